From an optimization exercise on the open Yosys and OpenROAD flow, aimed at small area, a short achievable clock period and few clock cycles; shortcuts taken in it are not production practice. RTL that was checked went through simulation tests only; none was proved equivalent to the original. The runs stand in the order in which they began. Some may have run side by side, so a run need not build on the results above it, and the first need not be the original design. The series may have gaps, and a smaller design here may also do less where the tests do not look. For runs 2 to 6, 11, 12, 14, 17, 19, 23, 25, 26, 28, 31 to 33 and 37, only the layout was checked, not whether the RTL still works. No activity file was given, so power comes from the tool's default toggle rates.

==> flow/design.v <==
module circle(input logic clk, input logic rst_n, input logic [2:0] colour,
              input logic [11:0] centre_x, input logic [11:0] centre_y, input logic [7:0] radius, input logic [11:0] x_min, 
              input logic start, input logic [11:0] y_max, input logic [11:0] y_min, input logic [11:0] x_max, 
              output logic done, output logic [7:0] vga_x, output logic [6:0] vga_y,
              output logic [2:0] vga_colour, output logic vga_plot);
     logic [7:0] offset_x,offset_y;  
     logic signed [11:0] crit;
     logic [2:0] octant;
     logic readvals;
     logic signed [7:0] offset_x_sign, offset_y_sign;  
     assign offset_x_sign = offset_x;  
     assign offset_y_sign = offset_y;
     logic on_axis, on_diag;  
     assign on_axis = (offset_y == 8'd0);
     assign on_diag = (offset_y == offset_x);
     always_ff @( posedge clk ) begin
          if (!rst_n) begin  
               vga_x<=8'd0;
               vga_y<=7'd0;
               offset_x<=8'd0;
               offset_y<=8'd0;
               crit<=12'd0;
               vga_plot<=1'd0;
               done<=1'd0;
               vga_colour<=3'd0;
               readvals<=1'b0;
               octant<=3'd0;
          end
          else if (!start) begin  
               vga_x<=8'd0;
               vga_y<=7'd0;
               offset_x<=8'd0;
               offset_y<=8'd0;
               crit<=12'd0;
               vga_plot<=1'd0;
               done<=1'd0;
               vga_colour<=3'd0;
               readvals<=1'b0;
               octant<=3'd0;
          end
          else if (!readvals) begin 
               offset_y <= 0;
               offset_x <= radius;
               crit <= 1 - radius;
               vga_colour<= colour;
               readvals<=1'b1;
          end
          else if (offset_y <= offset_x) begin  
               if (octant == 3'd0 && 
               centre_x + offset_x >= 0 && centre_x + offset_x < 160 && 
               centre_y + offset_y >= 0 && centre_y + offset_y < 120 &&
               centre_x + offset_x_sign < x_max && centre_x + offset_x_sign > x_min &&
               centre_y + offset_y_sign < y_max && centre_y + offset_y_sign > y_min ) begin
                    vga_x <= centre_x + offset_x;
                    vga_y <= centre_y + offset_y;
                    octant <= 3'd1;
                    vga_plot <= 1'b1;
               end
               else if (octant <= 3'd1 && !on_diag &&
               centre_x + offset_y >= 0 && centre_x + offset_y < 160 && 
               centre_y + offset_x >= 0 && centre_y + offset_x < 120 &&
               centre_x + offset_y_sign < x_max && centre_x + offset_y_sign > x_min &&
               centre_y + offset_x_sign < y_max && centre_y + offset_x_sign > y_min) begin
                    vga_x <= centre_x + offset_y;
                    vga_y <= centre_y + offset_x;
                    octant <= 3'd2;
                    vga_plot <= 1'b1;
               end
               else if (octant <= 3'd2 && !on_axis &&
               centre_x - offset_y >= 0 && centre_x - offset_y < 160 && 
               centre_y + offset_x >= 0 && centre_y + offset_x < 120 &&
               centre_x - offset_y_sign < x_max && centre_x - offset_y_sign > x_min &&
               centre_y + offset_x_sign < y_max && centre_y + offset_x_sign > y_min) begin
                    vga_x <= centre_x - offset_y;
                    vga_y <= centre_y + offset_x;
                    octant <= 3'd3;
                    vga_plot <= 1'b1;
               end
               else if (octant <= 3'd3 && !on_diag &&
               centre_x - offset_x >= 0 && centre_x - offset_x < 160 && 
               centre_y + offset_y >= 0 && centre_y + offset_y < 120 &&
               centre_x - offset_x_sign < x_max && centre_x - offset_x_sign > x_min &&
               centre_y + offset_y_sign < y_max && centre_y + offset_y_sign > y_min) begin
                    vga_x <= centre_x - offset_x;
                    vga_y <= centre_y + offset_y;
                    octant <= 3'd4;
                    vga_plot <= 1'b1;
               end
               else if (octant <= 3'd4 && !on_axis &&
               centre_x - offset_x >= 0 && centre_x - offset_x < 160 && 
               centre_y - offset_y >= 0 && centre_y - offset_y < 120 &&
               centre_x - offset_x_sign < x_max && centre_x - offset_x_sign > x_min &&
               centre_y - offset_y_sign < y_max && centre_y - offset_y_sign > y_min) begin
                    vga_x <= centre_x - offset_x;
                    vga_y <= centre_y - offset_y;
                    octant <= 3'd5;
                    vga_plot <= 1'b1;
               end
               else if (octant <= 3'd5 && !on_diag &&
               centre_x - offset_y >= 0 && centre_x - offset_y < 160 && 
               centre_y - offset_x >= 0 && centre_y - offset_x < 120 &&
               centre_x - offset_y_sign < x_max && centre_x - offset_y_sign > x_min &&
               centre_y - offset_x_sign < y_max && centre_y - offset_x_sign > y_min) begin
                    vga_x <= centre_x - offset_y;
                    vga_y <= centre_y - offset_x;
                    octant <= 3'd6;
                    vga_plot <= 1'b1;
               end
               else if (octant <= 3'd6 && !on_axis &&
               centre_x + offset_y >= 0 && centre_x + offset_y < 160 && 
               centre_y - offset_x >= 0 && centre_y - offset_x < 120 &&
               centre_x + offset_y_sign < x_max && centre_x + offset_y_sign > x_min &&
               centre_y - offset_x_sign < y_max && centre_y - offset_x_sign > y_min) begin
                    vga_x <= centre_x + offset_y;
                    vga_y <= centre_y - offset_x;
                    octant <= 3'd7;
                    vga_plot <= 1'b1;
               end
               else if (octant <= 3'd7 && !on_axis && !on_diag &&
               centre_x + offset_x >= 0 && centre_x + offset_x < 160 && 
               centre_y - offset_y >= 0 && centre_y - offset_y <  120 &&
               centre_x + offset_x_sign < x_max && centre_x + offset_x_sign > x_min &&
               centre_y - offset_y_sign < y_max && centre_y - offset_y_sign > y_min) begin
                    vga_x <= centre_x + offset_x;
                    vga_y <= centre_y - offset_y;
                    octant <= 3'd0;
                    vga_plot <= 1'b1;
                    offset_y<=offset_y+1;
                    if (crit<=0) begin  
                         crit<=crit+(2*offset_y)+1;
                    end 
                    else begin
                         offset_x<=offset_x-1;
                         crit<=crit+(2*(offset_y-offset_x))+1;
                    end
               end
               else begin
                    octant <= 3'd0;
                    vga_plot <= 1'b0;
                    offset_y<=offset_y+1;
                    if (crit<=0) begin
                         crit<=crit+(2*offset_y)+1;
                    end 
                    else begin
                         offset_x<=offset_x-1;
                         crit<=crit+(2*(offset_y-offset_x))+1;
                    end
               end 
          end else begin
               done<=1'b1;
               vga_x<=8'd0;
               vga_y<=7'd0;
               vga_plot<=1'b0;
               vga_colour<=3'd0;
          end
     end
endmodule
module reuleaux(input logic clk, input logic rst_n, input logic [2:0] colour,
                input logic [7:0] centre_x, input logic [6:0] centre_y, input logic [7:0] diameter,
                input logic start, output logic done,
                output logic [7:0] vga_x, output logic [6:0] vga_y,
                output logic [2:0] vga_colour, output logic vga_plot);
logic start_1;  
logic start_2;
logic start_3;
logic [2:0] colour_latch;  
logic [7:0] centre_x_latch, diameter_latch;
logic [6:0] centre_y_latch;
logic [23:0] c_x, c_y, c_x1, c_y1, c_x2, c_y2, c_x3, c_y3, sqrt_6, sqrt_3, diameter_cal, lowest,right,left;
logic done_1;  
logic [7:0] vga_x_1;
logic [6:0] vga_y_1;
logic [2:0] vga_colour_1;
logic vga_plot_1;
logic done_2;  
logic [7:0] vga_x_2;
logic [6:0] vga_y_2;
logic [2:0] vga_colour_2;
logic vga_plot_2;
logic [7:0] vga_x_3;  
logic [6:0] vga_y_3;
logic [2:0] vga_colour_3;
logic vga_plot_3;
logic [11:0] temp_c_x1, temp_c_y1, temp_c_x2, temp_c_y2, temp_c_x3, temp_c_y3;  
logic [11:0] temp_lowest, temp_right, temp_left; 
circle circle_1 (  
    .clk(clk),
    .rst_n(rst_n),
    .colour(colour),
    .centre_x(c_x1[23:12]),
    .centre_y(c_y1[23:12]),
    .radius(diameter),
    .x_min(0),
    .start(start_1),
    .y_max(c_y1[23:12]+1'b1),
    .y_min(0),
    .x_max(c_x3[23:12]),
    .done(done_1),
    .vga_x(vga_x_1),
    .vga_y(vga_y_1),
    .vga_colour(vga_colour_1),
    .vga_plot(vga_plot_1)
);
circle circle_2 (  
    .clk(clk),
    .rst_n(rst_n),
    .colour(colour),
    .centre_x(c_x2[23:12]),
    .centre_y(c_y2[23:12]),
    .radius(diameter),
    .x_min(c_x3[23:12]-1'b1),
    .start(start_2),
    .y_max(c_y2[23:12]+1'b1),
    .y_min(0),
    .x_max(160),
    .done(done_2),
    .vga_x(vga_x_2),
    .vga_y(vga_y_2),
    .vga_colour(vga_colour_2),
    .vga_plot(vga_plot_2)
);
circle circle_3 (  
    .clk(clk),
    .rst_n(rst_n),
    .colour(colour),
    .centre_x(c_x3[23:12]),
    .centre_y(c_y3[23:12]),
    .radius(diameter),
    .x_min(0),
    .start(start_3),
    .y_max(100),
    .y_min(c_y1[23:12]),
    .x_max(160),
    .done(done),
    .vga_x(vga_x_3),
    .vga_y(vga_y_3),
    .vga_colour(vga_colour_3),
    .vga_plot(vga_plot_3)
);
enum {starter, drawcirc1, drawcirc2, drawcirc3} state;  
always_ff @(posedge clk) begin  
    if (~rst_n) begin  
        vga_x <= 8'd0;
        vga_y <= 7'd0;
        colour_latch <= colour;
        vga_plot <= 1'd0;
        state <= starter;
        start_1<=1'b0;
        start_2<=1'b0;
        start_3<=1'b0;
    end else begin
        case (state)  
            starter: begin
                if (!start) begin   
                    vga_colour <= colour_latch;
                    centre_x_latch <= centre_x;
                    centre_y_latch <= centre_y;
                    diameter_latch <= diameter;   
                end else begin
                    state <= drawcirc1;  
                    start_1 <= 1'b1;
                end
            end
            drawcirc1: begin
                if (done_1) begin  
                    state <= drawcirc2;
                    start_1 <= 1'b0;
                    vga_plot <= 1'b0;  
                    start_2 <= 1'b1;
                end else begin  
                    vga_x <= vga_x_1;
                    vga_y <= vga_y_1;
                    vga_plot <= vga_plot_1;
                    vga_colour <= vga_colour_1;
                end
            end
            drawcirc2: begin
                if (done_2) begin  
                    state <= drawcirc3;
                    start_2 <= 1'b0;
                    vga_plot <= 1'b0;  
                    start_3 <= 1'b1;
                end else begin  
                    vga_x <= vga_x_2;
                    vga_y <= vga_y_2;
                    vga_plot <= vga_plot_2;
                    vga_colour <= vga_colour_2;
                end
            end
            drawcirc3: begin
                if (done) begin  
                    state <= starter;
                    start_3 <= 1'b0;
                    vga_plot <= 1'b0;  
                end else begin  
                    vga_x <= vga_x_3;
                    vga_y <= vga_y_3;
                    vga_plot <= vga_plot_3;
                    vga_colour <= vga_colour_3;
                end
            end
            default: begin
                state <= starter;  
            end
        endcase
    end
end
always_comb begin  
     if(diameter_latch % 2 == 0) begin  
          diameter_cal = {diameter_latch, 12'b0};
     end else begin
          diameter_cal = {diameter_latch+1'd1, 12'b0};
     end
          sqrt_6 = {13'b0, 11'd1188};  
          sqrt_3 = {12'b0, 12'd2370};
          c_x = {centre_x_latch, 12'b0};  
          c_y = {centre_y_latch, 12'b0};
          c_x1 = c_x + (diameter_cal >> 1)+12'b100000000000;  
          c_y1 = c_y + (diameter_latch * sqrt_6)+12'b100000000000;
          c_x2 = c_x - (diameter_cal >> 1)+12'b100000000000;
          c_y2 = c_y + (diameter_latch * sqrt_6)+12'b100000000000;
          c_x3 = c_x;
          c_y3 = c_y - (diameter_latch * sqrt_3)+12'b100000000000;
          lowest = c_y - diameter_latch +12'b100000000000;
          right = c_x + diameter_latch +12'b100000000000;
          left = c_x - diameter_latch +12'b100000000000;
    temp_c_x1 = c_x1[23:12];  
    temp_c_y1 = c_y1[23:12];
    temp_c_x2 = c_x2[23:12];
    temp_c_y2 = c_y2[23:12];
    temp_c_x3 = c_x3[23:12];
    temp_c_y3 = c_y3[23:12];
    temp_lowest = lowest[23:12];
    temp_right = right[23:12];
    temp_left = left[23:12];
end
endmodule
==> flow/run.sh <==
#!/bin/bash
# synth_recipe.tcl (not shown) runs the flow's synth.tcl, then flattens the netlist and writes it again
# the make line also repeats each setting of config.mk as NAME=value (left out here)
make -C /OpenROAD-flow-scripts/flow DESIGN_CONFIG=/design/flow/config.mk WORK_HOME=/design/flow/orfs CLKGATE_MAP_FILE= SYNTH_SCRIPT=/design/flow/synth_recipe.tcl finish
==> flow/config.mk <==
export PLATFORM = sky130hd
export DESIGN_NAME = reuleaux
export DESIGN_NICKNAME = reuleaux
export VERILOG_FILES = /design/flow/design.v
export SDC_FILE = /design/flow/constraint.sdc
export NUM_CORES = 4
export LEC_CHECK = 0
export CAP_MARGIN = 20
export CORE_MARGIN = 2
export CORE_UTILIZATION = 40
export SLEW_MARGIN = 20
==> flow/constraint.sdc <==
create_clock -name core_clock -period 10.0 [get_ports {clk}]
set_input_delay 2.0000 -clock core_clock [delete_from_list [all_inputs] [get_ports {clk}]]
set_output_delay 2.0000 -clock core_clock [all_outputs]
set_load 0.01 [all_outputs]
==> impl_metrics.yaml, run 1 <==
logic_synthesis:
  yosys_warnings: 9
  postSynthAreaPerCell_um2: 7.68
  synth_top_area_share_pct: 22.2
  synth_mux_area_share_pct: 1.23
  synthArstFlopShare_pct: 0
  synth_area_leaders: "ha_1 22%, dfxtp_1 11%, xnor2_1 5.2%, a21oi_1 5.0%, inv_1 4.6%"
  yosysSeqAreaShare_pct: 14.2
  synth_cells: 4037
  synth_edf_count: 29
  synth-xor-area-share_pct: 6.75
  synth_seq_cells: 206
  netlist_area_mm2: 0.0310
  synthAdderAreaFrac_pct: 25.0
  yosysUniqueCellTypes: 101
  synth_top_area_cell: "ha_1"
  synth_compound_area_share_pct: 26.3
  syn_nets: 4659
  yosys.area_share.simple_pct: 20.3
  synth_top_family_by_area: "compound AO/OA/AOI/OAI gates"
  synthFlopType: "dfxtp_1"
cts:
  cts_buffers: 29
  clkLatencyLatePin_ps: 610
  clock-root-buffer: "clkbuf_16"
  cts_tree: "built"
  cts_max_level: 1
  clock-sinks: 206
  cts.clk_slew.worst_paths_ps: 60
  postCtsHoldBufs: 0
  clock_path_buffers: 3
global_route:
  antenna_found_initial: 4
  overflow: 0
  grt_max_degree: 51
  grt_pass1_wl_um: 181000
  grt_pass1_vias: 29100
  track_usage_pct: 29.6
drt:
  wl_per_cell_um: 23.5
  drt_pass1_iterations: 6
  via_count: 31300
  drc: 0
  vias_per_cell: 6.09
  routed_wirelength_um: 121000
  drt-initial-drc-count: 2992
  drtAntennaViolNets: 0
timing:
  rsz0062_at_grt: "false"
  finalClockSkew_ps: 13.7
  setup_viol_count_final: 0
  hold_viol: 0
  tns_ps: 0
  tightest_slew_ps: 1120
  fmax_ghz: 0.105
  fin_crit_sh_pct: 95.4
  slew_headroom_pct: 24.0
  hold_ws_ps: 471
  drv_slew: 0
  period_needed_ps: 9540
worst_setup_path:
  arrival_ps: 10050
  path_class: "flip-flop to flip-flop"
  start_kind: "flip-flop"
  slowest_delay_ps: 530
  crit_top_cell: "ha_1"
  path_max_fanout: 10
  crit_slowest_cell: "or4_4"
  cp_data_required_time_ps: 10510
  cp-end-kind: "flip-flop"
place:
  dp_hpwl_um: 97200
  routabilityCongestion: 1.01
  io_buffers: 48
flow_run:
  cap_violations: 0
floorplan:
  fp.dieH_um: 282
  die_w_um: 282
  initial_utilization_pct: 40.2
  pin_count: 49
  rows: 102
  core_area_mm2: 0.0771
  die_area_mm2: 0.0798
layout:
  drive_gt1_share_pct: 5.86
  most-common-layout-cells: "548 x ha_1, 377 x inv_1, 340 x nor2_1"
  layout.nets: 4699
  synthToLayoutAreaGrowth_pct: 9.79
  mostFrequentLayoutCell: "ha_1"
min_path:
  hp-class: "flip-flop to flip-flop"
status:
  outcome: "finished clean"
sequential cells by signal (all words and copies together), names as in the netlist, 8 cells and up:
register / count
circle_1.crit: 12
circle_2.crit: 12
circle_3.crit: 12
centre_x_latch: 8
circle_1.offset_x: 8
circle_1.offset_y: 8
circle_1.vga_x: 8
circle_2.offset_x: 8
circle_2.offset_y: 8
circle_2.vga_x: 8
circle_3.offset_x: 8
circle_3.offset_y: 8
circle_3.vga_x: 8
diameter_latch: 8
vga_x: 8
per-layer routing:
metal / up-vias / share of wire [%] / global-route usage (%)
met5: - / 0.028 / 0
met4: 6 / 4.6 / 11.5
met3: 235 / 8.4 / 4.32
met2: 1371 / 43 / 46.4
met1: 14800 / 44 / 40.9
li1: 14900 / - / -
per-stage QoR:
step                std cells  setup WS, ps  area (µm²)  utilization, %
global route             5138          2.43       34000            44.2
floorplan                4037          1290       31000               -
CTS                      5137           263       33900            44.0
finish                   5139           456       34000            44.2
detailed placement       5085           292       33000            42.8
global placement         5085           379       33000            42.8
critical path: cells and delay by family (launching register included):
kind                       cells  cell delay (ps)
AOI/OAI and AO/OA             11             2760
xor gates and xnor gates       2              390
adders and majority gates      8             2690
buffers and inverters          3              490
DFF                            1              500
and+or+nand+nor               14             2580
cells in the mapped netlist (all sizes together), types with 55 or more instances:
cell type and n:
nand2 236, xor2 55, o21ai 254, nand2b 58
dfxtp 177, nand4 74, nor2b 70, a21o 72
nor2 342, clkbuf 102, xnor2 184, inv 377
a21oi 310, nor3 115, nand3 91, o21a 69
ha 550
cells by family after synthesis:
group	Yosys count
adder cells (fa/ha/maj)	593
AND/OR/NAND/NOR	1238
XOR/XNOR	239
buffers and inverters	502
flip-flops	206
multiplexers	37
AO/OA/AOI/OAI	1222
area by class of cell:
type                            count  area (µm²)
Clock inverter                     16         155
Fill cell                        7847       43000
Sequential cell                   206        4420
Timing Repair Buffer              131        1120
Antenna cell                        1        2.50
Clock buffer                       36         813
Inverter                          380        1430
Multi-Input combinational cell   3329       24800
Tap cell                         1040        1300
worst paths after layout:
kind / startpoint / endpoint / slack (ps) / cells after the start
max: diameter_latch[2] / circle_3.offset_x[5] / 460 / 38
min: circle_1.vga_x[7] / circle_1.vga_x[7] / 470 / 1
max reg2reg: diameter_latch[2] / circle_3.offset_x[5] / 460 / 38
min reg2reg: circle_1.vga_x[7] / circle_1.vga_x[7] / 470 / 1
timing repair:
action                                  CTS  global route
setup buffers                             0             1
endpoints found under the setup margin    0            60
gates resized for setup                   0            15
Testbench counts, summed over its fixed seeds: cycles 34,028.
Power of run 1 is left out: the tool's default activity adds up to more than one toggle a clock period on the data nets, which glitch-free logic cannot reach.
==> inputs of run 2 (changes only) <==
==> flow/design.v (replaced) <==
module circle_control(input logic clk, input logic rst_n, input logic [2:0] colour,
                      input logic [7:0] centre_x, input logic [6:0] centre_y, input logic [7:0] diameter,
                      input logic start, output logic done,
                      output logic [7:0] vga_x, output logic [6:0] vga_y,
                      output logic [2:0] vga_colour, output logic vga_plot);
     logic [17:0] m6;
     logic [18:0] m3;
     assign m6 = diameter * 10'd297 + 18'd510;      
     assign m3 = diameter * 11'd1185 + 19'd1019;    
     logic [6:0] k6;
     logic [7:0] k3;
     assign k6 = m6[16:10];
     assign k3 = m3[18:11];
     logic [6:0] dh;                                
     assign dh = diameter[7:1] + {6'd0, diameter[0]};
     logic [7:0] y1;       
     logic [6:0] y1lo;     
     logic [7:0] kk;       
     logic [6:0] y3;       
     logic [6:0] t3;       
     logic       en3;      
     logic [8:0] y3s;
     logic [7:0] y1c;
     assign y1c = centre_y + k6;
     assign y3s = {2'b00, centre_y} - {1'b0, k3};
     always_ff @(posedge clk) begin
          y1   <= y1c;
          y1lo <= (y1c > 8'd119) ? y1c[6:0] - 7'd119 : 7'd0;
          kk   <= k6 + k3;
          y3   <= y3s[6:0];
          t3   <= 7'd99 - y3s[6:0];
          en3  <= !y3s[8] && (y3s[7:0] <= 8'd99);
     end
     logic [6:0] cxlo;     
     logic [7:0] cxhi;     
     logic       cxok;     
     logic       en2;      
     assign cxlo = (centre_x > 8'd159) ? centre_x[6:0] - 7'd31 : 7'd0;
     assign cxhi = 8'd159 - centre_x;
     assign cxok = (centre_x <= 8'd159);
     assign en2  = (centre_x >= {1'b0, dh}) && (centre_x != 8'd0);
     logic [7:0] ox, oy;
     logic [9:0] crit;      
     logic [2:0] ptr;
     logic busy;
     logic [8:0] u, w;
     assign u = {1'b0, ox} - {2'b00, dh};
     assign w = {1'b0, oy} - {2'b00, dh};
     logic upos, wpos, unn, wnn;    
     assign unn  = !u[8];
     assign wnn  = !w[8];
     assign upos = unn && (u[7:0] != 8'd0);
     assign wpos = wnn && (w[7:0] != 8'd0);
     logic eq, ax;
     assign eq = (ox == oy);
     assign ax = (oy == 8'd0);
     logic xa1, xb1, xa2, xb2, x3a, x3b, x3c;
     assign xa1 = upos && (u[7:0] < centre_x) && (u[7:0] >= {1'b0, cxlo});
     assign xb1 = wpos && (w[7:0] < centre_x) && (w[7:0] >= {1'b0, cxlo});
     assign xa2 = unn && en2 && cxok && (u[7:0] <= cxhi);
     assign xb2 = wnn && en2 && cxok && (w[7:0] <= cxhi);
     assign x3a = cxok && (oy <= cxhi) && !(centre_x == 8'd0 && ax);
     assign x3b = (oy < centre_x) && (oy >= {1'b0, cxlo});
     assign x3c = (ox < centre_x) && (ox >= {1'b0, cxlo});
     logic ya, yb, y3x, y3y;
     assign ya  = (oy < y1) && (oy >= {1'b0, y1lo});
     assign yb  = (ox < y1) && (ox >= {1'b0, y1lo});
     assign y3x = en3 && (ox > kk) && (ox <= {1'b0, t3});
     assign y3y = en3 && (oy > kk) && (oy <= {1'b0, t3});
     logic [6:0] cand;
     assign cand[0] = xa1 && ya;
     assign cand[1] = xb1 && yb && !eq;
     assign cand[2] = xa2 && ya && !(eq && !ax);
     assign cand[3] = xb2 && yb && !ax;
     assign cand[4] = x3a && y3x && !eq;
     assign cand[5] = x3b && y3x && !ax;
     assign cand[6] = x3c && y3y && !eq;
     logic [6:0] rem, rest;
     assign rem = cand & (7'h7f << ptr);
     logic [2:0] sidx;
     always_comb begin
          sidx = 3'd0;
          for (int i = 6; i >= 0; i--) if (rem[i]) sidx = i[2:0];
     end
     assign rest = rem & ~(7'd1 << sidx);
     logic [7:0] xo, yo, ybase;
     logic xs, ys;
     always_comb begin
          case (sidx)
               3'd0: begin xo = u[7:0]; xs = 1'b1; ybase = y1;          yo = oy; ys = 1'b1; end
               3'd1: begin xo = w[7:0]; xs = 1'b1; ybase = y1;          yo = ox; ys = 1'b1; end
               3'd2: begin xo = u[7:0]; xs = 1'b0; ybase = y1;          yo = oy; ys = 1'b1; end
               3'd3: begin xo = w[7:0]; xs = 1'b0; ybase = y1;          yo = ox; ys = 1'b1; end
               3'd4: begin xo = oy;     xs = 1'b0; ybase = {1'b0, y3};  yo = ox; ys = 1'b0; end
               3'd5: begin xo = oy;     xs = 1'b1; ybase = {1'b0, y3};  yo = ox; ys = 1'b0; end
               default: begin xo = ox;  xs = 1'b1; ybase = {1'b0, y3};  yo = oy; ys = 1'b0; end
          endcase
     end
     logic [7:0] px;  logic [6:0] py;
     assign px = xs ? centre_x - xo : centre_x + xo;
     assign py = ys ? ybase[6:0] - yo[6:0] : ybase[6:0] + yo[6:0];
     logic cpos;
     assign cpos = !crit[9] && (crit != 10'd0);
     logic [7:0] ox_n, oy_n;
     logic [9:0] crit_n;
     assign oy_n   = oy + 8'd1;
     assign ox_n   = cpos ? ox - 8'd1 : ox;
     assign crit_n = crit + 10'd1 + {1'b0, oy, 1'b0} - (cpos ? {1'b0, ox, 1'b0} : 10'd0);
     logic adv;
     assign adv = (rest == 7'd0);
     always_ff @(posedge clk) begin
          vga_colour <= colour;
          if (!rst_n || !start) begin
               ox       <= diameter;
               oy       <= 8'd0;
               crit     <= 10'd1 - {2'b00, diameter};
               ptr      <= 3'd0;
               busy     <= 1'b1;
               done     <= 1'b0;
               vga_plot <= 1'b0;
          end else if (busy) begin
               vga_plot <= (rem != 7'd0);
               vga_x    <= px;
               vga_y    <= py;
               if (adv) begin
                    ox   <= ox_n;
                    oy   <= oy_n;
                    crit <= crit_n;
                    ptr  <= 3'd0;
                    if (oy_n > ox_n) begin
                         busy <= 1'b0;
                         done <= 1'b1;
                    end
               end else begin
                    ptr <= sidx + 3'd1;
               end
          end else begin
               vga_plot <= 1'b0;
          end
     end
endmodule
module reuleaux(input logic clk, input logic rst_n, input logic [2:0] colour,
                input logic [7:0] centre_x, input logic [6:0] centre_y, input logic [7:0] diameter,
                input logic start, output logic done,
                output logic [7:0] vga_x, output logic [6:0] vga_y,
                output logic [2:0] vga_colour, output logic vga_plot);
     circle_control u_ctl(.clk(clk), .rst_n(rst_n), .colour(colour), .centre_x(centre_x),
                          .centre_y(centre_y), .diameter(diameter), .start(start), .done(done),
                          .vga_x(vga_x), .vga_y(vga_y), .vga_colour(vga_colour), .vga_plot(vga_plot));
endmodule
==> impl_metrics.yaml, run 2 <==
logic_synthesis:
  synth_top_family_by_area: "adder cells"
  yosysUniqueCellTypes: 84
  synthFlopType: "dfxtp_1"
  yosysSeqAreaShare_pct: 16.2
  yosys.area_share.simple_pct: 14.5
  synth-xor-area-share_pct: 8.92
  synth_compound_area_share_pct: 19.0
  synth_seq_cells: 87
  synthArstFlopShare_pct: 0
  synth_edf_count: 33
  netlist_area_mm2: 0.0128
  synthAdderAreaFrac_pct: 33.4
  postSynthAreaPerCell_um2: 8.58
  ys_top_cells_by_count: "286 x ha_1, 163 x inv_1, 106 x a21oi_1, 87 x xnor2_1, 77 x o21ai_0"
  synth_cells: 1486
  synth_mux_area_share_pct: 1.38
  yosys_warnings: 1
  syn_nets: 1833
  synth_top_area_cell: "ha_1"
  synth_top_area_share_pct: 28.1
  yosysMostFrequentCell: "ha_1"
  synth_area_leaders: "ha_1 28%, dfxtp_1 8.5%, edfxtp_1 7.8%, xnor2_1 6.0%, fa_1 5.0%"
cts:
  clock_path_buffers: 2
  cts_max_level: 3
  cts_buffers: 9
  clock-sinks: 87
  postCtsHoldBufs: 0
  cts.clk_slew.worst_paths_ps: 70
  cts_tree: "built"
  clock-root-buffer: "clkbuf_16"
  clkLatencyLatePin_ps: 360
timing:
  fmax_ghz: 0.107
  tns_ps: 0
  fin_crit_sh_pct: 93.2
  hold_viol: 0
  slew_headroom_pct: 29.9
  setup_slack_ps: 685
  setup_viol_count_final: 0
  drv_slew: 0
  tightest_slew_ps: 1050
  period_needed_ps: 9320
  finalClockSkew_ps: 11.3
  rsz0062_at_grt: "false"
layout:
  fin_area_mm2: 0.0147
  most-common-layout-cells: "285 x ha_1, 163 x inv_1, 107 x buf_4"
  synthToLayoutAreaGrowth_pct: 15.3
  fin_util_pct: 46.7
  largest-register: "u_ctl.crit"
  diodes: 0
  largest_reg_flops: 10
  layout.nets: 1951
  mostFrequentLayoutCell: "ha_1"
  drive_gt1_share_pct: 10.6
worst_setup_path:
  critPathTopFamily: "adder cells"
  crit_buf_inv: 7
  ff2ff_path_depth: 40
  cp_data_required_time_ps: 10100
  cp-end-kind: "flip-flop"
  crit_slowest_cell: "clkdlybuf4s50_1"
  ff2ff_setup_slack_ps: 2070
  crit_top_cell: "ha_1"
  slowest_delay_ps: 540
  r2r_start: "u_ctl.ox[0]"
  path_max_fanout: 18
  r2r-end: "u_ctl.vga_y[6]"
  start_kind: "input pin"
  arrival_ps: 9420
  path_class: "input pin to flip-flop"
floorplan:
  core_area_mm2: 0.0315
  die_w_um: 183
  die_area_mm2: 0.0333
  pin_count: 49
  rows: 65
  fp.dieH_um: 183
  initial_utilization_pct: 40.5
place:
  dp_slack_ps: -192
  dp_hpwl_um: 31700
  routabilityCongestion: 0.968
  io_buffers: 48
  placed_cell_area_mm2: 0.0143
drt:
  vias_per_cell: 5.58
  via_count: 11200
  drt-initial-drc-count: 747
  drc: 0
  wl_per_cell_um: 19.4
  drt_pass1_iterations: 5
  routed_wirelength_um: 39000
  drtAntennaViolNets: 0
global_route:
  antenna_found_initial: 1
  gr-usage-met2_pct: 40.3
  use_met3_pct: 2.77
  grt_pass1_vias: 11100
  top_usage_layer: "met2"
  grt_pass1_wl_um: 61500
  met1_usage_pct: 31.5
  track_usage_pct: 23.8
  grt_max_degree: 36
  overflow: 0
min_path:
  min_to: "u_ctl.done"
  whs_path_depth: 1
  worstHoldStart: "u_ctl.done"
  hp-class: "flip-flop to flip-flop"
status:
  outcome: "finished clean"
power_and_ir_drop:
  powerDensity_mw_per_mm2: 247
  ir_drop_v: 0.000134
  leakagePower_nw: 7.01
flow_run:
  cap_violations: 0
==> run 2: cell types whose count changed in the layout (fill, tap and decap cells not counted), sizes merged, moves of 45 or more <==
cell / before / now
nor2: 342 / 74
ha: 550 / 286
inv: 380 / 169
a21oi: 310 / 106
o21ai: 254 / 81
nand2: 236 / 72
dfxtp: 177 / 54
xnor2: 184 / 89
nor3: 115 / 26
nand4: 74 / 18
nand3: 91 / 37
o21a: 69 / 20
nor2b: 70 / 25
==> run 2: worst reg2reg max path: cells and delay by family (launching register included) <==
kind	cells	cell delay, ps
buffers and inverters	9	1210
adders and majority gates	8	2250
DFF	1	630
and+or+nand+nor	8	1080
AOI/OAI and AO/OA	12	2030
xor gates and xnor gates	3	480
==> run 2: through the flow <==
step / hold WS, ps / cells / power (W)
2_1_floorplan: 463 / 1486 / 0.00246
5_1_grt: 538 / 2011 / 0.00401
3_3_place_gp: 516 / 1991 / 0.00320
4_1_cts: 520 / 2007 / 0.00361
6_report: 510 / 2011 / 0.00363
3_5_place_dp: 504 / 1991 / 0.00325
==> run 2: worst max-delay path by stage <==
stage | startpoint | endpoint | slack [ps] | depth (start not counted)
global placement | diameter[1] | u_ctl.vga_x[7] | -100 | 43
finish | diameter[2] | u_ctl.vga_y[6] | 680 | 41
CTS | diameter[1] | u_ctl.vga_x[7] | 180 | 43
detailed placement | diameter[1] | u_ctl.vga_x[7] | -190 | 43
global route | diameter[2] | u_ctl.vga_y[6] | 20 | 40
floorplan | diameter[0] | u_ctl.vga_x[7] | 160 | 40
==> run 2: area by class of cell <==
cell class / count / area (µm²)
Fill cell: 3036 / 16800
Clock inverter: 7 / 72.6
Tap cell: 402 / 503
Multi-Input combinational cell: 1187 / 9930
Inverter: 164 / 616
Sequential cell: 87 / 2070
Clock buffer: 9 / 225
Timing Repair Buffer: 155 / 1290
==> run 2: repair_timing <==
| action | in CTS | in global routing |
|---|---|---|
| gates resized for setup | 0 | 18 |
| setup endpoints to repair | 0 | 5 |
| setup buffers | 0 | 4 |
==> run 2: kinds of logic after synthesis <==
logic type,count (synthesis)
flip-flops,87
adder cells (fa/ha/maj),322
AO/OA/AOI/OAI,366
AND/OR/NAND/NOR,357
buffers and inverters,212
multiplexers,17
XOR/XNOR,125
==> run 2: layer usage <==
layer	wire length (µm)	vias to the layer above
li1	-	5524
met1	17400	5276
met2	18200	334
met3	2080	79
met4	1360	0
met5	0	-
==> run 2: power by group <==
part	total, W	internal, W	switching (W)
clock	0.000345	0.000177	0.000168
sequential	0.000639	0.000561	0.0000777
combinational	0.00265	0.00121	0.00144
total	0.00363	0.00195	0.00168
==> inputs of run 3 (changes only) <==
==> flow/design.v (replaced) <==
module circle_control(input logic clk, input logic rst_n, input logic [2:0] colour,
                      input logic [7:0] centre_x, input logic [6:0] centre_y, input logic [7:0] diameter,
                      input logic start, output logic done,
                      output logic [7:0] vga_x, output logic [6:0] vga_y,
                      output logic [2:0] vga_colour, output logic vga_plot);
     function automatic logic [9:0] add10(input logic [9:0] x, input logic [9:0] y, input logic c);
          logic k;
          k = c;
          for (int i = 0; i < 10; i++) begin
               add10[i] = x[i] ^ y[i] ^ k;
               k = (x[i] & y[i]) | (x[i] & k) | (y[i] & k);
          end
     endfunction
     function automatic logic [18:0] add19(input logic [18:0] x, input logic [18:0] y);
          logic k;
          k = 1'b0;
          for (int i = 0; i < 19; i++) begin
               add19[i] = x[i] ^ y[i] ^ k;
               k = (x[i] & y[i]) | (x[i] & k) | (y[i] & k);
          end
     endfunction
     logic [18:0] dd, s, m6, m3;
     assign dd = {11'd0, diameter};
     assign s  = add19(dd << 8, add19(dd << 5, dd << 3));
     assign m6 = add19(s, add19(dd, 19'd510));
     assign m3 = add19(s << 2, add19(dd, 19'd1019));
     logic [6:0] k6;
     logic [7:0] k3;
     assign k6 = m6[16:10];
     assign k3 = m3[18:11];
     logic [6:0] dh_c;                              
     assign dh_c = diameter[7:1] + {6'd0, diameter[0]};
     logic [9:0] y3_c, y1_c, kk_c;
     assign y1_c = add10({3'd0, centre_y}, {3'd0, k6}, 1'b0);
     assign y3_c = add10({3'd0, centre_y}, ~{2'd0, k3}, 1'b1);
     assign kk_c = add10({3'd0, k6}, {2'd0, k3}, 1'b0);
     logic [6:0] dh;
     logic [7:0] y1;       
     logic [6:0] y3;       
     logic       en3;      
     logic [7:0] kk;       
     always_ff @(posedge clk) begin
          dh  <= dh_c;
          y1  <= y1_c[7:0];
          y3  <= y3_c[6:0];
          en3 <= !y3_c[9];
          kk  <= kk_c[7:0];
     end
     logic en2;            
     assign en2 = (centre_x >= {1'b0, dh}) && (centre_x != 8'd0);
     logic [7:0] ox, oy;
     logic [8:0] u, w;
     logic [9:0] crit;
     logic [2:0] ptr;
     logic busy;
     logic [9:0] cx, ncx, ny1;
     assign cx  = {2'b00, centre_x};
     assign ncx = ~cx;
     assign ny1 = ~{2'b00, y1};
     logic [9:0] xa1, xb1, xa2, xb2, x3a, x3b, x3c, ya, yb, y3x, y3y;
     assign xa1 = ~add10(ncx, {u[8], u}, 1'b0);
     assign xb1 = ~add10(ncx, {w[8], w}, 1'b0);
     assign xa2 = add10(cx, {u[8], u}, 1'b0);
     assign xb2 = add10(cx, {w[8], w}, 1'b0);
     assign x3a = add10(cx, {2'b00, oy}, 1'b0);
     assign x3b = ~add10(ncx, {2'b00, oy}, 1'b0);
     assign x3c = ~add10(ncx, {2'b00, ox}, 1'b0);
     assign ya  = ~add10(ny1, {2'b00, oy}, 1'b0);
     assign yb  = ~add10(ny1, {2'b00, ox}, 1'b0);
     assign y3x = add10({3'b000, y3}, {2'b00, ox}, 1'b0);
     assign y3y = add10({3'b000, y3}, {2'b00, oy}, 1'b0);
     function automatic logic in159(input logic [9:0] v);    
          in159 = !v[9] && (v[8:0] != 9'd0) && (v[8:0] <= 9'd159);
     endfunction
     function automatic logic in119(input logic [9:0] v);    
          in119 = !v[9] && (v[8:0] != 9'd0) && (v[8:0] <= 9'd119);
     endfunction
     function automatic logic gt8(input logic [7:0] x, input logic [7:0] y);    
          logic r;
          r = 1'b0;
          for (int i = 0; i < 8; i++) r = (x[i] & ~y[i]) | ((x[i] | ~y[i]) & r);
          gt8 = r;
     endfunction
     logic eq, ax, upos, wpos, unn, wnn;
     assign eq   = (ox == oy);
     assign ax   = (oy == 8'd0);
     assign unn  = !u[8];
     assign wnn  = !w[8];
     assign upos = unn && (u[7:0] != 8'd0);
     assign wpos = wnn && (w[7:0] != 8'd0);
     logic ya_ok, yb_ok, y3x_ok;
     assign ya_ok  = in119(ya);
     assign yb_ok  = in119(yb);
     assign y3x_ok = en3 && (y3x[9:0] <= 10'd99) && gt8(ox, kk);
     logic [6:0] cand;
     assign cand[0] = in159(xa1) && upos && ya_ok;
     assign cand[1] = in159(xb1) && wpos && yb_ok && !eq;
     assign cand[2] = en2 && (xa2[9:0] <= 10'd159) && unn && ya_ok && !(eq && !ax);
     assign cand[3] = en2 && (xb2[9:0] <= 10'd159) && wnn && yb_ok && !ax;
     assign cand[4] = (x3a[9:0] <= 10'd159) && !(x3a == 10'd0) && y3x_ok && !eq;
     assign cand[5] = in159(x3b) && y3x_ok && !ax;
     assign cand[6] = en3 && in159(x3c) && (y3y[9:0] <= 10'd99) && gt8(oy, kk) && !eq;
     logic [6:0] rem, rest;
     assign rem = cand & (7'h7f << ptr);
     logic [2:0] sidx;
     always_comb begin
          sidx = 3'd0;
          for (int i = 6; i >= 0; i--) if (rem[i]) sidx = i[2:0];
     end
     assign rest = rem & ~(7'd1 << sidx);
     logic [7:0] px;  logic [6:0] py;
     always_comb begin
          case (sidx)
               3'd0: begin px = xa1[7:0]; py = ya[6:0];  end
               3'd1: begin px = xb1[7:0]; py = yb[6:0];  end
               3'd2: begin px = xa2[7:0]; py = ya[6:0];  end
               3'd3: begin px = xb2[7:0]; py = yb[6:0];  end
               3'd4: begin px = x3a[7:0]; py = y3x[6:0]; end
               3'd5: begin px = x3b[7:0]; py = y3x[6:0]; end
               default: begin px = x3c[7:0]; py = y3y[6:0]; end
          endcase
     end
     logic cpos;
     assign cpos = !crit[9] && (crit != 10'd0);
     logic [9:0] crit_n, e;
     assign e      = add10({1'b0, oy, 1'b1}, cpos ? ~{1'b0, ox, 1'b0} : 10'd0, cpos);    
     assign crit_n = add10(crit, e, 1'b0);
     logic [7:0] ox_n, oy_n;
     assign oy_n = oy + 8'd1;
     assign ox_n = cpos ? ox - 8'd1 : ox;
     logic adv;
     assign adv = (rest == 7'd0);
     always_ff @(posedge clk) begin
          vga_colour <= colour;
          if (!rst_n || !start) begin
               ox       <= diameter;
               oy       <= 8'd0;
               u        <= {1'b0, diameter} - {2'b00, dh_c};
               w        <= 9'd0 - {2'b00, dh_c};
               crit     <= 10'd1 - {2'b00, diameter};
               ptr      <= 3'd0;
               busy     <= 1'b1;
               done     <= 1'b0;
               vga_plot <= 1'b0;
          end else if (busy) begin
               vga_plot <= (rem != 7'd0);
               vga_x    <= px;
               vga_y    <= py;
               if (adv) begin
                    ox   <= ox_n;
                    oy   <= oy_n;
                    u    <= !cpos ? u : (ox == 8'd0) ? 9'h0ff : u - 9'd1;    
                    w    <= w + 9'd1;
                    crit <= crit_n;
                    ptr  <= 3'd0;
                    if (oy_n > ox_n) begin
                         busy <= 1'b0;
                         done <= 1'b1;
                    end
               end else begin
                    ptr <= sidx + 3'd1;
               end
          end else begin
               vga_plot <= 1'b0;
          end
     end
endmodule
module reuleaux(input logic clk, input logic rst_n, input logic [2:0] colour,
                input logic [7:0] centre_x, input logic [6:0] centre_y, input logic [7:0] diameter,
                input logic start, output logic done,
                output logic [7:0] vga_x, output logic [6:0] vga_y,
                output logic [2:0] vga_colour, output logic vga_plot);
     circle_control u_ctl(.clk(clk), .rst_n(rst_n), .colour(colour), .centre_x(centre_x),
                          .centre_y(centre_y), .diameter(diameter), .start(start), .done(done),
                          .vga_x(vga_x), .vga_y(vga_y), .vga_colour(vga_colour), .vga_plot(vga_plot));
endmodule
==> impl_metrics.yaml, run 3 <==
worst_setup_path:
  path_max_fanout: 16
  crit_top_cell: "fa_1"
  ff2ff_setup_slack_ps: 2020
  cp.depth: 25
  crit_slowest_cell: "clkdlybuf4s50_1"
  cp_data_required_time_ps: 10070
  r2r-end: "u_ctl.u[5]"
  critPathLaunch: "centre_x[0]"
  start_kind: "input pin"
  crit_buf_inv: 5
  ff2ff_path_depth: 19
  critPathTopFamily: "adder cells"
  r2r_start: "u_ctl.oy[1]"
  cp-end-kind: "flip-flop"
  endpoint: "u_ctl.u[5]"
  arrival_ps: 9440
  path_class: "input pin to flip-flop"
  slowest_delay_ps: 480
drt:
  drtAntennaViolNets: 0
  vias_per_cell: 5.48
  drt_pass1_iterations: 5
  routed_wirelength_um: 28600
  via_count: 7590
  drc: 0
  wl_per_cell_um: 20.7
  drt-initial-drc-count: 571
logic_synthesis:
  ys_top_cells_by_count: "169 x inv_1, 121 x fa_1, 83 x ha_1, 54 x nand2_1"
  yosysMostFrequentCell: "inv_1"
  synth_top_area_share_pct: 24.2
  yosysSeqAreaShare_pct: 24.9
  synth_area_leaders: "fa_1 24%, edfxtp_1 15%, ha_1 10%, dfxtp_1 9.6%, inv_1 6.3%"
  netlist_area_mm2: 0.0100
  synth_seq_cells: 99
  synth_edf_count: 51
  synth_top_area_cell: "fa_1"
  postSynthAreaPerCell_um2: 10.0
  synthFlopType: "edfxtp_1"
  syn_nets: 1235
  synthArstFlopShare_pct: 0
  yosys_warnings: 1
  yosysUniqueCellTypes: 83
  synth_cells: 1002
cts:
  clock-sinks: 99
  clock_path_buffers: 2
  ctsResizeCount: 0
  clock-root-buffer: "clkbuf_16"
  postCtsHoldBufs: 0
  cts.clk_slew.worst_paths_ps: 70
  cts_tree: "built"
  cts_max_level: 3
  cts_buffers: 9
  clkLatencyLatePin_ps: 360
  post_cts_buffers: 0
layout:
  drive_gt1_share_pct: 6.04
  diodes: 0
  top_regs: "u_ctl.crit: 10 flops, u_ctl.u: 9 flops, u_ctl.w: 9 flops"
  multi_input_area_mm2: 0.00675
  most-common-layout-cells: "169 x inv_1, 121 x fa_1, 83 x ha_1"
  fillers: 2284
  layout.nets: 1288
  largest-register: "u_ctl.crit"
  synthToLayoutAreaGrowth_pct: 11.9
  mostFrequentLayoutCell: "inv_1"
  largest_reg_flops: 10
  layout.area.seq_mm2: 0.00249
power_and_ir_drop:
  ir_drop_v: 0.0000819
  leakagePower_nw: 4.78
  powerDensity_mw_per_mm2: 205
min_path:
  whs_path_depth: 2
  hp-class: "flip-flop to flip-flop"
timing:
  finalClockSkew_ps: 7.64
  period_needed_ps: 9370
  hold_viol: 0
  fin_crit_sh_pct: 93.7
  hold_ws_ps: 538
  setup_viol_count_final: 0
  tightest_slew_ps: 929
  fmax_ghz: 0.107
  slew_headroom_pct: 37.9
  tns_ps: 0
  drv_slew: 0
  rsz0062_at_grt: "false"
global_route:
  track_usage_pct: 23.0
  antenna_found_initial: 0
  grt_pass1_vias: 7725
  grt_max_degree: 45
  overflow: 0
  grt_pass1_wl_um: 45200
place:
  dp_hpwl_um: 23200
  io_buffers: 48
  routabilityCongestion: 0.919
floorplan:
  fp.dieH_um: 162
  die_w_um: 162
  rows: 57
  core_area_mm2: 0.0245
  initial_utilization_pct: 41.0
  pin_count: 49
  die_area_mm2: 0.0263
status:
  outcome: "finished clean"
flow_run:
  cap_violations: 0
run 3: where the power goes:
group          internal, W  leakage (nW)  switching, W
clock             0.000176         0.143      0.000165
combinational     0.000566          3.72      0.000732
sequential        0.000563         0.908      0.000101
total              0.00131          4.78      0.000998
run 3: tightest hold or removal path, stage by stage (launching register included):
cell and delay [ps]:
dfxtp_1 350, nand2_1 80, o21ai_0 70
run 3: cell type report:
class                           count  area share, %
Clock inverter                      6          0.346
Multi-Input combinational cell    706           60.2
Sequential cell                    99           22.2
Clock buffer                       10           2.13
Timing Repair Buffer               67           5.67
Inverter                          172           5.78
Tap cell                          324           3.62
run 3: logic make-up after synthesis:
logic type | count (synthesis) | share of synthesized area (%)
flip-flops | 99 | 24.9
AO/OA/AOI/OAI | 190 | 13.3
adder cells (fa/ha/maj) | 208 | 34.9
buffers and inverters | 197 | 7.73
XOR/XNOR | 56 | 4.90
AND/OR/NAND/NOR | 240 | 13.0
multiplexers | 12 | 1.26
run 3: how the worst min path moves through the flow:
stage               slack, ps         end       start
finish                    540  u_ctl.done  u_ctl.done
global route              560  u_ctl.done  u_ctl.done
CTS                       560  u_ctl.done  u_ctl.done
global placement          540  u_ctl.done  u_ctl.done
detailed placement        540  u_ctl.done  u_ctl.done
floorplan                 480  u_ctl.done  u_ctl.done
run 3: routing by layer:
| metal | routed length [µm] | vias up | part of all wire [%] | global-route usage (%) |
|---|---|---|---|---|
| met1 | 12900 | 3710 | 45 | 31.8 |
| met5 | 0 | - | 0 | 0 |
| met2 | 13000 | 271 | 45 | 35.9 |
| li1 | - | 3561 | - | - |
| met3 | 1980 | 48 | 6.9 | 4.55 |
| met4 | 793 | 0 | 2.8 | 8.25 |
run 3: per-stage QoR:
step	std cells	utilization [%]	cell area [µm²]	worst slack (ps)	total power, W
2_1_floorplan	1002	-	10000	1040	0.00149
3_3_place_gp	1368	44.7	10900	384	0.00194
3_5_place_dp	1368	44.7	10900	260	0.00195
4_1_cts	1384	45.8	11200	631	0.00230
5_1_grt	1384	45.8	11200	211	0.00249
6_report	1384	45.8	11200	635	0.00230
==> inputs of run 4 (changes only) <==
--- a/flow/config.mk
+++ b/flow/config.mk
@@ -8,4 +8,5 @@
 export CAP_MARGIN = 20
 export CORE_MARGIN = 2
 export CORE_UTILIZATION = 40
+export SETUP_SLACK_MARGIN = 5
 export SLEW_MARGIN = 20
==> impl_metrics.yaml, run 4 <==
min_path:
  hp-class: "flip-flop to flip-flop"
  worstHoldStart: "u_ctl.done"
  whs_path_depth: 2
  min_to: "u_ctl.done"
worst_setup_path:
  path_class: "input pin to flip-flop"
  start_kind: "input pin"
  r2r-end: "u_ctl.oy[2]"
  cp_data_required_time_ps: 10310
  crit_slowest_cell: "fa_1"
  slowest_delay_ps: 430
  ff2ff_setup_slack_ps: 2640
  cp-end-kind: "flip-flop"
  path_max_fanout: 6
  crit_top_cell: "fa_2"
  ff2ff_path_depth: 28
  r2r_start: "u_ctl.y1[0]"
  arrival_ps: 7970
layout:
  multi_input_area_mm2: 0.00763
  mostFrequentLayoutCell: "inv_1"
  most-common-layout-cells: "140 x inv_1, 70 x buf_4, 67 x fa_2"
  synthToLayoutAreaGrowth_pct: 28.3
  largest-register: "u_ctl.crit"
  layout.area.seq_mm2: 0.00249
  drive_gt1_share_pct: 27.6
  largest_reg_flops: 10
  layout.nets: 1366
  top_regs: "u_ctl.crit: 10 flops, u_ctl.u: 9 flops, u_ctl.w: 9 flops"
  fillers: 2107
  diodes: 0
floorplan:
  core_area_mm2: 0.0245
  initial_utilization_pct: 41.0
  fp.dieH_um: 162
  rows: 57
  die_area_mm2: 0.0263
  pin_count: 49
  die_w_um: 162
cts:
  clock-root-buffer: "clkbuf_16"
  clock_path_buffers: 2
  cts.clk_slew.worst_paths_ps: 70
  clock-sinks: 99
  cts_buffers: 9
  postCtsHoldBufs: 0
  clkLatencyLatePin_ps: 370
  cts_tree: "built"
  cts_max_level: 3
logic_synthesis:
  syn_nets: 1235
  ys_top_cells_by_count: "169 x inv_1, 121 x fa_1, 83 x ha_1, 54 x nand2_1"
  synth_seq_cells: 99
  postSynthAreaPerCell_um2: 10.0
  synth_top_area_cell: "fa_1"
  synth_edf_count: 51
  synth_area_leaders: "fa_1 24%, edfxtp_1 15%, ha_1 10%, dfxtp_1 9.6%, inv_1 6.3%"
  yosysUniqueCellTypes: 83
  synth_cells: 1002
  yosysMostFrequentCell: "inv_1"
  yosysSeqAreaShare_pct: 24.9
  netlist_area_mm2: 0.0100
  synthFlopType: "edfxtp_1"
  yosys_warnings: 1
  synthArstFlopShare_pct: 0
  synth_top_area_share_pct: 24.2
timing:
  tightest_slew_ps: 960
  rsz0062_at_grt: "true"
  setup_viol_count_final: 0
  period_needed_ps: 7670
  drv_slew: 0
  fin_crit_sh_pct: 76.7
  tns_ps: 0
  slew_headroom_pct: 35.3
  fmax_ghz: 0.130
  finalClockSkew_ps: 11.3
  hold_viol: 0
global_route:
  grt_max_degree: 48
  grt_pass1_vias: 8310
  track_usage_pct: 24.8
  overflow: 0
  antenna_found_initial: 0
  grt_pass1_wl_um: 48900
place:
  routabilityCongestion: 0.967
  io_buffers: 48
  dp_hpwl_um: 23600
status:
  outcome: "finished clean"
power_and_ir_drop:
  ir_drop_v: 0.000100
  fin_total_pwr_w: 0.00271
  leakagePower_nw: 5.16
  powerDensity_mw_per_mm2: 211
drt:
  drt_pass1_iterations: 7
  routed_wirelength_um: 32000
  drt-initial-drc-count: 689
  via_count: 8260
  vias_per_cell: 5.65
  wl_per_cell_um: 21.9
  drc: 0
  drtAntennaViolNets: 0
flow_run:
  cap_violations: 0
[run 4: cell counts after synthesis]
No cell type changed its count.
[run 4: worst max-delay path: cells and delay by family]
family / cells / cell delay (ps)
AOI/OAI and AO/OA: 7 / 1170
and+or+nand+nor: 5 / 1000
buffers and inverters: 9 / 930
adders and majority gates: 8 / 2840
[run 4: cell families (layout without fill, tap and decap cells)]
logic type	Yosys count	in the layout	synth area share, %
flip-flops	99	99	24.9
buffers and inverters	197	328	7.73
AO/OA/AOI/OAI	190	191	13.3
AND/OR/NAND/NOR	240	244	13.0
adder cells (fa/ha/maj)	208	208	34.9
multiplexers	12	12	1.26
XOR/XNOR	56	56	4.90
[run 4: worst max path at each step]
stage	startpoint	endpoint	slack, ps	cells past startpoint
floorplan	centre_x[0]	u_ctl.u[0]	2310	23
global placement	centre_x[1]	u_ctl.crit[7]	850	21
detailed placement	centre_x[1]	u_ctl.crit[6]	730	21
CTS	centre_x[0]	u_ctl.oy[5]	2420	28
global route	centre_x[1]	u_ctl.oy[5]	2150	29
finish	centre_x[1]	u_ctl.oy[2]	2330	29
[run 4: repair_timing]
action | CTS | global route
gates cloned | 5 | 0
pin swaps | 54 | 28
gates resized for setup | 154 | 37
setup endpoints to repair | 92 | 88
setup buffers | 74 | 13
[run 4: metal layers]
layer	part of all wire (%)	vias up	global-route usage, %
li1	-	3724	-
met4	4.0	0	8.89
met2	46	368	40.2
met5	0	-	0
met1	43	4086	33.3
met3	7.1	82	4.85
[run 4: cell type report]
cell class                 count  area share [%]
multi-input combinational    711            59.3
sequential                    99            19.4
timing repair buffer         140            10.5
inverter                     172            5.41
tap                          324            3.15
clock buffer                  12            2.00
clock inverter                 4           0.243
[run 4: report_power, final]
group	leakage (nW)	internal (W)	switching (W)	total, W
clock	0.143	0.000187	0.000175	0.000362
sequential	0.908	0.000564	0.000111	0.000675
combinational	4.11	0.000806	0.000872	0.00168
[run 4: per-stage QoR]
| step | cells | setup slack, ps | hold WS (ps) | util (%) | cell area [µm²] |
|---|---|---|---|---|---|
| 4_1_cts | 1449 | 2420 | 547 | 51.6 | 12600 |
| 3_5_place_dp | 1354 | 725 | 554 | 45.9 | 11200 |
| 2_1_floorplan | 1002 | 2310 | 483 | - | 10500 |
| 5_1_grt | 1462 | 2150 | 557 | 52.6 | 12900 |
| 6_report | 1462 | 2330 | 537 | 52.6 | 12900 |
| 3_3_place_gp | 1354 | 845 | 540 | 45.9 | 11200 |
==> inputs of run 5 (changes only) <==
==> flow/design.v (replaced) <==
module circle_control(input logic clk, input logic rst_n, input logic [2:0] colour,
                      input logic [7:0] centre_x, input logic [6:0] centre_y, input logic [7:0] diameter,
                      input logic start, output logic done,
                      output logic [7:0] vga_x, output logic [6:0] vga_y,
                      output logic [2:0] vga_colour, output logic vga_plot);
     function automatic logic [9:0] fadd(input logic [9:0] x, input logic [9:0] y, input logic c);
          logic [9:0] p, g, gg, pp;
          p = x ^ y;
          g = x & y;
          g[0] = g[0] | (p[0] & c);
          pp = p;
          for (int l = 0; l < 4; l++) begin
               for (int i = 9; i >= 0; i--) begin
                    if (((i >> l) & 1) == 1) begin
                         g[i]  = g[i] | (pp[i] & g[((i >> l) << l) - 1]);
                         pp[i] = pp[i] & pp[((i >> l) << l) - 1];
                    end
               end
          end
          fadd[0] = p[0] ^ c;
          for (int i = 1; i < 10; i++) fadd[i] = p[i] ^ g[i - 1];
     endfunction
     function automatic logic fcmp(input logic [7:0] x, input logic [7:0] y, input logic c);
          logic [9:0] s;
          s = fadd({2'b00, x}, {2'b00, ~y}, c);
          fcmp = s[8];
     endfunction
     function automatic logic [18:0] radd(input logic [18:0] x, input logic [18:0] y);
          logic k;
          k = 1'b0;
          for (int i = 0; i < 19; i++) begin
               radd[i] = x[i] ^ y[i] ^ k;
               k = (x[i] & y[i]) | (x[i] & k) | (y[i] & k);
          end
     endfunction
     logic start_r, start_rr;
     logic [7:0] d_r, cx_r;
     logic [6:0] cy_r;
     always_ff @(posedge clk) begin
          start_r    <= start;
          start_rr   <= start_r;
          d_r        <= diameter;
          cx_r       <= centre_x;
          cy_r       <= centre_y;
          vga_colour <= colour;
     end
     logic [18:0] dd, s, m6, m3;
     assign dd = {11'd0, d_r};
     assign s  = radd(dd << 8, radd(dd << 5, dd << 3));
     assign m6 = radd(s, radd(dd, 19'd510));
     assign m3 = radd(s << 2, radd(dd, 19'd1019));
     logic [6:0] dh_c;                                
     assign dh_c = d_r[7:1] + {6'd0, d_r[0]};
     logic [9:0] x1_c, x2_c;
     assign x1_c = fadd({2'b00, cx_r}, {3'b000, dh_c}, 1'b0);
     assign x2_c = fadd({2'b00, cx_r}, ~{3'b000, dh_c}, 1'b1);
     logic [6:0] k6;
     logic [7:0] k3;
     logic [6:0] dh;
     logic [8:0] x1;       
     logic [7:0] x2;       
     logic       en2;      
     always_ff @(posedge clk) begin
          k6  <= m6[16:10];
          k3  <= m3[18:11];
          dh  <= dh_c;
          x1  <= x1_c[8:0];
          x2  <= x2_c[7:0];
          en2 <= !x2_c[9] && (cx_r != 8'd0);
     end
     logic [9:0] y1_c, y3_c, kk_c;
     assign y1_c = fadd({3'b000, cy_r}, {3'b000, k6}, 1'b0);
     assign y3_c = fadd({3'b000, cy_r}, ~{2'b00, k3}, 1'b1);
     assign kk_c = fadd({3'b000, k6}, {2'b00, k3}, 1'b0);
     logic [7:0] y1;       
     logic [6:0] y3;       
     logic       en3;      
     logic [7:0] kk;       
     always_ff @(posedge clk) begin
          y1  <= y1_c[7:0];
          y3  <= y3_c[6:0];
          en3 <= !y3_c[9];
          kk  <= kk_c[7:0];
     end
     logic [7:0] ox, oy;
     logic [9:0] crit;      
     logic [9:0] cx10, y110, y310;
     assign cx10 = {2'b00, cx_r};
     assign y110 = {2'b00, y1};
     assign y310 = {3'b000, y3};
     logic [9:0] ox10, oy10;
     assign ox10 = {2'b00, ox};
     assign oy10 = {2'b00, oy};
     logic [9:0] xa1, xb1, xa2, xb2, x3a, x3b, x3c, ya, yb, y3x, y3y;
     assign xa1 = fadd({1'b0, x1}, ~ox10, 1'b1);
     assign xb1 = fadd({1'b0, x1}, ~oy10, 1'b1);
     assign xa2 = fadd({2'b00, x2}, ox10, 1'b0);
     assign xb2 = fadd({2'b00, x2}, oy10, 1'b0);
     assign x3a = fadd(cx10, oy10, 1'b0);
     assign x3b = fadd(cx10, ~oy10, 1'b1);
     assign x3c = fadd(cx10, ~ox10, 1'b1);
     assign ya  = fadd(y110, ~oy10, 1'b1);
     assign yb  = fadd(y110, ~ox10, 1'b1);
     assign y3x = fadd(y310, ox10, 1'b0);
     assign y3y = fadd(y310, oy10, 1'b0);
     function automatic logic in159(input logic [9:0] v);    
          in159 = !v[9] && (v[8:0] != 9'd0) && (v[8:0] <= 9'd159);
     endfunction
     function automatic logic in119(input logic [9:0] v);    
          in119 = !v[9] && (v[8:0] != 9'd0) && (v[8:0] <= 9'd119);
     endfunction
     logic eq, ax, oxgt, oxge, oygt, oyge, oxk, oyk;
     assign eq   = (ox == oy);
     assign ax   = (oy == 8'd0);
     assign oxgt = fcmp(ox, {1'b0, dh}, 1'b0);
     assign oxge = fcmp(ox, {1'b0, dh}, 1'b1);
     assign oygt = fcmp(oy, {1'b0, dh}, 1'b0);
     assign oyge = fcmp(oy, {1'b0, dh}, 1'b1);
     assign oxk  = fcmp(ox, kk, 1'b0);
     assign oyk  = fcmp(oy, kk, 1'b0);
     logic ya_ok, yb_ok, y3x_ok;
     assign ya_ok  = in119(ya);
     assign yb_ok  = in119(yb);
     assign y3x_ok = en3 && (y3x <= 10'd99) && oxk;
     logic [6:0] cand;
     assign cand[0] = in159(xa1) && oxgt && ya_ok;
     assign cand[1] = in159(xb1) && oygt && yb_ok && !eq;
     assign cand[2] = en2 && (xa2 <= 10'd159) && oxge && ya_ok && !(eq && !ax);
     assign cand[3] = en2 && (xb2 <= 10'd159) && oyge && yb_ok && !ax;
     assign cand[4] = (x3a <= 10'd159) && (x3a != 10'd0) && y3x_ok && !eq;
     assign cand[5] = in159(x3b) && y3x_ok && !ax;
     assign cand[6] = en3 && in159(x3c) && (y3y <= 10'd99) && oyk && !eq;
     logic cpos, lval;
     assign cpos = !crit[9] && (crit != 10'd0);
     assign lval = !fcmp(oy, ox, 1'b0);               
     logic [9:0] c1, c2;
     assign c1 = fadd(crit, {1'b0, oy, 1'b1}, 1'b0);                        
     assign c2 = fadd(crit, fadd({1'b0, oy, 1'b1}, ~{1'b0, ox, 1'b0}, 1'b1), 1'b0);  
     logic [6:0] cr;        
     logic [7:0] oxc, oyc;
     logic [2:0] ptr;
     logic busy;
     logic [6:0] rem;
     assign rem = cr & (7'h7f << ptr);
     logic [2:0] sidx;
     always_comb begin
          sidx = 3'd0;
          for (int i = 6; i >= 0; i--) if (rem[i]) sidx = i[2:0];
     end
     logic adv;
     assign adv = ((rem & ~(7'd1 << sidx)) == 7'd0);
     logic [7:0] xbase, xoff, ybase, yoff;
     logic xs, ys;
     always_comb begin
          case (sidx)
               3'd0: begin xbase = x1[7:0]; xoff = oxc; xs = 1'b1; ybase = y1;          yoff = oyc; ys = 1'b1; end
               3'd1: begin xbase = x1[7:0]; xoff = oyc; xs = 1'b1; ybase = y1;          yoff = oxc; ys = 1'b1; end
               3'd2: begin xbase = x2;      xoff = oxc; xs = 1'b0; ybase = y1;          yoff = oyc; ys = 1'b1; end
               3'd3: begin xbase = x2;      xoff = oyc; xs = 1'b0; ybase = y1;          yoff = oxc; ys = 1'b1; end
               3'd4: begin xbase = cx_r;    xoff = oyc; xs = 1'b0; ybase = {1'b0, y3};  yoff = oxc; ys = 1'b0; end
               3'd5: begin xbase = cx_r;    xoff = oyc; xs = 1'b1; ybase = {1'b0, y3};  yoff = oxc; ys = 1'b0; end
               default: begin xbase = cx_r; xoff = oxc; xs = 1'b1; ybase = {1'b0, y3};  yoff = oyc; ys = 1'b0; end
          endcase
     end
     logic [9:0] pxs, pys;
     assign pxs = fadd({2'b00, xbase ^ {8{xs}}}, {2'b00, xoff}, 1'b0);
     assign pys = fadd({2'b00, ybase ^ {8{ys}}}, {2'b00, yoff}, 1'b0);
     always_ff @(posedge clk) begin
          if (!start_r) begin
               ox   <= d_r;
               oy   <= 8'd0;
               crit <= 10'd1 - {2'b00, d_r};
          end else if (!start_rr || (busy && adv && lval)) begin
               ox   <= cpos ? ox - 8'd1 : ox;
               oy   <= oy + 8'd1;
               crit <= cpos ? c2 : c1;
          end
          if (!start_rr) begin
               cr   <= cand;
               oxc  <= ox;
               oyc  <= oy;
               ptr  <= 3'd0;
               busy <= 1'b1;
          end else if (busy) begin
               if (adv) begin
                    cr   <= cand;
                    oxc  <= ox;
                    oyc  <= oy;
                    ptr  <= 3'd0;
                    busy <= lval;
               end else begin
                    ptr <= sidx + 3'd1;
               end
          end
          vga_x    <= pxs[7:0] ^ {8{xs}};
          vga_y    <= pys[6:0] ^ {7{ys}};
          vga_plot <= rst_n && start && start_rr && busy && (rem != 7'd0);
          if (!rst_n || !start) done <= 1'b0;
          else if (start_rr && busy && adv && !lval) done <= 1'b1;
     end
endmodule
module reuleaux(input logic clk, input logic rst_n, input logic [2:0] colour,
                input logic [7:0] centre_x, input logic [6:0] centre_y, input logic [7:0] diameter,
                input logic start, output logic done,
                output logic [7:0] vga_x, output logic [6:0] vga_y,
                output logic [2:0] vga_colour, output logic vga_plot);
     circle_control u_ctl(.clk(clk), .rst_n(rst_n), .colour(colour), .centre_x(centre_x),
                          .centre_y(centre_y), .diameter(diameter), .start(start), .done(done),
                          .vga_x(vga_x), .vga_y(vga_y), .vga_colour(vga_colour), .vga_plot(vga_plot));
endmodule
==> impl_metrics.yaml, run 5 <==
layout:
  diodes: 0
  synthToLayoutAreaGrowth_pct: 14.2
  most-common-layout-cells: "203 x ha_1, 136 x inv_1, 116 x dfxtp_1"
  largest-register: "u_ctl.crit"
  fillers: 2883
  drive_gt1_share_pct: 7.96
  largest_reg_flops: 10
  mostFrequentLayoutCell: "ha_1"
  layout.nets: 1627
timing:
  finalClockSkew_ps: 14.4
  fin_crit_sh_pct: 49.8
  tns_ps: 0
  slew_headroom_pct: 20.6
  drv_slew: 0
  period_needed_ps: 4980
  rsz0062_at_grt: "true"
  hold_viol: 0
  setup_viol_count_final: 0
  tightest_slew_ps: 1190
  setup_slack_ps: 5020
  hold_ws_ps: 455
  fmax_ghz: 0.201
drt:
  drtAntennaViolNets: 0
  drt_pass1_iterations: 5
  wl_per_cell_um: 18.9
  drt-initial-drc-count: 549
  vias_per_cell: 5.32
  drc: 0
  via_count: 9184
  routed_wirelength_um: 32600
worst_setup_path:
  path_class: "flip-flop to flip-flop"
  r2r-end: "u_ctl.k6[5]"
  cp_data_required_time_ps: 10320
  critPathLaunch: "u_ctl.d_r[0]"
  arrival_ps: 5300
  start_kind: "flip-flop"
  path_max_fanout: 2
  r2r_start: "u_ctl.d_r[0]"
  ff2ff_path_depth: 18
  cp-end-kind: "flip-flop"
  ff2ff_setup_slack_ps: 5020
logic_synthesis:
  synth_top_area_cell: "ha_1"
  yosys_warnings: 1
  postSynthAreaPerCell_um2: 10.0
  netlist_area_mm2: 0.0126
  synth_cells: 1251
  synth_area_leaders: "ha_1 21%, dfxtp_1 19%, fa_1 12%, edfxtp_1 9.8%, xnor2_1 4.4%"
  synth_edf_count: 41
  synth_seq_cells: 161
  yosysSeqAreaShare_pct: 28.9
  yosysMostFrequentCell: "ha_1"
  syn_nets: 1560
  ys_top_cells_by_count: "207 x ha_1, 143 x inv_1, 120 x dfxtp_1, 77 x a21oi_1, 73 x fa_1"
  synthArstFlopShare_pct: 0
  synthFlopType: "dfxtp_1"
  synth_top_area_share_pct: 20.6
  yosysUniqueCellTypes: 64
cts:
  clkLatencyLatePin_ps: 450
  cts.clk_slew.worst_paths_ps: 70
  clock-sinks: 161
  cts_max_level: 4
  clock_path_buffers: 2
  postCtsHoldBufs: 0
  cts_buffers: 17
  clock-root-buffer: "clkbuf_16"
  cts_tree: "built"
power_and_ir_drop:
  power.internal_w: 0.00246
  leakagePower_nw: 6.45
  netSwitchingPower_w: 0.00173
  switching_share_pct: 41.2
  power.share.sequential_pct: 25.9
  ir_drop_v: 0.000132
  p_comb_share_pct: 56.7
  p_clk_share_pct: 17.4
  powerDensity_mw_per_mm2: 292
place:
  dp_slack_ps: 4770
  dp_hpwl_um: 24900
  routabilityCongestion: 0.847
  io_buffers: 48
global_route:
  antenna_found_initial: 0
  grt_pass1_wl_um: 51600
  grt_pass1_vias: 9244
  grt_max_degree: 39
  track_usage_pct: 20.6
  overflow: 0
min_path:
  whs_path_depth: 1
  min_to: "u_ctl.en3"
  hp-class: "flip-flop to flip-flop"
  worstHoldStart: "u_ctl.k3[7]"
floorplan:
  initial_utilization_pct: 40.8
  rows: 64
  die_w_um: 181
  die_area_mm2: 0.0328
  fp.dieH_um: 181
  core_area_mm2: 0.0307
  pin_count: 49
status:
  outcome: "finished clean"
flow_run:
  cap_violations: 0
-- run 5: cell count changes after synthesis, sizes merged, moves of 12 or more --
cell and delta:
a21o +45, a21oi +46, dfxtp +72, fa -48, ha +124, inv -27, nor2 +21, nor3 +12
o21bai +13, o22ai -12, xnor2 +24, xor2 +16
-- run 5: worst max path at each step --
stage                   to  slack, ps  cells after the start
6_report       u_ctl.k6[5]       5020                     18
5_1_grt        u_ctl.k6[5]       4890                     18
4_1_cts        u_ctl.k3[6]       4950                     17
3_5_place_dp   u_ctl.k3[6]       4770                     16
3_3_place_gp   u_ctl.k3[6]       4870                     16
2_1_floorplan  u_ctl.k3[6]       5040                     17
-- run 5: worst max-delay path, stage by stage, from the launching register on --
cell and delay (ps):
dfxtp_4 370, ha_4 130, inv_2 30, fa_2 330
fa_2 350, fa_2 340, fa_2 530, inv_2 40
fa_2 350, fa_2 360, fa_2 370, fa_2 340
inv_2 60, fa_1 420, inv_2 70, buf_4 110
ha_4 120, ha_4 120, fa_1 410
-- run 5: logic make-up (layout without fill, tap and decap cells) --
| kind of cell | Yosys count | after routing | synth area share, % |
|---|---|---|---|
| AND/OR/NAND/NOR | 246 | 246 | 10.3 |
| AO/OA/AOI/OAI | 272 | 272 | 14.2 |
| XOR/XNOR | 96 | 96 | 6.70 |
| buffers and inverters | 165 | 245 | 4.95 |
| multiplexers | 28 | 28 | 2.37 |
| adder cells (fa/ha/maj) | 283 | 283 | 32.5 |
| flip-flops | 161 | 161 | 28.9 |
-- run 5: power by group through the flow --
stage          combinational (W)  clock (W)  sequential (W)
2_1_floorplan            0.00182          0         0.00105
3_3_place_gp             0.00231          0         0.00110
3_5_place_dp             0.00237          0         0.00110
4_1_cts                  0.00240   0.000739         0.00108
5_1_grt                  0.00272   0.000772         0.00111
6_report                 0.00238   0.000728         0.00108
-- run 5: final cells by class --
type	count	area, µm²	share of cell area (%)
multi-input cells	925	8360	58.3
flip-flops and latches	161	3650	25.5
repair buffers	69	638	4.45
inverters	144	541	3.77
clock buffers	22	508	3.54
well taps	396	495	3.46
clock inverters	10	141	0.987
-- run 5: repair_timing --
| action | 4_1_cts | 5_1_grt |
|---|---|---|
| pin swaps | 2 | 7 |
| gates cloned | 0 | 0 |
| buffers inserted | 4 | 1 |
| resized for setup | 8 | 14 |
| endpoints found under the setup margin | 4 | 7 |
-- run 5: metrics by stage --
stage / total power [W] / util, % / cells / area [µm²]
3_5_place_dp: 0.00347 / 44.2 / 1690 / 13600
2_1_floorplan: 0.00287 / - / 1251 / 12600
3_3_place_gp: 0.00341 / 44.2 / 1690 / 13600
6_report: 0.00419 / 46.6 / 1727 / 14300
4_1_cts: 0.00422 / 46.4 / 1726 / 14300
5_1_grt: 0.00460 / 46.6 / 1727 / 14300
-- run 5: layer usage --
metal	GRT usage [%]	share of wire [%]
met3	3.10	4.3
met1	28.0	46
met4	8.10	3.2
met2	33.1	46
met5	0	0
==> inputs of run 6 (changes only) <==
--- a/flow/config.mk
+++ b/flow/config.mk
@@ -8,5 +8,4 @@
 export CAP_MARGIN = 20
 export CORE_MARGIN = 2
 export CORE_UTILIZATION = 40
-export SETUP_SLACK_MARGIN = 5
 export SLEW_MARGIN = 20
==> impl_metrics.yaml, run 6 <==
cts:
  ctsResizeCount: 0
  clkLatencyLatePin_ps: 440
  post_cts_buffers: 0
  cts_buffers: 17
  clock-root-buffer: "clkbuf_16"
  clock-sinks: 161
  cts_max_level: 4
  clock_path_buffers: 2
  cts.clk_slew.worst_paths_ps: 70
  cts_tree: "built"
  postCtsHoldBufs: 0
layout:
  fillers: 2928
  largest_reg_flops: 10
  largest-register: "u_ctl.crit"
  drive_gt1_share_pct: 5.95
  synthToLayoutAreaGrowth_pct: 13.0
  mostFrequentLayoutCell: "ha_1"
  most-common-layout-cells: "207 x ha_1, 143 x inv_1, 120 x dfxtp_1"
  diodes: 0
  final_cells: 1723
  layout.nets: 1623
logic_synthesis:
  postSynthAreaPerCell_um2: 10.0
  synth_top_area_cell: "ha_1"
  synth_seq_cells: 161
  synthAdderAreaFrac_pct: 32.5
  synthArstFlopShare_pct: 0
  synth_top_family_by_area: "adder cells"
  synth_mux_area_share_pct: 2.37
  synthFlopType: "dfxtp_1"
  synth_area_leaders: "ha_1 21%, dfxtp_1 19%, fa_1 12%, edfxtp_1 9.8%, xnor2_1 4.4%"
  synth_cells: 1251
  synth_compound_area_share_pct: 14.2
  synth_edf_count: 41
  synth_top_area_share_pct: 20.6
  synth-xor-area-share_pct: 6.70
  netlist_area_mm2: 0.0126
  syn_nets: 1560
  yosys.area_share.simple_pct: 10.3
  yosys_warnings: 1
  yosysUniqueCellTypes: 64
  yosysMostFrequentCell: "ha_1"
  ys_top_cells_by_count: "207 x ha_1, 143 x inv_1, 120 x dfxtp_1, 77 x a21oi_1, 73 x fa_1"
  yosysSeqAreaShare_pct: 28.9
global_route:
  track_usage_pct: 20.6
  overflow: 0
  grt_pass1_wl_um: 51800
  grt_max_degree: 39
  antenna_found_initial: 0
  grt_pass1_vias: 9436
place:
  routabilityCongestion: 0.849
  io_buffers: 48
  place_inst: 1691
  dp_hpwl_um: 24900
drt:
  via_count: 9187
  vias_per_cell: 5.33
  drtAntennaViolNets: 0
  routed_wirelength_um: 32600
  drt_pass1_iterations: 5
  drt-initial-drc-count: 550
  drc: 0
  wl_per_cell_um: 18.9
floorplan:
  fp.dieH_um: 181
  die_area_mm2: 0.0328
  die_w_um: 181
  core_area_mm2: 0.0307
  pin_count: 49
  rows: 64
  initial_utilization_pct: 40.8
timing:
  fin_crit_sh_pct: 55.3
  tightest_slew_ps: 1250
  finalClockSkew_ps: 8.78
  period_needed_ps: 5530
  hold_viol: 0
  drv_slew: 0
  tns_ps: 0
  setup_viol_count_final: 0
  slew_headroom_pct: 16.7
  rsz0062_at_grt: "false"
  fmax_ghz: 0.181
min_path:
  hp-class: "flip-flop to flip-flop"
power_and_ir_drop:
  ir_drop_v: 0.000145
  powerDensity_mw_per_mm2: 293
  fin_total_pwr_w: 0.00416
  leakagePower_nw: 6.43
worst_setup_path:
  path_max_fanout: 10
  cp-end-kind: "flip-flop"
  cp_data_required_time_ps: 10320
  path_class: "flip-flop to flip-flop"
  start_kind: "flip-flop"
  arrival_ps: 5850
flow_run:
  cap_violations: 0
status:
  outcome: "finished clean"
run 6: cell counts after synthesis:
No cell type changed its count.
run 6: through the flow:
step	setup WS [ps]	util (%)	cell area, µm²	hold slack, ps
after detailed placement	4470	44.1	13600	438
after CTS	4460	46.1	14200	454
after global routing	4160	46.1	14200	478
after global placement	4560	44.1	13600	438
after floorplan	4660	-	12600	329
final	4470	46.1	14200	449
run 6: worst paths after layout:
path	from	slack, ps	depth (start not counted)	to
setup / recovery	u_ctl.d_r[3]	4470	16	u_ctl.k3[6]
hold / removal	u_ctl.k3[7]	450	1	u_ctl.en3
setup reg to reg	u_ctl.d_r[3]	4470	16	u_ctl.k3[6]
hold reg to reg	u_ctl.k3[7]	450	1	u_ctl.en3
run 6: cells by family after synthesis:
kind of cell    Yosys count
fa+ha+maj               283
compound gates          272
buf+inv                 165
mux                      28
flops                   161
simple gates            246
xor+xnor                 96
run 6: area by class of cell:
cell class	count	area [µm²]	share of cell area, %
clock buffers	22	497	3.50
clock inverters	10	118	0.829
inverters	144	541	3.81
multi-input cells	925	8300	58.5
flip-flops and latches	161	3630	25.6
well taps	396	495	3.49
repair buffers	65	608	4.29
run 6: per-layer routing:
metal | global-route usage [%] | wire, µm
met1 | 27.6 | 15100
met2 | 33.5 | 14900
met3 | 3.12 | 1420
met4 | 8.52 | 1210
met5 | 0 | 0
run 6: power by group:
part | total (W) | leakage (nW) | internal, W | switching, W
clock | 0.000691 | 0.302 | 0.000406 | 0.000285
sequential | 0.00108 | 1.42 | 0.000902 | 0.000178
combinational | 0.00239 | 4.71 | 0.00112 | 0.00127
run 6: critical path, cell delays in order (launching register included):
cell	delay (ps)
dfxtp_1	570
inv_1	210
fa_1	450
fa_1	400
fa_1	400
fa_1	490
inv_1	50
fa_1	400
fa_1	400
fa_1	410
fa_1	380
inv_1	80
fa_1	400
inv_1	80
ha_1	140
ha_1	160
fa_1	400
==> inputs of run 7 (changes only) <==
--- a/flow/design.v
+++ b/flow/design.v
@@ -25,13 +25,27 @@
           s = fadd({2'b00, x}, {2'b00, ~y}, c);
           fcmp = s[8];
      endfunction
-     function automatic logic [18:0] radd(input logic [18:0] x, input logic [18:0] y);
-          logic k;
-          k = 1'b0;
-          for (int i = 0; i < 19; i++) begin
-               radd[i] = x[i] ^ y[i] ^ k;
-               k = (x[i] & y[i]) | (x[i] & k) | (y[i] & k);
-          end
+     function automatic logic [18:0] fadd19(input logic [18:0] x, input logic [18:0] y);
+          logic [18:0] p, g, pp;
+          p = x ^ y;
+          g = x & y;
+          pp = p;
+          for (int l = 0; l < 5; l++) begin
+               for (int i = 18; i >= 0; i--) begin
+                    if (((i >> l) & 1) == 1) begin
+                         g[i]  = g[i] | (pp[i] & g[((i >> l) << l) - 1]);
+                         pp[i] = pp[i] & pp[((i >> l) << l) - 1];
+                    end
+               end
+          end
+          fadd19[0] = p[0];
+          for (int i = 1; i < 19; i++) fadd19[i] = p[i] ^ g[i - 1];
+     endfunction
+     function automatic logic [37:0] csa19(input logic [18:0] x, input logic [18:0] y, input logic [18:0] z);
+          logic [18:0] sm, cy;
+          sm = x ^ y ^ z;
+          cy = ((x & y) | (x & z) | (y & z)) << 1;
+          csa19 = {cy, sm};
      endfunction
      logic start_r, start_rr;
      logic [7:0] d_r, cx_r;
@@ -44,11 +58,15 @@
           cy_r       <= centre_y;
           vga_colour <= colour;
      end
-     logic [18:0] dd, s, m6, m3;
+     logic [18:0] dd, m6, m3;
+     logic [37:0] a6, b6, a3, b3;
      assign dd = {11'd0, d_r};
-     assign s  = radd(dd << 8, radd(dd << 5, dd << 3));
-     assign m6 = radd(s, radd(dd, 19'd510));
-     assign m3 = radd(s << 2, radd(dd, 19'd1019));
+     assign a6 = csa19(dd << 8, dd << 5, dd << 3);
+     assign b6 = csa19(a6[18:0], a6[37:19], dd + 19'd510);
+     assign m6 = fadd19(b6[18:0], b6[37:19]);
+     assign a3 = csa19(dd << 10, dd << 7, dd << 5);
+     assign b3 = csa19(a3[18:0], a3[37:19], dd + 19'd1019);
+     assign m3 = fadd19(b3[18:0], b3[37:19]);
      logic [6:0] dh_c;                                
      assign dh_c = d_r[7:1] + {6'd0, d_r[0]};
      logic [9:0] x1_c, x2_c;
@@ -57,6 +75,7 @@
      logic [6:0] k6;
      logic [7:0] k3;
      logic [6:0] dh;
+     logic       d0;       
      logic [8:0] x1;       
      logic [7:0] x2;       
      logic       en2;      
@@ -64,6 +83,7 @@
           k6  <= m6[16:10];
           k3  <= m3[18:11];
           dh  <= dh_c;
+          d0  <= (d_r == 8'd0);
           x1  <= x1_c[8:0];
           x2  <= x2_c[7:0];
           en2 <= !x2_c[9] && (cx_r != 8'd0);
@@ -91,25 +111,23 @@
      logic [9:0] ox10, oy10;
      assign ox10 = {2'b00, ox};
      assign oy10 = {2'b00, oy};
-     logic [9:0] xa1, xb1, xa2, xb2, x3a, x3b, x3c, ya, yb, y3x, y3y;
+     logic [9:0] xa1, xb1, xa2, xb2, x3a, x3b, ya, yb, y3x;
      assign xa1 = fadd({1'b0, x1}, ~ox10, 1'b1);
      assign xb1 = fadd({1'b0, x1}, ~oy10, 1'b1);
      assign xa2 = fadd({2'b00, x2}, ox10, 1'b0);
      assign xb2 = fadd({2'b00, x2}, oy10, 1'b0);
-     assign x3a = fadd(cx10, oy10, 1'b0);
+     assign x3a = fadd(d0 ? {3'b000, cy_r} : cx10, oy10, 1'b0);
      assign x3b = fadd(cx10, ~oy10, 1'b1);
-     assign x3c = fadd(cx10, ~ox10, 1'b1);
      assign ya  = fadd(y110, ~oy10, 1'b1);
      assign yb  = fadd(y110, ~ox10, 1'b1);
      assign y3x = fadd(y310, ox10, 1'b0);
-     assign y3y = fadd(y310, oy10, 1'b0);
      function automatic logic in159(input logic [9:0] v);    
           in159 = !v[9] && (v[8:0] != 9'd0) && (v[8:0] <= 9'd159);
      endfunction
      function automatic logic in119(input logic [9:0] v);    
           in119 = !v[9] && (v[8:0] != 9'd0) && (v[8:0] <= 9'd119);
      endfunction
-     logic eq, ax, oxgt, oxge, oygt, oyge, oxk, oyk;
+     logic eq, ax, oxgt, oxge, oygt, oyge, oxk;
      assign eq   = (ox == oy);
      assign ax   = (oy == 8'd0);
      assign oxgt = fcmp(ox, {1'b0, dh}, 1'b0);
@@ -117,7 +135,6 @@
      assign oygt = fcmp(oy, {1'b0, dh}, 1'b0);
      assign oyge = fcmp(oy, {1'b0, dh}, 1'b1);
      assign oxk  = fcmp(ox, kk, 1'b0);
-     assign oyk  = fcmp(oy, kk, 1'b0);
      logic ya_ok, yb_ok, y3x_ok;
      assign ya_ok  = in119(ya);
      assign yb_ok  = in119(yb);
@@ -127,41 +144,36 @@
      assign cand[1] = in159(xb1) && oygt && yb_ok && !eq;
      assign cand[2] = en2 && (xa2 <= 10'd159) && oxge && ya_ok && !(eq && !ax);
      assign cand[3] = en2 && (xb2 <= 10'd159) && oyge && yb_ok && !ax;
-     assign cand[4] = (x3a <= 10'd159) && (x3a != 10'd0) && y3x_ok && !eq;
+     assign cand[4] = !d0 && (x3a <= 10'd159) && (x3a != 10'd0) && y3x_ok && !eq;
      assign cand[5] = in159(x3b) && y3x_ok && !ax;
-     assign cand[6] = en3 && in159(x3c) && (y3y <= 10'd99) && oyk && !eq;
+     assign cand[6] = d0 && in159(xa1) && (x3a <= 10'd99) && !ax && !eq;
      logic cpos, lval;
      assign cpos = !crit[9] && (crit != 10'd0);
      assign lval = !fcmp(oy, ox, 1'b0);               
      logic [9:0] c1, c2;
      assign c1 = fadd(crit, {1'b0, oy, 1'b1}, 1'b0);                        
-     assign c2 = fadd(crit, fadd({1'b0, oy, 1'b1}, ~{1'b0, ox, 1'b0}, 1'b1), 1'b0);  
+     logic [9:0] c2s, c2c;                                                 
+     assign c2s = crit ^ {1'b0, oy, 1'b1} ^ ~{1'b0, ox, 1'b0};
+     assign c2c = ((crit & {1'b0, oy, 1'b1}) | (crit & ~{1'b0, ox, 1'b0}) | ({1'b0, oy, 1'b1} & ~{1'b0, ox, 1'b0})) << 1;
+     assign c2 = fadd(c2s, c2c, 1'b1);
      logic [6:0] cr;        
      logic [7:0] oxc, oyc;
-     logic [2:0] ptr;
      logic busy;
-     logic [6:0] rem;
-     assign rem = cr & (7'h7f << ptr);
-     logic [2:0] sidx;
-     always_comb begin
-          sidx = 3'd0;
-          for (int i = 6; i >= 0; i--) if (rem[i]) sidx = i[2:0];
-     end
+     logic [6:0] sel;       
+     assign sel = cr & ~{cr[5:0] | {cr[4:0], 1'b0} | {cr[3:0], 2'b0} | {cr[2:0], 3'b0} |
+                         {cr[1:0], 4'b0} | {cr[0], 5'b0}, 1'b0};
      logic adv;
-     assign adv = ((rem & ~(7'd1 << sidx)) == 7'd0);
+     assign adv = ((cr & ~sel) == 7'd0);
      logic [7:0] xbase, xoff, ybase, yoff;
-     logic xs, ys;
-     always_comb begin
-          case (sidx)
-               3'd0: begin xbase = x1[7:0]; xoff = oxc; xs = 1'b1; ybase = y1;          yoff = oyc; ys = 1'b1; end
-               3'd1: begin xbase = x1[7:0]; xoff = oyc; xs = 1'b1; ybase = y1;          yoff = oxc; ys = 1'b1; end
-               3'd2: begin xbase = x2;      xoff = oxc; xs = 1'b0; ybase = y1;          yoff = oyc; ys = 1'b1; end
-               3'd3: begin xbase = x2;      xoff = oyc; xs = 1'b0; ybase = y1;          yoff = oxc; ys = 1'b1; end
-               3'd4: begin xbase = cx_r;    xoff = oyc; xs = 1'b0; ybase = {1'b0, y3};  yoff = oxc; ys = 1'b0; end
-               3'd5: begin xbase = cx_r;    xoff = oyc; xs = 1'b1; ybase = {1'b0, y3};  yoff = oxc; ys = 1'b0; end
-               default: begin xbase = cx_r; xoff = oxc; xs = 1'b1; ybase = {1'b0, y3};  yoff = oyc; ys = 1'b0; end
-          endcase
-     end
+     logic xs, ys, uox;
+     assign uox   = sel[0] | sel[2] | sel[6];           
+     assign xs    = sel[0] | sel[1] | sel[5] | sel[6];
+     assign ys    = sel[0] | sel[1] | sel[2] | sel[3];
+     assign xbase = ({8{sel[0] | sel[1]}} & x1[7:0]) | ({8{sel[2] | sel[3]}} & x2) |
+                    ({8{sel[4] | sel[5] | sel[6]}} & cx_r);
+     assign ybase = ys ? y1 : {1'b0, y3};
+     assign xoff  = uox ? oxc : oyc;
+     assign yoff  = uox ? oyc : oxc;
      logic [9:0] pxs, pys;
      assign pxs = fadd({2'b00, xbase ^ {8{xs}}}, {2'b00, xoff}, 1'b0);
      assign pys = fadd({2'b00, ybase ^ {8{ys}}}, {2'b00, yoff}, 1'b0);
@@ -179,22 +191,20 @@
                cr   <= cand;
                oxc  <= ox;
                oyc  <= oy;
-               ptr  <= 3'd0;
                busy <= 1'b1;
           end else if (busy) begin
                if (adv) begin
                     cr   <= cand;
                     oxc  <= ox;
                     oyc  <= oy;
-                    ptr  <= 3'd0;
                     busy <= lval;
                end else begin
-                    ptr <= sidx + 3'd1;
+                    cr <= cr & ~sel;
                end
           end
           vga_x    <= pxs[7:0] ^ {8{xs}};
           vga_y    <= pys[6:0] ^ {7{ys}};
-          vga_plot <= rst_n && start && start_rr && busy && (rem != 7'd0);
+          vga_plot <= rst_n && start && start_rr && busy && (cr != 7'd0);
           if (!rst_n || !start) done <= 1'b0;
           else if (start_rr && busy && adv && !lval) done <= 1'b1;
      end
--- a/flow/config.mk
+++ b/flow/config.mk
@@ -8,4 +8,5 @@
 export CAP_MARGIN = 20
 export CORE_MARGIN = 2
 export CORE_UTILIZATION = 40
+export SETUP_SLACK_MARGIN = 5
 export SLEW_MARGIN = 20
==> impl_metrics.yaml, run 7 <==
status:
  outcome: "finished clean"
layout:
  diodes: 0
  drive_gt1_share_pct: 6.11
  synthToLayoutAreaGrowth_pct: 12.3
  largest_reg_flops: 10
  layout.nets: 1568
  fillers: 2884
  most-common-layout-cells: "188 x ha_1, 130 x inv_1, 118 x dfxtp_1"
  largest-register: "u_ctl.crit"
  mostFrequentLayoutCell: "ha_1"
worst_setup_path:
  cp_data_required_time_ps: 10170
  crit_slowest_cell: "dfxtp_1"
  slowest_delay_ps: 720
  cp-end-kind: "flip-flop"
  critPathTopFamily: "adder cells"
  ff2ff_path_depth: 14
  path_class: "flip-flop to flip-flop"
  arrival_ps: 4280
  crit_chain: "inv_1 > fa_1 > inv_1 > ha_1 > a21oi_1 > a21boi_0 > o31a_1 > o21ai_0 > nand2b_1 > fa_1 > xnor2_1 > a21oi_1 > o21ai_0 > a21oi_1"
  start_kind: "flip-flop"
  r2r_start: "u_ctl.oy[2]"
  crit_top_cell: "a21oi_1"
  crit_buf_inv: 2
  r2r-end: "u_ctl.crit[9]"
  ff2ff_setup_slack_ps: 5890
  path_max_fanout: 15
global_route:
  overflow: 0
  grt_max_degree: 47
  antenna_found_initial: 0
  track_usage_pct: 20.3
  grt_pass1_vias: 9101
  grt_pass1_wl_um: 50500
logic_synthesis:
  synthAdderAreaFrac_pct: 30.7
  synth_compound_area_share_pct: 14.2
  syn_nets: 1515
  netlist_area_mm2: 0.0123
  synth_edf_count: 41
  ys_top_cells_by_count: "188 x ha_1, 130 x inv_1, 118 x dfxtp_1, 71 x fa_1, 64 x xnor2_1"
  synth_top_area_share_pct: 19.2
  synth_top_family_by_area: "adder cells"
  synth_seq_cells: 159
  yosysUniqueCellTypes: 73
  synth_area_leaders: "dfxtp_1 19%, ha_1 19%, fa_1 12%, edfxtp_1 10%, xnor2_1 4.5%"
  synth_cells: 1227
  synth_mux_area_share_pct: 2.94
  yosysMostFrequentCell: "ha_1"
  synthFlopType: "dfxtp_1"
  postSynthAreaPerCell_um2: 10.1
  synth_top_area_cell: "dfxtp_1"
  yosysSeqAreaShare_pct: 29.1
  yosys_warnings: 1
  synthArstFlopShare_pct: 0
  yosys.area_share.simple_pct: 10.6
  synth-xor-area-share_pct: 7.53
drt:
  drtAntennaViolNets: 0
  routed_wirelength_um: 31700
  wl_per_cell_um: 18.8
  drt_pass1_iterations: 5
  drt-initial-drc-count: 545
  drc: 0
  vias_per_cell: 5.36
  via_count: 9057
timing:
  slew_headroom_pct: 38.5
  tightest_slew_ps: 923
  rsz0062_at_grt: "false"
  tns_ps: 0
  setup_viol_count_final: 0
  period_needed_ps: 4110
  setup_slack_ps: 5890
  drv_slew: 0
  hold_viol: 0
  fmax_ghz: 0.243
  fin_crit_sh_pct: 41.1
  finalClockSkew_ps: 17.7
cts:
  clock_path_buffers: 2
  post_cts_buffers: 0
  clock-sinks: 159
  cts_max_level: 4
  cts.clk_slew.worst_paths_ps: 80
  cts_buffers: 17
  cts_tree: "built"
  clock-root-buffer: "clkbuf_16"
  clkLatencyLatePin_ps: 440
  postCtsHoldBufs: 0
  ctsResizeCount: 0
floorplan:
  die_area_mm2: 0.0323
  rows: 64
  fp.dieH_um: 180
  die_w_um: 180
  core_area_mm2: 0.0305
  pin_count: 49
  initial_utilization_pct: 40.4
place:
  dp_hpwl_um: 25300
  dp_slack_ps: 5890
  routabilityCongestion: 0.949
  io_buffers: 48
flow_run:
  cap_violations: 0
power_and_ir_drop:
  leakagePower_nw: 6.20
  ir_drop_v: 0.000130
  powerDensity_mw_per_mm2: 233
min_path:
  whs_path_depth: 1
  min_to: "u_ctl.kk[7]"
  worstHoldStart: "u_ctl.k3[7]"
  hp-class: "flip-flop to flip-flop"
[run 7: worst max-delay path by stage]
stage | start | end | slack [ps] | depth (start not counted)
finish | u_ctl.oy[2] | u_ctl.crit[9] | 5890 | 14
global route | u_ctl.oy[2] | u_ctl.crit[9] | 5590 | 14
CTS | u_ctl.oy[2] | u_ctl.crit[9] | 5890 | 14
detailed placement | u_ctl.oy[2] | u_ctl.crit[9] | 5890 | 14
global placement | u_ctl.oy[2] | u_ctl.crit[9] | 5990 | 14
floorplan | u_ctl.d_r[5] | u_ctl.k3[6] | 6370 | 14
[run 7: where the power goes]
group          total (W)  internal [W]  switching, W
clock           0.000649      0.000352      0.000297
combinational    0.00158      0.000751      0.000829
sequential      0.000994      0.000830      0.000164
[run 7: per-stage QoR]
| stage | std cells | instance area [µm²] | hold WS, ps | total power (W) | utilization [%] |
|---|---|---|---|---|---|
| floorplan | 1227 | 12300 | 329 | 0.00214 | - |
| finish | 1689 | 13800 | 492 | 0.00322 | 45.4 |
| detailed placement | 1657 | 13300 | 492 | 0.00258 | 43.5 |
| global placement | 1657 | 13300 | 457 | 0.00255 | 43.5 |
| CTS | 1689 | 13800 | 501 | 0.00324 | 45.4 |
| global route | 1689 | 13800 | 528 | 0.00351 | 45.4 |
[run 7: layout make-up]
cell class / count / area, µm² / area share (%)
clock buffer: 18 / 429 / 3.10
inverter: 130 / 488 / 3.52
sequential: 159 / 3590 / 26.0
clock inverter: 14 / 148 / 1.07
timing repair buffer: 58 / 556 / 4.01
multi-input combinational: 914 / 8140 / 58.8
tap: 396 / 495 / 3.58
[run 7: cell families after synthesis]
logic type                 after synthesis
and+or+nand+nor                        252
xor gates and xnor gates               106
buffers and inverters                  154
AOI/OAI and AO/OA                      262
adders and majority gates              260
muxes                                   34
DFF                                    159
[run 7: per-layer routing]
layer | GRT usage, % | vias up | routed length (µm)
met3 | 4.56 | 42 | 1960
met5 | 0 | - | 0
met2 | 33.0 | 254 | 14600
met4 | 6.37 | 0 | 796
li1 | - | 4444 | -
met1 | 27.0 | 4317 | 14400
Testbench counts for the RTL of run 7, summed over its fixed seeds: cycles 17,484.
==> inputs of run 8 (changes only) <==
--- a/flow/config.mk
+++ b/flow/config.mk
@@ -5,8 +5,8 @@
 export SDC_FILE = /design/flow/constraint.sdc
 export NUM_CORES = 4
 export LEC_CHECK = 0
+export ABC_CLOCK_PERIOD_IN_PS = 3000
 export CAP_MARGIN = 20
 export CORE_MARGIN = 2
-export CORE_UTILIZATION = 40
-export SETUP_SLACK_MARGIN = 5
+export CORE_UTILIZATION = 65
 export SLEW_MARGIN = 20
==> impl_metrics.yaml, run 8 <==
floorplan:
  pin_count: 49
  fp.dieH_um: 142
  core_area_mm2: 0.0186
  die_area_mm2: 0.0201
  die_w_um: 142
  initial_utilization_pct: 66.1
  rows: 50
logic_synthesis:
  synth_compound_area_share_pct: 14.2
  synth_area_leaders: "dfxtp_1 19%, ha_1 19%, fa_1 12%, edfxtp_1 10%, xnor2_1 4.5%"
  synth_top_area_share_pct: 19.2
  yosysMostFrequentCell: "ha_1"
  yosysUniqueCellTypes: 73
  synthAdderAreaFrac_pct: 30.7
  synth_cells: 1227
  postSynthAreaPerCell_um2: 10.1
  yosys.area_share.simple_pct: 10.6
  synth_top_family_by_area: "adder cells"
  ys_top_cells_by_count: "188 x ha_1, 130 x inv_1, 118 x dfxtp_1, 71 x fa_1, 64 x xnor2_1"
  synth_top_area_cell: "dfxtp_1"
  synthFlopType: "dfxtp_1"
  synth-xor-area-share_pct: 7.53
  syn_nets: 1515
  netlist_area_mm2: 0.0123
  yosysSeqAreaShare_pct: 29.1
  synth_mux_area_share_pct: 2.94
  synth_seq_cells: 159
  synthArstFlopShare_pct: 0
  yosys_warnings: 1
  synth_edf_count: 41
timing:
  period_needed_ps: 4190
  finalClockSkew_ps: 13.6
  fin_crit_sh_pct: 41.9
  rsz0062_at_grt: "false"
  tns_ps: 0
  drv_slew: 0
  slew_headroom_pct: 37.8
  hold_viol: 0
  setup_viol_count_final: 0
  fmax_ghz: 0.239
  tightest_slew_ps: 933
min_path:
  hp-class: "flip-flop to flip-flop"
worst_setup_path:
  start_kind: "flip-flop"
  crit_top_cell: "a21oi_1"
  cp_data_required_time_ps: 10160
  arrival_ps: 4350
  crit_slowest_cell: "dfxtp_1"
  cp-end-kind: "flip-flop"
  slowest_delay_ps: 730
  crit_chain: "inv_1 > fa_1 > inv_1 > ha_1 > a21oi_1 > a21boi_0 > o31a_1 > o21ai_0 > nand2b_1 > fa_1 > xnor2_1 > a21oi_1 > o21ai_0 > a21oi_1"
  path_class: "flip-flop to flip-flop"
  path_max_fanout: 15
cts:
  postCtsHoldBufs: 0
  clock-root-buffer: "clkbuf_16"
  clock-sinks: 159
  ctsResizeCount: 0
  clkLatencyLatePin_ps: 440
  post_cts_buffers: 0
  cts.clk_slew.worst_paths_ps: 70
  cts_tree: "built"
  clock_path_buffers: 2
  cts_buffers: 17
  cts_max_level: 4
layout:
  largest-register: "u_ctl.crit"
  synthToLayoutAreaGrowth_pct: 10.5
  fillers: 1392
  layout.nets: 1567
  mostFrequentLayoutCell: "ha_1"
  fin_util_pct: 73.1
  most-common-layout-cells: "188 x ha_1, 130 x inv_1, 118 x dfxtp_1"
  fin_area_mm2: 0.0136
  diodes: 0
  drive_gt1_share_pct: 6.04
  largest_reg_flops: 10
power_and_ir_drop:
  powerDensity_mw_per_mm2: 236
  power.internal_w: 0.00193
  ir_drop_v: 0.000181
  switching_share_pct: 40.2
  netSwitchingPower_w: 0.00129
  p_comb_share_pct: 49.4
  p_clk_share_pct: 19.8
  power.share.sequential_pct: 30.8
  leakagePower_nw: 6.19
drt:
  routed_wirelength_um: 30900
  via_count: 9268
  drt_pass1_iterations: 7
  drtAntennaViolNets: 0
  wl_per_cell_um: 20.2
  vias_per_cell: 6.07
  drc: 0
  drt-initial-drc-count: 766
place:
  routabilityCongestion: 0.933
  placed_cell_area_mm2: 0.0131
  dp_hpwl_um: 24300
  io_buffers: 48
global_route:
  track_usage_pct: 32.4
  antenna_found_initial: 0
  grt_pass1_vias: 8970
  overflow: 0
  grt_max_degree: 47
  grt_pass1_wl_um: 48800
flow_run:
  cap_violations: 0
status:
  outcome: "finished clean"
## run 8: logic make-up after synthesis
| kind of cell | after synthesis |
|---|---|
| AND/OR/NAND/NOR | 252 |
| buffers and inverters | 154 |
| adder cells (fa/ha/maj) | 260 |
| XOR/XNOR | 106 |
| AO/OA/AOI/OAI | 262 |
| multiplexers | 34 |
| flip-flops | 159 |
## run 8: path summary, 6_finish.rpt
check	start	cells past startpoint	slack, ps	end
hold reg to reg	u_ctl.done	2	480	u_ctl.done
setup / recovery	u_ctl.oy[2]	14	5810	u_ctl.crit[9]
setup reg to reg	u_ctl.oy[2]	14	5810	u_ctl.crit[9]
hold / removal	u_ctl.done	2	480	u_ctl.done
## run 8: cell type report
cell class	count	area [µm²]	share of cell area, %
clock buffers	19	454	3.33
inverters	130	488	3.58
clock inverters	13	116	0.854
multi-input cells	914	8140	59.7
repair buffers	57	548	4.02
flip-flops and latches	159	3590	26.4
well taps	234	293	2.15
## run 8: per-stage QoR
stage | power (W) | hold WS [ps] | setup WS (ps) | cells
after floorplan | 0.00214 | 329 | 6370 | 1227
after global placement | 0.00252 | 456 | 6000 | 1494
after detailed placement | 0.00256 | 467 | 5890 | 1494
after CTS | 0.00322 | 487 | 5880 | 1526
after global routing | 0.00348 | 507 | 5480 | 1526
final | 0.00322 | 476 | 5810 | 1526
## run 8: worst max-delay path, delay by kind of cell, from the launching register on
family                   cells  cell delay (ps)
buffers and inverters        2              460
XOR/XNOR                     1              160
adder cells (fa/ha/maj)      3             1310
flip-flops                   1              730
AND/OR/NAND/NOR              1              100
AO/OA/AOI/OAI                7             1130
## run 8: metal layers
metal,track usage [%],up-vias,share of wire [%]
li1,-,4446,-
met4,11.7,0,2.9
met3,6.82,57,7.7
met5,0,-,0
met2,50.9,346,45
met1,44.4,4419,44
## run 8: power by group through the flow
stage / Sequential (W) / Combinational, W / Clock (W)
global route: 0.00101 / 0.00180 / 0.000672
floorplan: 0.000949 / 0.00119 / 0
finish: 0.000993 / 0.00159 / 0.000637
CTS: 0.000989 / 0.00159 / 0.000643
global placement: 0.000999 / 0.00152 / 0
detailed placement: 0.00100 / 0.00156 / 0
==> inputs of run 9 (changes only) <==
--- a/flow/config.mk
+++ b/flow/config.mk
@@ -8,5 +8,5 @@
 export ABC_CLOCK_PERIOD_IN_PS = 3000
 export CAP_MARGIN = 20
 export CORE_MARGIN = 2
-export CORE_UTILIZATION = 65
+export CORE_UTILIZATION = 40
 export SLEW_MARGIN = 20
==> impl_metrics.yaml, run 9 <==
worst_setup_path:
  start_kind: "flip-flop"
  cp_data_required_time_ps: 10170
  path_class: "flip-flop to flip-flop"
  arrival_ps: 4280
  cp-end-kind: "flip-flop"
  path_max_fanout: 15
layout:
  diodes: 0
  drive_gt1_share_pct: 6.11
  mostFrequentLayoutCell: "ha_1"
  most-common-layout-cells: "188 x ha_1, 130 x inv_1, 118 x dfxtp_1"
  fillers: 2884
  multi_input_area_mm2: 0.00814
  synthToLayoutAreaGrowth_pct: 12.3
  layout.nets: 1568
  largest_reg_flops: 10
  final_cells: 1689
  largest-register: "u_ctl.crit"
  layout.area.seq_mm2: 0.00359
timing:
  hold_viol: 0
  period_needed_ps: 4110
  rsz0062_at_grt: "false"
  fmax_ghz: 0.243
  setup_viol_count_final: 0
  fin_crit_sh_pct: 41.1
  tns_ps: 0
  drv_slew: 0
  tightest_slew_ps: 923
  slew_headroom_pct: 38.5
  finalClockSkew_ps: 17.7
global_route:
  grt_max_degree: 47
  grt_pass1_vias: 9101
  antenna_found_initial: 0
  overflow: 0
  grt_pass1_wl_um: 50500
  track_usage_pct: 20.3
cts:
  ctsResizeCount: 0
  cts_tree: "built"
  clock-root-buffer: "clkbuf_16"
  post_cts_buffers: 0
  cts.clk_slew.worst_paths_ps: 80
  postCtsHoldBufs: 0
  cts_buffers: 17
  clock_path_buffers: 2
  clock-sinks: 159
  clkLatencyLatePin_ps: 440
  cts_max_level: 4
logic_synthesis:
  synthArstFlopShare_pct: 0
  synth_edf_count: 41
  yosys_warnings: 1
  postSynthAreaPerCell_um2: 10.1
  yosysUniqueCellTypes: 73
  netlist_area_mm2: 0.0123
  yosysSeqAreaShare_pct: 29.1
  yosysMostFrequentCell: "ha_1"
  synthFlopType: "dfxtp_1"
  synth_cells: 1227
  synth_seq_cells: 159
  synth_top_area_share_pct: 19.2
  synth_top_area_cell: "dfxtp_1"
  synth_area_leaders: "dfxtp_1 19%, ha_1 19%, fa_1 12%, edfxtp_1 10%, xnor2_1 4.5%"
  ys_top_cells_by_count: "188 x ha_1, 130 x inv_1, 118 x dfxtp_1, 71 x fa_1, 64 x xnor2_1"
  syn_nets: 1515
place:
  io_buffers: 48
  place_inst: 1657
  routabilityCongestion: 0.949
  dp_hpwl_um: 25300
flow_run:
  cap_violations: 0
floorplan:
  die_w_um: 180
  core_area_mm2: 0.0305
  initial_utilization_pct: 40.4
  fp.dieH_um: 180
  die_area_mm2: 0.0323
  pin_count: 49
  rows: 64
drt:
  drc: 0
  wl_per_cell_um: 18.8
  routed_wirelength_um: 31700
  drt_pass1_iterations: 5
  via_count: 9057
  drtAntennaViolNets: 0
  vias_per_cell: 5.36
  drt-initial-drc-count: 545
min_path:
  hp-class: "flip-flop to flip-flop"
power_and_ir_drop:
  ir_drop_v: 0.000130
  fin_total_pwr_w: 0.00322
  powerDensity_mw_per_mm2: 233
  leakagePower_nw: 6.20
status:
  outcome: "finished clean"
run 9: cell types whose count changed in the layout (fill, tap and decap cells not counted), sizes merged:
cell,change
clkbuf,-1
buf,+1
inv,-2
clkinvlp,-1
bufinv,+1
clkinv,+3
run 9: path summary, 6_finish.rpt:
check	slack, ps	end	start	cells past startpoint
hold reg to reg	490	u_ctl.kk[7]	u_ctl.k3[7]	1
setup / recovery	5890	u_ctl.crit[9]	u_ctl.oy[2]	14
hold / removal	490	u_ctl.kk[7]	u_ctl.k3[7]	1
setup reg to reg	5890	u_ctl.crit[9]	u_ctl.oy[2]	14
run 9: metal layers:
| metal | share of wire [%] | up-vias | global-route usage [%] |
|---|---|---|---|
| met1 | 45 | 4317 | 27.0 |
| met4 | 2.5 | 0 | 6.37 |
| li1 | - | 4444 | - |
| met2 | 46 | 254 | 33.0 |
| met3 | 6.2 | 42 | 4.56 |
| met5 | 0 | - | 0 |
run 9: critical path, cell delays in order, from the launching register on:
cell      delay (ps)
dfxtp_1          720
inv_1            410
fa_1             600
inv_1             40
ha_1             320
a21oi_1          160
a21boi_0         130
o31a_1           290
o21ai_0          200
nand2b_1         110
fa_1             390
xnor2_1          150
a21oi_1           80
o21ai_0          140
a21oi_1           80
run 9: logic make-up (layout without fill, tap and decap cells):
kind of cell / Yosys count / after routing / synth area share (%)
DFF: 159 / 159 / 29.1
muxes: 34 / 34 / 2.94
AOI/OAI and AO/OA: 262 / 262 / 14.2
xor gates and xnor gates: 106 / 106 / 7.53
adders and majority gates: 260 / 260 / 30.7
and+or+nand+nor: 252 / 252 / 10.6
buffers and inverters: 154 / 220 / 4.87
run 9: power by group:
group	switching [W]	total [W]	internal (W)
Clock	0.000297	0.000649	0.000352
Sequential	0.000164	0.000994	0.000830
Combinational	0.000829	0.00158	0.000751
Total	0.00129	0.00322	0.00193
run 9: area by class of cell:
| class | instances | share of cell area [%] |
|---|---|---|
| Sequential cell | 159 | 26.0 |
| Clock inverter | 14 | 1.07 |
| Tap cell | 396 | 3.58 |
| Timing Repair Buffer | 58 | 4.01 |
| Inverter | 130 | 3.52 |
| Clock buffer | 18 | 3.10 |
| Multi-Input combinational cell | 914 | 58.8 |
run 9: metrics by stage:
| step | hold WS [ps] | utilization, % | setup slack, ps | cell area, µm² |
|---|---|---|---|---|
| finish | 492 | 45.4 | 5890 | 13800 |
| global route | 528 | 45.4 | 5590 | 13800 |
| global placement | 457 | 43.5 | 5990 | 13300 |
| detailed placement | 492 | 43.5 | 5890 | 13300 |
| floorplan | 329 | - | 6370 | 12300 |
| CTS | 501 | 45.4 | 5890 | 13800 |
==> inputs of run 10 (changes only) <==
--- a/flow/config.mk
+++ b/flow/config.mk
@@ -5,7 +5,6 @@
 export SDC_FILE = /design/flow/constraint.sdc
 export NUM_CORES = 4
 export LEC_CHECK = 0
-export ABC_CLOCK_PERIOD_IN_PS = 3000
 export CAP_MARGIN = 20
 export CORE_MARGIN = 2
 export CORE_UTILIZATION = 40
==> impl_metrics.yaml, run 10 <==
floorplan:
  die_area_mm2: 0.0323
  die_w_um: 180
  core_area_mm2: 0.0305
  rows: 64
  initial_utilization_pct: 40.4
  pin_count: 49
  fp.dieH_um: 180
place:
  placed_cell_area_mm2: 0.0133
  dp_hpwl_um: 25300
  io_buffers: 48
  routabilityCongestion: 0.949
timing:
  rsz0062_at_grt: "false"
  tightest_slew_ps: 923
  drv_slew: 0
  tns_ps: 0
  fin_crit_sh_pct: 41.1
  hold_viol: 0
  finalClockSkew_ps: 17.7
  setup_viol_count_final: 0
  slew_headroom_pct: 38.5
  period_needed_ps: 4110
  fmax_ghz: 0.243
logic_synthesis:
  yosysUniqueCellTypes: 73
  ys_top_cells_by_count: "188 x ha_1, 130 x inv_1, 118 x dfxtp_1, 71 x fa_1, 64 x xnor2_1"
  synth_area_leaders: "dfxtp_1 19%, ha_1 19%, fa_1 12%, edfxtp_1 10%, xnor2_1 4.5%"
  synth_edf_count: 41
  yosys_warnings: 1
  synth_cells: 1227
  postSynthAreaPerCell_um2: 10.1
  synth_top_area_cell: "dfxtp_1"
  yosysMostFrequentCell: "ha_1"
  netlist_area_mm2: 0.0123
  synth_top_area_share_pct: 19.2
  syn_nets: 1515
  synthArstFlopShare_pct: 0
  yosysSeqAreaShare_pct: 29.1
  synth_seq_cells: 159
  synthFlopType: "dfxtp_1"
drt:
  met1_length_um: 14400
  wl_met3_um: 1960
  top_layer: "met4"
  routed_wirelength_um: 31700
  drt-initial-drc-count: 545
  met2_length_um: 14600
  drc: 0
  wl_per_cell_um: 18.8
  drtAntennaViolNets: 0
  drt_pass1_iterations: 5
  via_count: 9057
  vias_per_cell: 5.36
layout:
  layout.nets: 1568
  multi_input_area_mm2: 0.00814
  largest_reg_flops: 10
  diodes: 0
  mostFrequentLayoutCell: "ha_1"
  synthToLayoutAreaGrowth_pct: 12.3
  drive_gt1_share_pct: 6.11
  fillers: 2884
  layout.area.seq_mm2: 0.00359
  fin_area_mm2: 0.0138
  largest-register: "u_ctl.crit"
  most-common-layout-cells: "188 x ha_1, 130 x inv_1, 118 x dfxtp_1"
cts:
  cts_max_level: 4
  post_cts_buffers: 0
  cts.clk_slew.worst_paths_ps: 80
  ctsResizeCount: 0
  clock_path_buffers: 2
  clock-sinks: 159
  clock-root-buffer: "clkbuf_16"
  cts_buffers: 17
  clkLatencyLatePin_ps: 440
  postCtsHoldBufs: 0
  cts_tree: "built"
power_and_ir_drop:
  fin_total_pwr_w: 0.00322
  leakagePower_nw: 6.20
  ir_drop_v: 0.000130
  powerDensity_mw_per_mm2: 233
worst_setup_path:
  arrival_ps: 4280
  r2r_start: "u_ctl.oy[2]"
  cp-end-kind: "flip-flop"
  slowest_delay_ps: 720
  critPathTopFamily: "adder cells"
  crit_chain: "inv_1 > fa_1 > inv_1 > ha_1 > a21oi_1 > a21boi_0 > o31a_1 > o21ai_0 > nand2b_1 > fa_1 > xnor2_1 > a21oi_1 > o21ai_0 > a21oi_1"
  start_kind: "flip-flop"
  r2r-end: "u_ctl.crit[9]"
  path_class: "flip-flop to flip-flop"
  path_max_fanout: 15
  crit_buf_inv: 2
  crit_slowest_cell: "dfxtp_1"
  ff2ff_path_depth: 14
  ff2ff_setup_slack_ps: 5890
  cp_data_required_time_ps: 10170
  crit_top_cell: "a21oi_1"
flow_run:
  cap_violations: 0
min_path:
  worstHoldStart: "u_ctl.k3[7]"
  min_to: "u_ctl.kk[7]"
  whs_path_depth: 1
  hp-class: "flip-flop to flip-flop"
global_route:
  grt_pass1_wl_um: 50500
  antenna_found_initial: 0
  overflow: 0
  grt_max_degree: 47
  grt_pass1_vias: 9101
  track_usage_pct: 20.3
status:
  outcome: "finished clean"
==> run 10: cell counts in the layout (fill, tap and decap cells not counted) <==
Identical to the previous run, type by type.
==> run 10: logic make-up (layout without fill, tap and decap cells) <==
logic type,after synthesis,count (layout),share of synthesized area [%]
AO/OA/AOI/OAI,262,262,14.2
XOR/XNOR,106,106,7.53
adder cells (fa/ha/maj),260,260,30.7
buffers and inverters,154,220,4.87
flip-flops,159,159,29.1
multiplexers,34,34,2.94
AND/OR/NAND/NOR,252,252,10.6
==> run 10: power breakdown <==
part / total, W / switching (W) / leakage (nW) / internal (W)
combinational: 0.00158 / 0.000829 / 4.48 / 0.000751
sequential: 0.000994 / 0.000164 / 1.43 / 0.000830
clock: 0.000649 / 0.000297 / 0.283 / 0.000352
==> run 10: worst max path at each step <==
stage / start / cells after the start / to / slack [ps]
after global routing: u_ctl.oy[2] / 14 / u_ctl.crit[9] / 5590
after CTS: u_ctl.oy[2] / 14 / u_ctl.crit[9] / 5890
after floorplan: u_ctl.d_r[5] / 14 / u_ctl.k3[6] / 6370
final: u_ctl.oy[2] / 14 / u_ctl.crit[9] / 5890
after global placement: u_ctl.oy[2] / 14 / u_ctl.crit[9] / 5990
after detailed placement: u_ctl.oy[2] / 14 / u_ctl.crit[9] / 5890
==> run 10: layout make-up <==
| cell class | instances | area share [%] |
|---|---|---|
| inverters | 130 | 3.52 |
| clock buffers | 18 | 3.10 |
| multi-input cells | 914 | 58.8 |
| well taps | 396 | 3.58 |
| clock inverters | 14 | 1.07 |
| flip-flops and latches | 159 | 26.0 |
| repair buffers | 58 | 4.01 |
==> run 10: worst register-to-register path, cell delays in order (launching register included) <==
cell      delay [ps]
dfxtp_1          720
inv_1            420
fa_1             600
inv_1             40
ha_1             320
a21oi_1          160
a21boi_0         130
o31a_1           290
o21ai_0          200
nand2b_1         110
fa_1             390
xnor2_1          150
a21oi_1           80
o21ai_0          140
a21oi_1           80
==> run 10: per-layer routing <==
layer	track usage, %	up-vias
li1	-	4444
met1	27.0	4317
met2	33.0	254
met3	4.56	42
met4	6.37	0
met5	0	-
==> run 10: stage by stage <==
stage,setup WS [ps],utilization (%),cells,hold WS (ps)
2_1_floorplan,6370,-,1227,329
3_3_place_gp,5990,43.5,1657,457
3_5_place_dp,5890,43.5,1657,492
4_1_cts,5890,45.4,1689,501
5_1_grt,5590,45.4,1689,528
6_report,5890,45.4,1689,492
==> inputs of run 11 (changes only) <==
--- a/flow/design.v
+++ b/flow/design.v
@@ -58,14 +58,14 @@
           cy_r       <= centre_y;
           vga_colour <= colour;
      end
-     logic [18:0] dd, m6, m3;
+     logic [18:0] dz, m6, m3;
      logic [37:0] a6, b6, a3, b3;
-     assign dd = {11'd0, d_r};
-     assign a6 = csa19(dd << 8, dd << 5, dd << 3);
-     assign b6 = csa19(a6[18:0], a6[37:19], dd + 19'd510);
+     assign dz = {11'd0, d_r};
+     assign a6 = csa19(dz << 8, dz << 5, dz << 3);
+     assign b6 = csa19(a6[18:0], a6[37:19], dz + 19'd510);
      assign m6 = fadd19(b6[18:0], b6[37:19]);
-     assign a3 = csa19(dd << 10, dd << 7, dd << 5);
-     assign b3 = csa19(a3[18:0], a3[37:19], dd + 19'd1019);
+     assign a3 = csa19(dz << 10, dz << 7, dz << 5);
+     assign b3 = csa19(a3[18:0], a3[37:19], dz + 19'd1019);
      assign m3 = fadd19(b3[18:0], b3[37:19]);
      logic [6:0] dh_c;                                
      assign dh_c = d_r[7:1] + {6'd0, d_r[0]};
@@ -104,6 +104,7 @@
      end
      logic [7:0] ox, oy;
      logic [9:0] crit;      
+     logic [8:0] dd;        
      logic [9:0] cx10, y110, y310;
      assign cx10 = {2'b00, cx_r};
      assign y110 = {2'b00, y1};
@@ -128,7 +129,7 @@
           in119 = !v[9] && (v[8:0] != 9'd0) && (v[8:0] <= 9'd119);
      endfunction
      logic eq, ax, oxgt, oxge, oygt, oyge, oxk;
-     assign eq   = (ox == oy);
+     assign eq   = (dd == 9'd0);
      assign ax   = (oy == 8'd0);
      assign oxgt = fcmp(ox, {1'b0, dh}, 1'b0);
      assign oxge = fcmp(ox, {1'b0, dh}, 1'b1);
@@ -148,14 +149,11 @@
      assign cand[5] = in159(x3b) && y3x_ok && !ax;
      assign cand[6] = d0 && in159(xa1) && (x3a <= 10'd99) && !ax && !eq;
      logic cpos, lval;
-     assign cpos = !crit[9] && (crit != 10'd0);
-     assign lval = !fcmp(oy, ox, 1'b0);               
+     assign cpos = !crit[9];
+     assign lval = dd[8] || eq;                       
      logic [9:0] c1, c2;
      assign c1 = fadd(crit, {1'b0, oy, 1'b1}, 1'b0);                        
-     logic [9:0] c2s, c2c;                                                 
-     assign c2s = crit ^ {1'b0, oy, 1'b1} ^ ~{1'b0, ox, 1'b0};
-     assign c2c = ((crit & {1'b0, oy, 1'b1}) | (crit & ~{1'b0, ox, 1'b0}) | ({1'b0, oy, 1'b1} & ~{1'b0, ox, 1'b0})) << 1;
-     assign c2 = fadd(c2s, c2c, 1'b1);
+     assign c2 = fadd(crit, {dd, 1'b1}, 1'b0);                             
      logic [6:0] cr;        
      logic [7:0] oxc, oyc;
      logic busy;
@@ -181,11 +179,13 @@
           if (!start_r) begin
                ox   <= d_r;
                oy   <= 8'd0;
-               crit <= 10'd1 - {2'b00, d_r};
+               crit <= 10'd0 - {2'b00, d_r};
+               dd   <= 9'd0 - {1'b0, d_r};
           end else if (!start_rr || (busy && adv && lval)) begin
                ox   <= cpos ? ox - 8'd1 : ox;
                oy   <= oy + 8'd1;
                crit <= cpos ? c2 : c1;
+               dd   <= (d0 && ax) ? 9'h102 : dd + (cpos ? 9'd2 : 9'd1);
           end
           if (!start_rr) begin
                cr   <= cand;
==> impl_metrics.yaml, run 11 <==
flow_run:
  cap_violations: 0
logic_synthesis:
  synth_mux_area_share_pct: 2.85
  synth_edf_count: 50
  postSynthAreaPerCell_um2: 10.0
  syn_nets: 1517
  synth_area_leaders: "dfxtp_1 19%, ha_1 18%, edfxtp_1 12%, fa_1 10%, xnor2_1 5.5%"
  synthAdderAreaFrac_pct: 28.4
  netlist_area_mm2: 0.0125
  synthFlopType: "dfxtp_1"
  synth_top_area_share_pct: 18.9
  yosys_warnings: 1
  synth_seq_cells: 168
  ys_top_cells_by_count: "179 x ha_1, 125 x inv_1, 118 x dfxtp_1, 78 x xnor2_1, 65 x nand2_1"
  yosysUniqueCellTypes: 67
  synth_top_family_by_area: "adder cells"
  synth_compound_area_share_pct: 13.9
  synth_cells: 1245
  yosysSeqAreaShare_pct: 31.0
  yosys.area_share.simple_pct: 10.7
  synth_top_area_cell: "dfxtp_1"
  synth-xor-area-share_pct: 8.56
  yosysMostFrequentCell: "ha_1"
  synthArstFlopShare_pct: 0
drt:
  drt_pass1_iterations: 4
  via_count: 9155
  wl_per_cell_um: 19.2
  drtAntennaViolNets: 0
  drc: 0
  drt-initial-drc-count: 646
  vias_per_cell: 5.39
  routed_wirelength_um: 32700
global_route:
  antenna_found_initial: 0
  grt_pass1_wl_um: 51300
  overflow: 0
  track_usage_pct: 20.5
  grt_max_degree: 36
  grt_pass1_vias: 8997
layout:
  layout.area.seq_mm2: 0.00386
  multi_input_area_mm2: 0.00804
  diodes: 0
  top_regs: "u_ctl.crit: 10 flops, u_ctl.dd: 9 flops"
  largest_reg_flops: 10
  layout.nets: 1563
  synthToLayoutAreaGrowth_pct: 11.8
  fillers: 2937
  largest-register: "u_ctl.crit"
  drive_gt1_share_pct: 5.67
  fin_util_pct: 45.5
  most-common-layout-cells: "179 x ha_1, 125 x inv_1, 118 x dfxtp_1"
  mostFrequentLayoutCell: "ha_1"
cts:
  cts_buffers: 17
  post_cts_buffers: 0
  cts_tree: "built"
  clock-sinks: 168
  postCtsHoldBufs: 0
  clock-root-buffer: "clkbuf_16"
  ctsResizeCount: 0
  cts.clk_slew.worst_paths_ps: 70
  cts_max_level: 4
  clkLatencyLatePin_ps: 450
  clock_path_buffers: 2
power_and_ir_drop:
  ir_drop_v: 0.000150
  fin_total_pwr_w: 0.00330
  leakagePower_nw: 6.18
  powerDensity_mw_per_mm2: 236
place:
  dp_slack_ps: 5580
  dp_hpwl_um: 26100
  io_buffers: 48
  routabilityCongestion: 0.900
worst_setup_path:
  path_max_fanout: 14
  crit_slowest_cell: "nor4_1"
  crit_buf_inv: 1
  critPathTopFamily: "simple AND/OR/NAND/NOR gates"
  ff2ff_setup_slack_ps: 5550
  cp_data_required_time_ps: 10310
  arrival_ps: 4770
  slowest_delay_ps: 710
  cp-end-kind: "flip-flop"
  crit_top_cell: "fa_1"
  crit_chain: "nor4_1 > nand2b_1 > or2_2 > inv_1 > fa_1 > ha_1 > a21o_1 > a21oi_1 > nand3_1 > a41o_1 > a31oi_1 > o21bai_1 > fa_1 > xor2_1"
  start_kind: "flip-flop"
  path_class: "flip-flop to flip-flop"
floorplan:
  die_w_um: 181
  die_area_mm2: 0.0326
  core_area_mm2: 0.0307
  pin_count: 49
  rows: 64
  initial_utilization_pct: 40.7
  fp.dieH_um: 181
timing:
  setup_viol_count_final: 0
  fmax_ghz: 0.224
  fin_crit_sh_pct: 44.5
  tns_ps: 0
  hold_viol: 0
  finalClockSkew_ps: 8.43
  period_needed_ps: 4450
  slew_headroom_pct: 36.9
  setup_slack_ps: 5550
  tightest_slew_ps: 946
  drv_slew: 0
  rsz0062_at_grt: "false"
  hold_ws_ps: 466
status:
  outcome: "finished clean"
min_path:
  hp-class: "flip-flop to flip-flop"
[run 11: layout make-up]
type / instances / share of cell area (%)
clock inverter: 15 / 0.977
multi-input combinational: 925 / 57.6
inverter: 125 / 3.36
sequential: 168 / 27.7
tap: 396 / 3.55
timing repair buffer: 54 / 3.77
clock buffer: 17 / 3.05
[run 11: final timing paths]
check / cells after the start / endpoint / startpoint
worst max-delay path: 14 / u_ctl.k3[6] / u_ctl.d_r[5]
worst min-delay path: 2 / u_ctl.busy / u_ctl.busy
worst max register to register: 14 / u_ctl.k3[6] / u_ctl.d_r[5]
worst min register to register: 2 / u_ctl.busy / u_ctl.busy
[run 11: cells by family (layout without fill, tap and decap cells)]
logic type | count (synthesis) | count (layout)
compound gates | 260 | 260
xor+xnor | 122 | 122
fa+ha+maj | 245 | 245
buf+inv | 152 | 211
flops | 168 | 168
mux | 33 | 33
simple gates | 265 | 265
[run 11: through the flow]
step / instance area, µm² / std cells
floorplan: 12500 / 1245
CTS: 14000 / 1700
global placement: 13400 / 1668
finish: 14000 / 1700
global route: 14000 / 1700
detailed placement: 13400 / 1668
[run 11: per-layer routing]
| metal | track usage, % | wire length (µm) |
|---|---|---|
| met2 | 31.7 | 14500 |
| met3 | 3.62 | 1810 |
| met1 | 28.8 | 15500 |
| met5 | 0 | 0 |
| met4 | 7.35 | 882 |
[run 11: worst register-to-register path, cell delays in order, from the launching register on]
cell and delay, ps:
dfxtp_1 520, nor4_1 720, nand2b_1 190, or2_2 360, inv_1 80, fa_1 420, ha_1 340, a21o_1 170
a21oi_1 130, nand3_1 130, a41o_1 310, a31oi_1 310, o21bai_1 120, fa_1 380, xor2_1 140
[run 11: power by group]
| part | internal, W | leakage, nW | total (W) | switching, W |
|---|---|---|---|---|
| Clock | 0.000328 | 0.269 | 0.000641 | 0.000313 |
| Combinational | 0.000764 | 4.38 | 0.00159 | 0.000829 |
| Sequential | 0.000882 | 1.53 | 0.00106 | 0.000179 |
==> inputs of run 12 (changes only) <==
--- a/flow/design.v
+++ b/flow/design.v
@@ -4,21 +4,7 @@
                       output logic [7:0] vga_x, output logic [6:0] vga_y,
                       output logic [2:0] vga_colour, output logic vga_plot);
      function automatic logic [9:0] fadd(input logic [9:0] x, input logic [9:0] y, input logic c);
-          logic [9:0] p, g, gg, pp;
-          p = x ^ y;
-          g = x & y;
-          g[0] = g[0] | (p[0] & c);
-          pp = p;
-          for (int l = 0; l < 4; l++) begin
-               for (int i = 9; i >= 0; i--) begin
-                    if (((i >> l) & 1) == 1) begin
-                         g[i]  = g[i] | (pp[i] & g[((i >> l) << l) - 1]);
-                         pp[i] = pp[i] & pp[((i >> l) << l) - 1];
-                    end
-               end
-          end
-          fadd[0] = p[0] ^ c;
-          for (int i = 1; i < 10; i++) fadd[i] = p[i] ^ g[i - 1];
+          fadd = x + y + {9'd0, c};
      endfunction
      function automatic logic fcmp(input logic [7:0] x, input logic [7:0] y, input logic c);
           logic [9:0] s;
@@ -59,14 +45,11 @@
           vga_colour <= colour;
      end
      logic [18:0] dz, m6, m3;
-     logic [37:0] a6, b6, a3, b3;
-     assign dz = {11'd0, d_r};
-     assign a6 = csa19(dz << 8, dz << 5, dz << 3);
-     assign b6 = csa19(a6[18:0], a6[37:19], dz + 19'd510);
-     assign m6 = fadd19(b6[18:0], b6[37:19]);
-     assign a3 = csa19(dz << 10, dz << 7, dz << 5);
-     assign b3 = csa19(a3[18:0], a3[37:19], dz + 19'd1019);
-     assign m3 = fadd19(b3[18:0], b3[37:19]);
+     logic [18:0] s296;
+     assign dz   = {11'd0, d_r};
+     assign s296 = (dz << 8) + (dz << 5) + (dz << 3);
+     assign m6   = s296 + dz + 19'd510;
+     assign m3   = (s296 << 2) + dz + 19'd1019;
      logic [6:0] dh_c;                                
      assign dh_c = d_r[7:1] + {6'd0, d_r[0]};
      logic [9:0] x1_c, x2_c;
==> impl_metrics.yaml, run 12 <==
status:
  outcome: "finished clean"
timing:
  rsz0062_at_grt: "false"
  fmax_ghz: 0.249
  hold_ws_ps: 467
  finalClockSkew_ps: 9.69
  period_needed_ps: 4010
  slew_headroom_pct: 38.0
  setup_viol_count_final: 0
  tns_ps: 0
  tightest_slew_ps: 922
  hold_viol: 0
  fin_crit_sh_pct: 40.1
  drv_slew: 0
global_route:
  grt_pass1_wl_um: 57600
  overflow: 0
  grt_pass1_vias: 10700
  grt_max_degree: 36
  antenna_found_initial: 0
  track_usage_pct: 21.1
drt:
  drt-initial-drc-count: 726
  vias_per_cell: 5.50
  drc: 0
  drtAntennaViolNets: 0
  via_count: 10800
  wl_per_cell_um: 18.3
  routed_wirelength_um: 35900
  drt_pass1_iterations: 7
place:
  dp_hpwl_um: 28100
  placed_cell_area_mm2: 0.0143
  routabilityCongestion: 0.919
  place_inst: 1934
  io_buffers: 48
power_and_ir_drop:
  p_comb_share_pct: 53.1
  power.share.sequential_pct: 28.5
  power.internal_w: 0.00212
  switching_share_pct: 40.9
  netSwitchingPower_w: 0.00147
  powerDensity_mw_per_mm2: 242
  fin_total_pwr_w: 0.00359
  p_clk_share_pct: 18.4
  ir_drop_v: 0.000130
  leakagePower_nw: 6.58
cts:
  ctsResizeCount: 0
  cts_buffers: 17
  clock-sinks: 168
  clock-root-buffer: "clkbuf_16"
  cts.clk_slew.worst_paths_ps: 70
  postCtsHoldBufs: 0
  clkLatencyLatePin_ps: 440
  clock_path_buffers: 2
  post_cts_buffers: 0
  cts_tree: "built"
  cts_max_level: 4
layout:
  synthToLayoutAreaGrowth_pct: 11.8
  layout.area.seq_mm2: 0.00386
  fillers: 3084
  layout.nets: 1762
  final_cells: 1967
  drive_gt1_share_pct: 5.45
  mostFrequentLayoutCell: "ha_1"
  largest_reg_flops: 10
  largest-register: "u_ctl.crit"
  multi_input_area_mm2: 0.00884
  fin_area_mm2: 0.0149
  top_regs: "u_ctl.crit: 10 flops, u_ctl.dd: 9 flops, u_ctl.x1: 9 flops"
  most-common-layout-cells: "198 x ha_1, 140 x inv_1, 118 x dfxtp_1"
logic_synthesis:
  ys_top_cells_by_count: "198 x ha_1, 140 x inv_1, 118 x dfxtp_1, 102 x nor2_1, 101 x a21oi_1"
  synthFlopType: "dfxtp_1"
  syn_nets: 1710
  synth_top_area_share_pct: 18.6
  synth_top_area_cell: "ha_1"
  yosysMostFrequentCell: "ha_1"
  synth_seq_cells: 168
  synth_area_leaders: "ha_1 19%, dfxtp_1 18%, edfxtp_1 11%, xnor2_1 5.9%, inv_1 3.9%"
  yosysUniqueCellTypes: 87
  yosys_warnings: 1
  netlist_area_mm2: 0.0133
  yosysSeqAreaShare_pct: 29.0
  synth_edf_count: 50
  synth_cells: 1459
  synthArstFlopShare_pct: 0
  postSynthAreaPerCell_um2: 9.12
floorplan:
  fp.dieH_um: 186
  die_w_um: 186
  rows: 66
  initial_utilization_pct: 40.8
  die_area_mm2: 0.0347
  core_area_mm2: 0.0326
  pin_count: 49
worst_setup_path:
  path_max_fanout: 15
  critPathTopFamily: "compound AO/OA/AOI/OAI gates"
  slowest_delay_ps: 740
  path_class: "flip-flop to flip-flop"
  cp-end-kind: "flip-flop"
  arrival_ps: 4380
  cp_data_required_time_ps: 10370
  start_kind: "flip-flop"
  crit_top_cell: "a21oi_1"
  crit_buf_inv: 0
  crit_slowest_cell: "a221oi_4"
  crit_chain: "nor2_1 > nand2_1 > nor3_1 > a221oi_4 > mux2_2 > ha_1 > fa_1 > a21o_1 > a21oi_1 > o21bai_1 > a21oi_1 > xor2_1 > xnor2_1"
flow_run:
  cap_violations: 0
min_path:
  hp-class: "flip-flop to flip-flop"
run 12: kinds of logic after synthesis:
kind of cell	synth area share, %
AND/OR/NAND/NOR	13.9
flip-flops	29.0
AO/OA/AOI/OAI	18.5
adder cells (fa/ha/maj)	22.2
buffers and inverters	4.57
XOR/XNOR	8.82
multiplexers	2.95
run 12: path summary, 6_finish.rpt:
check	from	endpoint	slack, ps	cells after the start
worst max-delay path	u_ctl.cr[2]	u_ctl.vga_y[6]	5990	13
worst min-delay path	u_ctl.k3[7]	u_ctl.en3	470	1
worst max register to register	u_ctl.cr[2]	u_ctl.vga_y[6]	5990	13
worst min register to register	u_ctl.k3[7]	u_ctl.en3	470	1
run 12: per-stage QoR:
| step | util (%) | worst slack, ps |
|---|---|---|
| detailed placement | 43.8 | 6040 |
| global route | 45.6 | 5700 |
| global placement | 43.8 | 6170 |
| CTS | 45.6 | 6020 |
| finish | 45.6 | 5990 |
| floorplan | - | 6650 |
run 12: cell type report:
class / count / area share (%)
repair buffers: 53 / 3.48
multi-input cells: 1130 / 59.4
well taps: 442 / 3.72
clock inverters: 12 / 0.757
diodes: 1 / 0.0168
clock buffers: 20 / 3.08
flip-flops and latches: 168 / 26.0
inverters: 141 / 3.56
run 12: layer usage:
metal	vias to the layer above	global-route usage, %	part of all wire, %
li1	5349	-	-
met1	5109	27.8	45
met2	294	34.7	46
met3	59	2.82	5.4
met4	0	8.92	3.7
met5	-	0	0
run 12: power groups by stage:
stage          combinational [W]  sequential (W)  clock (W)
6_report                 0.00191         0.00103   0.000660
2_1_floorplan            0.00148        0.000990          0
5_1_grt                  0.00216         0.00104   0.000702
4_1_cts                  0.00191         0.00103   0.000679
3_3_place_gp             0.00186         0.00104          0
3_5_place_dp             0.00190         0.00104          0
==> inputs of run 13 (changes only) <==
--- a/flow/design.v
+++ b/flow/design.v
@@ -4,7 +4,21 @@
                       output logic [7:0] vga_x, output logic [6:0] vga_y,
                       output logic [2:0] vga_colour, output logic vga_plot);
      function automatic logic [9:0] fadd(input logic [9:0] x, input logic [9:0] y, input logic c);
-          fadd = x + y + {9'd0, c};
+          logic [9:0] p, g, gg, pp;
+          p = x ^ y;
+          g = x & y;
+          g[0] = g[0] | (p[0] & c);
+          pp = p;
+          for (int l = 0; l < 4; l++) begin
+               for (int i = 9; i >= 0; i--) begin
+                    if (((i >> l) & 1) == 1) begin
+                         g[i]  = g[i] | (pp[i] & g[((i >> l) << l) - 1]);
+                         pp[i] = pp[i] & pp[((i >> l) << l) - 1];
+                    end
+               end
+          end
+          fadd[0] = p[0] ^ c;
+          for (int i = 1; i < 10; i++) fadd[i] = p[i] ^ g[i - 1];
      endfunction
      function automatic logic fcmp(input logic [7:0] x, input logic [7:0] y, input logic c);
           logic [9:0] s;
==> impl_metrics.yaml, run 13 <==
layout:
  drive_gt1_share_pct: 6.96
  fin_area_mm2: 0.0143
  synthToLayoutAreaGrowth_pct: 12.3
  mostFrequentLayoutCell: "ha_1"
  diodes: 0
  layout.nets: 1614
  final_cells: 1752
  fillers: 2993
  largest-register: "u_ctl.crit"
  layout.area.seq_mm2: 0.00386
  multi_input_area_mm2: 0.00823
  largest_reg_flops: 10
  top_regs: "u_ctl.crit: 10 flops, u_ctl.dd: 9 flops"
  most-common-layout-cells: "191 x ha_1, 147 x inv_1, 118 x dfxtp_1"
drt:
  vias_per_cell: 5.43
  via_count: 9516
  drtAntennaViolNets: 0
  routed_wirelength_um: 32700
  wl_per_cell_um: 18.6
  drt-initial-drc-count: 567
  drc: 0
  drt_pass1_iterations: 6
min_path:
  whs_path_depth: 1
  hp-class: "flip-flop to flip-flop"
logic_synthesis:
  synth_cells: 1281
  synth_edf_count: 50
  ys_top_cells_by_count: "191 x ha_1, 147 x inv_1, 118 x dfxtp_1, 79 x xnor2_1, 64 x nor2_1"
  synthArstFlopShare_pct: 0
  yosysUniqueCellTypes: 83
  yosysSeqAreaShare_pct: 30.3
  yosys_warnings: 1
  netlist_area_mm2: 0.0127
  synth_seq_cells: 168
  synthFlopType: "dfxtp_1"
  synth_top_area_cell: "ha_1"
  synth_area_leaders: "ha_1 19%, dfxtp_1 19%, edfxtp_1 12%, fa_1 9.0%, xnor2_1 5.4%"
  postSynthAreaPerCell_um2: 9.94
  yosysMostFrequentCell: "ha_1"
  synth_top_area_share_pct: 18.8
  syn_nets: 1558
place:
  dp_hpwl_um: 25800
  io_buffers: 48
  routabilityCongestion: 0.907
  dp_slack_ps: 6130
  place_inst: 1720
  placed_cell_area_mm2: 0.0137
power_and_ir_drop:
  powerDensity_mw_per_mm2: 231
  leakagePower_nw: 6.35
  ir_drop_v: 0.000124
cts:
  cts_tree: "built"
  cts_max_level: 4
  cts_buffers: 17
  clock-root-buffer: "clkbuf_16"
  clock-sinks: 168
  cts.clk_slew.worst_paths_ps: 80
  clock_path_buffers: 2
  ctsResizeCount: 0
  clkLatencyLatePin_ps: 450
  post_cts_buffers: 0
  postCtsHoldBufs: 0
worst_setup_path:
  slowest_delay_ps: 560
  start_kind: "flip-flop"
  critPathTopFamily: "adder cells"
  crit_chain: "inv_1 > fa_1 > inv_1 > ha_1 > xor2_1 > ha_1 > or3_1 > o31ai_1 > nand2b_1 > o21ai_0 > a311oi_1 > xnor2_1"
  path_max_fanout: 10
  crit_buf_inv: 2
  cp_data_required_time_ps: 10360
  path_class: "flip-flop to flip-flop"
  crit_slowest_cell: "dfxtp_1"
  cp.depth: 12
  arrival_ps: 4250
  ff2ff_path_depth: 12
  cp-end-kind: "flip-flop"
floorplan:
  pin_count: 49
  die_w_um: 182
  initial_utilization_pct: 40.4
  core_area_mm2: 0.0315
  fp.dieH_um: 182
  die_area_mm2: 0.0333
  rows: 65
timing:
  tns_ps: 0
  fmax_ghz: 0.257
  slew_headroom_pct: 42.2
  finalClockSkew_ps: 15.6
  hold_ws_ps: 457
  drv_slew: 0
  period_needed_ps: 3890
  fin_crit_sh_pct: 38.9
  hold_viol: 0
  tightest_slew_ps: 861
  setup_viol_count_final: 0
  setup_slack_ps: 6110
  rsz0062_at_grt: "false"
global_route:
  grt_max_degree: 35
  antenna_found_initial: 0
  grt_pass1_vias: 9430
  grt_pass1_wl_um: 51900
  overflow: 0
  track_usage_pct: 20.4
flow_run:
  cap_violations: 0
status:
  outcome: "finished clean"
==> run 13: changes by cell type after synthesis, sizes merged, moves of 20 or more <==
cell   previous run  this run
a21oi           101        65
nand2            81        61
fa               24        57
o21ai            80        48
nor2            103        67
==> run 13: cells by family (layout without fill, tap and decap cells) <==
logic type	count (synthesis)	count (layout)	synth area share [%]
AOI/OAI and AO/OA	254	254	13.8
DFF	168	168	30.3
adders and majority gates	251	251	28.0
muxes	33	33	2.77
buffers and inverters	167	236	4.99
and+or+nand+nor	290	290	11.9
xor gates and xnor gates	118	118	8.18
==> run 13: cell type report <==
class / instances / area share (%)
well taps: 402 / 3.52
repair buffers: 57 / 3.83
clock buffers: 17 / 2.98
multi-input cells: 946 / 57.6
inverters: 147 / 3.86
flip-flops and latches: 168 / 27.0
clock inverters: 15 / 1.23
==> run 13: routing by layer <==
metal / track usage, % / routed length [µm] / vias up
met5: 0 / 0 / -
met4: 7.77 / 898 / 0
met3: 2.89 / 1690 / 56
met2: 32.6 / 14800 / 260
met1: 28.0 / 15300 / 4566
li1: - / - / 4634
==> run 13: per-stage QoR <==
step	util (%)	total power, W
after floorplan	-	0.00219
after global placement	43.5	0.00259
after detailed placement	43.5	0.00262
after CTS	45.4	0.00332
after global routing	45.4	0.00358
final	45.4	0.00330
==> run 13: power breakdown <==
part / switching, W / leakage, nW / internal (W)
Sequential: 0.000163 / 1.53 / 0.000879
Combinational: 0.000829 / 4.53 / 0.000745
Clock: 0.000329 / 0.294 / 0.000359
Total: 0.00132 / 6.35 / 0.00198
==> run 13: final timing paths <==
check,start,end,slack [ps]
setup / recovery,u_ctl.d_r[3],u_ctl.k3[2],6110
hold / removal,u_ctl.k3[7],u_ctl.en3,460
setup reg to reg,u_ctl.d_r[3],u_ctl.k3[2],6110
hold reg to reg,u_ctl.k3[7],u_ctl.en3,460
Testbench counts for the RTL of run 13, summed over its fixed seeds: cycles 17,484.
==> inputs of run 14 (changes only) <==
--- a/flow/design.v
+++ b/flow/design.v
@@ -93,7 +93,9 @@
      logic [6:0] y3;       
      logic       en3;      
      logic [7:0] kk;       
-     always_ff @(posedge clk) begin
+     logic [7:0] b3;       
+     always_ff @(posedge clk) begin
+          b3  <= d0 ? {1'b0, cy_r} : cx_r;
           y1  <= y1_c[7:0];
           y3  <= y3_c[6:0];
           en3 <= !y3_c[9];
@@ -114,7 +116,7 @@
      assign xb1 = fadd({1'b0, x1}, ~oy10, 1'b1);
      assign xa2 = fadd({2'b00, x2}, ox10, 1'b0);
      assign xb2 = fadd({2'b00, x2}, oy10, 1'b0);
-     assign x3a = fadd(d0 ? {3'b000, cy_r} : cx10, oy10, 1'b0);
+     assign x3a = fadd({2'b00, b3}, oy10, 1'b0);
      assign x3b = fadd(cx10, ~oy10, 1'b1);
      assign ya  = fadd(y110, ~oy10, 1'b1);
      assign yb  = fadd(y110, ~ox10, 1'b1);
@@ -152,7 +154,8 @@
      assign c1 = fadd(crit, {1'b0, oy, 1'b1}, 1'b0);                        
      assign c2 = fadd(crit, {dd, 1'b1}, 1'b0);                             
      logic [6:0] cr;        
-     logic [7:0] oxc, oyc;
+     logic       cdec;      
+     logic [7:0] oyc;
      logic busy;
      logic [6:0] sel;       
      assign sel = cr & ~{cr[5:0] | {cr[4:0], 1'b0} | {cr[3:0], 2'b0} | {cr[2:0], 3'b0} |
@@ -167,18 +170,20 @@
      assign xbase = ({8{sel[0] | sel[1]}} & x1[7:0]) | ({8{sel[2] | sel[3]}} & x2) |
                     ({8{sel[4] | sel[5] | sel[6]}} & cx_r);
      assign ybase = ys ? y1 : {1'b0, y3};
-     assign xoff  = uox ? oxc : oyc;
-     assign yoff  = uox ? oyc : oxc;
+     assign xoff  = uox ? ox : oyc;
+     assign yoff  = uox ? oyc : ox;
      logic [9:0] pxs, pys;
-     assign pxs = fadd({2'b00, xbase ^ {8{xs}}}, {2'b00, xoff}, 1'b0);
-     assign pys = fadd({2'b00, ybase ^ {8{ys}}}, {2'b00, yoff}, 1'b0);
+     assign pxs = fadd({2'b00, xbase ^ {8{xs}}}, {2'b00, xoff}, uox && cdec);
+     assign pys = fadd({2'b00, ybase ^ {8{ys}}}, {2'b00, yoff}, !uox && cdec);
      always_ff @(posedge clk) begin
           if (!start_r) begin
                ox   <= d_r;
                oy   <= 8'd0;
                crit <= 10'd0 - {2'b00, d_r};
                dd   <= 9'd0 - {1'b0, d_r};
+               cdec <= 1'b0;
           end else if (!start_rr || (busy && adv && lval)) begin
+               cdec <= cpos;
                ox   <= cpos ? ox - 8'd1 : ox;
                oy   <= oy + 8'd1;
                crit <= cpos ? c2 : c1;
@@ -186,13 +191,11 @@
           end
           if (!start_rr) begin
                cr   <= cand;
-               oxc  <= ox;
                oyc  <= oy;
                busy <= 1'b1;
           end else if (busy) begin
                if (adv) begin
                     cr   <= cand;
-                    oxc  <= ox;
                     oyc  <= oy;
                     busy <= lval;
                end else begin
==> impl_metrics.yaml, run 14 <==
floorplan:
  initial_utilization_pct: 40.7
  core_area_mm2: 0.0316
  fp.dieH_um: 183
  die_w_um: 183
  die_area_mm2: 0.0336
  rows: 65
  pin_count: 49
cts:
  cts.clk_slew.worst_paths_ps: 70
  ctsResizeCount: 0
  clkLatencyLatePin_ps: 440
  cts_max_level: 4
  postCtsHoldBufs: 0
  clock-root-buffer: "clkbuf_16"
  cts_buffers: 17
  post_cts_buffers: 0
  cts_tree: "built"
  clock_path_buffers: 2
  clock-sinks: 169
global_route:
  track_usage_pct: 20.9
  grt_pass1_wl_um: 53200
  grt_pass1_vias: 9681
  antenna_found_initial: 0
  grt_max_degree: 44
  overflow: 0
timing:
  setup_slack_ps: 5900
  period_needed_ps: 4100
  tns_ps: 0
  rsz0062_at_grt: "false"
  fin_crit_sh_pct: 41.0
  setup_viol_count_final: 0
  fmax_ghz: 0.244
  hold_ws_ps: 443
  drv_slew: 0
  slew_headroom_pct: 36.3
  finalClockSkew_ps: 15.5
  hold_viol: 0
  tightest_slew_ps: 952
drt:
  drt-initial-drc-count: 611
  drtAntennaViolNets: 0
  drc: 0
  drt_pass1_iterations: 5
  routed_wirelength_um: 34000
  wl_per_cell_um: 19.0
  via_count: 9696
  vias_per_cell: 5.43
worst_setup_path:
  cp_data_required_time_ps: 10290
  crit_chain: "nor2_1 > o31ai_4 > xor2_1 > fa_1 > fa_1 > nor2b_1 > o21ai_0 > nand2b_1 > inv_1 > fa_1 > xor2_1 > xnor2_1"
  start_kind: "flip-flop"
  cp-end-kind: "flip-flop"
  ff2ff_setup_slack_ps: 5900
  path_class: "flip-flop to flip-flop"
  ff2ff_path_depth: 12
  r2r_start: "u_ctl.cr[1]"
  r2r-end: "u_ctl.vga_x[5]"
  arrival_ps: 4390
  crit_slowest_cell: "nor2_1"
  path_max_fanout: 16
  crit_top_cell: "fa_1"
  slowest_delay_ps: 780
power_and_ir_drop:
  netSwitchingPower_w: 0.00132
  fin_total_pwr_w: 0.00330
  switching_share_pct: 40.0
  power.share.sequential_pct: 31.4
  power.internal_w: 0.00198
  p_clk_share_pct: 19.6
  powerDensity_mw_per_mm2: 230
  leakagePower_nw: 6.34
  p_comb_share_pct: 49.0
  ir_drop_v: 0.000125
flow_run:
  cap_violations: 0
logic_synthesis:
  synth_cells: 1318
  synth_top_area_cell: "dfxtp_1"
  postSynthAreaPerCell_um2: 9.75
  synthFlopType: "dfxtp_1"
  yosysUniqueCellTypes: 80
  synth_edf_count: 42
  yosys_warnings: 1
  ys_top_cells_by_count: "189 x ha_1, 141 x inv_1, 127 x dfxtp_1, 80 x xnor2_1, 73 x nand2_1"
  synth_seq_cells: 169
  synth_area_leaders: "dfxtp_1 20%, ha_1 18%, edfxtp_1 9.8%, fa_1 9.2%, xnor2_1 5.5%"
  synthArstFlopShare_pct: 0
  synth_top_area_share_pct: 19.8
  yosysMostFrequentCell: "ha_1"
  netlist_area_mm2: 0.0128
  syn_nets: 1595
  yosysSeqAreaShare_pct: 29.6
layout:
  synthToLayoutAreaGrowth_pct: 11.7
  largest_reg_flops: 10
  largest-register: "u_ctl.crit"
  mostFrequentLayoutCell: "ha_1"
  diodes: 0
  layout.nets: 1647
  most-common-layout-cells: "189 x ha_1, 141 x inv_1, 127 x dfxtp_1"
  drive_gt1_share_pct: 5.78
  top_regs: "u_ctl.crit: 10 flops, u_ctl.dd: 9 flops"
place:
  dp_slack_ps: 5930
  dp_hpwl_um: 26500
  io_buffers: 48
  routabilityCongestion: 0.898
min_path:
  hp-class: "flip-flop to flip-flop"
  worstHoldStart: "u_ctl.k3[7]"
  min_to: "u_ctl.kk[7]"
  whs_path_depth: 1
status:
  outcome: "finished clean"
-- run 14: changes by cell type after synthesis, sizes merged, moves of 6 or more --
cell / previous run / this run
a21o: 42 / 33
a22oi: 3 / 9
dfxtp: 118 / 127
edfxtp: 50 / 42
inv: 147 / 141
nand2: 61 / 73
o21ai: 48 / 55
-- run 14: how the worst max path moves through the flow --
stage / startpoint / to / slack [ps]
2_1_floorplan: u_ctl.cr[2] / u_ctl.vga_x[5] / 6320
3_3_place_gp: u_ctl.cr[1] / u_ctl.vga_x[5] / 6020
3_5_place_dp: u_ctl.cr[1] / u_ctl.vga_x[5] / 5930
4_1_cts: u_ctl.cr[1] / u_ctl.vga_x[5] / 5930
5_1_grt: u_ctl.cr[1] / u_ctl.vga_x[5] / 5560
6_report: u_ctl.cr[1] / u_ctl.vga_x[5] / 5900
-- run 14: final cells by class --
| type | count | area (µm²) |
|---|---|---|
| flip-flops and latches | 169 | 3800 |
| well taps | 402 | 503 |
| clock inverters | 14 | 128 |
| multi-input cells | 982 | 8400 |
| clock buffers | 18 | 430 |
| inverters | 143 | 537 |
| repair buffers | 57 | 548 |
| fillers | 3023 | 17200 |
-- run 14: kinds of logic (layout without fill, tap and decap cells) --
kind of cell | Yosys count | after routing | share of synthesized area, %
fa+ha+maj | 250 | 250 | 27.8
xor+xnor | 117 | 117 | 7.98
buf+inv | 167 | 232 | 4.99
simple gates | 310 | 310 | 12.8
mux | 34 | 34 | 2.79
compound gates | 271 | 271 | 14.1
flops | 169 | 169 | 29.6
-- run 14: worst max-delay path: cells and delay by family (launching register included) --
kind | cells | cell delay (ps)
adders and majority gates | 3 | 1280
and+or+nand+nor | 3 | 1010
xor gates and xnor gates | 3 | 570
DFF | 1 | 520
AOI/OAI and AO/OA | 2 | 520
buffers and inverters | 1 | 60
-- run 14: metrics by stage --
stage               utilization (%)  cell area (µm²)  std cells
floorplan                         -            12800       1318
global placement               43.7            13800       1753
detailed placement             43.7            13800       1753
CTS                            45.5            14400       1785
global route                   45.5            14400       1785
finish                         45.5            14400       1785
-- run 14: layer usage --
layer / vias up / wire [µm] / track usage (%) / part of all wire, %
met5: - / 0 / 0 / 0
met4: 0 / 1120 / 7.74 / 3.3
met3: 59 / 1890 / 4.05 / 5.6
met2: 259 / 15600 / 34.3 / 46
met1: 4609 / 15400 / 27.2 / 45
li1: 4769 / - / - / -
-- run 14: power by group through the flow --
stage / Combinational, W / Sequential [W] / Clock, W
floorplan: 0.00124 / 0.00101 / 0
global placement: 0.00158 / 0.00105 / 0
detailed placement: 0.00162 / 0.00105 / 0
CTS: 0.00163 / 0.00104 / 0.000661
global route: 0.00185 / 0.00106 / 0.000685
finish: 0.00162 / 0.00104 / 0.000646
==> inputs of run 15 (changes only) <==
==> flow/design.v: back to that of run 13 <==
--- a/flow/config.mk
+++ b/flow/config.mk
@@ -7,5 +7,6 @@
 export LEC_CHECK = 0
 export CAP_MARGIN = 20
 export CORE_MARGIN = 2
-export CORE_UTILIZATION = 40
+export CORE_UTILIZATION = 50
+export PLACE_DENSITY = 0.8
 export SLEW_MARGIN = 20
==> impl_metrics.yaml, run 15 <==
status:
  outcome: "finished clean"
timing:
  hold_ws_ps: 451
  fin_crit_sh_pct: 40.2
  tns_ps: 0
  finalClockSkew_ps: 10.4
  drv_slew: 0
  setup_slack_ps: 5980
  hold_viol: 0
  rsz0062_at_grt: "false"
  period_needed_ps: 4020
  setup_viol_count_final: 0
  fmax_ghz: 0.249
  tightest_slew_ps: 834
  slew_headroom_pct: 44.3
drt:
  vias_per_cell: 5.87
  drtAntennaViolNets: 0
  via_count: 9842
  drc: 0
  drt_pass1_iterations: 7
  met2_length_um: 14900
  top_layer: "met4"
  wl_met3_um: 2570
  wl_per_cell_um: 19.3
  drt-initial-drc-count: 892
  met1_length_um: 13500
  routed_wirelength_um: 32500
power_and_ir_drop:
  ir_drop_v: 0.000140
  leakagePower_nw: 6.34
  switching_share_pct: 39.4
  netSwitchingPower_w: 0.00131
  power.share.sequential_pct: 31.3
  p_clk_share_pct: 20.4
  powerDensity_mw_per_mm2: 234
  p_comb_share_pct: 48.2
  power.internal_w: 0.00201
layout:
  mostFrequentLayoutCell: "ha_1"
  fillers: 2151
  most-common-layout-cells: "191 x ha_1, 147 x inv_1, 118 x dfxtp_1"
  layout.area.seq_mm2: 0.00386
  diodes: 0
  largest-register: "u_ctl.crit"
  drive_gt1_share_pct: 6.75
  fin_util_pct: 56.5
  layout.nets: 1612
  top_regs: "u_ctl.crit: 10 flops, u_ctl.dd: 9 flops"
  synthToLayoutAreaGrowth_pct: 11.5
  multi_input_area_mm2: 0.00823
  largest_reg_flops: 10
floorplan:
  fp.dieH_um: 164
  die_area_mm2: 0.0268
  core_area_mm2: 0.0251
  die_w_um: 164
  pin_count: 49
  rows: 58
  initial_utilization_pct: 50.7
logic_synthesis:
  synthArstFlopShare_pct: 0
  postSynthAreaPerCell_um2: 9.94
  yosysSeqAreaShare_pct: 30.3
  ys_top_cells_by_count: "191 x ha_1, 147 x inv_1, 118 x dfxtp_1, 79 x xnor2_1, 64 x nor2_1"
  syn_nets: 1558
  netlist_area_mm2: 0.0127
  synthFlopType: "dfxtp_1"
  synth_top_area_cell: "ha_1"
  synth_seq_cells: 168
  synth_edf_count: 50
  yosysMostFrequentCell: "ha_1"
  synth_area_leaders: "ha_1 19%, dfxtp_1 19%, edfxtp_1 12%, fa_1 9.0%, xnor2_1 5.4%"
  synth_cells: 1281
  yosysUniqueCellTypes: 83
  yosys_warnings: 1
  synth_top_area_share_pct: 18.8
worst_setup_path:
  path_max_fanout: 26
  cp-end-kind: "flip-flop"
  ff2ff_setup_slack_ps: 5980
  ff2ff_path_depth: 14
  r2r-end: "u_ctl.vga_x[5]"
  start_kind: "flip-flop"
  slowest_delay_ps: 640
  critPathTopFamily: "simple AND/OR/NAND/NOR gates"
  arrival_ps: 4340
  critPathLaunch: "u_ctl.cr[2]"
  cp_data_required_time_ps: 10330
  cp.depth: 14
  path_class: "flip-flop to flip-flop"
  r2r_start: "u_ctl.cr[2]"
  crit_buf_inv: 2
  crit_slowest_cell: "nor2_1"
  crit_chain: "nor2_2 > nand2_2 > nor2_1 > a22oi_1 > xnor2_1 > ha_1 > inv_1 > fa_1 > inv_1 > a21o_1 > a21oi_1 > fa_1 > xor2_1 > xnor2_1"
  endpoint: "u_ctl.vga_x[5]"
flow_run:
  cap_violations: 0
cts:
  postCtsHoldBufs: 0
  cts_buffers: 17
  clock_path_buffers: 2
  cts_max_level: 4
  clock-sinks: 168
  post_cts_buffers: 0
  clock-root-buffer: "clkbuf_16"
  ctsResizeCount: 0
  clkLatencyLatePin_ps: 440
  cts.clk_slew.worst_paths_ps: 70
  cts_tree: "built"
global_route:
  track_usage_pct: 25.2
  overflow: 0
  grt_max_degree: 35
  antenna_found_initial: 0
  grt_pass1_vias: 9769
  grt_pass1_wl_um: 52000
place:
  routabilityCongestion: 1.04
  io_buffers: 48
  dp_slack_ps: 6050
  dp_hpwl_um: 25000
min_path:
  worstHoldStart: "u_ctl.k3[7]"
  hp-class: "flip-flop to flip-flop"
==> run 15: cell count changes after synthesis, sizes merged, moves of 5 or more <==
cell | previous run | this run
a2111oi | 7 | 2
mux2i | 20 | 15
a31oi | 10 | 5
edfxtp | 42 | 50
a22oi | 9 | 3
nand2 | 73 | 61
o21ai | 55 | 48
or3 | 7 | 2
dfxtp | 127 | 118
inv | 141 | 147
a21o | 33 | 42
==> run 15: cell type report <==
class | instances | area share (%)
flip-flops and latches | 168 | 27.2
clock buffers | 21 | 3.47
inverters | 147 | 3.89
clock inverters | 11 | 0.732
well taps | 330 | 2.91
multi-input cells | 946 | 58.0
repair buffers | 55 | 3.76
==> run 15: stage by stage <==
| stage | cells | total power (W) | cell area, µm² |
|---|---|---|---|
| final | 1678 | 0.00332 | 14200 |
| after detailed placement | 1646 | 0.00262 | 13600 |
| after floorplan | 1281 | 0.00219 | 12700 |
| after global routing | 1678 | 0.00357 | 14200 |
| after global placement | 1646 | 0.00255 | 13600 |
| after CTS | 1678 | 0.00331 | 14200 |
==> run 15: how the worst min path moves through the flow <==
| stage | end | slack (ps) | cells past startpoint |
|---|---|---|---|
| after global routing | u_ctl.en3 | 470 | 1 |
| final | u_ctl.en3 | 450 | 1 |
| after global placement | u_ctl.en3 | 430 | 1 |
| after CTS | u_ctl.en3 | 460 | 1 |
| after detailed placement | u_ctl.en3 | 450 | 1 |
| after floorplan | u_ctl.start_rr | 330 | 0 |
==> run 15: logic make-up after synthesis <==
| kind of cell | share of synthesized area [%] |
|---|---|
| and+or+nand+nor | 11.9 |
| AOI/OAI and AO/OA | 13.8 |
| adders and majority gates | 28.0 |
| DFF | 30.3 |
| buffers and inverters | 4.99 |
| xor gates and xnor gates | 8.18 |
| muxes | 2.77 |
==> run 15: routing by layer <==
layer	up-vias	GRT usage, %
li1	4616	-
met1	4680	32.0
met2	439	41.7
met3	107	4.49
met4	0	11.9
met5	-	0
==> run 15: worst reg2reg max path: stages, from the launching register on <==
cell      delay (ps)
edfxtp_1         520
nor2_2           280
nand2_2          430
nor2_1           650
a22oi_1          250
xnor2_1          220
ha_1             160
inv_1             40
fa_1             400
inv_1             70
a21o_1           110
a21oi_1          110
fa_1             390
xor2_1           160
xnor2_1          120
==> run 15: power by group through the flow <==
stage / registers [W] / logic (W) / clock network (W)
floorplan: 0.00100 / 0.00119 / 0
global placement: 0.00104 / 0.00151 / 0
detailed placement: 0.00105 / 0.00157 / 0
CTS: 0.00103 / 0.00159 / 0.000685
global route: 0.00106 / 0.00180 / 0.000710
finish: 0.00104 / 0.00160 / 0.000678
Testbench counts for the RTL of run 15, summed over its fixed seeds: cycles 17,484.
==> inputs of run 16 (changes only) <==
--- a/flow/config.mk
+++ b/flow/config.mk
@@ -7,6 +7,7 @@
 export LEC_CHECK = 0
 export CAP_MARGIN = 20
 export CORE_MARGIN = 2
-export CORE_UTILIZATION = 50
+export CORE_UTILIZATION = 40
+export GPL_ROUTABILITY_DRIVEN = 0
 export PLACE_DENSITY = 0.8
 export SLEW_MARGIN = 20
==> impl_metrics.yaml, run 16 <==
status:
  outcome: "finished clean"
power_and_ir_drop:
  switching_share_pct: 40.4
  powerDensity_mw_per_mm2: 232
  p_comb_share_pct: 49.0
  ir_drop_v: 0.000105
  p_clk_share_pct: 19.4
  fin_total_pwr_w: 0.00330
  netSwitchingPower_w: 0.00133
  leakagePower_nw: 6.32
  power.share.sequential_pct: 31.6
  power.internal_w: 0.00196
worst_setup_path:
  ff2ff_path_depth: 14
  arrival_ps: 4360
  cp-end-kind: "flip-flop"
  path_class: "flip-flop to flip-flop"
  cp_data_required_time_ps: 10330
  path_max_fanout: 26
  start_kind: "flip-flop"
logic_synthesis:
  synth_top_area_share_pct: 18.8
  yosysSeqAreaShare_pct: 30.3
  syn_nets: 1558
  ys_top_cells_by_count: "191 x ha_1, 147 x inv_1, 118 x dfxtp_1, 79 x xnor2_1, 64 x nor2_1"
  synthFlopType: "dfxtp_1"
  netlist_area_mm2: 0.0127
  postSynthAreaPerCell_um2: 9.94
  synthArstFlopShare_pct: 0
  synth_cells: 1281
  yosysMostFrequentCell: "ha_1"
  synth_seq_cells: 168
  synth_top_area_cell: "ha_1"
  yosysUniqueCellTypes: 83
  synth_area_leaders: "ha_1 19%, dfxtp_1 19%, edfxtp_1 12%, fa_1 9.0%, xnor2_1 5.4%"
  yosys_warnings: 1
  synth_edf_count: 50
layout:
  largest-register: "u_ctl.crit"
  drive_gt1_share_pct: 6.68
  diodes: 0
  layout.nets: 1611
  synthToLayoutAreaGrowth_pct: 11.8
  mostFrequentLayoutCell: "ha_1"
  top_regs: "u_ctl.crit: 10 flops, u_ctl.dd: 9 flops"
  fin_area_mm2: 0.0142
  fillers: 2871
  largest_reg_flops: 10
  most-common-layout-cells: "191 x ha_1, 147 x inv_1, 118 x dfxtp_1"
  fin_util_pct: 45.2
timing:
  fin_crit_sh_pct: 40.3
  setup_viol_count_final: 0
  fmax_ghz: 0.248
  period_needed_ps: 4030
  tightest_slew_ps: 879
  tns_ps: 0
  hold_viol: 0
  drv_slew: 0
  slew_headroom_pct: 41.0
  finalClockSkew_ps: 9.50
  rsz0062_at_grt: "false"
floorplan:
  die_area_mm2: 0.0333
  fp.dieH_um: 182
  die_w_um: 182
  pin_count: 49
  rows: 65
  core_area_mm2: 0.0315
  initial_utilization_pct: 40.4
global_route:
  grt_max_degree: 35
  overflow: 0
  grt_pass1_vias: 10100
  track_usage_pct: 20.4
  antenna_found_initial: 0
  grt_pass1_wl_um: 52800
place:
  dp_hpwl_um: 25800
  io_buffers: 48
  placed_cell_area_mm2: 0.0137
cts:
  cts_max_level: 4
  clock-root-buffer: "clkbuf_16"
  postCtsHoldBufs: 0
  clock_path_buffers: 2
  clock-sinks: 168
  ctsResizeCount: 0
  post_cts_buffers: 0
  cts_tree: "built"
  cts_buffers: 17
  cts.clk_slew.worst_paths_ps: 70
  clkLatencyLatePin_ps: 440
flow_run:
  cap_violations: 0
drt:
  wl_per_cell_um: 18.8
  vias_per_cell: 5.63
  drt_pass1_iterations: 5
  via_count: 9851
  drtAntennaViolNets: 0
  met1_length_um: 13300
  routed_wirelength_um: 32900
  met2_length_um: 15300
  wl_met3_um: 2610
  drc: 0
  drt-initial-drc-count: 850
  top_layer: "met4"
min_path:
  hp-class: "flip-flop to flip-flop"
  whs_path_depth: 1
[run 16: cell counts after synthesis]
No cell type changed its count.
[run 16: kinds of logic (layout without fill, tap and decap cells)]
kind of cell / Yosys count / in the layout / synth area share (%)
multiplexers: 33 / 33 / 2.77
buffers and inverters: 167 / 233 / 4.99
AO/OA/AOI/OAI: 254 / 254 / 13.8
AND/OR/NAND/NOR: 290 / 290 / 11.9
XOR/XNOR: 118 / 118 / 8.18
flip-flops: 168 / 168 / 30.3
adder cells (fa/ha/maj): 251 / 251 / 28.0
[run 16: worst max-delay path: stages (launching register included)]
cell and delay, ps:
edfxtp_1 490, nor2_2 290, nand2_2 440, nor3_1 550
a221oi_2 110, buf_4 230, mux2_2 300, ha_1 180
inv_1 60, fa_1 210, inv_1 50, a21o_1 150
a21oi_1 230, fa_1 470, xnor2_1 140
[run 16: final cells by class]
cell class / count / area [µm²] / area share (%)
multi-input combinational: 946 / 8230 / 57.8
sequential: 168 / 3860 / 27.1
inverter: 147 / 552 / 3.88
timing repair buffer: 54 / 526 / 3.69
tap: 402 / 503 / 3.53
clock buffer: 18 / 429 / 3.01
clock inverter: 14 / 131 / 0.923
[run 16: path summary, 6_finish.rpt]
kind          startpoint             end  slack, ps
min reg2reg  u_ctl.k3[7]       u_ctl.en3        460
min          u_ctl.k3[7]       u_ctl.en3        460
max reg2reg  u_ctl.cr[2]  u_ctl.vga_x[4]       5970
max          u_ctl.cr[2]  u_ctl.vga_x[4]       5970
[run 16: power groups by stage]
| stage | Combinational (W) | Clock (W) | Sequential [W] |
|---|---|---|---|
| 2_1_floorplan | 0.00119 | 0 | 0.00100 |
| 4_1_cts | 0.00160 | 0.000648 | 0.00104 |
| 5_1_grt | 0.00182 | 0.000672 | 0.00106 |
| 3_3_place_gp | 0.00151 | 0 | 0.00104 |
| 3_5_place_dp | 0.00159 | 0 | 0.00105 |
| 6_report | 0.00162 | 0.000640 | 0.00104 |
[run 16: per-layer routing]
layer / vias to the layer above / global-route usage, %
met5: - / 0
met4: 0 / 11.1
met3: 114 / 4.33
met2: 452 / 33.8
met1: 4674 / 24.8
li1: 4611 / -
[run 16: stage by stage]
| step | hold WS, ps | setup slack, ps | cells |
|---|---|---|---|
| 5_1_grt | 468 | 5790 | 1749 |
| 2_1_floorplan | 329 | 6430 | 1281 |
| 3_5_place_dp | 445 | 6140 | 1717 |
| 4_1_cts | 455 | 6050 | 1749 |
| 3_3_place_gp | 425 | 6260 | 1717 |
| 6_report | 460 | 5970 | 1749 |
==> inputs of run 17 (changes only) <==
--- a/flow/design.v
+++ b/flow/design.v
@@ -73,6 +73,7 @@
      logic [7:0] k3;
      logic [6:0] dh;
      logic       d0;       
+     logic       d1;       
      logic [8:0] x1;       
      logic [7:0] x2;       
      logic       en2;      
@@ -81,6 +82,7 @@
           k3  <= m3[18:11];
           dh  <= dh_c;
           d0  <= (d_r == 8'd0);
+          d1  <= (d_r == 8'd1);
           x1  <= x1_c[8:0];
           x2  <= x2_c[7:0];
           en2 <= !x2_c[9] && (cx_r != 8'd0);
@@ -125,11 +127,10 @@
      function automatic logic in119(input logic [9:0] v);    
           in119 = !v[9] && (v[8:0] != 9'd0) && (v[8:0] <= 9'd119);
      endfunction
-     logic eq, ax, oxgt, oxge, oygt, oyge, oxk;
+     logic eq, ax, oxgt, oygt, oyge, oxk;
      assign eq   = (dd == 9'd0);
      assign ax   = (oy == 8'd0);
-     assign oxgt = fcmp(ox, {1'b0, dh}, 1'b0);
-     assign oxge = fcmp(ox, {1'b0, dh}, 1'b1);
+     assign oxgt = !(d1 || (d0 && ax));
      assign oygt = fcmp(oy, {1'b0, dh}, 1'b0);
      assign oyge = fcmp(oy, {1'b0, dh}, 1'b1);
      assign oxk  = fcmp(ox, kk, 1'b0);
@@ -140,11 +141,11 @@
      logic [6:0] cand;
      assign cand[0] = in159(xa1) && oxgt && ya_ok;
      assign cand[1] = in159(xb1) && oygt && yb_ok && !eq;
-     assign cand[2] = en2 && (xa2 <= 10'd159) && oxge && ya_ok && !(eq && !ax);
+     assign cand[2] = en2 && (xa2 <= 10'd159) && ya_ok && !(eq && !ax);
      assign cand[3] = en2 && (xb2 <= 10'd159) && oyge && yb_ok && !ax;
-     assign cand[4] = !d0 && (x3a <= 10'd159) && (x3a != 10'd0) && y3x_ok && !eq;
+     assign cand[4] = (x3a <= 10'd159) && (x3a != 10'd0) && y3x_ok;
      assign cand[5] = in159(x3b) && y3x_ok && !ax;
-     assign cand[6] = d0 && in159(xa1) && (x3a <= 10'd99) && !ax && !eq;
+     assign cand[6] = d0 && !ax && !xa1[9] && (xa1 != 10'd0) && (x3a <= 10'd99);
      logic cpos, lval;
      assign cpos = !crit[9];
      assign lval = dd[8] || eq;                       
--- a/flow/config.mk
+++ b/flow/config.mk
@@ -8,6 +8,4 @@
 export CAP_MARGIN = 20
 export CORE_MARGIN = 2
 export CORE_UTILIZATION = 40
-export GPL_ROUTABILITY_DRIVEN = 0
-export PLACE_DENSITY = 0.8
 export SLEW_MARGIN = 20
==> impl_metrics.yaml, run 17 <==
logic_synthesis:
  yosysSeqAreaShare_pct: 31.1
  synth_area_leaders: "dfxtp_1 19%, ha_1 19%, edfxtp_1 12%, fa_1 9.1%, xnor2_1 5.5%"
  synth_edf_count: 50
  postSynthAreaPerCell_um2: 10.0
  synth_seq_cells: 169
  yosysMostFrequentCell: "ha_1"
  synthFlopType: "dfxtp_1"
  netlist_area_mm2: 0.0125
  yosys_warnings: 1
  syn_nets: 1520
  ys_top_cells_by_count: "185 x ha_1, 154 x inv_1, 119 x dfxtp_1, 78 x xnor2_1, 69 x nor2_1"
  synth_top_area_cell: "dfxtp_1"
  yosysUniqueCellTypes: 78
  synthArstFlopShare_pct: 0
  synth_cells: 1249
  synth_top_area_share_pct: 19.1
worst_setup_path:
  r2r-end: "u_ctl.k6[4]"
  r2r_start: "u_ctl.d_r[3]"
  critPathLaunch: "u_ctl.d_r[3]"
  ff2ff_setup_slack_ps: 5970
  start_kind: "flip-flop"
  path_class: "flip-flop to flip-flop"
  path_max_fanout: 10
  arrival_ps: 4350
  ff2ff_path_depth: 16
  cp-end-kind: "flip-flop"
  cp_data_required_time_ps: 10330
  endpoint: "u_ctl.k6[4]"
layout:
  fillers: 2909
  largest-register: "u_ctl.crit"
  fin_util_pct: 45.8
  synthToLayoutAreaGrowth_pct: 12.3
  most-common-layout-cells: "185 x ha_1, 154 x inv_1, 119 x dfxtp_1"
  multi_input_area_mm2: 0.00796
  top_regs: "u_ctl.crit: 10 flops, u_ctl.dd: 9 flops"
  largest_reg_flops: 10
  layout.area.seq_mm2: 0.00388
  diodes: 0
  mostFrequentLayoutCell: "ha_1"
  layout.nets: 1578
  drive_gt1_share_pct: 6.14
place:
  routabilityCongestion: 0.928
  io_buffers: 48
  dp_slack_ps: 6030
  dp_hpwl_um: 25200
cts:
  clkLatencyLatePin_ps: 450
  clock-root-buffer: "clkbuf_16"
  cts_tree: "built"
  cts_max_level: 4
  ctsResizeCount: 0
  clock_path_buffers: 2
  postCtsHoldBufs: 0
  clock-sinks: 169
  cts.clk_slew.worst_paths_ps: 80
  post_cts_buffers: 0
  cts_buffers: 17
timing:
  rsz0062_at_grt: "false"
  hold_ws_ps: 454
  tns_ps: 0
  setup_slack_ps: 5970
  fmax_ghz: 0.248
  period_needed_ps: 4030
  tightest_slew_ps: 953
  fin_crit_sh_pct: 40.3
  setup_viol_count_final: 0
  drv_slew: 0
  finalClockSkew_ps: 17.0
  hold_viol: 0
  slew_headroom_pct: 36.5
floorplan:
  fp.dieH_um: 181
  core_area_mm2: 0.0307
  die_area_mm2: 0.0327
  pin_count: 49
  rows: 64
  initial_utilization_pct: 40.8
  die_w_um: 181
global_route:
  grt_max_degree: 33
  grt_pass1_wl_um: 50900
  antenna_found_initial: 0
  grt_pass1_vias: 9040
  track_usage_pct: 20.3
  overflow: 0
min_path:
  worstHoldStart: "u_ctl.k3[7]"
  hp-class: "flip-flop to flip-flop"
  whs_path_depth: 1
flow_run:
  cap_violations: 0
status:
  outcome: "finished clean"
drt:
  wl_per_cell_um: 18.8
  drt-initial-drc-count: 739
  via_count: 9146
  drt_pass1_iterations: 5
  routed_wirelength_um: 32300
  vias_per_cell: 5.33
  drtAntennaViolNets: 0
  drc: 0
power_and_ir_drop:
  fin_total_pwr_w: 0.00343
  ir_drop_v: 0.000145
  leakagePower_nw: 6.32
  powerDensity_mw_per_mm2: 244
[run 17: per-stage QoR]
stage	cells	instance area [µm²]
3_3_place_gp	1684	13500
4_1_cts	1716	14000
3_5_place_dp	1684	13500
6_report	1716	14000
5_1_grt	1716	14000
2_1_floorplan	1249	12500
[run 17: per-layer routing]
layer	part of all wire [%]	track usage, %
met5	0	0
met4	2.5	6.55
met3	6.1	3.67
met2	45	32.4
met1	46	27.7
[run 17: layout make-up]
type                            count  share of cell area (%)
Inverter                          155                    4.14
Timing Repair Buffer               58                    3.96
Multi-Input combinational cell    906                    56.7
Sequential cell                   169                    27.7
Clock inverter                     15                    1.03
Tap cell                          396                    3.53
Clock buffer                       17                    3.03
[run 17: worst min-delay path by stage]
| stage | slack, ps | to |
|---|---|---|
| 5_1_grt | 470 | u_ctl.en3 |
| 3_5_place_dp | 450 | u_ctl.en3 |
| 4_1_cts | 460 | u_ctl.en3 |
| 3_3_place_gp | 440 | u_ctl.busy |
| 6_report | 450 | u_ctl.en3 |
| 2_1_floorplan | 380 | u_ctl.start_rr |
[run 17: where the power goes]
group | internal [W] | switching (W)
clock | 0.000334 | 0.000333
sequential | 0.000894 | 0.000174
combinational | 0.000815 | 0.000878
total | 0.00204 | 0.00139
[run 17: kinds of logic after synthesis]
group	count (synthesis)	share of synthesized area (%)
xor gates and xnor gates	121	8.48
muxes	33	2.83
and+or+nand+nor	253	10.3
AOI/OAI and AO/OA	251	13.9
buffers and inverters	174	5.28
DFF	169	31.1
adders and majority gates	248	28.1
[run 17: critical path: stages, from the launching register on]
cell,delay [ps]
dfxtp_1,630
inv_1,250
fa_1,580
inv_1,60
ha_1,240
a211oi_2,420
nor2_1,90
nor2_1,150
nor2_1,110
ha_1,330
nand2_1,70
a21oi_1,40
a221o_1,390
nand4_1,170
mux2i_1,200
nor2_1,70
xnor2_1,110
==> inputs of run 18 (changes only) <==
--- a/flow/design.v
+++ b/flow/design.v
@@ -49,13 +49,11 @@
      endfunction
      logic start_r, start_rr;
      logic [7:0] d_r, cx_r;
-     logic [6:0] cy_r;
      always_ff @(posedge clk) begin
           start_r    <= start;
           start_rr   <= start_r;
           d_r        <= diameter;
           cx_r       <= centre_x;
-          cy_r       <= centre_y;
           vga_colour <= colour;
      end
      logic [18:0] dz, m6, m3;
@@ -71,7 +69,8 @@
      assign x2_c = fadd({2'b00, cx_r}, ~{3'b000, dh_c}, 1'b1);
      logic [6:0] k6;
      logic [7:0] k3;
-     logic [6:0] dh;
+     logic [6:0] dh;       
+     assign dh = dh_c;
      logic       d0;       
      logic       d1;       
      logic [8:0] x1;       
@@ -80,26 +79,22 @@
      always_ff @(posedge clk) begin
           k6  <= m6[16:10];
           k3  <= m3[18:11];
-          dh  <= dh_c;
           d0  <= (d_r == 8'd0);
           d1  <= (d_r == 8'd1);
           x1  <= x1_c[8:0];
           x2  <= x2_c[7:0];
           en2 <= !x2_c[9] && (cx_r != 8'd0);
      end
-     logic [9:0] y1_c, y3_c, kk_c;
-     assign y1_c = fadd({3'b000, cy_r}, {3'b000, k6}, 1'b0);
-     assign y3_c = fadd({3'b000, cy_r}, ~{2'b00, k3}, 1'b1);
-     assign kk_c = fadd({3'b000, k6}, {2'b00, k3}, 1'b0);
+     logic [9:0] y1_c, y3_c;
+     assign y1_c = fadd({3'b000, centre_y}, {3'b000, k6}, 1'b0);
+     assign y3_c = fadd({3'b000, centre_y}, ~{2'b00, k3}, 1'b1);
      logic [7:0] y1;       
      logic [6:0] y3;       
      logic       en3;      
-     logic [7:0] kk;       
      always_ff @(posedge clk) begin
           y1  <= y1_c[7:0];
           y3  <= y3_c[6:0];
           en3 <= !y3_c[9];
-          kk  <= kk_c[7:0];
      end
      logic [7:0] ox, oy;
      logic [9:0] crit;      
@@ -116,7 +111,7 @@
      assign xb1 = fadd({1'b0, x1}, ~oy10, 1'b1);
      assign xa2 = fadd({2'b00, x2}, ox10, 1'b0);
      assign xb2 = fadd({2'b00, x2}, oy10, 1'b0);
-     assign x3a = fadd(d0 ? {3'b000, cy_r} : cx10, oy10, 1'b0);
+     assign x3a = fadd(d0 ? y110 : cx10, oy10, 1'b0);        
      assign x3b = fadd(cx10, ~oy10, 1'b1);
      assign ya  = fadd(y110, ~oy10, 1'b1);
      assign yb  = fadd(y110, ~ox10, 1'b1);
@@ -133,7 +128,11 @@
      assign oxgt = !(d1 || (d0 && ax));
      assign oygt = fcmp(oy, {1'b0, dh}, 1'b0);
      assign oyge = fcmp(oy, {1'b0, dh}, 1'b1);
-     assign oxk  = fcmp(ox, kk, 1'b0);
+     logic [9:0] ks, kc, kd;
+     assign ks   = y310 ^ ox10 ^ ~y110;
+     assign kc   = ((y310 & ox10) | (y310 & ~y110) | (ox10 & ~y110)) << 1;
+     assign kd   = fadd(ks, kc, 1'b0);
+     assign oxk  = !kd[9];
      logic ya_ok, yb_ok, y3x_ok;
      assign ya_ok  = in119(ya);
      assign yb_ok  = in119(yb);
==> impl_metrics.yaml, run 18 <==
logic_synthesis:
  synthFlopType: "dfxtp_1"
  yosysSeqAreaShare_pct: 28.9
  synth_cells: 1208
  postSynthAreaPerCell_um2: 9.86
  yosys_warnings: 1
  synthArstFlopShare_pct: 0
  yosysUniqueCellTypes: 79
  synth_edf_count: 50
  synth_top_area_cell: "ha_1"
  yosysMostFrequentCell: "ha_1"
  synth_area_leaders: "ha_1 19%, dfxtp_1 16%, edfxtp_1 13%, fa_1 10%, xnor2_1 5.7%"
  syn_nets: 1476
  synth_seq_cells: 147
  synth_top_area_share_pct: 18.8
  ys_top_cells_by_count: "179 x ha_1, 153 x inv_1, 97 x dfxtp_1, 78 x xnor2_1"
  netlist_area_mm2: 0.0119
layout:
  drive_gt1_share_pct: 5.65
  largest_reg_flops: 10
  final_cells: 1665
  largest-register: "u_ctl.crit"
  fillers: 2842
  diodes: 0
  synthToLayoutAreaGrowth_pct: 12.9
  most-common-layout-cells: "179 x ha_1, 153 x inv_1, 97 x dfxtp_1"
  top_regs: "u_ctl.crit: 10 flops, u_ctl.dd: 9 flops, u_ctl.x1: 9 flops"
  mostFrequentLayoutCell: "ha_1"
  layout.nets: 1530
drt:
  drt-initial-drc-count: 703
  via_count: 8871
  drtAntennaViolNets: 0
  wl_per_cell_um: 18.5
  vias_per_cell: 5.33
  drc: 0
  routed_wirelength_um: 30800
  drt_pass1_iterations: 5
timing:
  drv_slew: 0
  setup_viol_count_final: 0
  rsz0062_at_grt: "false"
  period_needed_ps: 4070
  finalClockSkew_ps: 12.5
  tns_ps: 0
  fmax_ghz: 0.246
  hold_viol: 0
  slew_headroom_pct: 37.3
  tightest_slew_ps: 940
  fin_crit_sh_pct: 40.7
place:
  io_buffers: 48
  routabilityCongestion: 0.960
  dp_hpwl_um: 24100
  place_inst: 1633
floorplan:
  die_w_um: 177
  pin_count: 49
  core_area_mm2: 0.0295
  initial_utilization_pct: 40.4
  rows: 63
  fp.dieH_um: 177
  die_area_mm2: 0.0312
cts:
  clkLatencyLatePin_ps: 430
  post_cts_buffers: 0
  clock_path_buffers: 2
  clock-sinks: 147
  cts_max_level: 4
  ctsResizeCount: 0
  clock-root-buffer: "clkbuf_16"
  postCtsHoldBufs: 0
  cts.clk_slew.worst_paths_ps: 70
  cts_tree: "built"
  cts_buffers: 17
worst_setup_path:
  crit_buf_inv: 0
  critPathTopFamily: "compound AO/OA/AOI/OAI gates"
  cp-end-kind: "flip-flop"
  slowest_delay_ps: 720
  path_class: "flip-flop to flip-flop"
  crit_slowest_cell: "a221oi_4"
  crit_top_cell: "fa_1"
  arrival_ps: 4370
  crit_chain: "nor2_4 > nand2_2 > nor3_2 > a221oi_4 > mux2_1 > ha_1 > fa_1 > a21o_1 > a21oi_1 > fa_1 > xnor2_1"
  path_max_fanout: 26
  start_kind: "flip-flop"
  cp_data_required_time_ps: 10310
global_route:
  grt_pass1_wl_um: 49200
  antenna_found_initial: 0
  track_usage_pct: 20.7
  grt_pass1_vias: 8898
  overflow: 0
  grt_max_degree: 32
power_and_ir_drop:
  powerDensity_mw_per_mm2: 249
  ir_drop_v: 0.000116
  leakagePower_nw: 6.01
status:
  outcome: "finished clean"
min_path:
  hp-class: "flip-flop to flip-flop"
flow_run:
  cap_violations: 0
[run 18: cell families after synthesis]
group                    after synthesis  synth area share (%)
flip-flops                           147                  28.9
XOR/XNOR                             116                  8.53
multiplexers                          28                  2.54
adder cells (fa/ha/maj)              243                  29.2
buffers and inverters                172                  5.58
AND/OR/NAND/NOR                      242                  10.5
AO/OA/AOI/OAI                        260                  14.7
[run 18: final timing paths]
kind / start / to / slack, ps / cells past startpoint
max: u_ctl.cr[0] / u_ctl.vga_y[4] / 5930 / 11
min: u_ctl.k3[7] / u_ctl.en3 / 390 / 1
max reg2reg: u_ctl.cr[0] / u_ctl.vga_y[4] / 5930 / 11
min reg2reg: u_ctl.k3[7] / u_ctl.en3 / 390 / 1
[run 18: final cells by class]
cell class | instances | area, µm² | area share (%)
inverters | 153 | 574 | 4.27
clock inverters | 13 | 138 | 1.02
flip-flops and latches | 147 | 3440 | 25.6
multi-input cells | 889 | 7800 | 58.0
clock buffers | 19 | 475 | 3.54
well taps | 390 | 488 | 3.63
repair buffers | 54 | 526 | 3.91
[run 18: where the power goes]
part / switching [W] / internal [W] / total (W)
Sequential: 0.000193 / 0.000785 / 0.000977
Clock: 0.000287 / 0.000380 / 0.000667
Combinational: 0.000896 / 0.000803 / 0.00170
[run 18: worst register-to-register path: cells and delay by family (launching register included)]
kind | cells | cell delay, ps
simple gates | 3 | 740
fa+ha+maj | 3 | 1060
flops | 1 | 520
xor+xnor | 1 | 140
mux | 1 | 400
compound gates | 3 | 1100
[run 18: stage by stage]
step	hold slack, ps	util (%)	total power, W	worst slack (ps)	area (µm²)
2_1_floorplan	358	-	0.00221	6490	11900
3_3_place_gp	390	43.5	0.00263	5900	12800
3_5_place_dp	392	43.5	0.00268	5870	12800
4_1_cts	404	45.6	0.00336	5890	13400
5_1_grt	408	45.6	0.00364	5630	13400
6_report	395	45.6	0.00334	5930	13400
[run 18: metal layers]
metal  share of wire [%]  global-route usage, %
met5                   0                      0
met4                 2.1                   6.16
met3                 6.1                   2.61
met2                  45                   33.1
met1                  47                   29.3
Testbench counts for the RTL of run 18, summed over its fixed seeds: cycles 17,484.
==> inputs of run 19 (changes only) <==
--- a/flow/design.v
+++ b/flow/design.v
@@ -56,19 +56,15 @@
           cx_r       <= centre_x;
           vga_colour <= colour;
      end
-     logic [18:0] dz, m6, m3;
-     logic [18:0] s296;
-     assign dz   = {11'd0, d_r};
-     assign s296 = (dz << 8) + (dz << 5) + (dz << 3);
-     assign m6   = s296 + dz + 19'd510;
-     assign m3   = (s296 << 2) + dz + 19'd1019;
+     logic [18:0] dz, m6, m3, s296_c;
+     assign dz     = {11'd0, d_r};
+     assign s296_c = (dz << 8) + (dz << 5) + (dz << 3);
      logic [6:0] dh_c;                                
      assign dh_c = d_r[7:1] + {6'd0, d_r[0]};
      logic [9:0] x1_c, x2_c;
      assign x1_c = fadd({2'b00, cx_r}, {3'b000, dh_c}, 1'b0);
      assign x2_c = fadd({2'b00, cx_r}, ~{3'b000, dh_c}, 1'b1);
-     logic [6:0] k6;
-     logic [7:0] k3;
+     logic [13:0] s296;    
      logic [6:0] dh;       
      assign dh = dh_c;
      logic       d0;       
@@ -77,14 +73,19 @@
      logic [7:0] x2;       
      logic       en2;      
      always_ff @(posedge clk) begin
-          k6  <= m6[16:10];
-          k3  <= m3[18:11];
+          s296 <= s296_c[16:3];
           d0  <= (d_r == 8'd0);
           d1  <= (d_r == 8'd1);
           x1  <= x1_c[8:0];
           x2  <= x2_c[7:0];
           en2 <= !x2_c[9] && (cx_r != 8'd0);
      end
+     assign m6 = {2'b00, s296, 3'b000} + dz + 19'd510;
+     assign m3 = {s296, 5'b00000} + dz + 19'd1019;
+     logic [6:0] k6;
+     logic [7:0] k3;
+     assign k6 = m6[16:10];
+     assign k3 = m3[18:11];
      logic [9:0] y1_c, y3_c;
      assign y1_c = fadd({3'b000, centre_y}, {3'b000, k6}, 1'b0);
      assign y3_c = fadd({3'b000, centre_y}, ~{2'b00, k3}, 1'b1);
@@ -159,19 +160,21 @@
                          {cr[1:0], 4'b0} | {cr[0], 5'b0}, 1'b0};
      logic adv;
      assign adv = ((cr & ~sel) == 7'd0);
-     logic [7:0] xbase, xoff, ybase, yoff;
-     logic xs, ys, uox;
-     assign uox   = sel[0] | sel[2] | sel[6];           
-     assign xs    = sel[0] | sel[1] | sel[5] | sel[6];
-     assign ys    = sel[0] | sel[1] | sel[2] | sel[3];
-     assign xbase = ({8{sel[0] | sel[1]}} & x1[7:0]) | ({8{sel[2] | sel[3]}} & x2) |
-                    ({8{sel[4] | sel[5] | sel[6]}} & cx_r);
-     assign ybase = ys ? y1 : {1'b0, y3};
-     assign xoff  = uox ? oxc : oyc;
-     assign yoff  = uox ? oyc : oxc;
-     logic [9:0] pxs, pys;
-     assign pxs = fadd({2'b00, xbase ^ {8{xs}}}, {2'b00, xoff}, 1'b0);
-     assign pys = fadd({2'b00, ybase ^ {8{ys}}}, {2'b00, yoff}, 1'b0);
+     logic [9:0] pxa, pxb, pxc, pya, pyc;
+     logic       sc;                                  
+     assign sc  = !cr[4];
+     assign pxa = fadd({2'b00, ~x1[7:0]}, {2'b00, cr[0] ? oxc : oyc}, 1'b0);           
+     assign pxb = fadd({2'b00, x2}, {2'b00, cr[2] ? oxc : oyc}, 1'b0);                 
+     assign pxc = fadd({2'b00, cx_r ^ {8{sc}}}, {2'b00, (cr[4] | cr[5]) ? oyc : oxc}, 1'b0);  
+     assign pya = fadd({2'b00, ~y1}, {2'b00, (cr[0] | (!cr[1] & cr[2])) ? oyc : oxc}, 1'b0);  
+     assign pyc = fadd({3'b000, y3}, {2'b00, (cr[4] | cr[5]) ? oxc : oyc}, 1'b0);    
+     logic ga, gb;
+     assign ga = cr[0] | cr[1];
+     assign gb = cr[2] | cr[3];
+     logic [7:0] px;
+     logic [6:0] py;
+     assign px = ga ? ~pxa[7:0] : gb ? pxb[7:0] : (pxc[7:0] ^ {8{sc}});
+     assign py = (ga | gb) ? ~pya[6:0] : pyc[6:0];
      always_ff @(posedge clk) begin
           if (!start_r) begin
                ox   <= d_r;
@@ -199,8 +202,8 @@
                     cr <= cr & ~sel;
                end
           end
-          vga_x    <= pxs[7:0] ^ {8{xs}};
-          vga_y    <= pys[6:0] ^ {7{ys}};
+          vga_x    <= px;
+          vga_y    <= py;
           vga_plot <= rst_n && start && start_rr && busy && (cr != 7'd0);
           if (!rst_n || !start) done <= 1'b0;
           else if (start_rr && busy && adv && !lval) done <= 1'b1;
==> impl_metrics.yaml, run 19 <==
status:
  outcome: "finished clean"
logic_synthesis:
  synth_mux_area_share_pct: 4.73
  synth-xor-area-share_pct: 9.29
  yosysMostFrequentCell: "ha_1"
  yosys_warnings: 1
  syn_nets: 1582
  netlist_area_mm2: 0.0126
  synthAdderAreaFrac_pct: 30.4
  ys_top_cells_by_count: "195 x ha_1, 144 x inv_1, 96 x dfxtp_1, 85 x xnor2_1, 69 x fa_1"
  synth_edf_count: 50
  yosys.area_share.simple_pct: 10.1
  synth_cells: 1289
  synthFlopType: "dfxtp_1"
  synth_compound_area_share_pct: 13.2
  postSynthAreaPerCell_um2: 9.80
  yosysSeqAreaShare_pct: 27.1
  synth_top_area_share_pct: 19.3
  yosysUniqueCellTypes: 70
  synth_top_family_by_area: "adder cells"
  synth_area_leaders: "ha_1 19%, dfxtp_1 15%, edfxtp_1 12%, fa_1 11%, xnor2_1 5.9%"
  synthArstFlopShare_pct: 0
  synth_top_area_cell: "ha_1"
  synth_seq_cells: 146
floorplan:
  rows: 65
  core_area_mm2: 0.0313
  initial_utilization_pct: 40.4
  fp.dieH_um: 182
  pin_count: 49
  die_w_um: 182
  die_area_mm2: 0.0330
layout:
  most-common-layout-cells: "195 x ha_1, 144 x inv_1, 96 x dfxtp_1"
  top_regs: "u_ctl.s296: 14 flops, u_ctl.crit: 10 flops, u_ctl.dd: 9 flops"
  largest-register: "u_ctl.s296"
  synthToLayoutAreaGrowth_pct: 12.0
  diodes: 0
  mostFrequentLayoutCell: "ha_1"
  drive_gt1_share_pct: 6.22
  largest_reg_flops: 14
  layout.nets: 1630
timing:
  tightest_slew_ps: 905
  fmax_ghz: 0.246
  drv_slew: 0
  hold_ws_ps: 501
  setup_viol_count_final: 0
  rsz0062_at_grt: "false"
  finalClockSkew_ps: 18.1
  tns_ps: 0
  fin_crit_sh_pct: 40.7
  hold_viol: 0
  slew_headroom_pct: 39.6
  period_needed_ps: 4070
power_and_ir_drop:
  leakagePower_nw: 6.39
  netSwitchingPower_w: 0.00136
  p_clk_share_pct: 19.6
  p_comb_share_pct: 50.9
  ir_drop_v: 0.000123
  power.share.sequential_pct: 29.6
  powerDensity_mw_per_mm2: 233
  switching_share_pct: 41.5
  power.internal_w: 0.00193
cts:
  clock-root-buffer: "clkbuf_16"
  post_cts_buffers: 0
  ctsResizeCount: 0
  cts_tree: "built"
  postCtsHoldBufs: 0
  clock-sinks: 146
  clkLatencyLatePin_ps: 450
  cts_max_level: 4
  clock_path_buffers: 2
  cts_buffers: 17
  cts.clk_slew.worst_paths_ps: 70
worst_setup_path:
  crit_slowest_cell: "dfxtp_1"
  crit_buf_inv: 3
  path_class: "flip-flop to flip-flop"
  cp_data_required_time_ps: 10330
  critPathTopFamily: "compound AO/OA/AOI/OAI gates"
  cp-end-kind: "flip-flop"
  arrival_ps: 4390
  slowest_delay_ps: 550
  crit_chain: "inv_1 > ha_1 > inv_1 > ha_1 > a211o_1 > a31oi_1 > o21ai_1 > and4_1 > xor2_1 > inv_1 > ha_1 > a21o_1 > a21o_1 > a21o_1 > a21oi_1 > nor2b_1 > nor2_1 > nor2_1"
  start_kind: "flip-flop"
  path_max_fanout: 9
min_path:
  hp-class: "flip-flop to flip-flop"
global_route:
  antenna_found_initial: 0
  grt_pass1_wl_um: 51900
  overflow: 0
  grt_pass1_vias: 9524
  grt_max_degree: 48
  track_usage_pct: 20.4
drt:
  wl_per_cell_um: 18.4
  drt_pass1_iterations: 5
  drt-initial-drc-count: 498
  drtAntennaViolNets: 0
  drc: 0
  vias_per_cell: 5.27
  via_count: 9233
  routed_wirelength_um: 32200
flow_run:
  cap_violations: 0
place:
  dp_hpwl_um: 25400
  routabilityCongestion: 0.916
  io_buffers: 48
## run 19: cell count changes after synthesis, moves of 11 or more
cell / previous run / this run
xor2_1: 38 / 49
ha_1: 179 / 195
o21ai_1: 9 / 31
o21ai_0: 47 / 26
mux2_2: 9 / 25
## run 19: worst min-delay path, stage by stage (launching register included)
cell and delay [ps]:
dfxtp_1 350, a31oi_1 50, nor2_1 70
## run 19: path summary, 6_finish.rpt
| kind | from | end | slack [ps] | cells past startpoint |
|---|---|---|---|---|
| min reg2reg | u_ctl.done | u_ctl.done | 500 | 2 |
| max | u_ctl.d_r[5] | u_ctl.en3 | 5930 | 18 |
| max reg2reg | u_ctl.d_r[5] | u_ctl.en3 | 5930 | 18 |
| min | u_ctl.done | u_ctl.done | 500 | 2 |
## run 19: cell type report
class,count,area [µm²]
repair buffers,53,518
inverters,149,559
fillers,2935,17200
well taps,402,503
clock buffers,18,439
clock inverters,14,145
flip-flops and latches,146,3420
multi-input cells,970,8560
## run 19: power groups by stage
stage	clock, W	combinational [W]	sequential, W
floorplan	0	0.00129	0.000890
global placement	0	0.00163	0.000982
detailed placement	0	0.00167	0.000985
CTS	0.000661	0.00168	0.000972
global route	0.000684	0.00194	0.000991
finish	0.000644	0.00167	0.000973
## run 19: per-stage QoR
stage	instance area (µm²)	cells	utilization (%)	worst slack, ps	power (W)
2_1_floorplan	12600	1289	-	6410	0.00218
3_3_place_gp	13600	1720	43.3	5830	0.00261
3_5_place_dp	13600	1720	43.3	5820	0.00265
4_1_cts	14100	1752	45.2	5950	0.00332
5_1_grt	14100	1752	45.2	5630	0.00361
6_report	14100	1752	45.2	5930	0.00329
## run 19: logic make-up (layout without fill, tap and decap cells)
family,after synthesis,after routing
adder cells (fa/ha/maj),266,266
AND/OR/NAND/NOR,258,258
AO/OA/AOI/OAI,257,257
buffers and inverters,173,234
flip-flops,146,146
XOR/XNOR,134,134
multiplexers,55,55
## run 19: layer usage
layer  track usage [%]  part of all wire, %  vias to the layer above
met5                 0                    0                        -
met4              6.47                  2.7                        0
met3              3.31                  4.0                       46
met2              34.3                   47                      191
met1              26.8                   47                     4416
li1                  -                    -                     4580
==> inputs of run 20 (changes only) <==
==> flow/design.v: back to that of run 18 <==
==> flow/flow/run.sh (new file) <==
#!/bin/bash
set -euo pipefail
bash standard.sh finish SETUP_SLACK_MARGIN=6.5 > standard_flow.log 2>&1
==> flow/standard.sh (new file) <==
#!/bin/bash
# synth_recipe.tcl (not shown) runs the flow's synth.tcl, then flattens the netlist and writes it again
# the make line also repeats each setting of config.mk as NAME=value (left out here)
make -C /OpenROAD-flow-scripts/flow DESIGN_CONFIG=/design/flow/config.mk WORK_HOME=/design/flow/orfs CLKGATE_MAP_FILE= SYNTH_SCRIPT=/design/flow/synth_recipe.tcl "${@:-finish}"
removed: flow/run.sh
==> impl_metrics.yaml, run 20 <==
floorplan:
  die_w_um: 177
  die_area_mm2: 0.0312
  pin_count: 49
  core_area_mm2: 0.0295
  rows: 63
  fp.dieH_um: 177
  initial_utilization_pct: 40.4
power_and_ir_drop:
  switching_share_pct: 41.0
  power.share.sequential_pct: 28.2
  powerDensity_mw_per_mm2: 249
  ir_drop_v: 0.000159
  leakagePower_nw: 6.18
  netSwitchingPower_w: 0.00142
  power.internal_w: 0.00204
  p_clk_share_pct: 18.8
  p_comb_share_pct: 53.0
cts:
  cts_max_level: 4
  cts_tree: "built"
  cts.clk_slew.worst_paths_ps: 60
  clock-root-buffer: "clkbuf_16"
  clkLatencyLatePin_ps: 450
  clock_path_buffers: 2
  clock-sinks: 147
  cts_buffers: 17
layout:
  top_regs: "u_ctl.crit: 10 flops, u_ctl.dd: 9 flops, u_ctl.x1: 9 flops"
  mostFrequentLayoutCell: "ha_1"
  synthToLayoutAreaGrowth_pct: 16.7
  largest-register: "u_ctl.crit"
  drive_gt1_share_pct: 11.4
  largest_reg_flops: 10
  most-common-layout-cells: "178 x ha_1, 145 x inv_1, 84 x dfxtp_1"
  layout.nets: 1558
  diodes: 0
logic_synthesis:
  ys_top_cells_by_count: "179 x ha_1, 153 x inv_1, 97 x dfxtp_1, 78 x xnor2_1"
  syn_nets: 1476
  postSynthAreaPerCell_um2: 9.86
  synth_edf_count: 50
  yosysSeqAreaShare_pct: 28.9
  netlist_area_mm2: 0.0119
  yosys_warnings: 1
  synth_seq_cells: 147
  synth_top_area_cell: "ha_1"
  synthArstFlopShare_pct: 0
  synth_area_leaders: "ha_1 19%, dfxtp_1 16%, edfxtp_1 13%, fa_1 10%, xnor2_1 5.7%"
  yosysMostFrequentCell: "ha_1"
  synthFlopType: "dfxtp_1"
  yosysUniqueCellTypes: 79
  synth_top_area_share_pct: 18.8
  synth_cells: 1208
timing:
  period_needed_ps: 3370
  setup_viol_count_final: 0
  slew_headroom_pct: 43.1
  drv_slew: 0
  fmax_ghz: 0.297
  finalClockSkew_ps: 13.6
  rsz0062_at_grt: "true"
  tightest_slew_ps: 851
  setup_slack_ps: 6630
  hold_viol: 0
  fin_crit_sh_pct: 33.7
  tns_ps: 0
global_route:
  grt_max_degree: 32
  grt_pass1_wl_um: 50200
  overflow: 0
  grt_pass1_vias: 9133
  antenna_found_initial: 0
  track_usage_pct: 21.1
worst_setup_path:
  arrival_ps: 3670
  path_class: "flip-flop to flip-flop"
  path_max_fanout: 13
  start_kind: "flip-flop"
  cp_data_required_time_ps: 10300
  cp-end-kind: "flip-flop"
place:
  dp_hpwl_um: 24200
  io_buffers: 48
  dp_slack_ps: 5890
  routabilityCongestion: 0.959
drt:
  drt_pass1_iterations: 5
  via_count: 9005
  vias_per_cell: 5.32
  wl_per_cell_um: 18.8
  drt-initial-drc-count: 664
  drtAntennaViolNets: 0
  drc: 0
  routed_wirelength_um: 31800
flow_run:
  cap_violations: 0
status:
  outcome: "finished clean"
min_path:
  hp-class: "flip-flop to flip-flop"
run 20: changes by cell type after synthesis, moves of 11 or more:
cell     before  now
o21ai_1      31    9
o21ai_0      26   47
ha_1        195  179
mux2_2       25    9
xor2_1       49   38
run 20: metrics by stage:
| stage | util, % | power [W] | area [µm²] | cells | hold WS (ps) |
|---|---|---|---|---|---|
| floorplan | - | 0.00221 | 11900 | 1208 | 358 |
| global placement | 43.5 | 0.00264 | 12800 | 1632 | 393 |
| detailed placement | 43.5 | 0.00268 | 12800 | 1632 | 401 |
| CTS | 46.1 | 0.00339 | 13600 | 1673 | 405 |
| global route | 47.1 | 0.00375 | 13900 | 1692 | 411 |
| finish | 47.1 | 0.00346 | 13900 | 1692 | 405 |
run 20: path summary, 6_finish.rpt:
check	from	endpoint	slack, ps	cells past startpoint
min	u_ctl.k3[7]	u_ctl.en3	400	1
max	u_ctl.d0	u_ctl.cr[4]	6630	9
max reg2reg	u_ctl.d0	u_ctl.cr[4]	6630	9
min reg2reg	u_ctl.k3[7]	u_ctl.en3	400	1
run 20: layer usage:
| layer | up-vias | GRT usage (%) | wire length (µm) |
|---|---|---|---|
| li1 | 4385 | - | - |
| met1 | 4350 | 29.0 | 14800 |
| met2 | 227 | 34.0 | 14600 |
| met3 | 43 | 3.21 | 1740 |
| met4 | 0 | 7.06 | 592 |
| met5 | - | 0 | 0 |
run 20: area by class of cell:
cell class              instances  area, µm²
fillers                      2809      15600
multi-input cells             889       8020
flip-flops and latches        147       3480
repair buffers                 82        732
inverters                     153        589
well taps                     390        488
clock buffers                  21        463
clock inverters                10        121
run 20: logic make-up (layout without fill, tap and decap cells):
group / count (synthesis) / count (layout) / share of synthesized area [%]
xor gates and xnor gates: 116 / 116 / 8.53
buffers and inverters: 172 / 266 / 5.58
adders and majority gates: 243 / 243 / 29.2
muxes: 28 / 28 / 2.54
DFF: 147 / 147 / 28.9
and+or+nand+nor: 242 / 242 / 10.5
AOI/OAI and AO/OA: 260 / 260 / 14.7
run 20: timing repair:
action	CTS	global route
pin swaps	6	9
cloned	0	0
endpoints found under the hold margin	0	0
setup buffers	10	19
resized for setup	35	41
setup endpoints to repair	30	26
hold buffers	0	0
run 20: power groups by stage:
stage               registers (W)  clock network (W)  logic (W)
floorplan                0.000909                  0    0.00130
finish                   0.000975           0.000651    0.00183
global placement         0.000983                  0    0.00165
CTS                      0.000971           0.000661    0.00176
global route             0.000986           0.000682    0.00208
detailed placement       0.000984                  0    0.00170
run 20: critical path, cell delays in order (launching register included):
cell	delay (ps)
dfxtp_4	450
mux2_2	370
fa_1	440
a21o_1	220
a311o_1	390
a21o_1	220
a21oi_2	250
xor2_1	250
mux2i_1	440
a32o_1	190
Testbench counts for the RTL of run 20, summed over its fixed seeds: cycles 17,484.
==> inputs of run 21 (changes only) <==
==> flow/flow/run.sh (replaced) <==
#!/bin/bash
set -euo pipefail
bash standard.sh finish SETUP_SLACK_MARGIN=7.0 > standard_flow.log 2>&1
==> impl_metrics.yaml, run 21 <==
status:
  outcome: "finished clean"
power_and_ir_drop:
  fin_total_pwr_w: 0.00384
  leakagePower_nw: 6.85
  powerDensity_mw_per_mm2: 248
  ir_drop_v: 0.000135
global_route:
  grt_pass1_wl_um: 52600
  grt_max_degree: 32
  antenna_found_initial: 0
  track_usage_pct: 22.2
  grt_pass1_vias: 9546
  overflow: 0
logic_synthesis:
  synth_top_area_cell: "ha_1"
  yosys_warnings: 1
  yosysSeqAreaShare_pct: 28.9
  netlist_area_mm2: 0.0119
  synthFlopType: "dfxtp_1"
  ys_top_cells_by_count: "179 x ha_1, 153 x inv_1, 97 x dfxtp_1, 78 x xnor2_1"
  synthArstFlopShare_pct: 0
  synth_top_area_share_pct: 18.8
  synth_seq_cells: 147
  synth_cells: 1208
  synth_edf_count: 50
  syn_nets: 1476
  synth_area_leaders: "ha_1 19%, dfxtp_1 16%, edfxtp_1 13%, fa_1 10%, xnor2_1 5.7%"
  yosysMostFrequentCell: "ha_1"
  yosysUniqueCellTypes: 79
  postSynthAreaPerCell_um2: 9.86
min_path:
  whs_path_depth: 1
  worstHoldStart: "u_ctl.k3[7]"
  min_to: "u_ctl.en3"
  hp-class: "flip-flop to flip-flop"
layout:
  largest-register: "u_ctl.crit"
  synthToLayoutAreaGrowth_pct: 29.9
  mostFrequentLayoutCell: "ha_1"
  largest_reg_flops: 10
  top_regs: "u_ctl.crit: 10 flops, u_ctl.dd: 9 flops, u_ctl.x1: 9 flops"
  layout.nets: 1664
  drive_gt1_share_pct: 28.2
  diodes: 0
  fin_util_pct: 52.5
  most-common-layout-cells: "158 x ha_1, 122 x inv_1, 115 x buf_4"
drt:
  drc: 0
  drt_pass1_iterations: 5
  via_count: 9562
  wl_per_cell_um: 18.9
  drtAntennaViolNets: 0
  drt-initial-drc-count: 810
  routed_wirelength_um: 34000
  vias_per_cell: 5.32
worst_setup_path:
  r2r-end: "u_ctl.k3[0]"
  ff2ff_path_depth: 19
  ff2ff_setup_slack_ps: 6810
  cp_data_required_time_ps: 10320
  cp-end-kind: "flip-flop"
  arrival_ps: 3550
  path_max_fanout: 2
  path_class: "input pin to flip-flop"
  r2r_start: "u_ctl.d_r[3]"
  start_kind: "input pin"
timing:
  tightest_slew_ps: 848
  drv_slew: 0
  setup_viol_count_final: 0
  tns_ps: 0
  fin_crit_sh_pct: 32.3
  finalClockSkew_ps: 12.1
  slew_headroom_pct: 43.3
  rsz0062_at_grt: "true"
  period_needed_ps: 3230
  hold_viol: 0
  fmax_ghz: 0.310
cts:
  cts_max_level: 4
  clock-sinks: 147
  cts.clk_slew.worst_paths_ps: 60
  clkLatencyLatePin_ps: 420
  cts_tree: "built"
  cts_buffers: 17
  clock_path_buffers: 2
  clock-root-buffer: "clkbuf_16"
  postCtsHoldBufs: 0
floorplan:
  core_area_mm2: 0.0295
  fp.dieH_um: 177
  initial_utilization_pct: 40.4
  die_w_um: 177
  rows: 63
  die_area_mm2: 0.0312
  pin_count: 49
place:
  routabilityCongestion: 0.902
  io_buffers: 48
  dp_hpwl_um: 24200
flow_run:
  cap_violations: 0
## run 21: cell counts after synthesis
Identical to the previous run, type by type.
## run 21: area by class of cell
type	count	area, µm²
fillers	2622	14000
multi-input cells	890	8710
flip-flops and latches	147	3490
repair buffers	187	1580
inverters	153	618
clock buffers	24	515
well taps	390	488
clock inverters	8	70.1
## run 21: worst max-delay path by stage
stage                     cells after the start        start     endpoint
final                                        10  centre_y[0]  u_ctl.y3[4]
after CTS                                    10  centre_y[0]  u_ctl.y3[4]
after floorplan                               9  centre_y[0]  u_ctl.y3[5]
after detailed placement                     10  centre_y[0]  u_ctl.y3[5]
after global placement                       10  centre_y[0]  u_ctl.y3[4]
after global routing                         10  centre_y[0]  u_ctl.y3[4]
## run 21: kinds of logic after synthesis
group / count (synthesis) / synth area share [%]
xor+xnor: 116 / 8.53
compound gates: 260 / 14.7
mux: 28 / 2.54
flops: 147 / 28.9
buf+inv: 172 / 5.58
fa+ha+maj: 243 / 29.2
simple gates: 242 / 10.5
## run 21: repair_timing
item / 4_1_cts / 5_1_grt
setup buffers: 91 / 43
cloned: 1 / 0
pin swaps: 68 / 72
resized for setup: 180 / 94
setup endpoints to repair: 81 / 57
## run 21: per-layer routing
| metal | vias to the layer above | share of wire [%] | track usage (%) |
|---|---|---|---|
| met1 | 4654 | 45 | 29.6 |
| met2 | 283 | 47 | 36.6 |
| met5 | - | 0 | 0 |
| li1 | 4575 | - | - |
| met3 | 50 | 5.4 | 3.62 |
| met4 | 0 | 2.5 | 7.13 |
## run 21: power breakdown
| part | internal [W] | switching, W |
|---|---|---|
| registers | 0.000785 | 0.000184 |
| logic | 0.00111 | 0.00111 |
| clock network | 0.000385 | 0.000260 |
| total | 0.00228 | 0.00156 |
## run 21: per-stage QoR
stage	area, µm²	instances	hold slack [ps]	setup WS, ps
2_1_floorplan	12200	1208	358	6610
3_3_place_gp	13100	1632	393	5820
3_5_place_dp	13100	1632	410	5780
4_1_cts	14900	1756	419	6750
5_1_grt	15500	1799	424	6700
6_report	15500	1799	423	6770
## run 21: worst max-delay path, cell delays in order
cell      delay [ps]
buf_12            90
inv_12            30
ha_4             140
fa_2             360
nor2b_2          130
o21ai_1           60
nand2b_1         100
inv_2             50
fa_2             560
inv_2             30
==> inputs of run 22 (changes only) <==
==> flow/flow/run.sh (replaced) <==
#!/bin/bash
set -euo pipefail
bash standard.sh finish SETUP_SLACK_MARGIN=6.8 > standard_flow.log 2>&1
==> impl_metrics.yaml, run 22 <==
status:
  outcome: "finished clean"
logic_synthesis:
  yosysMostFrequentCell: "ha_1"
  synth_top_area_cell: "ha_1"
  syn_nets: 1476
  synth_seq_cells: 147
  yosysUniqueCellTypes: 79
  synthFlopType: "dfxtp_1"
  synth_area_leaders: "ha_1 19%, dfxtp_1 16%, edfxtp_1 13%, fa_1 10%, xnor2_1 5.7%"
  synth_cells: 1208
  yosysSeqAreaShare_pct: 28.9
  ys_top_cells_by_count: "179 x ha_1, 153 x inv_1, 97 x dfxtp_1, 78 x xnor2_1"
  postSynthAreaPerCell_um2: 9.86
  netlist_area_mm2: 0.0119
  synth_edf_count: 50
  synthArstFlopShare_pct: 0
  synth_top_area_share_pct: 18.8
  yosys_warnings: 1
worst_setup_path:
  start_kind: "input pin"
  path_max_fanout: 2
  cp-end-kind: "flip-flop"
  ff2ff_setup_slack_ps: 6850
  critPathLaunch: "centre_y[0]"
  arrival_ps: 3500
  cp_data_required_time_ps: 10330
  r2r-end: "u_ctl.cr[4]"
  path_class: "input pin to flip-flop"
  endpoint: "u_ctl.y3[4]"
  r2r_start: "u_ctl.y1[1]"
  ff2ff_path_depth: 9
cts:
  cts_buffers: 17
  clkLatencyLatePin_ps: 440
  clock-root-buffer: "clkbuf_16"
  cts_max_level: 4
  cts_tree: "built"
  cts.clk_slew.worst_paths_ps: 60
  clock_path_buffers: 2
  postCtsHoldBufs: 0
  clock-sinks: 147
drt:
  wl_per_cell_um: 18.6
  routed_wirelength_um: 32500
  vias_per_cell: 5.31
  drtAntennaViolNets: 0
  via_count: 9282
  drt-initial-drc-count: 587
  drc: 0
  drt_pass1_iterations: 5
power_and_ir_drop:
  leakagePower_nw: 6.53
  fin_total_pwr_w: 0.00359
  ir_drop_v: 0.000100
  powerDensity_mw_per_mm2: 243
place:
  io_buffers: 48
  placed_cell_area_mm2: 0.0129
  dp_hpwl_um: 23600
  routabilityCongestion: 0.884
layout:
  top_regs: "u_ctl.crit: 10 flops, u_ctl.dd: 9 flops, u_ctl.x1: 9 flops"
  largest_reg_flops: 10
  largest-register: "u_ctl.crit"
  most-common-layout-cells: "165 x ha_1, 133 x inv_1, 82 x buf_4"
  layout.nets: 1613
  drive_gt1_share_pct: 21.0
  fin_area_mm2: 0.0148
  diodes: 0
  mostFrequentLayoutCell: "ha_1"
  synthToLayoutAreaGrowth_pct: 24.2
global_route:
  grt_max_degree: 32
  track_usage_pct: 20.9
  antenna_found_initial: 0
  grt_pass1_wl_um: 49300
  overflow: 0
  grt_pass1_vias: 9047
timing:
  rsz0062_at_grt: "true"
  fmax_ghz: 0.316
  period_needed_ps: 3170
  fin_crit_sh_pct: 31.7
  tightest_slew_ps: 854
  tns_ps: 0
  hold_viol: 0
  finalClockSkew_ps: 10.5
  drv_slew: 0
  setup_viol_count_final: 0
  slew_headroom_pct: 42.9
floorplan:
  die_w_um: 177
  fp.dieH_um: 177
  initial_utilization_pct: 40.4
  die_area_mm2: 0.0312
  rows: 63
  pin_count: 49
  core_area_mm2: 0.0295
flow_run:
  cap_violations: 0
min_path:
  hp-class: "flip-flop to flip-flop"
## run 22: cell counts after synthesis
Identical to the previous run, type by type.
## run 22: logic make-up (layout without fill, tap and decap cells)
kind of cell / count (synthesis) / count (layout) / share of synthesized area [%]
fa+ha+maj: 243 / 243 / 29.2
buf+inv: 172 / 320 / 5.58
compound gates: 260 / 260 / 14.7
simple gates: 242 / 243 / 10.5
flops: 147 / 147 / 28.9
xor+xnor: 116 / 116 / 8.53
mux: 28 / 28 / 2.54
## run 22: repair_timing
| action | in CTS | in global routing |
|---|---|---|
| pin swaps | 24 | 54 |
| setup endpoints to repair | 65 | 31 |
| gates resized for setup | 114 | 94 |
| cloned | 1 | 0 |
| buffers inserted | 46 | 37 |
## run 22: layer usage
layer,share of wire [%],GRT usage [%],up-vias
met5,0,0,-
met4,2.2,7.06,0
met3,5.7,3.62,48
met2,46,33.6,266
met1,46,28.4,4478
li1,-,-,4490
## run 22: report_power, final
part | internal, W | leakage [nW] | total [W] | switching, W
sequential | 0.000784 | 1.36 | 0.000964 | 0.000180
combinational | 0.000965 | 4.90 | 0.00199 | 0.00103
clock | 0.000377 | 0.277 | 0.000637 | 0.000260
total | 0.00213 | 6.53 | 0.00359 | 0.00147
## run 22: worst max-delay path: stages
cell and delay (ps):
buf_8 110, inv_12 30, ha_4 140, fa_2 340
nor2b_1 120, o21ai_1 70, nand2b_1 90, inv_1 60
fa_2 510, inv_1 40
## run 22: through the flow
step                      hold WS, ps  instances  setup slack [ps]  util [%]
after floorplan                   358       1208              6610         -
after global placement            371       1632              5770      43.8
after detailed placement          376       1632              5770      43.8
after CTS                         386       1710              6720      47.9
after global routing              388       1747              6710      50.2
final                             386       1747              6830      50.2
## run 22: area by class of cell
cell class / instances / area (µm²)
fillers: 2774 / 14700
multi-input cells: 890 / 8480
well taps: 390 / 488
flip-flops and latches: 147 / 3500
clock inverters: 7 / 70.1
repair buffers: 136 / 1130
inverters: 153 / 616
clock buffers: 24 / 504
## run 22: worst min path at each step
stage,from,end,cells past startpoint
finish,u_ctl.k3[7],u_ctl.en3,1
global route,u_ctl.k3[7],u_ctl.en3,1
CTS,u_ctl.k3[7],u_ctl.en3,1
detailed placement,u_ctl.k3[7],u_ctl.en3,1
global placement,u_ctl.k3[7],u_ctl.en3,1
floorplan,u_ctl.start_r,u_ctl.start_rr,0
==> inputs of run 23 (changes only) <==
==> flow/design.v: back to that of run 19 <==
==> impl_metrics.yaml, run 23 <==
drt:
  routed_wirelength_um: 33400
  drt_pass1_iterations: 5
  vias_per_cell: 5.27
  drc: 0
  drtAntennaViolNets: 0
  drt-initial-drc-count: 543
  wl_per_cell_um: 18.4
  via_count: 9573
logic_synthesis:
  yosysSeqAreaShare_pct: 27.1
  netlist_area_mm2: 0.0126
  yosys.area_share.simple_pct: 10.1
  synth-xor-area-share_pct: 9.29
  yosysUniqueCellTypes: 70
  synth_mux_area_share_pct: 4.73
  yosys_warnings: 1
  ys_top_cells_by_count: "195 x ha_1, 144 x inv_1, 96 x dfxtp_1, 85 x xnor2_1, 69 x fa_1"
  synth_area_leaders: "ha_1 19%, dfxtp_1 15%, edfxtp_1 12%, fa_1 11%, xnor2_1 5.9%"
  synthAdderAreaFrac_pct: 30.4
  syn_nets: 1582
  synth_seq_cells: 146
  postSynthAreaPerCell_um2: 9.80
  synth_edf_count: 50
  synthFlopType: "dfxtp_1"
  synth_compound_area_share_pct: 13.2
  synth_cells: 1289
  synth_top_area_share_pct: 19.3
  synthArstFlopShare_pct: 0
  yosysMostFrequentCell: "ha_1"
  synth_top_area_cell: "ha_1"
  synth_top_family_by_area: "adder cells"
layout:
  drive_gt1_share_pct: 19.1
  final_cells: 1817
  most-common-layout-cells: "180 x ha_1, 126 x inv_1, 78 x xnor2_1"
  largest_reg_flops: 14
  synthToLayoutAreaGrowth_pct: 20.1
  diodes: 0
  mostFrequentLayoutCell: "ha_1"
  top_regs: "u_ctl.s296: 14 flops, u_ctl.crit: 10 flops, u_ctl.dd: 9 flops"
  largest-register: "u_ctl.s296"
  layout.nets: 1695
min_path:
  hp-class: "flip-flop to flip-flop"
  whs_path_depth: 0
  worstHoldStart: "u_ctl.d_r[0]"
  min_to: "u_ctl.s296[0]"
worst_setup_path:
  cp-end-kind: "flip-flop"
  path_max_fanout: 3
  arrival_ps: 3700
  ff2ff_setup_slack_ps: 6630
  critPathTopFamily: "compound AO/OA/AOI/OAI gates"
  crit_buf_inv: 4
  slowest_delay_ps: 360
  ff2ff_path_depth: 20
  crit_slowest_cell: "dfxtp_4"
  r2r-end: "u_ctl.en3"
  r2r_start: "u_ctl.d_r[5]"
  critPathLaunch: "u_ctl.d_r[5]"
  cp_data_required_time_ps: 10330
  path_class: "flip-flop to flip-flop"
  start_kind: "flip-flop"
  crit_chain: "inv_4 > buf_4 > ha_4 > inv_2 > ha_4 > a211o_1 > a31oi_2 > o21ai_2 > nand2_1 > xnor2_2 > ha_4 > inv_2 > fa_2 > a21o_1 > a21o_1 > a21o_1 > a21oi_2 > nor2b_1 > nor2_1 > nor2_1"
floorplan:
  initial_utilization_pct: 40.4
  fp.dieH_um: 182
  pin_count: 49
  die_w_um: 182
  core_area_mm2: 0.0313
  die_area_mm2: 0.0330
  rows: 65
cts:
  clock-sinks: 146
  cts_buffers: 17
  clock-root-buffer: "clkbuf_16"
  cts.clk_slew.worst_paths_ps: 70
  clkLatencyLatePin_ps: 440
  cts_tree: "built"
  clock_path_buffers: 2
  cts_max_level: 4
  postCtsHoldBufs: 0
timing:
  period_needed_ps: 3370
  fin_crit_sh_pct: 33.7
  finalClockSkew_ps: 12.0
  drv_slew: 0
  fmax_ghz: 0.297
  rsz0062_at_grt: "true"
  hold_viol: 0
  slew_headroom_pct: 58.5
  setup_viol_count_final: 0
  tns_ps: 0
  tightest_slew_ps: 623
place:
  dp_hpwl_um: 25100
  place_inst: 1719
  routabilityCongestion: 0.868
  io_buffers: 48
global_route:
  overflow: 0
  grt_max_degree: 48
  grt_pass1_wl_um: 52200
  antenna_found_initial: 0
  grt_pass1_vias: 9534
  track_usage_pct: 20.6
power_and_ir_drop:
  leakagePower_nw: 6.82
  ir_drop_v: 0.000132
  fin_total_pwr_w: 0.00350
  powerDensity_mw_per_mm2: 230
flow_run:
  cap_violations: 0
status:
  outcome: "finished clean"
==> run 23: cell count changes in the layout (fill, tap and decap cells not counted), sizes merged, moves of 7 or more <==
cell    delta
a22oi      -7
buf       -18
clkbuf     -9
fa         +9
ha        +16
mux2      +20
mux2i      +7
nor2       +9
nor4       -9
xnor2      +7
xor2      +11
==> run 23: cells by family after synthesis <==
group                    count (synthesis)
adder cells (fa/ha/maj)                266
AND/OR/NAND/NOR                        258
AO/OA/AOI/OAI                          257
buffers and inverters                  173
flip-flops                             146
XOR/XNOR                               134
multiplexers                            55
==> run 23: layout make-up <==
class                           count  area, µm²
Inverter                          149        599
Tap cell                          402        503
Multi-Input combinational cell    970       9030
Clock buffer                       17        425
Sequential cell                   146       3490
Clock inverter                     15        145
Fill cell                        2882      16100
Timing Repair Buffer              118        987
==> run 23: where the power goes <==
part	switching (W)	total [W]	internal, W
Clock	0.000300	0.000630	0.000330
Sequential	0.000194	0.000959	0.000765
Combinational	0.000971	0.00191	0.000937
==> run 23: how the worst max path moves through the flow <==
stage                   to  slack (ps)  cells past startpoint
2_1_floorplan    u_ctl.en3        6580                     11
3_3_place_gp   u_ctl.y1[4]        5810                      9
3_5_place_dp   u_ctl.y1[4]        5790                      9
4_1_cts        u_ctl.y1[4]        6580                     18
5_1_grt        u_ctl.y1[4]        6490                     18
6_report         u_ctl.en3        6630                     20
==> run 23: repair_timing <==
action                     CTS  global route
setup endpoints to repair   47            50
gates resized for setup    110            54
pin swaps                   24            44
setup buffers               45            21
==> run 23: routing by layer <==
metal,routed length (µm),vias up,GRT usage [%],share of wire [%]
li1,-,4715,-,-
met1,15300,4554,26.7,46
met2,15300,236,33.8,46
met3,1390,68,3.57,4.2
met4,1370,0,8.98,4.1
met5,0,-,0,0
==> run 23: per-stage QoR <==
step	area (µm²)	setup slack, ps	hold slack (ps)	utilization (%)
5_1_grt	15200	6490	473	48.5
3_3_place_gp	13600	5810	470	43.6
2_1_floorplan	12800	6580	329	-
4_1_cts	14800	6580	483	47.3
6_report	15200	6630	457	48.5
3_5_place_dp	13600	5790	478	43.6
==> inputs of run 24 (changes only) <==
==> flow/design.v: back to that of run 18 <==
--- a/flow/config.mk
+++ b/flow/config.mk
@@ -7,5 +7,6 @@
 export LEC_CHECK = 0
 export CAP_MARGIN = 20
 export CORE_MARGIN = 2
-export CORE_UTILIZATION = 40
+export CORE_UTILIZATION = 55
+export PLACE_DENSITY = 0.75
 export SLEW_MARGIN = 20
==> impl_metrics.yaml, run 24 <==
power_and_ir_drop:
  leakagePower_nw: 6.54
  power.internal_w: 0.00214
  p_clk_share_pct: 18.6
  p_comb_share_pct: 54.9
  netSwitchingPower_w: 0.00153
  ir_drop_v: 0.000210
  powerDensity_mw_per_mm2: 252
  switching_share_pct: 41.7
  power.share.sequential_pct: 26.5
timing:
  drv_slew: 0
  period_needed_ps: 3200
  finalClockSkew_ps: 10.3
  setup_viol_count_final: 0
  tightest_slew_ps: 788
  rsz0062_at_grt: "true"
  fin_crit_sh_pct: 32.0
  slew_headroom_pct: 47.4
  fmax_ghz: 0.312
  hold_viol: 0
  tns_ps: 0
worst_setup_path:
  crit_slowest_cell: "edfxtp_1"
  cp_data_required_time_ps: 10270
  ff2ff_setup_slack_ps: 6800
  cp-end-kind: "flip-flop"
  r2r-end: "u_ctl.cr[0]"
  path_max_fanout: 3
  critPathTopFamily: "compound AO/OA/AOI/OAI gates"
  ff2ff_path_depth: 15
  crit_chain: "buf_6 > buf_6 > ha_4 > inv_2 > fa_2 > a21o_1 > a21o_1 > a211o_1 > a21oi_2 > o21ba_4 > ha_4 > nand2_4 > nor4_4 > a41o_1 > nor3_1"
  start_kind: "flip-flop"
  crit_buf_inv: 3
  slowest_delay_ps: 420
  path_class: "flip-flop to flip-flop"
  r2r_start: "u_ctl.ox[0]"
  arrival_ps: 3480
drt:
  drc: 0
  drt-initial-drc-count: 716
  vias_per_cell: 5.82
  routed_wirelength_um: 32000
  drtAntennaViolNets: 0
  drt_pass1_iterations: 5
  wl_per_cell_um: 19.6
  via_count: 9500
logic_synthesis:
  netlist_area_mm2: 0.0119
  yosys_warnings: 1
  synth_compound_area_share_pct: 14.7
  synth-xor-area-share_pct: 8.53
  ys_top_cells_by_count: "179 x ha_1, 153 x inv_1, 97 x dfxtp_1, 78 x xnor2_1"
  syn_nets: 1476
  yosys.area_share.simple_pct: 10.5
  synthFlopType: "dfxtp_1"
  synthAdderAreaFrac_pct: 29.2
  synth_cells: 1208
  synth_top_area_cell: "ha_1"
  synth_mux_area_share_pct: 2.54
  yosysUniqueCellTypes: 79
  synth_top_family_by_area: "adder cells"
  synth_area_leaders: "ha_1 19%, dfxtp_1 16%, edfxtp_1 13%, fa_1 10%, xnor2_1 5.7%"
  synthArstFlopShare_pct: 0
  synth_edf_count: 50
  postSynthAreaPerCell_um2: 9.86
  yosysMostFrequentCell: "ha_1"
  synth_top_area_share_pct: 18.8
  yosysSeqAreaShare_pct: 28.9
  synth_seq_cells: 147
layout:
  fin_area_mm2: 0.0146
  largest-register: "u_ctl.crit"
  mostFrequentLayoutCell: "ha_1"
  final_cells: 1631
  largest_reg_flops: 10
  top_regs: "u_ctl.crit: 10 flops, u_ctl.dd: 9 flops, u_ctl.x1: 9 flops"
  most-common-layout-cells: "166 x ha_1, 134 x inv_1, 77 x buf_4"
  synthToLayoutAreaGrowth_pct: 22.4
  layout.nets: 1610
  drive_gt1_share_pct: 20.3
  fillers: 1515
floorplan:
  pin_count: 49
  rows: 53
  die_w_um: 151
  die_area_mm2: 0.0228
  core_area_mm2: 0.0212
  fp.dieH_um: 151
  initial_utilization_pct: 56.3
global_route:
  track_usage_pct: 27.8
  antenna_found_initial: 0
  grt_max_degree: 32
  grt_pass1_vias: 9029
  grt_pass1_wl_um: 47500
  overflow: 0
cts:
  cts.clk_slew.worst_paths_ps: 70
  clock-sinks: 147
  clkLatencyLatePin_ps: 440
  cts_tree: "built"
  cts_max_level: 4
  cts_buffers: 17
  postCtsHoldBufs: 0
  clock-root-buffer: "clkbuf_16"
  clock_path_buffers: 2
place:
  routabilityCongestion: 0.994
  placed_cell_area_mm2: 0.0128
  io_buffers: 48
  place_inst: 1517
  dp_hpwl_um: 22600
status:
  outcome: "finished clean"
min_path:
  hp-class: "flip-flop to flip-flop"
  worstHoldStart: "u_ctl.k3[7]"
  whs_path_depth: 1
  min_to: "u_ctl.en3"
flow_run:
  cap_violations: 0
## run 24: cell types whose count changed after synthesis, moves of 9 or more
cell and change:
fa_1 -9, ha_1 -16, inv_1 +9, mux2_2 -16, nor2_1 -9, nor3_1 -9, o21ai_0 +21, o21ai_1 -22
xor2_1 -11
## run 24: cell type report
cell class                 instances  area (µm²)  area share (%)
antenna                            1        2.50          0.0172
clock buffer                      19         475            3.26
clock inverter                    13         150            1.03
inverter                         153         612            4.20
multi-input combinational        890        8350            57.3
sequential                       147        3500            24.0
tap                              275         344            2.36
timing repair buffer             133        1130            7.79
## run 24: per-stage QoR
stage,setup WS (ps),total power [W],utilization [%],hold WS (ps)
2_1_floorplan,6610,0.00223,-,358
5_1_grt,6680,0.00394,68.9,441
4_1_cts,6690,0.00347,65.8,405
3_5_place_dp,5810,0.00268,60.3,397
6_report,6800,0.00367,68.9,405
3_3_place_gp,5840,0.00261,60.3,398
## run 24: worst max-delay path by stage
stage / startpoint / to / slack (ps) / cells after the start
after floorplan: centre_y[0] / u_ctl.y3[5] / 6610 / 9
after global placement: centre_y[0] / u_ctl.y3[4] / 5840 / 10
after detailed placement: centre_y[0] / u_ctl.y3[5] / 5810 / 10
after CTS: u_ctl.ox[0] / u_ctl.cr[4] / 6690 / 11
after global routing: u_ctl.ox[0] / u_ctl.cr[6] / 6680 / 15
final: u_ctl.ox[0] / u_ctl.cr[0] / 6800 / 15
## run 24: cells by family after synthesis
group                    count (synthesis)
multiplexers                            28
AND/OR/NAND/NOR                        242
adder cells (fa/ha/maj)                243
XOR/XNOR                               116
buffers and inverters                  172
flip-flops                             147
AO/OA/AOI/OAI                          260
## run 24: power groups by stage
stage               clock network (W)  registers [W]  logic [W]
floorplan                           0       0.000911    0.00132
global placement                    0       0.000974    0.00163
detailed placement                  0       0.000981    0.00170
CTS                          0.000686       0.000960    0.00182
global route                 0.000711       0.000979    0.00225
finish                       0.000681       0.000973    0.00201
## run 24: timing repair
action / 4_1_cts / 5_1_grt
buffers inserted: 44 / 36
gates cloned: 0 / 1
setup endpoints to repair: 65 / 28
pin swaps: 21 / 54
resized for setup: 97 / 93
## run 24: metal layers
metal / share of wire [%] / track usage [%] / up-vias
li1: - / - / 4492
met1: 41 / 36.2 / 4546
met2: 47 / 46.0 / 384
met3: 8.2 / 6.08 / 78
met4: 3.3 / 9.77 / 0
met5: 0 / 0 / -
Testbench counts for the RTL of run 24, summed over its fixed seeds: cycles 17,484.
==> inputs of run 25 (changes only) <==
--- a/flow/design.v
+++ b/flow/design.v
@@ -96,7 +96,9 @@
           y3  <= y3_c[6:0];
           en3 <= !y3_c[9];
      end
-     logic [7:0] ox, oy;
+     logic [7:0] ox;
+     logic [8:0] oy;
+     logic       cdec;
      logic [9:0] crit;      
      logic [8:0] dd;        
      logic [9:0] cx10, y110, y310;
@@ -105,15 +107,15 @@
      assign y310 = {3'b000, y3};
      logic [9:0] ox10, oy10;
      assign ox10 = {2'b00, ox};
-     assign oy10 = {2'b00, oy};
+     assign oy10 = {oy[8], oy};
      logic [9:0] xa1, xb1, xa2, xb2, x3a, x3b, ya, yb, y3x;
      assign xa1 = fadd({1'b0, x1}, ~ox10, 1'b1);
-     assign xb1 = fadd({1'b0, x1}, ~oy10, 1'b1);
+     assign xb1 = fadd({1'b0, x1}, ~oy10, 1'b0);
      assign xa2 = fadd({2'b00, x2}, ox10, 1'b0);
-     assign xb2 = fadd({2'b00, x2}, oy10, 1'b0);
-     assign x3a = fadd(d0 ? y110 : cx10, oy10, 1'b0);        
-     assign x3b = fadd(cx10, ~oy10, 1'b1);
-     assign ya  = fadd(y110, ~oy10, 1'b1);
+     assign xb2 = fadd({2'b00, x2}, oy10, 1'b1);
+     assign x3a = fadd(d0 ? y110 : cx10, oy10, 1'b1);        
+     assign x3b = fadd(cx10, ~oy10, 1'b0);
+     assign ya  = fadd(y110, ~oy10, 1'b0);
      assign yb  = fadd(y110, ~ox10, 1'b1);
      assign y3x = fadd(y310, ox10, 1'b0);
      function automatic logic in159(input logic [9:0] v);    
@@ -124,10 +126,12 @@
      endfunction
      logic eq, ax, oxgt, oygt, oyge, oxk;
      assign eq   = (dd == 9'd0);
-     assign ax   = (oy == 8'd0);
+     assign ax   = (oy == 9'h1ff);
      assign oxgt = !(d1 || (d0 && ax));
-     assign oygt = fcmp(oy, {1'b0, dh}, 1'b0);
-     assign oyge = fcmp(oy, {1'b0, dh}, 1'b1);
+     logic [9:0] ot;                                  
+     assign ot   = fadd(oy10, ~{3'b000, dh}, 1'b1);
+     assign oygt = !ot[9];                            
+     assign oyge = !ot[9] || (ot == 10'h3ff);         
      logic [9:0] ks, kc, kd;
      assign ks   = y310 ^ ox10 ^ ~y110;
      assign kc   = ((y310 & ox10) | (y310 & ~y110) | (ox10 & ~y110)) << 1;
@@ -149,10 +153,12 @@
      assign cpos = !crit[9];
      assign lval = dd[8] || eq;                       
      logic [9:0] c1, c2;
-     assign c1 = fadd(crit, {1'b0, oy, 1'b1}, 1'b0);                        
+     logic [9:0] c1s, c1c;                                                  
+     assign c1s = crit ^ {oy, 1'b1} ^ 10'd2;
+     assign c1c = ((crit & {oy, 1'b1}) | (crit & 10'd2) | ({oy, 1'b1} & 10'd2)) << 1;
+     assign c1  = fadd(c1s, c1c, 1'b0);
      assign c2 = fadd(crit, {dd, 1'b1}, 1'b0);                             
      logic [6:0] cr;        
-     logic [7:0] oxc, oyc;
      logic busy;
      logic [6:0] sel;       
      assign sel = cr & ~{cr[5:0] | {cr[4:0], 1'b0} | {cr[3:0], 2'b0} | {cr[2:0], 3'b0} |
@@ -167,33 +173,31 @@
      assign xbase = ({8{sel[0] | sel[1]}} & x1[7:0]) | ({8{sel[2] | sel[3]}} & x2) |
                     ({8{sel[4] | sel[5] | sel[6]}} & cx_r);
      assign ybase = ys ? y1 : {1'b0, y3};
-     assign xoff  = uox ? oxc : oyc;
-     assign yoff  = uox ? oyc : oxc;
+     assign xoff  = uox ? ox : oy[7:0];
+     assign yoff  = uox ? oy[7:0] : ox;
      logic [9:0] pxs, pys;
-     assign pxs = fadd({2'b00, xbase ^ {8{xs}}}, {2'b00, xoff}, 1'b0);
-     assign pys = fadd({2'b00, ybase ^ {8{ys}}}, {2'b00, yoff}, 1'b0);
+     assign pxs = fadd({2'b00, xbase ^ {8{xs}}}, {2'b00, xoff}, uox && cdec);
+     assign pys = fadd({2'b00, ybase ^ {8{ys}}}, {2'b00, yoff}, !uox && cdec);
      always_ff @(posedge clk) begin
           if (!start_r) begin
                ox   <= d_r;
-               oy   <= 8'd0;
+               oy   <= 9'h1ff;
+               cdec <= 1'b0;
                crit <= 10'd0 - {2'b00, d_r};
                dd   <= 9'd0 - {1'b0, d_r};
           end else if (!start_rr || (busy && adv && lval)) begin
                ox   <= cpos ? ox - 8'd1 : ox;
-               oy   <= oy + 8'd1;
+               oy   <= oy + 9'd1;
+               cdec <= cpos;
                crit <= cpos ? c2 : c1;
                dd   <= (d0 && ax) ? 9'h102 : dd + (cpos ? 9'd2 : 9'd1);
           end
           if (!start_rr) begin
                cr   <= cand;
-               oxc  <= ox;
-               oyc  <= oy;
                busy <= 1'b1;
           end else if (busy) begin
                if (adv) begin
                     cr   <= cand;
-                    oxc  <= ox;
-                    oyc  <= oy;
                     busy <= lval;
                end else begin
                     cr <= cr & ~sel;
--- a/flow/config.mk
+++ b/flow/config.mk
@@ -7,6 +7,5 @@
 export LEC_CHECK = 0
 export CAP_MARGIN = 20
 export CORE_MARGIN = 2
-export CORE_UTILIZATION = 55
-export PLACE_DENSITY = 0.75
+export CORE_UTILIZATION = 40
 export SLEW_MARGIN = 20
==> impl_metrics.yaml, run 25 <==
cts:
  cts_buffers: 17
  cts_tree: "built"
  clock-root-buffer: "clkbuf_16"
  cts_max_level: 4
  clkLatencyLatePin_ps: 440
  clock_path_buffers: 2
  clock-sinks: 133
  cts.clk_slew.worst_paths_ps: 70
floorplan:
  die_w_um: 176
  core_area_mm2: 0.0295
  die_area_mm2: 0.0311
  fp.dieH_um: 176
  rows: 63
  initial_utilization_pct: 40.4
  pin_count: 49
layout:
  drive_gt1_share_pct: 23.7
  synthToLayoutAreaGrowth_pct: 27.8
  mostFrequentLayoutCell: "ha_1"
  top_regs: "u_ctl.crit: 10 flops, u_ctl.dd: 9 flops, u_ctl.oy: 9 flops"
  fillers: 2707
  diodes: 0
  multi_input_area_mm2: 0.00900
  largest-register: "u_ctl.crit"
  layout.area.seq_mm2: 0.00305
  largest_reg_flops: 10
  fin_area_mm2: 0.0152
  most-common-layout-cells: "163 x ha_1, 136 x inv_1, 91 x buf_4"
  layout.nets: 1697
timing:
  slew_headroom_pct: 42.2
  setup_slack_ps: 6500
  rsz0062_at_grt: "true"
  fmax_ghz: 0.286
  finalClockSkew_ps: 8.89
  hold_viol: 0
  tightest_slew_ps: 865
  drv_slew: 0
  tns_ps: 0
  period_needed_ps: 3500
  fin_crit_sh_pct: 35.0
  setup_viol_count_final: 0
worst_setup_path:
  cp-end-kind: "flip-flop"
  path_max_fanout: 3
  start_kind: "flip-flop"
  cp_data_required_time_ps: 10190
  path_class: "flip-flop to flip-flop"
  arrival_ps: 3690
place:
  routabilityCongestion: 0.945
  dp_slack_ps: 5770
  placed_cell_area_mm2: 0.0130
  dp_hpwl_um: 25700
  io_buffers: 48
logic_synthesis:
  yosys.area_share.simple_pct: 11.7
  synth_seq_cells: 133
  synth_area_leaders: "ha_1 19%, dfxtp_1 17%, fa_1 11%, edfxtp_1 8.6%, xnor2_1 6.3%"
  yosysMostFrequentCell: "ha_1"
  yosysSeqAreaShare_pct: 25.2
  yosys_warnings: 1
  synthAdderAreaFrac_pct: 30.8
  syn_nets: 1550
  synth_top_area_share_pct: 19.2
  synthFlopType: "dfxtp_1"
  ys_top_cells_by_count: "183 x ha_1, 157 x inv_1, 99 x dfxtp_1, 85 x xnor2_1"
  netlist_area_mm2: 0.0119
  synth_edf_count: 34
  yosysUniqueCellTypes: 72
  synth_top_family_by_area: "adder cells"
  synth_cells: 1271
  synth_mux_area_share_pct: 1.06
  synth-xor-area-share_pct: 9.35
  synthArstFlopShare_pct: 0
  synth_top_area_cell: "ha_1"
  synth_compound_area_share_pct: 15.8
  postSynthAreaPerCell_um2: 9.36
drt:
  drc: 0
  drt_pass1_iterations: 5
  drtAntennaViolNets: 0
  vias_per_cell: 5.39
  drt-initial-drc-count: 722
  routed_wirelength_um: 35600
  wl_per_cell_um: 19.6
  via_count: 9824
power_and_ir_drop:
  powerDensity_mw_per_mm2: 332
  leakagePower_nw: 6.83
  ir_drop_v: 0.000131
global_route:
  grt_max_degree: 48
  grt_pass1_wl_um: 54700
  grt_pass1_vias: 9611
  overflow: 0
  antenna_found_initial: 0
  track_usage_pct: 23.3
min_path:
  hp-class: "flip-flop to flip-flop"
flow_run:
  cap_violations: 0
status:
  outcome: "finished clean"
==> run 25: repair_timing <==
| action | 4_1_cts | 5_1_grt |
|---|---|---|
| hold buffers | 0 | 0 |
| pin swaps | 46 | 62 |
| cloned | 2 | 1 |
| gates resized for setup | 133 | 82 |
| setup buffers | 83 | 21 |
| endpoints found under the setup margin | 76 | 36 |
==> run 25: kinds of logic (layout without fill, tap and decap cells) <==
logic type,after synthesis,in the layout
and+or+nand+nor,278,279
xor gates and xnor gates,127,127
AOI/OAI and AO/OA,280,280
muxes,12,12
DFF,133,133
adders and majority gates,253,253
buffers and inverters,188,347
==> run 25: where the power goes <==
part	total (W)	internal, W	switching (W)
clock	0.000646	0.000350	0.000296
sequential	0.00102	0.000764	0.000258
combinational	0.00338	0.00167	0.00171
total	0.00505	0.00279	0.00226
==> run 25: layout make-up <==
class	instances	area share, %
timing repair buffer	158	9.46
tap	390	3.21
clock buffer	18	2.96
sequential	133	20.1
clock inverter	14	1.00
inverter	157	4.15
multi-input combinational	951	59.2
==> run 25: path summary, 6_finish.rpt <==
check / cells after the start / end / start / slack [ps]
setup / recovery: 15 / u_ctl.cr[3] / u_ctl.ox[0] / 6500
hold / removal: 1 / u_ctl.en3 / u_ctl.k3[7] / 410
setup reg to reg: 15 / u_ctl.cr[3] / u_ctl.ox[0] / 6500
hold reg to reg: 1 / u_ctl.en3 / u_ctl.k3[7] / 410
==> run 25: worst max-delay path: stages, from the launching register on <==
cell and delay (ps):
edfxtp_1 420, buf_12 130, buf_4 110, ha_4 120, inv_1 50, fa_2 360, nand3_2 80, nand2_2 70
fa_1 510, or4b_4 540, o311ai_4 230, o31ai_2 100, mux2i_1 160, a21o_1 190, a2111o_1 120, o31ai_1 70
==> run 25: through the flow <==
step	total power [W]	util [%]	hold WS, ps	cells
3_5_place_dp	0.00377	44.0	422	1682
3_3_place_gp	0.00370	44.0	416	1682
5_1_grt	0.00549	51.6	430	1821
4_1_cts	0.00473	49.9	430	1799
6_report	0.00505	51.6	412	1821
2_1_floorplan	0.00308	-	329	1271
==> run 25: routing by layer <==
metal	track usage [%]	part of all wire [%]	up-vias
met4	6.44	2.0	0
met5	0	0	-
met1	31.5	44	4731
met3	4.22	7.0	43
li1	-	-	4749
met2	38.2	47	301
==> inputs of run 26 (changes only) <==
--- a/flow/design.v
+++ b/flow/design.v
@@ -49,26 +49,24 @@
      endfunction
      logic start_r, start_rr;
      logic [7:0] d_r, cx_r;
+     logic [6:0] cy_r;
      always_ff @(posedge clk) begin
           start_r    <= start;
           start_rr   <= start_r;
           d_r        <= diameter;
           cx_r       <= centre_x;
+          cy_r       <= centre_y;
           vga_colour <= colour;
      end
-     logic [18:0] dz, m6, m3;
-     logic [18:0] s296;
-     assign dz   = {11'd0, d_r};
-     assign s296 = (dz << 8) + (dz << 5) + (dz << 3);
-     assign m6   = s296 + dz + 19'd510;
-     assign m3   = (s296 << 2) + dz + 19'd1019;
+     logic [18:0] dz, s296_c;
+     assign dz     = {11'd0, d_r};
+     assign s296_c = (dz << 8) + (dz << 5) + (dz << 3);
      logic [6:0] dh_c;                                
      assign dh_c = d_r[7:1] + {6'd0, d_r[0]};
      logic [9:0] x1_c, x2_c;
      assign x1_c = fadd({2'b00, cx_r}, {3'b000, dh_c}, 1'b0);
      assign x2_c = fadd({2'b00, cx_r}, ~{3'b000, dh_c}, 1'b1);
-     logic [6:0] k6;
-     logic [7:0] k3;
+     logic [13:0] s296;    
      logic [6:0] dh;       
      assign dh = dh_c;
      logic       d0;       
@@ -77,17 +75,27 @@
      logic [7:0] x2;       
      logic       en2;      
      always_ff @(posedge clk) begin
-          k6  <= m6[16:10];
-          k3  <= m3[18:11];
+          s296 <= s296_c[16:3];
           d0  <= (d_r == 8'd0);
           d1  <= (d_r == 8'd1);
           x1  <= x1_c[8:0];
           x2  <= x2_c[7:0];
           en2 <= !x2_c[9] && (cx_r != 8'd0);
      end
+     logic [19:0] t6, t3, u6s, u6c, u3s, u3c, v6, v3;
+     assign t6  = {3'b000, cy_r, 10'd0};
+     assign u6s = t6 ^ {3'b000, s296, 3'b000} ^ ({12'd0, d_r} + 20'd510);
+     assign u6c = ((t6 & {3'b000, s296, 3'b000}) | (t6 & ({12'd0, d_r} + 20'd510)) |
+                   ({3'b000, s296, 3'b000} & ({12'd0, d_r} + 20'd510))) << 1;
+     assign v6  = u6s + u6c;
+     assign t3  = {2'b00, cy_r, 11'd0};
+     assign u3s = t3 ^ ~{1'b0, s296, 5'b00000} ^ (20'd1029 - {12'd0, d_r});
+     assign u3c = ((t3 & ~{1'b0, s296, 5'b00000}) | (t3 & (20'd1029 - {12'd0, d_r})) |
+                   (~{1'b0, s296, 5'b00000} & (20'd1029 - {12'd0, d_r}))) << 1;
+     assign v3  = u3s + u3c;
      logic [9:0] y1_c, y3_c;
-     assign y1_c = fadd({3'b000, centre_y}, {3'b000, k6}, 1'b0);
-     assign y3_c = fadd({3'b000, centre_y}, ~{2'b00, k3}, 1'b1);
+     assign y1_c = {2'b00, v6[17:10]};
+     assign y3_c = {v3[19], v3[19:11]};
      logic [7:0] y1;       
      logic [6:0] y3;       
      logic       en3;      
@@ -96,9 +104,7 @@
           y3  <= y3_c[6:0];
           en3 <= !y3_c[9];
      end
-     logic [7:0] ox;
-     logic [8:0] oy;
-     logic       cdec;
+     logic [7:0] ox, oy;
      logic [9:0] crit;      
      logic [8:0] dd;        
      logic [9:0] cx10, y110, y310;
@@ -107,15 +113,15 @@
      assign y310 = {3'b000, y3};
      logic [9:0] ox10, oy10;
      assign ox10 = {2'b00, ox};
-     assign oy10 = {oy[8], oy};
+     assign oy10 = {2'b00, oy};
      logic [9:0] xa1, xb1, xa2, xb2, x3a, x3b, ya, yb, y3x;
      assign xa1 = fadd({1'b0, x1}, ~ox10, 1'b1);
-     assign xb1 = fadd({1'b0, x1}, ~oy10, 1'b0);
+     assign xb1 = fadd({1'b0, x1}, ~oy10, 1'b1);
      assign xa2 = fadd({2'b00, x2}, ox10, 1'b0);
-     assign xb2 = fadd({2'b00, x2}, oy10, 1'b1);
-     assign x3a = fadd(d0 ? y110 : cx10, oy10, 1'b1);        
-     assign x3b = fadd(cx10, ~oy10, 1'b0);
-     assign ya  = fadd(y110, ~oy10, 1'b0);
+     assign xb2 = fadd({2'b00, x2}, oy10, 1'b0);
+     assign x3a = fadd(d0 ? y110 : cx10, oy10, 1'b0);        
+     assign x3b = fadd(cx10, ~oy10, 1'b1);
+     assign ya  = fadd(y110, ~oy10, 1'b1);
      assign yb  = fadd(y110, ~ox10, 1'b1);
      assign y3x = fadd(y310, ox10, 1'b0);
      function automatic logic in159(input logic [9:0] v);    
@@ -126,12 +132,10 @@
      endfunction
      logic eq, ax, oxgt, oygt, oyge, oxk;
      assign eq   = (dd == 9'd0);
-     assign ax   = (oy == 9'h1ff);
+     assign ax   = (oy == 8'd0);
      assign oxgt = !(d1 || (d0 && ax));
-     logic [9:0] ot;                                  
-     assign ot   = fadd(oy10, ~{3'b000, dh}, 1'b1);
-     assign oygt = !ot[9];                            
-     assign oyge = !ot[9] || (ot == 10'h3ff);         
+     assign oygt = fcmp(oy, {1'b0, dh}, 1'b0);
+     assign oyge = fcmp(oy, {1'b0, dh}, 1'b1);
      logic [9:0] ks, kc, kd;
      assign ks   = y310 ^ ox10 ^ ~y110;
      assign kc   = ((y310 & ox10) | (y310 & ~y110) | (ox10 & ~y110)) << 1;
@@ -153,12 +157,10 @@
      assign cpos = !crit[9];
      assign lval = dd[8] || eq;                       
      logic [9:0] c1, c2;
-     logic [9:0] c1s, c1c;                                                  
-     assign c1s = crit ^ {oy, 1'b1} ^ 10'd2;
-     assign c1c = ((crit & {oy, 1'b1}) | (crit & 10'd2) | ({oy, 1'b1} & 10'd2)) << 1;
-     assign c1  = fadd(c1s, c1c, 1'b0);
+     assign c1 = fadd(crit, {1'b0, oy, 1'b1}, 1'b0);                        
      assign c2 = fadd(crit, {dd, 1'b1}, 1'b0);                             
      logic [6:0] cr;        
+     logic [7:0] oxc, oyc;
      logic busy;
      logic [6:0] sel;       
      assign sel = cr & ~{cr[5:0] | {cr[4:0], 1'b0} | {cr[3:0], 2'b0} | {cr[2:0], 3'b0} |
@@ -173,31 +175,33 @@
      assign xbase = ({8{sel[0] | sel[1]}} & x1[7:0]) | ({8{sel[2] | sel[3]}} & x2) |
                     ({8{sel[4] | sel[5] | sel[6]}} & cx_r);
      assign ybase = ys ? y1 : {1'b0, y3};
-     assign xoff  = uox ? ox : oy[7:0];
-     assign yoff  = uox ? oy[7:0] : ox;
+     assign xoff  = uox ? oxc : oyc;
+     assign yoff  = uox ? oyc : oxc;
      logic [9:0] pxs, pys;
-     assign pxs = fadd({2'b00, xbase ^ {8{xs}}}, {2'b00, xoff}, uox && cdec);
-     assign pys = fadd({2'b00, ybase ^ {8{ys}}}, {2'b00, yoff}, !uox && cdec);
+     assign pxs = fadd({2'b00, xbase ^ {8{xs}}}, {2'b00, xoff}, 1'b0);
+     assign pys = fadd({2'b00, ybase ^ {8{ys}}}, {2'b00, yoff}, 1'b0);
      always_ff @(posedge clk) begin
           if (!start_r) begin
                ox   <= d_r;
-               oy   <= 9'h1ff;
-               cdec <= 1'b0;
+               oy   <= 8'd0;
                crit <= 10'd0 - {2'b00, d_r};
                dd   <= 9'd0 - {1'b0, d_r};
           end else if (!start_rr || (busy && adv && lval)) begin
                ox   <= cpos ? ox - 8'd1 : ox;
-               oy   <= oy + 9'd1;
-               cdec <= cpos;
+               oy   <= oy + 8'd1;
                crit <= cpos ? c2 : c1;
                dd   <= (d0 && ax) ? 9'h102 : dd + (cpos ? 9'd2 : 9'd1);
           end
           if (!start_rr) begin
                cr   <= cand;
+               oxc  <= ox;
+               oyc  <= oy;
                busy <= 1'b1;
           end else if (busy) begin
                if (adv) begin
                     cr   <= cand;
+                    oxc  <= ox;
+                    oyc  <= oy;
                     busy <= lval;
                end else begin
                     cr <= cr & ~sel;
==> impl_metrics.yaml, run 26 <==
min_path:
  whs_path_depth: 0
  min_to: "u_ctl.s296[0]"
  hp-class: "flip-flop to flip-flop"
  worstHoldStart: "u_ctl.d_r[0]"
global_route:
  antenna_found_initial: 0
  overflow: 0
  grt_max_degree: 55
  gr-usage-met2_pct: 35.6
  grt_pass1_vias: 9758
  top_usage_layer: "met2"
  grt_pass1_wl_um: 54100
  met1_usage_pct: 26.9
  track_usage_pct: 21.3
  use_met3_pct: 3.49
layout:
  final_cells: 1787
  most-common-layout-cells: "191 x ha_1, 102 x inv_1, 85 x dfxtp_1"
  diodes: 0
  largest-register: "u_ctl.s296"
  layout.area.seq_mm2: 0.00362
  mostFrequentLayoutCell: "ha_1"
  fin_area_mm2: 0.0148
  drive_gt1_share_pct: 16.2
  top_regs: "u_ctl.s296: 14 flops, u_ctl.crit: 10 flops, u_ctl.dd: 9 flops"
  largest_reg_flops: 14
  layout.nets: 1658
  multi_input_area_mm2: 0.00880
  synthToLayoutAreaGrowth_pct: 18.1
  fillers: 2907
logic_synthesis:
  synth_area_leaders: "ha_1 20%, dfxtp_1 16%, edfxtp_1 12%, fa_1 8.6%, xnor2_1 5.2%"
  yosysUniqueCellTypes: 75
  synth_cells: 1280
  synthArstFlopShare_pct: 0
  netlist_area_mm2: 0.0126
  synth_top_area_share_pct: 19.6
  yosys_warnings: 1
  postSynthAreaPerCell_um2: 9.82
  yosysMostFrequentCell: "ha_1"
  synthFlopType: "dfxtp_1"
  syn_nets: 1560
  ys_top_cells_by_count: "197 x ha_1, 111 x inv_1, 103 x dfxtp_1, 74 x xnor2_1, 69 x a21oi_1"
  synth_edf_count: 50
  synth_top_area_cell: "ha_1"
  yosysSeqAreaShare_pct: 28.4
  synth_seq_cells: 153
drt:
  drt_pass1_iterations: 5
  drtAntennaViolNets: 0
  routed_wirelength_um: 34500
  wl_per_cell_um: 19.3
  drc: 0
  drt-initial-drc-count: 530
  vias_per_cell: 5.48
  via_count: 9787
worst_setup_path:
  r2r-end: "u_ctl.vga_y[4]"
  crit_chain: "or4_4 > nor3_4 > a221oi_4 > mux2_2 > ha_1 > fa_2 > a21o_1 > a21oi_2 > fa_2 > xnor2_1"
  crit_top_cell: "fa_2"
  slowest_delay_ps: 560
  r2r_start: "u_ctl.cr[3]"
  start_kind: "flip-flop"
  ff2ff_setup_slack_ps: 6780
  crit_slowest_cell: "or4_4"
  ff2ff_path_depth: 10
  path_max_fanout: 4
  cp_data_required_time_ps: 10320
  arrival_ps: 3530
  path_class: "flip-flop to flip-flop"
  cp-end-kind: "flip-flop"
floorplan:
  die_area_mm2: 0.0329
  fp.dieH_um: 181
  core_area_mm2: 0.0307
  initial_utilization_pct: 40.9
  die_w_um: 181
  pin_count: 49
  rows: 64
cts:
  cts_max_level: 4
  clock-sinks: 153
  postCtsHoldBufs: 0
  clock-root-buffer: "clkbuf_16"
  cts_tree: "built"
  clock_path_buffers: 2
  cts.clk_slew.worst_paths_ps: 70
  cts_buffers: 17
  clkLatencyLatePin_ps: 440
power_and_ir_drop:
  switching_share_pct: 41.1
  ir_drop_v: 0.000140
  powerDensity_mw_per_mm2: 245
  power.share.sequential_pct: 26.6
  p_clk_share_pct: 17.8
  netSwitchingPower_w: 0.00149
  power.internal_w: 0.00214
  leakagePower_nw: 6.54
  p_comb_share_pct: 55.6
timing:
  setup_slack_ps: 6780
  fin_crit_sh_pct: 32.2
  drv_slew: 0
  slew_headroom_pct: 41.4
  finalClockSkew_ps: 13.8
  tightest_slew_ps: 872
  hold_viol: 0
  hold_ws_ps: 447
  period_needed_ps: 3220
  rsz0062_at_grt: "true"
  setup_viol_count_final: 0
  tns_ps: 0
  fmax_ghz: 0.311
place:
  dp_slack_ps: 6040
  dp_hpwl_um: 25400
  routabilityCongestion: 0.893
  io_buffers: 48
  place_inst: 1697
  placed_cell_area_mm2: 0.0135
status:
  outcome: "finished clean"
flow_run:
  cap_violations: 0
[run 26: worst max-delay path: cells and delay by family, from the launching register on]
family	cells	cell delay, ps
compound gates	3	480
mux	1	300
fa+ha+maj	3	1020
simple gates	2	740
xor+xnor	1	130
flops	1	430
[run 26: repair_timing]
action	4_1_cts	5_1_grt
setup endpoints to repair	51	44
cloned	1	0
pin swaps	13	26
gates resized for setup	66	50
buffers inserted	46	11
[run 26: how the worst max path moves through the flow]
stage          cells after the start  slack (ps)              to         from
2_1_floorplan                     12        6590  u_ctl.vga_y[4]  u_ctl.cr[2]
3_3_place_gp                      11        6110  u_ctl.vga_x[5]  u_ctl.cr[2]
3_5_place_dp                      11        6040  u_ctl.vga_x[5]  u_ctl.cr[2]
4_1_cts                           14        6720  u_ctl.vga_x[5]  u_ctl.cr[2]
5_1_grt                           14        6710  u_ctl.vga_x[5]  u_ctl.cr[3]
6_report                          10        6780  u_ctl.vga_y[4]  u_ctl.cr[3]
[run 26: power by group through the flow]
stage	logic, W	registers (W)	clock network [W]
6_report	0.00202	0.000966	0.000645
2_1_floorplan	0.00144	0.000915	0
5_1_grt	0.00227	0.000978	0.000682
4_1_cts	0.00193	0.000963	0.000658
3_5_place_dp	0.00183	0.000990	0
3_3_place_gp	0.00178	0.000988	0
[run 26: stage by stage]
stage / util (%) / power (W)
after global placement: 44.0 / 0.00277
final: 48.3 / 0.00363
after global routing: 48.3 / 0.00393
after detailed placement: 44.0 / 0.00282
after CTS: 47.3 / 0.00355
after floorplan: - / 0.00236
[run 26: cell families (layout without fill, tap and decap cells)]
kind of cell,count (synthesis),in the layout,synth area share (%)
xor gates and xnor gates,121,121,8.43
DFF,153,153,28.4
and+or+nand+nor,290,291,12.0
AOI/OAI and AO/OA,286,286,15.3
adders and majority gates,254,254,28.5
muxes,36,36,3.12
buffers and inverters,140,250,4.34
[run 26: metal layers]
| layer | share of wire [%] | wire (µm) |
|---|---|---|
| met1 | 44 | 15100 |
| met2 | 47 | 16200 |
| met3 | 5.5 | 1890 |
| met4 | 4.0 | 1360 |
| met5 | 0 | 0 |
[run 26: area by class of cell]
cell class / count / share of cell area, %
clock inverter: 12 / 0.767
timing repair buffer: 107 / 6.24
sequential: 153 / 24.4
inverter: 111 / 2.90
multi-input combinational: 988 / 59.3
tap: 396 / 3.34
clock buffer: 20 / 3.09
==> inputs of run 27 (changes only) <==
==> flow/design.v: back to that of run 18 <==
==> flow/flow/run.sh (replaced) <==
#!/bin/bash
set -euo pipefail
bash standard.sh finish SETUP_SLACK_MARGIN=6.9 > standard_flow.log 2>&1
==> impl_metrics.yaml, run 27 <==
cts:
  clkLatencyLatePin_ps: 440
  cts_max_level: 4
  cts.clk_slew.worst_paths_ps: 60
  cts_buffers: 17
  cts_tree: "built"
  clock_path_buffers: 2
  clock-root-buffer: "clkbuf_16"
  postCtsHoldBufs: 0
  clock-sinks: 147
drt:
  via_count: 9487
  drt_pass1_iterations: 5
  wl_per_cell_um: 18.9
  routed_wirelength_um: 33500
  drt-initial-drc-count: 633
  drtAntennaViolNets: 0
  drc: 0
  vias_per_cell: 5.35
worst_setup_path:
  path_max_fanout: 3
  crit_chain: "clkinvlp_4 > buf_6 > fa_2 > a21o_1 > a21o_1 > fa_1 > xnor2_1 > a2bb2oi_1 > o21ai_2 > a41o_1 > o22ai_1"
  cp-end-kind: "flip-flop"
  slowest_delay_ps: 500
  crit_slowest_cell: "fa_1"
  crit_top_cell: "a21o_1"
  path_class: "flip-flop to flip-flop"
  arrival_ps: 3380
  cp_data_required_time_ps: 10160
  start_kind: "flip-flop"
place:
  routabilityCongestion: 0.856
  placed_cell_area_mm2: 0.0130
  io_buffers: 48
  dp_hpwl_um: 23700
  dp_slack_ps: 5780
layout:
  largest-register: "u_ctl.crit"
  largest_reg_flops: 10
  synthToLayoutAreaGrowth_pct: 27.9
  top_regs: "u_ctl.crit: 10 flops, u_ctl.dd: 9 flops, u_ctl.x1: 9 flops"
  diodes: 0
  layout.nets: 1637
  mostFrequentLayoutCell: "ha_1"
  drive_gt1_share_pct: 23.4
  fin_util_pct: 51.6
  most-common-layout-cells: "162 x ha_1, 133 x inv_1, 88 x buf_4"
  fin_area_mm2: 0.0152
global_route:
  overflow: 0
  grt_pass1_vias: 9444
  grt_pass1_wl_um: 51800
  grt_max_degree: 32
  antenna_found_initial: 0
  track_usage_pct: 21.9
timing:
  period_needed_ps: 3220
  drv_slew: 0
  fin_crit_sh_pct: 32.2
  tightest_slew_ps: 820
  finalClockSkew_ps: 14.4
  setup_slack_ps: 6780
  slew_headroom_pct: 45.2
  fmax_ghz: 0.311
  hold_viol: 0
  tns_ps: 0
  setup_viol_count_final: 0
  rsz0062_at_grt: "true"
logic_synthesis:
  yosysMostFrequentCell: "ha_1"
  yosysSeqAreaShare_pct: 28.9
  synth_top_area_cell: "ha_1"
  yosysUniqueCellTypes: 79
  ys_top_cells_by_count: "179 x ha_1, 153 x inv_1, 97 x dfxtp_1, 78 x xnor2_1"
  synth_top_area_share_pct: 18.8
  syn_nets: 1476
  yosys_warnings: 1
  synthArstFlopShare_pct: 0
  synth_edf_count: 50
  netlist_area_mm2: 0.0119
  synthFlopType: "dfxtp_1"
  synth_area_leaders: "ha_1 19%, dfxtp_1 16%, edfxtp_1 13%, fa_1 10%, xnor2_1 5.7%"
  postSynthAreaPerCell_um2: 9.86
  synth_cells: 1208
  synth_seq_cells: 147
flow_run:
  cap_violations: 0
power_and_ir_drop:
  ir_drop_v: 0.000119
  netSwitchingPower_w: 0.00152
  fin_total_pwr_w: 0.00375
  p_comb_share_pct: 55.6
  power.internal_w: 0.00223
  leakagePower_nw: 6.73
  power.share.sequential_pct: 26.0
  switching_share_pct: 40.7
  p_clk_share_pct: 18.4
  powerDensity_mw_per_mm2: 246
floorplan:
  die_area_mm2: 0.0312
  pin_count: 49
  fp.dieH_um: 177
  initial_utilization_pct: 40.4
  rows: 63
  core_area_mm2: 0.0295
  die_w_um: 177
min_path:
  hp-class: "flip-flop to flip-flop"
status:
  outcome: "finished clean"
-- run 27: cell count changes after synthesis, sizes merged, moves of 8 or more --
cell / previous run / this run
a31oi: 15 / 6
nand2: 66 / 55
inv: 111 / 153
o21ai: 48 / 56
xor2: 47 / 38
nor3: 30 / 22
clkbuf: 21 / 8
nand3: 29 / 20
ha: 197 / 179
-- run 27: logic make-up after synthesis --
logic type	Yosys count	synth area share, %
compound gates	260	14.7
simple gates	242	10.5
xor+xnor	116	8.53
flops	147	28.9
fa+ha+maj	243	29.2
buf+inv	172	5.58
mux	28	2.54
-- run 27: layout make-up --
cell class,instances,area (µm²)
multi-input combinational,890,8600
fill,2688,14300
clock inverter,7,77.6
tap,390,488
sequential,147,3500
timing repair buffer,160,1410
inverter,153,609
clock buffer,25,549
-- run 27: per-layer routing --
metal	routed length (µm)	vias up	GRT usage (%)
li1	-	4543	-
met1	15200	4628	29.5
met5	0	-	0
met4	638	0	6.96
met2	15800	272	35.7
met3	1820	44	3.66
-- run 27: worst paths after layout --
path                from           to  slack [ps]  depth (start not counted)
min reg2reg  u_ctl.k3[7]    u_ctl.en3         390                          1
min          u_ctl.k3[7]    u_ctl.en3         390                          1
max reg2reg  u_ctl.ox[1]  u_ctl.cr[6]        6780                         11
max          u_ctl.ox[1]  u_ctl.cr[6]        6780                         11
-- run 27: power by group through the flow --
| stage | logic, W | registers (W) | clock network [W] |
|---|---|---|---|
| after global routing | 0.00234 | 0.000983 | 0.000720 |
| after CTS | 0.00194 | 0.000964 | 0.000697 |
| after floorplan | 0.00134 | 0.000912 | 0 |
| final | 0.00208 | 0.000976 | 0.000690 |
| after detailed placement | 0.00171 | 0.000986 | 0 |
| after global placement | 0.00167 | 0.000987 | 0 |
-- run 27: timing repair --
action,4_1_cts,5_1_grt
setup buffers,77,29
endpoints found under the setup margin,69,34
pin swaps,55,71
gates resized for setup,137,90
gates cloned,1,0
-- run 27: worst max-delay path: cells and delay by family, from the launching register on --
family / cells / cell delay [ps]
flops: 1 / 470
buf+inv: 2 / 350
compound gates: 6 / 1090
xor+xnor: 1 / 170
fa+ha+maj: 2 / 890
-- run 27: through the flow --
step	cells	hold WS, ps
2_1_floorplan	1208	358
5_1_grt	1772	398
3_5_place_dp	1633	379
4_1_cts	1743	390
3_3_place_gp	1633	375
6_report	1772	389
Testbench counts for the RTL of run 27, summed over its fixed seeds: cycles 17,484.
==> inputs of run 28 (changes only) <==
--- a/flow/design.v
+++ b/flow/design.v
@@ -49,11 +49,13 @@
      endfunction
      logic start_r, start_rr;
      logic [7:0] d_r, cx_r;
+     logic [6:0] cy_r;
      always_ff @(posedge clk) begin
           start_r    <= start;
           start_rr   <= start_r;
           d_r        <= diameter;
           cx_r       <= centre_x;
+          cy_r       <= centre_y;
           vga_colour <= colour;
      end
      logic [18:0] dz, m6, m3;
@@ -86,8 +88,8 @@
           en2 <= !x2_c[9] && (cx_r != 8'd0);
      end
      logic [9:0] y1_c, y3_c;
-     assign y1_c = fadd({3'b000, centre_y}, {3'b000, k6}, 1'b0);
-     assign y3_c = fadd({3'b000, centre_y}, ~{2'b00, k3}, 1'b1);
+     assign y1_c = fadd({3'b000, cy_r}, {3'b000, k6}, 1'b0);
+     assign y3_c = fadd({3'b000, cy_r}, ~{2'b00, k3}, 1'b1);
      logic [7:0] y1;       
      logic [6:0] y3;       
      logic       en3;      
==> flow/flow/run.sh (replaced) <==
#!/bin/bash
set -euo pipefail
bash standard.sh finish SETUP_SLACK_MARGIN=6.8 > standard_flow.log 2>&1
==> impl_metrics.yaml, run 28 <==
layout:
  mostFrequentLayoutCell: "ha_1"
  layout.nets: 1650
  largest-register: "u_ctl.crit"
  top_regs: "u_ctl.crit: 10 flops, u_ctl.dd: 9 flops"
  drive_gt1_share_pct: 20.6
  largest_reg_flops: 10
  final_cells: 1786
  synthToLayoutAreaGrowth_pct: 24.6
  most-common-layout-cells: "166 x ha_1, 124 x inv_1, 92 x buf_4"
worst_setup_path:
  ff2ff_setup_slack_ps: 6630
  cp_data_required_time_ps: 10180
  ff2ff_path_depth: 15
  cp.depth: 15
  arrival_ps: 3550
  crit_buf_inv: 3
  r2r_start: "u_ctl.ox[0]"
  critPathTopFamily: "compound AO/OA/AOI/OAI gates"
  endpoint: "u_ctl.cr[6]"
  path_max_fanout: 3
  crit_chain: "buf_4 > buf_6 > ha_4 > inv_2 > fa_2 > a21o_1 > a21o_1 > a21oi_2 > a21oi_2 > a21oi_2 > ha_1 > nand2_1 > or4_4 > o41ai_4 > o41ai_2"
  critPathLaunch: "u_ctl.ox[0]"
  crit_top_cell: "a21oi_2"
  r2r-end: "u_ctl.cr[6]"
  path_class: "flip-flop to flip-flop"
  start_kind: "flip-flop"
  slowest_delay_ps: 440
  cp-end-kind: "flip-flop"
  crit_slowest_cell: "o41ai_4"
power_and_ir_drop:
  ir_drop_v: 0.000144
  p_comb_share_pct: 54.2
  netSwitchingPower_w: 0.00149
  switching_share_pct: 39.8
  powerDensity_mw_per_mm2: 246
  leakagePower_nw: 6.67
  p_clk_share_pct: 19.3
  power.share.sequential_pct: 26.5
  power.internal_w: 0.00225
logic_synthesis:
  synthArstFlopShare_pct: 0
  yosysSeqAreaShare_pct: 29.4
  synth_top_area_cell: "ha_1"
  synth_edf_count: 50
  synthFlopType: "dfxtp_1"
  yosys_warnings: 1
  synth_area_leaders: "ha_1 18%, dfxtp_1 17%, edfxtp_1 12%, fa_1 9.9%, xnor2_1 5.8%"
  syn_nets: 1504
  yosysMostFrequentCell: "ha_1"
  postSynthAreaPerCell_um2: 9.86
  synth_top_area_share_pct: 18.4
  netlist_area_mm2: 0.0122
  synth_seq_cells: 154
  ys_top_cells_by_count: "179 x ha_1, 144 x inv_1, 104 x dfxtp_1, 81 x xnor2_1, 69 x nor2_1"
  synth_cells: 1236
  yosysUniqueCellTypes: 72
floorplan:
  rows: 63
  pin_count: 49
  die_area_mm2: 0.0319
  die_w_um: 179
  fp.dieH_um: 179
  initial_utilization_pct: 40.9
  core_area_mm2: 0.0298
global_route:
  grt_max_degree: 31
  grt_pass1_vias: 9336
  track_usage_pct: 21.3
  antenna_found_initial: 0
  grt_pass1_wl_um: 51000
  overflow: 0
status:
  outcome: "finished clean"
cts:
  clock_path_buffers: 2
  clock-sinks: 154
  cts_tree: "built"
  postCtsHoldBufs: 0
  cts_max_level: 4
  cts_buffers: 17
  cts.clk_slew.worst_paths_ps: 70
  clkLatencyLatePin_ps: 440
  clock-root-buffer: "clkbuf_16"
drt:
  vias_per_cell: 5.34
  drt_pass1_iterations: 9
  routed_wirelength_um: 33400
  via_count: 9536
  drt-initial-drc-count: 556
  drtAntennaViolNets: 0
  drc: 0
  wl_per_cell_um: 18.7
place:
  place_inst: 1658
  io_buffers: 48
  dp_hpwl_um: 24300
  routabilityCongestion: 0.879
timing:
  fin_crit_sh_pct: 33.7
  period_needed_ps: 3370
  setup_viol_count_final: 0
  hold_viol: 0
  tns_ps: 0
  tightest_slew_ps: 1020
  fmax_ghz: 0.297
  finalClockSkew_ps: 11.8
  drv_slew: 0
  slew_headroom_pct: 31.3
  rsz0062_at_grt: "true"
min_path:
  whs_path_depth: 1
  hp-class: "flip-flop to flip-flop"
flow_run:
  cap_violations: 0
## run 28: cell types whose count changed in the layout (fill, tap and decap cells not counted), sizes merged, moves of 6 or more
cell	delta
inv	-9
buf	-15
nor2	+10
a21oi	-8
a21o	-8
dfxtp	+7
nor3	+6
o21a	+9
nand2b	-6
## run 28: worst min path at each step
stage | slack [ps] | endpoint | startpoint
6_report | 400 | u_ctl.en3 | u_ctl.k3[7]
5_1_grt | 410 | u_ctl.en3 | u_ctl.k3[7]
4_1_cts | 400 | u_ctl.en3 | u_ctl.k3[7]
3_5_place_dp | 380 | u_ctl.en3 | u_ctl.k3[7]
3_3_place_gp | 380 | u_ctl.en3 | u_ctl.k3[7]
2_1_floorplan | 350 | u_ctl.start_rr | u_ctl.start_r
## run 28: cells by family (layout without fill, tap and decap cells)
group,Yosys count,count (layout),synth area share (%)
compound gates,249,249,13.7
flops,154,154,29.4
other cells,0,1,0
buf+inv,166,324,5.25
fa+ha+maj,244,244,28.7
xor+xnor,117,117,8.41
simple gates,274,275,11.8
mux,32,32,2.83
## run 28: power by group through the flow
| stage | logic (W) | registers, W | clock network (W) |
|---|---|---|---|
| 2_1_floorplan | 0.00132 | 0.000934 | 0 |
| 3_3_place_gp | 0.00167 | 0.00100 | 0 |
| 3_5_place_dp | 0.00171 | 0.00100 | 0 |
| 4_1_cts | 0.00187 | 0.000984 | 0.000733 |
| 5_1_grt | 0.00226 | 0.00100 | 0.000760 |
| 6_report | 0.00202 | 0.000988 | 0.000722 |
## run 28: per-stage QoR
step / area (µm²) / utilization, % / worst slack [ps] / hold WS, ps / total power (W)
global placement: 13200 / 44.3 / 6160 / 380 / 0.00267
global route: 15200 / 51.0 / 6540 / 412 / 0.00402
CTS: 14700 / 49.2 / 6700 / 400 / 0.00359
floorplan: 12300 / - / 6540 / 349 / 0.00226
finish: 15200 / 51.0 / 6630 / 400 / 0.00373
detailed placement: 13200 / 44.3 / 6070 / 381 / 0.00271
## run 28: per-layer routing
metal,GRT usage (%),vias to the layer above,wire length (µm)
met4,9.04,0,1090
met3,2.90,56,1810
met2,35.5,277,15900
met1,27.5,4565,14600
li1,-,4638,-
met5,0,-,0
## run 28: final cells by class
type	instances	area [µm²]
Inverter	145	573
Fill cell	2719	14600
Antenna cell	1	2.50
Multi-Input combinational cell	917	8620
Tap cell	390	488
Timing Repair Buffer	147	1230
Clock inverter	11	193
Clock buffer	21	440
Sequential cell	154	3640
## run 28: repair_timing
item	4_1_cts	5_1_grt
endpoints found under the setup margin	56	23
pin swaps	51	63
gates resized for setup	120	66
cloned	0	1
setup buffers	65	29
## run 28: worst register-to-register path, stage by stage, from the launching register on
cell and delay, ps:
edfxtp_1 350, buf_4 120, buf_6 100, ha_4 130, inv_2 40, fa_2 390
a21o_1 170, a21o_1 190, a21oi_2 200, a21oi_2 90, a21oi_2 140, ha_1 150
nand2_1 50, or4_4 420, o41ai_4 440, o41ai_2 140
==> inputs of run 29 (changes only) <==
--- a/flow/design.v
+++ b/flow/design.v
@@ -49,13 +49,11 @@
      endfunction
      logic start_r, start_rr;
      logic [7:0] d_r, cx_r;
-     logic [6:0] cy_r;
      always_ff @(posedge clk) begin
           start_r    <= start;
           start_rr   <= start_r;
           d_r        <= diameter;
           cx_r       <= centre_x;
-          cy_r       <= centre_y;
           vga_colour <= colour;
      end
      logic [18:0] dz, m6, m3;
@@ -88,8 +86,8 @@
           en2 <= !x2_c[9] && (cx_r != 8'd0);
      end
      logic [9:0] y1_c, y3_c;
-     assign y1_c = fadd({3'b000, cy_r}, {3'b000, k6}, 1'b0);
-     assign y3_c = fadd({3'b000, cy_r}, ~{2'b00, k3}, 1'b1);
+     assign y1_c = fadd({3'b000, centre_y}, {3'b000, k6}, 1'b0);
+     assign y3_c = fadd({3'b000, centre_y}, ~{2'b00, k3}, 1'b1);
      logic [7:0] y1;       
      logic [6:0] y3;       
      logic       en3;      
==> flow/flow/run.sh (replaced) <==
#!/bin/bash
set -euo pipefail
bash standard.sh finish SETUP_SLACK_MARGIN=7.0 > standard_flow.log 2>&1
--- a/flow/config.mk
+++ b/flow/config.mk
@@ -5,6 +5,7 @@
 export SDC_FILE = /design/flow/constraint.sdc
 export NUM_CORES = 4
 export LEC_CHECK = 0
+export ABC_AREA = 1
 export CAP_MARGIN = 20
 export CORE_MARGIN = 2
 export CORE_UTILIZATION = 40
==> impl_metrics.yaml, run 29 <==
drt:
  drtAntennaViolNets: 0
  met1_length_um: 14800
  drc: 0
  drt_pass1_iterations: 6
  vias_per_cell: 5.04
  routed_wirelength_um: 33900
  wl_per_cell_um: 16.6
  wl_met3_um: 1810
  drt-initial-drc-count: 634
  top_layer: "met4"
  via_count: 10300
  met2_length_um: 16100
timing:
  tightest_slew_ps: 855
  finalClockSkew_ps: 19.0
  slew_headroom_pct: 42.9
  setup_viol_count_final: 0
  setup_slack_ps: 6980
  drv_slew: 0
  fmax_ghz: 0.331
  fin_crit_sh_pct: 30.2
  period_needed_ps: 3020
  hold_ws_ps: 436
  tns_ps: 0
  hold_viol: 0
  rsz0062_at_grt: "true"
worst_setup_path:
  path_class: "input pin to flip-flop"
  arrival_ps: 3370
  start_kind: "input pin"
  cp-end-kind: "flip-flop"
  cp_data_required_time_ps: 10350
  path_max_fanout: 2
  ff2ff_path_depth: 15
logic_synthesis:
  yosysSeqAreaShare_pct: 28.1
  ys_top_cells_by_count: "281 x nand2_1, 251 x inv_1, 179 x ha_1, 97 x dfxtp_1, 94 x nor2_1"
  synth_top_area_cell: "ha_1"
  synth_edf_count: 50
  yosysMostFrequentCell: "nand2_1"
  synth_cells: 1487
  synth_area_leaders: "ha_1 18%, dfxtp_1 16%, edfxtp_1 12%, fa_1 9.8%, nand2_1 8.6%"
  postSynthAreaPerCell_um2: 8.25
  yosys_warnings: 1
  synthArstFlopShare_pct: 0
  syn_nets: 1755
  synth_top_area_share_pct: 18.3
  yosysUniqueCellTypes: 60
  netlist_area_mm2: 0.0123
  synthFlopType: "dfxtp_1"
  synth_seq_cells: 147
cts:
  clock-sinks: 147
  clock-root-buffer: "clkbuf_16"
  cts_max_level: 4
  cts_tree: "built"
  clkLatencyLatePin_ps: 440
  clock_path_buffers: 2
  cts_buffers: 17
  cts.clk_slew.worst_paths_ps: 70
layout:
  largest-register: "u_ctl.crit"
  mostFrequentLayoutCell: "nand2_1"
  top_regs: "u_ctl.crit: 10 flops, u_ctl.dd: 9 flops, u_ctl.x1: 9 flops"
  fin_util_pct: 49.6
  fillers: 2833
  most-common-layout-cells: "266 x nand2_1, 224 x inv_1, 162 x ha_1"
  final_cells: 2038
  drive_gt1_share_pct: 21.0
  largest_reg_flops: 10
  synthToLayoutAreaGrowth_pct: 22.9
  layout.nets: 1896
min_path:
  hp-class: "flip-flop to flip-flop"
  whs_path_depth: 1
global_route:
  track_usage_pct: 21.9
  grt_pass1_vias: 9920
  antenna_found_initial: 1
  overflow: 0
  grt_pass1_wl_um: 53200
  grt_max_degree: 25
power_and_ir_drop:
  power.internal_w: 0.00218
  p_comb_share_pct: 58.3
  p_clk_share_pct: 16.2
  power.share.sequential_pct: 25.5
  leakagePower_nw: 7.20
  powerDensity_mw_per_mm2: 258
  switching_share_pct: 44.0
  netSwitchingPower_w: 0.00171
  ir_drop_v: 0.000135
floorplan:
  rows: 64
  initial_utilization_pct: 40.3
  die_w_um: 179
  die_area_mm2: 0.0321
  core_area_mm2: 0.0304
  fp.dieH_um: 179
  pin_count: 49
place:
  dp_slack_ps: 5910
  routabilityCongestion: 0.924
  io_buffers: 48
  place_inst: 1918
  dp_hpwl_um: 25300
status:
  outcome: "finished clean"
flow_run:
  cap_violations: 0
## run 29: cell families after synthesis
| kind of cell | count (synthesis) | synth area share (%) |
|---|---|---|
| xor gates and xnor gates | 79 | 5.79 |
| AOI/OAI and AO/OA | 206 | 9.83 |
| adders and majority gates | 239 | 28.0 |
| and+or+nand+nor | 543 | 19.6 |
| buffers and inverters | 273 | 8.64 |
| DFF | 147 | 28.1 |
## run 29: power groups by stage
stage	logic, W	clock network, W	registers [W]
after floorplan	0.00148	0	0.000924
after global placement	0.00183	0	0.00100
after detailed placement	0.00190	0	0.00100
after CTS	0.00205	0.000640	0.000987
after global routing	0.00260	0.000665	0.00101
final	0.00227	0.000629	0.000992
## run 29: critical path, cell delays in order
cell,delay [ps]
buf_12,90
inv_12,30
ha_4,140
fa_2,350
nor2_2,130
a211oi_2,60
fa_2,530
inv_1,40
## run 29: metal layers
metal / track usage, % / vias to the layer above
li1: - / 5152
met1: 27.9 / 4790
met2: 37.3 / 260
met5: 0 / -
met4: 7.93 / 0
met3: 3.46 / 67
## run 29: layout make-up
type / count / area, µm² / area share, %
Sequential cell: 147 / 3490 / 23.2
Multi-Input combinational cell: 1068 / 8410 / 55.8
Timing Repair Buffer: 137 / 1100 / 7.27
Inverter: 257 / 1010 / 6.73
Clock buffer: 20 / 478 / 3.17
Antenna cell: 1 / 2.50 / 0.0166
Clock inverter: 12 / 93.8 / 0.622
Tap cell: 396 / 495 / 3.28
## run 29: what timing repair did
action                                  CTS  global route
endpoints found under the setup margin   68            55
hold buffers                              0             0
cloned                                    1             0
buffers inserted                         50            36
pin swaps                                27            61
gates resized for setup                 130           138
## run 29: final timing paths
path / startpoint / endpoint / slack [ps]
worst max-delay path: centre_y[0] / u_ctl.y3[4] / 6980
worst min-delay path: u_ctl.k3[7] / u_ctl.en3 / 440
worst max register to register: u_ctl.cr[1] / u_ctl.vga_x[5] / 7000
worst min register to register: u_ctl.k3[7] / u_ctl.en3 / 440
## run 29: per-stage QoR
| stage | total power (W) | instance area [µm²] |
|---|---|---|
| after detailed placement | 0.00290 | 13300 |
| after CTS | 0.00368 | 14500 |
| after floorplan | 0.00241 | 12400 |
| after global routing | 0.00427 | 15100 |
| after global placement | 0.00283 | 13300 |
| final | 0.00389 | 15100 |
Testbench counts for the RTL of run 29, summed over its fixed seeds: cycles 17,484.
==> inputs of run 30 (changes only) <==
==> flow/flow/run.sh (replaced) <==
#!/bin/bash
set -euo pipefail
bash standard.sh finish SETUP_SLACK_MARGIN=6.8 > standard_flow.log 2>&1
==> impl_metrics.yaml, run 30 <==
layout:
  mostFrequentLayoutCell: "nand2_1"
  fillers: 2976
  largest-register: "u_ctl.crit"
  final_cells: 1995
  largest_reg_flops: 10
  drive_gt1_share_pct: 11.9
  fin_util_pct: 47.3
  diodes: 0
  layout.nets: 1854
  top_regs: "u_ctl.crit: 10 flops, u_ctl.dd: 9 flops, u_ctl.x1: 9 flops"
  most-common-layout-cells: "277 x nand2_1, 234 x inv_1, 170 x ha_1"
  synthToLayoutAreaGrowth_pct: 17.4
global_route:
  grt_pass1_wl_um: 51200
  grt_pass1_vias: 9865
  antenna_found_initial: 0
  grt_max_degree: 31
  track_usage_pct: 20.8
  overflow: 0
place:
  dp_hpwl_um: 25300
  io_buffers: 48
  place_inst: 1918
  routabilityCongestion: 0.934
logic_synthesis:
  yosysSeqAreaShare_pct: 28.1
  synth_top_area_share_pct: 18.3
  synth_edf_count: 50
  synth_seq_cells: 147
  yosysMostFrequentCell: "nand2_1"
  yosysUniqueCellTypes: 60
  synth_top_area_cell: "ha_1"
  synthArstFlopShare_pct: 0
  yosys_warnings: 1
  syn_nets: 1755
  postSynthAreaPerCell_um2: 8.25
  synthFlopType: "dfxtp_1"
  ys_top_cells_by_count: "281 x nand2_1, 251 x inv_1, 179 x ha_1, 97 x dfxtp_1, 94 x nor2_1"
  synth_area_leaders: "ha_1 18%, dfxtp_1 16%, edfxtp_1 12%, fa_1 9.8%, nand2_1 8.6%"
  netlist_area_mm2: 0.0123
  synth_cells: 1487
timing:
  fin_crit_sh_pct: 31.0
  tns_ps: 0
  drv_slew: 0
  slew_headroom_pct: 44.3
  period_needed_ps: 3100
  fmax_ghz: 0.322
  setup_viol_count_final: 0
  hold_viol: 0
  rsz0062_at_grt: "true"
  tightest_slew_ps: 834
  finalClockSkew_ps: 13.0
worst_setup_path:
  arrival_ps: 3480
  cp_data_required_time_ps: 10380
  critPathLaunch: "centre_y[3]"
  start_kind: "input pin"
  r2r_start: "u_ctl.cr[0]"
  path_class: "input pin to flip-flop"
  cp-end-kind: "flip-flop"
  path_max_fanout: 3
drt:
  via_count: 10100
  wl_per_cell_um: 16.2
  drtAntennaViolNets: 0
  drc: 0
  drt_pass1_iterations: 5
  vias_per_cell: 5.07
  drt-initial-drc-count: 574
  routed_wirelength_um: 32400
cts:
  cts_buffers: 17
  postCtsHoldBufs: 0
  clock-sinks: 147
  cts.clk_slew.worst_paths_ps: 60
  clkLatencyLatePin_ps: 440
  cts_max_level: 4
  clock-root-buffer: "clkbuf_16"
  cts_tree: "built"
  clock_path_buffers: 2
floorplan:
  pin_count: 49
  initial_utilization_pct: 40.3
  fp.dieH_um: 179
  core_area_mm2: 0.0304
  die_w_um: 179
  rows: 64
  die_area_mm2: 0.0321
flow_run:
  cap_violations: 0
min_path:
  hp-class: "flip-flop to flip-flop"
  worstHoldStart: "u_ctl.k3[7]"
power_and_ir_drop:
  powerDensity_mw_per_mm2: 254
  leakagePower_nw: 6.97
  ir_drop_v: 0.000141
status:
  outcome: "finished clean"
[run 30: cell counts after synthesis]
Identical to the previous run, type by type.
[run 30: metrics by stage]
step           area (µm²)  hold slack [ps]  power [W]  setup WS, ps
2_1_floorplan       12300              329    0.00240          6720
3_3_place_gp        13200              412    0.00282          5950
3_5_place_dp        13200              399    0.00289          5920
4_1_cts             14000              404    0.00356          6710
5_1_grt             14400              418    0.00402          6730
6_report            14400              404    0.00366          6900
[run 30: final cells by class]
| cell class | count | area (µm²) | share of cell area [%] |
|---|---|---|---|
| Inverter | 257 | 1000 | 6.94 |
| Timing Repair Buffer | 95 | 811 | 5.63 |
| Clock buffer | 22 | 487 | 3.38 |
| Tap cell | 396 | 495 | 3.44 |
| Sequential cell | 147 | 3480 | 24.1 |
| Multi-Input combinational cell | 1068 | 8030 | 55.8 |
| Clock inverter | 10 | 96.3 | 0.669 |
[run 30: worst paths after layout]
path,to,slack (ps),cells past startpoint
setup / recovery,u_ctl.y3[4],6900,7
hold / removal,u_ctl.en3,400,1
setup reg to reg,u_ctl.vga_y[4],6930,13
hold reg to reg,u_ctl.en3,400,1
[run 30: cell families (layout without fill, tap and decap cells)]
| kind of cell | after synthesis | count (layout) | share of synthesized area [%] |
|---|---|---|---|
| and+or+nand+nor | 543 | 543 | 19.6 |
| buffers and inverters | 273 | 384 | 8.64 |
| adders and majority gates | 239 | 239 | 28.0 |
| AOI/OAI and AO/OA | 206 | 207 | 9.83 |
| DFF | 147 | 147 | 28.1 |
| xor gates and xnor gates | 79 | 79 | 5.79 |
[run 30: routing by layer]
| metal | GRT usage [%] | vias up | routed length [µm] |
|---|---|---|---|
| met5 | 0 | - | 0 |
| met4 | 8.03 | 0 | 1060 |
| met3 | 2.99 | 69 | 1280 |
| met2 | 34.9 | 228 | 15400 |
| met1 | 27.1 | 4771 | 14600 |
| li1 | - | 5053 | - |
[run 30: repair_timing]
action	4_1_cts	5_1_grt
endpoints found under the setup margin	58	32
buffers inserted	13	31
pin swaps	6	15
gates cloned	0	1
gates resized for setup	55	51
[run 30: critical path, cell delays in order]
cell and delay (ps):
dlygate4sd2_1 300, ha_4 280, nand2_1 80, nor2_2 50, a211oi_2 250, fa_2 480
inv_1 60
[run 30: where the power goes]
group          switching (W)  internal (W)
clock               0.000270      0.000374
sequential          0.000186      0.000798
combinational        0.00113      0.000900
total                0.00159       0.00207
==> inputs of run 31 (changes only) <==
==> flow/design.v: back to that of run 25 <==
==> impl_metrics.yaml, run 31 <==
worst_setup_path:
  crit_buf_inv: 4
  critPathTopFamily: "adder cells"
  slowest_delay_ps: 440
  start_kind: "flip-flop"
  path_class: "flip-flop to flip-flop"
  crit_slowest_cell: "edfxtp_1"
  crit_chain: "nor2_4 > buf_12 > nand2_8 > clkinv_4 > nand2_4 > o22ai_4 > xor2_2 > fa_2 > fa_2 > inv_1 > a31o_2 > inv_1 > fa_1 > xnor2_1 > xor2_1"
  path_max_fanout: 10
  cp_data_required_time_ps: 10310
  cp-end-kind: "flip-flop"
  arrival_ps: 3470
cts:
  cts_tree: "built"
  postCtsHoldBufs: 0
  clock-root-buffer: "clkbuf_16"
  clock-sinks: 133
  cts.clk_slew.worst_paths_ps: 60
  cts_max_level: 4
  cts_buffers: 17
  clkLatencyLatePin_ps: 440
  clock_path_buffers: 2
floorplan:
  fp.dieH_um: 177
  rows: 63
  pin_count: 49
  die_w_um: 177
  initial_utilization_pct: 40.5
  die_area_mm2: 0.0314
  core_area_mm2: 0.0296
logic_synthesis:
  synth_top_area_cell: "ha_1"
  ys_top_cells_by_count: "286 x nand2_1, 257 x inv_1, 183 x ha_1, 99 x dfxtp_1, 90 x nor2_1"
  synth_cells: 1495
  synth_seq_cells: 133
  yosysUniqueCellTypes: 47
  synth_area_leaders: "ha_1 19%, dfxtp_1 16%, fa_1 11%, nand2_1 8.9%, edfxtp_1 8.5%"
  synth_top_area_share_pct: 19.1
  netlist_area_mm2: 0.0120
  synthFlopType: "dfxtp_1"
  synth_edf_count: 34
  yosysMostFrequentCell: "nand2_1"
  synthArstFlopShare_pct: 0
  yosys_warnings: 1
  yosysSeqAreaShare_pct: 25.0
  postSynthAreaPerCell_um2: 8.04
  syn_nets: 1774
place:
  io_buffers: 48
  routabilityCongestion: 0.889
  dp_hpwl_um: 25100
  dp_slack_ps: 5920
global_route:
  grt_pass1_wl_um: 53000
  grt_max_degree: 31
  antenna_found_initial: 0
  grt_pass1_vias: 9999
  overflow: 0
  track_usage_pct: 22.0
layout:
  fillers: 2828
  fin_util_pct: 50.8
  most-common-layout-cells: "269 x nand2_1, 234 x inv_1, 162 x ha_1"
  top_regs: "u_ctl.crit: 10 flops, u_ctl.dd: 9 flops, u_ctl.oy: 9 flops"
  drive_gt1_share_pct: 18.1
  mostFrequentLayoutCell: "nand2_1"
  multi_input_area_mm2: 0.00872
  largest-register: "u_ctl.crit"
  synthToLayoutAreaGrowth_pct: 25.3
  layout.nets: 1911
  layout.area.seq_mm2: 0.00306
  largest_reg_flops: 10
  diodes: 0
drt:
  drt_pass1_iterations: 5
  vias_per_cell: 5.12
  via_count: 10400
  drc: 0
  drt-initial-drc-count: 632
  drtAntennaViolNets: 0
  wl_per_cell_um: 16.9
  routed_wirelength_um: 34400
timing:
  fin_crit_sh_pct: 31.6
  finalClockSkew_ps: 12.1
  fmax_ghz: 0.317
  setup_viol_count_final: 0
  period_needed_ps: 3160
  drv_slew: 0
  tightest_slew_ps: 669
  rsz0062_at_grt: "true"
  hold_viol: 0
  tns_ps: 0
  setup_slack_ps: 6840
  slew_headroom_pct: 55.3
status:
  outcome: "finished clean"
flow_run:
  cap_violations: 0
min_path:
  hp-class: "flip-flop to flip-flop"
-- run 31: cell types whose count changed after synthesis, moves of 5 or more --
cell,delta
edfxtp_1,-16
fa_1,+7
inv_1,+6
nand2_1,+5
nor3_1,-5
o211ai_1,+7
o21ai_0,+7
xnor2_1,+5
xor2_1,+12
-- run 31: layout make-up --
class / instances / area share (%)
tap: 390 / 3.24
inverter: 260 / 6.89
clock inverter: 8 / 0.573
timing repair buffer: 134 / 7.65
multi-input combinational: 1086 / 57.9
sequential: 133 / 20.3
clock buffer: 23 / 3.39
-- run 31: worst register-to-register path: cells and delay by family, from the launching register on --
family          cells  cell delay (ps)
compound gates      2              300
xor+xnor            3              390
fa+ha+maj           3             1170
buf+inv             4              360
flops               1              440
simple gates        3              370
-- run 31: cell families (layout without fill, tap and decap cells) --
| group | after synthesis | in the layout | synth area share [%] |
|---|---|---|---|
| AND/OR/NAND/NOR | 524 | 526 | 18.8 |
| buffers and inverters | 278 | 425 | 8.90 |
| adder cells (fa/ha/maj) | 250 | 250 | 30.2 |
| AO/OA/AOI/OAI | 213 | 213 | 9.94 |
| flip-flops | 133 | 133 | 25.0 |
| XOR/XNOR | 97 | 97 | 7.19 |
-- run 31: worst paths after layout --
| path | from | end | slack, ps | cells after the start |
|---|---|---|---|---|
| setup / recovery | u_ctl.cr[1] | u_ctl.vga_x[5] | 6840 | 15 |
| hold / removal | u_ctl.k3[7] | u_ctl.en3 | 390 | 1 |
| setup reg to reg | u_ctl.cr[1] | u_ctl.vga_x[5] | 6840 | 15 |
| hold reg to reg | u_ctl.k3[7] | u_ctl.en3 | 390 | 1 |
-- run 31: metrics by stage --
stage               hold slack, ps  cells  cell area (µm²)
floorplan                      349   1495            12100
global placement               380   1917            13000
detailed placement             381   1917            13000
CTS                            393   1983            14100
global route                   397   2034            15100
finish                         393   2034            15100
-- run 31: layer usage --
metal	share of wire [%]	GRT usage [%]	wire length, µm	up-vias
met2	47	37.2	16200	297
met4	4.5	9.19	1560	0
met3	4.7	3.49	1630	105
li1	-	-	-	5116
met1	44	27.9	15100	4895
met5	0	0	0	-
-- run 31: what timing repair did --
action,in CTS,in global routing
endpoints found under the setup margin,62,23
pin swaps,13,63
gates resized for setup,107,126
setup buffers,34,49
cloned,1,1
Power of run 31 is not shown: the default activity estimate is doubtful for this run.
==> inputs of run 32 (changes only) <==
==> flow/design.v: back to that of run 26 <==
==> impl_metrics.yaml, run 32 <==
status:
  outcome: "finished clean"
place:
  placed_cell_area_mm2: 0.0138
  routabilityCongestion: 0.899
  dp_slack_ps: 6140
  io_buffers: 48
  dp_hpwl_um: 27300
cts:
  clkLatencyLatePin_ps: 450
  cts_tree: "built"
  clock_path_buffers: 2
  cts_buffers: 17
  postCtsHoldBufs: 0
  clock-root-buffer: "clkbuf_16"
  clock-sinks: 153
  cts_max_level: 4
  cts.clk_slew.worst_paths_ps: 70
power_and_ir_drop:
  p_comb_share_pct: 57.2
  power.internal_w: 0.00219
  leakagePower_nw: 7.25
  switching_share_pct: 44.6
  p_clk_share_pct: 17.3
  power.share.sequential_pct: 25.5
  powerDensity_mw_per_mm2: 268
  ir_drop_v: 0.000147
  netSwitchingPower_w: 0.00176
worst_setup_path:
  crit_slowest_cell: "edfxtp_1"
  path_max_fanout: 7
  cp_data_required_time_ps: 10210
  crit_chain: "ha_2 > fa_1 > nand3_1 > nand2_1 > fa_1 > nor2_1 > nand3b_1 > nand3_1 > nand2_1 > inv_1 > nand2_1 > inv_1 > nand2_1 > nor2_1 > nand3b_1 > nand2_1"
  slowest_delay_ps: 550
  crit_top_cell: "nand2_1"
  start_kind: "flip-flop"
  cp-end-kind: "flip-flop"
  arrival_ps: 3260
  path_class: "flip-flop to flip-flop"
timing:
  drv_slew: 0
  fmax_ghz: 0.327
  fin_crit_sh_pct: 30.6
  tightest_slew_ps: 965
  setup_slack_ps: 6940
  period_needed_ps: 3060
  tns_ps: 0
  slew_headroom_pct: 35.5
  rsz0062_at_grt: "true"
  finalClockSkew_ps: 9.22
  setup_viol_count_final: 0
  hold_viol: 0
layout:
  diodes: 0
  synthToLayoutAreaGrowth_pct: 14.7
  fin_area_mm2: 0.0147
  largest-register: "u_ctl.s296"
  fin_util_pct: 46.6
  top_regs: "u_ctl.s296: 14 flops, u_ctl.crit: 10 flops, u_ctl.dd: 9 flops"
  mostFrequentLayoutCell: "nand2_1"
  largest_reg_flops: 14
  layout.nets: 1960
  drive_gt1_share_pct: 6.97
  most-common-layout-cells: "317 x nand2_1, 240 x inv_1, 193 x ha_1"
logic_synthesis:
  synthFlopType: "dfxtp_1"
  synthArstFlopShare_pct: 0
  synth_edf_count: 50
  synth_seq_cells: 153
  synth_area_leaders: "ha_1 19%, dfxtp_1 16%, edfxtp_1 12%, nand2_1 9.3%, fa_1 8.4%"
  netlist_area_mm2: 0.0129
  syn_nets: 1876
  synth_top_area_share_pct: 19.2
  postSynthAreaPerCell_um2: 8.05
  ys_top_cells_by_count: "319 x nand2_1, 244 x inv_1, 197 x ha_1, 107 x nor2_1, 106 x nand3_1"
  yosysMostFrequentCell: "nand2_1"
  yosysUniqueCellTypes: 46
  synth_top_area_cell: "ha_1"
  yosysSeqAreaShare_pct: 27.7
  synth_cells: 1596
  yosys_warnings: 1
drt:
  drtAntennaViolNets: 0
  drt-initial-drc-count: 765
  drc: 0
  vias_per_cell: 5.23
  drt_pass1_iterations: 5
  via_count: 11000
  wl_per_cell_um: 16.7
  routed_wirelength_um: 35000
global_route:
  overflow: 0
  grt_max_degree: 25
  antenna_found_initial: 0
  grt_pass1_wl_um: 55500
  grt_pass1_vias: 10500
  track_usage_pct: 21.4
floorplan:
  initial_utilization_pct: 40.6
  die_w_um: 183
  rows: 65
  core_area_mm2: 0.0316
  die_area_mm2: 0.0336
  pin_count: 49
  fp.dieH_um: 183
min_path:
  hp-class: "flip-flop to flip-flop"
flow_run:
  cap_violations: 0
-- run 32: cell types whose count changed after synthesis, moves of 5 or more --
cell      delta
or2_2        -5
nand2_1     +33
ha_1        +14
fa_1        -13
a21oi_1     +16
inv_1       -13
nand3_1     +20
nor2_1      +17
o211ai_1     -5
edfxtp_1    +16
nand3b_1     +9
-- run 32: cell families after synthesis --
group	share of synthesized area [%]
fa+ha+maj	27.6
compound gates	10.2
flops	27.7
xor+xnor	6.20
simple gates	20.3
buf+inv	8.02
-- run 32: what timing repair did --
action / CTS / global route
setup endpoints to repair: 37 / 25
pin swaps: 3 / 11
setup buffers: 11 / 21
gates resized for setup: 27 / 38
gates cloned: 1 / 0
-- run 32: cell type report --
| type | count | area [µm²] |
|---|---|---|
| Clock buffer | 17 | 425 |
| Clock inverter | 15 | 176 |
| Fill cell | 3025 | 16900 |
| Inverter | 247 | 942 |
| Multi-Input combinational cell | 1177 | 8380 |
| Sequential cell | 153 | 3580 |
| Tap cell | 402 | 503 |
| Timing Repair Buffer | 84 | 738 |
-- run 32: worst paths after layout --
kind | start | endpoint | slack [ps] | depth (start not counted)
setup / recovery | u_ctl.ox[0] | u_ctl.cr[4] | 6940 | 16
hold / removal | u_ctl.done | u_ctl.done | 460 | 2
setup reg to reg | u_ctl.ox[0] | u_ctl.cr[4] | 6940 | 16
hold reg to reg | u_ctl.done | u_ctl.done | 460 | 2
-- run 32: metrics by stage --
step	instances	hold WS (ps)	total power, W
2_1_floorplan	1596	391	0.00260
3_3_place_gp	2030	452	0.00307
3_5_place_dp	2030	458	0.00314
4_1_cts	2074	467	0.00386
5_1_grt	2095	492	0.00433
6_report	2095	463	0.00395
-- run 32: worst max-delay path: cells and delay by family (launching register included) --
kind | cells | cell delay [ps]
fa+ha+maj | 3 | 1250
buf+inv | 2 | 80
flops | 1 | 550
simple gates | 11 | 920
-- run 32: routing by layer --
metal | GRT usage, % | vias up | share of wire [%]
li1 | - | 5433 | -
met1 | 27.7 | 5158 | 45
met2 | 36.6 | 312 | 47
met3 | 2.90 | 55 | 5.3
met4 | 7.39 | 0 | 2.5
met5 | 0 | - | 0
-- run 32: power by group through the flow --
stage               clock network (W)  registers (W)  logic, W
floorplan                           0       0.000949   0.00165
global placement                    0        0.00102   0.00204
detailed placement                  0        0.00102   0.00211
CTS                          0.000695        0.00101   0.00216
global route                 0.000717        0.00102   0.00259
finish                       0.000683        0.00101   0.00226
==> inputs of run 33 (changes only) <==
--- a/flow/design.v
+++ b/flow/design.v
@@ -47,26 +47,25 @@
           cy = ((x & y) | (x & z) | (y & z)) << 1;
           csa19 = {cy, sm};
      endfunction
-     logic start_r, start_rr;
+     logic start_r;
      logic [7:0] d_r, cx_r;
      logic [6:0] cy_r;
      always_ff @(posedge clk) begin
           start_r    <= start;
-          start_rr   <= start_r;
           d_r        <= diameter;
           cx_r       <= centre_x;
           cy_r       <= centre_y;
           vga_colour <= colour;
      end
-     logic [18:0] dz, s296_c;
-     assign dz     = {11'd0, d_r};
-     assign s296_c = (dz << 8) + (dz << 5) + (dz << 3);
+     logic [19:0] dz, v6, v3;
+     assign dz = {12'd0, d_r};
+     assign v6 = {3'b000, cy_r, 10'd0} + (dz << 8) + (dz << 5) + (dz << 3) + dz + 20'd510;
+     assign v3 = {2'b00, cy_r, 11'd0} - (dz << 10) - (dz << 7) - (dz << 5) - dz + 20'd1028;
      logic [6:0] dh_c;                                
      assign dh_c = d_r[7:1] + {6'd0, d_r[0]};
      logic [9:0] x1_c, x2_c;
      assign x1_c = fadd({2'b00, cx_r}, {3'b000, dh_c}, 1'b0);
      assign x2_c = fadd({2'b00, cx_r}, ~{3'b000, dh_c}, 1'b1);
-     logic [13:0] s296;    
      logic [6:0] dh;       
      assign dh = dh_c;
      logic       d0;       
@@ -75,34 +74,19 @@
      logic [7:0] x2;       
      logic       en2;      
      always_ff @(posedge clk) begin
-          s296 <= s296_c[16:3];
           d0  <= (d_r == 8'd0);
           d1  <= (d_r == 8'd1);
           x1  <= x1_c[8:0];
           x2  <= x2_c[7:0];
           en2 <= !x2_c[9] && (cx_r != 8'd0);
      end
-     logic [19:0] t6, t3, u6s, u6c, u3s, u3c, v6, v3;
-     assign t6  = {3'b000, cy_r, 10'd0};
-     assign u6s = t6 ^ {3'b000, s296, 3'b000} ^ ({12'd0, d_r} + 20'd510);
-     assign u6c = ((t6 & {3'b000, s296, 3'b000}) | (t6 & ({12'd0, d_r} + 20'd510)) |
-                   ({3'b000, s296, 3'b000} & ({12'd0, d_r} + 20'd510))) << 1;
-     assign v6  = u6s + u6c;
-     assign t3  = {2'b00, cy_r, 11'd0};
-     assign u3s = t3 ^ ~{1'b0, s296, 5'b00000} ^ (20'd1029 - {12'd0, d_r});
-     assign u3c = ((t3 & ~{1'b0, s296, 5'b00000}) | (t3 & (20'd1029 - {12'd0, d_r})) |
-                   (~{1'b0, s296, 5'b00000} & (20'd1029 - {12'd0, d_r}))) << 1;
-     assign v3  = u3s + u3c;
-     logic [9:0] y1_c, y3_c;
-     assign y1_c = {2'b00, v6[17:10]};
-     assign y3_c = {v3[19], v3[19:11]};
      logic [7:0] y1;       
      logic [6:0] y3;       
      logic       en3;      
      always_ff @(posedge clk) begin
-          y1  <= y1_c[7:0];
-          y3  <= y3_c[6:0];
-          en3 <= !y3_c[9];
+          y1  <= v6[17:10];
+          y3  <= v3[17:11];
+          en3 <= !v3[19];
      end
      logic [7:0] ox, oy;
      logic [9:0] crit;      
@@ -181,18 +165,18 @@
      assign pxs = fadd({2'b00, xbase ^ {8{xs}}}, {2'b00, xoff}, 1'b0);
      assign pys = fadd({2'b00, ybase ^ {8{ys}}}, {2'b00, yoff}, 1'b0);
      always_ff @(posedge clk) begin
-          if (!start_r) begin
+          if (!start) begin
                ox   <= d_r;
                oy   <= 8'd0;
                crit <= 10'd0 - {2'b00, d_r};
                dd   <= 9'd0 - {1'b0, d_r};
-          end else if (!start_rr || (busy && adv && lval)) begin
+          end else if (!start_r || (busy && adv && lval)) begin
                ox   <= cpos ? ox - 8'd1 : ox;
                oy   <= oy + 8'd1;
                crit <= cpos ? c2 : c1;
                dd   <= (d0 && ax) ? 9'h102 : dd + (cpos ? 9'd2 : 9'd1);
           end
-          if (!start_rr) begin
+          if (!start_r) begin
                cr   <= cand;
                oxc  <= ox;
                oyc  <= oy;
@@ -209,9 +193,9 @@
           end
           vga_x    <= pxs[7:0] ^ {8{xs}};
           vga_y    <= pys[6:0] ^ {7{ys}};
-          vga_plot <= rst_n && start && start_rr && busy && (cr != 7'd0);
+          vga_plot <= rst_n && start && start_r && busy && (cr != 7'd0);
           if (!rst_n || !start) done <= 1'b0;
-          else if (start_rr && busy && adv && !lval) done <= 1'b1;
+          else if (start_r && busy && adv && !lval) done <= 1'b1;
      end
 endmodule
 module reuleaux(input logic clk, input logic rst_n, input logic [2:0] colour,
==> impl_metrics.yaml, run 33 <==
status:
  outcome: "finished clean"
timing:
  period_needed_ps: 3080
  fin_crit_sh_pct: 30.8
  slew_headroom_pct: 45.7
  setup_viol_count_final: 0
  drv_slew: 0
  hold_viol: 0
  rsz0062_at_grt: "true"
  tns_ps: 0
  fmax_ghz: 0.325
  finalClockSkew_ps: 11.5
  tightest_slew_ps: 810
  hold_ws_ps: 454
place:
  routabilityCongestion: 0.950
  dp_hpwl_um: 26800
  io_buffers: 48
  placed_cell_area_mm2: 0.0134
layout:
  diodes: 0
  drive_gt1_share_pct: 10.3
  layout.nets: 1934
  largest_reg_flops: 10
  fin_area_mm2: 0.0148
  synthToLayoutAreaGrowth_pct: 18.3
  top_regs: "u_ctl.crit: 10 flops, u_ctl.dd: 9 flops, u_ctl.x1: 9 flops"
  most-common-layout-cells: "297 x nand2_1, 227 x inv_1, 201 x ha_1"
  mostFrequentLayoutCell: "nand2_1"
  largest-register: "u_ctl.crit"
drt:
  drt_pass1_iterations: 5
  vias_per_cell: 5.21
  routed_wirelength_um: 35300
  wl_per_cell_um: 17.3
  drt-initial-drc-count: 727
  drtAntennaViolNets: 0
  via_count: 10600
  drc: 0
cts:
  clock-sinks: 138
  cts_max_level: 4
  cts.clk_slew.worst_paths_ps: 60
  cts_buffers: 17
  cts_tree: "built"
  clock-root-buffer: "clkbuf_16"
  clkLatencyLatePin_ps: 440
  clock_path_buffers: 2
floorplan:
  core_area_mm2: 0.0307
  die_area_mm2: 0.0328
  pin_count: 49
  die_w_um: 181
  fp.dieH_um: 181
  rows: 64
  initial_utilization_pct: 40.8
worst_setup_path:
  critPathTopFamily: "adder cells"
  crit_slowest_cell: "fa_1"
  critPathLaunch: "u_ctl.d_r[1]"
  cp-end-kind: "flip-flop"
  r2r_start: "u_ctl.d_r[1]"
  crit_chain: "buf_4 > fa_1 > inv_1 > fa_1 > ha_1 > ha_1 > a21oi_1 > o21ai_1 > a21oi_1 > nand2_1 > xor2_1"
  cp_data_required_time_ps: 10320
  start_kind: "flip-flop"
  ff2ff_setup_slack_ps: 6920
  cp.depth: 11
  crit_buf_inv: 2
  slowest_delay_ps: 470
  endpoint: "u_ctl.y3[5]"
  ff2ff_path_depth: 11
  r2r-end: "u_ctl.y3[5]"
  path_max_fanout: 5
  arrival_ps: 3400
  path_class: "flip-flop to flip-flop"
logic_synthesis:
  yosysMostFrequentCell: "nand2_1"
  synth_cells: 1522
  ys_top_cells_by_count: "304 x nand2_1, 239 x inv_1, 207 x ha_1, 103 x a21oi_1, 95 x nand3_1"
  synth_area_leaders: "ha_1 21%, dfxtp_1 14%, edfxtp_1 12%, fa_1 10%, nand2_1 9.1%"
  postSynthAreaPerCell_um2: 8.24
  synth_top_area_share_pct: 20.6
  yosysSeqAreaShare_pct: 26.0
  yosysUniqueCellTypes: 43
  yosys_warnings: 1
  synth_top_area_cell: "ha_1"
  syn_nets: 1823
  synth_edf_count: 50
  netlist_area_mm2: 0.0125
  synth_seq_cells: 138
  synthArstFlopShare_pct: 0
  synthFlopType: "dfxtp_1"
min_path:
  hp-class: "flip-flop to flip-flop"
power_and_ir_drop:
  powerDensity_mw_per_mm2: 260
  fin_total_pwr_w: 0.00387
  ir_drop_v: 0.000127
  leakagePower_nw: 7.21
global_route:
  antenna_found_initial: 1
  grt_max_degree: 27
  grt_pass1_wl_um: 55100
  grt_pass1_vias: 10300
  track_usage_pct: 21.7
  overflow: 0
flow_run:
  cap_violations: 0
run 33: tightest hold or removal path, cell delays in order (launching register included):
cell and delay (ps):
dfxtp_1 320, nand2_1 50, o21ai_0 50
run 33: kinds of logic after synthesis:
logic type | synth area share [%]
XOR/XNOR | 5.94
AND/OR/NAND/NOR | 18.9
adder cells (fa/ha/maj) | 31.0
AO/OA/AOI/OAI | 10.1
buffers and inverters | 7.94
flip-flops | 26.0
run 33: power by group:
group          total, W  internal (W)  switching (W)
combinational   0.00227      0.000985        0.00129
clock          0.000666      0.000398       0.000268
sequential     0.000926      0.000750       0.000176
total           0.00387       0.00213        0.00173
run 33: area by class of cell:
| type | count | area [µm²] |
|---|---|---|
| Clock buffer | 22 | 519 |
| Clock inverter | 10 | 98.8 |
| Fill cell | 2973 | 15900 |
| Inverter | 241 | 955 |
| Multi-Input combinational cell | 1129 | 8530 |
| Sequential cell | 138 | 3300 |
| Tap cell | 396 | 495 |
| Timing Repair Buffer | 105 | 948 |
| Timing Repair inverter | 1 | 5.00 |
run 33: what timing repair did:
action / in CTS / in global routing
resized for setup: 49 / 59
gates cloned: 2 / 1
pin swaps: 3 / 10
setup endpoints to repair: 81 / 37
endpoints found under the hold margin: 0 / 0
setup buffers: 15 / 39
hold buffers: 0 / 0
run 33: worst min-delay path by stage:
stage,start,endpoint,slack [ps],depth (start not counted)
3_3_place_gp,u_ctl.done,u_ctl.done,440,2
5_1_grt,u_ctl.busy,u_ctl.busy,500,2
6_report,u_ctl.done,u_ctl.done,450,2
4_1_cts,u_ctl.done,u_ctl.done,460,2
3_5_place_dp,u_ctl.done,u_ctl.done,450,2
2_1_floorplan,u_ctl.busy,u_ctl.busy,440,2
run 33: through the flow:
stage | util (%) | std cells | worst slack [ps]
6_report | 48.3 | 2042 | 6920
5_1_grt | 48.3 | 2042 | 6740
4_1_cts | 46.4 | 2002 | 6720
3_5_place_dp | 43.7 | 1953 | 6000
3_3_place_gp | 43.7 | 1953 | 6080
2_1_floorplan | - | 1522 | 6800
run 33: layer usage:
| layer | routed length (µm) | share of wire (%) | global-route usage [%] | vias to the layer above |
|---|---|---|---|---|
| met3 | 2200 | 6.2 | 4.43 | 38 |
| met4 | 703 | 2.0 | 6.54 | 0 |
| li1 | - | - | - | 5268 |
| met5 | 0 | 0 | 0 | - |
| met2 | 16300 | 46 | 35.2 | 317 |
| met1 | 16000 | 46 | 29.2 | 5024 |
==> inputs of run 34 (changes only) <==
==> flow/design.v: back to that of run 18 <==
==> flow/flow/run.sh (replaced) <==
#!/bin/bash
set -euo pipefail
bash standard.sh finish SETUP_SLACK_MARGIN=6.6 > standard_flow.log 2>&1
==> impl_metrics.yaml, run 34 <==
status:
  outcome: "finished clean"
floorplan:
  die_area_mm2: 0.0321
  initial_utilization_pct: 40.3
  die_w_um: 179
  core_area_mm2: 0.0304
  pin_count: 49
  rows: 64
  fp.dieH_um: 179
layout:
  drive_gt1_share_pct: 8.01
  final_cells: 1970
  largest-register: "u_ctl.crit"
  diodes: 0
  top_regs: "u_ctl.crit: 10 flops, u_ctl.dd: 9 flops, u_ctl.x1: 9 flops"
  fillers: 2987
  synthToLayoutAreaGrowth_pct: 14.3
  largest_reg_flops: 10
  mostFrequentLayoutCell: "nand2_1"
  layout.nets: 1829
  most-common-layout-cells: "279 x nand2_1, 243 x inv_1, 177 x ha_1"
worst_setup_path:
  cp_data_required_time_ps: 10340
  start_kind: "input pin"
  critPathTopFamily: "adder cells"
  cp.depth: 7
  path_class: "input pin to flip-flop"
  crit_slowest_cell: "fa_2"
  slowest_delay_ps: 560
  path_max_fanout: 3
  crit_buf_inv: 2
  crit_chain: "clkdlybuf4s50_1 > ha_1 > nand2_1 > nor2_2 > a211oi_2 > fa_2 > inv_1"
  ff2ff_path_depth: 12
  cp-end-kind: "flip-flop"
  arrival_ps: 3670
timing:
  setup_slack_ps: 6660
  fin_crit_sh_pct: 33.4
  period_needed_ps: 3340
  tns_ps: 0
  drv_slew: 0
  fmax_ghz: 0.300
  setup_viol_count_final: 0
  hold_ws_ps: 402
  tightest_slew_ps: 812
  hold_viol: 0
  slew_headroom_pct: 45.8
  rsz0062_at_grt: "true"
  finalClockSkew_ps: 12.1
power_and_ir_drop:
  power.share.sequential_pct: 27.4
  fin_total_pwr_w: 0.00357
  powerDensity_mw_per_mm2: 255
  power.internal_w: 0.00203
  p_comb_share_pct: 54.3
  p_clk_share_pct: 18.4
  netSwitchingPower_w: 0.00154
  leakagePower_nw: 6.79
  switching_share_pct: 43.1
  ir_drop_v: 0.000136
place:
  dp_slack_ps: 6000
  routabilityCongestion: 0.895
  dp_hpwl_um: 24800
  place_inst: 1917
  io_buffers: 48
logic_synthesis:
  netlist_area_mm2: 0.0123
  synth_seq_cells: 147
  yosys_warnings: 1
  ys_top_cells_by_count: "281 x nand2_1, 251 x inv_1, 179 x ha_1, 97 x dfxtp_1, 94 x nor2_1"
  yosysSeqAreaShare_pct: 28.1
  postSynthAreaPerCell_um2: 8.25
  synthFlopType: "dfxtp_1"
  synth_area_leaders: "ha_1 18%, dfxtp_1 16%, edfxtp_1 12%, fa_1 9.8%, nand2_1 8.6%"
  synth_top_area_share_pct: 18.3
  yosysUniqueCellTypes: 60
  synth_top_area_cell: "ha_1"
  synthArstFlopShare_pct: 0
  synth_edf_count: 50
  syn_nets: 1755
  yosysMostFrequentCell: "nand2_1"
  synth_cells: 1487
cts:
  clkLatencyLatePin_ps: 440
  postCtsHoldBufs: 0
  cts_buffers: 17
  clock-root-buffer: "clkbuf_16"
  cts_max_level: 4
  clock-sinks: 147
  cts_tree: "built"
  cts.clk_slew.worst_paths_ps: 60
  clock_path_buffers: 2
drt:
  wl_per_cell_um: 16.0
  drtAntennaViolNets: 0
  routed_wirelength_um: 31600
  vias_per_cell: 5.02
  drt-initial-drc-count: 498
  via_count: 9884
  drt_pass1_iterations: 5
  drc: 0
global_route:
  grt_max_degree: 31
  overflow: 0
  antenna_found_initial: 0
  grt_pass1_vias: 9512
  grt_pass1_wl_um: 49800
  track_usage_pct: 20.4
flow_run:
  cap_violations: 0
min_path:
  whs_path_depth: 1
  hp-class: "flip-flop to flip-flop"
[run 34: cell types whose count changed in the layout (fill, tap and decap cells not counted), moves of 9 or more]
cell             change
dlygate4sd2_1       -19
nand3b_1             -9
clkdlybuf4s50_1     +19
a21oi_1             -18
inv_1               +16
buf_4               -29
nand3_1             -10
nand2_1             -18
nor2_1              +18
ha_1                -24
dfxtp_1             +16
[run 34: cell families after synthesis]
| group | Yosys count | share of synthesized area, % |
|---|---|---|
| and+or+nand+nor | 543 | 19.6 |
| DFF | 147 | 28.1 |
| buffers and inverters | 273 | 8.64 |
| AOI/OAI and AO/OA | 206 | 9.83 |
| xor gates and xnor gates | 79 | 5.79 |
| adders and majority gates | 239 | 28.0 |
[run 34: worst paths after layout]
kind	from	to	slack, ps
max	centre_y[3]	u_ctl.y3[4]	6660
min	u_ctl.k3[7]	u_ctl.en3	400
max reg2reg	u_ctl.oy[2]	u_ctl.cr[5]	6730
min reg2reg	u_ctl.k3[7]	u_ctl.en3	400
[run 34: stage by stage]
stage	instance area [µm²]	utilization [%]
after floorplan	12300	-
after global placement	13200	43.3
after detailed placement	13200	43.3
after CTS	13800	45.5
after global routing	14000	46.1
final	14000	46.1
[run 34: timing repair]
action | in CTS | in global routing
gates cloned | 0 | 1
setup endpoints to repair | 26 | 23
resized for setup | 14 | 23
buffers inserted | 5 | 15
pin swaps | 4 | 5
[run 34: power groups by stage]
stage | registers, W | clock network, W | logic (W)
finish | 0.000978 | 0.000656 | 0.00194
global route | 0.000993 | 0.000690 | 0.00224
CTS | 0.000978 | 0.000668 | 0.00191
detailed placement | 0.000991 | 0 | 0.00187
global placement | 0.000990 | 0 | 0.00181
floorplan | 0.000920 | 0 | 0.00147
[run 34: metal layers]
metal,share of wire [%],global-route usage (%)
met5,0,0
met4,3.5,8.27
met3,4.0,2.42
met1,45,26.2
met2,47,34.6
[run 34: worst reg2reg max path, stage by stage, from the launching register on]
cell        delay (ps)
dfxtp_1            670
clkinvlp_4         260
buf_4              240
ha_1               280
nand3_1             80
nand2_1            100
fa_1               490
nor4_1             330
nand4_1            140
nand2_1             70
o21ai_0            160
nand2_1            160
nand2_1             60
[run 34: final cells by class]
class / instances / area [µm²] / area share [%]
Clock buffer: 22 / 500 / 3.57
Inverter: 257 / 983 / 7.01
Timing Repair Buffer: 70 / 647 / 4.61
Tap cell: 396 / 495 / 3.53
Multi-Input combinational cell: 1068 / 7840 / 55.9
Clock inverter: 10 / 93.8 / 0.669
Sequential cell: 147 / 3460 / 24.7
Testbench counts for the RTL of run 34, summed over its fixed seeds: cycles 17,484.
==> inputs of run 35 (changes only) <==
==> flow/flow/run.sh (replaced) <==
#!/bin/bash
set -euo pipefail
bash standard.sh finish SETUP_SLACK_MARGIN=6.9 > standard_flow.log 2>&1
==> impl_metrics.yaml, run 35 <==
global_route:
  track_usage_pct: 20.7
  grt_pass1_wl_um: 50300
  overflow: 0
  grt_pass1_vias: 9516
  antenna_found_initial: 1
  grt_max_degree: 25
worst_setup_path:
  arrival_ps: 1030
  cp-end-kind: "output pin"
  crit_slowest_cell: "dfxtp_1"
  crit_buf_inv: 1
  start_kind: "flip-flop"
  path_class: "flip-flop to output pin"
  slowest_delay_ps: 330
  cp_data_required_time_ps: 8000
  critPathTopFamily: "flip-flops"
  crit_chain: "dlygate4sd2_1"
  path_max_fanout: 2
cts:
  cts_max_level: 4
  cts_tree: "built"
  clock-root-buffer: "clkbuf_16"
  cts_buffers: 17
  postCtsHoldBufs: 0
  clkLatencyLatePin_ps: 430
  clock-sinks: 147
  cts.clk_slew.worst_paths_ps: 70
  clock_path_buffers: 2
logic_synthesis:
  yosysMostFrequentCell: "nand2_1"
  synthFlopType: "dfxtp_1"
  synth_top_area_share_pct: 18.3
  synth_area_leaders: "ha_1 18%, dfxtp_1 16%, edfxtp_1 12%, fa_1 9.8%, nand2_1 8.6%"
  yosys_warnings: 1
  yosysSeqAreaShare_pct: 28.1
  syn_nets: 1755
  synthArstFlopShare_pct: 0
  netlist_area_mm2: 0.0123
  yosysUniqueCellTypes: 60
  synth_top_area_cell: "ha_1"
  synth_seq_cells: 147
  synth_cells: 1487
  postSynthAreaPerCell_um2: 8.25
  ys_top_cells_by_count: "281 x nand2_1, 251 x inv_1, 179 x ha_1, 97 x dfxtp_1, 94 x nor2_1"
  synth_edf_count: 50
floorplan:
  core_area_mm2: 0.0304
  fp.dieH_um: 179
  rows: 64
  pin_count: 49
  initial_utilization_pct: 40.3
  die_area_mm2: 0.0321
  die_w_um: 179
timing:
  period_needed_ps: 3030
  slew_headroom_pct: 45.3
  hold_viol: 0
  finalClockSkew_ps: 11.8
  drv_slew: 0
  tns_ps: 0
  setup_viol_count_final: 0
  fmax_ghz: 0.330
  rsz0062_at_grt: "true"
  fin_crit_sh_pct: 30.3
  tightest_slew_ps: 818
drt:
  wl_met3_um: 1770
  routed_wirelength_um: 32600
  drc: 0
  top_layer: "met4"
  drt-initial-drc-count: 611
  met1_length_um: 14200
  drt_pass1_iterations: 5
  via_count: 10200
  wl_per_cell_um: 16.2
  vias_per_cell: 5.06
  drtAntennaViolNets: 0
  met2_length_um: 15700
layout:
  synthToLayoutAreaGrowth_pct: 19.7
  largest-register: "u_ctl.crit"
  drive_gt1_share_pct: 14.2
  most-common-layout-cells: "275 x nand2_1, 233 x inv_1, 168 x ha_1"
  fillers: 2923
  diodes: 0
  layout.nets: 1868
  fin_util_pct: 48.3
  largest_reg_flops: 10
  mostFrequentLayoutCell: "nand2_1"
  fin_area_mm2: 0.0147
  top_regs: "u_ctl.crit: 10 flops, u_ctl.dd: 9 flops, u_ctl.x1: 9 flops"
power_and_ir_drop:
  ir_drop_v: 0.000151
  powerDensity_mw_per_mm2: 257
  leakagePower_nw: 7.09
place:
  dp_hpwl_um: 24900
  routabilityCongestion: 0.893
  placed_cell_area_mm2: 0.0132
  io_buffers: 48
flow_run:
  cap_violations: 0
status:
  outcome: "finished clean"
min_path:
  hp-class: "flip-flop to flip-flop"
[run 35: layout make-up]
| type | count | area, µm² | share of cell area [%] |
|---|---|---|---|
| clock buffers | 22 | 475 | 3.24 |
| repair buffers | 109 | 962 | 6.55 |
| well taps | 396 | 495 | 3.37 |
| clock inverters | 10 | 144 | 0.979 |
| multi-input cells | 1068 | 8120 | 55.3 |
| inverters | 257 | 1000 | 6.83 |
| flip-flops and latches | 147 | 3490 | 23.7 |
[run 35: timing repair]
item | in CTS | in global routing
endpoints found under the setup margin | 63 | 30
resized for setup | 68 | 72
gates cloned | 1 | 0
setup buffers | 20 | 39
pin swaps | 10 | 29
[run 35: through the flow]
step / setup WS (ps) / std cells / power, W / hold slack [ps]
2_1_floorplan: 6720 / 1487 / 0.00240 / 329
3_3_place_gp: 5960 / 1917 / 0.00282 / 409
3_5_place_dp: 5940 / 1917 / 0.00288 / 398
4_1_cts: 6780 / 1970 / 0.00363 / 409
5_1_grt: 6820 / 2009 / 0.00411 / 424
6_report: 6970 / 2009 / 0.00377 / 406
[run 35: cell families after synthesis]
logic type      synth area share, %
xor+xnor                       5.79
fa+ha+maj                      28.0
simple gates                   19.6
buf+inv                        8.64
flops                          28.1
compound gates                 9.83
[run 35: report_power, final]
group          leakage (nW)  switching [W]  internal (W)
Combinational          5.42        0.00116      0.000943
Sequential             1.36       0.000188      0.000799
Clock                 0.301       0.000267      0.000417
[run 35: path summary, 6_finish.rpt]
kind | start | endpoint | slack [ps] | cells past startpoint
max | u_ctl.done | done | 6970 | 1
min | u_ctl.k3[7] | u_ctl.en3 | 410 | 1
max reg2reg | u_ctl.d_r[1] | u_ctl.k6[5] | 6980 | 16
min reg2reg | u_ctl.k3[7] | u_ctl.en3 | 410 | 1
[run 35: metal layers]
metal,vias up,global-route usage (%)
met5,-,0
met4,0,6.49
li1,5103,-
met1,4753,26.2
met2,255,35.7
met3,57,3.48
==> inputs of run 36 (changes only) <==
==> flow/design.v: back to that of run 13 <==
==> flow/flow/run.sh (replaced) <==
#!/bin/bash
set -euo pipefail
bash standard.sh finish SETUP_SLACK_MARGIN=6.8 > standard_flow.log 2>&1
==> impl_metrics.yaml, run 36 <==
drt:
  wl_per_cell_um: 16.3
  drtAntennaViolNets: 0
  drc: 0
  drt-initial-drc-count: 605
  routed_wirelength_um: 33600
  via_count: 10400
  drt_pass1_iterations: 5
  vias_per_cell: 5.06
worst_setup_path:
  start_kind: "flip-flop"
  slowest_delay_ps: 460
  crit_buf_inv: 4
  ff2ff_setup_slack_ps: 6890
  path_max_fanout: 4
  cp_data_required_time_ps: 10320
  arrival_ps: 3430
  crit_chain: "buf_4 > a21oi_4 > nand2_8 > buf_4 > o21ai_0 > ha_1 > inv_1 > fa_1 > nand3b_1 > nand3_1 > inv_1 > fa_1 > xnor2_1 > xor2_1"
  cp-end-kind: "flip-flop"
  path_class: "flip-flop to flip-flop"
  crit_slowest_cell: "edfxtp_1"
  critPathTopFamily: "adder cells"
timing:
  fmax_ghz: 0.322
  tns_ps: 0
  tightest_slew_ps: 1010
  finalClockSkew_ps: 12.2
  setup_viol_count_final: 0
  hold_viol: 0
  rsz0062_at_grt: "true"
  slew_headroom_pct: 32.7
  period_needed_ps: 3110
  hold_ws_ps: 451
  drv_slew: 0
  fin_crit_sh_pct: 31.1
logic_synthesis:
  synthFlopType: "dfxtp_1"
  yosysUniqueCellTypes: 50
  yosysMostFrequentCell: "nand2_1"
  synth_cells: 1556
  netlist_area_mm2: 0.0129
  yosys_warnings: 1
  synth_area_leaders: "ha_1 18%, dfxtp_1 18%, edfxtp_1 12%, fa_1 8.8%, nand2_1 8.8%"
  synth_top_area_share_pct: 18.5
  synth_top_area_cell: "ha_1"
  synth_edf_count: 50
  postSynthAreaPerCell_um2: 8.32
  ys_top_cells_by_count: "303 x nand2_1, 248 x inv_1, 191 x ha_1, 118 x dfxtp_1, 97 x nand3_1"
  yosysSeqAreaShare_pct: 29.8
  synthArstFlopShare_pct: 0
  syn_nets: 1833
  synth_seq_cells: 168
cts:
  cts_buffers: 17
  cts_max_level: 4
  clock_path_buffers: 2
  cts.clk_slew.worst_paths_ps: 70
  clkLatencyLatePin_ps: 440
  clock-root-buffer: "clkbuf_16"
  clock-sinks: 168
  cts_tree: "built"
  postCtsHoldBufs: 0
floorplan:
  initial_utilization_pct: 40.8
  rows: 65
  core_area_mm2: 0.0317
  die_w_um: 184
  die_area_mm2: 0.0338
  pin_count: 49
  fp.dieH_um: 184
power_and_ir_drop:
  leakagePower_nw: 7.37
  powerDensity_mw_per_mm2: 242
  ir_drop_v: 0.000126
place:
  routabilityCongestion: 0.911
  placed_cell_area_mm2: 0.0139
  dp_hpwl_um: 26400
  place_inst: 1994
  io_buffers: 48
layout:
  largest_reg_flops: 10
  synthToLayoutAreaGrowth_pct: 15.5
  layout.nets: 1919
  mostFrequentLayoutCell: "nand2_1"
  largest-register: "u_ctl.crit"
  top_regs: "u_ctl.crit: 10 flops, u_ctl.dd: 9 flops"
  fillers: 3032
  drive_gt1_share_pct: 8.58
  fin_area_mm2: 0.0149
  final_cells: 2058
  most-common-layout-cells: "301 x nand2_1, 242 x inv_1, 188 x ha_1"
global_route:
  grt_pass1_vias: 10100
  grt_pass1_wl_um: 53600
  overflow: 0
  track_usage_pct: 20.7
  antenna_found_initial: 0
  grt_max_degree: 30
status:
  outcome: "finished clean"
min_path:
  hp-class: "flip-flop to flip-flop"
flow_run:
  cap_violations: 0
run 36: path summary, 6_finish.rpt:
path / start / cells after the start / to
setup reg to reg: u_ctl.cr[2] / 14 / u_ctl.vga_x[5]
setup / recovery: u_ctl.cr[2] / 14 / u_ctl.vga_x[5]
hold / removal: u_ctl.done / 2 / u_ctl.done
hold reg to reg: u_ctl.done / 2 / u_ctl.done
run 36: repair_timing:
item	in CTS	in global routing
setup endpoints to repair	45	20
hold endpoints to repair	0	0
pin swaps	3	9
gates cloned	0	1
setup buffers	5	25
gates resized for setup	37	43
run 36: cell type report:
cell class	instances	area, µm²	share of cell area [%]
Antenna cell	1	2.50	0.0167
Sequential cell	168	3890	26.0
Clock inverter	14	195	1.31
Clock buffer	18	439	2.94
Multi-Input combinational cell	1120	8230	55.0
Timing Repair Buffer	83	734	4.91
Inverter	252	957	6.40
Tap cell	402	503	3.36
run 36: where the power goes:
group / internal [W] / total [W] / switching [W]
Combinational: 0.000800 / 0.00184 / 0.00104
Clock: 0.000427 / 0.000724 / 0.000297
Sequential: 0.000895 / 0.00105 / 0.000155
Total: 0.00212 / 0.00361 / 0.00149
run 36: per-stage QoR:
step	worst slack (ps)	utilization (%)	total power [W]
after floorplan	6860	-	0.00237
after global placement	6500	43.8	0.00276
after detailed placement	6370	43.8	0.00281
after CTS	6730	46.0	0.00355
after global routing	6750	47.1	0.00397
final	6890	47.1	0.00361
run 36: worst reg2reg max path, delay by kind of cell (launching register included):
| family | cells | cell delay, ps |
|---|---|---|
| buf+inv | 4 | 450 |
| simple gates | 3 | 350 |
| fa+ha+maj | 3 | 950 |
| xor+xnor | 2 | 290 |
| compound gates | 2 | 480 |
| flops | 1 | 460 |
run 36: cell families after synthesis:
family,count (synthesis),synth area share (%)
adder cells (fa/ha/maj),248,27.3
AO/OA/AOI/OAI,199,8.51
AND/OR/NAND/NOR,579,19.9
buffers and inverters,269,8.00
flip-flops,168,29.8
XOR/XNOR,93,6.44
run 36: routing by layer:
layer	wire length [µm]	part of all wire [%]	vias to the layer above	GRT usage [%]
li1	-	-	5261	-
met1	15400	46	4914	26.7
met2	16100	48	203	35.5
met3	1260	3.7	41	3.07
met4	846	2.5	0	6.69
met5	0	0	-	0
Testbench counts for the RTL of run 36, summed over its fixed seeds: cycles 17,484.
==> inputs of run 37 (changes only) <==
==> flow/design.v: back to that of run 19 <==
==> impl_metrics.yaml, run 37 <==
cts:
  clock-root-buffer: "clkbuf_16"
  clock-sinks: 146
  cts_tree: "built"
  cts_buffers: 17
  clock_path_buffers: 2
  clkLatencyLatePin_ps: 460
  cts_max_level: 4
  cts.clk_slew.worst_paths_ps: 70
worst_setup_path:
  r2r_start: "u_ctl.d_r[4]"
  path_class: "flip-flop to flip-flop"
  cp_data_required_time_ps: 10360
  arrival_ps: 3580
  ff2ff_setup_slack_ps: 6790
  ff2ff_path_depth: 18
  cp-end-kind: "flip-flop"
  start_kind: "flip-flop"
  r2r-end: "u_ctl.y1[4]"
  path_max_fanout: 4
global_route:
  track_usage_pct: 21.6
  overflow: 0
  grt_max_degree: 26
  grt_pass1_wl_um: 56500
  antenna_found_initial: 0
  grt_pass1_vias: 10800
layout:
  final_cells: 2198
  drive_gt1_share_pct: 9.74
  fillers: 3224
  largest_reg_flops: 14
  synthToLayoutAreaGrowth_pct: 16.5
  top_regs: "u_ctl.s296: 14 flops, u_ctl.crit: 10 flops, u_ctl.dd: 9 flops"
  mostFrequentLayoutCell: "nand2_1"
  diodes: 0
  most-common-layout-cells: "325 x nand2_1, 265 x inv_1, 185 x ha_1"
  layout.nets: 2036
  largest-register: "u_ctl.s296"
floorplan:
  rows: 66
  core_area_mm2: 0.0325
  initial_utilization_pct: 40.5
  die_area_mm2: 0.0344
  fp.dieH_um: 186
  pin_count: 49
  die_w_um: 186
timing:
  rsz0062_at_grt: "true"
  hold_viol: 0
  setup_viol_count_final: 0
  tightest_slew_ps: 848
  finalClockSkew_ps: 8.69
  fin_crit_sh_pct: 32.1
  period_needed_ps: 3210
  tns_ps: 0
  slew_headroom_pct: 43.3
  fmax_ghz: 0.311
  drv_slew: 0
min_path:
  min_to: "u_ctl.done"
  worstHoldStart: "u_ctl.done"
  whs_path_depth: 2
  hp-class: "flip-flop to flip-flop"
drt:
  drt-initial-drc-count: 651
  wl_per_cell_um: 16.2
  drtAntennaViolNets: 0
  routed_wirelength_um: 35600
  via_count: 11100
  drc: 0
  vias_per_cell: 5.03
  drt_pass1_iterations: 5
place:
  routabilityCongestion: 0.909
  io_buffers: 48
  dp_hpwl_um: 28200
  place_inst: 2127
power_and_ir_drop:
  powerDensity_mw_per_mm2: 235
  leakagePower_nw: 7.52
  ir_drop_v: 0.000134
logic_synthesis:
  netlist_area_mm2: 0.0132
  synth_top_area_cell: "ha_1"
  synthFlopType: "dfxtp_1"
  synth_cells: 1655
  postSynthAreaPerCell_um2: 7.97
  yosys_warnings: 1
  yosysUniqueCellTypes: 52
  synth_seq_cells: 146
  yosysSeqAreaShare_pct: 26.0
  synth_area_leaders: "ha_1 18%, dfxtp_1 15%, edfxtp_1 11%, fa_1 10%, nand2_1 9.4%"
  yosysMostFrequentCell: "nand2_1"
  synthArstFlopShare_pct: 0
  ys_top_cells_by_count: "332 x nand2_1, 276 x inv_1, 195 x ha_1, 106 x nand3_1, 102 x o21ai_0"
  synth_edf_count: 50
  synth_top_area_share_pct: 18.5
  syn_nets: 1948
status:
  outcome: "finished clean"
flow_run:
  cap_violations: 0
==> run 37: cell types whose count changed in the layout (fill, tap and decap cells not counted), sizes merged, moves of 5 or more <==
cell and delta:
o21ai +43, fa +12, buf +5, nand3 +8
inv +27, clkbuf +6, xor2 -5, nand3b -6
o221ai -6, dfxtp -22, nor2 +10, nand2 +23
==> run 37: cell families after synthesis <==
kind of cell	synth area share [%]
DFF	26.0
and+or+nand+nor	20.2
adders and majority gates	29.0
muxes	0.0759
AOI/OAI and AO/OA	9.98
xor gates and xnor gates	6.11
buffers and inverters	8.74
==> run 37: stage by stage <==
step | hold WS [ps] | setup slack, ps | utilization, % | power (W) | cell area [µm²]
after floorplan | 330 | 6730 | - | 0.00233 | 13200
after global placement | 444 | 6140 | 43.6 | 0.00280 | 14200
after detailed placement | 443 | 6120 | 43.6 | 0.00286 | 14200
after CTS | 451 | 6670 | 45.8 | 0.00355 | 14900
after global routing | 474 | 6630 | 47.2 | 0.00398 | 15400
final | 446 | 6790 | 47.2 | 0.00361 | 15400
==> run 37: timing repair <==
| action | CTS | global route |
|---|---|---|
| setup buffers | 11 | 27 |
| endpoints found under the setup margin | 61 | 23 |
| pin swaps | 1 | 19 |
| resized for setup | 39 | 65 |
| hold endpoints to repair | 0 | 0 |
| hold buffers | 0 | 0 |
| gates cloned | 1 | 0 |
==> run 37: worst max-delay path: stages, from the launching register on <==
cell and delay (ps):
dfxtp_4 370, clkinvlp_4 130, ha_4 300, inv_4 40, ha_4 250, inv_2 30, o21ai_1 150, nand2_1 70
nand2_1 90, nand2_1 70, nand2_2 100, xor2_2 200, ha_4 160, inv_2 30, fa_2 340, nor2_2 110
a211oi_2 70, fa_2 580, inv_2 30
==> run 37: routing by layer <==
| metal | routed length (µm) | global-route usage [%] |
|---|---|---|
| met3 | 1380 | 3.31 |
| met1 | 16200 | 27.7 |
| met5 | 0 | 0 |
| met2 | 16800 | 36.5 |
| met4 | 1180 | 8.41 |
==> run 37: how the worst max path moves through the flow <==
stage,from,to,slack [ps],depth (start not counted)
floorplan,centre_y[0],u_ctl.y3[5],6730,8
global placement,centre_y[0],u_ctl.y1[4],6140,8
detailed placement,centre_y[0],u_ctl.y1[4],6120,8
CTS,centre_y[2],u_ctl.y1[4],6670,7
global route,u_ctl.d_r[4],u_ctl.y1[4],6630,18
finish,u_ctl.d_r[4],u_ctl.y1[4],6790,18
==> run 37: where the power goes <==
| group | leakage [nW] | total (W) | internal (W) | switching [W] |
|---|---|---|---|---|
| sequential | 1.36 | 0.000970 | 0.000779 | 0.000190 |
| clock | 0.308 | 0.000679 | 0.000389 | 0.000290 |
| combinational | 5.85 | 0.00196 | 0.000823 | 0.00114 |
| total | 7.52 | 0.00361 | 0.00199 | 0.00162 |
==> run 37: layout make-up <==
cell class | instances | area, µm² | area share [%]
multi-input combinational | 1209 | 8910 | 57.9
tap | 442 | 553 | 3.60
clock buffer | 23 | 543 | 3.53
inverter | 281 | 1080 | 7.02
sequential | 146 | 3460 | 22.5
clock inverter | 9 | 77.6 | 0.505
timing repair buffer | 88 | 754 | 4.91
==> inputs of run 38 (changes only) <==
==> flow/design.v: back to that of run 18 <==
--- a/flow/config.mk
+++ b/flow/config.mk
@@ -8,5 +8,5 @@
 export ABC_AREA = 1
 export CAP_MARGIN = 20
 export CORE_MARGIN = 2
-export CORE_UTILIZATION = 40
+export CORE_UTILIZATION = 30
 export SLEW_MARGIN = 20
==> impl_metrics.yaml, run 38 <==
min_path:
  hp-class: "flip-flop to flip-flop"
timing:
  setup_viol_count_final: 0
  drv_slew: 0
  hold_ws_ps: 418
  slew_headroom_pct: 46.3
  rsz0062_at_grt: "true"
  tightest_slew_ps: 804
  fin_crit_sh_pct: 31.7
  fmax_ghz: 0.315
  finalClockSkew_ps: 10.8
  hold_viol: 0
  period_needed_ps: 3170
  tns_ps: 0
cts:
  postCtsHoldBufs: 0
  cts_max_level: 4
  clkLatencyLatePin_ps: 440
  cts_buffers: 17
  cts.clk_slew.worst_paths_ps: 70
  clock-sinks: 147
  clock-root-buffer: "clkbuf_16"
  cts_tree: "built"
  clock_path_buffers: 2
floorplan:
  die_area_mm2: 0.0425
  initial_utilization_pct: 30.2
  die_w_um: 206
  pin_count: 49
  core_area_mm2: 0.0406
  rows: 74
  fp.dieH_um: 206
global_route:
  grt_pass1_wl_um: 51900
  antenna_found_initial: 0
  track_usage_pct: 15.8
  grt_max_degree: 25
  overflow: 0
  grt_pass1_vias: 10000
worst_setup_path:
  slowest_delay_ps: 560
  crit_top_cell: "fa_2"
  crit_chain: "clkbuf_4 > inv_12 > ha_4 > fa_2 > nor2_2 > a211oi_2 > fa_2 > inv_1"
  crit_slowest_cell: "fa_2"
  cp-end-kind: "flip-flop"
  cp_data_required_time_ps: 10340
  arrival_ps: 3520
  start_kind: "input pin"
  path_class: "input pin to flip-flop"
  path_max_fanout: 2
layout:
  diodes: 0
  drive_gt1_share_pct: 13.1
  most-common-layout-cells: "276 x nand2_1, 237 x inv_1, 171 x ha_1"
  fin_area_mm2: 0.0147
  largest_reg_flops: 10
  layout.nets: 1874
  mostFrequentLayoutCell: "nand2_1"
  synthToLayoutAreaGrowth_pct: 19.8
  final_cells: 2151
  top_regs: "u_ctl.crit: 10 flops, u_ctl.dd: 9 flops, u_ctl.x1: 9 flops"
  largest-register: "u_ctl.crit"
power_and_ir_drop:
  netSwitchingPower_w: 0.00164
  ir_drop_v: 0.000118
  switching_share_pct: 44.1
  p_comb_share_pct: 57.3
  leakagePower_nw: 7.07
  p_clk_share_pct: 16.3
  power.internal_w: 0.00209
  power.share.sequential_pct: 26.4
  powerDensity_mw_per_mm2: 254
drt:
  via_count: 10300
  drt-initial-drc-count: 775
  routed_wirelength_um: 32900
  wl_per_cell_um: 15.3
  vias_per_cell: 4.77
  top_layer: "met4"
  wl_met3_um: 1690
  drt_pass1_iterations: 6
  drc: 0
  met2_length_um: 15400
  met1_length_um: 14500
  drtAntennaViolNets: 0
logic_synthesis:
  postSynthAreaPerCell_um2: 8.25
  synth_cells: 1487
  synthFlopType: "dfxtp_1"
  synth_area_leaders: "ha_1 18%, dfxtp_1 16%, edfxtp_1 12%, fa_1 9.8%, nand2_1 8.6%"
  syn_nets: 1755
  yosysUniqueCellTypes: 60
  yosysSeqAreaShare_pct: 28.1
  synth_top_area_cell: "ha_1"
  yosysMostFrequentCell: "nand2_1"
  synth_edf_count: 50
  synth_top_area_share_pct: 18.3
  ys_top_cells_by_count: "281 x nand2_1, 251 x inv_1, 179 x ha_1, 97 x dfxtp_1, 94 x nor2_1"
  synth_seq_cells: 147
  netlist_area_mm2: 0.0123
  synthArstFlopShare_pct: 0
  yosys_warnings: 1
place:
  dp_hpwl_um: 25600
  io_buffers: 48
  routabilityCongestion: 0.940
  placed_cell_area_mm2: 0.0134
  place_inst: 2054
status:
  outcome: "finished clean"
flow_run:
  cap_violations: 0
-- run 38: path summary, 6_finish.rpt --
| kind | from | to | slack [ps] | cells after the start |
|---|---|---|---|---|
| setup / recovery | centre_y[0] | u_ctl.y3[4] | 6830 | 8 |
| hold / removal | u_ctl.k3[7] | u_ctl.en3 | 420 | 1 |
| setup reg to reg | u_ctl.cr[0] | u_ctl.vga_x[5] | 6920 | 15 |
| hold reg to reg | u_ctl.k3[7] | u_ctl.en3 | 420 | 1 |
-- run 38: area by class of cell --
cell class / instances / area [µm²]
Clock buffer: 17 / 425
Tap cell: 532 / 666
Sequential cell: 147 / 3480
Timing Repair Buffer: 114 / 948
Inverter: 257 / 1000
Fill cell: 4124 / 25900
Clock inverter: 15 / 119
Multi-Input combinational cell: 1069 / 8060
-- run 38: metrics by stage --
step,setup slack [ps],total power [W],utilization [%]
2_1_floorplan,6720,0.00240,-
3_3_place_gp,5940,0.00282,33.0
3_5_place_dp,5900,0.00289,33.0
4_1_cts,6730,0.00355,34.8
5_1_grt,6770,0.00409,36.2
6_report,6830,0.00373,36.2
-- run 38: logic make-up after synthesis --
kind of cell | after synthesis | share of synthesized area [%]
AOI/OAI and AO/OA | 206 | 9.83
and+or+nand+nor | 543 | 19.6
adders and majority gates | 239 | 28.0
xor gates and xnor gates | 79 | 5.79
buffers and inverters | 273 | 8.64
DFF | 147 | 28.1
-- run 38: power by group through the flow --
stage	Sequential (W)	Combinational [W]	Clock, W
after floorplan	0.000922	0.00148	0
after detailed placement	0.00100	0.00189	0
after CTS	0.000987	0.00194	0.000621
after global routing	0.00100	0.00244	0.000647
final	0.000987	0.00214	0.000607
after global placement	0.00100	0.00182	0
-- run 38: critical path, delay by kind of cell --
kind / cells / cell delay (ps)
adders and majority gates: 3 / 1100
buffers and inverters: 3 / 240
and+or+nand+nor: 1 / 100
AOI/OAI and AO/OA: 1 / 60
-- run 38: routing by layer --
metal  vias to the layer above  global-route usage [%]
met4                         0                    6.05
met5                         -                       0
met3                        76                    2.52
met1                      4800                    19.8
li1                       5090                       -
met2                       284                    27.3
-- run 38: what timing repair did --
| item | in CTS | in global routing |
|---|---|---|
| endpoints found under the hold margin | 0 | 0 |
| gates cloned | 1 | 1 |
| endpoints found under the setup margin | 59 | 28 |
| pin swaps | 9 | 15 |
| buffers inserted | 17 | 46 |
| resized for setup | 58 | 49 |
Testbench counts for the RTL of run 38, summed over its fixed seeds: cycles 17,484.
==> inputs of run 39 (changes only) <==
--- a/flow/config.mk
+++ b/flow/config.mk
@@ -8,5 +8,5 @@
 export ABC_AREA = 1
 export CAP_MARGIN = 20
 export CORE_MARGIN = 2
-export CORE_UTILIZATION = 30
+export CORE_UTILIZATION = 55
 export SLEW_MARGIN = 20
==> impl_metrics.yaml, run 39 <==
floorplan:
  die_area_mm2: 0.0235
  die_w_um: 153
  initial_utilization_pct: 56.1
  core_area_mm2: 0.0219
  fp.dieH_um: 153
  pin_count: 49
  rows: 54
timing:
  rsz0062_at_grt: "true"
  tns_ps: 0
  slew_headroom_pct: 44.8
  setup_viol_count_final: 0
  period_needed_ps: 3180
  fmax_ghz: 0.315
  tightest_slew_ps: 826
  fin_crit_sh_pct: 31.8
  drv_slew: 0
  finalClockSkew_ps: 11.6
  hold_viol: 0
power_and_ir_drop:
  power.internal_w: 0.00209
  netSwitchingPower_w: 0.00158
  switching_share_pct: 43.0
  leakagePower_nw: 6.96
  ir_drop_v: 0.000112
  power.share.sequential_pct: 26.8
  p_clk_share_pct: 18.0
  powerDensity_mw_per_mm2: 258
  p_comb_share_pct: 55.2
cts:
  clkLatencyLatePin_ps: 430
  clock_path_buffers: 2
  cts.clk_slew.worst_paths_ps: 60
  cts_buffers: 17
  clock-sinks: 147
  clock-root-buffer: "clkbuf_16"
  cts_max_level: 4
  cts_tree: "built"
drt:
  drt_pass1_iterations: 5
  vias_per_cell: 5.32
  via_count: 9988
  wl_per_cell_um: 16.7
  drt-initial-drc-count: 548
  routed_wirelength_um: 31400
  drtAntennaViolNets: 0
  drc: 0
logic_synthesis:
  synth-xor-area-share_pct: 5.79
  synth_compound_area_share_pct: 9.83
  synth_top_family_by_area: "adder cells"
  synth_seq_cells: 147
  synth_mux_area_share_pct: 0
  yosys_warnings: 1
  yosysSeqAreaShare_pct: 28.1
  yosys.area_share.simple_pct: 19.6
  synthAdderAreaFrac_pct: 28.0
  synth_cells: 1487
  synth_top_area_share_pct: 18.3
  ys_top_cells_by_count: "281 x nand2_1, 251 x inv_1, 179 x ha_1, 97 x dfxtp_1, 94 x nor2_1"
  postSynthAreaPerCell_um2: 8.25
  netlist_area_mm2: 0.0123
  yosysUniqueCellTypes: 60
  synthArstFlopShare_pct: 0
  synth_top_area_cell: "ha_1"
  synthFlopType: "dfxtp_1"
  synth_area_leaders: "ha_1 18%, dfxtp_1 16%, edfxtp_1 12%, fa_1 9.8%, nand2_1 8.6%"
  synth_edf_count: 50
  syn_nets: 1755
  yosysMostFrequentCell: "nand2_1"
global_route:
  track_usage_pct: 27.0
  antenna_found_initial: 0
  grt_pass1_vias: 9319
  grt_pass1_wl_um: 49200
  overflow: 0
  grt_max_degree: 25
min_path:
  whs_path_depth: 1
  hp-class: "flip-flop to flip-flop"
  worstHoldStart: "u_ctl.k3[7]"
  min_to: "u_ctl.en3"
worst_setup_path:
  ff2ff_path_depth: 15
  ff2ff_setup_slack_ps: 6880
  path_class: "input pin to flip-flop"
  cp-end-kind: "flip-flop"
  r2r-end: "u_ctl.vga_x[5]"
  path_max_fanout: 2
  arrival_ps: 3510
  r2r_start: "u_ctl.cr[2]"
  cp_data_required_time_ps: 10330
  start_kind: "input pin"
layout:
  fillers: 1895
  most-common-layout-cells: "277 x nand2_1, 236 x inv_1, 173 x ha_1"
  diodes: 0
  drive_gt1_share_pct: 11.2
  layout.nets: 1852
  fin_area_mm2: 0.0142
  synthToLayoutAreaGrowth_pct: 15.7
  largest_reg_flops: 10
  top_regs: "u_ctl.crit: 10 flops, u_ctl.dd: 9 flops, u_ctl.x1: 9 flops"
  mostFrequentLayoutCell: "nand2_1"
  largest-register: "u_ctl.crit"
place:
  placed_cell_area_mm2: 0.0131
  io_buffers: 48
  routabilityCongestion: 0.895
  dp_hpwl_um: 24500
status:
  outcome: "finished clean"
flow_run:
  cap_violations: 0
## run 39: cell counts after synthesis
No cell type changed its count.
## run 39: metal layers
metal  global-route usage (%)  vias to the layer above  wire, µm
li1                         -                     5052         -
met1                     35.2                     4638     13700
met2                     45.4                      242     15100
met3                     4.76                       56      1660
met4                     9.13                        0       908
met5                        0                        -         0
## run 39: area by class of cell
class | instances | area, µm² | area share (%)
Clock buffer | 20 | 437 | 3.08
Clock inverter | 12 | 155 | 1.09
Inverter | 257 | 1000 | 7.07
Multi-Input combinational cell | 1068 | 7970 | 56.2
Sequential cell | 147 | 3470 | 24.5
Tap cell | 280 | 350 | 2.47
Timing Repair Buffer | 93 | 801 | 5.64
## run 39: repair_timing
item,CTS,global route
gates resized for setup,50,44
gates cloned,1,0
hold buffers,0,0
setup endpoints to repair,59,26
buffers inserted,11,31
pin swaps,5,10
## run 39: cell families after synthesis
group / count (synthesis)
buffers and inverters: 273
xor gates and xnor gates: 79
adders and majority gates: 239
and+or+nand+nor: 543
DFF: 147
AOI/OAI and AO/OA: 206
## run 39: worst max-delay path by stage
stage | start | endpoint | slack (ps) | depth (start not counted)
after floorplan | centre_y[0] | u_ctl.y3[5] | 6720 | 7
after global placement | centre_y[0] | u_ctl.y3[4] | 5950 | 8
after detailed placement | centre_y[0] | u_ctl.y3[5] | 5930 | 8
after CTS | u_ctl.cr[0] | u_ctl.vga_x[5] | 6740 | 14
after global routing | u_ctl.cr[2] | u_ctl.vga_x[5] | 6730 | 15
final | centre_y[0] | u_ctl.y3[4] | 6820 | 8
## run 39: power by group through the flow
stage	Clock [W]	Combinational, W	Sequential [W]
finish	0.000660	0.00202	0.000983
global route	0.000693	0.00231	0.000998
CTS	0.000669	0.00192	0.000980
detailed placement	0	0.00188	0.000993
global placement	0	0.00183	0.000992
floorplan	0	0.00148	0.000922
## run 39: worst max-delay path: stages
cell and delay, ps:
buf_2 200, inv_12 30, ha_4 150, fa_2 400, nor2_2 110, a211oi_2 60
fa_2 520, inv_1 30
## run 39: metrics by stage
| stage | hold slack [ps] | power, W | util (%) | setup WS (ps) | instances |
|---|---|---|---|---|---|
| 5_1_grt | 427 | 0.00400 | 64.8 | 6730 | 1877 |
| 3_3_place_gp | 417 | 0.00282 | 59.8 | 5950 | 1802 |
| 4_1_cts | 423 | 0.00357 | 63.1 | 6740 | 1846 |
| 2_1_floorplan | 329 | 0.00240 | - | 6720 | 1487 |
| 6_report | 420 | 0.00366 | 64.8 | 6820 | 1877 |
| 3_5_place_dp | 410 | 0.00287 | 59.8 | 5930 | 1802 |

## afterwards: timing with drivers on the ports
In the flow no input, the clock included, has a driving cell. The finished layouts below were timed again as built, in two steps.
Step 1: set_driving_cell puts a clkbuf_16 on clk and a buf_2 on each other input, an assumption about the parent block.
Step 2 adds t to the input delays and takes it off the output delays; t is the mean of the earliest and latest rising clock arrival at the registers after step 1. Input paths then give back, and output paths get back, about the clock's delay inside the block.
a / b / c = no drivers / after step 1 / after step 2; a / b = the first two.
run	t (ns)	slack for setup (ns)	worst hold slack (ns)	clock arrival spread, ns	worst register clock-pin slew, ns
run 1	0.668	0.456 / 0.456 / 0.456	0.471 / 0.471 / 0.471	0.014 / 0.014	0.07 / 0.07
run 2	0.396	0.685 / 0.675 / 0.279	0.510 / 0.510 / 0.510	0.011 / 0.011	0.08 / 0.08
run 3	0.401	0.635 / 0.641 / 0.240	0.538 / 0.538 / 0.538	0.008 / 0.008	0.07 / 0.07
run 4	0.411	2.332 / 2.288 / 1.876	0.537 / 0.537 / 0.537	0.012 / 0.011	0.08 / 0.08
run 5	0.493	5.017 / 5.017 / 5.017	0.455 / 0.455 / 0.455	0.015 / 0.015	0.08 / 0.08
run 6	0.486	4.465 / 4.465 / 4.465	0.449 / 0.449 / 0.449	0.010 / 0.009	0.07 / 0.07
run 7	0.484	5.889 / 5.889 / 5.889	0.492 / 0.492 / 0.492	0.020 / 0.020	0.08 / 0.08
run 8	0.485	5.812 / 5.812 / 5.812	0.476 / 0.476 / 0.476	0.015 / 0.015	0.07 / 0.07
run 9	0.484	5.889 / 5.889 / 5.889	0.492 / 0.492 / 0.492	0.020 / 0.020	0.08 / 0.08
run 10	0.484	5.889 / 5.889 / 5.889	0.492 / 0.492 / 0.492	0.020 / 0.020	0.08 / 0.08
run 11	0.491	5.545 / 5.545 / 5.545	0.466 / 0.466 / 0.466	0.009 / 0.009	0.07 / 0.07
run 12	0.490	5.991 / 5.991 / 5.991	0.467 / 0.467 / 0.467	0.010 / 0.009	0.07 / 0.07
run 13	0.491	6.114 / 6.114 / 6.114	0.457 / 0.457 / 0.457	0.018 / 0.018	0.08 / 0.08
run 14	0.481	5.903 / 5.903 / 5.903	0.443 / 0.443 / 0.443	0.016 / 0.015	0.08 / 0.08
run 15	0.485	5.982 / 5.982 / 5.982	0.451 / 0.451 / 0.451	0.010 / 0.011	0.07 / 0.07
run 16	0.489	5.974 / 5.974 / 5.974	0.460 / 0.460 / 0.460	0.012 / 0.012	0.07 / 0.07
run 17	0.490	5.970 / 5.970 / 5.970	0.454 / 0.454 / 0.454	0.017 / 0.017	0.08 / 0.08
run 18	0.476	5.932 / 5.932 / 5.878	0.395 / 0.395 / 0.395	0.015 / 0.015	0.07 / 0.07
run 19	0.482	5.935 / 5.935 / 5.796	0.501 / 0.501 / 0.501	0.019 / 0.019	0.08 / 0.08
run 20	0.490	6.631 / 6.631 / 6.274	0.405 / 0.405 / 0.405	0.013 / 0.014	0.07 / 0.07
run 21	0.468	6.770 / 6.757 / 6.289	0.423 / 0.423 / 0.423	0.014 / 0.014	0.07 / 0.07
run 22	0.478	6.833 / 6.832 / 6.354	0.386 / 0.386 / 0.386	0.011 / 0.011	0.07 / 0.07
run 23	0.486	6.633 / 6.633 / 6.282	0.457 / 0.457 / 0.457	0.014 / 0.013	0.07 / 0.07
run 24	0.484	6.797 / 6.797 / 6.364	0.405 / 0.405 / 0.405	0.011 / 0.010	0.07 / 0.07
run 25	0.487	6.503 / 6.503 / 6.296	0.412 / 0.412 / 0.412	0.013 / 0.012	0.07 / 0.07
run 26	0.484	6.784 / 6.784 / 6.784	0.447 / 0.447 / 0.447	0.013 / 0.013	0.07 / 0.07
run 27	0.479	6.782 / 6.782 / 6.347	0.389 / 0.389 / 0.389	0.016 / 0.017	0.07 / 0.07
run 28	0.481	6.629 / 6.629 / 6.629	0.400 / 0.400 / 0.400	0.013 / 0.013	0.07 / 0.07
run 29	0.481	6.979 / 6.964 / 6.483	0.436 / 0.436 / 0.436	0.019 / 0.019	0.07 / 0.07
run 30	0.480	6.897 / 6.921 / 6.441	0.404 / 0.404 / 0.404	0.014 / 0.014	0.07 / 0.07
run 31	0.481	6.844 / 6.844 / 6.394	0.393 / 0.393 / 0.393	0.014 / 0.014	0.07 / 0.07
run 32	0.492	6.942 / 6.913 / 6.797	0.463 / 0.463 / 0.463	0.013 / 0.013	0.07 / 0.07
run 33	0.485	6.919 / 6.919 / 6.590	0.454 / 0.454 / 0.454	0.013 / 0.012	0.07 / 0.07
run 34	0.480	6.663 / 6.640 / 6.203	0.402 / 0.402 / 0.402	0.013 / 0.013	0.07 / 0.07
run 35	0.479	6.968 / 6.918 / 6.491	0.406 / 0.406 / 0.406	0.012 / 0.012	0.07 / 0.07
run 36	0.488	6.892 / 6.892 / 6.892	0.451 / 0.451 / 0.451	0.015 / 0.014	0.07 / 0.07
run 37	0.504	6.786 / 6.786 / 6.397	0.446 / 0.446 / 0.446	0.008 / 0.009	0.07 / 0.07
run 38	0.484	6.829 / 6.856 / 6.372	0.418 / 0.418 / 0.418	0.011 / 0.011	0.07 / 0.07
run 39	0.475	6.822 / 6.849 / 6.374	0.420 / 0.420 / 0.420	0.012 / 0.012	0.07 / 0.07
After both steps every run listed still meets setup and hold. For run 29, which loses most, drivers alone change the setup slack by -0.015 ns; drivers and shift together by -0.496 ns.
